From an optimization exercise on the open Yosys and OpenROAD flow, aimed at small area and a short achievable clock period; shortcuts taken in it are not production practice. Where RTL was checked, it was by simulation tests only, not by an equivalence proof against the original. The runs stand in the order in which they began. Some may have run side by side, so a run need not build on the results above it, and the first need not be the original design. Not every run is shown, and edits may drop behaviour that the tests do not exercise. Only the layout flow was run in runs 2 to 4, 9, 11 and 19; the RTL was not checked for function there. No activity file was given, so power comes from the tool's default toggle rates.

===== design.v =====
`timescale 1ns / 1ps
module computing_core(
    input clk,
    input reset,
    input [31:0] data_kernel,
    input [31:0] data_in_0,
    output [31:0] data_out_0,
    output reg en,
    output reg done
    );
    reg [31:0] mem [7:0];
    reg [2:0] w_pt, r_pt;
    reg [1:0] countr;
    reg [31:0] x;
    wire [2:0] diff = w_pt - r_pt;
    wire wr = ~(w_pt < r_pt) & (diff != 3'd7);
    wire rd = (w_pt != r_pt);
    always @(posedge clk or negedge reset)
        if (!reset) begin
            w_pt <= 0;
            r_pt <= 0;
            countr <= 0;
            en <= 1;
        end else begin
            en <= wr;
            if (wr) w_pt <= w_pt + 1;
            if (countr == 2) begin
                countr <= 0;
                r_pt <= r_pt - 1;
            end else if (rd) begin
                countr <= countr + 1;
                r_pt <= r_pt + 1;
            end
        end
    always @(posedge clk) begin
        if (wr) mem[w_pt] <= data_in_0;
        if (rd) x <= mem[r_pt];
    end
    reg [31:0] kr0, kr1, kr2;
    reg [1:0] kc;
    wire ld = (kc != 2'd3);
    always @(posedge clk or negedge reset)
        if (!reset) kc <= 0;
        else if (ld) kc <= kc + 1;
    always @(posedge clk) begin
        kr0 <= ld ? data_kernel : kr2;
        kr1 <= kr0;
        kr2 <= kr1;
    end
    reg [2:0] c;
    always @(posedge clk or negedge reset)
        if (!reset) begin
            c <= 0;
            done <= 0;
        end else begin
            c <= (c == 3'd7) ? 3'd5 : c + 1;
            done <= (c == 3'd5);
        end
    reg [31:0] p, s;
    always @(posedge clk) begin
        p <= x * kr1;
        s <= p + (done ? 32'd0 : s);
    end
    assign data_out_0 = s;
endmodule

===== run.sh =====
#!/bin/bash
# synth_recipe.tcl (not shown) runs the flow's synth.tcl, then flattens the netlist and writes it again
# the make line also repeats each setting of config.mk as NAME=value (left out here)
make -C /OpenROAD-flow-scripts/flow DESIGN_CONFIG=/design/flow/config.mk WORK_HOME=/design/flow/orfs CLKGATE_MAP_FILE= SYNTH_SCRIPT=/design/flow/synth_recipe.tcl finish

===== config.mk =====
export PLATFORM = sky130hd
export DESIGN_NAME = computing_core
export DESIGN_NICKNAME = computing_core
export VERILOG_FILES = /design/flow/design.v
export SDC_FILE = /design/flow/constraint.sdc
export NUM_CORES = 4
export LEC_CHECK = 0
export CAP_MARGIN = 20
export CORE_MARGIN = 2
export CORE_UTILIZATION = 40
export SLEW_MARGIN = 20

===== constraint.sdc =====
create_clock -name core_clock -period 8.0 [get_ports {clk}]
set_input_delay 1.6000 -clock core_clock [delete_from_list [all_inputs] [get_ports {clk}]]
set_output_delay 1.6000 -clock core_clock [all_outputs]
set_load 0.01 [all_outputs]

==> results of run 1 <==
-- layer usage --
layer / track usage (%) / vias to the layer above / wire, µm
li1: - / 8826 / -
met1: 25.0 / 9914 / 33000
met2: 31.8 / 414 / 36900
met3: 3.24 / 125 / 3690
met4: 4.96 / 4 / 1830
met5: 0 / - / 24
-- synth_stat cells, types with 2 or more instances --
cell type    n  area [µm²]
or2_2        3        18.8
xor2_1      25         219
fa_1       411        8230
mux4_2      64        1440
dfrtp_1     14         350
nand2b_1     8        50.1
o31a_1       2        17.5
nor2_1      35         131
ha_1       161        2010
nor3b_1      5        37.5
dfxtp_1    160        3200
a21o_1      29         218
buf_1       11        41.3
edfxtp_1   288        8650
nand4_1      5        31.3
o21a_1      14         105
xnor2_1     91         797
mux2_2      35         394
nor4_1       2        12.5
and2_1     292        1830
and3_1       4        25.0
o21ai_0     27         135
o21bai_1     7        52.6
a31oi_1      6        37.5
a211o_1      2        17.5
inv_1      412        1550
nand3_1     12        60.1
or3_1        4        25.0
nand2_1    359        1350
a21boi_0     4        30.0
a21oi_1     46         230
clkbuf_1   107         402
nor2b_1     41         257
a211oi_1     5        37.5
nor3_1      15        75.1
-- cells in the final DEF, fill, tap and decap left out, drive strengths merged, types with 14 or more instances in the layout --
master and count:
mux2 35, o21ai 28, nor2b 41, o21a 14, nor3 15, nand2 359
clkdlybuf4s50 99, clkbuf 65, dfrtp 14, a21o 29, a21oi 47, clkinv 16
inv 416, nor2 36, mux4 64, fa 411, xnor2 91, dfxtp 160
edfxtp 288, xor2 25, ha 161, buf 47, and2 292
-- sequential cells by signal (all words and copies together) (netlist names) --
register,count
kr0,32
done,1
mem,256
kc,2
s,32
w_pt,3
p,32
kr2,32
countr,2
kr1,32
en,1
r_pt,3
c,3
x,32
-- logic make-up after synthesis --
family	Yosys count	share of synthesized area [%]
AO/OA/AOI/OAI	157	3.14
XOR/XNOR	116	3.15
adder cells (fa/ha/maj)	572	31.8
buffers and inverters	530	6.17
flip-flops	463	37.9
multiplexers	99	5.69
AND/OR/NAND/NOR	789	12.2
-- final timing paths --
check / endpoint / slack, ns / cells past startpoint
setup / recovery: p[28] / 0.39 / 22
hold / removal: kr1[23] / 0.33 / 0
setup reg to reg: p[28] / 0.39 / 22
hold reg to reg: kr1[23] / 0.33 / 0
max in group asynchronous: r_pt[0] / 6.08 / 1
min in group asynchronous: w_pt[0] / 1.41 / 1
-- final cells by class --
| type | instances | area, µm² |
|---|---|---|
| Fill cell | 7471 | 44000 |
| Tap cell | 1060 | 1330 |
| Timing Repair Buffer | 146 | 1340 |
| Inverter | 412 | 1550 |
| Clock buffer | 65 | 1370 |
| Sequential cell | 463 | 12200 |
| Multi-Input combinational cell | 1733 | 18100 |
| Clock inverter | 25 | 272 |
-- through the flow --
step / hold slack [ns] / setup slack, ns / instance area (µm²) / cells
after global routing: 0.331 / 0.0165 / 36200 / 3904
after CTS: 0.324 / 0.423 / 36200 / 3904
after global placement: 0.310 / 0.608 / 34500 / 3814
after detailed placement: 0.312 / 0.458 / 34500 / 3814
final: 0.326 / 0.389 / 36200 / 3904
after floorplan: 0.310 / 1.09 / 32300 / 2726
-- worst max-delay path, delay by kind of cell, from the launching register on --
family	cells	cell delay, ns
xor gates and xnor gates	1	0.11
and+or+nand+nor	2	0.33
AOI/OAI and AO/OA	7	1.71
adders and majority gates	9	4.19
buffers and inverters	3	0.45
DFF	1	0.72
==> flow_metrics.env, run 1 <==
export IMPL_fin_nets=3444
export IMPL_routedWlPerCell_um=19.3
export IMPL_die_height_um=288
export IMPL_crit_slowest_cell="dfxtp_1"
export IMPL_synth_seq_cells=463
export IMPL_num_vias=19300
export IMPL_num_antenna_cells=0
export IMPL_hold_class="register to register"
export IMPL_clkTransAtPathRegs_ns=0.06
export IMPL_dieArea_um2=82900
export IMPL_ys_flop_type="edfxtp_1"
export IMPL_vias_per_cell=4.94
export IMPL_cts_repair_resized=0
export IMPL_holdBufCountCts=0
export IMPL_dr_pass1_iters=5
export IMPL_drv_slew=0
export IMPL_cp_start_kind="register"
export IMPL_post_route_period_util_pct=95.1
export IMPL_root_buffer="clkbuf_16"
export IMPL_drive_gt1_share_pct=8.51
export IMPL_worstSetupStartpoint="kr1[2]"
export IMPL_syn_nets=3364
export IMPL_core_area_um2=80200
export IMPL_route_antenna_remaining_nets=0
export IMPL_synth_cells=2726
export IMPL_setup_tns_ns=0
export IMPL_grt_pass1_vias=21200
export IMPL_ys_async_sr_fraction_pct=3.24
export IMPL_dieWidth_um=288
export IMPL_synth_distinct_cells=55
export IMPL_drcViolationCount=0
export IMPL_critPathMaxFanout=19
export IMPL_cts_buffers=50
export IMPL_dpl_hpwl_um=56000
export IMPL_synth_edf_count=288
export IMPL_cts_tree="built"
export IMPL_critPathCaptureType="register"
export IMPL_clk_path_buf_depth=3
export IMPL_slowest_delay_ns=0.72
export IMPL_hold_viol_final=0
export IMPL_worst_pin_slew_ns=1.08
export IMPL_grt_overflow=0
export IMPL_grt_max_degree=67
export IMPL_grtUsageTotal_pct=18.8
export IMPL_cts_htree_levels=2
export IMPL_seq_area_frac_synth_pct=37.9
export IMPL_period_minus_slack_ns=7.61
export IMPL_rr_startpoint="kr1[2]"
export IMPL_skew_ns=0.0431
export IMPL_synth_avg_cell_area_um2=11.8
export IMPL_num_rows=104
export IMPL_crit_type="register to register"
export IMPL_syn_area_um2=32300
export IMPL_routed_wl_um=75400
export IMPL_worstHoldStart="kr0[23]"
export IMPL_slew_limit_headroom_pct=28.1
export IMPL_crit_arrival_ns=8.12
export IMPL_cpMostUsedCell="fa_1"
export IMPL_area_growth_synth_to_final_pct=12.1
export IMPL_maxCapViolCount=0
export IMPL_cp_cell_sequence="buf_4 -> and2_1 -> fa_1 -> inv_1 -> fa_1 -> fa_1 -> fa_1 -> inv_1 -> fa_1 -> fa_1 -> fa_1 -> fa_1 -> ha_1 -> a21oi_1 -> a21boi_0 -> a21o_1 -> a21o_1 -> a2111oi_2 -> nor3_1 -> a311o_1 -> a21oi_2 -> xnor2_1"
export IMPL_grt_pass1_wl_um=120000
export IMPL_start_util_pct=40.2
export IMPL_setup_viol=0
export IMPL_worstPathRequired_ns=8.51
export IMPL_antenna_found_initial=3
export IMPL_postCtsSetupBuffers=0
export IMPL_status="finished clean"
export IMPL_insertion_delay_ns=0.62
export IMPL_place_congestion=0.897
export IMPL_ys_warnings_count=1
export IMPL_ioPinCount=100
export IMPL_port_buffers=99
export IMPL_final_core_util_pct=45.1
export IMPL_fmax_ghz=0.131
export IMPL_drt_initial_drc_count=1144
export IMPL_rsz0062_at_grt="false"
export IMPL_clkSinkCount=463
Power of run 1 is not shown: default switching activity piles up to over one toggle a cycle in this logic, so the estimate is an artifact.
==> inputs of run 2 (changes only) <==
==> design.v (replaced) <==
`timescale 1ns / 1ps
module computing_core(
    input clk,
    input reset,
    input [31:0] data_kernel,
    input [31:0] data_in_0,
    output [31:0] data_out_0,
    output reg en,
    output reg done
    );
    reg [5:0] st;
    always @(posedge clk or negedge reset)
        if (!reset) st <= 6'd0;
        else st <= (st == 6'd46) ? 6'd23 : st + 6'd1;
    reg en_n, done_n;
    reg [5:0] wsl;
    reg [6:0] ysl;    
    always @(*) begin
        case (st)
        6'd0: begin en_n = 1'b1; done_n = 1'b0; wsl = 6'b000000; ysl = 7'b1000000; end
        6'd1: begin en_n = 1'b1; done_n = 1'b0; wsl = 6'b000001; ysl = 7'b1000000; end
        6'd2: begin en_n = 1'b1; done_n = 1'b0; wsl = 6'b000010; ysl = 7'b1000000; end
        6'd3: begin en_n = 1'b1; done_n = 1'b0; wsl = 6'b000001; ysl = 7'b0000001; end
        6'd4: begin en_n = 1'b1; done_n = 1'b0; wsl = 6'b000100; ysl = 7'b0000010; end
        6'd5: begin en_n = 1'b1; done_n = 1'b1; wsl = 6'b001000; ysl = 7'b0000001; end
        6'd6: begin en_n = 1'b1; done_n = 1'b0; wsl = 6'b000010; ysl = 7'b0000010; end
        6'd7: begin en_n = 1'b1; done_n = 1'b0; wsl = 6'b010000; ysl = 7'b0000001; end
        6'd8: begin en_n = 1'b0; done_n = 1'b1; wsl = 6'b000000; ysl = 7'b0000100; end
        6'd9: begin en_n = 1'b0; done_n = 1'b0; wsl = 6'b000000; ysl = 7'b0000001; end
        6'd10: begin en_n = 1'b0; done_n = 1'b0; wsl = 6'b000000; ysl = 7'b0000100; end
        6'd11: begin en_n = 1'b0; done_n = 1'b1; wsl = 6'b000000; ysl = 7'b0001000; end
        6'd12: begin en_n = 1'b0; done_n = 1'b0; wsl = 6'b000000; ysl = 7'b0000100; end
        6'd13: begin en_n = 1'b0; done_n = 1'b0; wsl = 6'b000000; ysl = 7'b0001000; end
        6'd14: begin en_n = 1'b0; done_n = 1'b1; wsl = 6'b000000; ysl = 7'b0000010; end
        6'd15: begin en_n = 1'b0; done_n = 1'b0; wsl = 6'b000000; ysl = 7'b0001000; end
        6'd16: begin en_n = 1'b0; done_n = 1'b0; wsl = 6'b000000; ysl = 7'b0000010; end
        6'd17: begin en_n = 1'b0; done_n = 1'b1; wsl = 6'b000000; ysl = 7'b0010000; end
        6'd18: begin en_n = 1'b0; done_n = 1'b0; wsl = 6'b000000; ysl = 7'b0000010; end
        6'd19: begin en_n = 1'b0; done_n = 1'b0; wsl = 6'b000000; ysl = 7'b0010000; end
        6'd20: begin en_n = 1'b0; done_n = 1'b1; wsl = 6'b000000; ysl = 7'b0010000; end
        6'd21: begin en_n = 1'b1; done_n = 1'b0; wsl = 6'b000001; ysl = 7'b0010000; end
        6'd22: begin en_n = 1'b0; done_n = 1'b0; wsl = 6'b000000; ysl = 7'b0000001; end
        6'd23: begin en_n = 1'b1; done_n = 1'b1; wsl = 6'b000010; ysl = 7'b1000000; end
        6'd24: begin en_n = 1'b1; done_n = 1'b0; wsl = 6'b000001; ysl = 7'b0000001; end
        6'd25: begin en_n = 1'b1; done_n = 1'b0; wsl = 6'b000100; ysl = 7'b0000010; end
        6'd26: begin en_n = 1'b1; done_n = 1'b1; wsl = 6'b001000; ysl = 7'b0000001; end
        6'd27: begin en_n = 1'b1; done_n = 1'b0; wsl = 6'b000010; ysl = 7'b0000010; end
        6'd28: begin en_n = 1'b1; done_n = 1'b0; wsl = 6'b010000; ysl = 7'b0000001; end
        6'd29: begin en_n = 1'b1; done_n = 1'b1; wsl = 6'b100000; ysl = 7'b0000100; end
        6'd30: begin en_n = 1'b0; done_n = 1'b0; wsl = 6'b000000; ysl = 7'b0000001; end
        6'd31: begin en_n = 1'b0; done_n = 1'b0; wsl = 6'b000000; ysl = 7'b0000100; end
        6'd32: begin en_n = 1'b0; done_n = 1'b1; wsl = 6'b000000; ysl = 7'b0001000; end
        6'd33: begin en_n = 1'b0; done_n = 1'b0; wsl = 6'b000000; ysl = 7'b0000100; end
        6'd34: begin en_n = 1'b0; done_n = 1'b0; wsl = 6'b000000; ysl = 7'b0001000; end
        6'd35: begin en_n = 1'b0; done_n = 1'b1; wsl = 6'b000000; ysl = 7'b0000010; end
        6'd36: begin en_n = 1'b0; done_n = 1'b0; wsl = 6'b000000; ysl = 7'b0001000; end
        6'd37: begin en_n = 1'b0; done_n = 1'b0; wsl = 6'b000000; ysl = 7'b0000010; end
        6'd38: begin en_n = 1'b0; done_n = 1'b1; wsl = 6'b000000; ysl = 7'b0010000; end
        6'd39: begin en_n = 1'b0; done_n = 1'b0; wsl = 6'b000000; ysl = 7'b0000010; end
        6'd40: begin en_n = 1'b0; done_n = 1'b0; wsl = 6'b000000; ysl = 7'b0010000; end
        6'd41: begin en_n = 1'b0; done_n = 1'b1; wsl = 6'b000000; ysl = 7'b0100000; end
        6'd42: begin en_n = 1'b0; done_n = 1'b0; wsl = 6'b000000; ysl = 7'b0010000; end
        6'd43: begin en_n = 1'b0; done_n = 1'b0; wsl = 6'b000000; ysl = 7'b0100000; end
        6'd44: begin en_n = 1'b0; done_n = 1'b1; wsl = 6'b000000; ysl = 7'b0100000; end
        6'd45: begin en_n = 1'b1; done_n = 1'b0; wsl = 6'b000001; ysl = 7'b0100000; end
        6'd46: begin en_n = 1'b0; done_n = 1'b0; wsl = 6'b000000; ysl = 7'b0000001; end
        default: begin en_n = 1'b0; done_n = 1'b0; wsl = 6'b0; ysl = 7'b0; end
        endcase
    end
    always @(posedge clk or negedge reset)
        if (!reset) begin
            en <= 1'b1;
            done <= 1'b0;
        end else begin
            en <= en_n;
            done <= done_n;
        end
    reg [31:0] q0;
    reg [31:0] q1;
    reg [31:0] q2;
    reg [31:0] q3;
    reg [31:0] q4;
    reg [31:0] q5;
    always @(posedge clk) begin
        if (wsl[0]) q0 <= data_in_0;
        if (wsl[1]) q1 <= data_in_0;
        if (wsl[2]) q2 <= data_in_0;
        if (wsl[3]) q3 <= data_in_0;
        if (wsl[4]) q4 <= data_in_0;
        if (wsl[5]) q5 <= data_in_0;
    end
    wire [31:0] xs = ({32{ysl[0]}} & q0) | ({32{ysl[1]}} & q1) | ({32{ysl[2]}} & q2) | ({32{ysl[3]}} & q3) | ({32{ysl[4]}} & q4) | ({32{ysl[5]}} & q5) | ({32{ysl[6]}} & data_in_0);
    wire [32:0] xe = {xs, 1'b0};
    reg [15:0] b_one, b_two, b_neg;
    integer i;
    always @(posedge clk)
        for (i = 0; i < 16; i = i + 1) begin
            b_neg[i] <= xe[2*i+2];
            b_one[i] <= xe[2*i+1] ^ xe[2*i];
            b_two[i] <= (xe[2*i+2] & ~xe[2*i+1] & ~xe[2*i]) | (~xe[2*i+2] & xe[2*i+1] & xe[2*i]);
        end
    reg [31:0] kr0, kr1, kr2;
    always @(posedge clk) begin
        kr0 <= (st < 6'd3) ? data_kernel : kr2;
        kr1 <= kr0;
        kr2 <= kr1;
    end
    wire pp0_0 = ((b_one[0] & kr0[0]) | (b_two[0] & 1'b0)) ^ b_neg[0];
    wire pp0_1 = ((b_one[0] & kr0[1]) | (b_two[0] & kr0[0])) ^ b_neg[0];
    wire pp0_2 = ((b_one[0] & kr0[2]) | (b_two[0] & kr0[1])) ^ b_neg[0];
    wire pp0_3 = ((b_one[0] & kr0[3]) | (b_two[0] & kr0[2])) ^ b_neg[0];
    wire pp0_4 = ((b_one[0] & kr0[4]) | (b_two[0] & kr0[3])) ^ b_neg[0];
    wire pp0_5 = ((b_one[0] & kr0[5]) | (b_two[0] & kr0[4])) ^ b_neg[0];
    wire pp0_6 = ((b_one[0] & kr0[6]) | (b_two[0] & kr0[5])) ^ b_neg[0];
    wire pp0_7 = ((b_one[0] & kr0[7]) | (b_two[0] & kr0[6])) ^ b_neg[0];
    wire pp0_8 = ((b_one[0] & kr0[8]) | (b_two[0] & kr0[7])) ^ b_neg[0];
    wire pp0_9 = ((b_one[0] & kr0[9]) | (b_two[0] & kr0[8])) ^ b_neg[0];
    wire pp0_10 = ((b_one[0] & kr0[10]) | (b_two[0] & kr0[9])) ^ b_neg[0];
    wire pp0_11 = ((b_one[0] & kr0[11]) | (b_two[0] & kr0[10])) ^ b_neg[0];
    wire pp0_12 = ((b_one[0] & kr0[12]) | (b_two[0] & kr0[11])) ^ b_neg[0];
    wire pp0_13 = ((b_one[0] & kr0[13]) | (b_two[0] & kr0[12])) ^ b_neg[0];
    wire pp0_14 = ((b_one[0] & kr0[14]) | (b_two[0] & kr0[13])) ^ b_neg[0];
    wire pp0_15 = ((b_one[0] & kr0[15]) | (b_two[0] & kr0[14])) ^ b_neg[0];
    wire pp0_16 = ((b_one[0] & kr0[16]) | (b_two[0] & kr0[15])) ^ b_neg[0];
    wire pp0_17 = ((b_one[0] & kr0[17]) | (b_two[0] & kr0[16])) ^ b_neg[0];
    wire pp0_18 = ((b_one[0] & kr0[18]) | (b_two[0] & kr0[17])) ^ b_neg[0];
    wire pp0_19 = ((b_one[0] & kr0[19]) | (b_two[0] & kr0[18])) ^ b_neg[0];
    wire pp0_20 = ((b_one[0] & kr0[20]) | (b_two[0] & kr0[19])) ^ b_neg[0];
    wire pp0_21 = ((b_one[0] & kr0[21]) | (b_two[0] & kr0[20])) ^ b_neg[0];
    wire pp0_22 = ((b_one[0] & kr0[22]) | (b_two[0] & kr0[21])) ^ b_neg[0];
    wire pp0_23 = ((b_one[0] & kr0[23]) | (b_two[0] & kr0[22])) ^ b_neg[0];
    wire pp0_24 = ((b_one[0] & kr0[24]) | (b_two[0] & kr0[23])) ^ b_neg[0];
    wire pp0_25 = ((b_one[0] & kr0[25]) | (b_two[0] & kr0[24])) ^ b_neg[0];
    wire pp0_26 = ((b_one[0] & kr0[26]) | (b_two[0] & kr0[25])) ^ b_neg[0];
    wire pp0_27 = ((b_one[0] & kr0[27]) | (b_two[0] & kr0[26])) ^ b_neg[0];
    wire pp0_28 = ((b_one[0] & kr0[28]) | (b_two[0] & kr0[27])) ^ b_neg[0];
    wire pp0_29 = ((b_one[0] & kr0[29]) | (b_two[0] & kr0[28])) ^ b_neg[0];
    wire pp0_30 = ((b_one[0] & kr0[30]) | (b_two[0] & kr0[29])) ^ b_neg[0];
    wire pp0_31 = ((b_one[0] & kr0[31]) | (b_two[0] & kr0[30])) ^ b_neg[0];
    wire pp1_0 = ((b_one[1] & kr0[0]) | (b_two[1] & 1'b0)) ^ b_neg[1];
    wire pp1_1 = ((b_one[1] & kr0[1]) | (b_two[1] & kr0[0])) ^ b_neg[1];
    wire pp1_2 = ((b_one[1] & kr0[2]) | (b_two[1] & kr0[1])) ^ b_neg[1];
    wire pp1_3 = ((b_one[1] & kr0[3]) | (b_two[1] & kr0[2])) ^ b_neg[1];
    wire pp1_4 = ((b_one[1] & kr0[4]) | (b_two[1] & kr0[3])) ^ b_neg[1];
    wire pp1_5 = ((b_one[1] & kr0[5]) | (b_two[1] & kr0[4])) ^ b_neg[1];
    wire pp1_6 = ((b_one[1] & kr0[6]) | (b_two[1] & kr0[5])) ^ b_neg[1];
    wire pp1_7 = ((b_one[1] & kr0[7]) | (b_two[1] & kr0[6])) ^ b_neg[1];
    wire pp1_8 = ((b_one[1] & kr0[8]) | (b_two[1] & kr0[7])) ^ b_neg[1];
    wire pp1_9 = ((b_one[1] & kr0[9]) | (b_two[1] & kr0[8])) ^ b_neg[1];
    wire pp1_10 = ((b_one[1] & kr0[10]) | (b_two[1] & kr0[9])) ^ b_neg[1];
    wire pp1_11 = ((b_one[1] & kr0[11]) | (b_two[1] & kr0[10])) ^ b_neg[1];
    wire pp1_12 = ((b_one[1] & kr0[12]) | (b_two[1] & kr0[11])) ^ b_neg[1];
    wire pp1_13 = ((b_one[1] & kr0[13]) | (b_two[1] & kr0[12])) ^ b_neg[1];
    wire pp1_14 = ((b_one[1] & kr0[14]) | (b_two[1] & kr0[13])) ^ b_neg[1];
    wire pp1_15 = ((b_one[1] & kr0[15]) | (b_two[1] & kr0[14])) ^ b_neg[1];
    wire pp1_16 = ((b_one[1] & kr0[16]) | (b_two[1] & kr0[15])) ^ b_neg[1];
    wire pp1_17 = ((b_one[1] & kr0[17]) | (b_two[1] & kr0[16])) ^ b_neg[1];
    wire pp1_18 = ((b_one[1] & kr0[18]) | (b_two[1] & kr0[17])) ^ b_neg[1];
    wire pp1_19 = ((b_one[1] & kr0[19]) | (b_two[1] & kr0[18])) ^ b_neg[1];
    wire pp1_20 = ((b_one[1] & kr0[20]) | (b_two[1] & kr0[19])) ^ b_neg[1];
    wire pp1_21 = ((b_one[1] & kr0[21]) | (b_two[1] & kr0[20])) ^ b_neg[1];
    wire pp1_22 = ((b_one[1] & kr0[22]) | (b_two[1] & kr0[21])) ^ b_neg[1];
    wire pp1_23 = ((b_one[1] & kr0[23]) | (b_two[1] & kr0[22])) ^ b_neg[1];
    wire pp1_24 = ((b_one[1] & kr0[24]) | (b_two[1] & kr0[23])) ^ b_neg[1];
    wire pp1_25 = ((b_one[1] & kr0[25]) | (b_two[1] & kr0[24])) ^ b_neg[1];
    wire pp1_26 = ((b_one[1] & kr0[26]) | (b_two[1] & kr0[25])) ^ b_neg[1];
    wire pp1_27 = ((b_one[1] & kr0[27]) | (b_two[1] & kr0[26])) ^ b_neg[1];
    wire pp1_28 = ((b_one[1] & kr0[28]) | (b_two[1] & kr0[27])) ^ b_neg[1];
    wire pp1_29 = ((b_one[1] & kr0[29]) | (b_two[1] & kr0[28])) ^ b_neg[1];
    wire pp2_0 = ((b_one[2] & kr0[0]) | (b_two[2] & 1'b0)) ^ b_neg[2];
    wire pp2_1 = ((b_one[2] & kr0[1]) | (b_two[2] & kr0[0])) ^ b_neg[2];
    wire pp2_2 = ((b_one[2] & kr0[2]) | (b_two[2] & kr0[1])) ^ b_neg[2];
    wire pp2_3 = ((b_one[2] & kr0[3]) | (b_two[2] & kr0[2])) ^ b_neg[2];
    wire pp2_4 = ((b_one[2] & kr0[4]) | (b_two[2] & kr0[3])) ^ b_neg[2];
    wire pp2_5 = ((b_one[2] & kr0[5]) | (b_two[2] & kr0[4])) ^ b_neg[2];
    wire pp2_6 = ((b_one[2] & kr0[6]) | (b_two[2] & kr0[5])) ^ b_neg[2];
    wire pp2_7 = ((b_one[2] & kr0[7]) | (b_two[2] & kr0[6])) ^ b_neg[2];
    wire pp2_8 = ((b_one[2] & kr0[8]) | (b_two[2] & kr0[7])) ^ b_neg[2];
    wire pp2_9 = ((b_one[2] & kr0[9]) | (b_two[2] & kr0[8])) ^ b_neg[2];
    wire pp2_10 = ((b_one[2] & kr0[10]) | (b_two[2] & kr0[9])) ^ b_neg[2];
    wire pp2_11 = ((b_one[2] & kr0[11]) | (b_two[2] & kr0[10])) ^ b_neg[2];
    wire pp2_12 = ((b_one[2] & kr0[12]) | (b_two[2] & kr0[11])) ^ b_neg[2];
    wire pp2_13 = ((b_one[2] & kr0[13]) | (b_two[2] & kr0[12])) ^ b_neg[2];
    wire pp2_14 = ((b_one[2] & kr0[14]) | (b_two[2] & kr0[13])) ^ b_neg[2];
    wire pp2_15 = ((b_one[2] & kr0[15]) | (b_two[2] & kr0[14])) ^ b_neg[2];
    wire pp2_16 = ((b_one[2] & kr0[16]) | (b_two[2] & kr0[15])) ^ b_neg[2];
    wire pp2_17 = ((b_one[2] & kr0[17]) | (b_two[2] & kr0[16])) ^ b_neg[2];
    wire pp2_18 = ((b_one[2] & kr0[18]) | (b_two[2] & kr0[17])) ^ b_neg[2];
    wire pp2_19 = ((b_one[2] & kr0[19]) | (b_two[2] & kr0[18])) ^ b_neg[2];
    wire pp2_20 = ((b_one[2] & kr0[20]) | (b_two[2] & kr0[19])) ^ b_neg[2];
    wire pp2_21 = ((b_one[2] & kr0[21]) | (b_two[2] & kr0[20])) ^ b_neg[2];
    wire pp2_22 = ((b_one[2] & kr0[22]) | (b_two[2] & kr0[21])) ^ b_neg[2];
    wire pp2_23 = ((b_one[2] & kr0[23]) | (b_two[2] & kr0[22])) ^ b_neg[2];
    wire pp2_24 = ((b_one[2] & kr0[24]) | (b_two[2] & kr0[23])) ^ b_neg[2];
    wire pp2_25 = ((b_one[2] & kr0[25]) | (b_two[2] & kr0[24])) ^ b_neg[2];
    wire pp2_26 = ((b_one[2] & kr0[26]) | (b_two[2] & kr0[25])) ^ b_neg[2];
    wire pp2_27 = ((b_one[2] & kr0[27]) | (b_two[2] & kr0[26])) ^ b_neg[2];
    wire pp3_0 = ((b_one[3] & kr0[0]) | (b_two[3] & 1'b0)) ^ b_neg[3];
    wire pp3_1 = ((b_one[3] & kr0[1]) | (b_two[3] & kr0[0])) ^ b_neg[3];
    wire pp3_2 = ((b_one[3] & kr0[2]) | (b_two[3] & kr0[1])) ^ b_neg[3];
    wire pp3_3 = ((b_one[3] & kr0[3]) | (b_two[3] & kr0[2])) ^ b_neg[3];
    wire pp3_4 = ((b_one[3] & kr0[4]) | (b_two[3] & kr0[3])) ^ b_neg[3];
    wire pp3_5 = ((b_one[3] & kr0[5]) | (b_two[3] & kr0[4])) ^ b_neg[3];
    wire pp3_6 = ((b_one[3] & kr0[6]) | (b_two[3] & kr0[5])) ^ b_neg[3];
    wire pp3_7 = ((b_one[3] & kr0[7]) | (b_two[3] & kr0[6])) ^ b_neg[3];
    wire pp3_8 = ((b_one[3] & kr0[8]) | (b_two[3] & kr0[7])) ^ b_neg[3];
    wire pp3_9 = ((b_one[3] & kr0[9]) | (b_two[3] & kr0[8])) ^ b_neg[3];
    wire pp3_10 = ((b_one[3] & kr0[10]) | (b_two[3] & kr0[9])) ^ b_neg[3];
    wire pp3_11 = ((b_one[3] & kr0[11]) | (b_two[3] & kr0[10])) ^ b_neg[3];
    wire pp3_12 = ((b_one[3] & kr0[12]) | (b_two[3] & kr0[11])) ^ b_neg[3];
    wire pp3_13 = ((b_one[3] & kr0[13]) | (b_two[3] & kr0[12])) ^ b_neg[3];
    wire pp3_14 = ((b_one[3] & kr0[14]) | (b_two[3] & kr0[13])) ^ b_neg[3];
    wire pp3_15 = ((b_one[3] & kr0[15]) | (b_two[3] & kr0[14])) ^ b_neg[3];
    wire pp3_16 = ((b_one[3] & kr0[16]) | (b_two[3] & kr0[15])) ^ b_neg[3];
    wire pp3_17 = ((b_one[3] & kr0[17]) | (b_two[3] & kr0[16])) ^ b_neg[3];
    wire pp3_18 = ((b_one[3] & kr0[18]) | (b_two[3] & kr0[17])) ^ b_neg[3];
    wire pp3_19 = ((b_one[3] & kr0[19]) | (b_two[3] & kr0[18])) ^ b_neg[3];
    wire pp3_20 = ((b_one[3] & kr0[20]) | (b_two[3] & kr0[19])) ^ b_neg[3];
    wire pp3_21 = ((b_one[3] & kr0[21]) | (b_two[3] & kr0[20])) ^ b_neg[3];
    wire pp3_22 = ((b_one[3] & kr0[22]) | (b_two[3] & kr0[21])) ^ b_neg[3];
    wire pp3_23 = ((b_one[3] & kr0[23]) | (b_two[3] & kr0[22])) ^ b_neg[3];
    wire pp3_24 = ((b_one[3] & kr0[24]) | (b_two[3] & kr0[23])) ^ b_neg[3];
    wire pp3_25 = ((b_one[3] & kr0[25]) | (b_two[3] & kr0[24])) ^ b_neg[3];
    wire pp4_0 = ((b_one[4] & kr0[0]) | (b_two[4] & 1'b0)) ^ b_neg[4];
    wire pp4_1 = ((b_one[4] & kr0[1]) | (b_two[4] & kr0[0])) ^ b_neg[4];
    wire pp4_2 = ((b_one[4] & kr0[2]) | (b_two[4] & kr0[1])) ^ b_neg[4];
    wire pp4_3 = ((b_one[4] & kr0[3]) | (b_two[4] & kr0[2])) ^ b_neg[4];
    wire pp4_4 = ((b_one[4] & kr0[4]) | (b_two[4] & kr0[3])) ^ b_neg[4];
    wire pp4_5 = ((b_one[4] & kr0[5]) | (b_two[4] & kr0[4])) ^ b_neg[4];
    wire pp4_6 = ((b_one[4] & kr0[6]) | (b_two[4] & kr0[5])) ^ b_neg[4];
    wire pp4_7 = ((b_one[4] & kr0[7]) | (b_two[4] & kr0[6])) ^ b_neg[4];
    wire pp4_8 = ((b_one[4] & kr0[8]) | (b_two[4] & kr0[7])) ^ b_neg[4];
    wire pp4_9 = ((b_one[4] & kr0[9]) | (b_two[4] & kr0[8])) ^ b_neg[4];
    wire pp4_10 = ((b_one[4] & kr0[10]) | (b_two[4] & kr0[9])) ^ b_neg[4];
    wire pp4_11 = ((b_one[4] & kr0[11]) | (b_two[4] & kr0[10])) ^ b_neg[4];
    wire pp4_12 = ((b_one[4] & kr0[12]) | (b_two[4] & kr0[11])) ^ b_neg[4];
    wire pp4_13 = ((b_one[4] & kr0[13]) | (b_two[4] & kr0[12])) ^ b_neg[4];
    wire pp4_14 = ((b_one[4] & kr0[14]) | (b_two[4] & kr0[13])) ^ b_neg[4];
    wire pp4_15 = ((b_one[4] & kr0[15]) | (b_two[4] & kr0[14])) ^ b_neg[4];
    wire pp4_16 = ((b_one[4] & kr0[16]) | (b_two[4] & kr0[15])) ^ b_neg[4];
    wire pp4_17 = ((b_one[4] & kr0[17]) | (b_two[4] & kr0[16])) ^ b_neg[4];
    wire pp4_18 = ((b_one[4] & kr0[18]) | (b_two[4] & kr0[17])) ^ b_neg[4];
    wire pp4_19 = ((b_one[4] & kr0[19]) | (b_two[4] & kr0[18])) ^ b_neg[4];
    wire pp4_20 = ((b_one[4] & kr0[20]) | (b_two[4] & kr0[19])) ^ b_neg[4];
    wire pp4_21 = ((b_one[4] & kr0[21]) | (b_two[4] & kr0[20])) ^ b_neg[4];
    wire pp4_22 = ((b_one[4] & kr0[22]) | (b_two[4] & kr0[21])) ^ b_neg[4];
    wire pp4_23 = ((b_one[4] & kr0[23]) | (b_two[4] & kr0[22])) ^ b_neg[4];
    wire pp5_0 = ((b_one[5] & kr0[0]) | (b_two[5] & 1'b0)) ^ b_neg[5];
    wire pp5_1 = ((b_one[5] & kr0[1]) | (b_two[5] & kr0[0])) ^ b_neg[5];
    wire pp5_2 = ((b_one[5] & kr0[2]) | (b_two[5] & kr0[1])) ^ b_neg[5];
    wire pp5_3 = ((b_one[5] & kr0[3]) | (b_two[5] & kr0[2])) ^ b_neg[5];
    wire pp5_4 = ((b_one[5] & kr0[4]) | (b_two[5] & kr0[3])) ^ b_neg[5];
    wire pp5_5 = ((b_one[5] & kr0[5]) | (b_two[5] & kr0[4])) ^ b_neg[5];
    wire pp5_6 = ((b_one[5] & kr0[6]) | (b_two[5] & kr0[5])) ^ b_neg[5];
    wire pp5_7 = ((b_one[5] & kr0[7]) | (b_two[5] & kr0[6])) ^ b_neg[5];
    wire pp5_8 = ((b_one[5] & kr0[8]) | (b_two[5] & kr0[7])) ^ b_neg[5];
    wire pp5_9 = ((b_one[5] & kr0[9]) | (b_two[5] & kr0[8])) ^ b_neg[5];
    wire pp5_10 = ((b_one[5] & kr0[10]) | (b_two[5] & kr0[9])) ^ b_neg[5];
    wire pp5_11 = ((b_one[5] & kr0[11]) | (b_two[5] & kr0[10])) ^ b_neg[5];
    wire pp5_12 = ((b_one[5] & kr0[12]) | (b_two[5] & kr0[11])) ^ b_neg[5];
    wire pp5_13 = ((b_one[5] & kr0[13]) | (b_two[5] & kr0[12])) ^ b_neg[5];
    wire pp5_14 = ((b_one[5] & kr0[14]) | (b_two[5] & kr0[13])) ^ b_neg[5];
    wire pp5_15 = ((b_one[5] & kr0[15]) | (b_two[5] & kr0[14])) ^ b_neg[5];
    wire pp5_16 = ((b_one[5] & kr0[16]) | (b_two[5] & kr0[15])) ^ b_neg[5];
    wire pp5_17 = ((b_one[5] & kr0[17]) | (b_two[5] & kr0[16])) ^ b_neg[5];
    wire pp5_18 = ((b_one[5] & kr0[18]) | (b_two[5] & kr0[17])) ^ b_neg[5];
    wire pp5_19 = ((b_one[5] & kr0[19]) | (b_two[5] & kr0[18])) ^ b_neg[5];
    wire pp5_20 = ((b_one[5] & kr0[20]) | (b_two[5] & kr0[19])) ^ b_neg[5];
    wire pp5_21 = ((b_one[5] & kr0[21]) | (b_two[5] & kr0[20])) ^ b_neg[5];
    wire pp6_0 = ((b_one[6] & kr0[0]) | (b_two[6] & 1'b0)) ^ b_neg[6];
    wire pp6_1 = ((b_one[6] & kr0[1]) | (b_two[6] & kr0[0])) ^ b_neg[6];
    wire pp6_2 = ((b_one[6] & kr0[2]) | (b_two[6] & kr0[1])) ^ b_neg[6];
    wire pp6_3 = ((b_one[6] & kr0[3]) | (b_two[6] & kr0[2])) ^ b_neg[6];
    wire pp6_4 = ((b_one[6] & kr0[4]) | (b_two[6] & kr0[3])) ^ b_neg[6];
    wire pp6_5 = ((b_one[6] & kr0[5]) | (b_two[6] & kr0[4])) ^ b_neg[6];
    wire pp6_6 = ((b_one[6] & kr0[6]) | (b_two[6] & kr0[5])) ^ b_neg[6];
    wire pp6_7 = ((b_one[6] & kr0[7]) | (b_two[6] & kr0[6])) ^ b_neg[6];
    wire pp6_8 = ((b_one[6] & kr0[8]) | (b_two[6] & kr0[7])) ^ b_neg[6];
    wire pp6_9 = ((b_one[6] & kr0[9]) | (b_two[6] & kr0[8])) ^ b_neg[6];
    wire pp6_10 = ((b_one[6] & kr0[10]) | (b_two[6] & kr0[9])) ^ b_neg[6];
    wire pp6_11 = ((b_one[6] & kr0[11]) | (b_two[6] & kr0[10])) ^ b_neg[6];
    wire pp6_12 = ((b_one[6] & kr0[12]) | (b_two[6] & kr0[11])) ^ b_neg[6];
    wire pp6_13 = ((b_one[6] & kr0[13]) | (b_two[6] & kr0[12])) ^ b_neg[6];
    wire pp6_14 = ((b_one[6] & kr0[14]) | (b_two[6] & kr0[13])) ^ b_neg[6];
    wire pp6_15 = ((b_one[6] & kr0[15]) | (b_two[6] & kr0[14])) ^ b_neg[6];
    wire pp6_16 = ((b_one[6] & kr0[16]) | (b_two[6] & kr0[15])) ^ b_neg[6];
    wire pp6_17 = ((b_one[6] & kr0[17]) | (b_two[6] & kr0[16])) ^ b_neg[6];
    wire pp6_18 = ((b_one[6] & kr0[18]) | (b_two[6] & kr0[17])) ^ b_neg[6];
    wire pp6_19 = ((b_one[6] & kr0[19]) | (b_two[6] & kr0[18])) ^ b_neg[6];
    wire pp7_0 = ((b_one[7] & kr0[0]) | (b_two[7] & 1'b0)) ^ b_neg[7];
    wire pp7_1 = ((b_one[7] & kr0[1]) | (b_two[7] & kr0[0])) ^ b_neg[7];
    wire pp7_2 = ((b_one[7] & kr0[2]) | (b_two[7] & kr0[1])) ^ b_neg[7];
    wire pp7_3 = ((b_one[7] & kr0[3]) | (b_two[7] & kr0[2])) ^ b_neg[7];
    wire pp7_4 = ((b_one[7] & kr0[4]) | (b_two[7] & kr0[3])) ^ b_neg[7];
    wire pp7_5 = ((b_one[7] & kr0[5]) | (b_two[7] & kr0[4])) ^ b_neg[7];
    wire pp7_6 = ((b_one[7] & kr0[6]) | (b_two[7] & kr0[5])) ^ b_neg[7];
    wire pp7_7 = ((b_one[7] & kr0[7]) | (b_two[7] & kr0[6])) ^ b_neg[7];
    wire pp7_8 = ((b_one[7] & kr0[8]) | (b_two[7] & kr0[7])) ^ b_neg[7];
    wire pp7_9 = ((b_one[7] & kr0[9]) | (b_two[7] & kr0[8])) ^ b_neg[7];
    wire pp7_10 = ((b_one[7] & kr0[10]) | (b_two[7] & kr0[9])) ^ b_neg[7];
    wire pp7_11 = ((b_one[7] & kr0[11]) | (b_two[7] & kr0[10])) ^ b_neg[7];
    wire pp7_12 = ((b_one[7] & kr0[12]) | (b_two[7] & kr0[11])) ^ b_neg[7];
    wire pp7_13 = ((b_one[7] & kr0[13]) | (b_two[7] & kr0[12])) ^ b_neg[7];
    wire pp7_14 = ((b_one[7] & kr0[14]) | (b_two[7] & kr0[13])) ^ b_neg[7];
    wire pp7_15 = ((b_one[7] & kr0[15]) | (b_two[7] & kr0[14])) ^ b_neg[7];
    wire pp7_16 = ((b_one[7] & kr0[16]) | (b_two[7] & kr0[15])) ^ b_neg[7];
    wire pp7_17 = ((b_one[7] & kr0[17]) | (b_two[7] & kr0[16])) ^ b_neg[7];
    wire pp8_0 = ((b_one[8] & kr0[0]) | (b_two[8] & 1'b0)) ^ b_neg[8];
    wire pp8_1 = ((b_one[8] & kr0[1]) | (b_two[8] & kr0[0])) ^ b_neg[8];
    wire pp8_2 = ((b_one[8] & kr0[2]) | (b_two[8] & kr0[1])) ^ b_neg[8];
    wire pp8_3 = ((b_one[8] & kr0[3]) | (b_two[8] & kr0[2])) ^ b_neg[8];
    wire pp8_4 = ((b_one[8] & kr0[4]) | (b_two[8] & kr0[3])) ^ b_neg[8];
    wire pp8_5 = ((b_one[8] & kr0[5]) | (b_two[8] & kr0[4])) ^ b_neg[8];
    wire pp8_6 = ((b_one[8] & kr0[6]) | (b_two[8] & kr0[5])) ^ b_neg[8];
    wire pp8_7 = ((b_one[8] & kr0[7]) | (b_two[8] & kr0[6])) ^ b_neg[8];
    wire pp8_8 = ((b_one[8] & kr0[8]) | (b_two[8] & kr0[7])) ^ b_neg[8];
    wire pp8_9 = ((b_one[8] & kr0[9]) | (b_two[8] & kr0[8])) ^ b_neg[8];
    wire pp8_10 = ((b_one[8] & kr0[10]) | (b_two[8] & kr0[9])) ^ b_neg[8];
    wire pp8_11 = ((b_one[8] & kr0[11]) | (b_two[8] & kr0[10])) ^ b_neg[8];
    wire pp8_12 = ((b_one[8] & kr0[12]) | (b_two[8] & kr0[11])) ^ b_neg[8];
    wire pp8_13 = ((b_one[8] & kr0[13]) | (b_two[8] & kr0[12])) ^ b_neg[8];
    wire pp8_14 = ((b_one[8] & kr0[14]) | (b_two[8] & kr0[13])) ^ b_neg[8];
    wire pp8_15 = ((b_one[8] & kr0[15]) | (b_two[8] & kr0[14])) ^ b_neg[8];
    wire pp9_0 = ((b_one[9] & kr0[0]) | (b_two[9] & 1'b0)) ^ b_neg[9];
    wire pp9_1 = ((b_one[9] & kr0[1]) | (b_two[9] & kr0[0])) ^ b_neg[9];
    wire pp9_2 = ((b_one[9] & kr0[2]) | (b_two[9] & kr0[1])) ^ b_neg[9];
    wire pp9_3 = ((b_one[9] & kr0[3]) | (b_two[9] & kr0[2])) ^ b_neg[9];
    wire pp9_4 = ((b_one[9] & kr0[4]) | (b_two[9] & kr0[3])) ^ b_neg[9];
    wire pp9_5 = ((b_one[9] & kr0[5]) | (b_two[9] & kr0[4])) ^ b_neg[9];
    wire pp9_6 = ((b_one[9] & kr0[6]) | (b_two[9] & kr0[5])) ^ b_neg[9];
    wire pp9_7 = ((b_one[9] & kr0[7]) | (b_two[9] & kr0[6])) ^ b_neg[9];
    wire pp9_8 = ((b_one[9] & kr0[8]) | (b_two[9] & kr0[7])) ^ b_neg[9];
    wire pp9_9 = ((b_one[9] & kr0[9]) | (b_two[9] & kr0[8])) ^ b_neg[9];
    wire pp9_10 = ((b_one[9] & kr0[10]) | (b_two[9] & kr0[9])) ^ b_neg[9];
    wire pp9_11 = ((b_one[9] & kr0[11]) | (b_two[9] & kr0[10])) ^ b_neg[9];
    wire pp9_12 = ((b_one[9] & kr0[12]) | (b_two[9] & kr0[11])) ^ b_neg[9];
    wire pp9_13 = ((b_one[9] & kr0[13]) | (b_two[9] & kr0[12])) ^ b_neg[9];
    wire pp10_0 = ((b_one[10] & kr0[0]) | (b_two[10] & 1'b0)) ^ b_neg[10];
    wire pp10_1 = ((b_one[10] & kr0[1]) | (b_two[10] & kr0[0])) ^ b_neg[10];
    wire pp10_2 = ((b_one[10] & kr0[2]) | (b_two[10] & kr0[1])) ^ b_neg[10];
    wire pp10_3 = ((b_one[10] & kr0[3]) | (b_two[10] & kr0[2])) ^ b_neg[10];
    wire pp10_4 = ((b_one[10] & kr0[4]) | (b_two[10] & kr0[3])) ^ b_neg[10];
    wire pp10_5 = ((b_one[10] & kr0[5]) | (b_two[10] & kr0[4])) ^ b_neg[10];
    wire pp10_6 = ((b_one[10] & kr0[6]) | (b_two[10] & kr0[5])) ^ b_neg[10];
    wire pp10_7 = ((b_one[10] & kr0[7]) | (b_two[10] & kr0[6])) ^ b_neg[10];
    wire pp10_8 = ((b_one[10] & kr0[8]) | (b_two[10] & kr0[7])) ^ b_neg[10];
    wire pp10_9 = ((b_one[10] & kr0[9]) | (b_two[10] & kr0[8])) ^ b_neg[10];
    wire pp10_10 = ((b_one[10] & kr0[10]) | (b_two[10] & kr0[9])) ^ b_neg[10];
    wire pp10_11 = ((b_one[10] & kr0[11]) | (b_two[10] & kr0[10])) ^ b_neg[10];
    wire pp11_0 = ((b_one[11] & kr0[0]) | (b_two[11] & 1'b0)) ^ b_neg[11];
    wire pp11_1 = ((b_one[11] & kr0[1]) | (b_two[11] & kr0[0])) ^ b_neg[11];
    wire pp11_2 = ((b_one[11] & kr0[2]) | (b_two[11] & kr0[1])) ^ b_neg[11];
    wire pp11_3 = ((b_one[11] & kr0[3]) | (b_two[11] & kr0[2])) ^ b_neg[11];
    wire pp11_4 = ((b_one[11] & kr0[4]) | (b_two[11] & kr0[3])) ^ b_neg[11];
    wire pp11_5 = ((b_one[11] & kr0[5]) | (b_two[11] & kr0[4])) ^ b_neg[11];
    wire pp11_6 = ((b_one[11] & kr0[6]) | (b_two[11] & kr0[5])) ^ b_neg[11];
    wire pp11_7 = ((b_one[11] & kr0[7]) | (b_two[11] & kr0[6])) ^ b_neg[11];
    wire pp11_8 = ((b_one[11] & kr0[8]) | (b_two[11] & kr0[7])) ^ b_neg[11];
    wire pp11_9 = ((b_one[11] & kr0[9]) | (b_two[11] & kr0[8])) ^ b_neg[11];
    wire pp12_0 = ((b_one[12] & kr0[0]) | (b_two[12] & 1'b0)) ^ b_neg[12];
    wire pp12_1 = ((b_one[12] & kr0[1]) | (b_two[12] & kr0[0])) ^ b_neg[12];
    wire pp12_2 = ((b_one[12] & kr0[2]) | (b_two[12] & kr0[1])) ^ b_neg[12];
    wire pp12_3 = ((b_one[12] & kr0[3]) | (b_two[12] & kr0[2])) ^ b_neg[12];
    wire pp12_4 = ((b_one[12] & kr0[4]) | (b_two[12] & kr0[3])) ^ b_neg[12];
    wire pp12_5 = ((b_one[12] & kr0[5]) | (b_two[12] & kr0[4])) ^ b_neg[12];
    wire pp12_6 = ((b_one[12] & kr0[6]) | (b_two[12] & kr0[5])) ^ b_neg[12];
    wire pp12_7 = ((b_one[12] & kr0[7]) | (b_two[12] & kr0[6])) ^ b_neg[12];
    wire pp13_0 = ((b_one[13] & kr0[0]) | (b_two[13] & 1'b0)) ^ b_neg[13];
    wire pp13_1 = ((b_one[13] & kr0[1]) | (b_two[13] & kr0[0])) ^ b_neg[13];
    wire pp13_2 = ((b_one[13] & kr0[2]) | (b_two[13] & kr0[1])) ^ b_neg[13];
    wire pp13_3 = ((b_one[13] & kr0[3]) | (b_two[13] & kr0[2])) ^ b_neg[13];
    wire pp13_4 = ((b_one[13] & kr0[4]) | (b_two[13] & kr0[3])) ^ b_neg[13];
    wire pp13_5 = ((b_one[13] & kr0[5]) | (b_two[13] & kr0[4])) ^ b_neg[13];
    wire pp14_0 = ((b_one[14] & kr0[0]) | (b_two[14] & 1'b0)) ^ b_neg[14];
    wire pp14_1 = ((b_one[14] & kr0[1]) | (b_two[14] & kr0[0])) ^ b_neg[14];
    wire pp14_2 = ((b_one[14] & kr0[2]) | (b_two[14] & kr0[1])) ^ b_neg[14];
    wire pp14_3 = ((b_one[14] & kr0[3]) | (b_two[14] & kr0[2])) ^ b_neg[14];
    wire pp15_0 = ((b_one[15] & kr0[0]) | (b_two[15] & 1'b0)) ^ b_neg[15];
    wire pp15_1 = ((b_one[15] & kr0[1]) | (b_two[15] & kr0[0])) ^ b_neg[15];
    wire ta_s0 = pp0_24 ^ pp1_22;
    wire ta_c0 = pp0_24 & pp1_22;
    wire ta_s1 = pp0_25 ^ pp1_23;
    wire ta_c1 = pp0_25 & pp1_23;
    wire ta_s2 = pp0_26 ^ pp1_24 ^ pp2_22;
    wire ta_c2 = (pp0_26 & pp1_24) | (pp0_26 & pp2_22) | (pp1_24 & pp2_22);
    wire ta_s3 = pp3_20 ^ pp4_18;
    wire ta_c3 = pp3_20 & pp4_18;
    wire ta_s4 = pp0_27 ^ pp1_25 ^ pp2_23;
    wire ta_c4 = (pp0_27 & pp1_25) | (pp0_27 & pp2_23) | (pp1_25 & pp2_23);
    wire ta_s5 = pp3_21 ^ pp4_19;
    wire ta_c5 = pp3_21 & pp4_19;
    wire ta_s6 = pp0_28 ^ pp1_26 ^ pp2_24;
    wire ta_c6 = (pp0_28 & pp1_26) | (pp0_28 & pp2_24) | (pp1_26 & pp2_24);
    wire ta_s7 = pp3_22 ^ pp4_20 ^ pp5_18;
    wire ta_c7 = (pp3_22 & pp4_20) | (pp3_22 & pp5_18) | (pp4_20 & pp5_18);
    wire ta_s8 = pp6_16 ^ pp7_14;
    wire ta_c8 = pp6_16 & pp7_14;
    wire ta_s9 = pp0_29 ^ pp1_27 ^ pp2_25;
    wire ta_c9 = (pp0_29 & pp1_27) | (pp0_29 & pp2_25) | (pp1_27 & pp2_25);
    wire ta_s10 = pp3_23 ^ pp4_21 ^ pp5_19;
    wire ta_c10 = (pp3_23 & pp4_21) | (pp3_23 & pp5_19) | (pp4_21 & pp5_19);
    wire ta_s11 = pp6_17 ^ pp7_15;
    wire ta_c11 = pp6_17 & pp7_15;
    wire ta_s12 = pp0_30 ^ pp1_28 ^ pp2_26;
    wire ta_c12 = (pp0_30 & pp1_28) | (pp0_30 & pp2_26) | (pp1_28 & pp2_26);
    wire ta_s13 = pp3_24 ^ pp4_22 ^ pp5_20;
    wire ta_c13 = (pp3_24 & pp4_22) | (pp3_24 & pp5_20) | (pp4_22 & pp5_20);
    wire ta_s14 = pp6_18 ^ pp7_16 ^ pp8_14;
    wire ta_c14 = (pp6_18 & pp7_16) | (pp6_18 & pp8_14) | (pp7_16 & pp8_14);
    wire ta_s15 = pp9_12 ^ pp10_10;
    wire ta_c15 = pp9_12 & pp10_10;
    wire ta_s16 = pp0_31 ^ pp1_29 ^ pp2_27;
    wire ta_s17 = pp3_25 ^ pp4_23 ^ pp5_21;
    wire ta_s18 = pp6_19 ^ pp7_17 ^ pp8_15;
    wire ta_s19 = pp9_13 ^ pp10_11;
    wire ta_s20 = pp0_16 ^ pp1_14;
    wire ta_c20 = pp0_16 & pp1_14;
    wire ta_s21 = pp0_17 ^ pp1_15;
    wire ta_c21 = pp0_17 & pp1_15;
    wire ta_s22 = pp0_18 ^ pp1_16 ^ pp2_14;
    wire ta_c22 = (pp0_18 & pp1_16) | (pp0_18 & pp2_14) | (pp1_16 & pp2_14);
    wire ta_s23 = pp3_12 ^ pp4_10;
    wire ta_c23 = pp3_12 & pp4_10;
    wire ta_s24 = pp0_19 ^ pp1_17 ^ pp2_15;
    wire ta_c24 = (pp0_19 & pp1_17) | (pp0_19 & pp2_15) | (pp1_17 & pp2_15);
    wire ta_s25 = pp3_13 ^ pp4_11;
    wire ta_c25 = pp3_13 & pp4_11;
    wire ta_s26 = pp0_20 ^ pp1_18 ^ pp2_16;
    wire ta_c26 = (pp0_20 & pp1_18) | (pp0_20 & pp2_16) | (pp1_18 & pp2_16);
    wire ta_s27 = pp3_14 ^ pp4_12 ^ pp5_10;
    wire ta_c27 = (pp3_14 & pp4_12) | (pp3_14 & pp5_10) | (pp4_12 & pp5_10);
    wire ta_s28 = pp6_8 ^ pp7_6;
    wire ta_c28 = pp6_8 & pp7_6;
    wire ta_s29 = pp0_21 ^ pp1_19 ^ pp2_17;
    wire ta_c29 = (pp0_21 & pp1_19) | (pp0_21 & pp2_17) | (pp1_19 & pp2_17);
    wire ta_s30 = pp3_15 ^ pp4_13 ^ pp5_11;
    wire ta_c30 = (pp3_15 & pp4_13) | (pp3_15 & pp5_11) | (pp4_13 & pp5_11);
    wire ta_s31 = pp6_9 ^ pp7_7;
    wire ta_c31 = pp6_9 & pp7_7;
    wire ta_s32 = pp0_22 ^ pp1_20 ^ pp2_18;
    wire ta_c32 = (pp0_22 & pp1_20) | (pp0_22 & pp2_18) | (pp1_20 & pp2_18);
    wire ta_s33 = pp3_16 ^ pp4_14 ^ pp5_12;
    wire ta_c33 = (pp3_16 & pp4_14) | (pp3_16 & pp5_12) | (pp4_14 & pp5_12);
    wire ta_s34 = pp6_10 ^ pp7_8 ^ pp8_6;
    wire ta_c34 = (pp6_10 & pp7_8) | (pp6_10 & pp8_6) | (pp7_8 & pp8_6);
    wire ta_s35 = pp9_4 ^ pp10_2;
    wire ta_c35 = pp9_4 & pp10_2;
    wire ta_s36 = pp0_23 ^ pp1_21 ^ pp2_19;
    wire ta_c36 = (pp0_23 & pp1_21) | (pp0_23 & pp2_19) | (pp1_21 & pp2_19);
    wire ta_s37 = pp3_17 ^ pp4_15 ^ pp5_13;
    wire ta_c37 = (pp3_17 & pp4_15) | (pp3_17 & pp5_13) | (pp4_15 & pp5_13);
    wire ta_s38 = pp6_11 ^ pp7_9 ^ pp8_7;
    wire ta_c38 = (pp6_11 & pp7_9) | (pp6_11 & pp8_7) | (pp7_9 & pp8_7);
    wire ta_s39 = pp9_5 ^ pp10_3;
    wire ta_c39 = pp9_5 & pp10_3;
    wire ta_s40 = ta_s0 ^ pp2_20 ^ pp3_18;
    wire ta_c40 = (ta_s0 & pp2_20) | (ta_s0 & pp3_18) | (pp2_20 & pp3_18);
    wire ta_s41 = pp4_16 ^ pp5_14 ^ pp6_12;
    wire ta_c41 = (pp4_16 & pp5_14) | (pp4_16 & pp6_12) | (pp5_14 & pp6_12);
    wire ta_s42 = pp7_10 ^ pp8_8 ^ pp9_6;
    wire ta_c42 = (pp7_10 & pp8_8) | (pp7_10 & pp9_6) | (pp8_8 & pp9_6);
    wire ta_s43 = pp10_4 ^ pp11_2 ^ pp12_0;
    wire ta_c43 = (pp10_4 & pp11_2) | (pp10_4 & pp12_0) | (pp11_2 & pp12_0);
    wire ta_s44 = ta_c0 ^ ta_s1 ^ pp2_21;
    wire ta_c44 = (ta_c0 & ta_s1) | (ta_c0 & pp2_21) | (ta_s1 & pp2_21);
    wire ta_s45 = pp3_19 ^ pp4_17 ^ pp5_15;
    wire ta_c45 = (pp3_19 & pp4_17) | (pp3_19 & pp5_15) | (pp4_17 & pp5_15);
    wire ta_s46 = pp6_13 ^ pp7_11 ^ pp8_9;
    wire ta_c46 = (pp6_13 & pp7_11) | (pp6_13 & pp8_9) | (pp7_11 & pp8_9);
    wire ta_s47 = pp9_7 ^ pp10_5 ^ pp11_3;
    wire ta_c47 = (pp9_7 & pp10_5) | (pp9_7 & pp11_3) | (pp10_5 & pp11_3);
    wire ta_s48 = ta_c1 ^ ta_s2 ^ ta_s3;
    wire ta_c48 = (ta_c1 & ta_s2) | (ta_c1 & ta_s3) | (ta_s2 & ta_s3);
    wire ta_s49 = pp5_16 ^ pp6_14 ^ pp7_12;
    wire ta_c49 = (pp5_16 & pp6_14) | (pp5_16 & pp7_12) | (pp6_14 & pp7_12);
    wire ta_s50 = pp8_10 ^ pp9_8 ^ pp10_6;
    wire ta_c50 = (pp8_10 & pp9_8) | (pp8_10 & pp10_6) | (pp9_8 & pp10_6);
    wire ta_s51 = pp11_4 ^ pp12_2 ^ pp13_0;
    wire ta_c51 = (pp11_4 & pp12_2) | (pp11_4 & pp13_0) | (pp12_2 & pp13_0);
    wire ta_s52 = ta_c2 ^ ta_c3 ^ ta_s4;
    wire ta_c52 = (ta_c2 & ta_c3) | (ta_c2 & ta_s4) | (ta_c3 & ta_s4);
    wire ta_s53 = ta_s5 ^ pp5_17 ^ pp6_15;
    wire ta_c53 = (ta_s5 & pp5_17) | (ta_s5 & pp6_15) | (pp5_17 & pp6_15);
    wire ta_s54 = pp7_13 ^ pp8_11 ^ pp9_9;
    wire ta_c54 = (pp7_13 & pp8_11) | (pp7_13 & pp9_9) | (pp8_11 & pp9_9);
    wire ta_s55 = pp10_7 ^ pp11_5 ^ pp12_3;
    wire ta_c55 = (pp10_7 & pp11_5) | (pp10_7 & pp12_3) | (pp11_5 & pp12_3);
    wire ta_s56 = ta_c4 ^ ta_c5 ^ ta_s6;
    wire ta_c56 = (ta_c4 & ta_c5) | (ta_c4 & ta_s6) | (ta_c5 & ta_s6);
    wire ta_s57 = ta_s7 ^ ta_s8 ^ pp8_12;
    wire ta_c57 = (ta_s7 & ta_s8) | (ta_s7 & pp8_12) | (ta_s8 & pp8_12);
    wire ta_s58 = pp9_10 ^ pp10_8 ^ pp11_6;
    wire ta_c58 = (pp9_10 & pp10_8) | (pp9_10 & pp11_6) | (pp10_8 & pp11_6);
    wire ta_s59 = pp12_4 ^ pp13_2 ^ pp14_0;
    wire ta_c59 = (pp12_4 & pp13_2) | (pp12_4 & pp14_0) | (pp13_2 & pp14_0);
    wire ta_s60 = ta_c6 ^ ta_c7 ^ ta_c8;
    wire ta_c60 = (ta_c6 & ta_c7) | (ta_c6 & ta_c8) | (ta_c7 & ta_c8);
    wire ta_s61 = ta_s9 ^ ta_s10 ^ ta_s11;
    wire ta_c61 = (ta_s9 & ta_s10) | (ta_s9 & ta_s11) | (ta_s10 & ta_s11);
    wire ta_s62 = pp8_13 ^ pp9_11 ^ pp10_9;
    wire ta_c62 = (pp8_13 & pp9_11) | (pp8_13 & pp10_9) | (pp9_11 & pp10_9);
    wire ta_s63 = pp11_7 ^ pp12_5 ^ pp13_3;
    wire ta_c63 = (pp11_7 & pp12_5) | (pp11_7 & pp13_3) | (pp12_5 & pp13_3);
    wire ta_s64 = ta_c9 ^ ta_c10 ^ ta_c11;
    wire ta_c64 = (ta_c9 & ta_c10) | (ta_c9 & ta_c11) | (ta_c10 & ta_c11);
    wire ta_s65 = ta_s12 ^ ta_s13 ^ ta_s14;
    wire ta_c65 = (ta_s12 & ta_s13) | (ta_s12 & ta_s14) | (ta_s13 & ta_s14);
    wire ta_s66 = ta_s15 ^ pp11_8 ^ pp12_6;
    wire ta_c66 = (ta_s15 & pp11_8) | (ta_s15 & pp12_6) | (pp11_8 & pp12_6);
    wire ta_s67 = pp13_4 ^ pp14_2 ^ pp15_0;
    wire ta_c67 = (pp13_4 & pp14_2) | (pp13_4 & pp15_0) | (pp14_2 & pp15_0);
    wire ta_s68 = ta_c12 ^ ta_c13 ^ ta_c14;
    wire ta_s69 = ta_c15 ^ ta_s16 ^ ta_s17;
    wire ta_s70 = ta_s18 ^ ta_s19 ^ pp11_9;
    wire ta_s71 = pp12_7 ^ pp13_5 ^ pp14_3;
    wire ta_s72 = pp0_10 ^ pp1_8;
    wire ta_c72 = pp0_10 & pp1_8;
    wire ta_s73 = pp0_11 ^ pp1_9;
    wire ta_c73 = pp0_11 & pp1_9;
    wire ta_s74 = pp0_12 ^ pp1_10 ^ pp2_8;
    wire ta_c74 = (pp0_12 & pp1_10) | (pp0_12 & pp2_8) | (pp1_10 & pp2_8);
    wire ta_s75 = pp3_6 ^ pp4_4;
    wire ta_c75 = pp3_6 & pp4_4;
    wire ta_s76 = pp0_13 ^ pp1_11 ^ pp2_9;
    wire ta_c76 = (pp0_13 & pp1_11) | (pp0_13 & pp2_9) | (pp1_11 & pp2_9);
    wire ta_s77 = pp3_7 ^ pp4_5;
    wire ta_c77 = pp3_7 & pp4_5;
    wire ta_s78 = pp0_14 ^ pp1_12 ^ pp2_10;
    wire ta_c78 = (pp0_14 & pp1_12) | (pp0_14 & pp2_10) | (pp1_12 & pp2_10);
    wire ta_s79 = pp3_8 ^ pp4_6 ^ pp5_4;
    wire ta_c79 = (pp3_8 & pp4_6) | (pp3_8 & pp5_4) | (pp4_6 & pp5_4);
    wire ta_s80 = pp6_2 ^ pp7_0;
    wire ta_c80 = pp6_2 & pp7_0;
    wire ta_s81 = pp0_15 ^ pp1_13 ^ pp2_11;
    wire ta_c81 = (pp0_15 & pp1_13) | (pp0_15 & pp2_11) | (pp1_13 & pp2_11);
    wire ta_s82 = pp3_9 ^ pp4_7 ^ pp5_5;
    wire ta_c82 = (pp3_9 & pp4_7) | (pp3_9 & pp5_5) | (pp4_7 & pp5_5);
    wire ta_s83 = pp6_3 ^ pp7_1;
    wire ta_c83 = pp6_3 & pp7_1;
    wire ta_s84 = ta_s20 ^ pp2_12 ^ pp3_10;
    wire ta_c84 = (ta_s20 & pp2_12) | (ta_s20 & pp3_10) | (pp2_12 & pp3_10);
    wire ta_s85 = pp4_8 ^ pp5_6 ^ pp6_4;
    wire ta_c85 = (pp4_8 & pp5_6) | (pp4_8 & pp6_4) | (pp5_6 & pp6_4);
    wire ta_s86 = pp7_2 ^ pp8_0 ^ b_neg[8];
    wire ta_c86 = (pp7_2 & pp8_0) | (pp7_2 & b_neg[8]) | (pp8_0 & b_neg[8]);
    wire ta_s87 = ta_c20 ^ ta_s21 ^ pp2_13;
    wire ta_c87 = (ta_c20 & ta_s21) | (ta_c20 & pp2_13) | (ta_s21 & pp2_13);
    wire ta_s88 = pp3_11 ^ pp4_9 ^ pp5_7;
    wire ta_c88 = (pp3_11 & pp4_9) | (pp3_11 & pp5_7) | (pp4_9 & pp5_7);
    wire ta_s89 = pp6_5 ^ pp7_3 ^ pp8_1;
    wire ta_c89 = (pp6_5 & pp7_3) | (pp6_5 & pp8_1) | (pp7_3 & pp8_1);
    wire ta_s90 = ta_c21 ^ ta_s22 ^ ta_s23;
    wire ta_c90 = (ta_c21 & ta_s22) | (ta_c21 & ta_s23) | (ta_s22 & ta_s23);
    wire ta_s91 = pp5_8 ^ pp6_6 ^ pp7_4;
    wire ta_c91 = (pp5_8 & pp6_6) | (pp5_8 & pp7_4) | (pp6_6 & pp7_4);
    wire ta_s92 = pp8_2 ^ pp9_0 ^ b_neg[9];
    wire ta_c92 = (pp8_2 & pp9_0) | (pp8_2 & b_neg[9]) | (pp9_0 & b_neg[9]);
    wire ta_s93 = ta_c22 ^ ta_c23 ^ ta_s24;
    wire ta_c93 = (ta_c22 & ta_c23) | (ta_c22 & ta_s24) | (ta_c23 & ta_s24);
    wire ta_s94 = ta_s25 ^ pp5_9 ^ pp6_7;
    wire ta_c94 = (ta_s25 & pp5_9) | (ta_s25 & pp6_7) | (pp5_9 & pp6_7);
    wire ta_s95 = pp7_5 ^ pp8_3 ^ pp9_1;
    wire ta_c95 = (pp7_5 & pp8_3) | (pp7_5 & pp9_1) | (pp8_3 & pp9_1);
    wire ta_s96 = ta_c24 ^ ta_c25 ^ ta_s26;
    wire ta_c96 = (ta_c24 & ta_c25) | (ta_c24 & ta_s26) | (ta_c25 & ta_s26);
    wire ta_s97 = ta_s27 ^ ta_s28 ^ pp8_4;
    wire ta_c97 = (ta_s27 & ta_s28) | (ta_s27 & pp8_4) | (ta_s28 & pp8_4);
    wire ta_s98 = pp9_2 ^ pp10_0 ^ b_neg[10];
    wire ta_c98 = (pp9_2 & pp10_0) | (pp9_2 & b_neg[10]) | (pp10_0 & b_neg[10]);
    wire ta_s99 = ta_c26 ^ ta_c27 ^ ta_c28;
    wire ta_c99 = (ta_c26 & ta_c27) | (ta_c26 & ta_c28) | (ta_c27 & ta_c28);
    wire ta_s100 = ta_s29 ^ ta_s30 ^ ta_s31;
    wire ta_c100 = (ta_s29 & ta_s30) | (ta_s29 & ta_s31) | (ta_s30 & ta_s31);
    wire ta_s101 = pp8_5 ^ pp9_3 ^ pp10_1;
    wire ta_c101 = (pp8_5 & pp9_3) | (pp8_5 & pp10_1) | (pp9_3 & pp10_1);
    wire ta_s102 = ta_c29 ^ ta_c30 ^ ta_c31;
    wire ta_c102 = (ta_c29 & ta_c30) | (ta_c29 & ta_c31) | (ta_c30 & ta_c31);
    wire ta_s103 = ta_s32 ^ ta_s33 ^ ta_s34;
    wire ta_c103 = (ta_s32 & ta_s33) | (ta_s32 & ta_s34) | (ta_s33 & ta_s34);
    wire ta_s104 = ta_s35 ^ pp11_0 ^ b_neg[11];
    wire ta_c104 = (ta_s35 & pp11_0) | (ta_s35 & b_neg[11]) | (pp11_0 & b_neg[11]);
    wire ta_s105 = ta_c32 ^ ta_c33 ^ ta_c34;
    wire ta_c105 = (ta_c32 & ta_c33) | (ta_c32 & ta_c34) | (ta_c33 & ta_c34);
    wire ta_s106 = ta_c35 ^ ta_s36 ^ ta_s37;
    wire ta_c106 = (ta_c35 & ta_s36) | (ta_c35 & ta_s37) | (ta_s36 & ta_s37);
    wire ta_s107 = ta_s38 ^ ta_s39 ^ pp11_1;
    wire ta_c107 = (ta_s38 & ta_s39) | (ta_s38 & pp11_1) | (ta_s39 & pp11_1);
    wire ta_s108 = ta_c36 ^ ta_c37 ^ ta_c38;
    wire ta_c108 = (ta_c36 & ta_c37) | (ta_c36 & ta_c38) | (ta_c37 & ta_c38);
    wire ta_s109 = ta_c39 ^ ta_s40 ^ ta_s41;
    wire ta_c109 = (ta_c39 & ta_s40) | (ta_c39 & ta_s41) | (ta_s40 & ta_s41);
    wire ta_s110 = ta_s42 ^ ta_s43 ^ b_neg[12];
    wire ta_c110 = (ta_s42 & ta_s43) | (ta_s42 & b_neg[12]) | (ta_s43 & b_neg[12]);
    wire ta_s111 = ta_c40 ^ ta_c41 ^ ta_c42;
    wire ta_c111 = (ta_c40 & ta_c41) | (ta_c40 & ta_c42) | (ta_c41 & ta_c42);
    wire ta_s112 = ta_c43 ^ ta_s44 ^ ta_s45;
    wire ta_c112 = (ta_c43 & ta_s44) | (ta_c43 & ta_s45) | (ta_s44 & ta_s45);
    wire ta_s113 = ta_s46 ^ ta_s47 ^ pp12_1;
    wire ta_c113 = (ta_s46 & ta_s47) | (ta_s46 & pp12_1) | (ta_s47 & pp12_1);
    wire ta_s114 = ta_c44 ^ ta_c45 ^ ta_c46;
    wire ta_c114 = (ta_c44 & ta_c45) | (ta_c44 & ta_c46) | (ta_c45 & ta_c46);
    wire ta_s115 = ta_c47 ^ ta_s48 ^ ta_s49;
    wire ta_c115 = (ta_c47 & ta_s48) | (ta_c47 & ta_s49) | (ta_s48 & ta_s49);
    wire ta_s116 = ta_s50 ^ ta_s51 ^ b_neg[13];
    wire ta_c116 = (ta_s50 & ta_s51) | (ta_s50 & b_neg[13]) | (ta_s51 & b_neg[13]);
    wire ta_s117 = ta_c48 ^ ta_c49 ^ ta_c50;
    wire ta_c117 = (ta_c48 & ta_c49) | (ta_c48 & ta_c50) | (ta_c49 & ta_c50);
    wire ta_s118 = ta_c51 ^ ta_s52 ^ ta_s53;
    wire ta_c118 = (ta_c51 & ta_s52) | (ta_c51 & ta_s53) | (ta_s52 & ta_s53);
    wire ta_s119 = ta_s54 ^ ta_s55 ^ pp13_1;
    wire ta_c119 = (ta_s54 & ta_s55) | (ta_s54 & pp13_1) | (ta_s55 & pp13_1);
    wire ta_s120 = ta_c52 ^ ta_c53 ^ ta_c54;
    wire ta_c120 = (ta_c52 & ta_c53) | (ta_c52 & ta_c54) | (ta_c53 & ta_c54);
    wire ta_s121 = ta_c55 ^ ta_s56 ^ ta_s57;
    wire ta_c121 = (ta_c55 & ta_s56) | (ta_c55 & ta_s57) | (ta_s56 & ta_s57);
    wire ta_s122 = ta_s58 ^ ta_s59 ^ b_neg[14];
    wire ta_c122 = (ta_s58 & ta_s59) | (ta_s58 & b_neg[14]) | (ta_s59 & b_neg[14]);
    wire ta_s123 = ta_c56 ^ ta_c57 ^ ta_c58;
    wire ta_c123 = (ta_c56 & ta_c57) | (ta_c56 & ta_c58) | (ta_c57 & ta_c58);
    wire ta_s124 = ta_c59 ^ ta_s60 ^ ta_s61;
    wire ta_c124 = (ta_c59 & ta_s60) | (ta_c59 & ta_s61) | (ta_s60 & ta_s61);
    wire ta_s125 = ta_s62 ^ ta_s63 ^ pp14_1;
    wire ta_c125 = (ta_s62 & ta_s63) | (ta_s62 & pp14_1) | (ta_s63 & pp14_1);
    wire ta_s126 = ta_c60 ^ ta_c61 ^ ta_c62;
    wire ta_c126 = (ta_c60 & ta_c61) | (ta_c60 & ta_c62) | (ta_c61 & ta_c62);
    wire ta_s127 = ta_c63 ^ ta_s64 ^ ta_s65;
    wire ta_c127 = (ta_c63 & ta_s64) | (ta_c63 & ta_s65) | (ta_s64 & ta_s65);
    wire ta_s128 = ta_s66 ^ ta_s67 ^ b_neg[15];
    wire ta_c128 = (ta_s66 & ta_s67) | (ta_s66 & b_neg[15]) | (ta_s67 & b_neg[15]);
    wire ta_s129 = ta_c64 ^ ta_c65 ^ ta_c66;
    wire ta_s130 = ta_c67 ^ ta_s68 ^ ta_s69;
    wire ta_s131 = ta_s70 ^ ta_s71 ^ pp15_1;
    reg [166:0] ca;    
    always @(posedge clk) begin
        ca[0] <= pp0_0;
        ca[1] <= b_neg[0];
        ca[2] <= pp0_1;
        ca[3] <= pp0_2;
        ca[4] <= pp1_0;
        ca[5] <= b_neg[1];
        ca[6] <= pp0_3;
        ca[7] <= pp1_1;
        ca[8] <= pp0_4;
        ca[9] <= pp1_2;
        ca[10] <= pp2_0;
        ca[11] <= b_neg[2];
        ca[12] <= pp0_5;
        ca[13] <= pp1_3;
        ca[14] <= pp2_1;
        ca[15] <= pp0_6;
        ca[16] <= pp1_4;
        ca[17] <= pp2_2;
        ca[18] <= pp3_0;
        ca[19] <= b_neg[3];
        ca[20] <= pp0_7;
        ca[21] <= pp1_5;
        ca[22] <= pp2_3;
        ca[23] <= pp3_1;
        ca[24] <= pp0_8;
        ca[25] <= pp1_6;
        ca[26] <= pp2_4;
        ca[27] <= pp3_2;
        ca[28] <= pp4_0;
        ca[29] <= b_neg[4];
        ca[30] <= pp0_9;
        ca[31] <= pp1_7;
        ca[32] <= pp2_5;
        ca[33] <= pp3_3;
        ca[34] <= pp4_1;
        ca[35] <= ta_s72;
        ca[36] <= pp2_6;
        ca[37] <= pp3_4;
        ca[38] <= pp4_2;
        ca[39] <= pp5_0;
        ca[40] <= b_neg[5];
        ca[41] <= ta_c72;
        ca[42] <= ta_s73;
        ca[43] <= pp2_7;
        ca[44] <= pp3_5;
        ca[45] <= pp4_3;
        ca[46] <= pp5_1;
        ca[47] <= ta_c73;
        ca[48] <= ta_s74;
        ca[49] <= ta_s75;
        ca[50] <= pp5_2;
        ca[51] <= pp6_0;
        ca[52] <= b_neg[6];
        ca[53] <= ta_c74;
        ca[54] <= ta_c75;
        ca[55] <= ta_s76;
        ca[56] <= ta_s77;
        ca[57] <= pp5_3;
        ca[58] <= pp6_1;
        ca[59] <= ta_c76;
        ca[60] <= ta_c77;
        ca[61] <= ta_s78;
        ca[62] <= ta_s79;
        ca[63] <= ta_s80;
        ca[64] <= b_neg[7];
        ca[65] <= ta_c78;
        ca[66] <= ta_c79;
        ca[67] <= ta_c80;
        ca[68] <= ta_s81;
        ca[69] <= ta_s82;
        ca[70] <= ta_s83;
        ca[71] <= ta_c81;
        ca[72] <= ta_c82;
        ca[73] <= ta_c83;
        ca[74] <= ta_s84;
        ca[75] <= ta_s85;
        ca[76] <= ta_s86;
        ca[77] <= ta_c84;
        ca[78] <= ta_c85;
        ca[79] <= ta_c86;
        ca[80] <= ta_s87;
        ca[81] <= ta_s88;
        ca[82] <= ta_s89;
        ca[83] <= ta_c87;
        ca[84] <= ta_c88;
        ca[85] <= ta_c89;
        ca[86] <= ta_s90;
        ca[87] <= ta_s91;
        ca[88] <= ta_s92;
        ca[89] <= ta_c90;
        ca[90] <= ta_c91;
        ca[91] <= ta_c92;
        ca[92] <= ta_s93;
        ca[93] <= ta_s94;
        ca[94] <= ta_s95;
        ca[95] <= ta_c93;
        ca[96] <= ta_c94;
        ca[97] <= ta_c95;
        ca[98] <= ta_s96;
        ca[99] <= ta_s97;
        ca[100] <= ta_s98;
        ca[101] <= ta_c96;
        ca[102] <= ta_c97;
        ca[103] <= ta_c98;
        ca[104] <= ta_s99;
        ca[105] <= ta_s100;
        ca[106] <= ta_s101;
        ca[107] <= ta_c99;
        ca[108] <= ta_c100;
        ca[109] <= ta_c101;
        ca[110] <= ta_s102;
        ca[111] <= ta_s103;
        ca[112] <= ta_s104;
        ca[113] <= ta_c102;
        ca[114] <= ta_c103;
        ca[115] <= ta_c104;
        ca[116] <= ta_s105;
        ca[117] <= ta_s106;
        ca[118] <= ta_s107;
        ca[119] <= ta_c105;
        ca[120] <= ta_c106;
        ca[121] <= ta_c107;
        ca[122] <= ta_s108;
        ca[123] <= ta_s109;
        ca[124] <= ta_s110;
        ca[125] <= ta_c108;
        ca[126] <= ta_c109;
        ca[127] <= ta_c110;
        ca[128] <= ta_s111;
        ca[129] <= ta_s112;
        ca[130] <= ta_s113;
        ca[131] <= ta_c111;
        ca[132] <= ta_c112;
        ca[133] <= ta_c113;
        ca[134] <= ta_s114;
        ca[135] <= ta_s115;
        ca[136] <= ta_s116;
        ca[137] <= ta_c114;
        ca[138] <= ta_c115;
        ca[139] <= ta_c116;
        ca[140] <= ta_s117;
        ca[141] <= ta_s118;
        ca[142] <= ta_s119;
        ca[143] <= ta_c117;
        ca[144] <= ta_c118;
        ca[145] <= ta_c119;
        ca[146] <= ta_s120;
        ca[147] <= ta_s121;
        ca[148] <= ta_s122;
        ca[149] <= ta_c120;
        ca[150] <= ta_c121;
        ca[151] <= ta_c122;
        ca[152] <= ta_s123;
        ca[153] <= ta_s124;
        ca[154] <= ta_s125;
        ca[155] <= ta_c123;
        ca[156] <= ta_c124;
        ca[157] <= ta_c125;
        ca[158] <= ta_s126;
        ca[159] <= ta_s127;
        ca[160] <= ta_s128;
        ca[161] <= ta_c126;
        ca[162] <= ta_c127;
        ca[163] <= ta_c128;
        ca[164] <= ta_s129;
        ca[165] <= ta_s130;
        ca[166] <= ta_s131;
    end
    wire tb_s132 = ca[15] ^ ca[16];
    wire tb_c132 = ca[15] & ca[16];
    wire tb_s133 = ca[20] ^ ca[21];
    wire tb_c133 = ca[20] & ca[21];
    wire tb_s134 = ca[24] ^ ca[25] ^ ca[26];
    wire tb_c134 = (ca[24] & ca[25]) | (ca[24] & ca[26]) | (ca[25] & ca[26]);
    wire tb_s135 = ca[27] ^ ca[28];
    wire tb_c135 = ca[27] & ca[28];
    wire tb_s136 = ca[30] ^ ca[31] ^ ca[32];
    wire tb_c136 = (ca[30] & ca[31]) | (ca[30] & ca[32]) | (ca[31] & ca[32]);
    wire tb_s137 = ca[33] ^ ca[34];
    wire tb_c137 = ca[33] & ca[34];
    wire tb_s138 = ca[35] ^ ca[36] ^ ca[37];
    wire tb_c138 = (ca[35] & ca[36]) | (ca[35] & ca[37]) | (ca[36] & ca[37]);
    wire tb_s139 = ca[38] ^ ca[39] ^ ca[40];
    wire tb_c139 = (ca[38] & ca[39]) | (ca[38] & ca[40]) | (ca[39] & ca[40]);
    wire tb_s140 = ca[41] ^ ca[42] ^ ca[43];
    wire tb_c140 = (ca[41] & ca[42]) | (ca[41] & ca[43]) | (ca[42] & ca[43]);
    wire tb_s141 = ca[44] ^ ca[45] ^ ca[46];
    wire tb_c141 = (ca[44] & ca[45]) | (ca[44] & ca[46]) | (ca[45] & ca[46]);
    wire tb_s142 = ca[47] ^ ca[48] ^ ca[49];
    wire tb_c142 = (ca[47] & ca[48]) | (ca[47] & ca[49]) | (ca[48] & ca[49]);
    wire tb_s143 = ca[50] ^ ca[51] ^ ca[52];
    wire tb_c143 = (ca[50] & ca[51]) | (ca[50] & ca[52]) | (ca[51] & ca[52]);
    wire tb_s144 = ca[53] ^ ca[54] ^ ca[55];
    wire tb_c144 = (ca[53] & ca[54]) | (ca[53] & ca[55]) | (ca[54] & ca[55]);
    wire tb_s145 = ca[56] ^ ca[57] ^ ca[58];
    wire tb_c145 = (ca[56] & ca[57]) | (ca[56] & ca[58]) | (ca[57] & ca[58]);
    wire tb_s146 = ca[59] ^ ca[60] ^ ca[61];
    wire tb_c146 = (ca[59] & ca[60]) | (ca[59] & ca[61]) | (ca[60] & ca[61]);
    wire tb_s147 = ca[62] ^ ca[63] ^ ca[64];
    wire tb_c147 = (ca[62] & ca[63]) | (ca[62] & ca[64]) | (ca[63] & ca[64]);
    wire tb_s148 = ca[65] ^ ca[66] ^ ca[67];
    wire tb_c148 = (ca[65] & ca[66]) | (ca[65] & ca[67]) | (ca[66] & ca[67]);
    wire tb_s149 = ca[68] ^ ca[69] ^ ca[70];
    wire tb_c149 = (ca[68] & ca[69]) | (ca[68] & ca[70]) | (ca[69] & ca[70]);
    wire tb_s150 = ca[71] ^ ca[72] ^ ca[73];
    wire tb_c150 = (ca[71] & ca[72]) | (ca[71] & ca[73]) | (ca[72] & ca[73]);
    wire tb_s151 = ca[74] ^ ca[75] ^ ca[76];
    wire tb_c151 = (ca[74] & ca[75]) | (ca[74] & ca[76]) | (ca[75] & ca[76]);
    wire tb_s152 = ca[77] ^ ca[78] ^ ca[79];
    wire tb_c152 = (ca[77] & ca[78]) | (ca[77] & ca[79]) | (ca[78] & ca[79]);
    wire tb_s153 = ca[80] ^ ca[81] ^ ca[82];
    wire tb_c153 = (ca[80] & ca[81]) | (ca[80] & ca[82]) | (ca[81] & ca[82]);
    wire tb_s154 = ca[83] ^ ca[84] ^ ca[85];
    wire tb_c154 = (ca[83] & ca[84]) | (ca[83] & ca[85]) | (ca[84] & ca[85]);
    wire tb_s155 = ca[86] ^ ca[87] ^ ca[88];
    wire tb_c155 = (ca[86] & ca[87]) | (ca[86] & ca[88]) | (ca[87] & ca[88]);
    wire tb_s156 = ca[89] ^ ca[90] ^ ca[91];
    wire tb_c156 = (ca[89] & ca[90]) | (ca[89] & ca[91]) | (ca[90] & ca[91]);
    wire tb_s157 = ca[92] ^ ca[93] ^ ca[94];
    wire tb_c157 = (ca[92] & ca[93]) | (ca[92] & ca[94]) | (ca[93] & ca[94]);
    wire tb_s158 = ca[95] ^ ca[96] ^ ca[97];
    wire tb_c158 = (ca[95] & ca[96]) | (ca[95] & ca[97]) | (ca[96] & ca[97]);
    wire tb_s159 = ca[98] ^ ca[99] ^ ca[100];
    wire tb_c159 = (ca[98] & ca[99]) | (ca[98] & ca[100]) | (ca[99] & ca[100]);
    wire tb_s160 = ca[101] ^ ca[102] ^ ca[103];
    wire tb_c160 = (ca[101] & ca[102]) | (ca[101] & ca[103]) | (ca[102] & ca[103]);
    wire tb_s161 = ca[104] ^ ca[105] ^ ca[106];
    wire tb_c161 = (ca[104] & ca[105]) | (ca[104] & ca[106]) | (ca[105] & ca[106]);
    wire tb_s162 = ca[107] ^ ca[108] ^ ca[109];
    wire tb_c162 = (ca[107] & ca[108]) | (ca[107] & ca[109]) | (ca[108] & ca[109]);
    wire tb_s163 = ca[110] ^ ca[111] ^ ca[112];
    wire tb_c163 = (ca[110] & ca[111]) | (ca[110] & ca[112]) | (ca[111] & ca[112]);
    wire tb_s164 = ca[113] ^ ca[114] ^ ca[115];
    wire tb_c164 = (ca[113] & ca[114]) | (ca[113] & ca[115]) | (ca[114] & ca[115]);
    wire tb_s165 = ca[116] ^ ca[117] ^ ca[118];
    wire tb_c165 = (ca[116] & ca[117]) | (ca[116] & ca[118]) | (ca[117] & ca[118]);
    wire tb_s166 = ca[119] ^ ca[120] ^ ca[121];
    wire tb_c166 = (ca[119] & ca[120]) | (ca[119] & ca[121]) | (ca[120] & ca[121]);
    wire tb_s167 = ca[122] ^ ca[123] ^ ca[124];
    wire tb_c167 = (ca[122] & ca[123]) | (ca[122] & ca[124]) | (ca[123] & ca[124]);
    wire tb_s168 = ca[125] ^ ca[126] ^ ca[127];
    wire tb_c168 = (ca[125] & ca[126]) | (ca[125] & ca[127]) | (ca[126] & ca[127]);
    wire tb_s169 = ca[128] ^ ca[129] ^ ca[130];
    wire tb_c169 = (ca[128] & ca[129]) | (ca[128] & ca[130]) | (ca[129] & ca[130]);
    wire tb_s170 = ca[131] ^ ca[132] ^ ca[133];
    wire tb_c170 = (ca[131] & ca[132]) | (ca[131] & ca[133]) | (ca[132] & ca[133]);
    wire tb_s171 = ca[134] ^ ca[135] ^ ca[136];
    wire tb_c171 = (ca[134] & ca[135]) | (ca[134] & ca[136]) | (ca[135] & ca[136]);
    wire tb_s172 = ca[137] ^ ca[138] ^ ca[139];
    wire tb_c172 = (ca[137] & ca[138]) | (ca[137] & ca[139]) | (ca[138] & ca[139]);
    wire tb_s173 = ca[140] ^ ca[141] ^ ca[142];
    wire tb_c173 = (ca[140] & ca[141]) | (ca[140] & ca[142]) | (ca[141] & ca[142]);
    wire tb_s174 = ca[143] ^ ca[144] ^ ca[145];
    wire tb_c174 = (ca[143] & ca[144]) | (ca[143] & ca[145]) | (ca[144] & ca[145]);
    wire tb_s175 = ca[146] ^ ca[147] ^ ca[148];
    wire tb_c175 = (ca[146] & ca[147]) | (ca[146] & ca[148]) | (ca[147] & ca[148]);
    wire tb_s176 = ca[149] ^ ca[150] ^ ca[151];
    wire tb_c176 = (ca[149] & ca[150]) | (ca[149] & ca[151]) | (ca[150] & ca[151]);
    wire tb_s177 = ca[152] ^ ca[153] ^ ca[154];
    wire tb_c177 = (ca[152] & ca[153]) | (ca[152] & ca[154]) | (ca[153] & ca[154]);
    wire tb_s178 = ca[155] ^ ca[156] ^ ca[157];
    wire tb_c178 = (ca[155] & ca[156]) | (ca[155] & ca[157]) | (ca[156] & ca[157]);
    wire tb_s179 = ca[158] ^ ca[159] ^ ca[160];
    wire tb_c179 = (ca[158] & ca[159]) | (ca[158] & ca[160]) | (ca[159] & ca[160]);
    wire tb_s180 = ca[161] ^ ca[162] ^ ca[163];
    wire tb_s181 = ca[164] ^ ca[165] ^ ca[166];
    wire tb_s182 = ca[8] ^ ca[9];
    wire tb_c182 = ca[8] & ca[9];
    wire tb_s183 = ca[12] ^ ca[13];
    wire tb_c183 = ca[12] & ca[13];
    wire tb_s184 = tb_s132 ^ ca[17] ^ ca[18];
    wire tb_c184 = (tb_s132 & ca[17]) | (tb_s132 & ca[18]) | (ca[17] & ca[18]);
    wire tb_s185 = tb_c132 ^ tb_s133 ^ ca[22];
    wire tb_c185 = (tb_c132 & tb_s133) | (tb_c132 & ca[22]) | (tb_s133 & ca[22]);
    wire tb_s186 = tb_c133 ^ tb_s134 ^ tb_s135;
    wire tb_c186 = (tb_c133 & tb_s134) | (tb_c133 & tb_s135) | (tb_s134 & tb_s135);
    wire tb_s187 = tb_c134 ^ tb_c135 ^ tb_s136;
    wire tb_c187 = (tb_c134 & tb_c135) | (tb_c134 & tb_s136) | (tb_c135 & tb_s136);
    wire tb_s188 = tb_c136 ^ tb_c137 ^ tb_s138;
    wire tb_c188 = (tb_c136 & tb_c137) | (tb_c136 & tb_s138) | (tb_c137 & tb_s138);
    wire tb_s189 = tb_c138 ^ tb_c139 ^ tb_s140;
    wire tb_c189 = (tb_c138 & tb_c139) | (tb_c138 & tb_s140) | (tb_c139 & tb_s140);
    wire tb_s190 = tb_c140 ^ tb_c141 ^ tb_s142;
    wire tb_c190 = (tb_c140 & tb_c141) | (tb_c140 & tb_s142) | (tb_c141 & tb_s142);
    wire tb_s191 = tb_c142 ^ tb_c143 ^ tb_s144;
    wire tb_c191 = (tb_c142 & tb_c143) | (tb_c142 & tb_s144) | (tb_c143 & tb_s144);
    wire tb_s192 = tb_c144 ^ tb_c145 ^ tb_s146;
    wire tb_c192 = (tb_c144 & tb_c145) | (tb_c144 & tb_s146) | (tb_c145 & tb_s146);
    wire tb_s193 = tb_c146 ^ tb_c147 ^ tb_s148;
    wire tb_c193 = (tb_c146 & tb_c147) | (tb_c146 & tb_s148) | (tb_c147 & tb_s148);
    wire tb_s194 = tb_c148 ^ tb_c149 ^ tb_s150;
    wire tb_c194 = (tb_c148 & tb_c149) | (tb_c148 & tb_s150) | (tb_c149 & tb_s150);
    wire tb_s195 = tb_c150 ^ tb_c151 ^ tb_s152;
    wire tb_c195 = (tb_c150 & tb_c151) | (tb_c150 & tb_s152) | (tb_c151 & tb_s152);
    wire tb_s196 = tb_c152 ^ tb_c153 ^ tb_s154;
    wire tb_c196 = (tb_c152 & tb_c153) | (tb_c152 & tb_s154) | (tb_c153 & tb_s154);
    wire tb_s197 = tb_c154 ^ tb_c155 ^ tb_s156;
    wire tb_c197 = (tb_c154 & tb_c155) | (tb_c154 & tb_s156) | (tb_c155 & tb_s156);
    wire tb_s198 = tb_c156 ^ tb_c157 ^ tb_s158;
    wire tb_c198 = (tb_c156 & tb_c157) | (tb_c156 & tb_s158) | (tb_c157 & tb_s158);
    wire tb_s199 = tb_c158 ^ tb_c159 ^ tb_s160;
    wire tb_c199 = (tb_c158 & tb_c159) | (tb_c158 & tb_s160) | (tb_c159 & tb_s160);
    wire tb_s200 = tb_c160 ^ tb_c161 ^ tb_s162;
    wire tb_c200 = (tb_c160 & tb_c161) | (tb_c160 & tb_s162) | (tb_c161 & tb_s162);
    wire tb_s201 = tb_c162 ^ tb_c163 ^ tb_s164;
    wire tb_c201 = (tb_c162 & tb_c163) | (tb_c162 & tb_s164) | (tb_c163 & tb_s164);
    wire tb_s202 = tb_c164 ^ tb_c165 ^ tb_s166;
    wire tb_c202 = (tb_c164 & tb_c165) | (tb_c164 & tb_s166) | (tb_c165 & tb_s166);
    wire tb_s203 = tb_c166 ^ tb_c167 ^ tb_s168;
    wire tb_c203 = (tb_c166 & tb_c167) | (tb_c166 & tb_s168) | (tb_c167 & tb_s168);
    wire tb_s204 = tb_c168 ^ tb_c169 ^ tb_s170;
    wire tb_c204 = (tb_c168 & tb_c169) | (tb_c168 & tb_s170) | (tb_c169 & tb_s170);
    wire tb_s205 = tb_c170 ^ tb_c171 ^ tb_s172;
    wire tb_c205 = (tb_c170 & tb_c171) | (tb_c170 & tb_s172) | (tb_c171 & tb_s172);
    wire tb_s206 = tb_c172 ^ tb_c173 ^ tb_s174;
    wire tb_c206 = (tb_c172 & tb_c173) | (tb_c172 & tb_s174) | (tb_c173 & tb_s174);
    wire tb_s207 = tb_c174 ^ tb_c175 ^ tb_s176;
    wire tb_c207 = (tb_c174 & tb_c175) | (tb_c174 & tb_s176) | (tb_c175 & tb_s176);
    wire tb_s208 = tb_c176 ^ tb_c177 ^ tb_s178;
    wire tb_c208 = (tb_c176 & tb_c177) | (tb_c176 & tb_s178) | (tb_c177 & tb_s178);
    wire tb_s209 = tb_c178 ^ tb_c179 ^ tb_s180;
    wire tb_s210 = ca[3] ^ ca[4];
    wire tb_c210 = ca[3] & ca[4];
    wire tb_s211 = ca[6] ^ ca[7];
    wire tb_c211 = ca[6] & ca[7];
    wire tb_s212 = tb_s182 ^ ca[10] ^ ca[11];
    wire tb_c212 = (tb_s182 & ca[10]) | (tb_s182 & ca[11]) | (ca[10] & ca[11]);
    wire tb_s213 = tb_c182 ^ tb_s183 ^ ca[14];
    wire tb_c213 = (tb_c182 & tb_s183) | (tb_c182 & ca[14]) | (tb_s183 & ca[14]);
    wire tb_s214 = tb_c183 ^ tb_s184 ^ ca[19];
    wire tb_c214 = (tb_c183 & tb_s184) | (tb_c183 & ca[19]) | (tb_s184 & ca[19]);
    wire tb_s215 = tb_c184 ^ tb_s185 ^ ca[23];
    wire tb_c215 = (tb_c184 & tb_s185) | (tb_c184 & ca[23]) | (tb_s185 & ca[23]);
    wire tb_s216 = tb_c185 ^ tb_s186 ^ ca[29];
    wire tb_c216 = (tb_c185 & tb_s186) | (tb_c185 & ca[29]) | (tb_s186 & ca[29]);
    wire tb_s217 = tb_c186 ^ tb_s187 ^ tb_s137;
    wire tb_c217 = (tb_c186 & tb_s187) | (tb_c186 & tb_s137) | (tb_s187 & tb_s137);
    wire tb_s218 = tb_c187 ^ tb_s188 ^ tb_s139;
    wire tb_c218 = (tb_c187 & tb_s188) | (tb_c187 & tb_s139) | (tb_s188 & tb_s139);
    wire tb_s219 = tb_c188 ^ tb_s189 ^ tb_s141;
    wire tb_c219 = (tb_c188 & tb_s189) | (tb_c188 & tb_s141) | (tb_s189 & tb_s141);
    wire tb_s220 = tb_c189 ^ tb_s190 ^ tb_s143;
    wire tb_c220 = (tb_c189 & tb_s190) | (tb_c189 & tb_s143) | (tb_s190 & tb_s143);
    wire tb_s221 = tb_c190 ^ tb_s191 ^ tb_s145;
    wire tb_c221 = (tb_c190 & tb_s191) | (tb_c190 & tb_s145) | (tb_s191 & tb_s145);
    wire tb_s222 = tb_c191 ^ tb_s192 ^ tb_s147;
    wire tb_c222 = (tb_c191 & tb_s192) | (tb_c191 & tb_s147) | (tb_s192 & tb_s147);
    wire tb_s223 = tb_c192 ^ tb_s193 ^ tb_s149;
    wire tb_c223 = (tb_c192 & tb_s193) | (tb_c192 & tb_s149) | (tb_s193 & tb_s149);
    wire tb_s224 = tb_c193 ^ tb_s194 ^ tb_s151;
    wire tb_c224 = (tb_c193 & tb_s194) | (tb_c193 & tb_s151) | (tb_s194 & tb_s151);
    wire tb_s225 = tb_c194 ^ tb_s195 ^ tb_s153;
    wire tb_c225 = (tb_c194 & tb_s195) | (tb_c194 & tb_s153) | (tb_s195 & tb_s153);
    wire tb_s226 = tb_c195 ^ tb_s196 ^ tb_s155;
    wire tb_c226 = (tb_c195 & tb_s196) | (tb_c195 & tb_s155) | (tb_s196 & tb_s155);
    wire tb_s227 = tb_c196 ^ tb_s197 ^ tb_s157;
    wire tb_c227 = (tb_c196 & tb_s197) | (tb_c196 & tb_s157) | (tb_s197 & tb_s157);
    wire tb_s228 = tb_c197 ^ tb_s198 ^ tb_s159;
    wire tb_c228 = (tb_c197 & tb_s198) | (tb_c197 & tb_s159) | (tb_s198 & tb_s159);
    wire tb_s229 = tb_c198 ^ tb_s199 ^ tb_s161;
    wire tb_c229 = (tb_c198 & tb_s199) | (tb_c198 & tb_s161) | (tb_s199 & tb_s161);
    wire tb_s230 = tb_c199 ^ tb_s200 ^ tb_s163;
    wire tb_c230 = (tb_c199 & tb_s200) | (tb_c199 & tb_s163) | (tb_s200 & tb_s163);
    wire tb_s231 = tb_c200 ^ tb_s201 ^ tb_s165;
    wire tb_c231 = (tb_c200 & tb_s201) | (tb_c200 & tb_s165) | (tb_s201 & tb_s165);
    wire tb_s232 = tb_c201 ^ tb_s202 ^ tb_s167;
    wire tb_c232 = (tb_c201 & tb_s202) | (tb_c201 & tb_s167) | (tb_s202 & tb_s167);
    wire tb_s233 = tb_c202 ^ tb_s203 ^ tb_s169;
    wire tb_c233 = (tb_c202 & tb_s203) | (tb_c202 & tb_s169) | (tb_s203 & tb_s169);
    wire tb_s234 = tb_c203 ^ tb_s204 ^ tb_s171;
    wire tb_c234 = (tb_c203 & tb_s204) | (tb_c203 & tb_s171) | (tb_s204 & tb_s171);
    wire tb_s235 = tb_c204 ^ tb_s205 ^ tb_s173;
    wire tb_c235 = (tb_c204 & tb_s205) | (tb_c204 & tb_s173) | (tb_s205 & tb_s173);
    wire tb_s236 = tb_c205 ^ tb_s206 ^ tb_s175;
    wire tb_c236 = (tb_c205 & tb_s206) | (tb_c205 & tb_s175) | (tb_s206 & tb_s175);
    wire tb_s237 = tb_c206 ^ tb_s207 ^ tb_s177;
    wire tb_c237 = (tb_c206 & tb_s207) | (tb_c206 & tb_s177) | (tb_s207 & tb_s177);
    wire tb_s238 = tb_c207 ^ tb_s208 ^ tb_s179;
    wire tb_c238 = (tb_c207 & tb_s208) | (tb_c207 & tb_s179) | (tb_s208 & tb_s179);
    wire tb_s239 = tb_c208 ^ tb_s209 ^ tb_s181;
    reg [31:0] cb0, cb1;
    always @(posedge clk) begin
        cb0[0] <= ca[0];
        cb1[0] <= ca[1];
        cb0[1] <= ca[2];
        cb1[1] <= 1'b0;
        cb0[2] <= tb_s210;
        cb1[2] <= ca[5];
        cb0[3] <= tb_c210;
        cb1[3] <= tb_s211;
        cb0[4] <= tb_c211;
        cb1[4] <= tb_s212;
        cb0[5] <= tb_c212;
        cb1[5] <= tb_s213;
        cb0[6] <= tb_c213;
        cb1[6] <= tb_s214;
        cb0[7] <= tb_c214;
        cb1[7] <= tb_s215;
        cb0[8] <= tb_c215;
        cb1[8] <= tb_s216;
        cb0[9] <= tb_c216;
        cb1[9] <= tb_s217;
        cb0[10] <= tb_c217;
        cb1[10] <= tb_s218;
        cb0[11] <= tb_c218;
        cb1[11] <= tb_s219;
        cb0[12] <= tb_c219;
        cb1[12] <= tb_s220;
        cb0[13] <= tb_c220;
        cb1[13] <= tb_s221;
        cb0[14] <= tb_c221;
        cb1[14] <= tb_s222;
        cb0[15] <= tb_c222;
        cb1[15] <= tb_s223;
        cb0[16] <= tb_c223;
        cb1[16] <= tb_s224;
        cb0[17] <= tb_c224;
        cb1[17] <= tb_s225;
        cb0[18] <= tb_c225;
        cb1[18] <= tb_s226;
        cb0[19] <= tb_c226;
        cb1[19] <= tb_s227;
        cb0[20] <= tb_c227;
        cb1[20] <= tb_s228;
        cb0[21] <= tb_c228;
        cb1[21] <= tb_s229;
        cb0[22] <= tb_c229;
        cb1[22] <= tb_s230;
        cb0[23] <= tb_c230;
        cb1[23] <= tb_s231;
        cb0[24] <= tb_c231;
        cb1[24] <= tb_s232;
        cb0[25] <= tb_c232;
        cb1[25] <= tb_s233;
        cb0[26] <= tb_c233;
        cb1[26] <= tb_s234;
        cb0[27] <= tb_c234;
        cb1[27] <= tb_s235;
        cb0[28] <= tb_c235;
        cb1[28] <= tb_s236;
        cb0[29] <= tb_c236;
        cb1[29] <= tb_s237;
        cb0[30] <= tb_c237;
        cb1[30] <= tb_s238;
        cb0[31] <= tb_c238;
        cb1[31] <= tb_s239;
    end
    reg [31:0] s;
    wire [31:0] m = done ? 32'd0 : s;
    wire [31:0] cs = cb0 ^ cb1 ^ m;
    wire [31:0] cc = (cb0 & cb1) | (cb0 & m) | (cb1 & m);
    always @(posedge clk)
        s <= cs + {cc[30:0], 1'b0};
    assign data_out_0 = s;
endmodule
==> run 2 against run 1 <==
Net effect: sequential share of layout area up 7.4 points; final area down 5.5%; still clean; area after synthesis down 7.4%; critical endpoint is now s[26]; first-iteration DRC count up 33%; sequential cell count up 143; setup slack better by 3.5 ns; largest cell class is now sequential cells; register-to-register slack better by 3.5 ns.
==> flow_metrics.env, run 2 <==
export IMPL_status="finished clean"
export IMPL_yosysMostFrequentCell="dfxtp_1"
export IMPL_reg2regPathDepth=11
export IMPL_synth_area_leader_cell="dfxtp_1"
export IMPL_instances_no_fill=3562
export IMPL_holdBufCountCts=0
export IMPL_worst_pin_slew_ns=1.08
export IMPL_worstHoldStart="kr1[14]"
export IMPL_synth_seq_cells=606
export IMPL_cts_htree_levels=3
export IMPL_cp_start_kind="register"
export IMPL_start_util_pct=40.3
export IMPL_port_buffers=99
export IMPL_layout_commonest_cell="dfxtp_1"
export IMPL_synth_edf_count=192
export IMPL_p_leak_uw=0.0138
export IMPL_hold_viol_final=0
export IMPL_num_vias=18700
export IMPL_ioPinCount=100
export IMPL_worstPathRequired_ns=8.50
export IMPL_grt_pass1_wl_um=116000
export IMPL_routedWlPerCell_um=20.8
export IMPL_cp_cell_sequence="nand2b_1 -> fa_1 -> inv_1 -> ha_1 -> a21oi_1 -> nor2_1 -> o41ai_1 -> a21oi_1 -> o21ai_0 -> o21ai_0 -> a311oi_1"
export IMPL_post_route_period_util_pct=51.5
export IMPL_fin_nets=2893
export IMPL_critical_path_top_delay_family="compound AO/OA/AOI/OAI gates"
export IMPL_clk_path_buf_depth=3
export IMPL_ys_flop_type="dfxtp_1"
export IMPL_path_buf_inv=1
export IMPL_regMostFlops="ca"
export IMPL_most_common_layout_cells="dfxtp_1, inv_1, a22oi_1, xnor2_1, fa_1"
export IMPL_vias_per_cell=5.26
export IMPL_route_antenna_remaining_nets=0
export IMPL_largest_reg_flops=167
export IMPL_cts_repair_resized=0
export IMPL_fmax_ghz=0.243
export IMPL_placed_cells=3436
export IMPL_seq_area_frac_synth_pct=47.2
export IMPL_grt_pass1_vias=19900
export IMPL_drt_initial_drc_count=1526
export IMPL_dr_pass1_iters=5
export IMPL_totalPowerFinal_uw=13200
export IMPL_maxCapViolCount=0
export IMPL_cts_buffers=67
export IMPL_critPathMaxFanout=33
export IMPL_ir_drop_mv=0.236
export IMPL_area_growth_synth_to_final_pct=14.4
export IMPL_ff2ff_setup_slack_ns=3.88
export IMPL_grt_overflow=0
export IMPL_rr_endpoint="s[26]"
export IMPL_synth_top_area_share_pct=27.2
export IMPL_min_path_cells=0
export IMPL_period_minus_slack_ns=4.12
export IMPL_syn_nets=2860
export IMPL_grt_max_degree=34
export IMPL_skew_ns=0.0170
export IMPL_crit_type="register to register"
export IMPL_ys_warnings_count=1
export IMPL_cts_tree="built"
export IMPL_num_rows=100
export IMPL_crit_arrival_ns=4.62
export IMPL_root_buffer="clkbuf_16"
export IMPL_clkSinkCount=606
export IMPL_syn_area_um2=29900
export IMPL_dpl_hpwl_um=49700
export IMPL_clkTransAtPathRegs_ns=0.06
export IMPL_dieWidth_um=277
export IMPL_postCtsSetupBuffers=0
export IMPL_hold_class="register to register"
export IMPL_antenna_found_initial=3
export IMPL_rsz0062_at_grt="false"
export IMPL_core_area_um2=74200
export IMPL_insertion_delay_ns=0.61
export IMPL_drive_gt1_share_pct=8.56
export IMPL_crit_slowest_cell="dfrtp_1"
export IMPL_drv_slew=0
export IMPL_die_height_um=277
export IMPL_setup_viol=0
export IMPL_synth_cells=2504
export IMPL_slowest_delay_ns=0.90
export IMPL_grtUsageTotal_pct=19.4
export IMPL_dieArea_um2=76900
export IMPL_synth_distinct_cells=72
export IMPL_power_density_nw_per_um2=387
export IMPL_holdPathEnd="kr2[14]"
export IMPL_ys_async_sr_fraction_pct=1.32
export IMPL_synthTopCellsByArea="dfxtp_1, edfxtp_1, fa_1"
export IMPL_synth_avg_cell_area_um2=11.9
export IMPL_place_congestion=0.922
export IMPL_yosys_top_cells_count="dfxtp_1, inv_1, a22oi_1"
export IMPL_critPathCaptureType="register"
export IMPL_drcViolationCount=0
export IMPL_rr_startpoint="done"
export IMPL_slew_limit_headroom_pct=28.1
export IMPL_setup_tns_ns=0
export IMPL_routed_wl_um=74200
==> run 2: cell count changes in the layout (fill, tap and decap cells not counted), moves of 63 or more <==
cell | before | now
fa_1 | 411 | 223
mux4_2 | 64 | 1
xor2_1 | 25 | 91
xnor2_1 | 91 | 259
and2_1 | 292 | 4
inv_1 | 411 | 331
edfxtp_1 | 288 | 192
dfxtp_1 | 160 | 403
nand2_1 | 359 | 45
a22oi_1 | 0 | 290
ha_1 | 160 | 67
==> run 2: final cells by class <==
class	instances	area, µm²
Multi-Input combinational cell	1388	13800
Clock buffer	88	1920
Tap cell	969	1210
Timing Repair Buffer	143	1330
Fill cell	6681	40000
Inverter	331	1240
Antenna cell	1	2.50
Clock inverter	36	542
Sequential cell	606	14100
==> run 2: cell families (layout without fill, tap and decap cells) <==
logic type      after synthesis  after routing  synth area share (%)
simple gates                208            208                  3.65
compound gates              484            484                  12.4
flops                       606            606                  47.2
fa+ha+maj                   290            290                  17.8
other cells                   0              1                     0
buf+inv                     510            598                  6.68
mux                          56             56                  2.09
xor+xnor                    350            350                  10.3
==> run 2: worst max-delay path by stage <==
stage	startpoint	to	slack, ns	cells after the start
after floorplan	done	s[19]	4.62	12
after global placement	done	s[19]	3.93	11
after detailed placement	done	s[19]	3.83	11
after CTS	done	s[19]	3.82	11
after global routing	done	s[26]	3.39	11
final	done	s[26]	3.88	11
==> run 2: stage by stage <==
step | area (µm²) | utilization, % | setup WS, ns | hold slack, ns
after floorplan | 29900 | - | 4.62 | 0.310
after global placement | 31700 | 42.7 | 3.93 | 0.311
after global routing | 34200 | 46.1 | 3.39 | 0.330
final | 34200 | 46.1 | 3.88 | 0.324
after CTS | 34200 | 46.0 | 3.82 | 0.326
after detailed placement | 31700 | 42.7 | 3.83 | 0.312
==> run 2: power by group <==
part | switching (µW) | internal [µW] | leakage [µW]
combinational | 3330 | 2420 | 0.00730
sequential | 254 | 3830 | 0.00529
clock | 1270 | 2100 | 0.00121
==> run 2: worst reg2reg max path: stages, from the launching register on <==
cell and delay (ns):
dfrtp_1 0.90, nand2b_1 0.22, fa_1 0.41, inv_1 0.10
ha_1 0.24, a21oi_1 0.21, nor2_1 0.11, o41ai_1 0.57
a21oi_1 0.19, o21ai_0 0.53, o21ai_0 0.25, a311oi_1 0.31
==> run 2: metal layers <==
metal | global-route usage [%] | wire, µm
met1 | 24.9 | 31400
met2 | 32.8 | 36200
met3 | 3.27 | 4070
met5 | 0 | 0
met4 | 7.50 | 2500
==> inputs of run 3 (changes only) <==
--- a/config.mk
+++ b/config.mk
@@ -7,2 +7,3 @@
 export LEC_CHECK = 0
+export ABC_CLOCK_PERIOD_IN_PS = 2500
 export CAP_MARGIN = 20
@@ -10,2 +11,3 @@
 export CORE_UTILIZATION = 40
+export SETUP_SLACK_MARGIN = 5
 export SLEW_MARGIN = 20
==> run 3 against run 2 <==
Net effect: total power grew 12%; highest routed layer is now met5; clock power shrank 3%; synthesized cell count is the same; critical path depth is the same; hold slack lost 0.0026 ns; setup slack gained 0.62 ns; area after synthesis is the same; combinational power grew 29%; via count grew 1.7%; utilization grew 1.5 points; critical path type unchanged.
==> flow_metrics.env, run 3 <==
export IMPL_period_minus_slack_ns=3.50
export IMPL_maxCapViolCount=0
export IMPL_fmax_ghz=0.285
export IMPL_num_vias=19100
export IMPL_synth_cells=2504
export IMPL_grt_pass1_vias=20000
export IMPL_post_route_period_util_pct=43.8
export IMPL_synthTopCellsByArea="dfxtp_1, edfxtp_1, fa_1"
export IMPL_layout_commonest_cell="dfxtp_1"
export IMPL_power_density_nw_per_um2=420
export IMPL_grt_pass1_wl_um=117000
export IMPL_num_antenna_cells=0
export IMPL_clkSinkCount=606
export IMPL_num_fill_cells=6613
export IMPL_ir_drop_mv=0.285
export IMPL_worst_pin_slew_ns=1.00
export IMPL_worstSetupStartpoint="done"
export IMPL_ys_warnings_count=1
export IMPL_grtUsageTotal_pct=19.7
export IMPL_worstHoldStart="kr1[25]"
export IMPL_ioPinCount=100
export IMPL_syn_nets=2860
export IMPL_yosys_top_cells_count="dfxtp_1, inv_1, a22oi_1"
export IMPL_slew_limit_headroom_pct=33.2
export IMPL_largest_reg_flops=167
export IMPL_placed_cells=3435
export IMPL_synth_distinct_cells=72
export IMPL_drv_slew=0
export IMPL_critPathMaxFanout=7
export IMPL_synth_avg_cell_area_um2=11.9
export IMPL_clkTransAtPathRegs_ns=0.06
export IMPL_worstPathRequired_ns=8.48
export IMPL_dpl_hpwl_um=49300
export IMPL_area_growth_synth_to_final_pct=18.0
export IMPL_regArea_um2=14100
export IMPL_dieWidth_um=277
export IMPL_routed_wl_um=76000
export IMPL_multi_input_area_um2=14600
export IMPL_die_height_um=277
export IMPL_ys_flop_type="dfxtp_1"
export IMPL_synth_seq_cells=606
export IMPL_synth_edf_count=192
export IMPL_root_buffer="clkbuf_16"
export IMPL_critPathCaptureType="register"
export IMPL_crit_type="register to register"
export IMPL_rr_startpoint="done"
export IMPL_status="finished clean"
export IMPL_num_rows=100
export IMPL_regMostFlops="ca"
export IMPL_core_area_um2=74200
export IMPL_slowest_delay_ns=0.57
export IMPL_crit_slowest_cell="or4_4"
export IMPL_setup_viol=0
export IMPL_seq_area_frac_synth_pct=47.2
export IMPL_routedWlPerCell_um=21.1
export IMPL_skew_ns=0.0223
export IMPL_yosysMostFrequentCell="dfxtp_1"
export IMPL_most_common_layout_cells="dfxtp_1, inv_1, a22oi_1, xnor2_1, fa_1"
export IMPL_route_antenna_remaining_nets=0
export IMPL_insertion_delay_ns=0.61
export IMPL_syn_area_um2=29900
export IMPL_synth_area_leader_cell="dfxtp_1"
export IMPL_clk_path_buf_depth=3
export IMPL_cts_htree_levels=3
export IMPL_grt_max_degree=34
export IMPL_vias_per_cell=5.29
export IMPL_hold_class="register to register"
export IMPL_ys_async_sr_fraction_pct=1.32
export IMPL_cp_cell_sequence="buf_12 -> nand2b_4 -> fa_1 -> inv_2 -> ha_4 -> nand4_1 -> or3_4 -> or4_4 -> a221oi_4 -> a221oi_2 -> xnor2_1"
export IMPL_cts_buffers=67
export IMPL_place_congestion=0.869
export IMPL_setup_tns_ns=0
export IMPL_port_buffers=99
export IMPL_final_core_util_pct=47.5
export IMPL_start_util_pct=40.3
export IMPL_synth_top_area_share_pct=27.2
export IMPL_drcViolationCount=0
export IMPL_ff2ff_setup_slack_ns=4.50
export IMPL_crit_arrival_ns=3.99
export IMPL_dr_pass1_iters=7
export IMPL_instances_no_fill=3607
export IMPL_drive_gt1_share_pct=14.6
export IMPL_hold_viol_final=0
export IMPL_antenna_found_initial=3
export IMPL_drt_initial_drc_count=1613
export IMPL_fin_nets=2940
export IMPL_p_leak_uw=0.0141
export IMPL_cts_tree="built"
export IMPL_dieArea_um2=76900
export IMPL_grt_overflow=0
export IMPL_cp_start_kind="register"
export IMPL_rsz0062_at_grt="true"
run 3: final timing paths:
path	end	cells after the start
setup / recovery	s[31]	11
hold / removal	kr2[25]	0
setup reg to reg	s[31]	11
hold reg to reg	kr2[25]	0
max in group asynchronous	done	1
min in group asynchronous	st[4]	1
run 3: cell families (layout without fill, tap and decap cells):
family | after synthesis | after routing | synth area share (%)
flip-flops | 606 | 606 | 47.2
buffers and inverters | 510 | 643 | 6.68
AO/OA/AOI/OAI | 484 | 484 | 12.4
XOR/XNOR | 350 | 350 | 10.3
adder cells (fa/ha/maj) | 290 | 290 | 17.8
AND/OR/NAND/NOR | 208 | 209 | 3.65
multiplexers | 56 | 56 | 2.09
run 3: repair_timing:
| action | in CTS | in global routing |
|---|---|---|
| pin swaps | 29 | 43 |
| endpoints found under the hold margin | 0 | 0 |
| buffers inserted | 25 | 23 |
| endpoints found under the setup margin | 118 | 44 |
| resized for setup | 141 | 61 |
| gates cloned | 1 | 0 |
| hold buffers | 0 | 0 |
run 3: cell type report:
type | instances | area share [%]
tap | 969 | 3.44
timing repair buffer | 189 | 4.80
clock inverter | 29 | 1.19
sequential | 606 | 40.1
clock buffer | 94 | 5.62
inverter | 331 | 3.52
multi-input combinational | 1389 | 41.3
run 3: stage by stage:
step / setup slack (ns) / hold slack [ns] / instance area (µm²) / power, µW
2_1_floorplan: 4.80 / 0.310 / 30000 / 8220
3_3_place_gp: 4.32 / 0.311 / 31800 / 9850
3_5_place_dp: 4.20 / 0.312 / 31800 / 9960
4_1_cts: 4.57 / 0.325 / 34800 / 14100
5_1_grt: 4.38 / 0.329 / 35300 / 15800
6_report: 4.50 / 0.322 / 35300 / 14800
run 3: power breakdown:
group	total, µW	internal, µW	switching, µW
Combinational	7440	3450	3990
Sequential	4090	3830	259
Clock	3290	2030	1250
run 3: routing by layer:
layer / track usage, % / up-vias / part of all wire, %
li1: - / 8609 / -
met1: 25.1 / 9623 / 42
met2: 34.0 / 685 / 50
met3: 2.95 / 149 / 5.7
met4: 6.70 / 2 / 2.8
met5: 0 / - / 0.017
run 3: critical path: cells and delay by family (launching register included):
kind,cells,cell delay (ns)
AO/OA/AOI/OAI,2,0.48
AND/OR/NAND/NOR,4,1.24
flip-flops,1,0.54
adder cells (fa/ha/maj),2,0.78
XOR/XNOR,1,0.14
buffers and inverters,2,0.21
==> run 4: too many edits to list; what changed since run 3 <==
design.v: 1089 -> 980 lines; modules unchanged: 0
  computing_core: edited, 1088 -> 979 lines, shown in part
==> module computing_core, changes in run 4, first 30 of 1985 lines <==
@@ -10,60 +10,112 @@
     reg [5:0] st;
+    wire [5:0] nst = (st == 6'd46) ? 6'd23 : st + 6'd1;
     always @(posedge clk or negedge reset)
         if (!reset) st <= 6'd0;
-        else st <= (st == 6'd46) ? 6'd23 : st + 6'd1;
-    reg en_n, done_n;
-    reg [5:0] wsl;
-    reg [6:0] ysl;    
+        else st <= nst;
+    reg en_n, dn_n;
+    reg [5:0] wsl_n;
+    reg [6:0] ysl_n;    
     always @(*) begin
         case (st)
-        6'd0: begin en_n = 1'b1; done_n = 1'b0; wsl = 6'b000000; ysl = 7'b1000000; end
-        6'd1: begin en_n = 1'b1; done_n = 1'b0; wsl = 6'b000001; ysl = 7'b1000000; end
-        6'd2: begin en_n = 1'b1; done_n = 1'b0; wsl = 6'b000010; ysl = 7'b1000000; end
-        6'd3: begin en_n = 1'b1; done_n = 1'b0; wsl = 6'b000001; ysl = 7'b0000001; end
-        6'd4: begin en_n = 1'b1; done_n = 1'b0; wsl = 6'b000100; ysl = 7'b0000010; end
-        6'd5: begin en_n = 1'b1; done_n = 1'b1; wsl = 6'b001000; ysl = 7'b0000001; end
-        6'd6: begin en_n = 1'b1; done_n = 1'b0; wsl = 6'b000010; ysl = 7'b0000010; end
-        6'd7: begin en_n = 1'b1; done_n = 1'b0; wsl = 6'b010000; ysl = 7'b0000001; end
-        6'd8: begin en_n = 1'b0; done_n = 1'b1; wsl = 6'b000000; ysl = 7'b0000100; end
-        6'd9: begin en_n = 1'b0; done_n = 1'b0; wsl = 6'b000000; ysl = 7'b0000001; end
-        6'd10: begin en_n = 1'b0; done_n = 1'b0; wsl = 6'b000000; ysl = 7'b0000100; end
-        6'd11: begin en_n = 1'b0; done_n = 1'b1; wsl = 6'b000000; ysl = 7'b0001000; end
-        6'd12: begin en_n = 1'b0; done_n = 1'b0; wsl = 6'b000000; ysl = 7'b0000100; end
-        6'd13: begin en_n = 1'b0; done_n = 1'b0; wsl = 6'b000000; ysl = 7'b0001000; end
-        6'd14: begin en_n = 1'b0; done_n = 1'b1; wsl = 6'b000000; ysl = 7'b0000010; end
--- a/config.mk
+++ b/config.mk
@@ -10,3 +10,3 @@
 export CORE_MARGIN = 2
-export CORE_UTILIZATION = 40
+export CORE_UTILIZATION = 50
 export SETUP_SLACK_MARGIN = 5
==> run 4 against run 3 <==
Net effect: combinational power down 47%; area after synthesis rose by 1.6%; setup slack better by 0.54 ns; non-clock buffer count down 34; total power shrank 25%.
==> flow_metrics.env, run 4 <==
export IMPL_grt_pass1_wl_um=125000
export IMPL_post_route_period_util_pct=37.1
export IMPL_die_height_um=250
export IMPL_antenna_found_initial=2
export IMPL_start_util_pct=50.5
export IMPL_rsz0062_at_grt="true"
export IMPL_synth_area_leader_cell="dfxtp_1"
export IMPL_crit_type="register to register"
export IMPL_clkTransAtPathRegs_ns=0.06
export IMPL_most_common_layout_cells="dfxtp_1, inv_1, xnor2_1, edfxtp_1, fa_1"
export IMPL_synth_distinct_cells=83
export IMPL_crit_arrival_ns=3.44
export IMPL_worst_pin_slew_ns=1.16
export IMPL_route_antenna_remaining_nets=0
export IMPL_synthTopCellsByArea="dfxtp_1, edfxtp_1, fa_1"
export IMPL_cpMostUsedCell="fa_1"
export IMPL_grtUsageTotal_pct=25.8
export IMPL_clk_path_buf_depth=3
export IMPL_layout_commonest_cell="dfxtp_1"
export IMPL_largest_reg_flops=113
export IMPL_maxCapViolCount=0
export IMPL_worstSetupStartpoint="b_m4[0]"
export IMPL_setup_viol=0
export IMPL_num_rows=90
export IMPL_core_area_um2=60100
export IMPL_crit_slowest_cell="fa_1"
export IMPL_fmax_ghz=0.337
export IMPL_syn_nets=2952
export IMPL_drive_gt1_share_pct=10.0
export IMPL_ioPinCount=100
export IMPL_area_growth_synth_to_final_pct=13.2
export IMPL_critPathMaxFanout=30
export IMPL_dpl_hpwl_um=52800
export IMPL_synth_top_area_share_pct=26.5
export IMPL_place_congestion=0.904
export IMPL_grt_overflow=0
export IMPL_num_vias=21200
export IMPL_yosysMostFrequentCell="dfxtp_1"
export IMPL_cts_tree="built"
export IMPL_slowest_delay_ns=0.56
export IMPL_hold_class="register to register"
export IMPL_cts_htree_levels=3
export IMPL_seqPwrFrac_pct=37.1
export IMPL_cts_buffers=66
export IMPL_cp_start_kind="register"
export IMPL_syn_area_um2=30300
export IMPL_clockPowerShare_pct=27.6
export IMPL_rr_endpoint="ca[96]"
export IMPL_yosys_top_cells_count="dfxtp_1, inv_1, xnor2_1"
export IMPL_status="finished clean"
export IMPL_synth_cells=2615
export IMPL_dr_pass1_iters=6
export IMPL_power_density_nw_per_um2=322
export IMPL_drv_slew=0
export IMPL_regMostFlops="ca"
export IMPL_critPathCaptureType="register"
export IMPL_reg2regPathDepth=7
export IMPL_clkSinkCount=603
export IMPL_setup_tns_ns=0
export IMPL_drcViolationCount=0
export IMPL_worstPathRequired_ns=8.47
export IMPL_ys_async_sr_fraction_pct=1.49
export IMPL_vias_per_cell=6.09
export IMPL_cp_cell_sequence="buf_4 -> a22o_1 -> a221oi_1 -> xnor2_1 -> fa_1 -> fa_1 -> fa_1"
export IMPL_insertion_delay_ns=0.62
export IMPL_synth_avg_cell_area_um2=11.6
export IMPL_grt_pass1_vias=21200
export IMPL_grt_max_degree=64
export IMPL_skew_ns=0.0304
export IMPL_hold_viol_final=0
export IMPL_holdBufCountCts=0
export IMPL_seq_area_frac_synth_pct=46.3
export IMPL_period_minus_slack_ns=2.97
export IMPL_p_leak_uw=0.0135
export IMPL_rr_startpoint="b_m4[0]"
export IMPL_ys_flop_type="dfxtp_1"
export IMPL_synth_edf_count=192
export IMPL_dieArea_um2=62700
export IMPL_slew_limit_headroom_pct=22.7
export IMPL_dieWidth_um=250
export IMPL_routed_wl_um=80700
export IMPL_routedWlPerCell_um=23.2
export IMPL_p_comb_share_pct=35.3
export IMPL_ir_drop_mv=0.196
export IMPL_synth_seq_cells=603
export IMPL_drt_initial_drc_count=1970
export IMPL_ys_warnings_count=1
export IMPL_fin_nets=2975
export IMPL_switching_power_uw=3700
export IMPL_swShare_pct=33.5
export IMPL_min_path_cells=0
export IMPL_root_buffer="clkbuf_16"
export IMPL_crit_end="ca[96]"
export IMPL_port_buffers=99
export IMPL_p_int_uw=7360
export IMPL_ff2ff_setup_slack_ns=5.03
export IMPL_holdWs_ns=0.324
## run 4: changes by cell type in the layout (fill, tap and decap cells not counted), moves of 51 or more
cell,delta
xnor2_1,-60
ha_1,+58
nor2_1,+55
a221oi_1,+160
a22oi_1,-214
a22o_1,+134
inv_1,-113
fa_1,-51
nor2b_1,+57
## run 4: power groups by stage
stage / registers (µW) / logic, µW / clock network, µW
after global placement: 4150 / 3830 / 0
after detailed placement: 4160 / 3980 / 0
final: 4100 / 3910 / 3060
after CTS: 4100 / 3960 / 3130
after global routing: 4160 / 4630 / 3260
after floorplan: 4060 / 2970 / 0
## run 4: through the flow
step,power (µW),util [%],instance area (µm²),cells,setup slack (ns)
floorplan,7030,-,30300,2615,5.05
global placement,7980,53.0,31900,3338,4.40
detailed placement,8140,53.0,31900,3338,4.38
CTS,11200,56.7,34100,3459,5.00
global route,12000,57.1,34300,3472,4.98
finish,11100,57.1,34300,3472,5.03
## run 4: worst min path at each step
stage               to     from  slack, ns
2_1_floorplan   kr2[0]   kr1[0]       0.31
3_3_place_gp   kr2[25]  kr1[25]       0.31
3_5_place_dp   kr2[22]  kr1[22]       0.31
4_1_cts         kr2[8]   kr1[8]       0.32
5_1_grt        kr2[17]  kr1[17]       0.33
6_report        kr2[7]   kr1[7]       0.32
## run 4: critical path, delay by kind of cell (launching register included)
family | cells | cell delay (ns)
XOR/XNOR | 1 | 0.21
flip-flops | 1 | 0.29
adder cells (fa/ha/maj) | 3 | 1.50
buffers and inverters | 1 | 0.24
AO/OA/AOI/OAI | 2 | 0.55
## run 4: repair_timing
action,CTS,global route
pin swaps,3,10
setup endpoints to repair,40,17
resized for setup,50,32
buffers inserted,3,11
## run 4: kinds of logic after synthesis
| kind of cell | Yosys count | synth area share [%] |
|---|---|---|
| buffers and inverters | 413 | 5.18 |
| muxes | 45 | 1.62 |
| AOI/OAI and AO/OA | 660 | 17.6 |
| DFF | 603 | 46.3 |
| adders and majority gates | 271 | 15.4 |
| xor gates and xnor gates | 272 | 7.85 |
| and+or+nand+nor | 351 | 6.00 |
## run 4: final cells by class
type	instances	area (µm²)
Multi-Input combinational cell	1599	14900
Antenna cell	2	5.00
Tap cell	782	978
Timing Repair Buffer	155	1390
Fill cell	5098	25800
Clock buffer	92	1890
Clock inverter	26	335
Sequential cell	603	14100
Inverter	213	807
## run 4: per-layer routing
layer	vias to the layer above	share of wire [%]	GRT usage, %
li1	9527	-	-
met1	10500	43	35.3
met2	952	45	39.5
met3	218	7.7	5.45
met4	0	4.7	12.0
met5	-	0	0
==> run 5: too many edits to list; what changed since run 4 <==
design.v: 980 -> 1274 lines; modules unchanged: 0
  computing_core: edited, 979 -> 1273 lines, shown in part
==> module computing_core as of run 5, first 66 of 1273 lines <==
module computing_core(
    input clk,
    input reset,
    input [31:0] data_kernel,
    input [31:0] data_in_0,
    output [31:0] data_out_0,
    output reg en,
    output reg done
    );
    reg [5:0] st;
    wire [5:0] nst = (st == 6'd46) ? 6'd23 : st + 6'd1;
    always @(posedge clk or negedge reset)
        if (!reset) st <= 6'd0;
        else st <= nst;
    reg en_n, dn_n;
    reg [5:0] wsl_n;
    reg [6:0] ysl_n;    
    always @(*) begin
        case (st)
        6'd0: en_n = 1'b1;
        6'd1: en_n = 1'b1;
        6'd2: en_n = 1'b1;
        6'd3: en_n = 1'b1;
        6'd4: en_n = 1'b1;
        6'd5: en_n = 1'b1;
        6'd6: en_n = 1'b1;
        6'd7: en_n = 1'b1;
        6'd8: en_n = 1'b0;
        6'd9: en_n = 1'b0;
        6'd10: en_n = 1'b0;
        6'd11: en_n = 1'b0;
        6'd12: en_n = 1'b0;
        6'd13: en_n = 1'b0;
        6'd14: en_n = 1'b0;
        6'd15: en_n = 1'b0;
        6'd16: en_n = 1'b0;
        6'd17: en_n = 1'b0;
        6'd18: en_n = 1'b0;
        6'd19: en_n = 1'b0;
        6'd20: en_n = 1'b0;
        6'd21: en_n = 1'b1;
        6'd22: en_n = 1'b0;
        6'd23: en_n = 1'b1;
        6'd24: en_n = 1'b1;
        6'd25: en_n = 1'b1;
        6'd26: en_n = 1'b1;
        6'd27: en_n = 1'b1;
        6'd28: en_n = 1'b1;
        6'd29: en_n = 1'b1;
        6'd30: en_n = 1'b0;
        6'd31: en_n = 1'b0;
        6'd32: en_n = 1'b0;
        6'd33: en_n = 1'b0;
        6'd34: en_n = 1'b0;
        6'd35: en_n = 1'b0;
        6'd36: en_n = 1'b0;
        6'd37: en_n = 1'b0;
        6'd38: en_n = 1'b0;
        6'd39: en_n = 1'b0;
        6'd40: en_n = 1'b0;
        6'd41: en_n = 1'b0;
        6'd42: en_n = 1'b0;
        6'd43: en_n = 1'b0;
        6'd44: en_n = 1'b0;
        6'd45: en_n = 1'b1;
        6'd46: en_n = 1'b0;
==> run 5 against run 4 <==
Net effect: still clean on timing, DRC and antenna; sequential power rose by 3%; wire length shrank 13%; synthesized cell count fell by 1.5%; via count down 11%; final cell count is 0.81% lower; hold slack hardly changed; final area is 1.0% higher; critical endpoint is now en; largest power group is now combinational logic; highest routed layer unchanged.
==> flow_metrics.env, run 5 <==
export IMPL_dieWidth_um=251
export IMPL_regArea_um2=14400
export IMPL_fmax_ghz=0.348
export IMPL_reg2regPathDepth=8
export IMPL_synthTopCellsByArea="dfxtp_1, edfxtp_1, fa_1"
export IMPL_fin_nets=2993
export IMPL_grt_max_degree=64
export IMPL_num_antenna_cells=0
export IMPL_holdWs_ns=0.325
export IMPL_synth_edf_count=192
export IMPL_vias_per_cell=5.48
export IMPL_worst_pin_slew_ns=1.03
export IMPL_start_util_pct=50.6
export IMPL_maxCapViolCount=0
export IMPL_ys_async_sr_fraction_pct=1.45
export IMPL_port_buffers=99
export IMPL_num_rows=90
export IMPL_gr_usage_met1_pct=30.2
export IMPL_drive_gt1_share_pct=8.41
export IMPL_setup_viol=0
export IMPL_routed_wl_um=70200
export IMPL_setup_tns_ns=0
export IMPL_crit_type="register to output port"
export IMPL_die_height_um=251
export IMPL_worstSetupStartpoint="en"
export IMPL_p_leak_uw=0.0142
export IMPL_cts_buffers=68
export IMPL_post_route_period_util_pct=35.9
export IMPL_cp_cell_sequence="clkbuf_2"
export IMPL_root_buffer="clkbuf_16"
export IMPL_critPathCaptureType="output port"
export IMPL_path_buf_inv=1
export IMPL_synth_distinct_cells=60
export IMPL_ys_flop_type="dfxtp_1"
export IMPL_yosys_top_cells_count="dfxtp_1, inv_1, a22oi_1"
export IMPL_worstHoldStart="kr1[0]"
export IMPL_ys_warnings_count=1
export IMPL_rr_endpoint="ca[165]"
export IMPL_area_growth_synth_to_final_pct=13.4
export IMPL_grtUsageTotal_pct=23.0
export IMPL_ff2ff_setup_slack_ns=5.14
export IMPL_hold_class="register to register"
export IMPL_clkTransAtPathRegs_ns=0.06
export IMPL_yosysMostFrequentCell="dfxtp_1"
export IMPL_dr_pass1_iters=6
export IMPL_regMostFlops="ca"
export IMPL_synth_cells=2576
export IMPL_num_vias=18900
export IMPL_rsz0062_at_grt="true"
export IMPL_synth_top_area_share_pct=27.4
export IMPL_syn_nets=2962
export IMPL_cts_htree_levels=3
export IMPL_cts_tree="built"
export IMPL_critical_path_top_delay_family="flip-flops"
export IMPL_holdPathEnd="kr2[0]"
export IMPL_drv_slew=0
export IMPL_slew_limit_headroom_pct=31.5
export IMPL_insertion_delay_ns=0.63
export IMPL_critPathMaxFanout=1
export IMPL_grt_overflow=0
export IMPL_status="finished clean"
export IMPL_num_fill_cells=4981
export IMPL_syn_area_um2=30600
export IMPL_grt_pass1_wl_um=113000
export IMPL_grtUsageMet2_pct=38.3
export IMPL_synth_area_leader_cell="dfxtp_1"
export IMPL_seq_area_frac_synth_pct=47.0
export IMPL_grt_pass1_vias=20000
export IMPL_hold_viol_final=0
export IMPL_drt_initial_drc_count=1254
export IMPL_route_antenna_remaining_nets=0
export IMPL_dieArea_um2=63200
export IMPL_met3_usage_pct=3.40
export IMPL_slowest_delay_ns=0.51
export IMPL_period_minus_slack_ns=2.87
export IMPL_clkSinkCount=620
export IMPL_place_congestion=0.821
export IMPL_dpl_hpwl_um=47300
export IMPL_antenna_found_initial=0
export IMPL_crit_slowest_cell="dfstp_2"
export IMPL_most_common_layout_cells="dfxtp_1, inv_1, a22oi_1, xnor2_1, fa_1"
export IMPL_synth_seq_cells=620
export IMPL_cp_start_kind="register"
export IMPL_routedWlPerCell_um=20.4
export IMPL_power_density_nw_per_um2=369
export IMPL_layout_commonest_cell="dfxtp_1"
export IMPL_core_area_um2=60500
export IMPL_ir_drop_mv=0.213
export IMPL_skew_ns=0.0257
export IMPL_synth_avg_cell_area_um2=11.9
export IMPL_top_usage_layer="met2"
export IMPL_crit_arrival_ns=1.27
export IMPL_drcViolationCount=0
export IMPL_ioPinCount=100
export IMPL_clk_path_buf_depth=3
export IMPL_worstPathRequired_ns=6.40
export IMPL_largest_reg_flops=167
export IMPL_min_path_cells=0
export IMPL_rr_startpoint="kr0[11]"
export IMPL_multi_input_area_um2=14300
==> run 5: worst reg2reg max path, cell delays in order (launching register included) <==
cell and delay, ns:
dfxtp_1 0.99, a22oi_1 0.20, xnor2_1 0.18, ha_1 0.23
xnor2_1 0.38, xnor2_1 0.21, xnor2_1 0.16, xnor2_1 0.10
xnor2_1 0.30
==> run 5: routing by layer <==
metal / wire (µm) / part of all wire, %
met1: 30100 / 43
met2: 34300 / 49
met3: 3430 / 4.9
met4: 2310 / 3.3
met5: 0 / 0
==> run 5: where the power goes <==
part | total, µW | leakage, µW | switching (µW) | internal (µW)
Clock | 3400 | 0.00122 | 1330 | 2060
Combinational | 5170 | 0.00755 | 2960 | 2210
Sequential | 4230 | 0.00542 | 271 | 3950
Total | 12800 | 0.0142 | 4570 | 8230
==> run 5: worst max path at each step <==
stage,end,cells after the start
2_1_floorplan,ca[153],9
3_3_place_gp,b_two[12],5
3_5_place_dp,b_two[7],5
4_1_cts,en,1
5_1_grt,dpre,10
6_report,en,1
==> run 5: area by class of cell <==
cell class	count	share of cell area [%]
Timing Repair Buffer	136	3.52
Sequential cell	620	41.5
Clock inverter	30	1.48
Tap cell	782	2.82
Clock buffer	95	5.75
Multi-Input combinational cell	1434	41.1
Inverter	347	3.76
==> run 5: cells by family (layout without fill, tap and decap cells) <==
kind of cell / Yosys count / after routing / share of synthesized area [%]
buffers and inverters: 522 / 608 / 6.42
AO/OA/AOI/OAI: 490 / 490 / 11.8
adder cells (fa/ha/maj): 320 / 320 / 19.3
flip-flops: 620 / 620 / 47.0
multiplexers: 36 / 36 / 1.32
AND/OR/NAND/NOR: 237 / 237 / 4.16
XOR/XNOR: 351 / 351 / 10.0
==> run 5: metrics by stage <==
stage | total power [µW] | setup WS, ns | std cells | area, µm² | utilization (%)
CTS | 13000 | 4.96 | 3443 | 34700 | 57.4
floorplan | 8070 | 5.04 | 2576 | 30600 | -
detailed placement | 9640 | 4.82 | 3318 | 32200 | 53.2
global placement | 9410 | 4.86 | 3318 | 32200 | 53.2
finish | 12800 | 5.13 | 3444 | 34700 | 57.4
global route | 14100 | 4.97 | 3444 | 34700 | 57.4
==> run 5: what timing repair did <==
action	4_1_cts	5_1_grt
buffers inserted	0	1
setup endpoints to repair	44	11
resized for setup	43	14
hold endpoints to repair	0	0
pin swaps	0	1
hold buffers	0	0
==> inputs of run 6 (changes only) <==
--- a/config.mk
+++ b/config.mk
@@ -10,3 +10,5 @@
 export CORE_MARGIN = 2
-export CORE_UTILIZATION = 50
+export CORE_UTILIZATION = 65
+export CTS_CLUSTER_DIAMETER = 80
+export CTS_CLUSTER_SIZE = 30
 export SETUP_SLACK_MARGIN = 5
==> run 6 against run 5 <==
Net effect: register-to-register slack worse by 0.04 ns; final cell count is 7.3% lower; largest cell class unchanged; utilization is 13 points higher; combinational power is 2% higher; largest power group unchanged; critical path depth is 5 higher.
==> flow_metrics.env, run 6 <==
export IMPL_hold_viol_final=0
export IMPL_slew_limit_headroom_pct=37.4
export IMPL_synth_avg_cell_area_um2=11.9
export IMPL_insertion_delay_ns=0.63
export IMPL_synthTopCellsByArea="dfxtp_1, edfxtp_1, fa_1"
export IMPL_cts_buffers=30
export IMPL_cts_htree_levels=1
export IMPL_grt_pass1_vias=19800
export IMPL_rsz0062_at_grt="true"
export IMPL_drv_slew=0
export IMPL_num_vias=19000
export IMPL_final_core_util_pct=70.7
export IMPL_holdWs_ns=0.334
export IMPL_holdBufCountCts=0
export IMPL_clkTransAtPathRegs_ns=0.11
export IMPL_ff2ff_setup_slack_ns=5.10
export IMPL_placed_cells=3138
export IMPL_syn_nets=2962
export IMPL_rr_endpoint="ca[153]"
export IMPL_core_area_um2=46600
export IMPL_routedWlPerCell_um=21.5
export IMPL_drt_initial_drc_count=1613
export IMPL_holdPathEnd="kr2[28]"
export IMPL_synth_top_area_share_pct=27.4
export IMPL_instances_no_fill=3194
export IMPL_hold_class="register to register"
export IMPL_die_height_um=221
export IMPL_drcViolationCount=0
export IMPL_dieArea_um2=48800
export IMPL_area_growth_synth_to_final_pct=7.63
export IMPL_post_route_period_util_pct=36.2
export IMPL_skew_ns=0.0222
export IMPL_syn_area_um2=30600
export IMPL_drive_gt1_share_pct=6.07
export IMPL_ys_flop_type="dfxtp_1"
export IMPL_maxCapViolCount=0
export IMPL_worstHoldStart="kr1[28]"
export IMPL_reg2regPathDepth=6
export IMPL_grt_overflow=0
export IMPL_critPathMaxFanout=15
export IMPL_largest_reg_flops=167
export IMPL_start_util_pct=65.7
export IMPL_vias_per_cell=5.93
export IMPL_grt_pass1_wl_um=110000
export IMPL_most_common_layout_cells="dfxtp_1, inv_1, a22oi_1, xnor2_1, fa_1"
export IMPL_crit_arrival_ns=3.40
export IMPL_antenna_found_initial=0
export IMPL_dieWidth_um=221
export IMPL_power_density_nw_per_um2=343
export IMPL_cts_tree="built"
export IMPL_synth_seq_cells=620
export IMPL_cp_start_kind="register"
export IMPL_period_minus_slack_ns=2.90
export IMPL_route_antenna_remaining_nets=0
export IMPL_yosysMostFrequentCell="dfxtp_1"
export IMPL_num_antenna_cells=0
export IMPL_num_rows=79
export IMPL_fmax_ghz=0.345
export IMPL_grt_max_degree=63
export IMPL_dr_pass1_iters=8
export IMPL_synth_area_leader_cell="dfxtp_1"
export IMPL_yosys_top_cells_count="dfxtp_1, inv_1, a22oi_1"
export IMPL_root_buffer="clkbuf_16"
export IMPL_critPathCaptureType="register"
export IMPL_status="finished clean"
export IMPL_clk_path_buf_depth=3
export IMPL_setup_tns_ns=0
export IMPL_totalPowerFinal_uw=11300
export IMPL_worst_pin_slew_ns=0.939
export IMPL_fin_nets=2949
export IMPL_synth_cells=2576
export IMPL_layout_commonest_cell="dfxtp_1"
export IMPL_p_leak_uw=0.0134
export IMPL_synth_edf_count=192
export IMPL_ys_warnings_count=1
export IMPL_routed_wl_um=68800
export IMPL_seq_area_frac_synth_pct=47.0
export IMPL_ir_drop_mv=0.364
export IMPL_rr_startpoint="kr0[18]"
export IMPL_ys_async_sr_fraction_pct=1.45
export IMPL_ioPinCount=100
export IMPL_setup_viol=0
export IMPL_regMostFlops="ca"
export IMPL_dpl_hpwl_um=47200
export IMPL_port_buffers=99
export IMPL_worstPathRequired_ns=8.51
export IMPL_place_congestion=0.854
export IMPL_synth_distinct_cells=60
export IMPL_clkSinkCount=620
export IMPL_crit_type="register to register"
export IMPL_min_path_cells=0
export IMPL_grtUsageTotal_pct=28.4
run 6: cell types whose count changed in the layout (fill, tap and decap cells not counted), moves of 2 or more:
| cell | change |
|---|---|
| buf_4 | -6 |
| clkinv_2 | -5 |
| clkinv_16 | -4 |
| clkbuf_16 | -39 |
| bufinv_16 | -8 |
| dfxtp_1 | -3 |
| clkbuf_8 | -17 |
| dfxtp_2 | +3 |
| clkinvlp_4 | -3 |
| clkinv_8 | +3 |
| inv_6 | +3 |
| clkbuf_1 | -2 |
| clkinv_1 | -2 |
run 6: how the worst max path moves through the flow:
stage / from / end / slack, ns / depth (start not counted)
after floorplan: b_neg[1] / ca[153] / 5.04 / 9
after global placement: data_in_0[27] / b_two[13] / 4.67 / 5
after detailed placement: data_in_0[27] / b_two[13] / 4.67 / 5
after CTS: en / en / 4.96 / 1
after global routing: st[0] / dpre / 4.97 / 10
final: kr0[18] / ca[153] / 5.10 / 6
run 6: worst max-delay path: stages (launching register included):
cell and delay [ns]:
dfxtp_1 0.77, a22oi_1 0.23, xor2_1 0.21, fa_1 0.53
fa_1 0.52, inv_1 0.06, fa_1 0.47
run 6: repair_timing:
item | 4_1_cts | 5_1_grt
buffers inserted | 0 | 0
resized for setup | 44 | 15
setup endpoints to repair | 50 | 11
run 6: per-layer routing:
layer,vias to the layer above,global-route usage [%],wire (µm)
met5,-,0,0
li1,8600,-,-
met4,0,9.29,2310
met1,9554,37.9,28400
met3,147,3.72,4010
met2,651,48.5,34100
run 6: kinds of logic after synthesis:
logic type	count (synthesis)	synth area share [%]
buffers and inverters	522	6.42
muxes	36	1.32
AOI/OAI and AO/OA	490	11.8
adders and majority gates	320	19.3
xor gates and xnor gates	351	10.0
DFF	620	47.0
and+or+nand+nor	237	4.16
run 6: cell type report:
cell class,count,area (µm²)
Clock inverter,19,220
Fill cell,3335,13600
Multi-Input combinational cell,1434,14300
Clock buffer,37,777
Timing Repair Buffer,130,1180
Sequential cell,620,14400
Tap cell,607,759
Inverter,347,1300
run 6: where the power goes:
group	leakage [µW]	internal, µW	switching, µW
clock	0.000491	770	1050
sequential	0.00542	3950	276
combinational	0.00752	2240	3010
run 6: through the flow:
stage                     setup slack (ns)  instance area (µm²)
after detailed placement              4.67                31900
after global routing                  4.97                32900
after global placement                4.67                31900
after CTS                             4.96                32900
final                                 5.10                32900
after floorplan                       5.04                30600
==> inputs of run 7 (changes only) <==
--- a/design.v
+++ b/design.v
@@ -7,3 +7,3 @@
     output [31:0] data_out_0,
-    output reg en,
+    output en,
     output reg done
@@ -120,6 +120,7 @@
     end
-    reg dpre;
+    reg dpre, en_b;
+    assign en = ~en_b;
     always @(posedge clk or negedge reset)
         if (!reset) begin
-            en <= 1'b1;
+            en_b <= 1'b0;
             dpre <= 1'b0;
@@ -127,3 +128,3 @@
         end else begin
-            en <= en_n;
+            en_b <= ~en_n;
             dpre <= dn_n;
@@ -167,277 +168,277 @@
         end
-    wire pp0_0 = ((b_one[0] & kr0[0]) | (b_two[0] & 1'b0)) ^ b_neg[0];
-    wire pp0_1 = ((b_one[0] & kr0[1]) | (b_two[0] & kr0[0])) ^ b_neg[0];
-    wire pp0_2 = ((b_one[0] & kr0[2]) | (b_two[0] & kr0[1])) ^ b_neg[0];
-    wire pp0_3 = ((b_one[0] & kr0[3]) | (b_two[0] & kr0[2])) ^ b_neg[0];
-    wire pp0_4 = ((b_one[0] & kr0[4]) | (b_two[0] & kr0[3])) ^ b_neg[0];
-    wire pp0_5 = ((b_one[0] & kr0[5]) | (b_two[0] & kr0[4])) ^ b_neg[0];
-    wire pp0_6 = ((b_one[0] & kr0[6]) | (b_two[0] & kr0[5])) ^ b_neg[0];
-    wire pp0_7 = ((b_one[0] & kr0[7]) | (b_two[0] & kr0[6])) ^ b_neg[0];
-    wire pp0_8 = ((b_one[0] & kr0[8]) | (b_two[0] & kr0[7])) ^ b_neg[0];
-    wire pp0_9 = ((b_one[0] & kr0[9]) | (b_two[0] & kr0[8])) ^ b_neg[0];
-    wire pp0_10 = ((b_one[0] & kr0[10]) | (b_two[0] & kr0[9])) ^ b_neg[0];
-    wire pp0_11 = ((b_one[0] & kr0[11]) | (b_two[0] & kr0[10])) ^ b_neg[0];
-    wire pp0_12 = ((b_one[0] & kr0[12]) | (b_two[0] & kr0[11])) ^ b_neg[0];
-    wire pp0_13 = ((b_one[0] & kr0[13]) | (b_two[0] & kr0[12])) ^ b_neg[0];
-    wire pp0_14 = ((b_one[0] & kr0[14]) | (b_two[0] & kr0[13])) ^ b_neg[0];
-    wire pp0_15 = ((b_one[0] & kr0[15]) | (b_two[0] & kr0[14])) ^ b_neg[0];
-    wire pp0_16 = ((b_one[0] & kr0[16]) | (b_two[0] & kr0[15])) ^ b_neg[0];
-    wire pp0_17 = ((b_one[0] & kr0[17]) | (b_two[0] & kr0[16])) ^ b_neg[0];
-    wire pp0_18 = ((b_one[0] & kr0[18]) | (b_two[0] & kr0[17])) ^ b_neg[0];
-    wire pp0_19 = ((b_one[0] & kr0[19]) | (b_two[0] & kr0[18])) ^ b_neg[0];
-    wire pp0_20 = ((b_one[0] & kr0[20]) | (b_two[0] & kr0[19])) ^ b_neg[0];
-    wire pp0_21 = ((b_one[0] & kr0[21]) | (b_two[0] & kr0[20])) ^ b_neg[0];
-    wire pp0_22 = ((b_one[0] & kr0[22]) | (b_two[0] & kr0[21])) ^ b_neg[0];
-    wire pp0_23 = ((b_one[0] & kr0[23]) | (b_two[0] & kr0[22])) ^ b_neg[0];
-    wire pp0_24 = ((b_one[0] & kr0[24]) | (b_two[0] & kr0[23])) ^ b_neg[0];
-    wire pp0_25 = ((b_one[0] & kr0[25]) | (b_two[0] & kr0[24])) ^ b_neg[0];
-    wire pp0_26 = ((b_one[0] & kr0[26]) | (b_two[0] & kr0[25])) ^ b_neg[0];
-    wire pp0_27 = ((b_one[0] & kr0[27]) | (b_two[0] & kr0[26])) ^ b_neg[0];
-    wire pp0_28 = ((b_one[0] & kr0[28]) | (b_two[0] & kr0[27])) ^ b_neg[0];
-    wire pp0_29 = ((b_one[0] & kr0[29]) | (b_two[0] & kr0[28])) ^ b_neg[0];
-    wire pp0_30 = ((b_one[0] & kr0[30]) | (b_two[0] & kr0[29])) ^ b_neg[0];
-    wire pp0_31 = ((b_one[0] & kr0[31]) | (b_two[0] & kr0[30])) ^ b_neg[0];
-    wire pp1_0 = ((b_one[1] & kr0[0]) | (b_two[1] & 1'b0)) ^ b_neg[1];
-    wire pp1_1 = ((b_one[1] & kr0[1]) | (b_two[1] & kr0[0])) ^ b_neg[1];
-    wire pp1_2 = ((b_one[1] & kr0[2]) | (b_two[1] & kr0[1])) ^ b_neg[1];
-    wire pp1_3 = ((b_one[1] & kr0[3]) | (b_two[1] & kr0[2])) ^ b_neg[1];
-    wire pp1_4 = ((b_one[1] & kr0[4]) | (b_two[1] & kr0[3])) ^ b_neg[1];
-    wire pp1_5 = ((b_one[1] & kr0[5]) | (b_two[1] & kr0[4])) ^ b_neg[1];
-    wire pp1_6 = ((b_one[1] & kr0[6]) | (b_two[1] & kr0[5])) ^ b_neg[1];
-    wire pp1_7 = ((b_one[1] & kr0[7]) | (b_two[1] & kr0[6])) ^ b_neg[1];
-    wire pp1_8 = ((b_one[1] & kr0[8]) | (b_two[1] & kr0[7])) ^ b_neg[1];
-    wire pp1_9 = ((b_one[1] & kr0[9]) | (b_two[1] & kr0[8])) ^ b_neg[1];
-    wire pp1_10 = ((b_one[1] & kr0[10]) | (b_two[1] & kr0[9])) ^ b_neg[1];
-    wire pp1_11 = ((b_one[1] & kr0[11]) | (b_two[1] & kr0[10])) ^ b_neg[1];
-    wire pp1_12 = ((b_one[1] & kr0[12]) | (b_two[1] & kr0[11])) ^ b_neg[1];
-    wire pp1_13 = ((b_one[1] & kr0[13]) | (b_two[1] & kr0[12])) ^ b_neg[1];
-    wire pp1_14 = ((b_one[1] & kr0[14]) | (b_two[1] & kr0[13])) ^ b_neg[1];
-    wire pp1_15 = ((b_one[1] & kr0[15]) | (b_two[1] & kr0[14])) ^ b_neg[1];
-    wire pp1_16 = ((b_one[1] & kr0[16]) | (b_two[1] & kr0[15])) ^ b_neg[1];
-    wire pp1_17 = ((b_one[1] & kr0[17]) | (b_two[1] & kr0[16])) ^ b_neg[1];
-    wire pp1_18 = ((b_one[1] & kr0[18]) | (b_two[1] & kr0[17])) ^ b_neg[1];
-    wire pp1_19 = ((b_one[1] & kr0[19]) | (b_two[1] & kr0[18])) ^ b_neg[1];
-    wire pp1_20 = ((b_one[1] & kr0[20]) | (b_two[1] & kr0[19])) ^ b_neg[1];
-    wire pp1_21 = ((b_one[1] & kr0[21]) | (b_two[1] & kr0[20])) ^ b_neg[1];
-    wire pp1_22 = ((b_one[1] & kr0[22]) | (b_two[1] & kr0[21])) ^ b_neg[1];
-    wire pp1_23 = ((b_one[1] & kr0[23]) | (b_two[1] & kr0[22])) ^ b_neg[1];
-    wire pp1_24 = ((b_one[1] & kr0[24]) | (b_two[1] & kr0[23])) ^ b_neg[1];
-    wire pp1_25 = ((b_one[1] & kr0[25]) | (b_two[1] & kr0[24])) ^ b_neg[1];
-    wire pp1_26 = ((b_one[1] & kr0[26]) | (b_two[1] & kr0[25])) ^ b_neg[1];
-    wire pp1_27 = ((b_one[1] & kr0[27]) | (b_two[1] & kr0[26])) ^ b_neg[1];
-    wire pp1_28 = ((b_one[1] & kr0[28]) | (b_two[1] & kr0[27])) ^ b_neg[1];
-    wire pp1_29 = ((b_one[1] & kr0[29]) | (b_two[1] & kr0[28])) ^ b_neg[1];
-    wire pp2_0 = ((b_one[2] & kr0[0]) | (b_two[2] & 1'b0)) ^ b_neg[2];
-    wire pp2_1 = ((b_one[2] & kr0[1]) | (b_two[2] & kr0[0])) ^ b_neg[2];
-    wire pp2_2 = ((b_one[2] & kr0[2]) | (b_two[2] & kr0[1])) ^ b_neg[2];
-    wire pp2_3 = ((b_one[2] & kr0[3]) | (b_two[2] & kr0[2])) ^ b_neg[2];
-    wire pp2_4 = ((b_one[2] & kr0[4]) | (b_two[2] & kr0[3])) ^ b_neg[2];
-    wire pp2_5 = ((b_one[2] & kr0[5]) | (b_two[2] & kr0[4])) ^ b_neg[2];
-    wire pp2_6 = ((b_one[2] & kr0[6]) | (b_two[2] & kr0[5])) ^ b_neg[2];
-    wire pp2_7 = ((b_one[2] & kr0[7]) | (b_two[2] & kr0[6])) ^ b_neg[2];
-    wire pp2_8 = ((b_one[2] & kr0[8]) | (b_two[2] & kr0[7])) ^ b_neg[2];
-    wire pp2_9 = ((b_one[2] & kr0[9]) | (b_two[2] & kr0[8])) ^ b_neg[2];
-    wire pp2_10 = ((b_one[2] & kr0[10]) | (b_two[2] & kr0[9])) ^ b_neg[2];
-    wire pp2_11 = ((b_one[2] & kr0[11]) | (b_two[2] & kr0[10])) ^ b_neg[2];
-    wire pp2_12 = ((b_one[2] & kr0[12]) | (b_two[2] & kr0[11])) ^ b_neg[2];
-    wire pp2_13 = ((b_one[2] & kr0[13]) | (b_two[2] & kr0[12])) ^ b_neg[2];
-    wire pp2_14 = ((b_one[2] & kr0[14]) | (b_two[2] & kr0[13])) ^ b_neg[2];
-    wire pp2_15 = ((b_one[2] & kr0[15]) | (b_two[2] & kr0[14])) ^ b_neg[2];
-    wire pp2_16 = ((b_one[2] & kr0[16]) | (b_two[2] & kr0[15])) ^ b_neg[2];
-    wire pp2_17 = ((b_one[2] & kr0[17]) | (b_two[2] & kr0[16])) ^ b_neg[2];
-    wire pp2_18 = ((b_one[2] & kr0[18]) | (b_two[2] & kr0[17])) ^ b_neg[2];
-    wire pp2_19 = ((b_one[2] & kr0[19]) | (b_two[2] & kr0[18])) ^ b_neg[2];
-    wire pp2_20 = ((b_one[2] & kr0[20]) | (b_two[2] & kr0[19])) ^ b_neg[2];
-    wire pp2_21 = ((b_one[2] & kr0[21]) | (b_two[2] & kr0[20])) ^ b_neg[2];
-    wire pp2_22 = ((b_one[2] & kr0[22]) | (b_two[2] & kr0[21])) ^ b_neg[2];
-    wire pp2_23 = ((b_one[2] & kr0[23]) | (b_two[2] & kr0[22])) ^ b_neg[2];
-    wire pp2_24 = ((b_one[2] & kr0[24]) | (b_two[2] & kr0[23])) ^ b_neg[2];
-    wire pp2_25 = ((b_one[2] & kr0[25]) | (b_two[2] & kr0[24])) ^ b_neg[2];
-    wire pp2_26 = ((b_one[2] & kr0[26]) | (b_two[2] & kr0[25])) ^ b_neg[2];
-    wire pp2_27 = ((b_one[2] & kr0[27]) | (b_two[2] & kr0[26])) ^ b_neg[2];
-    wire pp3_0 = ((b_one[3] & kr0[0]) | (b_two[3] & 1'b0)) ^ b_neg[3];
-    wire pp3_1 = ((b_one[3] & kr0[1]) | (b_two[3] & kr0[0])) ^ b_neg[3];
-    wire pp3_2 = ((b_one[3] & kr0[2]) | (b_two[3] & kr0[1])) ^ b_neg[3];
-    wire pp3_3 = ((b_one[3] & kr0[3]) | (b_two[3] & kr0[2])) ^ b_neg[3];
-    wire pp3_4 = ((b_one[3] & kr0[4]) | (b_two[3] & kr0[3])) ^ b_neg[3];
-    wire pp3_5 = ((b_one[3] & kr0[5]) | (b_two[3] & kr0[4])) ^ b_neg[3];
-    wire pp3_6 = ((b_one[3] & kr0[6]) | (b_two[3] & kr0[5])) ^ b_neg[3];
-    wire pp3_7 = ((b_one[3] & kr0[7]) | (b_two[3] & kr0[6])) ^ b_neg[3];
-    wire pp3_8 = ((b_one[3] & kr0[8]) | (b_two[3] & kr0[7])) ^ b_neg[3];
-    wire pp3_9 = ((b_one[3] & kr0[9]) | (b_two[3] & kr0[8])) ^ b_neg[3];
-    wire pp3_10 = ((b_one[3] & kr0[10]) | (b_two[3] & kr0[9])) ^ b_neg[3];
-    wire pp3_11 = ((b_one[3] & kr0[11]) | (b_two[3] & kr0[10])) ^ b_neg[3];
-    wire pp3_12 = ((b_one[3] & kr0[12]) | (b_two[3] & kr0[11])) ^ b_neg[3];
-    wire pp3_13 = ((b_one[3] & kr0[13]) | (b_two[3] & kr0[12])) ^ b_neg[3];
-    wire pp3_14 = ((b_one[3] & kr0[14]) | (b_two[3] & kr0[13])) ^ b_neg[3];
-    wire pp3_15 = ((b_one[3] & kr0[15]) | (b_two[3] & kr0[14])) ^ b_neg[3];
-    wire pp3_16 = ((b_one[3] & kr0[16]) | (b_two[3] & kr0[15])) ^ b_neg[3];
-    wire pp3_17 = ((b_one[3] & kr0[17]) | (b_two[3] & kr0[16])) ^ b_neg[3];
-    wire pp3_18 = ((b_one[3] & kr0[18]) | (b_two[3] & kr0[17])) ^ b_neg[3];
-    wire pp3_19 = ((b_one[3] & kr0[19]) | (b_two[3] & kr0[18])) ^ b_neg[3];
-    wire pp3_20 = ((b_one[3] & kr0[20]) | (b_two[3] & kr0[19])) ^ b_neg[3];
-    wire pp3_21 = ((b_one[3] & kr0[21]) | (b_two[3] & kr0[20])) ^ b_neg[3];
-    wire pp3_22 = ((b_one[3] & kr0[22]) | (b_two[3] & kr0[21])) ^ b_neg[3];
-    wire pp3_23 = ((b_one[3] & kr0[23]) | (b_two[3] & kr0[22])) ^ b_neg[3];
-    wire pp3_24 = ((b_one[3] & kr0[24]) | (b_two[3] & kr0[23])) ^ b_neg[3];
-    wire pp3_25 = ((b_one[3] & kr0[25]) | (b_two[3] & kr0[24])) ^ b_neg[3];
-    wire pp4_0 = ((b_one[4] & kr0[0]) | (b_two[4] & 1'b0)) ^ b_neg[4];
-    wire pp4_1 = ((b_one[4] & kr0[1]) | (b_two[4] & kr0[0])) ^ b_neg[4];
-    wire pp4_2 = ((b_one[4] & kr0[2]) | (b_two[4] & kr0[1])) ^ b_neg[4];
-    wire pp4_3 = ((b_one[4] & kr0[3]) | (b_two[4] & kr0[2])) ^ b_neg[4];
-    wire pp4_4 = ((b_one[4] & kr0[4]) | (b_two[4] & kr0[3])) ^ b_neg[4];
-    wire pp4_5 = ((b_one[4] & kr0[5]) | (b_two[4] & kr0[4])) ^ b_neg[4];
-    wire pp4_6 = ((b_one[4] & kr0[6]) | (b_two[4] & kr0[5])) ^ b_neg[4];
-    wire pp4_7 = ((b_one[4] & kr0[7]) | (b_two[4] & kr0[6])) ^ b_neg[4];
-    wire pp4_8 = ((b_one[4] & kr0[8]) | (b_two[4] & kr0[7])) ^ b_neg[4];
-    wire pp4_9 = ((b_one[4] & kr0[9]) | (b_two[4] & kr0[8])) ^ b_neg[4];
-    wire pp4_10 = ((b_one[4] & kr0[10]) | (b_two[4] & kr0[9])) ^ b_neg[4];
-    wire pp4_11 = ((b_one[4] & kr0[11]) | (b_two[4] & kr0[10])) ^ b_neg[4];
-    wire pp4_12 = ((b_one[4] & kr0[12]) | (b_two[4] & kr0[11])) ^ b_neg[4];
-    wire pp4_13 = ((b_one[4] & kr0[13]) | (b_two[4] & kr0[12])) ^ b_neg[4];
-    wire pp4_14 = ((b_one[4] & kr0[14]) | (b_two[4] & kr0[13])) ^ b_neg[4];
-    wire pp4_15 = ((b_one[4] & kr0[15]) | (b_two[4] & kr0[14])) ^ b_neg[4];
-    wire pp4_16 = ((b_one[4] & kr0[16]) | (b_two[4] & kr0[15])) ^ b_neg[4];
-    wire pp4_17 = ((b_one[4] & kr0[17]) | (b_two[4] & kr0[16])) ^ b_neg[4];
-    wire pp4_18 = ((b_one[4] & kr0[18]) | (b_two[4] & kr0[17])) ^ b_neg[4];
-    wire pp4_19 = ((b_one[4] & kr0[19]) | (b_two[4] & kr0[18])) ^ b_neg[4];
-    wire pp4_20 = ((b_one[4] & kr0[20]) | (b_two[4] & kr0[19])) ^ b_neg[4];
-    wire pp4_21 = ((b_one[4] & kr0[21]) | (b_two[4] & kr0[20])) ^ b_neg[4];
-    wire pp4_22 = ((b_one[4] & kr0[22]) | (b_two[4] & kr0[21])) ^ b_neg[4];
-    wire pp4_23 = ((b_one[4] & kr0[23]) | (b_two[4] & kr0[22])) ^ b_neg[4];
-    wire pp5_0 = ((b_one[5] & kr0[0]) | (b_two[5] & 1'b0)) ^ b_neg[5];
-    wire pp5_1 = ((b_one[5] & kr0[1]) | (b_two[5] & kr0[0])) ^ b_neg[5];
-    wire pp5_2 = ((b_one[5] & kr0[2]) | (b_two[5] & kr0[1])) ^ b_neg[5];
-    wire pp5_3 = ((b_one[5] & kr0[3]) | (b_two[5] & kr0[2])) ^ b_neg[5];
-    wire pp5_4 = ((b_one[5] & kr0[4]) | (b_two[5] & kr0[3])) ^ b_neg[5];
-    wire pp5_5 = ((b_one[5] & kr0[5]) | (b_two[5] & kr0[4])) ^ b_neg[5];
-    wire pp5_6 = ((b_one[5] & kr0[6]) | (b_two[5] & kr0[5])) ^ b_neg[5];
-    wire pp5_7 = ((b_one[5] & kr0[7]) | (b_two[5] & kr0[6])) ^ b_neg[5];
-    wire pp5_8 = ((b_one[5] & kr0[8]) | (b_two[5] & kr0[7])) ^ b_neg[5];
-    wire pp5_9 = ((b_one[5] & kr0[9]) | (b_two[5] & kr0[8])) ^ b_neg[5];
-    wire pp5_10 = ((b_one[5] & kr0[10]) | (b_two[5] & kr0[9])) ^ b_neg[5];
-    wire pp5_11 = ((b_one[5] & kr0[11]) | (b_two[5] & kr0[10])) ^ b_neg[5];
-    wire pp5_12 = ((b_one[5] & kr0[12]) | (b_two[5] & kr0[11])) ^ b_neg[5];
-    wire pp5_13 = ((b_one[5] & kr0[13]) | (b_two[5] & kr0[12])) ^ b_neg[5];
-    wire pp5_14 = ((b_one[5] & kr0[14]) | (b_two[5] & kr0[13])) ^ b_neg[5];
-    wire pp5_15 = ((b_one[5] & kr0[15]) | (b_two[5] & kr0[14])) ^ b_neg[5];
-    wire pp5_16 = ((b_one[5] & kr0[16]) | (b_two[5] & kr0[15])) ^ b_neg[5];
-    wire pp5_17 = ((b_one[5] & kr0[17]) | (b_two[5] & kr0[16])) ^ b_neg[5];
-    wire pp5_18 = ((b_one[5] & kr0[18]) | (b_two[5] & kr0[17])) ^ b_neg[5];
-    wire pp5_19 = ((b_one[5] & kr0[19]) | (b_two[5] & kr0[18])) ^ b_neg[5];
-    wire pp5_20 = ((b_one[5] & kr0[20]) | (b_two[5] & kr0[19])) ^ b_neg[5];
-    wire pp5_21 = ((b_one[5] & kr0[21]) | (b_two[5] & kr0[20])) ^ b_neg[5];
-    wire pp6_0 = ((b_one[6] & kr0[0]) | (b_two[6] & 1'b0)) ^ b_neg[6];
-    wire pp6_1 = ((b_one[6] & kr0[1]) | (b_two[6] & kr0[0])) ^ b_neg[6];
-    wire pp6_2 = ((b_one[6] & kr0[2]) | (b_two[6] & kr0[1])) ^ b_neg[6];
-    wire pp6_3 = ((b_one[6] & kr0[3]) | (b_two[6] & kr0[2])) ^ b_neg[6];
-    wire pp6_4 = ((b_one[6] & kr0[4]) | (b_two[6] & kr0[3])) ^ b_neg[6];
-    wire pp6_5 = ((b_one[6] & kr0[5]) | (b_two[6] & kr0[4])) ^ b_neg[6];
-    wire pp6_6 = ((b_one[6] & kr0[6]) | (b_two[6] & kr0[5])) ^ b_neg[6];
-    wire pp6_7 = ((b_one[6] & kr0[7]) | (b_two[6] & kr0[6])) ^ b_neg[6];
-    wire pp6_8 = ((b_one[6] & kr0[8]) | (b_two[6] & kr0[7])) ^ b_neg[6];
-    wire pp6_9 = ((b_one[6] & kr0[9]) | (b_two[6] & kr0[8])) ^ b_neg[6];
-    wire pp6_10 = ((b_one[6] & kr0[10]) | (b_two[6] & kr0[9])) ^ b_neg[6];
-    wire pp6_11 = ((b_one[6] & kr0[11]) | (b_two[6] & kr0[10])) ^ b_neg[6];
-    wire pp6_12 = ((b_one[6] & kr0[12]) | (b_two[6] & kr0[11])) ^ b_neg[6];
-    wire pp6_13 = ((b_one[6] & kr0[13]) | (b_two[6] & kr0[12])) ^ b_neg[6];
-    wire pp6_14 = ((b_one[6] & kr0[14]) | (b_two[6] & kr0[13])) ^ b_neg[6];
-    wire pp6_15 = ((b_one[6] & kr0[15]) | (b_two[6] & kr0[14])) ^ b_neg[6];
-    wire pp6_16 = ((b_one[6] & kr0[16]) | (b_two[6] & kr0[15])) ^ b_neg[6];
-    wire pp6_17 = ((b_one[6] & kr0[17]) | (b_two[6] & kr0[16])) ^ b_neg[6];
-    wire pp6_18 = ((b_one[6] & kr0[18]) | (b_two[6] & kr0[17])) ^ b_neg[6];
-    wire pp6_19 = ((b_one[6] & kr0[19]) | (b_two[6] & kr0[18])) ^ b_neg[6];
-    wire pp7_0 = ((b_one[7] & kr0[0]) | (b_two[7] & 1'b0)) ^ b_neg[7];
-    wire pp7_1 = ((b_one[7] & kr0[1]) | (b_two[7] & kr0[0])) ^ b_neg[7];
-    wire pp7_2 = ((b_one[7] & kr0[2]) | (b_two[7] & kr0[1])) ^ b_neg[7];
-    wire pp7_3 = ((b_one[7] & kr0[3]) | (b_two[7] & kr0[2])) ^ b_neg[7];
-    wire pp7_4 = ((b_one[7] & kr0[4]) | (b_two[7] & kr0[3])) ^ b_neg[7];
-    wire pp7_5 = ((b_one[7] & kr0[5]) | (b_two[7] & kr0[4])) ^ b_neg[7];
-    wire pp7_6 = ((b_one[7] & kr0[6]) | (b_two[7] & kr0[5])) ^ b_neg[7];
-    wire pp7_7 = ((b_one[7] & kr0[7]) | (b_two[7] & kr0[6])) ^ b_neg[7];
-    wire pp7_8 = ((b_one[7] & kr0[8]) | (b_two[7] & kr0[7])) ^ b_neg[7];
-    wire pp7_9 = ((b_one[7] & kr0[9]) | (b_two[7] & kr0[8])) ^ b_neg[7];
-    wire pp7_10 = ((b_one[7] & kr0[10]) | (b_two[7] & kr0[9])) ^ b_neg[7];
-    wire pp7_11 = ((b_one[7] & kr0[11]) | (b_two[7] & kr0[10])) ^ b_neg[7];
-    wire pp7_12 = ((b_one[7] & kr0[12]) | (b_two[7] & kr0[11])) ^ b_neg[7];
-    wire pp7_13 = ((b_one[7] & kr0[13]) | (b_two[7] & kr0[12])) ^ b_neg[7];
-    wire pp7_14 = ((b_one[7] & kr0[14]) | (b_two[7] & kr0[13])) ^ b_neg[7];
-    wire pp7_15 = ((b_one[7] & kr0[15]) | (b_two[7] & kr0[14])) ^ b_neg[7];
-    wire pp7_16 = ((b_one[7] & kr0[16]) | (b_two[7] & kr0[15])) ^ b_neg[7];
-    wire pp7_17 = ((b_one[7] & kr0[17]) | (b_two[7] & kr0[16])) ^ b_neg[7];
-    wire pp8_0 = ((b_one[8] & kr0[0]) | (b_two[8] & 1'b0)) ^ b_neg[8];
-    wire pp8_1 = ((b_one[8] & kr0[1]) | (b_two[8] & kr0[0])) ^ b_neg[8];
-    wire pp8_2 = ((b_one[8] & kr0[2]) | (b_two[8] & kr0[1])) ^ b_neg[8];
-    wire pp8_3 = ((b_one[8] & kr0[3]) | (b_two[8] & kr0[2])) ^ b_neg[8];
-    wire pp8_4 = ((b_one[8] & kr0[4]) | (b_two[8] & kr0[3])) ^ b_neg[8];
-    wire pp8_5 = ((b_one[8] & kr0[5]) | (b_two[8] & kr0[4])) ^ b_neg[8];
-    wire pp8_6 = ((b_one[8] & kr0[6]) | (b_two[8] & kr0[5])) ^ b_neg[8];
-    wire pp8_7 = ((b_one[8] & kr0[7]) | (b_two[8] & kr0[6])) ^ b_neg[8];
-    wire pp8_8 = ((b_one[8] & kr0[8]) | (b_two[8] & kr0[7])) ^ b_neg[8];
-    wire pp8_9 = ((b_one[8] & kr0[9]) | (b_two[8] & kr0[8])) ^ b_neg[8];
-    wire pp8_10 = ((b_one[8] & kr0[10]) | (b_two[8] & kr0[9])) ^ b_neg[8];
-    wire pp8_11 = ((b_one[8] & kr0[11]) | (b_two[8] & kr0[10])) ^ b_neg[8];
-    wire pp8_12 = ((b_one[8] & kr0[12]) | (b_two[8] & kr0[11])) ^ b_neg[8];
-    wire pp8_13 = ((b_one[8] & kr0[13]) | (b_two[8] & kr0[12])) ^ b_neg[8];
-    wire pp8_14 = ((b_one[8] & kr0[14]) | (b_two[8] & kr0[13])) ^ b_neg[8];
-    wire pp8_15 = ((b_one[8] & kr0[15]) | (b_two[8] & kr0[14])) ^ b_neg[8];
-    wire pp9_0 = ((b_one[9] & kr0[0]) | (b_two[9] & 1'b0)) ^ b_neg[9];
-    wire pp9_1 = ((b_one[9] & kr0[1]) | (b_two[9] & kr0[0])) ^ b_neg[9];
-    wire pp9_2 = ((b_one[9] & kr0[2]) | (b_two[9] & kr0[1])) ^ b_neg[9];
-    wire pp9_3 = ((b_one[9] & kr0[3]) | (b_two[9] & kr0[2])) ^ b_neg[9];
-    wire pp9_4 = ((b_one[9] & kr0[4]) | (b_two[9] & kr0[3])) ^ b_neg[9];
-    wire pp9_5 = ((b_one[9] & kr0[5]) | (b_two[9] & kr0[4])) ^ b_neg[9];
-    wire pp9_6 = ((b_one[9] & kr0[6]) | (b_two[9] & kr0[5])) ^ b_neg[9];
-    wire pp9_7 = ((b_one[9] & kr0[7]) | (b_two[9] & kr0[6])) ^ b_neg[9];
-    wire pp9_8 = ((b_one[9] & kr0[8]) | (b_two[9] & kr0[7])) ^ b_neg[9];
-    wire pp9_9 = ((b_one[9] & kr0[9]) | (b_two[9] & kr0[8])) ^ b_neg[9];
-    wire pp9_10 = ((b_one[9] & kr0[10]) | (b_two[9] & kr0[9])) ^ b_neg[9];
-    wire pp9_11 = ((b_one[9] & kr0[11]) | (b_two[9] & kr0[10])) ^ b_neg[9];
-    wire pp9_12 = ((b_one[9] & kr0[12]) | (b_two[9] & kr0[11])) ^ b_neg[9];
-    wire pp9_13 = ((b_one[9] & kr0[13]) | (b_two[9] & kr0[12])) ^ b_neg[9];
-    wire pp10_0 = ((b_one[10] & kr0[0]) | (b_two[10] & 1'b0)) ^ b_neg[10];
-    wire pp10_1 = ((b_one[10] & kr0[1]) | (b_two[10] & kr0[0])) ^ b_neg[10];
-    wire pp10_2 = ((b_one[10] & kr0[2]) | (b_two[10] & kr0[1])) ^ b_neg[10];
-    wire pp10_3 = ((b_one[10] & kr0[3]) | (b_two[10] & kr0[2])) ^ b_neg[10];
-    wire pp10_4 = ((b_one[10] & kr0[4]) | (b_two[10] & kr0[3])) ^ b_neg[10];
-    wire pp10_5 = ((b_one[10] & kr0[5]) | (b_two[10] & kr0[4])) ^ b_neg[10];
-    wire pp10_6 = ((b_one[10] & kr0[6]) | (b_two[10] & kr0[5])) ^ b_neg[10];
-    wire pp10_7 = ((b_one[10] & kr0[7]) | (b_two[10] & kr0[6])) ^ b_neg[10];
-    wire pp10_8 = ((b_one[10] & kr0[8]) | (b_two[10] & kr0[7])) ^ b_neg[10];
-    wire pp10_9 = ((b_one[10] & kr0[9]) | (b_two[10] & kr0[8])) ^ b_neg[10];
-    wire pp10_10 = ((b_one[10] & kr0[10]) | (b_two[10] & kr0[9])) ^ b_neg[10];
-    wire pp10_11 = ((b_one[10] & kr0[11]) | (b_two[10] & kr0[10])) ^ b_neg[10];
-    wire pp11_0 = ((b_one[11] & kr0[0]) | (b_two[11] & 1'b0)) ^ b_neg[11];
-    wire pp11_1 = ((b_one[11] & kr0[1]) | (b_two[11] & kr0[0])) ^ b_neg[11];
-    wire pp11_2 = ((b_one[11] & kr0[2]) | (b_two[11] & kr0[1])) ^ b_neg[11];
-    wire pp11_3 = ((b_one[11] & kr0[3]) | (b_two[11] & kr0[2])) ^ b_neg[11];
-    wire pp11_4 = ((b_one[11] & kr0[4]) | (b_two[11] & kr0[3])) ^ b_neg[11];
-    wire pp11_5 = ((b_one[11] & kr0[5]) | (b_two[11] & kr0[4])) ^ b_neg[11];
-    wire pp11_6 = ((b_one[11] & kr0[6]) | (b_two[11] & kr0[5])) ^ b_neg[11];
-    wire pp11_7 = ((b_one[11] & kr0[7]) | (b_two[11] & kr0[6])) ^ b_neg[11];
-    wire pp11_8 = ((b_one[11] & kr0[8]) | (b_two[11] & kr0[7])) ^ b_neg[11];
-    wire pp11_9 = ((b_one[11] & kr0[9]) | (b_two[11] & kr0[8])) ^ b_neg[11];
-    wire pp12_0 = ((b_one[12] & kr0[0]) | (b_two[12] & 1'b0)) ^ b_neg[12];
-    wire pp12_1 = ((b_one[12] & kr0[1]) | (b_two[12] & kr0[0])) ^ b_neg[12];
-    wire pp12_2 = ((b_one[12] & kr0[2]) | (b_two[12] & kr0[1])) ^ b_neg[12];
-    wire pp12_3 = ((b_one[12] & kr0[3]) | (b_two[12] & kr0[2])) ^ b_neg[12];
-    wire pp12_4 = ((b_one[12] & kr0[4]) | (b_two[12] & kr0[3])) ^ b_neg[12];
-    wire pp12_5 = ((b_one[12] & kr0[5]) | (b_two[12] & kr0[4])) ^ b_neg[12];
-    wire pp12_6 = ((b_one[12] & kr0[6]) | (b_two[12] & kr0[5])) ^ b_neg[12];
-    wire pp12_7 = ((b_one[12] & kr0[7]) | (b_two[12] & kr0[6])) ^ b_neg[12];
-    wire pp13_0 = ((b_one[13] & kr0[0]) | (b_two[13] & 1'b0)) ^ b_neg[13];
-    wire pp13_1 = ((b_one[13] & kr0[1]) | (b_two[13] & kr0[0])) ^ b_neg[13];
-    wire pp13_2 = ((b_one[13] & kr0[2]) | (b_two[13] & kr0[1])) ^ b_neg[13];
-    wire pp13_3 = ((b_one[13] & kr0[3]) | (b_two[13] & kr0[2])) ^ b_neg[13];
-    wire pp13_4 = ((b_one[13] & kr0[4]) | (b_two[13] & kr0[3])) ^ b_neg[13];
-    wire pp13_5 = ((b_one[13] & kr0[5]) | (b_two[13] & kr0[4])) ^ b_neg[13];
-    wire pp14_0 = ((b_one[14] & kr0[0]) | (b_two[14] & 1'b0)) ^ b_neg[14];
-    wire pp14_1 = ((b_one[14] & kr0[1]) | (b_two[14] & kr0[0])) ^ b_neg[14];
-    wire pp14_2 = ((b_one[14] & kr0[2]) | (b_two[14] & kr0[1])) ^ b_neg[14];
-    wire pp14_3 = ((b_one[14] & kr0[3]) | (b_two[14] & kr0[2])) ^ b_neg[14];
-    wire pp15_0 = ((b_one[15] & kr0[0]) | (b_two[15] & 1'b0)) ^ b_neg[15];
-    wire pp15_1 = ((b_one[15] & kr0[1]) | (b_two[15] & kr0[0])) ^ b_neg[15];
-    wire ta_s0 = pp0_24 ^ pp1_22;
+    wire pp0_0 = (((b_one[0] & kr0[0]) | (b_two[0] & 1'b0)) ^ b_neg[0]);
+    wire pp0_1 = (((b_one[0] & kr0[1]) | (b_two[0] & kr0[0])) ^ b_neg[0]);
+    wire pp0_2 = (((b_one[0] & kr0[2]) | (b_two[0] & kr0[1])) ^ b_neg[0]);
+    wire pp0_3 = (((b_one[0] & kr0[3]) | (b_two[0] & kr0[2])) ^ b_neg[0]);
+    wire pp0_4 = (((b_one[0] & kr0[4]) | (b_two[0] & kr0[3])) ^ b_neg[0]);
+    wire pp0_5 = (((b_one[0] & kr0[5]) | (b_two[0] & kr0[4])) ^ b_neg[0]);
+    wire pp0_6 = (((b_one[0] & kr0[6]) | (b_two[0] & kr0[5])) ^ b_neg[0]);
+    wire pp0_7 = (((b_one[0] & kr0[7]) | (b_two[0] & kr0[6])) ^ b_neg[0]);
+    wire pp0_8 = (((b_one[0] & kr0[8]) | (b_two[0] & kr0[7])) ^ b_neg[0]);
+    wire pp0_9 = (((b_one[0] & kr0[9]) | (b_two[0] & kr0[8])) ^ b_neg[0]);
+    wire pp0_10 = (((b_one[0] & kr0[10]) | (b_two[0] & kr0[9])) ^ b_neg[0]);
+    wire pp0_11 = (((b_one[0] & kr0[11]) | (b_two[0] & kr0[10])) ^ b_neg[0]);
+    wire pp0_12 = (((b_one[0] & kr0[12]) | (b_two[0] & kr0[11])) ^ b_neg[0]);
+    wire pp0_13 = (((b_one[0] & kr0[13]) | (b_two[0] & kr0[12])) ^ b_neg[0]);
+    wire pp0_14 = (((b_one[0] & kr0[14]) | (b_two[0] & kr0[13])) ^ b_neg[0]);
+    wire pp0_15 = (((b_one[0] & kr0[15]) | (b_two[0] & kr0[14])) ^ b_neg[0]);
+    wire pp0_16 = (((b_one[0] & kr0[16]) | (b_two[0] & kr0[15])) ^ b_neg[0]);
+    wire pp0_17 = (((b_one[0] & kr0[17]) | (b_two[0] & kr0[16])) ^ b_neg[0]);
+    wire pp0_18 = (((b_one[0] & kr0[18]) | (b_two[0] & kr0[17])) ^ b_neg[0]);
+    wire pp0_19 = (((b_one[0] & kr0[19]) | (b_two[0] & kr0[18])) ^ b_neg[0]);
+    wire pp0_20 = (((b_one[0] & kr0[20]) | (b_two[0] & kr0[19])) ^ b_neg[0]);
+    wire pp0_21 = (((b_one[0] & kr0[21]) | (b_two[0] & kr0[20])) ^ b_neg[0]);
+    wire pp0_22 = (((b_one[0] & kr0[22]) | (b_two[0] & kr0[21])) ^ b_neg[0]);
+    wire pp0_23 = (((b_one[0] & kr0[23]) | (b_two[0] & kr0[22])) ^ b_neg[0]);
+    wire pp0_24 = (((b_one[0] & kr0[24]) | (b_two[0] & kr0[23])) ^ b_neg[0]);
+    wire pp0_25 = (((b_one[0] & kr0[25]) | (b_two[0] & kr0[24])) ^ b_neg[0]);
+    wire pp0_26 = (((b_one[0] & kr0[26]) | (b_two[0] & kr0[25])) ^ b_neg[0]);
+    wire pp0_27 = (((b_one[0] & kr0[27]) | (b_two[0] & kr0[26])) ^ b_neg[0]);
+    wire pp0_28 = (((b_one[0] & kr0[28]) | (b_two[0] & kr0[27])) ^ b_neg[0]);
+    wire pp0_29 = (((b_one[0] & kr0[29]) | (b_two[0] & kr0[28])) ^ b_neg[0]);
+    wire pp0_30 = (((b_one[0] & kr0[30]) | (b_two[0] & kr0[29])) ^ b_neg[0]);
+    wire pp0_31 = (((b_one[0] & kr0[31]) | (b_two[0] & kr0[30])) ^ b_neg[0]);
+    wire pp1_0 = (((b_one[1] & kr0[0]) | (b_two[1] & 1'b0)) ^ b_neg[1]);
+    wire pp1_1 = (((b_one[1] & kr0[1]) | (b_two[1] & kr0[0])) ^ b_neg[1]);
+    wire pp1_2 = (((b_one[1] & kr0[2]) | (b_two[1] & kr0[1])) ^ b_neg[1]);
+    wire pp1_3 = (((b_one[1] & kr0[3]) | (b_two[1] & kr0[2])) ^ b_neg[1]);
+    wire pp1_4 = (((b_one[1] & kr0[4]) | (b_two[1] & kr0[3])) ^ b_neg[1]);
+    wire pp1_5 = (((b_one[1] & kr0[5]) | (b_two[1] & kr0[4])) ^ b_neg[1]);
+    wire pp1_6 = (((b_one[1] & kr0[6]) | (b_two[1] & kr0[5])) ^ b_neg[1]);
+    wire pp1_7 = (((b_one[1] & kr0[7]) | (b_two[1] & kr0[6])) ^ b_neg[1]);
+    wire pp1_8 = (((b_one[1] & kr0[8]) | (b_two[1] & kr0[7])) ^ b_neg[1]);
+    wire pp1_9 = (((b_one[1] & kr0[9]) | (b_two[1] & kr0[8])) ^ b_neg[1]);
+    wire pp1_10 = (((b_one[1] & kr0[10]) | (b_two[1] & kr0[9])) ^ b_neg[1]);
+    wire pp1_11 = (((b_one[1] & kr0[11]) | (b_two[1] & kr0[10])) ^ b_neg[1]);
+    wire pp1_12 = (((b_one[1] & kr0[12]) | (b_two[1] & kr0[11])) ^ b_neg[1]);
+    wire pp1_13 = (((b_one[1] & kr0[13]) | (b_two[1] & kr0[12])) ^ b_neg[1]);
+    wire pp1_14 = (((b_one[1] & kr0[14]) | (b_two[1] & kr0[13])) ^ b_neg[1]);
+    wire pp1_15 = (((b_one[1] & kr0[15]) | (b_two[1] & kr0[14])) ^ b_neg[1]);
+    wire pp1_16 = (((b_one[1] & kr0[16]) | (b_two[1] & kr0[15])) ^ b_neg[1]);
+    wire pp1_17 = (((b_one[1] & kr0[17]) | (b_two[1] & kr0[16])) ^ b_neg[1]);
+    wire pp1_18 = (((b_one[1] & kr0[18]) | (b_two[1] & kr0[17])) ^ b_neg[1]);
+    wire pp1_19 = (((b_one[1] & kr0[19]) | (b_two[1] & kr0[18])) ^ b_neg[1]);
+    wire pp1_20 = (((b_one[1] & kr0[20]) | (b_two[1] & kr0[19])) ^ b_neg[1]);
+    wire pp1_21 = (((b_one[1] & kr0[21]) | (b_two[1] & kr0[20])) ^ b_neg[1]);
+    wire pp1_22 = (((b_one[1] & kr0[22]) | (b_two[1] & kr0[21])) ^ b_neg[1]);
+    wire pp1_23 = (((b_one[1] & kr0[23]) | (b_two[1] & kr0[22])) ^ b_neg[1]);
+    wire pp1_24 = (((b_one[1] & kr0[24]) | (b_two[1] & kr0[23])) ^ b_neg[1]);
+    wire pp1_25 = (((b_one[1] & kr0[25]) | (b_two[1] & kr0[24])) ^ b_neg[1]);
+    wire pp1_26 = (((b_one[1] & kr0[26]) | (b_two[1] & kr0[25])) ^ b_neg[1]);
+    wire pp1_27 = (((b_one[1] & kr0[27]) | (b_two[1] & kr0[26])) ^ b_neg[1]);
+    wire pp1_28 = (((b_one[1] & kr0[28]) | (b_two[1] & kr0[27])) ^ b_neg[1]);
+    wire pp1_29 = (((b_one[1] & kr0[29]) | (b_two[1] & kr0[28])) ^ b_neg[1]);
+    wire pp2_0 = (((b_one[2] & kr0[0]) | (b_two[2] & 1'b0)) ^ b_neg[2]);
+    wire pp2_1 = (((b_one[2] & kr0[1]) | (b_two[2] & kr0[0])) ^ b_neg[2]);
+    wire pp2_2 = (((b_one[2] & kr0[2]) | (b_two[2] & kr0[1])) ^ b_neg[2]);
+    wire pp2_3 = (((b_one[2] & kr0[3]) | (b_two[2] & kr0[2])) ^ b_neg[2]);
+    wire pp2_4 = (((b_one[2] & kr0[4]) | (b_two[2] & kr0[3])) ^ b_neg[2]);
+    wire pp2_5 = (((b_one[2] & kr0[5]) | (b_two[2] & kr0[4])) ^ b_neg[2]);
+    wire pp2_6 = (((b_one[2] & kr0[6]) | (b_two[2] & kr0[5])) ^ b_neg[2]);
+    wire pp2_7 = (((b_one[2] & kr0[7]) | (b_two[2] & kr0[6])) ^ b_neg[2]);
+    wire pp2_8 = (((b_one[2] & kr0[8]) | (b_two[2] & kr0[7])) ^ b_neg[2]);
+    wire pp2_9 = (((b_one[2] & kr0[9]) | (b_two[2] & kr0[8])) ^ b_neg[2]);
+    wire pp2_10 = (((b_one[2] & kr0[10]) | (b_two[2] & kr0[9])) ^ b_neg[2]);
+    wire pp2_11 = (((b_one[2] & kr0[11]) | (b_two[2] & kr0[10])) ^ b_neg[2]);
+    wire pp2_12 = (((b_one[2] & kr0[12]) | (b_two[2] & kr0[11])) ^ b_neg[2]);
+    wire pp2_13 = (((b_one[2] & kr0[13]) | (b_two[2] & kr0[12])) ^ b_neg[2]);
+    wire pp2_14 = (((b_one[2] & kr0[14]) | (b_two[2] & kr0[13])) ^ b_neg[2]);
+    wire pp2_15 = (((b_one[2] & kr0[15]) | (b_two[2] & kr0[14])) ^ b_neg[2]);
+    wire pp2_16 = (((b_one[2] & kr0[16]) | (b_two[2] & kr0[15])) ^ b_neg[2]);
+    wire pp2_17 = (((b_one[2] & kr0[17]) | (b_two[2] & kr0[16])) ^ b_neg[2]);
+    wire pp2_18 = (((b_one[2] & kr0[18]) | (b_two[2] & kr0[17])) ^ b_neg[2]);
+    wire pp2_19 = (((b_one[2] & kr0[19]) | (b_two[2] & kr0[18])) ^ b_neg[2]);
+    wire pp2_20 = (((b_one[2] & kr0[20]) | (b_two[2] & kr0[19])) ^ b_neg[2]);
+    wire pp2_21 = (((b_one[2] & kr0[21]) | (b_two[2] & kr0[20])) ^ b_neg[2]);
+    wire pp2_22 = (((b_one[2] & kr0[22]) | (b_two[2] & kr0[21])) ^ b_neg[2]);
+    wire pp2_23 = (((b_one[2] & kr0[23]) | (b_two[2] & kr0[22])) ^ b_neg[2]);
+    wire pp2_24 = (((b_one[2] & kr0[24]) | (b_two[2] & kr0[23])) ^ b_neg[2]);
+    wire pp2_25 = (((b_one[2] & kr0[25]) | (b_two[2] & kr0[24])) ^ b_neg[2]);
+    wire pp2_26 = (((b_one[2] & kr0[26]) | (b_two[2] & kr0[25])) ^ b_neg[2]);
+    wire pp2_27 = (((b_one[2] & kr0[27]) | (b_two[2] & kr0[26])) ^ b_neg[2]);
+    wire pp3_0 = (((b_one[3] & kr0[0]) | (b_two[3] & 1'b0)) ^ b_neg[3]);
+    wire pp3_1 = (((b_one[3] & kr0[1]) | (b_two[3] & kr0[0])) ^ b_neg[3]);
+    wire pp3_2 = (((b_one[3] & kr0[2]) | (b_two[3] & kr0[1])) ^ b_neg[3]);
+    wire pp3_3 = (((b_one[3] & kr0[3]) | (b_two[3] & kr0[2])) ^ b_neg[3]);
+    wire pp3_4 = (((b_one[3] & kr0[4]) | (b_two[3] & kr0[3])) ^ b_neg[3]);
+    wire pp3_5 = (((b_one[3] & kr0[5]) | (b_two[3] & kr0[4])) ^ b_neg[3]);
+    wire pp3_6 = (((b_one[3] & kr0[6]) | (b_two[3] & kr0[5])) ^ b_neg[3]);
+    wire pp3_7 = (((b_one[3] & kr0[7]) | (b_two[3] & kr0[6])) ^ b_neg[3]);
+    wire pp3_8 = (((b_one[3] & kr0[8]) | (b_two[3] & kr0[7])) ^ b_neg[3]);
+    wire pp3_9 = (((b_one[3] & kr0[9]) | (b_two[3] & kr0[8])) ^ b_neg[3]);
+    wire pp3_10 = (((b_one[3] & kr0[10]) | (b_two[3] & kr0[9])) ^ b_neg[3]);
+    wire pp3_11 = (((b_one[3] & kr0[11]) | (b_two[3] & kr0[10])) ^ b_neg[3]);
+    wire pp3_12 = (((b_one[3] & kr0[12]) | (b_two[3] & kr0[11])) ^ b_neg[3]);
+    wire pp3_13 = (((b_one[3] & kr0[13]) | (b_two[3] & kr0[12])) ^ b_neg[3]);
+    wire pp3_14 = (((b_one[3] & kr0[14]) | (b_two[3] & kr0[13])) ^ b_neg[3]);
+    wire pp3_15 = (((b_one[3] & kr0[15]) | (b_two[3] & kr0[14])) ^ b_neg[3]);
+    wire pp3_16 = (((b_one[3] & kr0[16]) | (b_two[3] & kr0[15])) ^ b_neg[3]);
+    wire pp3_17 = (((b_one[3] & kr0[17]) | (b_two[3] & kr0[16])) ^ b_neg[3]);
+    wire pp3_18 = (((b_one[3] & kr0[18]) | (b_two[3] & kr0[17])) ^ b_neg[3]);
+    wire pp3_19 = (((b_one[3] & kr0[19]) | (b_two[3] & kr0[18])) ^ b_neg[3]);
+    wire pp3_20 = (((b_one[3] & kr0[20]) | (b_two[3] & kr0[19])) ^ b_neg[3]);
+    wire pp3_21 = (((b_one[3] & kr0[21]) | (b_two[3] & kr0[20])) ^ b_neg[3]);
+    wire pp3_22 = (((b_one[3] & kr0[22]) | (b_two[3] & kr0[21])) ^ b_neg[3]);
+    wire pp3_23 = (((b_one[3] & kr0[23]) | (b_two[3] & kr0[22])) ^ b_neg[3]);
+    wire pp3_24 = (((b_one[3] & kr0[24]) | (b_two[3] & kr0[23])) ^ b_neg[3]);
+    wire pp3_25 = (((b_one[3] & kr0[25]) | (b_two[3] & kr0[24])) ^ b_neg[3]);
+    wire pp4_0 = (((b_one[4] & kr0[0]) | (b_two[4] & 1'b0)) ^ b_neg[4]);
+    wire pp4_1 = (((b_one[4] & kr0[1]) | (b_two[4] & kr0[0])) ^ b_neg[4]);
+    wire pp4_2 = (((b_one[4] & kr0[2]) | (b_two[4] & kr0[1])) ^ b_neg[4]);
+    wire pp4_3 = (((b_one[4] & kr0[3]) | (b_two[4] & kr0[2])) ^ b_neg[4]);
+    wire pp4_4 = (((b_one[4] & kr0[4]) | (b_two[4] & kr0[3])) ^ b_neg[4]);
+    wire pp4_5 = (((b_one[4] & kr0[5]) | (b_two[4] & kr0[4])) ^ b_neg[4]);
+    wire pp4_6 = (((b_one[4] & kr0[6]) | (b_two[4] & kr0[5])) ^ b_neg[4]);
+    wire pp4_7 = (((b_one[4] & kr0[7]) | (b_two[4] & kr0[6])) ^ b_neg[4]);
+    wire pp4_8 = (((b_one[4] & kr0[8]) | (b_two[4] & kr0[7])) ^ b_neg[4]);
+    wire pp4_9 = (((b_one[4] & kr0[9]) | (b_two[4] & kr0[8])) ^ b_neg[4]);
+    wire pp4_10 = (((b_one[4] & kr0[10]) | (b_two[4] & kr0[9])) ^ b_neg[4]);
+    wire pp4_11 = (((b_one[4] & kr0[11]) | (b_two[4] & kr0[10])) ^ b_neg[4]);
+    wire pp4_12 = (((b_one[4] & kr0[12]) | (b_two[4] & kr0[11])) ^ b_neg[4]);
+    wire pp4_13 = (((b_one[4] & kr0[13]) | (b_two[4] & kr0[12])) ^ b_neg[4]);
+    wire pp4_14 = (((b_one[4] & kr0[14]) | (b_two[4] & kr0[13])) ^ b_neg[4]);
+    wire pp4_15 = (((b_one[4] & kr0[15]) | (b_two[4] & kr0[14])) ^ b_neg[4]);
+    wire pp4_16 = (((b_one[4] & kr0[16]) | (b_two[4] & kr0[15])) ^ b_neg[4]);
+    wire pp4_17 = (((b_one[4] & kr0[17]) | (b_two[4] & kr0[16])) ^ b_neg[4]);
+    wire pp4_18 = (((b_one[4] & kr0[18]) | (b_two[4] & kr0[17])) ^ b_neg[4]);
+    wire pp4_19 = (((b_one[4] & kr0[19]) | (b_two[4] & kr0[18])) ^ b_neg[4]);
+    wire pp4_20 = (((b_one[4] & kr0[20]) | (b_two[4] & kr0[19])) ^ b_neg[4]);
+    wire pp4_21 = (((b_one[4] & kr0[21]) | (b_two[4] & kr0[20])) ^ b_neg[4]);
+    wire pp4_22 = (((b_one[4] & kr0[22]) | (b_two[4] & kr0[21])) ^ b_neg[4]);
+    wire pp4_23 = (((b_one[4] & kr0[23]) | (b_two[4] & kr0[22])) ^ b_neg[4]);
+    wire pp5_0 = (((b_one[5] & kr0[0]) | (b_two[5] & 1'b0)) ^ b_neg[5]);
+    wire pp5_1 = (((b_one[5] & kr0[1]) | (b_two[5] & kr0[0])) ^ b_neg[5]);
+    wire pp5_2 = (((b_one[5] & kr0[2]) | (b_two[5] & kr0[1])) ^ b_neg[5]);
+    wire pp5_3 = (((b_one[5] & kr0[3]) | (b_two[5] & kr0[2])) ^ b_neg[5]);
+    wire pp5_4 = (((b_one[5] & kr0[4]) | (b_two[5] & kr0[3])) ^ b_neg[5]);
+    wire pp5_5 = (((b_one[5] & kr0[5]) | (b_two[5] & kr0[4])) ^ b_neg[5]);
+    wire pp5_6 = (((b_one[5] & kr0[6]) | (b_two[5] & kr0[5])) ^ b_neg[5]);
+    wire pp5_7 = (((b_one[5] & kr0[7]) | (b_two[5] & kr0[6])) ^ b_neg[5]);
+    wire pp5_8 = (((b_one[5] & kr0[8]) | (b_two[5] & kr0[7])) ^ b_neg[5]);
+    wire pp5_9 = (((b_one[5] & kr0[9]) | (b_two[5] & kr0[8])) ^ b_neg[5]);
+    wire pp5_10 = (((b_one[5] & kr0[10]) | (b_two[5] & kr0[9])) ^ b_neg[5]);
+    wire pp5_11 = (((b_one[5] & kr0[11]) | (b_two[5] & kr0[10])) ^ b_neg[5]);
+    wire pp5_12 = (((b_one[5] & kr0[12]) | (b_two[5] & kr0[11])) ^ b_neg[5]);
+    wire pp5_13 = (((b_one[5] & kr0[13]) | (b_two[5] & kr0[12])) ^ b_neg[5]);
+    wire pp5_14 = (((b_one[5] & kr0[14]) | (b_two[5] & kr0[13])) ^ b_neg[5]);
+    wire pp5_15 = (((b_one[5] & kr0[15]) | (b_two[5] & kr0[14])) ^ b_neg[5]);
+    wire pp5_16 = (((b_one[5] & kr0[16]) | (b_two[5] & kr0[15])) ^ b_neg[5]);
+    wire pp5_17 = (((b_one[5] & kr0[17]) | (b_two[5] & kr0[16])) ^ b_neg[5]);
+    wire pp5_18 = (((b_one[5] & kr0[18]) | (b_two[5] & kr0[17])) ^ b_neg[5]);
+    wire pp5_19 = (((b_one[5] & kr0[19]) | (b_two[5] & kr0[18])) ^ b_neg[5]);
+    wire pp5_20 = (((b_one[5] & kr0[20]) | (b_two[5] & kr0[19])) ^ b_neg[5]);
+    wire pp5_21 = (((b_one[5] & kr0[21]) | (b_two[5] & kr0[20])) ^ b_neg[5]);
+    wire pp6_0 = (((b_one[6] & kr0[0]) | (b_two[6] & 1'b0)) ^ b_neg[6]);
+    wire pp6_1 = (((b_one[6] & kr0[1]) | (b_two[6] & kr0[0])) ^ b_neg[6]);
+    wire pp6_2 = (((b_one[6] & kr0[2]) | (b_two[6] & kr0[1])) ^ b_neg[6]);
+    wire pp6_3 = (((b_one[6] & kr0[3]) | (b_two[6] & kr0[2])) ^ b_neg[6]);
+    wire pp6_4 = (((b_one[6] & kr0[4]) | (b_two[6] & kr0[3])) ^ b_neg[6]);
+    wire pp6_5 = (((b_one[6] & kr0[5]) | (b_two[6] & kr0[4])) ^ b_neg[6]);
+    wire pp6_6 = (((b_one[6] & kr0[6]) | (b_two[6] & kr0[5])) ^ b_neg[6]);
+    wire pp6_7 = (((b_one[6] & kr0[7]) | (b_two[6] & kr0[6])) ^ b_neg[6]);
+    wire pp6_8 = (((b_one[6] & kr0[8]) | (b_two[6] & kr0[7])) ^ b_neg[6]);
+    wire pp6_9 = (((b_one[6] & kr0[9]) | (b_two[6] & kr0[8])) ^ b_neg[6]);
+    wire pp6_10 = (((b_one[6] & kr0[10]) | (b_two[6] & kr0[9])) ^ b_neg[6]);
+    wire pp6_11 = (((b_one[6] & kr0[11]) | (b_two[6] & kr0[10])) ^ b_neg[6]);
+    wire pp6_12 = (((b_one[6] & kr0[12]) | (b_two[6] & kr0[11])) ^ b_neg[6]);
+    wire pp6_13 = (((b_one[6] & kr0[13]) | (b_two[6] & kr0[12])) ^ b_neg[6]);
+    wire pp6_14 = (((b_one[6] & kr0[14]) | (b_two[6] & kr0[13])) ^ b_neg[6]);
+    wire pp6_15 = (((b_one[6] & kr0[15]) | (b_two[6] & kr0[14])) ^ b_neg[6]);
+    wire pp6_16 = (((b_one[6] & kr0[16]) | (b_two[6] & kr0[15])) ^ b_neg[6]);
+    wire pp6_17 = (((b_one[6] & kr0[17]) | (b_two[6] & kr0[16])) ^ b_neg[6]);
+    wire pp6_18 = (((b_one[6] & kr0[18]) | (b_two[6] & kr0[17])) ^ b_neg[6]);
+    wire pp6_19 = (((b_one[6] & kr0[19]) | (b_two[6] & kr0[18])) ^ b_neg[6]);
+    wire pp7_0 = (((b_one[7] & kr0[0]) | (b_two[7] & 1'b0)) ^ b_neg[7]);
+    wire pp7_1 = (((b_one[7] & kr0[1]) | (b_two[7] & kr0[0])) ^ b_neg[7]);
+    wire pp7_2 = (((b_one[7] & kr0[2]) | (b_two[7] & kr0[1])) ^ b_neg[7]);
+    wire pp7_3 = (((b_one[7] & kr0[3]) | (b_two[7] & kr0[2])) ^ b_neg[7]);
+    wire pp7_4 = (((b_one[7] & kr0[4]) | (b_two[7] & kr0[3])) ^ b_neg[7]);
+    wire pp7_5 = (((b_one[7] & kr0[5]) | (b_two[7] & kr0[4])) ^ b_neg[7]);
+    wire pp7_6 = (((b_one[7] & kr0[6]) | (b_two[7] & kr0[5])) ^ b_neg[7]);
+    wire pp7_7 = (((b_one[7] & kr0[7]) | (b_two[7] & kr0[6])) ^ b_neg[7]);
+    wire pp7_8 = (((b_one[7] & kr0[8]) | (b_two[7] & kr0[7])) ^ b_neg[7]);
+    wire pp7_9 = (((b_one[7] & kr0[9]) | (b_two[7] & kr0[8])) ^ b_neg[7]);
+    wire pp7_10 = (((b_one[7] & kr0[10]) | (b_two[7] & kr0[9])) ^ b_neg[7]);
+    wire pp7_11 = (((b_one[7] & kr0[11]) | (b_two[7] & kr0[10])) ^ b_neg[7]);
+    wire pp7_12 = (((b_one[7] & kr0[12]) | (b_two[7] & kr0[11])) ^ b_neg[7]);
+    wire pp7_13 = (((b_one[7] & kr0[13]) | (b_two[7] & kr0[12])) ^ b_neg[7]);
+    wire pp7_14 = (((b_one[7] & kr0[14]) | (b_two[7] & kr0[13])) ^ b_neg[7]);
+    wire pp7_15 = (((b_one[7] & kr0[15]) | (b_two[7] & kr0[14])) ^ b_neg[7]);
+    wire pp7_16 = (((b_one[7] & kr0[16]) | (b_two[7] & kr0[15])) ^ b_neg[7]);
+    wire pp7_17 = (((b_one[7] & kr0[17]) | (b_two[7] & kr0[16])) ^ b_neg[7]);
+    wire pp8_0 = (((b_one[8] & kr0[0]) | (b_two[8] & 1'b0)) ^ b_neg[8]);
+    wire pp8_1 = (((b_one[8] & kr0[1]) | (b_two[8] & kr0[0])) ^ b_neg[8]);
+    wire pp8_2 = (((b_one[8] & kr0[2]) | (b_two[8] & kr0[1])) ^ b_neg[8]);
+    wire pp8_3 = (((b_one[8] & kr0[3]) | (b_two[8] & kr0[2])) ^ b_neg[8]);
+    wire pp8_4 = (((b_one[8] & kr0[4]) | (b_two[8] & kr0[3])) ^ b_neg[8]);
+    wire pp8_5 = (((b_one[8] & kr0[5]) | (b_two[8] & kr0[4])) ^ b_neg[8]);
+    wire pp8_6 = (((b_one[8] & kr0[6]) | (b_two[8] & kr0[5])) ^ b_neg[8]);
+    wire pp8_7 = (((b_one[8] & kr0[7]) | (b_two[8] & kr0[6])) ^ b_neg[8]);
+    wire pp8_8 = (((b_one[8] & kr0[8]) | (b_two[8] & kr0[7])) ^ b_neg[8]);
+    wire pp8_9 = (((b_one[8] & kr0[9]) | (b_two[8] & kr0[8])) ^ b_neg[8]);
+    wire pp8_10 = (((b_one[8] & kr0[10]) | (b_two[8] & kr0[9])) ^ b_neg[8]);
+    wire pp8_11 = (((b_one[8] & kr0[11]) | (b_two[8] & kr0[10])) ^ b_neg[8]);
+    wire pp8_12 = (((b_one[8] & kr0[12]) | (b_two[8] & kr0[11])) ^ b_neg[8]);
+    wire pp8_13 = (((b_one[8] & kr0[13]) | (b_two[8] & kr0[12])) ^ b_neg[8]);
+    wire pp8_14 = (((b_one[8] & kr0[14]) | (b_two[8] & kr0[13])) ^ b_neg[8]);
+    wire pp8_15 = (((b_one[8] & kr0[15]) | (b_two[8] & kr0[14])) ^ b_neg[8]);
+    wire pp9_0 = (((b_one[9] & kr0[0]) | (b_two[9] & 1'b0)) ^ b_neg[9]);
+    wire pp9_1 = (((b_one[9] & kr0[1]) | (b_two[9] & kr0[0])) ^ b_neg[9]);
+    wire pp9_2 = (((b_one[9] & kr0[2]) | (b_two[9] & kr0[1])) ^ b_neg[9]);
+    wire pp9_3 = (((b_one[9] & kr0[3]) | (b_two[9] & kr0[2])) ^ b_neg[9]);
+    wire pp9_4 = (((b_one[9] & kr0[4]) | (b_two[9] & kr0[3])) ^ b_neg[9]);
+    wire pp9_5 = (((b_one[9] & kr0[5]) | (b_two[9] & kr0[4])) ^ b_neg[9]);
+    wire pp9_6 = (((b_one[9] & kr0[6]) | (b_two[9] & kr0[5])) ^ b_neg[9]);
+    wire pp9_7 = (((b_one[9] & kr0[7]) | (b_two[9] & kr0[6])) ^ b_neg[9]);
+    wire pp9_8 = (((b_one[9] & kr0[8]) | (b_two[9] & kr0[7])) ^ b_neg[9]);
+    wire pp9_9 = (((b_one[9] & kr0[9]) | (b_two[9] & kr0[8])) ^ b_neg[9]);
+    wire pp9_10 = (((b_one[9] & kr0[10]) | (b_two[9] & kr0[9])) ^ b_neg[9]);
+    wire pp9_11 = (((b_one[9] & kr0[11]) | (b_two[9] & kr0[10])) ^ b_neg[9]);
+    wire pp9_12 = (((b_one[9] & kr0[12]) | (b_two[9] & kr0[11])) ^ b_neg[9]);
+    wire pp9_13 = (((b_one[9] & kr0[13]) | (b_two[9] & kr0[12])) ^ b_neg[9]);
+    wire pp10_0 = (((b_one[10] & kr0[0]) | (b_two[10] & 1'b0)) ^ b_neg[10]);
+    wire pp10_1 = (((b_one[10] & kr0[1]) | (b_two[10] & kr0[0])) ^ b_neg[10]);
+    wire pp10_2 = (((b_one[10] & kr0[2]) | (b_two[10] & kr0[1])) ^ b_neg[10]);
+    wire pp10_3 = (((b_one[10] & kr0[3]) | (b_two[10] & kr0[2])) ^ b_neg[10]);
+    wire pp10_4 = (((b_one[10] & kr0[4]) | (b_two[10] & kr0[3])) ^ b_neg[10]);
+    wire pp10_5 = (((b_one[10] & kr0[5]) | (b_two[10] & kr0[4])) ^ b_neg[10]);
+    wire pp10_6 = (((b_one[10] & kr0[6]) | (b_two[10] & kr0[5])) ^ b_neg[10]);
+    wire pp10_7 = (((b_one[10] & kr0[7]) | (b_two[10] & kr0[6])) ^ b_neg[10]);
+    wire pp10_8 = (((b_one[10] & kr0[8]) | (b_two[10] & kr0[7])) ^ b_neg[10]);
+    wire pp10_9 = (((b_one[10] & kr0[9]) | (b_two[10] & kr0[8])) ^ b_neg[10]);
+    wire pp10_10 = (((b_one[10] & kr0[10]) | (b_two[10] & kr0[9])) ^ b_neg[10]);
+    wire pp10_11 = (((b_one[10] & kr0[11]) | (b_two[10] & kr0[10])) ^ b_neg[10]);
+    wire pp11_0 = (((b_one[11] & kr0[0]) | (b_two[11] & 1'b0)) ^ b_neg[11]);
+    wire pp11_1 = (((b_one[11] & kr0[1]) | (b_two[11] & kr0[0])) ^ b_neg[11]);
+    wire pp11_2 = (((b_one[11] & kr0[2]) | (b_two[11] & kr0[1])) ^ b_neg[11]);
+    wire pp11_3 = (((b_one[11] & kr0[3]) | (b_two[11] & kr0[2])) ^ b_neg[11]);
+    wire pp11_4 = (((b_one[11] & kr0[4]) | (b_two[11] & kr0[3])) ^ b_neg[11]);
+    wire pp11_5 = (((b_one[11] & kr0[5]) | (b_two[11] & kr0[4])) ^ b_neg[11]);
+    wire pp11_6 = (((b_one[11] & kr0[6]) | (b_two[11] & kr0[5])) ^ b_neg[11]);
+    wire pp11_7 = (((b_one[11] & kr0[7]) | (b_two[11] & kr0[6])) ^ b_neg[11]);
+    wire pp11_8 = (((b_one[11] & kr0[8]) | (b_two[11] & kr0[7])) ^ b_neg[11]);
+    wire pp11_9 = (((b_one[11] & kr0[9]) | (b_two[11] & kr0[8])) ^ b_neg[11]);
+    wire pp12_0 = (((b_one[12] & kr0[0]) | (b_two[12] & 1'b0)) ^ b_neg[12]);
+    wire pp12_1 = (((b_one[12] & kr0[1]) | (b_two[12] & kr0[0])) ^ b_neg[12]);
+    wire pp12_2 = (((b_one[12] & kr0[2]) | (b_two[12] & kr0[1])) ^ b_neg[12]);
+    wire pp12_3 = (((b_one[12] & kr0[3]) | (b_two[12] & kr0[2])) ^ b_neg[12]);
+    wire pp12_4 = (((b_one[12] & kr0[4]) | (b_two[12] & kr0[3])) ^ b_neg[12]);
+    wire pp12_5 = (((b_one[12] & kr0[5]) | (b_two[12] & kr0[4])) ^ b_neg[12]);
+    wire pp12_6 = (((b_one[12] & kr0[6]) | (b_two[12] & kr0[5])) ^ b_neg[12]);
+    wire pp12_7 = (((b_one[12] & kr0[7]) | (b_two[12] & kr0[6])) ^ b_neg[12]);
+    wire pp13_0 = (((b_one[13] & kr0[0]) | (b_two[13] & 1'b0)) ^ b_neg[13]);
+    wire pp13_1 = (((b_one[13] & kr0[1]) | (b_two[13] & kr0[0])) ^ b_neg[13]);
+    wire pp13_2 = (((b_one[13] & kr0[2]) | (b_two[13] & kr0[1])) ^ b_neg[13]);
+    wire pp13_3 = (((b_one[13] & kr0[3]) | (b_two[13] & kr0[2])) ^ b_neg[13]);
+    wire pp13_4 = (((b_one[13] & kr0[4]) | (b_two[13] & kr0[3])) ^ b_neg[13]);
+    wire pp13_5 = (((b_one[13] & kr0[5]) | (b_two[13] & kr0[4])) ^ b_neg[13]);
+    wire pp14_0 = (((b_one[14] & kr0[0]) | (b_two[14] & 1'b0)) ^ b_neg[14]);
+    wire pp14_1 = (((b_one[14] & kr0[1]) | (b_two[14] & kr0[0])) ^ b_neg[14]);
+    wire pp14_2 = (((b_one[14] & kr0[2]) | (b_two[14] & kr0[1])) ^ b_neg[14]);
+    wire pp14_3 = (((b_one[14] & kr0[3]) | (b_two[14] & kr0[2])) ^ b_neg[14]);
+    wire pp15_0 = (((b_one[15] & kr0[0]) | (b_two[15] & 1'b0)) ^ b_neg[15]);
+    wire pp15_1 = (((b_one[15] & kr0[1]) | (b_two[15] & kr0[0])) ^ b_neg[15]);
+    wire ta_s0 = (pp0_24 ^ pp1_22);
     wire ta_c0 = pp0_24 & pp1_22;
-    wire ta_s1 = pp0_25 ^ pp1_23;
+    wire ta_s1 = (pp0_25 ^ pp1_23);
     wire ta_c1 = pp0_25 & pp1_23;
@@ -445,3 +446,3 @@
     wire ta_c2 = (pp0_26 & pp1_24) | (pp0_26 & pp2_22) | (pp1_24 & pp2_22);
-    wire ta_s3 = pp3_20 ^ pp4_18;
+    wire ta_s3 = (pp3_20 ^ pp4_18);
     wire ta_c3 = pp3_20 & pp4_18;
@@ -449,3 +450,3 @@
     wire ta_c4 = (pp0_27 & pp1_25) | (pp0_27 & pp2_23) | (pp1_25 & pp2_23);
-    wire ta_s5 = pp3_21 ^ pp4_19;
+    wire ta_s5 = (pp3_21 ^ pp4_19);
     wire ta_c5 = pp3_21 & pp4_19;
@@ -455,3 +456,3 @@
     wire ta_c7 = (pp3_22 & pp4_20) | (pp3_22 & pp5_18) | (pp4_20 & pp5_18);
-    wire ta_s8 = pp6_16 ^ pp7_14;
+    wire ta_s8 = (pp6_16 ^ pp7_14);
     wire ta_c8 = pp6_16 & pp7_14;
@@ -461,3 +462,3 @@
     wire ta_c10 = (pp3_23 & pp4_21) | (pp3_23 & pp5_19) | (pp4_21 & pp5_19);
-    wire ta_s11 = pp6_17 ^ pp7_15;
+    wire ta_s11 = (pp6_17 ^ pp7_15);
     wire ta_c11 = pp6_17 & pp7_15;
@@ -469,3 +470,3 @@
     wire ta_c14 = (pp6_18 & pp7_16) | (pp6_18 & pp8_14) | (pp7_16 & pp8_14);
-    wire ta_s15 = pp9_12 ^ pp10_10;
+    wire ta_s15 = (pp9_12 ^ pp10_10);
     wire ta_c15 = pp9_12 & pp10_10;
@@ -474,6 +475,6 @@
     wire ta_s18 = pp6_19 ^ pp7_17 ^ pp8_15;
-    wire ta_s19 = pp9_13 ^ pp10_11;
-    wire ta_s20 = pp0_16 ^ pp1_14;
+    wire ta_s19 = (pp9_13 ^ pp10_11);
+    wire ta_s20 = (pp0_16 ^ pp1_14);
     wire ta_c20 = pp0_16 & pp1_14;
-    wire ta_s21 = pp0_17 ^ pp1_15;
+    wire ta_s21 = (pp0_17 ^ pp1_15);
     wire ta_c21 = pp0_17 & pp1_15;
@@ -481,3 +482,3 @@
     wire ta_c22 = (pp0_18 & pp1_16) | (pp0_18 & pp2_14) | (pp1_16 & pp2_14);
-    wire ta_s23 = pp3_12 ^ pp4_10;
+    wire ta_s23 = (pp3_12 ^ pp4_10);
     wire ta_c23 = pp3_12 & pp4_10;
@@ -485,3 +486,3 @@
     wire ta_c24 = (pp0_19 & pp1_17) | (pp0_19 & pp2_15) | (pp1_17 & pp2_15);
-    wire ta_s25 = pp3_13 ^ pp4_11;
+    wire ta_s25 = (pp3_13 ^ pp4_11);
     wire ta_c25 = pp3_13 & pp4_11;
@@ -491,3 +492,3 @@
     wire ta_c27 = (pp3_14 & pp4_12) | (pp3_14 & pp5_10) | (pp4_12 & pp5_10);
-    wire ta_s28 = pp6_8 ^ pp7_6;
+    wire ta_s28 = (pp6_8 ^ pp7_6);
     wire ta_c28 = pp6_8 & pp7_6;
@@ -497,3 +498,3 @@
     wire ta_c30 = (pp3_15 & pp4_13) | (pp3_15 & pp5_11) | (pp4_13 & pp5_11);
-    wire ta_s31 = pp6_9 ^ pp7_7;
+    wire ta_s31 = (pp6_9 ^ pp7_7);
     wire ta_c31 = pp6_9 & pp7_7;
@@ -505,3 +506,3 @@
     wire ta_c34 = (pp6_10 & pp7_8) | (pp6_10 & pp8_6) | (pp7_8 & pp8_6);
-    wire ta_s35 = pp9_4 ^ pp10_2;
+    wire ta_s35 = (pp9_4 ^ pp10_2);
     wire ta_c35 = pp9_4 & pp10_2;
@@ -513,3 +514,3 @@
     wire ta_c38 = (pp6_11 & pp7_9) | (pp6_11 & pp8_7) | (pp7_9 & pp8_7);
-    wire ta_s39 = pp9_5 ^ pp10_3;
+    wire ta_s39 = (pp9_5 ^ pp10_3);
     wire ta_c39 = pp9_5 & pp10_3;
@@ -575,5 +576,5 @@
     wire ta_s71 = pp12_7 ^ pp13_5 ^ pp14_3;
-    wire ta_s72 = pp0_10 ^ pp1_8;
+    wire ta_s72 = (pp0_10 ^ pp1_8);
     wire ta_c72 = pp0_10 & pp1_8;
-    wire ta_s73 = pp0_11 ^ pp1_9;
+    wire ta_s73 = (pp0_11 ^ pp1_9);
     wire ta_c73 = pp0_11 & pp1_9;
@@ -581,3 +582,3 @@
     wire ta_c74 = (pp0_12 & pp1_10) | (pp0_12 & pp2_8) | (pp1_10 & pp2_8);
-    wire ta_s75 = pp3_6 ^ pp4_4;
+    wire ta_s75 = (pp3_6 ^ pp4_4);
     wire ta_c75 = pp3_6 & pp4_4;
@@ -585,3 +586,3 @@
     wire ta_c76 = (pp0_13 & pp1_11) | (pp0_13 & pp2_9) | (pp1_11 & pp2_9);
-    wire ta_s77 = pp3_7 ^ pp4_5;
+    wire ta_s77 = (pp3_7 ^ pp4_5);
     wire ta_c77 = pp3_7 & pp4_5;
@@ -591,3 +592,3 @@
     wire ta_c79 = (pp3_8 & pp4_6) | (pp3_8 & pp5_4) | (pp4_6 & pp5_4);
-    wire ta_s80 = pp6_2 ^ pp7_0;
+    wire ta_s80 = (pp6_2 ^ pp7_0);
     wire ta_c80 = pp6_2 & pp7_0;
@@ -597,3 +598,3 @@
     wire ta_c82 = (pp3_9 & pp4_7) | (pp3_9 & pp5_5) | (pp4_7 & pp5_5);
-    wire ta_s83 = pp6_3 ^ pp7_1;
+    wire ta_s83 = (pp6_3 ^ pp7_1);
     wire ta_c83 = pp6_3 & pp7_1;
@@ -865,5 +866,5 @@
     wire [31:0] m1 = dpre ? 32'd0 : acc1;
-    wire tb_s132 = ca[15] ^ ca[16];
+    wire tb_s132 = (ca[15] ^ ca[16]);
     wire tb_c132 = ca[15] & ca[16];
-    wire tb_s133 = ca[20] ^ ca[21];
+    wire tb_s133 = (ca[20] ^ ca[21]);
     wire tb_c133 = ca[20] & ca[21];
@@ -871,3 +872,3 @@
     wire tb_c134 = (ca[24] & ca[25]) | (ca[24] & ca[26]) | (ca[25] & ca[26]);
-    wire tb_s135 = ca[27] ^ ca[28];
+    wire tb_s135 = (ca[27] ^ ca[28]);
     wire tb_c135 = ca[27] & ca[28];
@@ -875,3 +876,3 @@
     wire tb_c136 = (ca[30] & ca[31]) | (ca[30] & ca[32]) | (ca[31] & ca[32]);
-    wire tb_s137 = ca[33] ^ ca[34];
+    wire tb_s137 = (ca[33] ^ ca[34]);
     wire tb_c137 = ca[33] & ca[34];
@@ -963,5 +964,5 @@
     wire tb_s181 = ca[164] ^ ca[165] ^ ca[166];
-    wire tb_s182 = ca[3] ^ ca[4];
+    wire tb_s182 = (ca[3] ^ ca[4]);
     wire tb_c182 = ca[3] & ca[4];
-    wire tb_s183 = ca[6] ^ ca[7];
+    wire tb_s183 = (ca[6] ^ ca[7]);
     wire tb_c183 = ca[6] & ca[7];
@@ -969,3 +970,3 @@
     wire tb_c184 = (ca[8] & ca[9]) | (ca[8] & ca[10]) | (ca[9] & ca[10]);
-    wire tb_s185 = ca[11] ^ m0[4];
+    wire tb_s185 = (ca[11] ^ m0[4]);
     wire tb_c185 = ca[11] & m0[4];
@@ -973,3 +974,3 @@
     wire tb_c186 = (ca[12] & ca[13]) | (ca[12] & ca[14]) | (ca[13] & ca[14]);
-    wire tb_s187 = m0[5] ^ m1[5];
+    wire tb_s187 = (m0[5] ^ m1[5]);
     wire tb_c187 = m0[5] & m1[5];
@@ -1077,5 +1078,5 @@
     wire tb_s239 = tb_s181 ^ m0[31] ^ m1[31];
-    wire tb_s240 = ca[0] ^ ca[1];
+    wire tb_s240 = (ca[0] ^ ca[1]);
     wire tb_c240 = ca[0] & ca[1];
-    wire tb_s241 = ca[2] ^ m0[1];
+    wire tb_s241 = (ca[2] ^ m0[1]);
     wire tb_c241 = ca[2] & m0[1];
@@ -1140,3 +1141,3 @@
     wire tb_s271 = tb_c236 ^ tb_c237 ^ tb_s238;
-    wire tb_s272 = tb_s240 ^ m0[0];
+    wire tb_s272 = (tb_s240 ^ m0[0]);
     wire tb_c272 = tb_s240 & m0[0];
==> run 7 against run 6 <==
Net effect: clock-buffer cell count rose by 8; hold slack got worse by 0.0054 ns; combinational power barely moved; area after synthesis rose by 0.63%; utilization rose by 0.64 points; clock power rose by 13%; register-to-register slack got worse by 0.02 ns; final cell count rose by 1.1%; global-route usage rose by 0.47 points; sequential share of layout area fell by 0.48 points; maximum frequency fell by 0.73%; non-clock buffer count fell by 3; critical path type unchanged.
==> flow_metrics.env, run 7 <==
export IMPL_power_density_nw_per_um2=347
export IMPL_fmax_ghz=0.343
export IMPL_regMostFlops="ca"
export IMPL_num_rows=79
export IMPL_antenna_found_initial=0
export IMPL_clkTransAtPathRegs_ns=0.11
export IMPL_grt_max_degree=63
export IMPL_critPathCaptureType="register"
export IMPL_routed_wl_um=69300
export IMPL_area_growth_synth_to_final_pct=8.15
export IMPL_synth_area_leader_cell="dfxtp_1"
export IMPL_p_leak_uw=0.0135
export IMPL_synthAdderAreaFrac_pct=19.1
export IMPL_worst_pin_slew_ns=0.966
export IMPL_drcViolationCount=0
export IMPL_synthSimpleGateAreaFrac_pct=4.64
export IMPL_hold_viol_final=0
export IMPL_synth_xor_area_share_pct=9.95
export IMPL_final_core_util_pct=71.4
export IMPL_slowest_delay_ns=0.79
export IMPL_post_route_period_util_pct=36.5
export IMPL_cpMostUsedCell="fa_1"
export IMPL_yosysMostFrequentCell="dfxtp_1"
export IMPL_drv_slew=0
export IMPL_port_buffers=99
export IMPL_critPathMaxFanout=17
export IMPL_clkSinkCount=620
export IMPL_dieWidth_um=222
export IMPL_holdBufCountCts=0
export IMPL_syn_area_um2=30800
export IMPL_maxCapViolCount=0
export IMPL_setup_tns_ns=0
export IMPL_route_antenna_remaining_nets=0
export IMPL_rsz0062_at_grt="true"
export IMPL_dr_pass1_iters=19
export IMPL_instances_no_fill=3229
export IMPL_cts_htree_levels=2
export IMPL_layout_commonest_cell="dfxtp_1"
export IMPL_synth_edf_count=192
export IMPL_seq_area_frac_synth_pct=46.7
export IMPL_dieArea_um2=49100
export IMPL_ys_warnings_count=1
export IMPL_drt_initial_drc_count=1576
export IMPL_grtUsageTotal_pct=28.9
export IMPL_setup_viol=0
export IMPL_grt_pass1_wl_um=111000
export IMPL_routedWlPerCell_um=21.5
export IMPL_ys_async_sr_fraction_pct=1.45
export IMPL_num_vias=19300
export IMPL_ff2ff_setup_slack_ns=5.08
export IMPL_clk_path_buf_depth=3
export IMPL_die_height_um=222
export IMPL_cts_tree="built"
export IMPL_slew_limit_headroom_pct=35.5
export IMPL_fin_nets=2982
export IMPL_crit_type="register to register"
export IMPL_ioPinCount=100
export IMPL_largest_reg_flops=167
export IMPL_period_minus_slack_ns=2.92
export IMPL_most_common_layout_cells="dfxtp_1, inv_1, a22oi_1, fa_1, xnor2_1"
export IMPL_ys_flop_type="dfxtp_1"
export IMPL_synth_distinct_cells=69
export IMPL_num_fill_cells=3364
export IMPL_grt_pass1_vias=20300
export IMPL_status="finished clean"
export IMPL_worstPathRequired_ns=8.44
export IMPL_crit_slowest_cell="dfxtp_1"
export IMPL_critical_path_top_delay_family="adder cells"
export IMPL_synthMuxAreaShare_pct=1.32
export IMPL_synth_compound_area_share_pct=11.8
export IMPL_num_antenna_cells=0
export IMPL_core_area_um2=46700
export IMPL_cp_start_kind="register"
export IMPL_place_congestion=0.865
export IMPL_synth_top_family_by_area="adder cells"
export IMPL_start_util_pct=66.0
export IMPL_syn_nets=2992
export IMPL_crit_arrival_ns=3.35
export IMPL_ir_drop_mv=0.316
export IMPL_cts_buffers=35
export IMPL_placed_cells=3165
export IMPL_synthTopCellsByArea="dfxtp_1, edfxtp_1, fa_1"
export IMPL_grt_overflow=0
export IMPL_synth_cells=2606
export IMPL_dpl_hpwl_um=47300
export IMPL_path_buf_inv=1
export IMPL_synth_avg_cell_area_um2=11.8
export IMPL_synth_top_area_share_pct=27.2
export IMPL_skew_ns=0.0361
export IMPL_insertion_delay_ns=0.59
export IMPL_root_buffer="clkbuf_16"
export IMPL_drive_gt1_share_pct=6.48
export IMPL_yosys_top_cells_count="dfxtp_1, inv_1, a22oi_1"
export IMPL_vias_per_cell=5.99
export IMPL_hold_class="register to register"
export IMPL_synth_seq_cells=620
export IMPL_cp_cell_sequence="a22oi_1 -> xor2_1 -> fa_1 -> fa_1 -> inv_1 -> fa_1"
[run 7: cell types whose count changed in the layout (fill, tap and decap cells not counted), moves of 4 or more]
cell       change
dfxtp_1        -4
clkbuf_16      +8
xnor2_1        -6
a21oi_1        +7
or3_1          +5
nor3_1         +4
nand3_1        +6
dfxtp_2        +4
nand2_1        +8
and3_1         -5
[run 7: final cells by class]
cell class	count	area [µm²]	area share [%]
Clock buffer	45	987	2.96
Clock inverter	18	224	0.672
Inverter	349	1310	3.94
Multi-Input combinational cell	1463	14400	43.4
Sequential cell	620	14400	43.3
Tap cell	607	759	2.28
Timing Repair Buffer	127	1160	3.48
[run 7: final timing paths]
check	startpoint	endpoint	cells after the start
worst max-delay path	kr0[16]	ca[159]	6
worst min-delay path	kr1[22]	kr2[22]	0
worst max register to register	kr0[16]	ca[159]	6
worst min register to register	kr1[22]	kr2[22]	0
max in group asynchronous	reset	st[1]	1
min in group asynchronous	reset	st[0]	1
[run 7: kinds of logic (layout without fill, tap and decap cells)]
logic type / after synthesis / count (layout)
buffers and inverters: 523 / 539
flip-flops: 620 / 620
AND/OR/NAND/NOR: 263 / 263
multiplexers: 36 / 36
XOR/XNOR: 349 / 349
adder cells (fa/ha/maj): 320 / 320
AO/OA/AOI/OAI: 495 / 495
[run 7: layer usage]
| layer | share of wire, % | global-route usage [%] | vias to the layer above |
|---|---|---|---|
| li1 | - | - | 8714 |
| met1 | 41 | 38.1 | 9721 |
| met2 | 50 | 49.6 | 751 |
| met3 | 6.1 | 3.58 | 145 |
| met4 | 3.0 | 10.2 | 0 |
| met5 | 0 | 0 | - |
[run 7: power breakdown]
group | switching, µW | internal, µW
combinational | 3020 | 2240
clock | 1120 | 937
sequential | 288 | 3950
[run 7: through the flow]
| step | hold WS [ns] | total power, µW | area (µm²) | setup WS (ns) |
|---|---|---|---|---|
| after floorplan | 0.310 | 8140 | 30800 | 5.04 |
| after global placement | 0.310 | 9300 | 32100 | 4.79 |
| after detailed placement | 0.312 | 9690 | 32100 | 4.67 |
| after CTS | 0.325 | 11700 | 33300 | 5.00 |
| after global routing | 0.342 | 12700 | 33300 | 4.98 |
| final | 0.328 | 11500 | 33300 | 5.08 |
[run 7: worst register-to-register path: stages (launching register included)]
cell	delay, ns
dfxtp_1	0.79
a22oi_1	0.17
xor2_1	0.20
fa_1	0.51
fa_1	0.55
inv_1	0.07
fa_1	0.47
[run 7: repair_timing]
item                                    4_1_cts  5_1_grt
pin swaps                                     1        0
buffers inserted                              1        0
resized for setup                            52        9
cloned                                        0        0
endpoints found under the setup margin       71       16
==> inputs of run 8 (changes only) <==
==> flow/run.sh (new file) <==
#!/bin/bash
# Own flow: the standard layout, with two changes to how the layout is made:
# the port buffers are plain buffers (buf_2) instead of the delay cells
# buffer_ports picks by default, and timing repair aims at a tighter setup margin.
# Each step's full output goes to a log file in the work folder.
set -uo pipefail
bash standard.sh synth > synth.log 2>&1 || { tail -n 50 synth.log; exit 1; }
bash standard.sh "BUFFER_PORTS_ARGS=-buffer_cell sky130_fd_sc_hd__buf_2" SETUP_SLACK_MARGIN=5.25 finish > layout.log 2>&1 || { tail -n 50 layout.log; exit 1; }
==> standard.sh (new file) <==
#!/bin/bash
# synth_recipe.tcl (not shown) runs the flow's synth.tcl, then flattens the netlist and writes it again
# the make line also repeats each setting of config.mk as NAME=value (left out here)
make -C /OpenROAD-flow-scripts/flow DESIGN_CONFIG=/design/flow/config.mk WORK_HOME=/design/flow/orfs CLKGATE_MAP_FILE= SYNTH_SCRIPT=/design/flow/synth_recipe.tcl "${@:-finish}"
removed: run.sh
==> run 8 against run 7 <==
Net effect: still clean on timing, DRC and antenna; sequential cell count did not move; final cell count about the same; sequential share of layout area rose by 0.81 points; first-iteration DRC count is 15% higher; hold slack better by 0.0091 ns; area after synthesis did not move; sequential power about the same; via count fell by 1.4%; combinational power up 0.8%; critical endpoint is now en.
==> flow_metrics.env, run 8 <==
export IMPL_synthMuxAreaShare_pct=1.32
export IMPL_routed_wl_um=67600
export IMPL_cts_buffers=30
export IMPL_cp_start_kind="register"
export IMPL_ir_drop_mv=0.300
export IMPL_p_leak_uw=0.0134
export IMPL_drt_initial_drc_count=1817
export IMPL_root_buffer="clkbuf_16"
export IMPL_power_density_nw_per_um2=347
export IMPL_grt_pass1_wl_um=109000
export IMPL_yosysMostFrequentCell="dfxtp_1"
export IMPL_dieArea_um2=49100
export IMPL_most_common_layout_cells="dfxtp_1, inv_1, a22oi_1, fa_1, xnor2_1"
export IMPL_worstHoldStart="kr1[4]"
export IMPL_area_growth_synth_to_final_pct=6.57
export IMPL_num_vias=19100
export IMPL_num_rows=79
export IMPL_hold_class="register to register"
export IMPL_critPathMaxFanout=1
export IMPL_grt_max_degree=64
export IMPL_dpl_hpwl_um=47000
export IMPL_num_fill_cells=3418
export IMPL_fin_area_um2=32800
export IMPL_grt_pass1_vias=19700
export IMPL_setup_tns_ns=0
export IMPL_ys_async_sr_fraction_pct=1.45
export IMPL_ys_warnings_count=1
export IMPL_dr_pass1_iters=17
export IMPL_finalWorstSetupSlack_ns=5.26
export IMPL_critPathCaptureType="output port"
export IMPL_status="finished clean"
export IMPL_maxCapViolCount=0
export IMPL_skew_ns=0.0196
export IMPL_period_minus_slack_ns=2.74
export IMPL_clkSinkCount=620
export IMPL_slew_limit_headroom_pct=41.3
export IMPL_synthSimpleGateAreaFrac_pct=4.64
export IMPL_grtUsageTotal_pct=28.0
export IMPL_min_path_cells=0
export IMPL_clkTransAtPathRegs_ns=0.11
export IMPL_syn_area_um2=30800
export IMPL_synth_area_leader_cell="dfxtp_1"
export IMPL_drv_slew=0
export IMPL_dieWidth_um=222
export IMPL_drive_gt1_share_pct=12.0
export IMPL_vias_per_cell=5.90
export IMPL_core_area_um2=46700
export IMPL_synth_avg_cell_area_um2=11.8
export IMPL_ff2ff_setup_slack_ns=5.31
export IMPL_synth_distinct_cells=69
export IMPL_synth_xor_area_share_pct=9.95
export IMPL_crit_arrival_ns=1.14
export IMPL_fmax_ghz=0.365
export IMPL_port_buffers=99
export IMPL_synth_top_family_by_area="adder cells"
export IMPL_reg2regPathDepth=8
export IMPL_cts_htree_levels=1
export IMPL_routedWlPerCell_um=20.9
export IMPL_holdBufCountCts=0
export IMPL_regMostFlops="ca"
export IMPL_dpl_worst_slack_ns=4.59
export IMPL_instances_no_fill=3230
export IMPL_holdPathEnd="kr2[4]"
export IMPL_crit_type="register to output port"
export IMPL_start_util_pct=66.0
export IMPL_ys_flop_type="dfxtp_1"
export IMPL_rr_startpoint="ca[144]"
export IMPL_cts_tree="built"
export IMPL_setup_viol=0
export IMPL_largest_reg_flops=167
export IMPL_synthTopCellsByArea="dfxtp_1, edfxtp_1, fa_1"
export IMPL_rsz0062_at_grt="true"
export IMPL_drcViolationCount=0
export IMPL_ioPinCount=100
export IMPL_syn_nets=2992
export IMPL_worst_pin_slew_ns=0.881
export IMPL_hold_viol_final=0
export IMPL_fin_nets=2981
export IMPL_post_route_period_util_pct=34.3
export IMPL_place_congestion=0.846
export IMPL_synth_compound_area_share_pct=11.8
export IMPL_synth_top_area_share_pct=27.2
export IMPL_die_height_um=222
export IMPL_rr_endpoint="acc1[28]"
export IMPL_clk_path_buf_depth=3
export IMPL_synth_cells=2606
export IMPL_layout_commonest_cell="dfxtp_1"
export IMPL_route_antenna_remaining_nets=0
export IMPL_synth_edf_count=192
export IMPL_placed_area_um2=31600
export IMPL_insertion_delay_ns=0.61
export IMPL_synthAdderAreaFrac_pct=19.1
export IMPL_synth_seq_cells=620
export IMPL_yosys_top_cells_count="dfxtp_1, inv_1, a22oi_1"
export IMPL_placed_cells=3166
export IMPL_seq_area_frac_synth_pct=46.7
export IMPL_worstPathRequired_ns=6.40
export IMPL_antenna_found_initial=12
export IMPL_grt_overflow=0
[run 8: cell counts after synthesis]
Identical to the previous run, type by type.
[run 8: power breakdown]
part           total, µW  leakage, µW  switching (µW)  internal [µW]
Combinational       5300      0.00751            3050           2240
Sequential          4240      0.00543             292           3950
Clock               1830     0.000496            1020            811
Total              11400       0.0134            4370           7000
[run 8: worst max path at each step]
stage	from	end	slack (ns)	cells past startpoint
final	en_b	en	5.26	2
after detailed placement	st[0]	dpre	4.59	10
after global placement	st[0]	dpre	4.77	9
after CTS	kr0[21]	ca[135]	5.17	6
after floorplan	b_neg[1]	ca[153]	5.26	9
after global routing	en_b	en	5.20	2
[run 8: timing repair]
action	4_1_cts	5_1_grt
buffers inserted	1	3
pin swaps	4	31
setup endpoints to repair	60	60
gates resized for setup	40	53
[run 8: through the flow]
step	util [%]	power, µW	hold WS [ns]
6_report	70.3	11400	0.337
5_1_grt	70.3	12600	0.345
4_1_cts	70.1	11500	0.338
3_5_place_dp	67.7	9610	0.312
3_3_place_gp	67.7	9220	0.312
2_1_floorplan	-	8140	0.310
[run 8: metal layers]
layer	global-route usage (%)	routed length (µm)	up-vias
met1	37.4	27500	9494
met2	47.6	33500	696
met5	0	68	-
li1	-	-	8726
met4	10.0	2360	10
met3	3.31	4180	125
[run 8: logic make-up after synthesis]
family	after synthesis
flops	620
buf+inv	523
compound gates	495
xor+xnor	349
fa+ha+maj	320
simple gates	263
mux	36
[run 8: area by class of cell]
class / instances / area, µm² / area share, %
Timing Repair Buffer: 131 / 748 / 2.28
Clock buffer: 41 / 845 / 2.57
Tap cell: 607 / 759 / 2.31
Sequential cell: 620 / 14500 / 44.1
Inverter: 349 / 1320 / 4.02
Clock inverter: 14 / 171 / 0.522
Multi-Input combinational cell: 1463 / 14500 / 44.1
Antenna cell: 5 / 12.5 / 0.0381
[run 8: critical path: stages, from the launching register on]
cell and delay, ns:
dfrtp_1 0.37, inv_1 0.04, buf_2 0.12
## Run 9: large edit since run 8, in outline
design.v: 1275 -> 981 lines; modules unchanged: 0
  computing_core: edited, 1274 -> 980 lines, shown in part
==> module computing_core, changes in run 9, first 33 of 1912 lines <==
@@ -158,537 +158,401 @@
     wire [31:0] xs = ({32{ysl[0]}} & q0) | ({32{ysl[1]}} & q1) | ({32{ysl[2]}} & q2) | ({32{ysl[3]}} & q3) | ({32{ysl[4]}} & q4) | ({32{ysl[5]}} & q5) | ({32{ysl[6]}} & data_in_0);
-    wire [32:0] xe = {xs, 1'b0};
-    reg [15:0] b_one, b_two, b_neg;
-    integer i;
-    always @(posedge clk)
-        for (i = 0; i < 16; i = i + 1) begin
-            b_neg[i] <= xe[2*i+2];
-            b_one[i] <= xe[2*i+1] ^ xe[2*i];
-            b_two[i] <= (xe[2*i+2] & ~xe[2*i+1] & ~xe[2*i]) | (~xe[2*i+2] & xe[2*i+1] & xe[2*i]);
+    wire [33:0] xe = {1'b0, xs, 1'b0};
+    wire [10:0] c2, c1, c0;
+    reg [10:0] b_m1, b_m2, b_m3, b_m4, b_neg;
+    genvar g;
+    generate for (g = 0; g < 11; g = g + 1) begin : enc
+        assign c2[g] = xe[3*g+2] ^ xe[3*g+3];
+        assign c1[g] = xe[3*g+1] ^ xe[3*g+3];
+        assign c0[g] = xe[3*g] ^ xe[3*g+3];
+        always @(posedge clk) begin
+            b_neg[g] <= xe[3*g+3];
+            b_m1[g] <= ~c2[g] & (c1[g] ^ c0[g]);
+            b_m2[g] <= (c2[g] & ~c1[g] & ~c0[g]) | (~c2[g] & c1[g] & c0[g]);
+            b_m3[g] <= c2[g] & (c1[g] ^ c0[g]);
+            b_m4[g] <= c2[g] & c1[g] & c0[g];
         end
-    wire pp0_0 = (((b_one[0] & kr0[0]) | (b_two[0] & 1'b0)) ^ b_neg[0]);
-    wire pp0_1 = (((b_one[0] & kr0[1]) | (b_two[0] & kr0[0])) ^ b_neg[0]);
-    wire pp0_2 = (((b_one[0] & kr0[2]) | (b_two[0] & kr0[1])) ^ b_neg[0]);
-    wire pp0_3 = (((b_one[0] & kr0[3]) | (b_two[0] & kr0[2])) ^ b_neg[0]);
-    wire pp0_4 = (((b_one[0] & kr0[4]) | (b_two[0] & kr0[3])) ^ b_neg[0]);
-    wire pp0_5 = (((b_one[0] & kr0[5]) | (b_two[0] & kr0[4])) ^ b_neg[0]);
-    wire pp0_6 = (((b_one[0] & kr0[6]) | (b_two[0] & kr0[5])) ^ b_neg[0]);
-    wire pp0_7 = (((b_one[0] & kr0[7]) | (b_two[0] & kr0[6])) ^ b_neg[0]);
==> run 9 against run 8 <==
Net effect: final area increased by 1.1%; combinational power is 25% lower; first-iteration DRC count increased by 29%; critical endpoint is now ca[108]; total power fell by 12%; sequential share of layout area fell by 1.6 points; hold slack worse by 0.0061 ns; still clean on timing, DRC and antenna; via count up 11%; register-to-register slack worse by 0.11 ns; sequential power down 3%; non-clock buffer count is 37 higher; clock-buffer cell count down 3; critical path type is now register to register.
==> flow_metrics.env, run 9 <==
export IMPL_synth_seq_cells=603
export IMPL_dpl_worst_slack_ns=4.82
export IMPL_root_buffer="clkbuf_16"
export IMPL_clkSinkCount=603
export IMPL_grtUsageTotal_pct=31.4
export IMPL_num_antenna_cells=0
export IMPL_dieArea_um2=48500
export IMPL_grt_max_degree=63
export IMPL_layout_commonest_cell="dfxtp_1"
export IMPL_num_vias=21200
export IMPL_power_density_nw_per_um2=302
export IMPL_setup_tns_ns=0
export IMPL_cts_htree_levels=1
export IMPL_rsz0062_at_grt="true"
export IMPL_cp_start_kind="register"
export IMPL_multi_input_area_um2=15100
export IMPL_synthTopCellsByArea="dfxtp_1, edfxtp_1, fa_1"
export IMPL_synth_area_leader_cell="dfxtp_1"
export IMPL_finalWorstSetupSlack_ns=5.20
export IMPL_ys_warnings_count=1
export IMPL_syn_area_um2=30400
export IMPL_drive_gt1_share_pct=13.3
export IMPL_dr_pass1_iters=8
export IMPL_drv_slew=0
export IMPL_insertion_delay_ns=0.63
export IMPL_slew_limit_headroom_pct=35.0
export IMPL_period_minus_slack_ns=2.80
export IMPL_antenna_found_initial=2
export IMPL_critPathCaptureType="register"
export IMPL_synth_cells=2645
export IMPL_die_height_um=220
export IMPL_cts_buffers=30
export IMPL_clk_path_buf_depth=3
export IMPL_most_common_layout_cells="dfxtp_1, inv_1, xnor2_1, edfxtp_1, fa_1"
export IMPL_vias_per_cell=6.47
export IMPL_synth_avg_cell_area_um2=11.5
export IMPL_drt_initial_drc_count=2350
export IMPL_ioPinCount=100
export IMPL_yosys_top_cells_count="dfxtp_1, inv_1, xnor2_1"
export IMPL_num_rows=79
export IMPL_fin_area_um2=33200
export IMPL_synth_top_area_share_pct=26.5
export IMPL_yosysMostFrequentCell="dfxtp_1"
export IMPL_ys_async_sr_fraction_pct=1.49
export IMPL_area_growth_synth_to_final_pct=9.08
export IMPL_cts_tree="built"
export IMPL_post_route_period_util_pct=35.0
export IMPL_critPathMaxFanout=9
export IMPL_dpl_hpwl_um=51800
export IMPL_syn_nets=2982
export IMPL_ir_drop_mv=0.375
export IMPL_fmax_ghz=0.357
export IMPL_start_util_pct=65.6
export IMPL_grt_pass1_vias=20300
export IMPL_ys_flop_type="dfxtp_1"
export IMPL_p_leak_uw=0.0132
export IMPL_worst_pin_slew_ns=0.976
export IMPL_regMostFlops="ca"
export IMPL_port_buffers=99
export IMPL_hold_class="register to register"
export IMPL_hold_viol_final=0
export IMPL_regArea_um2=14100
export IMPL_skew_ns=0.0386
export IMPL_placed_area_um2=31300
export IMPL_synth_edf_count=192
export IMPL_totalPowerFinal_uw=10000
export IMPL_place_congestion=0.992
export IMPL_worstPathRequired_ns=8.50
export IMPL_routed_wl_um=76700
export IMPL_setup_viol=0
export IMPL_seq_area_frac_synth_pct=46.2
export IMPL_dieWidth_um=220
export IMPL_fin_nets=2985
export IMPL_core_area_um2=46400
export IMPL_grt_pass1_wl_um=117000
export IMPL_num_fill_cells=3245
export IMPL_final_core_util_pct=71.5
export IMPL_crit_arrival_ns=3.30
export IMPL_synth_distinct_cells=65
export IMPL_largest_reg_flops=113
export IMPL_maxCapViolCount=0
export IMPL_grt_overflow=0
export IMPL_route_antenna_remaining_nets=0
export IMPL_status="finished clean"
export IMPL_drcViolationCount=0
export IMPL_routedWlPerCell_um=23.4
export IMPL_clkTransAtPathRegs_ns=0.11
export IMPL_crit_type="register to register"
export IMPL_holdBufCountCts=0
==> run 9: timing repair <==
| item | CTS | global route |
|---|---|---|
| buffers inserted | 12 | 6 |
| gates resized for setup | 64 | 57 |
| endpoints found under the setup margin | 39 | 52 |
| pin swaps | 11 | 20 |
| gates cloned | 4 | 2 |
==> run 9: worst paths after layout <==
| check | from | end | slack, ns | depth (start not counted) |
|---|---|---|---|---|
| max reg2reg | b_m4[0] | ca[108] | 5.20 | 8 |
| max | b_m4[0] | ca[108] | 5.20 | 8 |
| min in group asynchronous | reset | en_b | 0.83 | 1 |
| min | kr1[2] | kr2[2] | 0.33 | 0 |
| max in group asynchronous | reset | st[0] | 6.97 | 1 |
| min reg2reg | kr1[2] | kr2[2] | 0.33 | 0 |
==> run 9: per-layer routing <==
metal / track usage (%) / wire length, µm / up-vias
met1: 45.8 / 33400 / 10400
met3: 5.13 / 6530 / 198
li1: - / - / 9540
met5: 0 / 0 / -
met2: 47.1 / 33100 / 1069
met4: 12.8 / 3650 / 0
==> run 9: logic make-up after synthesis <==
kind of cell | after synthesis | share of synthesized area (%)
compound gates | 669 | 17.6
xor+xnor | 296 | 8.53
fa+ha+maj | 271 | 15.4
buf+inv | 411 | 5.10
flops | 603 | 46.2
mux | 34 | 1.26
simple gates | 361 | 5.97
==> run 9: report_power, final <==
group | switching [µW] | internal [µW]
sequential | 315 | 3790
combinational | 2230 | 1740
clock | 1070 | 859
total | 3620 | 6390
==> run 9: layout make-up <==
type,count,share of cell area [%]
multi-input combinational,1631,45.6
sequential,603,42.5
timing repair buffer,168,3.81
clock buffer,38,2.48
inverter,214,2.43
tap,607,2.29
clock inverter,18,0.883
==> run 9: worst max-delay path, stage by stage (launching register included) <==
cell	delay, ns
dfxtp_4	0.37
buf_12	0.14
a22o_1	0.21
a221oi_2	0.19
xor2_1	0.27
fa_1	0.48
fa_1	0.53
inv_1	0.06
fa_1	0.42
==> run 9: metrics by stage <==
step           instances  hold WS [ns]
2_1_floorplan       2645         0.310
3_3_place_gp        3199         0.310
3_5_place_dp        3199         0.312
4_1_cts             3271         0.333
5_1_grt             3279         0.336
6_report            3279         0.331
==> inputs of run 10 (changes only) <==
==> design.v: back to that of run 7 <==
--- a/config.mk
+++ b/config.mk
@@ -10,3 +10,3 @@
 export CORE_MARGIN = 2
-export CORE_UTILIZATION = 65
+export CORE_UTILIZATION = 75
 export CTS_CLUSTER_DIAMETER = 80
==> run 10 against run 9 <==
Net effect: total power grew 15%; global-route usage grew 1.2 points; final area shrank 1.4%; largest power group is now combinational logic; via count shrank 8.5%; sequential share of layout area grew 1.8 points; critical path type is now register to output port; sequential cell count grew 17; clock skew shrank 0.012 ns; clock-buffer cell count shrank 1; maximum frequency grew 1.7%; clock power shrank 9%.
==> flow_metrics.env, run 10 <==
export IMPL_area_growth_synth_to_final_pct=6.22
export IMPL_drive_gt1_share_pct=12.6
export IMPL_slew_limit_headroom_pct=43.3
export IMPL_holdBufCountCts=0
export IMPL_cp_cell_sequence="inv_1 -> buf_2"
export IMPL_ys_flop_type="dfxtp_1"
export IMPL_crit_arrival_ns=1.16
export IMPL_hold_class="register to register"
export IMPL_clkTransAtPathRegs_ns=0.11
export IMPL_grt_pass1_vias=19700
export IMPL_seqPwrFrac_pct=36.9
export IMPL_dr_pass1_iters=9
export IMPL_p_leak_uw=0.0134
export IMPL_yosys_top_cells_count="dfxtp_1, inv_1, a22oi_1"
export IMPL_die_height_um=207
export IMPL_port_buffers=99
export IMPL_route_antenna_remaining_nets=0
export IMPL_critPathMaxFanout=1
export IMPL_clk_path_buf_depth=3
export IMPL_most_common_layout_cells="dfxtp_1, inv_1, a22oi_1, fa_1, xnor2_1"
export IMPL_p_int_uw=7040
export IMPL_crit_type="register to output port"
export IMPL_slowest_delay_ns=0.38
export IMPL_layout_commonest_cell="dfxtp_1"
export IMPL_ir_drop_mv=0.303
export IMPL_fin_nets=2981
export IMPL_crit_slowest_cell="dfrtp_1"
export IMPL_synth_seq_cells=620
export IMPL_largest_reg_flops=167
export IMPL_dpl_hpwl_um=47600
export IMPL_synth_distinct_cells=69
export IMPL_num_vias=19400
export IMPL_period_minus_slack_ns=2.76
export IMPL_ff2ff_setup_slack_ns=5.29
export IMPL_regMostFlops="ca"
export IMPL_syn_nets=2992
export IMPL_swShare_pct=38.9
export IMPL_worstPathRequired_ns=6.40
export IMPL_ys_warnings_count=1
export IMPL_seq_area_frac_synth_pct=46.7
export IMPL_p_comb_share_pct=47.7
export IMPL_hold_viol_final=0
export IMPL_switching_power_uw=4470
export IMPL_path_buf_inv=2
export IMPL_synth_cells=2606
export IMPL_maxCapViolCount=0
export IMPL_drt_initial_drc_count=1981
export IMPL_setup_tns_ns=0
export IMPL_clockPowerShare_pct=15.3
export IMPL_setup_viol=0
export IMPL_ioPinCount=100
export IMPL_critical_path_top_delay_family="flip-flops"
export IMPL_vias_per_cell=6.16
export IMPL_synth_area_leader_cell="dfxtp_1"
export IMPL_synthTopCellsByArea="dfxtp_1, edfxtp_1, fa_1"
export IMPL_critPathCaptureType="output port"
export IMPL_holdWs_ns=0.336
export IMPL_worst_pin_slew_ns=0.850
export IMPL_num_fill_cells=2423
export IMPL_grt_max_degree=64
export IMPL_cts_buffers=27
export IMPL_root_buffer="clkbuf_16"
export IMPL_syn_area_um2=30800
export IMPL_ys_async_sr_fraction_pct=1.45
export IMPL_synth_top_area_share_pct=27.2
export IMPL_routedWlPerCell_um=21.6
export IMPL_routed_wl_um=67900
export IMPL_dieWidth_um=207
export IMPL_fmax_ghz=0.363
export IMPL_power_density_nw_per_um2=352
export IMPL_skew_ns=0.0271
export IMPL_drv_slew=0
export IMPL_cp_start_kind="register"
export IMPL_cts_htree_levels=1
export IMPL_grt_pass1_wl_um=107000
export IMPL_insertion_delay_ns=0.62
export IMPL_clkSinkCount=620
export IMPL_core_area_um2=40600
export IMPL_rsz0062_at_grt="true"
export IMPL_yosysMostFrequentCell="dfxtp_1"
export IMPL_grt_overflow=0
export IMPL_grtUsageTotal_pct=32.6
export IMPL_status="finished clean"
export IMPL_start_util_pct=75.8
export IMPL_cts_tree="built"
export IMPL_antenna_found_initial=4
export IMPL_synth_avg_cell_area_um2=11.8
export IMPL_dieArea_um2=42700
export IMPL_place_congestion=0.881
export IMPL_num_rows=74
export IMPL_drcViolationCount=0
export IMPL_synth_edf_count=192
export IMPL_post_route_period_util_pct=34.5
run 10: kinds of logic (layout without fill, tap and decap cells):
| family | count (synthesis) | in the layout | share of synthesized area, % |
|---|---|---|---|
| adders and majority gates | 320 | 320 | 19.1 |
| AOI/OAI and AO/OA | 495 | 495 | 11.8 |
| other | 0 | 2 | 0 |
| DFF | 620 | 620 | 46.7 |
| and+or+nand+nor | 263 | 263 | 4.64 |
| buffers and inverters | 523 | 531 | 6.49 |
| xor gates and xnor gates | 349 | 349 | 9.95 |
| muxes | 36 | 36 | 1.32 |
run 10: layer usage:
metal | share of wire, % | vias to the layer above | global-route usage (%) | wire (µm)
met3 | 7.1 | 184 | 3.92 | 4810
met4 | 4.8 | 4 | 14.1 | 3240
met1 | 38 | 9592 | 43.1 | 26100
li1 | - | 8696 | - | -
met2 | 50 | 916 | 54.9 | 33800
met5 | 0.032 | - | 0.461 | 22
run 10: path summary, 6_finish.rpt:
path / depth (start not counted) / end / startpoint
min reg2reg: 0 / kr2[8] / kr1[8]
min: 0 / kr2[8] / kr1[8]
max in group asynchronous: 1 / st[0] / reset
max: 2 / en / en_b
max reg2reg: 8 / acc1[28] / ca[143]
min in group asynchronous: 1 / st[2] / reset
run 10: per-stage QoR:
| stage | cells | power, µW | setup slack (ns) | cell area (µm²) | util (%) |
|---|---|---|---|---|---|
| global route | 3147 | 12600 | 5.18 | 32700 | 80.5 |
| CTS | 3143 | 11500 | 5.21 | 32500 | 80.0 |
| finish | 3148 | 11500 | 5.24 | 32700 | 80.5 |
| detailed placement | 3092 | 9670 | 4.70 | 31500 | 77.5 |
| floorplan | 2606 | 8140 | 5.26 | 30800 | - |
| global placement | 3092 | 9150 | 4.88 | 31500 | 77.5 |
run 10: power groups by stage:
stage          Clock [µW]  Combinational [µW]  Sequential [µW]
4_1_cts              1790                5440             4250
2_1_floorplan           0                3900             4240
5_1_grt              1880                6440             4310
6_report             1760                5490             4250
3_5_place_dp            0                5350             4320
3_3_place_gp            0                4850             4300
run 10: timing repair:
| item | CTS | global route |
|---|---|---|
| buffers inserted | 3 | 3 |
| pin swaps | 3 | 44 |
| endpoints found under the setup margin | 53 | 68 |
| resized for setup | 43 | 81 |
run 10: area by class of cell:
type / count / area (µm²) / area share, %
Multi-Input combinational cell: 1463 / 14500 / 44.4
Sequential cell: 620 / 14500 / 44.3
Antenna cell: 2 / 5.00 / 0.0153
Clock buffer: 37 / 723 / 2.21
Tap cell: 532 / 666 / 2.04
Inverter: 349 / 1310 / 4.01
Clock inverter: 11 / 204 / 0.624
Timing Repair Buffer: 134 / 777 / 2.38
run 10: worst reg2reg max path: cells and delay by family, from the launching register on:
family / cells / cell delay (ns)
adders and majority gates: 4 / 2.06
DFF: 1 / 0.35
buffers and inverters: 4 / 0.18
--- run 11: outline of the changes from run 10 ---
design.v: 1275 -> 1291 lines; modules unchanged: 0
  computing_core: edited, 1274 -> 1290 lines, shown in part
==> module computing_core, changes in run 11, first 35 of 1126 lines <==
@@ -443,33 +443,36 @@
     wire ta_c1 = pp0_25 & pp1_23;
-    wire ta_s2 = pp0_26 ^ pp1_24 ^ pp2_22;
-    wire ta_c2 = (pp0_26 & pp1_24) | (pp0_26 & pp2_22) | (pp1_24 & pp2_22);
+    wire ta_s2, ta_c2;
+    assign {ta_c2, ta_s2} = {1'b0,pp0_26} + {1'b0,pp1_24} + {1'b0,pp2_22};
     wire ta_s3 = (pp3_20 ^ pp4_18);
     wire ta_c3 = pp3_20 & pp4_18;
-    wire ta_s4 = pp0_27 ^ pp1_25 ^ pp2_23;
-    wire ta_c4 = (pp0_27 & pp1_25) | (pp0_27 & pp2_23) | (pp1_25 & pp2_23);
+    wire ta_s4, ta_c4;
+    assign {ta_c4, ta_s4} = {1'b0,pp0_27} + {1'b0,pp1_25} + {1'b0,pp2_23};
     wire ta_s5 = (pp3_21 ^ pp4_19);
     wire ta_c5 = pp3_21 & pp4_19;
-    wire ta_s6 = pp0_28 ^ pp1_26 ^ pp2_24;
-    wire ta_c6 = (pp0_28 & pp1_26) | (pp0_28 & pp2_24) | (pp1_26 & pp2_24);
-    wire ta_s7 = pp3_22 ^ pp4_20 ^ pp5_18;
-    wire ta_c7 = (pp3_22 & pp4_20) | (pp3_22 & pp5_18) | (pp4_20 & pp5_18);
+    wire ta_s6, ta_c6;
+    assign {ta_c6, ta_s6} = {1'b0,pp0_28} + {1'b0,pp1_26} + {1'b0,pp2_24};
+    wire ta_s7, ta_c7;
+    assign {ta_c7, ta_s7} = {1'b0,pp3_22} + {1'b0,pp4_20} + {1'b0,pp5_18};
     wire ta_s8 = (pp6_16 ^ pp7_14);
     wire ta_c8 = pp6_16 & pp7_14;
-    wire ta_s9 = pp0_29 ^ pp1_27 ^ pp2_25;
-    wire ta_c9 = (pp0_29 & pp1_27) | (pp0_29 & pp2_25) | (pp1_27 & pp2_25);
-    wire ta_s10 = pp3_23 ^ pp4_21 ^ pp5_19;
-    wire ta_c10 = (pp3_23 & pp4_21) | (pp3_23 & pp5_19) | (pp4_21 & pp5_19);
+    wire ta_s9, ta_c9;
+    assign {ta_c9, ta_s9} = {1'b0,pp0_29} + {1'b0,pp1_27} + {1'b0,pp2_25};
+    wire ta_s10, ta_c10;
+    assign {ta_c10, ta_s10} = {1'b0,pp3_23} + {1'b0,pp4_21} + {1'b0,pp5_19};
     wire ta_s11 = (pp6_17 ^ pp7_15);
     wire ta_c11 = pp6_17 & pp7_15;
-    wire ta_s12 = pp0_30 ^ pp1_28 ^ pp2_26;
--- a/config.mk
+++ b/config.mk
@@ -10,3 +10,3 @@
 export CORE_MARGIN = 2
-export CORE_UTILIZATION = 75
+export CORE_UTILIZATION = 65
 export CTS_CLUSTER_DIAMETER = 80
==> run 11 against run 10 <==
Net effect: utilization shrank 9.8 points; total power grew 1.8%; sequential cell count is the same; register-to-register slack gained 0.05 ns; via count shrank 2.5%; maximum frequency grew 0.56%; final area grew 0.58%; clock power grew about 10%; sequential power grew 0.9%; area after synthesis shrank 0.34%; wire length grew 0.34%; final cell count grew 1.4%; critical endpoint unchanged.
==> flow_metrics.env, run 11 <==
export IMPL_status="finished clean"
export IMPL_power_density_nw_per_um2=356
export IMPL_seq_area_frac_synth_pct=46.9
export IMPL_p_leak_uw=0.0133
export IMPL_hold_class="register to register"
export IMPL_crit_arrival_ns=1.14
export IMPL_dpl_hpwl_um=46900
export IMPL_root_buffer="clkbuf_16"
export IMPL_slowest_delay_ns=0.37
export IMPL_period_minus_slack_ns=2.74
export IMPL_yosysMostFrequentCell="dfxtp_1"
export IMPL_fin_area_um2=32900
export IMPL_ys_flop_type="dfxtp_1"
export IMPL_post_route_period_util_pct=34.3
export IMPL_setup_tns_ns=0
export IMPL_synth_edf_count=192
export IMPL_drt_initial_drc_count=1760
export IMPL_cts_buffers=31
export IMPL_grt_overflow=0
export IMPL_routedWlPerCell_um=21.4
export IMPL_cp_start_kind="register"
export IMPL_slew_limit_headroom_pct=39.9
export IMPL_rsz0062_at_grt="true"
export IMPL_cts_tree="built"
export IMPL_most_common_layout_cells="dfxtp_1, a22oi_1, inv_1, fa_1, edfxtp_1"
export IMPL_setup_viol=0
export IMPL_swShare_pct=37.6
export IMPL_dpl_worst_slack_ns=4.81
export IMPL_seqPwrFrac_pct=36.6
export IMPL_route_antenna_remaining_nets=0
export IMPL_ff2ff_setup_slack_ns=5.34
export IMPL_num_vias=18900
export IMPL_syn_nets=2945
export IMPL_port_buffers=99
export IMPL_routed_wl_um=68200
export IMPL_switching_power_uw=4410
export IMPL_dieWidth_um=221
export IMPL_finalWorstSetupSlack_ns=5.26
export IMPL_yosys_top_cells_count="dfxtp_1, a22oi_1, inv_1"
export IMPL_dr_pass1_iters=6
export IMPL_fin_nets=2946
export IMPL_start_util_pct=65.9
export IMPL_die_height_um=221
export IMPL_p_int_uw=7310
export IMPL_dieArea_um2=49000
export IMPL_place_congestion=0.883
export IMPL_synth_cells=2559
export IMPL_grt_max_degree=65
export IMPL_skew_ns=0.0431
export IMPL_vias_per_cell=5.92
export IMPL_grt_pass1_vias=19700
export IMPL_synth_top_area_share_pct=27.3
export IMPL_clk_path_buf_depth=3
export IMPL_synthTopCellsByArea="dfxtp_1, edfxtp_1, fa_1"
export IMPL_rr_startpoint="acc0[1]"
export IMPL_synth_area_leader_cell="dfxtp_1"
export IMPL_drcViolationCount=0
export IMPL_num_rows=79
export IMPL_synth_distinct_cells=78
export IMPL_ir_drop_mv=0.453
export IMPL_reg2regPathDepth=11
export IMPL_crit_slowest_cell="dfrtp_1"
export IMPL_hold_viol_final=0
export IMPL_ys_async_sr_fraction_pct=1.45
export IMPL_clkSinkCount=620
export IMPL_crit_end="en"
export IMPL_drive_gt1_share_pct=11.4
export IMPL_layout_commonest_cell="dfxtp_1"
export IMPL_worstPathRequired_ns=6.40
export IMPL_rr_endpoint="s[27]"
export IMPL_worst_pin_slew_ns=0.901
export IMPL_fmax_ghz=0.365
export IMPL_critPathMaxFanout=1
export IMPL_p_comb_share_pct=46.8
export IMPL_clkTransAtPathRegs_ns=0.10
export IMPL_maxCapViolCount=0
export IMPL_ys_warnings_count=1
export IMPL_largest_reg_flops=167
export IMPL_synth_seq_cells=620
export IMPL_regMostFlops="ca"
export IMPL_ioPinCount=100
export IMPL_cts_htree_levels=1
export IMPL_placed_area_um2=31500
export IMPL_insertion_delay_ns=0.63
export IMPL_crit_type="register to output port"
export IMPL_clockPowerShare_pct=16.6
export IMPL_area_growth_synth_to_final_pct=7.20
export IMPL_worstSetupStartpoint="en_b"
export IMPL_critPathCaptureType="output port"
export IMPL_antenna_found_initial=3
export IMPL_core_area_um2=46600
export IMPL_synth_avg_cell_area_um2=12.0
export IMPL_grtUsageTotal_pct=28.3
export IMPL_syn_area_um2=30700
export IMPL_cp_cell_sequence="inv_1 -> buf_2"
export IMPL_drv_slew=0
export IMPL_grt_pass1_wl_um=109000
[run 11: changes by cell type after synthesis, moves of 5 or more]
cell	before	now
a21o_1	11	6
a21oi_1	47	30
inv_1	347	303
nand2_1	55	46
nor2_1	23	34
xnor2_1	250	186
xor2_1	98	164
[run 11: worst min-delay path by stage]
stage               cells past startpoint  endpoint     from  slack, ns
floorplan                               0    kr2[0]   kr1[0]       0.31
global placement                        0    kr2[1]   kr1[1]       0.31
detailed placement                      0   kr2[23]  kr1[23]       0.31
CTS                                     0   kr2[24]  kr1[24]       0.34
global route                            0   kr2[11]  kr1[11]       0.34
finish                                  0    kr2[9]   kr1[9]       0.34
[run 11: power groups by stage]
stage / Sequential, µW / Clock, µW / Combinational (µW)
after detailed placement: 4360 / 0 / 5490
after global placement: 4350 / 0 / 5200
after global routing: 4340 / 2090 / 6460
after CTS: 4290 / 1980 / 5550
final: 4290 / 1940 / 5490
after floorplan: 4280 / 0 / 4210
[run 11: critical path, delay by kind of cell (launching register included)]
kind	cells	cell delay [ns]
flops	1	0.37
buf+inv	2	0.15
[run 11: metrics by stage]
stage / std cells / utilization, % / power, µW / hold WS (ns)
3_5_place_dp: 3123 / 67.7 / 9850 / 0.312
6_report: 3192 / 70.7 / 11700 / 0.338
2_1_floorplan: 2559 / - / 8490 / 0.310
4_1_cts: 3180 / 70.2 / 11800 / 0.336
5_1_grt: 3191 / 70.7 / 12900 / 0.344
3_3_place_gp: 3123 / 67.7 / 9550 / 0.311
[run 11: repair_timing]
item	in CTS	in global routing
hold buffers	0	0
gates cloned	0	1
buffers inserted	0	10
setup endpoints to repair	41	66
pin swaps	0	13
resized for setup	24	35
[run 11: cells by family (layout without fill, tap and decap cells)]
logic type / count (synthesis) / count (layout) / synth area share (%)
AOI/OAI and AO/OA: 481 / 481 / 11.7
xor gates and xnor gates: 352 / 352 / 10.1
adders and majority gates: 320 / 320 / 19.2
buffers and inverters: 479 / 503 / 5.95
DFF: 620 / 620 / 46.9
muxes: 40 / 40 / 1.49
other: 0 / 1 / 0
and+or+nand+nor: 267 / 268 / 4.71
[run 11: layout make-up]
| class | count | area (µm²) |
|---|---|---|
| multi-input cells | 1461 | 14600 |
| flip-flops and latches | 620 | 14400 |
| fillers | 3350 | 13700 |
| inverters | 304 | 1140 |
| repair buffers | 142 | 862 |
| clock buffers | 40 | 831 |
| well taps | 607 | 759 |
| clock inverters | 17 | 294 |
| diodes | 1 | 2.50 |
[run 11: metal layers]
metal / track usage [%] / vias up / wire length, µm
met5: 0 / - / 27
met1: 36.9 / 9471 / 27400
met4: 11.3 / 4 / 3000
li1: - / 8630 / -
met3: 3.57 / 151 / 3850
met2: 48.3 / 653 / 33900
## Run 12: large edit since run 11, in outline
design.v: 1291 -> 1209 lines; modules unchanged: 0
  computing_core: edited, 1290 -> 1208 lines, shown in part
==> module computing_core as of run 12, first 66 of 1208 lines <==
module computing_core(
    input clk,
    input reset,
    input [31:0] data_kernel,
    input [31:0] data_in_0,
    output [31:0] data_out_0,
    output en,
    output reg done
    );
    reg [5:0] st;
    wire [5:0] nst = (st == 6'd46) ? 6'd23 : st + 6'd1;
    always @(posedge clk or negedge reset)
        if (!reset) st <= 6'd0;
        else st <= nst;
    reg en_n, dn_n;
    reg [5:0] wsl_n;
    reg [6:0] ysl_n;    
    always @(*) begin
        case (st)
        6'd0: en_n = 1'b1;
        6'd1: en_n = 1'b1;
        6'd2: en_n = 1'b1;
        6'd3: en_n = 1'b1;
        6'd4: en_n = 1'b1;
        6'd5: en_n = 1'b1;
        6'd6: en_n = 1'b1;
        6'd7: en_n = 1'b1;
        6'd8: en_n = 1'b0;
        6'd9: en_n = 1'b0;
        6'd10: en_n = 1'b0;
        6'd11: en_n = 1'b0;
        6'd12: en_n = 1'b0;
        6'd13: en_n = 1'b0;
        6'd14: en_n = 1'b0;
        6'd15: en_n = 1'b0;
        6'd16: en_n = 1'b0;
        6'd17: en_n = 1'b0;
        6'd18: en_n = 1'b0;
        6'd19: en_n = 1'b0;
        6'd20: en_n = 1'b0;
        6'd21: en_n = 1'b1;
        6'd22: en_n = 1'b0;
        6'd23: en_n = 1'b1;
        6'd24: en_n = 1'b1;
        6'd25: en_n = 1'b1;
        6'd26: en_n = 1'b1;
        6'd27: en_n = 1'b1;
        6'd28: en_n = 1'b1;
        6'd29: en_n = 1'b1;
        6'd30: en_n = 1'b0;
        6'd31: en_n = 1'b0;
        6'd32: en_n = 1'b0;
        6'd33: en_n = 1'b0;
        6'd34: en_n = 1'b0;
        6'd35: en_n = 1'b0;
        6'd36: en_n = 1'b0;
        6'd37: en_n = 1'b0;
        6'd38: en_n = 1'b0;
        6'd39: en_n = 1'b0;
        6'd40: en_n = 1'b0;
        6'd41: en_n = 1'b0;
        6'd42: en_n = 1'b0;
        6'd43: en_n = 1'b0;
        6'd44: en_n = 1'b0;
        6'd45: en_n = 1'b1;
        6'd46: en_n = 1'b0;
==> run 12 against run 11 <==
Net effect: still clean on timing, DRC and antenna; maximum frequency shrank 0.55%; via count fell by 0.77%; sequential cell count is 66 lower; largest cell class unchanged.
==> flow_metrics.env, run 12 <==
export IMPL_wl_met3_um=5540
export IMPL_setup_tns_ns=0
export IMPL_syn_area_um2=29200
export IMPL_clkSinkCount=554
export IMPL_maxCapViolCount=0
export IMPL_critPathCaptureType="output port"
export IMPL_ioPinCount=100
export IMPL_skew_ns=0.0547
export IMPL_fmax_ghz=0.363
export IMPL_critPathMaxFanout=1
export IMPL_cts_htree_levels=1
export IMPL_dpl_hpwl_um=45300
export IMPL_num_rows=77
export IMPL_largest_reg_flops=101
export IMPL_worstPathRequired_ns=6.40
export IMPL_grt_pass1_vias=19300
export IMPL_slew_limit_headroom_pct=41.5
export IMPL_worst_pin_slew_ns=0.877
export IMPL_ys_flop_type="dfxtp_1"
export IMPL_crit_arrival_ns=1.16
export IMPL_rsz0062_at_grt="true"
export IMPL_insertion_delay_ns=0.64
export IMPL_drv_slew=0
export IMPL_p_leak_uw=0.0128
export IMPL_synth_top_area_share_pct=24.2
export IMPL_top_layer="met5"
export IMPL_cp_start_kind="register"
export IMPL_dr_pass1_iters=7
export IMPL_clkTransAtPathRegs_ns=0.10
export IMPL_hold_class="register to register"
export IMPL_drcViolationCount=0
export IMPL_setup_viol=0
export IMPL_ys_warnings_count=1
export IMPL_cts_tree="built"
export IMPL_drt_initial_drc_count=1868
export IMPL_grtUsageTotal_pct=29.4
export IMPL_hold_viol_final=0
export IMPL_yosysMostFrequentCell="dfxtp_1"
export IMPL_grt_pass1_wl_um=107000
export IMPL_most_common_layout_cells="a22oi_1, dfxtp_1, fa_1, inv_1, xnor2_1"
export IMPL_routedWlPerCell_um=22.6
export IMPL_seq_area_frac_synth_pct=44.7
export IMPL_wl_met2_um=34200
export IMPL_route_antenna_remaining_nets=0
export IMPL_holdBufCountCts=0
export IMPL_layout_commonest_cell="a22oi_1"
export IMPL_ir_drop_mv=0.294
export IMPL_clk_path_buf_depth=3
export IMPL_dieArea_um2=46700
export IMPL_crit_type="register to output port"
export IMPL_dieWidth_um=216
export IMPL_synthTopCellsByArea="dfxtp_1, edfxtp_1, fa_1"
export IMPL_routed_wl_um=70100
export IMPL_vias_per_cell=6.05
export IMPL_post_route_period_util_pct=34.5
export IMPL_grt_overflow=0
export IMPL_num_antenna_cells=0
export IMPL_place_congestion=0.913
export IMPL_synth_distinct_cells=74
export IMPL_cp_cell_sequence="inv_1 -> buf_2"
export IMPL_power_density_nw_per_um2=306
export IMPL_regMostFlops="ca"
export IMPL_slowest_delay_ns=0.37
export IMPL_cts_buffers=28
export IMPL_period_minus_slack_ns=2.76
export IMPL_regArea_um2=13200
export IMPL_die_height_um=216
export IMPL_final_core_util_pct=72.1
export IMPL_port_buffers=99
export IMPL_crit_slowest_cell="dfrtp_1"
export IMPL_area_growth_synth_to_final_pct=9.31
export IMPL_core_area_um2=44300
export IMPL_yosys_top_cells_count="dfxtp_1, a22oi_1, fa_1"
export IMPL_root_buffer="clkbuf_16"
export IMPL_grt_max_degree=64
export IMPL_synth_area_leader_cell="dfxtp_1"
export IMPL_ys_async_sr_fraction_pct=1.62
export IMPL_antenna_found_initial=1
export IMPL_fin_nets=2871
export IMPL_wl_met1_um=27000
export IMPL_num_fill_cells=3110
export IMPL_num_vias=18800
export IMPL_synth_cells=2469
export IMPL_status="finished clean"
export IMPL_synth_avg_cell_area_um2=11.8
export IMPL_drive_gt1_share_pct=13.9
export IMPL_multi_input_area_um2=14600
export IMPL_synth_edf_count=192
export IMPL_start_util_pct=65.9
export IMPL_syn_nets=2851
export IMPL_synth_seq_cells=554
## run 12: changes by cell type after synthesis, sizes merged, moves of 9 or more
cell    delta
nand2b    -33
nor2      +11
a21oi     +13
dfxtp     -66
o21ai      +9
xnor2     +43
nor2b     +18
nand2     +27
inv       -51
xor2      -41
## run 12: cell families (layout without fill, tap and decap cells)
group	after synthesis	count (layout)	share of synthesized area, %
adder cells (fa/ha/maj)	316	316	19.9
AND/OR/NAND/NOR	277	277	4.83
AO/OA/AOI/OAI	499	499	12.8
XOR/XNOR	354	354	10.7
buffers and inverters	430	471	5.62
flip-flops	554	554	44.7
multiplexers	39	39	1.49
## run 12: cell type report
class	instances	area share, %
repair buffers	166	4.13
clock buffers	37	2.46
inverters	254	3.01
clock inverters	14	0.862
multi-input cells	1485	45.8
well taps	592	2.32
flip-flops and latches	554	41.4
## run 12: worst paths after layout
kind / startpoint / endpoint / slack (ns) / cells past startpoint
worst max-delay path: en_b / en / 5.24 / 2
worst min-delay path: kr1[0] / kr2[0] / 0.33 / 0
worst max register to register: kr0[2] / ca[18] / 5.26 / 9
worst min register to register: kr1[0] / kr2[0] / 0.33 / 0
max in group asynchronous: reset / st[0] / 7.02 / 1
min in group asynchronous: reset / st[1] / 0.79 / 1
## run 12: timing repair
action	CTS	global route
gates resized for setup	77	75
cloned	0	4
endpoints found under the setup margin	88	61
setup buffers	4	32
pin swaps	1	5
## run 12: worst max-delay path, delay by kind of cell, from the launching register on
kind     cells  cell delay [ns]
flops        1             0.37
buf+inv      2             0.15
## run 12: through the flow
step | setup slack (ns) | area [µm²] | total power, µW | std cells | hold WS, ns
2_1_floorplan | 5.21 | 29300 | 6970 | 2469 | 0.310
3_3_place_gp | 4.71 | 30000 | 7820 | 3011 | 0.310
3_5_place_dp | 4.67 | 30000 | 8040 | 3011 | 0.312
4_1_cts | 5.19 | 31200 | 9850 | 3066 | 0.337
5_1_grt | 5.18 | 31900 | 10700 | 3102 | 0.341
6_report | 5.24 | 31900 | 9770 | 3102 | 0.331
## run 12: routing by layer
metal | up-vias | track usage [%]
li1 | 8449 | -
met1 | 9224 | 37.4
met2 | 874 | 51.4
met3 | 215 | 4.19
met4 | 2 | 11.0
met5 | - | 0
## run 12: report_power, final
part / internal [µW] / switching, µW / leakage, µW
registers: 3520 / 235 / 0.00488
logic: 1810 / 2420 / 0.00739
clock network: 793 / 1000 / 0.000503
==> inputs of run 13 (changes only) <==
--- a/config.mk
+++ b/config.mk
@@ -10,3 +10,3 @@
 export CORE_MARGIN = 2
-export CORE_UTILIZATION = 65
+export CORE_UTILIZATION = 55
 export CTS_CLUSTER_DIAMETER = 80
==> run 13 against run 12 <==
Net effect: still clean; first-iteration DRC count rose by 1.3%; register-to-register slack got worse by 0.03 ns; sequential power barely moved; maximum frequency fell by 0.52%; global-route usage fell by 2.6 points; final area rose by 1.8%; combinational power rose by 1%; critical path depth rose by 5; die area rose by 18%; wire length rose by 6.9%; largest power group unchanged.
==> flow_metrics.env, run 13 <==
export IMPL_cts_buffers=34
export IMPL_dieArea_um2=55000
export IMPL_critPathMaxFanout=9
export IMPL_cp_start_kind="register"
export IMPL_drt_initial_drc_count=1893
export IMPL_cts_htree_levels=2
export IMPL_placed_cells=3110
export IMPL_synthTopCellsByArea="dfxtp_1, edfxtp_1, fa_1"
export IMPL_routed_wl_um=74900
export IMPL_finalWorstSetupSlack_ns=5.23
export IMPL_drcViolationCount=0
export IMPL_clkTransAtPathRegs_ns=0.11
export IMPL_dieWidth_um=235
export IMPL_ys_flop_type="dfxtp_1"
export IMPL_slew_limit_headroom_pct=40.0
export IMPL_rsz0062_at_grt="true"
export IMPL_synth_distinct_cells=74
export IMPL_insertion_delay_ns=0.60
export IMPL_worstPathRequired_ns=8.47
export IMPL_port_buffers=99
export IMPL_ff2ff_setup_slack_ns=5.23
export IMPL_cpMostUsedCell="fa_1"
export IMPL_hold_class="register to register"
export IMPL_dpl_worst_slack_ns=4.63
export IMPL_status="finished clean"
export IMPL_rr_endpoint="ca[94]"
export IMPL_period_minus_slack_ns=2.77
export IMPL_dpl_hpwl_um=47800
export IMPL_grt_pass1_vias=19300
export IMPL_critPathCaptureType="register"
export IMPL_maxCapViolCount=0
export IMPL_synth_cells=2469
export IMPL_synth_area_leader_cell="dfxtp_1"
export IMPL_route_antenna_remaining_nets=0
export IMPL_yosysMostFrequentCell="dfxtp_1"
export IMPL_fin_area_um2=32500
export IMPL_root_buffer="clkbuf_16"
export IMPL_drive_gt1_share_pct=15.4
export IMPL_clk_path_buf_depth=3
export IMPL_largest_reg_flops=101
export IMPL_die_height_um=235
export IMPL_num_fill_cells=4251
export IMPL_min_path_cells=0
export IMPL_setup_tns_ns=0
export IMPL_start_util_pct=55.6
export IMPL_place_congestion=0.851
export IMPL_reg2regPathDepth=7
export IMPL_crit_arrival_ns=3.24
export IMPL_crit_type="register to register"
export IMPL_ioPinCount=100
export IMPL_placed_area_um2=30100
export IMPL_crit_slowest_cell="fa_1"
export IMPL_rr_startpoint="b_two[1]"
export IMPL_hold_viol_final=0
export IMPL_antenna_found_initial=3
export IMPL_clkSinkCount=554
export IMPL_layout_commonest_cell="a22oi_1"
export IMPL_skew_ns=0.0378
export IMPL_ys_warnings_count=1
export IMPL_cts_tree="built"
export IMPL_setup_viol=0
export IMPL_grt_overflow=0
export IMPL_num_vias=18900
export IMPL_post_route_period_util_pct=34.7
export IMPL_regMostFlops="ca"
export IMPL_vias_per_cell=5.87
export IMPL_syn_area_um2=29200
export IMPL_fin_nets=2884
export IMPL_multi_input_area_um2=14700
export IMPL_synth_edf_count=192
export IMPL_fmax_ghz=0.361
export IMPL_seq_area_frac_synth_pct=44.7
export IMPL_synth_avg_cell_area_um2=11.8
export IMPL_syn_nets=2851
export IMPL_p_leak_uw=0.0130
export IMPL_grt_pass1_wl_um=112000
export IMPL_ys_async_sr_fraction_pct=1.62
export IMPL_slowest_delay_ns=0.55
export IMPL_num_rows=84
export IMPL_synth_seq_cells=554
export IMPL_power_density_nw_per_um2=310
export IMPL_ir_drop_mv=0.171
export IMPL_worst_pin_slew_ns=0.899
export IMPL_grt_max_degree=39
export IMPL_instances_no_fill=3217
export IMPL_most_common_layout_cells="a22oi_1, dfxtp_1, fa_1, inv_1, xnor2_1"
export IMPL_area_growth_synth_to_final_pct=11.3
export IMPL_regArea_um2=13200
export IMPL_drv_slew=0
export IMPL_dr_pass1_iters=6
export IMPL_grtUsageTotal_pct=26.8
export IMPL_synth_top_area_share_pct=24.2
export IMPL_yosys_top_cells_count="dfxtp_1, a22oi_1, fa_1"
export IMPL_cp_cell_sequence="buf_4 -> a22oi_1 -> xor2_1 -> fa_1 -> fa_1 -> inv_1 -> fa_1"
export IMPL_routedWlPerCell_um=23.3
export IMPL_holdPathEnd="kr2[3]"
export IMPL_worstHoldStart="kr1[3]"
export IMPL_core_area_um2=52600
## run 13: cell counts after synthesis
No cell type changed its count.
## run 13: worst max-delay path by stage
stage               cells after the start  startpoint  slack [ns]  endpoint
floorplan                              10    b_neg[5]        5.21    ca[18]
global placement                        7    b_two[0]        4.69    ca[66]
detailed placement                      7    b_two[1]        4.63    ca[66]
CTS                                     9    b_neg[2]        5.15    ca[18]
global route                            8    b_two[1]        5.18    ca[66]
finish                                  7    b_two[1]        5.23    ca[94]
## run 13: logic make-up (layout without fill, tap and decap cells)
family	after synthesis	in the layout	share of synthesized area (%)
and+or+nand+nor	277	277	4.83
DFF	554	554	44.7
muxes	39	39	1.49
AOI/OAI and AO/OA	499	499	12.8
xor gates and xnor gates	354	354	10.7
adders and majority gates	316	316	19.9
other	0	2	0
buffers and inverters	430	488	5.62
## run 13: final cells by class
class                      instances  share of cell area (%)
antenna                            2                  0.0154
clock buffer                      43                    3.04
clock inverter                    18                   0.819
inverter                         254                    2.98
multi-input combinational       1485                    45.2
sequential                       554                    40.7
tap                              688                    2.65
timing repair buffer             173                    4.64
## run 13: metrics by stage
stage	power, µW	utilization [%]	hold WS, ns
CTS	10200	60.2	0.332
global placement	7900	57.3	0.310
detailed placement	8090	57.3	0.312
global route	11000	61.9	0.335
floorplan	6970	-	0.310
finish	10100	61.9	0.327
## run 13: worst max-delay path, delay by kind of cell (launching register included)
kind                       cells  cell delay (ns)
buffers and inverters          2             0.24
adders and majority gates      3             1.52
AOI/OAI and AO/OA              1             0.23
xor gates and xnor gates       1             0.24
DFF                            1             0.41
## run 13: metal layers
metal,share of wire (%),track usage [%],vias up,wire length [µm]
met3,6.1,3.50,182,4580
met1,41,34.3,9474,30400
met5,0.028,0,-,21
met4,3.8,9.39,4,2850
li1,-,-,8506,-
met2,50,47.0,702,37100
## run 13: where the power goes
| part | total [µW] | switching [µW] | leakage [µW] | internal, µW |
|---|---|---|---|---|
| sequential | 3760 | 242 | 0.00488 | 3520 |
| clock | 2030 | 1050 | 0.000613 | 987 |
| combinational | 4280 | 2450 | 0.00747 | 1830 |
| total | 10100 | 3740 | 0.0130 | 6340 |
## run 13: timing repair
action / CTS / global route
resized for setup: 88 / 101
buffers inserted: 1 / 35
pin swaps: 2 / 13
setup endpoints to repair: 89 / 62
hold buffers: 0 / 0
cloned: 1 / 7
==> inputs of run 14 (changes only) <==
==> flow/run.sh (replaced) <==
#!/bin/bash
# Own flow: the standard layout with these changes to how the layout is made:
#  - after the standard synthesis, flow/faopt.py re-chooses the polarity of the
#    full-adder cells (a full adder is self-dual) to drop most of the inverters
#    Yosys's extract_fa leaves between them; registers and other cells are kept;
#  - the port buffers are plain buffers (buf_2) instead of the delay cells
#    buffer_ports picks by default;
#  - timing repair aims at a tighter setup margin.
# Each step's full output goes to a log file in the work folder.
set -uo pipefail
R=orfs/results/sky130hd/computing_core/base
bash standard.sh synth > synth.log 2>&1 || { tail -n 50 synth.log; exit 1; }
cp $R/1_2_yosys.v $R/1_2_yosys_standard.v
python3 flow/faopt.py $R/1_2_yosys_standard.v $R/1_2_yosys.v > faopt.log 2>&1 || { tail -n 20 faopt.log; exit 1; }
rm -f $R/1_synth.odb $R/1_synth.sdc
bash standard.sh "BUFFER_PORTS_ARGS=-buffer_cell sky130_fd_sc_hd__buf_2" SETUP_SLACK_MARGIN=5.25 finish > layout.log 2>&1 || { tail -n 50 layout.log; exit 1; }
==> flow/faopt.py (new file) <==
#!/usr/bin/env python3
"""Full-adder polarity clean-up of a synthesized sky130 netlist.

Yosys's extract_fa leaves inverters on many full-adder pins. A full adder is
self-dual: fa(~a, ~b, ~c) = (~sum, ~cout). This script chooses, for each
sky130_fd_sc_hd__fa_* cell, whether it works on complemented signals, so that
as few inverters as possible are needed, and rewrites the netlist. Registers
and all other cells are kept; only inverters are removed or added and
full-adder pins reconnected.
usage: faopt.py IN.v OUT.v"""
import re, sys, random

src = open(sys.argv[1]).read()
m = re.search(r'^module\s+(\w+)\s*\((.*?)\);', src, re.S | re.M)
body_start = m.end()
endm = src.rindex('endmodule')
body = src[body_start:endm]
inst_re = re.compile(r'^\s*(sky130_fd_sc_hd__\w+)\s+(\S+)\s*\((.*?)\);\s*$', re.S | re.M)
pin_re = re.compile(r'\.(\w+)\((.*?)\)\s*(?:,|$)', re.S)
insts = []
first = None
for mm in inst_re.finditer(body):
    if first is None: first = mm.start()
    pins = [(p, n.strip()) for p, n in pin_re.findall(mm.group(3))]
    insts.append([mm.group(1), mm.group(2), pins])
decls = body[:first]
rest = body[first:]
# everything in the body after the declarations must be instances
leftover = inst_re.sub('', rest).strip()
if leftover:
    sys.exit("unexpected netlist content: " + leftover[:200])

OUTS = {'X', 'Y', 'Q', 'Q_N', 'SUM', 'COUT', 'HI', 'LO'}
ports = set()
for d in re.findall(r'^\s*(input|output|inout)\s+(\[[^\]]*\]\s*)?(.*?);', decls, re.M):
    for nm in d[2].split(','):
        nm = nm.strip()
        if d[1]:
            hi, lo = [int(x) for x in d[1].strip()[1:-1].split(':')]
            for i in range(min(hi, lo), max(hi, lo) + 1): ports.add('%s[%d]' % (nm, i))
        ports.add(nm)

driver = {}
loads = {}
for k, (t, nm, pins) in enumerate(insts):
    for p, n in pins:
        if p in OUTS: driver[n] = (k, p)
        else: loads.setdefault(n, []).append((k, p))
isinv = lambda k: re.match(r'sky130_fd_sc_hd__inv_\d+$', insts[k][0]) is not None
isfa = lambda k: re.match(r'sky130_fd_sc_hd__fa_\d+$', insts[k][0]) is not None

def pin(k, p):
    for q, n in insts[k][2]:
        if q == p: return n
    return None

# resolve each net to (base net, relative polarity) through chains of inverters
base = {}
def resolve(n):
    if n in base: return base[n]
    seen = []
    r = 0
    cur = n
    while cur in driver and isinv(driver[cur][0]):
        seen.append(cur)
        cur = pin(driver[cur][0], 'A')
        r ^= 1
        if len(seen) > 50: sys.exit("inverter loop")
    base[n] = (cur, r)
    return base[n]

nets = set(driver) | set(loads)
classes = {}
for n in nets:
    b, r = resolve(n)
    classes.setdefault(b, set()).add(n)
frozen = set()
for b, members in classes.items():
    if members & ports or b not in driver:
        frozen.add(b)
fa_ids = [k for k in range(len(insts)) if isfa(k)]
flippable = set()
for k in fa_ids:
    ok = True
    for p, n in insts[k][2]:
        if resolve(n)[0] in frozen: ok = False
    if ok: flippable.add(k)

# loads of each class: (inst, pin, rel) for non-inverter loads
cl_loads = {}
for b, members in classes.items():
    L = []
    for n in members:
        r = resolve(n)[1]
        for k, p in loads.get(n, []):
            if isinv(k): continue
            L.append((k, p, r))
    cl_loads[b] = L
flip = {k: 0 for k in fa_ids}
def dp(b):
    k, p = driver[b]
    return flip.get(k, 0) if isfa(k) else 0
def need_flags(b):
    d = dp(b)
    pos = neg = False
    for k, p, r in cl_loads[b]:
        w = r ^ (flip.get(k, 0) if isfa(k) else 0)
        if w == d: pos = True
        else: neg = True
    return pos, neg
def cost(b):
    if b in frozen: return 0
    return 1 if need_flags(b)[1] else 0
fa_classes = {}
for k in fa_ids:
    s = set(resolve(n)[0] for p, n in insts[k][2])
    fa_classes[k] = [b for b in s if b not in frozen]
def total():
    return sum(cost(b) for b in classes if b not in frozen)
start = total()
import math
random.seed(1)
order = sorted(flippable)
cur = start
best = cur
best_flip = dict(flip)
T = 2.0
steps = 200000
for it in range(steps):
    k = order[random.randrange(len(order))]
    cs = fa_classes[k]
    before = sum(cost(b) for b in cs)
    flip[k] ^= 1
    delta = sum(cost(b) for b in cs) - before
    if delta <= 0 or random.random() < math.exp(-delta / T):
        cur += delta
        if cur < best:
            best = cur
            best_flip = dict(flip)
    else:
        flip[k] ^= 1
    T = max(0.02, 2.0 * (1 - it / steps))
flip = best_flip
end = total()

# rewrite
remove = set()
newwires = []
newinsts = []
conn = {}   # (inst, pin) -> net
cnt = 0
for b, members in classes.items():
    if b in frozen: continue
    pos, neg = need_flags(b)
    for n in members:
        if n in driver and isinv(driver[n][0]): remove.add(driver[n][0])
    if neg:
        cnt += 1
        cn = "_faopt_n%d_" % cnt
        newwires.append(cn)
        newinsts.append(("sky130_fd_sc_hd__inv_1", "_faopt_i%d_" % cnt, [("A", b), ("Y", cn)]))
    d = dp(b)
    for k, p, r in cl_loads[b]:
        w = r ^ (flip.get(k, 0) if isfa(k) else 0)
        conn[(k, p)] = b if w == d else cn
out = []
for k, (t, nm, pins) in enumerate(insts):
    if k in remove: continue
    ps = [(p, conn.get((k, p), n)) for p, n in pins]
    out.append((t, nm, ps))
out += newinsts
def esc(n):
    return n + " " if n.startswith("\\") else n
def fmt(t, nm, ps):
    return "  %s %s (\n%s\n  );\n" % (t, esc(nm), ",\n".join("    .%s(%s)" % (p, esc(n)) for p, n in ps))
text = src[:body_start] + decls + "".join("  wire %s;\n" % w for w in newwires) + "".join(fmt(*x) for x in out) + "endmodule\n"
open(sys.argv[2], 'w').write(text)
ninv0 = sum(1 for k in range(len(insts)) if isinv(k))
ninv1 = sum(1 for t, nm, ps in out if re.match(r'sky130_fd_sc_hd__inv_\d+$', t))
print("faopt: %d full adders (%d may flip, %d flipped); inverters %d -> %d" % (
    len(fa_ids), len(flippable), sum(flip.values()), ninv0, ninv1))
--- a/config.mk
+++ b/config.mk
@@ -10,3 +10,3 @@
 export CORE_MARGIN = 2
-export CORE_UTILIZATION = 55
+export CORE_UTILIZATION = 65
 export CTS_CLUSTER_DIAMETER = 80
==> run 14 against run 13 <==
Net effect: sequential cell count unchanged; still clean; first-iteration DRC count increased by 12%; sequential power about the same; hold slack improved by 0.00068 ns; critical path depth unchanged; largest power group unchanged; final area decreased by 3.7%; critical path type unchanged; utilization increased by 9.4 points; clock skew decreased by 0.0027 ns.
==> flow_metrics.env, run 14 <==
export IMPL_routedWlPerCell_um=24.3
export IMPL_critPathCaptureType="register"
export IMPL_hold_class="register to register"
export IMPL_num_rows=77
export IMPL_maxCapViolCount=0
export IMPL_dieWidth_um=214
export IMPL_clkTransAtPathRegs_ns=0.11
export IMPL_insertion_delay_ns=0.61
export IMPL_hold_viol_final=0
export IMPL_fin_nets=2727
export IMPL_crit_type="register to register"
export IMPL_route_antenna_remaining_nets=0
export IMPL_worst_pin_slew_ns=0.868
export IMPL_area_growth_synth_to_final_pct=9.08
export IMPL_setup_tns_ns=0
export IMPL_skew_ns=0.0351
export IMPL_regMostFlops="ca"
export IMPL_cts_htree_levels=1
export IMPL_totalPowerFinal_uw=9790
export IMPL_period_minus_slack_ns=2.80
export IMPL_cts_buffers=29
export IMPL_dieArea_um2=45900
export IMPL_layout_commonest_cell="a22oi_1"
export IMPL_place_congestion=0.943
export IMPL_critPathMaxFanout=26
export IMPL_antenna_found_initial=4
export IMPL_p_leak_uw=0.0120
export IMPL_drcViolationCount=0
export IMPL_cp_cell_sequence="buf_4 -> a22oi_1 -> xor2_1 -> fa_1 -> fa_1 -> fa_1 -> inv_1"
export IMPL_regArea_um2=13200
export IMPL_grt_max_degree=64
export IMPL_die_height_um=214
export IMPL_worstPathRequired_ns=8.49
export IMPL_synth_avg_cell_area_um2=12.3
export IMPL_grt_pass1_vias=19600
export IMPL_drt_initial_drc_count=2114
export IMPL_routed_wl_um=71900
export IMPL_setup_viol=0
export IMPL_most_common_layout_cells="a22oi_1, dfxtp_1, fa_1, xnor2_1, edfxtp_1"
export IMPL_syn_area_um2=28700
export IMPL_num_fill_cells=3098
export IMPL_syn_nets=2715
export IMPL_slew_limit_headroom_pct=42.2
export IMPL_grt_overflow=0
export IMPL_vias_per_cell=6.30
export IMPL_num_vias=18700
export IMPL_rsz0062_at_grt="true"
export IMPL_slowest_delay_ns=0.55
export IMPL_clk_path_buf_depth=3
export IMPL_power_density_nw_per_um2=313
export IMPL_post_route_period_util_pct=35.0
export IMPL_clkSinkCount=554
export IMPL_grtUsageTotal_pct=31.5
export IMPL_cpMostUsedCell="fa_1"
export IMPL_drv_slew=0
export IMPL_root_buffer="clkbuf_16"
export IMPL_multi_input_area_um2=14600
export IMPL_core_area_um2=43900
export IMPL_status="finished clean"
export IMPL_start_util_pct=65.4
export IMPL_port_buffers=99
export IMPL_grt_pass1_wl_um=113000
export IMPL_crit_arrival_ns=3.29
export IMPL_ir_drop_mv=0.321
export IMPL_ys_warnings_count=1
export IMPL_dpl_hpwl_um=46100
export IMPL_ioPinCount=100
export IMPL_cp_start_kind="register"
export IMPL_largest_reg_flops=101
export IMPL_drive_gt1_share_pct=13.5
export IMPL_synth_cells=2333
export IMPL_crit_slowest_cell="fa_1"
export IMPL_dr_pass1_iters=8
export IMPL_fmax_ghz=0.357
export IMPL_cts_tree="built"
[run 14: power breakdown]
part	internal [µW]	switching [µW]	leakage, µW
logic	1930	2290	0.00667
clock network	773	1010	0.000496
registers	3520	266	0.00487
[run 14: worst max-delay path, delay by kind of cell (launching register included)]
family | cells | cell delay [ns]
xor+xnor | 1 | 0.31
fa+ha+maj | 3 | 1.53
flops | 1 | 0.32
compound gates | 1 | 0.15
buf+inv | 2 | 0.38
[run 14: through the flow]
step	cells	area [µm²]	hold slack (ns)	utilization (%)	setup slack (ns)
floorplan	2333	28800	0.310	-	5.23
global placement	2880	29500	0.311	67.2	4.58
detailed placement	2880	29500	0.312	67.2	4.63
CTS	2942	30900	0.334	70.2	5.20
global route	2959	31300	0.338	71.3	5.15
finish	2960	31300	0.328	71.3	5.20
[run 14: cell type report]
cell class                 instances  area share [%]
inverter                         118            1.47
antenna                            2          0.0160
clock inverter                    15           0.947
timing repair buffer             157            4.00
multi-input combinational       1485            46.7
tap                              592            2.37
clock buffer                      37            2.41
sequential                       554            42.1
[run 14: worst paths after layout]
path                           from       to  depth (start not counted)  slack (ns)
max                        b_one[3]   ca[94]                          7        5.20
min                         kr1[24]  kr2[24]                          0        0.33
max reg2reg                b_one[3]   ca[94]                          7        5.20
min reg2reg                 kr1[24]  kr2[24]                          0        0.33
max in group asynchronous     reset     dpre                          1        6.97
min in group asynchronous     reset    st[5]                          1        0.83
[run 14: metal layers]
metal	wire (µm)	GRT usage, %
met4	3440	14.5
met1	27900	40.7
met2	34600	52.8
met5	21	0
met3	5970	5.08
[run 14: what timing repair did]
| item | CTS | global route |
|---|---|---|
| pin swaps | 0 | 9 |
| cloned | 1 | 1 |
| endpoints found under the setup margin | 89 | 59 |
| hold buffers | 0 | 0 |
| gates resized for setup | 65 | 77 |
| buffers inserted | 9 | 15 |
==> inputs of run 15 (changes only) <==
--- a/flow/run.sh
+++ b/flow/run.sh
@@ -15,2 +15,2 @@
 rm -f $R/1_synth.odb $R/1_synth.sdc
-bash standard.sh "BUFFER_PORTS_ARGS=-buffer_cell sky130_fd_sc_hd__buf_2" SETUP_SLACK_MARGIN=5.25 finish > layout.log 2>&1 || { tail -n 50 layout.log; exit 1; }
+bash standard.sh "BUFFER_PORTS_ARGS=-buffer_cell sky130_fd_sc_hd__buf_2" SETUP_SLACK_MARGIN=5.35 finish > layout.log 2>&1 || { tail -n 50 layout.log; exit 1; }
==> run 15 against run 14 <==
Net effect: synthesized cell count is the same; sequential cell count stayed put; sequential share of layout area is 1.8 points lower; largest power group unchanged; sequential power is essentially flat.
==> flow_metrics.env, run 15 <==
export IMPL_ff2ff_setup_slack_ns=5.24
export IMPL_ioPinCount=100
export IMPL_critPathMaxFanout=1
export IMPL_finalWorstSetupSlack_ns=5.23
export IMPL_core_area_um2=43900
export IMPL_largest_reg_flops=101
export IMPL_grtUsageTotal_pct=30.9
export IMPL_dpl_hpwl_um=45800
export IMPL_critical_path_top_delay_family="flip-flops"
export IMPL_placed_area_um2=29500
export IMPL_cts_tree="built"
export IMPL_worst_pin_slew_ns=0.896
export IMPL_route_antenna_remaining_nets=0
export IMPL_drcViolationCount=0
export IMPL_crit_arrival_ns=1.17
export IMPL_critPathCaptureType="output port"
export IMPL_placed_cells=2875
export IMPL_synth_avg_cell_area_um2=12.3
export IMPL_clkTransAtPathRegs_ns=0.11
export IMPL_holdWs_ns=0.336
export IMPL_clkSinkCount=554
export IMPL_status="finished clean"
export IMPL_cp_depth=2
export IMPL_min_path_cells=0
export IMPL_grt_max_degree=63
export IMPL_cts_htree_levels=1
export IMPL_crit_slowest_cell="dfrtp_1"
export IMPL_routed_wl_um=80100
export IMPL_clk_path_buf_depth=3
export IMPL_syn_area_um2=28700
export IMPL_num_antenna_cells=0
export IMPL_grt_pass1_wl_um=110000
export IMPL_path_buf_inv=2
export IMPL_maxCapViolCount=0
export IMPL_setup_tns_ns=0
export IMPL_dr_pass1_iters=7
export IMPL_drt_initial_drc_count=2333
export IMPL_worstPathRequired_ns=6.40
export IMPL_p_leak_uw=0.0127
export IMPL_area_growth_synth_to_final_pct=14.6
export IMPL_start_util_pct=65.4
export IMPL_num_rows=77
export IMPL_cts_buffers=29
export IMPL_rsz0062_at_grt="true"
export IMPL_instances_no_fill=3037
export IMPL_syn_nets=2715
export IMPL_fin_nets=2804
export IMPL_port_buffers=99
export IMPL_slew_limit_headroom_pct=40.3
export IMPL_reg2regPathDepth=6
export IMPL_dpl_worst_slack_ns=4.70
export IMPL_antenna_found_initial=2
export IMPL_holdBufCountCts=0
export IMPL_fmax_ghz=0.361
export IMPL_regMostFlops="ca"
export IMPL_dieWidth_um=214
export IMPL_ys_warnings_count=1
export IMPL_vias_per_cell=6.46
export IMPL_routedWlPerCell_um=26.4
export IMPL_hold_viol_final=0
export IMPL_grt_overflow=0
export IMPL_drv_slew=0
export IMPL_most_common_layout_cells="dfxtp_1, a22oi_1, fa_1, xnor2_1, edfxtp_1"
export IMPL_crit_type="register to output port"
export IMPL_ir_drop_mv=0.256
export IMPL_synth_cells=2333
export IMPL_period_minus_slack_ns=2.77
export IMPL_fin_area_um2=32900
export IMPL_cp_cell_sequence="inv_1 -> buf_2"
export IMPL_layout_commonest_cell="dfxtp_1"
export IMPL_hold_class="register to register"
export IMPL_drive_gt1_share_pct=20.6
export IMPL_insertion_delay_ns=0.65
export IMPL_setup_viol=0
export IMPL_skew_ns=0.0321
export IMPL_power_density_nw_per_um2=302
export IMPL_place_congestion=0.901
export IMPL_num_vias=19600
export IMPL_root_buffer="clkbuf_16"
export IMPL_post_route_period_util_pct=34.6
export IMPL_die_height_um=214
export IMPL_grt_pass1_vias=19500
export IMPL_cp_start_kind="register"
export IMPL_dieArea_um2=45900
export IMPL_slowest_delay_ns=0.37
==> run 15: path summary, 6_finish.rpt <==
path                       startpoint     end
hold reg to reg                kr1[1]  kr2[1]
setup reg to reg             b_two[1]  ca[28]
hold / removal                 kr1[1]  kr2[1]
setup / recovery                 en_b      en
max in group asynchronous       reset   st[0]
min in group asynchronous       reset    done
==> run 15: layer usage <==
layer | GRT usage [%] | vias up | part of all wire (%)
met5 | 0 | - | 0.034
met4 | 13.6 | 4 | 7.0
met3 | 4.89 | 414 | 11
met2 | 52.1 | 1231 | 46
met1 | 39.7 | 9662 | 36
li1 | - | 8318 | -
==> run 15: final cells by class <==
| type | count | area [µm²] |
|---|---|---|
| Timing Repair Buffer | 234 | 2350 |
| Clock buffer | 36 | 752 |
| Clock inverter | 18 | 310 |
| Sequential cell | 554 | 13300 |
| Multi-Input combinational cell | 1485 | 15000 |
| Inverter | 118 | 464 |
| Fill cell | 2854 | 11000 |
| Tap cell | 592 | 741 |
==> run 15: through the flow <==
stage / util [%] / total power, µW
global route: 74.9 / 10800
CTS: 70.8 / 9900
floorplan: - / 6890
detailed placement: 67.2 / 8050
global placement: 67.1 / 7760
finish: 74.9 / 9930
==> run 15: where the power goes <==
part | leakage (µW) | internal [µW] | switching (µW)
Sequential | 0.00488 | 3520 | 263
Clock | 0.000502 | 776 | 1040
Combinational | 0.00732 | 1990 | 2340
Total | 0.0127 | 6280 | 3640
==> run 15: what timing repair did <==
action                     CTS  global route
buffers inserted            17            78
setup endpoints to repair  137           106
resized for setup          117           156
gates cloned                 1            12
pin swaps                    1            55
hold endpoints to repair     0             0
==> inputs of run 16 (changes only) <==
==> flow/run.sh (replaced) <==
#!/bin/bash
# Own flow: the standard layout, with two changes to how the layout is made:
# the port buffers are plain buffers (buf_2) instead of the delay cells
# buffer_ports picks by default, and timing repair aims at a tighter setup margin.
# Each step's full output goes to a log file in the work folder.
set -uo pipefail
bash standard.sh synth > synth.log 2>&1 || { tail -n 50 synth.log; exit 1; }
bash standard.sh "BUFFER_PORTS_ARGS=-buffer_cell sky130_fd_sc_hd__buf_2" SETUP_SLACK_MARGIN=5.2 finish > layout.log 2>&1 || { tail -n 50 layout.log; exit 1; }
removed: flow/faopt.py
==> run 16 against run 15 <==
Net effect: still clean on timing, DRC and antenna; synthesized cell count grew 5.8%; final cell count grew 1.3%; clock-buffer cell count shrank 2.
==> flow_metrics.env, run 16 <==
export IMPL_fmax_ghz=0.362
export IMPL_num_rows=77
export IMPL_synth_top_area_share_pct=24.2
export IMPL_crit_arrival_ns=1.16
export IMPL_rsz0062_at_grt="true"
export IMPL_routedWlPerCell_um=22.6
export IMPL_ys_async_sr_fraction_pct=1.62
export IMPL_maxCapViolCount=0
export IMPL_regMostFlops="ca"
export IMPL_met3_usage_pct=4.16
export IMPL_worst_pin_slew_ns=0.904
export IMPL_synth_avg_cell_area_um2=11.8
export IMPL_worstSetupStartpoint="en_b"
export IMPL_top_usage_layer="met2"
export IMPL_drive_gt1_share_pct=12.3
export IMPL_layout_commonest_cell="a22oi_1"
export IMPL_synth_seq_cells=554
export IMPL_synth_cells=2469
export IMPL_route_antenna_remaining_nets=0
export IMPL_crit_end="en"
export IMPL_ys_flop_type="dfxtp_1"
export IMPL_skew_ns=0.0304
export IMPL_port_buffers=99
export IMPL_syn_nets=2851
export IMPL_ys_warnings_count=1
export IMPL_crit_type="register to output port"
export IMPL_syn_area_um2=29200
export IMPL_root_buffer="clkbuf_16"
export IMPL_hold_viol_final=0
export IMPL_grt_overflow=0
export IMPL_drt_initial_drc_count=1973
export IMPL_largest_reg_flops=101
export IMPL_dieArea_um2=46700
export IMPL_yosysMostFrequentCell="dfxtp_1"
export IMPL_period_minus_slack_ns=2.76
export IMPL_synth_edf_count=192
export IMPL_grtUsageTotal_pct=30.2
export IMPL_routed_wl_um=69600
export IMPL_critPathCaptureType="output port"
export IMPL_drcViolationCount=0
export IMPL_setup_tns_ns=0
export IMPL_worstHoldStart="kr1[5]"
export IMPL_grt_pass1_wl_um=110000
export IMPL_seq_area_frac_synth_pct=44.7
export IMPL_reg2regPathDepth=9
export IMPL_setup_viol=0
export IMPL_synth_distinct_cells=74
export IMPL_finalWorstSetupSlack_ns=5.24
export IMPL_dr_pass1_iters=7
export IMPL_dieWidth_um=216
export IMPL_rr_endpoint="ca[18]"
export IMPL_final_core_util_pct=70.9
export IMPL_grt_max_degree=64
export IMPL_status="finished clean"
export IMPL_clk_path_buf_depth=3
export IMPL_drv_slew=0
export IMPL_place_congestion=0.907
export IMPL_post_route_period_util_pct=34.5
export IMPL_holdBufCountCts=0
export IMPL_grtUsageMet2_pct=52.4
export IMPL_clkTransAtPathRegs_ns=0.10
export IMPL_synthTopCellsByArea="dfxtp_1, edfxtp_1, fa_1"
export IMPL_worstPathRequired_ns=6.40
export IMPL_core_area_um2=44300
export IMPL_start_util_pct=65.9
export IMPL_ff2ff_setup_slack_ns=5.24
export IMPL_num_fill_cells=3182
export IMPL_die_height_um=216
export IMPL_most_common_layout_cells="a22oi_1, dfxtp_1, inv_1, fa_1, xnor2_1"
export IMPL_dpl_hpwl_um=46100
export IMPL_insertion_delay_ns=0.62
export IMPL_clkSinkCount=554
export IMPL_fin_nets=2846
export IMPL_power_density_nw_per_um2=308
export IMPL_num_vias=18700
export IMPL_ioPinCount=100
export IMPL_cts_buffers=27
export IMPL_slew_limit_headroom_pct=39.7
export IMPL_ir_drop_mv=0.270
export IMPL_cp_start_kind="register"
export IMPL_p_leak_uw=0.0125
export IMPL_gr_usage_met1_pct=39.0
export IMPL_rr_startpoint="b_neg[2]"
export IMPL_critPathMaxFanout=1
export IMPL_cts_tree="built"
export IMPL_dpl_worst_slack_ns=4.69
export IMPL_yosys_top_cells_count="dfxtp_1, a22oi_1, fa_1"
export IMPL_grt_pass1_vias=19600
export IMPL_area_growth_synth_to_final_pct=7.57
export IMPL_antenna_found_initial=2
export IMPL_hold_class="register to register"
export IMPL_synth_area_leader_cell="dfxtp_1"
export IMPL_cts_htree_levels=1
export IMPL_vias_per_cell=6.09
[run 16: report_power, final]
group,leakage (µW),switching (µW),total (µW),internal (µW)
Combinational,0.00720,2430,4250,1820
Clock,0.000452,975,1670,693
Sequential,0.00487,239,3760,3520
Total,0.0125,3650,9680,6040
[run 16: cells by family (layout without fill, tap and decap cells)]
group	Yosys count	in the layout	synth area share [%]
fa+ha+maj	316	316	19.9
other cells	0	2	0
flops	554	554	44.7
compound gates	499	499	12.8
buf+inv	430	444	5.62
xor+xnor	354	354	10.7
simple gates	277	277	4.83
mux	39	39	1.49
[run 16: cell type report]
| class | count | area, µm² | area share [%] |
|---|---|---|---|
| timing repair buffer | 142 | 1010 | 3.20 |
| sequential | 554 | 13200 | 42.0 |
| multi-input combinational | 1485 | 14600 | 46.4 |
| clock inverter | 14 | 224 | 0.713 |
| tap | 592 | 741 | 2.36 |
| clock buffer | 34 | 712 | 2.26 |
| antenna | 2 | 5.00 | 0.0159 |
| inverter | 254 | 967 | 3.08 |
[run 16: routing by layer]
layer / vias to the layer above / part of all wire [%] / wire [µm]
met4: 0 / 3.7 / 2590
li1: 8404 / - / -
met2: 835 / 50 / 35000
met3: 162 / 6.8 / 4730
met5: - / 0 / 0
met1: 9330 / 39 / 27300
[run 16: through the flow]
step,total power [µW],cell area [µm²],instances,hold slack (ns)
2_1_floorplan,6970,29300,2469,0.310
3_3_place_gp,7830,30000,3012,0.310
3_5_place_dp,8080,30000,3012,0.312
4_1_cts,9740,31000,3060,0.334
5_1_grt,10600,31400,3076,0.343
6_report,9680,31400,3077,0.335
[run 16: worst min-delay path by stage]
stage	endpoint	slack, ns	cells past startpoint
finish	kr2[5]	0.33	0
global route	kr2[5]	0.34	0
CTS	kr2[5]	0.33	0
detailed placement	kr2[7]	0.31	0
global placement	kr2[2]	0.31	0
floorplan	kr2[0]	0.31	0
[run 16: worst max-delay path, cell delays in order, from the launching register on]
cell	delay (ns)
dfrtp_1	0.37
inv_1	0.05
buf_2	0.12
[run 16: timing repair]
item / CTS / global route
setup buffers: 0 / 13
endpoints found under the hold margin: 0 / 0
setup endpoints to repair: 82 / 50
pin swaps: 0 / 3
gates resized for setup: 59 / 61
cloned: 0 / 2
==> inputs of run 17 (changes only) <==
==> flow/run.sh (replaced) <==
#!/bin/bash
# Own flow: the standard layout with these changes to how the layout is made:
#  - after the standard synthesis, flow/faopt.py re-chooses the polarity of the
#    full-adder cells (a full adder is self-dual) to drop most of the inverters
#    Yosys's extract_fa leaves between them; registers and other cells are kept;
#  - the port buffers are plain buffers (buf_2) instead of the delay cells
#    buffer_ports picks by default;
#  - timing repair aims at a tighter setup margin.
# Each step's full output goes to a log file in the work folder.
set -uo pipefail
R=orfs/results/sky130hd/computing_core/base
bash standard.sh synth > synth.log 2>&1 || { tail -n 50 synth.log; exit 1; }
cp $R/1_2_yosys.v $R/1_2_yosys_standard.v
python3 flow/faopt.py $R/1_2_yosys_standard.v $R/1_2_yosys.v > faopt.log 2>&1 || { tail -n 20 faopt.log; exit 1; }
rm -f $R/1_synth.odb $R/1_synth.sdc
bash standard.sh "BUFFER_PORTS_ARGS=-buffer_cell sky130_fd_sc_hd__buf_2" SETUP_SLACK_MARGIN=5.2 finish > layout.log 2>&1 || { tail -n 50 layout.log; exit 1; }
==> flow/faopt.py: back to that of run 14 <==
==> run 17 against run 16 <==
Net effect: non-clock buffer count is 4 higher; sequential power hardly changed; clock power hardly changed; final cell count is 4.3% lower; setup slack worse by 0.0041 ns; still clean; hold slack better by 0.0015 ns; highest routed layer is now met5; wire length is 0.39% higher; sequential cell count stayed put; global-route usage is 0.54 points higher; utilization is 0.45 points lower; critical path depth is 5 higher.
==> flow_metrics.env, run 17 <==
export IMPL_drcViolationCount=0
export IMPL_clkTransAtPathRegs_ns=0.11
export IMPL_cts_htree_levels=1
export IMPL_power_density_nw_per_um2=310
export IMPL_cpMostUsedCell="fa_1"
export IMPL_period_minus_slack_ns=2.76
export IMPL_placed_area_um2=29500
export IMPL_min_path_cells=0
export IMPL_core_area_um2=43900
export IMPL_num_rows=77
export IMPL_grt_pass1_wl_um=110000
export IMPL_crit_slowest_cell="fa_1"
export IMPL_setup_viol=0
export IMPL_synth_avg_cell_area_um2=12.3
export IMPL_slew_limit_headroom_pct=41.9
export IMPL_port_buffers=99
export IMPL_clkSinkCount=554
export IMPL_drt_initial_drc_count=2003
export IMPL_dr_pass1_iters=6
export IMPL_holdWs_ns=0.336
export IMPL_crit_end="ca[48]"
export IMPL_cts_buffers=27
export IMPL_start_util_pct=65.4
export IMPL_regMostFlops="ca"
export IMPL_regArea_um2=13200
export IMPL_crit_arrival_ns=3.25
export IMPL_grt_overflow=0
export IMPL_placed_cells=2877
export IMPL_critPathCaptureType="register"
export IMPL_syn_area_um2=28700
export IMPL_drive_gt1_share_pct=13.1
export IMPL_hold_class="register to register"
export IMPL_ys_warnings_count=1
export IMPL_fin_area_um2=31000
export IMPL_critPathMaxFanout=14
export IMPL_ioPinCount=100
export IMPL_place_congestion=0.878
export IMPL_dpl_hpwl_um=45400
export IMPL_clk_path_buf_depth=3
export IMPL_largest_reg_flops=101
export IMPL_cp_start_kind="register"
export IMPL_worstPathRequired_ns=8.48
export IMPL_reg2regPathDepth=7
export IMPL_ff2ff_setup_slack_ns=5.24
export IMPL_holdBufCountCts=0
export IMPL_maxCapViolCount=0
export IMPL_die_height_um=214
export IMPL_route_antenna_remaining_nets=0
export IMPL_num_fill_cells=3146
export IMPL_rr_startpoint="kr0[8]"
export IMPL_crit_type="register to register"
export IMPL_setup_tns_ns=0
export IMPL_synth_cells=2333
export IMPL_status="finished clean"
export IMPL_layout_commonest_cell="a22oi_1"
export IMPL_final_core_util_pct=70.5
export IMPL_worst_pin_slew_ns=0.872
export IMPL_hold_viol_final=0
export IMPL_p_leak_uw=0.0119
export IMPL_skew_ns=0.0416
export IMPL_multi_input_area_um2=14600
export IMPL_insertion_delay_ns=0.60
export IMPL_most_common_layout_cells="a22oi_1, dfxtp_1, fa_1, xnor2_1, edfxtp_1"
export IMPL_instances_no_fill=2945
export IMPL_worstSetupStartpoint="kr0[8]"
export IMPL_routed_wl_um=69900
export IMPL_antenna_found_initial=2
export IMPL_fin_nets=2714
export IMPL_post_route_period_util_pct=34.5
export IMPL_dieArea_um2=45900
export IMPL_fmax_ghz=0.362
export IMPL_grt_max_degree=64
export IMPL_cp_cell_sequence="buf_8 -> a22oi_1 -> xnor2_1 -> fa_1 -> fa_1 -> fa_1 -> inv_1"
export IMPL_rr_endpoint="ca[48]"
export IMPL_grtUsageTotal_pct=30.7
export IMPL_area_growth_synth_to_final_pct=7.84
export IMPL_syn_nets=2715
export IMPL_grt_pass1_vias=19400
export IMPL_dieWidth_um=214
export IMPL_rsz0062_at_grt="true"
export IMPL_drv_slew=0
export IMPL_routedWlPerCell_um=23.7
export IMPL_cts_tree="built"
export IMPL_vias_per_cell=6.27
export IMPL_root_buffer="clkbuf_16"
export IMPL_slowest_delay_ns=0.57
export IMPL_num_vias=18500
export IMPL_ir_drop_mv=0.286
## run 17: per-layer routing
metal	part of all wire, %	global-route usage, %	vias up
li1	-	-	8130
met4	3.9	11.7	2
met2	49	51.9	901
met3	7.8	4.74	197
met1	39	40.3	9246
met5	0.019	0	-
## run 17: worst min path at each step
| stage | startpoint | end | slack (ns) |
|---|---|---|---|
| after floorplan | kr1[0] | kr2[0] | 0.31 |
| after CTS | kr1[7] | kr2[7] | 0.34 |
| after global placement | kr1[3] | kr2[3] | 0.31 |
| after detailed placement | kr1[13] | kr2[13] | 0.31 |
| final | kr1[11] | kr2[11] | 0.34 |
| after global routing | kr1[26] | kr2[26] | 0.34 |
## run 17: cell type report
class,instances,share of cell area [%]
sequential,554,42.6
clock buffer,37,2.34
clock inverter,12,0.752
timing repair buffer,146,3.19
antenna,1,0.00808
inverter,118,1.50
multi-input combinational,1485,47.3
tap,592,2.39
## run 17: per-stage QoR
step | setup WS, ns | power (µW)
2_1_floorplan | 5.20 | 6890
3_3_place_gp | 4.57 | 7750
3_5_place_dp | 4.57 | 7980
4_1_cts | 5.21 | 9660
5_1_grt | 5.18 | 10500
6_report | 5.24 | 9600
## run 17: report_power, final
part	switching (µW)	total (µW)	internal [µW]
Sequential	268	3790	3520
Clock	951	1680	724
Combinational	2250	4130	1880
Total	3470	9600	6130
## run 17: worst max-delay path, delay by kind of cell (launching register included)
family / cells / cell delay (ns)
xor gates and xnor gates: 1 / 0.17
DFF: 1 / 0.54
buffers and inverters: 2 / 0.28
adders and majority gates: 3 / 1.55
AOI/OAI and AO/OA: 1 / 0.10
## run 17: repair_timing
item / 4_1_cts / 5_1_grt
gates cloned: 0 / 1
gates resized for setup: 49 / 60
pin swaps: 0 / 1
endpoints found under the hold margin: 0 / 0
setup buffers: 9 / 8
setup endpoints to repair: 84 / 59
==> inputs of run 18 (changes only) <==
==> flow/run.sh (replaced) <==
#!/bin/bash
# Own flow: the standard layout, with two changes to how the layout is made:
# the port buffers are plain buffers (buf_2) instead of the delay cells
# buffer_ports picks by default, and timing repair aims at a tighter setup margin.
# Each step's full output goes to a log file in the work folder.
set -uo pipefail
bash standard.sh synth > synth.log 2>&1 || { tail -n 50 synth.log; exit 1; }
bash standard.sh "BUFFER_PORTS_ARGS=-buffer_cell sky130_fd_sc_hd__buf_2" SETUP_SLACK_MARGIN=5.2 finish > layout.log 2>&1 || { tail -n 50 layout.log; exit 1; }
--- a/config.mk
+++ b/config.mk
@@ -8,3 +8,3 @@
 export ABC_CLOCK_PERIOD_IN_PS = 2500
-export CAP_MARGIN = 20
+export CAP_MARGIN = 5
 export CORE_MARGIN = 2
@@ -14,2 +14,2 @@
 export SETUP_SLACK_MARGIN = 5
-export SLEW_MARGIN = 20
+export SLEW_MARGIN = 5
removed: flow/faopt.py
==> run 18 against run 17 <==
Net effect: setup slack better by 0.0041 ns; area after synthesis is 1.8% higher; final area is 1.5% higher; synthesized cell count is 5.8% higher; sequential power hardly changed; sequential share of layout area is 0.61 points lower; first-iteration DRC count is 1.5% lower; register-to-register slack hardly changed; via count is 1.4% higher; critical endpoint is now en; largest cell class unchanged; largest power group unchanged.
==> flow_metrics.env, run 18 <==
export IMPL_hold_class="register to register"
export IMPL_setup_tns_ns=0
export IMPL_routedWlPerCell_um=22.6
export IMPL_critPathMaxFanout=1
export IMPL_instances_no_fill=3077
export IMPL_regMostFlops="ca"
export IMPL_worstPathRequired_ns=6.40
export IMPL_period_minus_slack_ns=2.76
export IMPL_insertion_delay_ns=0.62
export IMPL_clk_path_buf_depth=3
export IMPL_antenna_found_initial=2
export IMPL_synth_edf_count=192
export IMPL_drv_slew=0
export IMPL_grt_overflow=0
export IMPL_dpl_hpwl_um=46100
export IMPL_route_antenna_remaining_nets=0
export IMPL_slew_limit_headroom_pct=39.7
export IMPL_setup_viol=0
export IMPL_fin_nets=2846
export IMPL_hold_viol_final=0
export IMPL_clockPowerShare_pct=17.2
export IMPL_cp_start_kind="register"
export IMPL_layout_commonest_cell="a22oi_1"
export IMPL_start_util_pct=65.9
export IMPL_critPathCaptureType="output port"
export IMPL_ir_drop_mv=0.270
export IMPL_routed_wl_um=69600
export IMPL_cts_buffers=27
export IMPL_syn_nets=2851
export IMPL_seqPwrFrac_pct=38.9
export IMPL_area_growth_synth_to_final_pct=7.57
export IMPL_drcViolationCount=0
export IMPL_synth_cells=2469
export IMPL_die_height_um=216
export IMPL_status="finished clean"
export IMPL_synth_distinct_cells=74
export IMPL_p_comb_share_pct=43.9
export IMPL_fmax_ghz=0.362
export IMPL_port_buffers=99
export IMPL_skew_ns=0.0304
export IMPL_yosysMostFrequentCell="dfxtp_1"
export IMPL_syn_area_um2=29200
export IMPL_p_int_uw=6040
export IMPL_seq_area_frac_synth_pct=44.7
export IMPL_p_leak_uw=0.0125
export IMPL_grt_pass1_vias=19600
export IMPL_rsz0062_at_grt="true"
export IMPL_cts_htree_levels=1
export IMPL_dr_pass1_iters=7
export IMPL_ys_async_sr_fraction_pct=1.62
export IMPL_drt_initial_drc_count=1973
export IMPL_crit_type="register to output port"
export IMPL_min_path_cells=0
export IMPL_num_fill_cells=3182
export IMPL_largest_reg_flops=101
export IMPL_dieArea_um2=46700
export IMPL_crit_arrival_ns=1.16
export IMPL_ys_warnings_count=1
export IMPL_placed_cells=3012
export IMPL_swShare_pct=37.7
export IMPL_num_vias=18700
export IMPL_place_congestion=0.907
export IMPL_grt_max_degree=64
export IMPL_clkSinkCount=554
export IMPL_grtUsageTotal_pct=30.2
export IMPL_power_density_nw_per_um2=308
export IMPL_cts_tree="built"
export IMPL_post_route_period_util_pct=34.5
export IMPL_reg2regPathDepth=9
export IMPL_grt_pass1_wl_um=110000
export IMPL_most_common_layout_cells="a22oi_1, dfxtp_1, inv_1, fa_1, xnor2_1"
export IMPL_yosys_top_cells_count="dfxtp_1, a22oi_1, fa_1"
export IMPL_synth_seq_cells=554
export IMPL_root_buffer="clkbuf_16"
export IMPL_ioPinCount=100
export IMPL_worst_pin_slew_ns=0.904
export IMPL_dieWidth_um=216
export IMPL_placed_area_um2=30000
export IMPL_synth_top_area_share_pct=24.2
export IMPL_vias_per_cell=6.09
export IMPL_num_rows=77
export IMPL_fin_area_um2=31400
export IMPL_synthTopCellsByArea="dfxtp_1, edfxtp_1, fa_1"
export IMPL_ys_flop_type="dfxtp_1"
export IMPL_switching_power_uw=3650
export IMPL_drive_gt1_share_pct=12.3
export IMPL_synth_avg_cell_area_um2=11.8
export IMPL_synth_area_leader_cell="dfxtp_1"
export IMPL_maxCapViolCount=0
export IMPL_clkTransAtPathRegs_ns=0.10
export IMPL_core_area_um2=44300
run 18: layout make-up:
class | instances | area [µm²] | share of cell area, %
diodes | 2 | 5.00 | 0.0159
flip-flops and latches | 554 | 13200 | 42.0
inverters | 254 | 967 | 3.08
clock buffers | 34 | 712 | 2.26
multi-input cells | 1485 | 14600 | 46.4
well taps | 592 | 741 | 2.36
repair buffers | 142 | 1010 | 3.20
clock inverters | 14 | 224 | 0.713
run 18: final timing paths:
check,slack [ns],start,endpoint
max in group asynchronous,6.99,reset,st[0]
worst min register to register,0.33,kr1[5],kr2[5]
worst min-delay path,0.33,kr1[5],kr2[5]
min in group asynchronous,0.81,reset,st[1]
worst max register to register,5.24,b_neg[2],ca[18]
worst max-delay path,5.24,en_b,en
run 18: routing by layer:
layer  global-route usage, %  part of all wire (%)  vias to the layer above  wire [µm]
li1                        -                     -                     8404          -
met1                    39.0                    39                     9330      27300
met2                    52.4                    50                      835      35000
met3                    4.16                   6.8                      162       4730
met4                    10.5                   3.7                        0       2590
met5                       0                     0                        -          0
run 18: kinds of logic after synthesis:
| logic type | synth area share [%] |
|---|---|
| AOI/OAI and AO/OA | 12.8 |
| adders and majority gates | 19.9 |
| DFF | 44.7 |
| muxes | 1.49 |
| buffers and inverters | 5.62 |
| xor gates and xnor gates | 10.7 |
| and+or+nand+nor | 4.83 |
run 18: per-stage QoR:
stage	hold WS, ns	utilization, %	total power [µW]	worst slack (ns)
after floorplan	0.310	-	6970	5.21
after global placement	0.310	67.7	7830	4.71
after detailed placement	0.312	67.7	8080	4.69
after CTS	0.334	70.1	9740	5.12
after global routing	0.343	70.9	10600	5.15
final	0.335	70.9	9680	5.24
run 18: timing repair:
action                     in CTS  in global routing
pin swaps                       0                  3
buffers inserted                0                 13
hold buffers                    0                  0
setup endpoints to repair      82                 50
resized for setup              59                 61
gates cloned                    0                  2
run 18: power by group through the flow:
stage               Combinational [µW]  Clock, µW  Sequential (µW)
floorplan                         3190          0             3780
CTS                               4270       1700             3770
detailed placement                4250          0             3830
finish                            4250       1670             3760
global placement                  4010          0             3820
global route                      5030       1790             3810
run 18: worst max-delay path, stage by stage, from the launching register on:
cell     delay [ns]
dfrtp_1        0.37
inv_1          0.05
buf_2          0.12
==> inputs of run 19 (changes only) <==
--- a/design.v
+++ b/design.v
@@ -161,2 +161,3 @@
     reg [15:0] b_one, b_two, b_neg;
+    reg [3:0] b_onen, b_twon, b_negn;
     integer i;
@@ -168,2 +169,8 @@
         end
+    always @(posedge clk)
+        for (i = 0; i < 4; i = i + 1) begin
+            b_negn[i] <= ~xe[2*i+2];
+            b_onen[i] <= ~(xe[2*i+1] ^ xe[2*i]);
+            b_twon[i] <= ~((xe[2*i+2] & ~xe[2*i+1] & ~xe[2*i]) | (~xe[2*i+2] & xe[2*i+1] & xe[2*i]));
+        end
     wire pp0_0 = (((b_one[0] & kr0[0]) | (b_two[0] & 1'b0)) ^ b_neg[0]);
@@ -184,18 +191,18 @@
     wire pp0_15 = (((b_one[0] & kr0[15]) | (b_two[0] & kr0[14])) ^ b_neg[0]);
-    wire pp0_16 = (((b_one[0] & kr0[16]) | (b_two[0] & kr0[15])) ^ b_neg[0]);
-    wire pp0_17 = (((b_one[0] & kr0[17]) | (b_two[0] & kr0[16])) ^ b_neg[0]);
-    wire pp0_18 = (((b_one[0] & kr0[18]) | (b_two[0] & kr0[17])) ^ b_neg[0]);
-    wire pp0_19 = (((b_one[0] & kr0[19]) | (b_two[0] & kr0[18])) ^ b_neg[0]);
-    wire pp0_20 = (((b_one[0] & kr0[20]) | (b_two[0] & kr0[19])) ^ b_neg[0]);
-    wire pp0_21 = (((b_one[0] & kr0[21]) | (b_two[0] & kr0[20])) ^ b_neg[0]);
-    wire pp0_22 = (((b_one[0] & kr0[22]) | (b_two[0] & kr0[21])) ^ b_neg[0]);
-    wire pp0_23 = (((b_one[0] & kr0[23]) | (b_two[0] & kr0[22])) ^ b_neg[0]);
-    wire pp0_24 = (((b_one[0] & kr0[24]) | (b_two[0] & kr0[23])) ^ b_neg[0]);
-    wire pp0_25 = (((b_one[0] & kr0[25]) | (b_two[0] & kr0[24])) ^ b_neg[0]);
-    wire pp0_26 = (((b_one[0] & kr0[26]) | (b_two[0] & kr0[25])) ^ b_neg[0]);
-    wire pp0_27 = (((b_one[0] & kr0[27]) | (b_two[0] & kr0[26])) ^ b_neg[0]);
-    wire pp0_28 = (((b_one[0] & kr0[28]) | (b_two[0] & kr0[27])) ^ b_neg[0]);
-    wire pp0_29 = (((b_one[0] & kr0[29]) | (b_two[0] & kr0[28])) ^ b_neg[0]);
-    wire pp0_30 = (((b_one[0] & kr0[30]) | (b_two[0] & kr0[29])) ^ b_neg[0]);
-    wire pp0_31 = (((b_one[0] & kr0[31]) | (b_two[0] & kr0[30])) ^ b_neg[0]);
+    wire pp0_16 = (((~b_onen[0] & kr0[16]) | (~b_twon[0] & kr0[15])) ^ ~b_negn[0]);
+    wire pp0_17 = (((~b_onen[0] & kr0[17]) | (~b_twon[0] & kr0[16])) ^ ~b_negn[0]);
+    wire pp0_18 = (((~b_onen[0] & kr0[18]) | (~b_twon[0] & kr0[17])) ^ ~b_negn[0]);
+    wire pp0_19 = (((~b_onen[0] & kr0[19]) | (~b_twon[0] & kr0[18])) ^ ~b_negn[0]);
+    wire pp0_20 = (((~b_onen[0] & kr0[20]) | (~b_twon[0] & kr0[19])) ^ ~b_negn[0]);
+    wire pp0_21 = (((~b_onen[0] & kr0[21]) | (~b_twon[0] & kr0[20])) ^ ~b_negn[0]);
+    wire pp0_22 = (((~b_onen[0] & kr0[22]) | (~b_twon[0] & kr0[21])) ^ ~b_negn[0]);
+    wire pp0_23 = (((~b_onen[0] & kr0[23]) | (~b_twon[0] & kr0[22])) ^ ~b_negn[0]);
+    wire pp0_24 = (((~b_onen[0] & kr0[24]) | (~b_twon[0] & kr0[23])) ^ ~b_negn[0]);
+    wire pp0_25 = (((~b_onen[0] & kr0[25]) | (~b_twon[0] & kr0[24])) ^ ~b_negn[0]);
+    wire pp0_26 = (((~b_onen[0] & kr0[26]) | (~b_twon[0] & kr0[25])) ^ ~b_negn[0]);
+    wire pp0_27 = (((~b_onen[0] & kr0[27]) | (~b_twon[0] & kr0[26])) ^ ~b_negn[0]);
+    wire pp0_28 = (((~b_onen[0] & kr0[28]) | (~b_twon[0] & kr0[27])) ^ ~b_negn[0]);
+    wire pp0_29 = (((~b_onen[0] & kr0[29]) | (~b_twon[0] & kr0[28])) ^ ~b_negn[0]);
+    wire pp0_30 = (((~b_onen[0] & kr0[30]) | (~b_twon[0] & kr0[29])) ^ ~b_negn[0]);
+    wire pp0_31 = (((~b_onen[0] & kr0[31]) | (~b_twon[0] & kr0[30])) ^ ~b_negn[0]);
     wire pp1_0 = (((b_one[1] & kr0[0]) | (b_two[1] & 1'b0)) ^ b_neg[1]);
@@ -215,17 +222,17 @@
     wire pp1_14 = (((b_one[1] & kr0[14]) | (b_two[1] & kr0[13])) ^ b_neg[1]);
-    wire pp1_15 = (((b_one[1] & kr0[15]) | (b_two[1] & kr0[14])) ^ b_neg[1]);
-    wire pp1_16 = (((b_one[1] & kr0[16]) | (b_two[1] & kr0[15])) ^ b_neg[1]);
-    wire pp1_17 = (((b_one[1] & kr0[17]) | (b_two[1] & kr0[16])) ^ b_neg[1]);
-    wire pp1_18 = (((b_one[1] & kr0[18]) | (b_two[1] & kr0[17])) ^ b_neg[1]);
-    wire pp1_19 = (((b_one[1] & kr0[19]) | (b_two[1] & kr0[18])) ^ b_neg[1]);
-    wire pp1_20 = (((b_one[1] & kr0[20]) | (b_two[1] & kr0[19])) ^ b_neg[1]);
-    wire pp1_21 = (((b_one[1] & kr0[21]) | (b_two[1] & kr0[20])) ^ b_neg[1]);
-    wire pp1_22 = (((b_one[1] & kr0[22]) | (b_two[1] & kr0[21])) ^ b_neg[1]);
-    wire pp1_23 = (((b_one[1] & kr0[23]) | (b_two[1] & kr0[22])) ^ b_neg[1]);
-    wire pp1_24 = (((b_one[1] & kr0[24]) | (b_two[1] & kr0[23])) ^ b_neg[1]);
-    wire pp1_25 = (((b_one[1] & kr0[25]) | (b_two[1] & kr0[24])) ^ b_neg[1]);
-    wire pp1_26 = (((b_one[1] & kr0[26]) | (b_two[1] & kr0[25])) ^ b_neg[1]);
-    wire pp1_27 = (((b_one[1] & kr0[27]) | (b_two[1] & kr0[26])) ^ b_neg[1]);
-    wire pp1_28 = (((b_one[1] & kr0[28]) | (b_two[1] & kr0[27])) ^ b_neg[1]);
-    wire pp1_29 = (((b_one[1] & kr0[29]) | (b_two[1] & kr0[28])) ^ b_neg[1]);
+    wire pp1_15 = (((~b_onen[1] & kr0[15]) | (~b_twon[1] & kr0[14])) ^ ~b_negn[1]);
+    wire pp1_16 = (((~b_onen[1] & kr0[16]) | (~b_twon[1] & kr0[15])) ^ ~b_negn[1]);
+    wire pp1_17 = (((~b_onen[1] & kr0[17]) | (~b_twon[1] & kr0[16])) ^ ~b_negn[1]);
+    wire pp1_18 = (((~b_onen[1] & kr0[18]) | (~b_twon[1] & kr0[17])) ^ ~b_negn[1]);
+    wire pp1_19 = (((~b_onen[1] & kr0[19]) | (~b_twon[1] & kr0[18])) ^ ~b_negn[1]);
+    wire pp1_20 = (((~b_onen[1] & kr0[20]) | (~b_twon[1] & kr0[19])) ^ ~b_negn[1]);
+    wire pp1_21 = (((~b_onen[1] & kr0[21]) | (~b_twon[1] & kr0[20])) ^ ~b_negn[1]);
+    wire pp1_22 = (((~b_onen[1] & kr0[22]) | (~b_twon[1] & kr0[21])) ^ ~b_negn[1]);
+    wire pp1_23 = (((~b_onen[1] & kr0[23]) | (~b_twon[1] & kr0[22])) ^ ~b_negn[1]);
+    wire pp1_24 = (((~b_onen[1] & kr0[24]) | (~b_twon[1] & kr0[23])) ^ ~b_negn[1]);
+    wire pp1_25 = (((~b_onen[1] & kr0[25]) | (~b_twon[1] & kr0[24])) ^ ~b_negn[1]);
+    wire pp1_26 = (((~b_onen[1] & kr0[26]) | (~b_twon[1] & kr0[25])) ^ ~b_negn[1]);
+    wire pp1_27 = (((~b_onen[1] & kr0[27]) | (~b_twon[1] & kr0[26])) ^ ~b_negn[1]);
+    wire pp1_28 = (((~b_onen[1] & kr0[28]) | (~b_twon[1] & kr0[27])) ^ ~b_negn[1]);
+    wire pp1_29 = (((~b_onen[1] & kr0[29]) | (~b_twon[1] & kr0[28])) ^ ~b_negn[1]);
     wire pp2_0 = (((b_one[2] & kr0[0]) | (b_two[2] & 1'b0)) ^ b_neg[2]);
@@ -244,16 +251,16 @@
     wire pp2_13 = (((b_one[2] & kr0[13]) | (b_two[2] & kr0[12])) ^ b_neg[2]);
-    wire pp2_14 = (((b_one[2] & kr0[14]) | (b_two[2] & kr0[13])) ^ b_neg[2]);
-    wire pp2_15 = (((b_one[2] & kr0[15]) | (b_two[2] & kr0[14])) ^ b_neg[2]);
-    wire pp2_16 = (((b_one[2] & kr0[16]) | (b_two[2] & kr0[15])) ^ b_neg[2]);
-    wire pp2_17 = (((b_one[2] & kr0[17]) | (b_two[2] & kr0[16])) ^ b_neg[2]);
-    wire pp2_18 = (((b_one[2] & kr0[18]) | (b_two[2] & kr0[17])) ^ b_neg[2]);
-    wire pp2_19 = (((b_one[2] & kr0[19]) | (b_two[2] & kr0[18])) ^ b_neg[2]);
-    wire pp2_20 = (((b_one[2] & kr0[20]) | (b_two[2] & kr0[19])) ^ b_neg[2]);
-    wire pp2_21 = (((b_one[2] & kr0[21]) | (b_two[2] & kr0[20])) ^ b_neg[2]);
-    wire pp2_22 = (((b_one[2] & kr0[22]) | (b_two[2] & kr0[21])) ^ b_neg[2]);
-    wire pp2_23 = (((b_one[2] & kr0[23]) | (b_two[2] & kr0[22])) ^ b_neg[2]);
-    wire pp2_24 = (((b_one[2] & kr0[24]) | (b_two[2] & kr0[23])) ^ b_neg[2]);
-    wire pp2_25 = (((b_one[2] & kr0[25]) | (b_two[2] & kr0[24])) ^ b_neg[2]);
-    wire pp2_26 = (((b_one[2] & kr0[26]) | (b_two[2] & kr0[25])) ^ b_neg[2]);
-    wire pp2_27 = (((b_one[2] & kr0[27]) | (b_two[2] & kr0[26])) ^ b_neg[2]);
+    wire pp2_14 = (((~b_onen[2] & kr0[14]) | (~b_twon[2] & kr0[13])) ^ ~b_negn[2]);
+    wire pp2_15 = (((~b_onen[2] & kr0[15]) | (~b_twon[2] & kr0[14])) ^ ~b_negn[2]);
+    wire pp2_16 = (((~b_onen[2] & kr0[16]) | (~b_twon[2] & kr0[15])) ^ ~b_negn[2]);
+    wire pp2_17 = (((~b_onen[2] & kr0[17]) | (~b_twon[2] & kr0[16])) ^ ~b_negn[2]);
+    wire pp2_18 = (((~b_onen[2] & kr0[18]) | (~b_twon[2] & kr0[17])) ^ ~b_negn[2]);
+    wire pp2_19 = (((~b_onen[2] & kr0[19]) | (~b_twon[2] & kr0[18])) ^ ~b_negn[2]);
+    wire pp2_20 = (((~b_onen[2] & kr0[20]) | (~b_twon[2] & kr0[19])) ^ ~b_negn[2]);
+    wire pp2_21 = (((~b_onen[2] & kr0[21]) | (~b_twon[2] & kr0[20])) ^ ~b_negn[2]);
+    wire pp2_22 = (((~b_onen[2] & kr0[22]) | (~b_twon[2] & kr0[21])) ^ ~b_negn[2]);
+    wire pp2_23 = (((~b_onen[2] & kr0[23]) | (~b_twon[2] & kr0[22])) ^ ~b_negn[2]);
+    wire pp2_24 = (((~b_onen[2] & kr0[24]) | (~b_twon[2] & kr0[23])) ^ ~b_negn[2]);
+    wire pp2_25 = (((~b_onen[2] & kr0[25]) | (~b_twon[2] & kr0[24])) ^ ~b_negn[2]);
+    wire pp2_26 = (((~b_onen[2] & kr0[26]) | (~b_twon[2] & kr0[25])) ^ ~b_negn[2]);
+    wire pp2_27 = (((~b_onen[2] & kr0[27]) | (~b_twon[2] & kr0[26])) ^ ~b_negn[2]);
     wire pp3_0 = (((b_one[3] & kr0[0]) | (b_two[3] & 1'b0)) ^ b_neg[3]);
@@ -271,15 +278,15 @@
     wire pp3_12 = (((b_one[3] & kr0[12]) | (b_two[3] & kr0[11])) ^ b_neg[3]);
-    wire pp3_13 = (((b_one[3] & kr0[13]) | (b_two[3] & kr0[12])) ^ b_neg[3]);
-    wire pp3_14 = (((b_one[3] & kr0[14]) | (b_two[3] & kr0[13])) ^ b_neg[3]);
-    wire pp3_15 = (((b_one[3] & kr0[15]) | (b_two[3] & kr0[14])) ^ b_neg[3]);
-    wire pp3_16 = (((b_one[3] & kr0[16]) | (b_two[3] & kr0[15])) ^ b_neg[3]);
-    wire pp3_17 = (((b_one[3] & kr0[17]) | (b_two[3] & kr0[16])) ^ b_neg[3]);
-    wire pp3_18 = (((b_one[3] & kr0[18]) | (b_two[3] & kr0[17])) ^ b_neg[3]);
-    wire pp3_19 = (((b_one[3] & kr0[19]) | (b_two[3] & kr0[18])) ^ b_neg[3]);
-    wire pp3_20 = (((b_one[3] & kr0[20]) | (b_two[3] & kr0[19])) ^ b_neg[3]);
-    wire pp3_21 = (((b_one[3] & kr0[21]) | (b_two[3] & kr0[20])) ^ b_neg[3]);
-    wire pp3_22 = (((b_one[3] & kr0[22]) | (b_two[3] & kr0[21])) ^ b_neg[3]);
-    wire pp3_23 = (((b_one[3] & kr0[23]) | (b_two[3] & kr0[22])) ^ b_neg[3]);
-    wire pp3_24 = (((b_one[3] & kr0[24]) | (b_two[3] & kr0[23])) ^ b_neg[3]);
-    wire pp3_25 = (((b_one[3] & kr0[25]) | (b_two[3] & kr0[24])) ^ b_neg[3]);
+    wire pp3_13 = (((~b_onen[3] & kr0[13]) | (~b_twon[3] & kr0[12])) ^ ~b_negn[3]);
+    wire pp3_14 = (((~b_onen[3] & kr0[14]) | (~b_twon[3] & kr0[13])) ^ ~b_negn[3]);
+    wire pp3_15 = (((~b_onen[3] & kr0[15]) | (~b_twon[3] & kr0[14])) ^ ~b_negn[3]);
+    wire pp3_16 = (((~b_onen[3] & kr0[16]) | (~b_twon[3] & kr0[15])) ^ ~b_negn[3]);
+    wire pp3_17 = (((~b_onen[3] & kr0[17]) | (~b_twon[3] & kr0[16])) ^ ~b_negn[3]);
+    wire pp3_18 = (((~b_onen[3] & kr0[18]) | (~b_twon[3] & kr0[17])) ^ ~b_negn[3]);
+    wire pp3_19 = (((~b_onen[3] & kr0[19]) | (~b_twon[3] & kr0[18])) ^ ~b_negn[3]);
+    wire pp3_20 = (((~b_onen[3] & kr0[20]) | (~b_twon[3] & kr0[19])) ^ ~b_negn[3]);
+    wire pp3_21 = (((~b_onen[3] & kr0[21]) | (~b_twon[3] & kr0[20])) ^ ~b_negn[3]);
+    wire pp3_22 = (((~b_onen[3] & kr0[22]) | (~b_twon[3] & kr0[21])) ^ ~b_negn[3]);
+    wire pp3_23 = (((~b_onen[3] & kr0[23]) | (~b_twon[3] & kr0[22])) ^ ~b_negn[3]);
+    wire pp3_24 = (((~b_onen[3] & kr0[24]) | (~b_twon[3] & kr0[23])) ^ ~b_negn[3]);
+    wire pp3_25 = (((~b_onen[3] & kr0[25]) | (~b_twon[3] & kr0[24])) ^ ~b_negn[3]);
     wire pp4_0 = (((b_one[4] & kr0[0]) | (b_two[4] & 1'b0)) ^ b_neg[4]);
==> flow/run.sh (replaced) <==
#!/bin/bash
# Own flow: the standard layout with these changes to how the layout is made:
#  - after the standard synthesis, flow/faopt.py re-chooses the polarity of the
#    full-adder cells (a full adder is self-dual) to drop most of the inverters
#    Yosys's extract_fa leaves between them; registers and other cells are kept;
#  - the port buffers are plain buffers (buf_2) instead of the delay cells
#    buffer_ports picks by default;
#  - timing repair aims at a tighter setup margin.
# Each step's full output goes to a log file in the work folder.
set -uo pipefail
R=orfs/results/sky130hd/computing_core/base
bash standard.sh synth > synth.log 2>&1 || { tail -n 50 synth.log; exit 1; }
cp $R/1_2_yosys.v $R/1_2_yosys_standard.v
python3 flow/faopt.py $R/1_2_yosys_standard.v $R/1_2_yosys.v > faopt.log 2>&1 || { tail -n 20 faopt.log; exit 1; }
rm -f $R/1_synth.odb $R/1_synth.sdc
bash standard.sh "BUFFER_PORTS_ARGS=-buffer_cell sky130_fd_sc_hd__buf_2" SETUP_SLACK_MARGIN=5.2 finish > layout.log 2>&1 || { tail -n 50 layout.log; exit 1; }
==> flow/faopt.py: back to that of run 14 <==
--- a/config.mk
+++ b/config.mk
@@ -8,3 +8,3 @@
 export ABC_CLOCK_PERIOD_IN_PS = 2500
-export CAP_MARGIN = 5
+export CAP_MARGIN = 20
 export CORE_MARGIN = 2
@@ -14,2 +14,2 @@
 export SETUP_SLACK_MARGIN = 5
-export SLEW_MARGIN = 5
+export SLEW_MARGIN = 20
==> run 19 against run 18 <==
Net effect: combinational power is 3% lower; final cell count is 3.5% lower; first-iteration DRC count is 4.0% higher.
==> flow_metrics.env, run 19 <==
export IMPL_die_height_um=215
export IMPL_maxCapViolCount=0
export IMPL_fmax_ghz=0.361
export IMPL_hold_class="register to register"
export IMPL_cts_tree="built"
export IMPL_fin_area_um2=31000
export IMPL_place_congestion=0.929
export IMPL_dieWidth_um=215
export IMPL_hold_viol_final=0
export IMPL_setup_tns_ns=0
export IMPL_most_common_layout_cells="dfxtp_1, a22oi_1, fa_1, xnor2_1, edfxtp_1"
export IMPL_crit_type="register to register"
export IMPL_instances_no_fill=2968
export IMPL_worstPathRequired_ns=8.53
export IMPL_holdBufCountCts=0
export IMPL_critPathMaxFanout=9
export IMPL_num_rows=77
export IMPL_rsz0062_at_grt="true"
export IMPL_placed_cells=2903
export IMPL_worst_pin_slew_ns=0.888
export IMPL_root_buffer="clkbuf_16"
export IMPL_drt_initial_drc_count=2052
export IMPL_largest_reg_flops=101
export IMPL_dpl_hpwl_um=46800
export IMPL_antenna_found_initial=3
export IMPL_ir_drop_mv=0.266
export IMPL_clk_path_buf_depth=3
export IMPL_syn_nets=2736
export IMPL_syn_area_um2=28800
export IMPL_ys_warnings_count=1
export IMPL_period_minus_slack_ns=2.77
export IMPL_cts_buffers=29
export IMPL_vias_per_cell=6.19
export IMPL_layout_commonest_cell="dfxtp_1"
export IMPL_clkTransAtPathRegs_ns=0.11
export IMPL_routed_wl_um=69300
export IMPL_status="finished clean"
export IMPL_grt_max_degree=64
export IMPL_slew_limit_headroom_pct=40.8
export IMPL_p_leak_uw=0.0120
export IMPL_drcViolationCount=0
export IMPL_critPathCaptureType="register"
export IMPL_route_antenna_remaining_nets=0
export IMPL_skew_ns=0.0343
export IMPL_start_util_pct=65.5
export IMPL_setup_viol=0
export IMPL_cts_htree_levels=1
export IMPL_synth_avg_cell_area_um2=12.3
export IMPL_drive_gt1_share_pct=12.8
export IMPL_fin_nets=2735
export IMPL_ff2ff_setup_slack_ns=5.23
export IMPL_grtUsageTotal_pct=30.5
export IMPL_core_area_um2=44000
export IMPL_holdWs_ns=0.336
export IMPL_grt_pass1_vias=19200
export IMPL_port_buffers=99
export IMPL_synth_cells=2354
export IMPL_clkSinkCount=566
export IMPL_regMostFlops="ca"
export IMPL_power_density_nw_per_um2=314
export IMPL_drv_slew=0
export IMPL_dr_pass1_iters=6
export IMPL_num_antenna_cells=0
export IMPL_routedWlPerCell_um=23.4
export IMPL_num_vias=18400
export IMPL_grt_pass1_wl_um=109000
export IMPL_area_growth_synth_to_final_pct=7.50
export IMPL_dieArea_um2=46100
export IMPL_post_route_period_util_pct=34.7
export IMPL_grt_overflow=0
export IMPL_crit_arrival_ns=3.30
export IMPL_insertion_delay_ns=0.63
export IMPL_cp_start_kind="register"
export IMPL_placed_area_um2=29600
export IMPL_ioPinCount=100
==> run 19: through the flow <==
stage,total power (µW),worst slack (ns),util [%]
after global routing,10600,5.10,70.4
after global placement,7770,4.70,67.3
after CTS,9840,5.17,70.0
after floorplan,6940,5.20,-
final,9730,5.23,70.4
after detailed placement,8060,4.62,67.3
==> run 19: final cells by class <==
type / count / area [µm²]
Multi-Input combinational cell: 1476 / 14400
Sequential cell: 566 / 13400
Fill cell: 3198 / 13000
Timing Repair Buffer: 133 / 826
Clock buffer: 37 / 756
Tap cell: 592 / 741
Inverter: 147 / 582
Clock inverter: 17 / 292
==> run 19: report_power, final <==
group / internal (µW) / switching, µW
sequential: 3580 / 241
clock: 772 / 1020
combinational: 1890 / 2220
==> run 19: repair_timing <==
action | CTS | global route
setup buffers | 5 | 6
resized for setup | 51 | 55
pin swaps | 0 | 1
setup endpoints to repair | 71 | 61
endpoints found under the hold margin | 0 | 0
==> run 19: per-layer routing <==
| layer | global-route usage, % | up-vias | wire length [µm] |
|---|---|---|---|
| met5 | 0 | - | 26 |
| met1 | 40.9 | 9143 | 28400 |
| met4 | 10.3 | 4 | 1940 |
| met3 | 4.85 | 165 | 5480 |
| met2 | 51.0 | 854 | 33400 |
| li1 | - | 8205 | - |
==> run 19: worst max-delay path, cell delays in order, from the launching register on <==
cell	delay, ns
dfxtp_1	0.64
a22oi_1	0.16
xor2_1	0.20
fa_1	0.54
fa_1	0.52
fa_1	0.57
inv_1	0.04
==> run 19: path summary, 6_finish.rpt <==
path,from,to,depth (start not counted)
setup / recovery,b_two[11],ca[94],6
hold reg to reg,kr1[7],kr2[7],0
max in group asynchronous,reset,st[0],1
min in group asynchronous,reset,en_b,1
setup reg to reg,b_two[11],ca[94],6
hold / removal,kr1[7],kr2[7],0
==> inputs of run 20 (changes only) <==
==> design.v: back to that of run 12 <==
--- a/config.mk
+++ b/config.mk
@@ -13,2 +13,3 @@
 export CTS_CLUSTER_SIZE = 30
+export PLACE_DENSITY = 0.75
 export SETUP_SLACK_MARGIN = 5
==> run 20 against run 19 <==
Net effect: first-iteration DRC count is 5.4% higher; largest cell class unchanged; sequential cell count is 12 lower; sequential power shrank 1%; setup slack worse by 0.047 ns; synthesized cell count is 0.89% lower; via count up 1.4%; global-route usage is essentially flat; utilization grew 0.10 points; maximum frequency is 1.7% lower; clock-buffer cell count increased by 1; final cell count fell by 0.40%.
==> flow_metrics.env, run 20 <==
export IMPL_die_height_um=214
export IMPL_critPathCaptureType="register"
export IMPL_skew_ns=0.0382
export IMPL_most_common_layout_cells="a22oi_1, dfxtp_1, fa_1, xnor2_1, edfxtp_1"
export IMPL_ys_warnings_count=1
export IMPL_clk_path_buf_depth=3
export IMPL_power_density_nw_per_um2=310
export IMPL_syn_nets=2715
export IMPL_route_antenna_remaining_nets=0
export IMPL_fin_nets=2724
export IMPL_clkTransAtPathRegs_ns=0.11
export IMPL_grt_max_degree=64
export IMPL_cts_tree="built"
export IMPL_clkSinkCount=554
export IMPL_synth_avg_cell_area_um2=12.3
export IMPL_synth_cells=2333
export IMPL_antenna_found_initial=1
export IMPL_p_leak_uw=0.0119
export IMPL_drv_slew=0
export IMPL_regMostFlops="ca"
export IMPL_crit_arrival_ns=3.31
export IMPL_grt_pass1_wl_um=109000
export IMPL_dieWidth_um=214
export IMPL_critPathMaxFanout=14
export IMPL_ir_drop_mv=0.284
export IMPL_dpl_hpwl_um=45300
export IMPL_period_minus_slack_ns=2.82
export IMPL_routedWlPerCell_um=23.5
export IMPL_top_layer="met4"
export IMPL_worst_pin_slew_ns=0.849
export IMPL_grt_pass1_vias=19600
export IMPL_fmax_ghz=0.354
export IMPL_num_vias=18600
export IMPL_maxCapViolCount=0
export IMPL_finalWorstSetupSlack_ns=5.18
export IMPL_crit_type="register to register"
export IMPL_num_fill_cells=3120
export IMPL_cts_buffers=28
export IMPL_wl_met3_um=5630
export IMPL_rsz0062_at_grt="true"
export IMPL_grtUsageTotal_pct=30.4
export IMPL_worstPathRequired_ns=8.49
export IMPL_wl_met1_um=27500
export IMPL_cts_htree_levels=1
export IMPL_port_buffers=99
export IMPL_setup_viol=0
export IMPL_setup_tns_ns=0
export IMPL_layout_commonest_cell="a22oi_1"
export IMPL_wl_met2_um=33000
export IMPL_grt_overflow=0
export IMPL_drive_gt1_share_pct=13.3
export IMPL_area_growth_synth_to_final_pct=7.91
export IMPL_insertion_delay_ns=0.61
export IMPL_largest_reg_flops=101
export IMPL_core_area_um2=43900
export IMPL_drcViolationCount=0
export IMPL_hold_viol_final=0
export IMPL_vias_per_cell=6.30
export IMPL_hold_class="register to register"
export IMPL_root_buffer="clkbuf_16"
export IMPL_dr_pass1_iters=6
export IMPL_place_congestion=0.879
export IMPL_dpl_worst_slack_ns=4.60
export IMPL_drt_initial_drc_count=2163
export IMPL_routed_wl_um=69600
export IMPL_syn_area_um2=28700
export IMPL_cp_start_kind="register"
export IMPL_ioPinCount=100
export IMPL_start_util_pct=65.4
export IMPL_slew_limit_headroom_pct=43.4
export IMPL_dieArea_um2=45900
export IMPL_num_rows=77
export IMPL_post_route_period_util_pct=35.3
export IMPL_status="finished clean"
export IMPL_holdBufCountCts=0
run 20: cell type report:
cell class                      count  area [µm²]  area share (%)
Antenna cell                        1        2.50         0.00808
Clock buffer                       38         758            2.45
Clock inverter                     13         210           0.678
Tap cell                          592         741            2.39
Inverter                          118         459            1.48
Sequential cell                   554       13200            42.5
Multi-Input combinational cell   1485       14600            47.1
Timing Repair Buffer              155        1050            3.40
run 20: path summary, 6_finish.rpt:
check                      startpoint      end  slack (ns)  cells past startpoint
max in group asynchronous       reset     dpre        6.99                      1
max reg2reg                   kr0[19]   ca[94]        5.18                      6
min in group asynchronous       reset    st[3]        0.81                      1
min reg2reg                   kr1[21]  kr2[21]        0.33                      0
max                           kr0[19]   ca[94]        5.18                      6
min                           kr1[21]  kr2[21]        0.33                      0
run 20: power breakdown:
group          switching (µW)  internal (µW)
registers                 266           3530
clock network             939            740
logic                    2240           1890
total                    3450           6150
run 20: repair_timing:
item                       in CTS  in global routing
gates cloned                    0                  1
buffers inserted               14                 11
pin swaps                       0                  1
setup endpoints to repair      75                 56
resized for setup              50                 55
run 20: stage by stage:
step / hold slack [ns] / area (µm²) / util, % / power, µW / cells
finish: 0.335 / 31000 / 70.5 / 9600 / 2956
global route: 0.342 / 31000 / 70.5 / 10400 / 2955
CTS: 0.337 / 30700 / 69.9 / 9690 / 2943
detailed placement: 0.312 / 29500 / 67.2 / 8030 / 2878
global placement: 0.310 / 29500 / 67.2 / 7720 / 2878
floorplan: 0.310 / 28700 / - / 6890 / 2333
run 20: layer usage:
metal / track usage (%) / vias to the layer above
li1: - / 8167
met1: 39.9 / 9193
met2: 51.0 / 1008
met3: 4.51 / 264
met4: 13.0 / 0
met5: 0 / -
run 20: critical path, cell delays in order (launching register included):
cell	delay (ns)
dfxtp_2	0.63
a22oi_1	0.19
xnor2_1	0.31
fa_1	0.46
fa_1	0.49
fa_1	0.56
inv_1	0.04
==> inputs of run 21 (changes only) <==
--- a/flow/run.sh
+++ b/flow/run.sh
@@ -15,2 +15,2 @@
 rm -f $R/1_synth.odb $R/1_synth.sdc
-bash standard.sh "BUFFER_PORTS_ARGS=-buffer_cell sky130_fd_sc_hd__buf_2" SETUP_SLACK_MARGIN=5.2 finish > layout.log 2>&1 || { tail -n 50 layout.log; exit 1; }
+bash standard.sh "BUFFER_PORTS_ARGS=-buffer_cell sky130_fd_sc_hd__buf_2" SETUP_SLACK_MARGIN=5.2 "CTS_ARGS=-sink_clustering_enable -repair_clock_nets -sink_clustering_size 30 -sink_clustering_max_diameter 80 -dont_use_dummy_load" finish > layout.log 2>&1 || { tail -n 50 layout.log; exit 1; }
--- a/config.mk
+++ b/config.mk
@@ -13,3 +13,2 @@
 export CTS_CLUSTER_SIZE = 30
-export PLACE_DENSITY = 0.75
 export SETUP_SLACK_MARGIN = 5
==> run 21 against run 20 <==
Net effect: still clean on timing, DRC and antenna; non-clock buffer count is 12 higher; setup slack better by 0.066 ns; combinational power hardly changed; clock power is 14% lower; final cell count is 0.27% lower; maximum frequency is 2.4% higher; global-route usage is 0.81 points higher; sequential power hardly changed; wire length is 4.1% higher; critical path type is now register to output port; largest power group unchanged.
==> flow_metrics.env, run 21 <==
export IMPL_status="finished clean"
export IMPL_switching_power_uw=3330
export IMPL_dpl_worst_slack_ns=4.55
export IMPL_cts_buffers=28
export IMPL_crit_slowest_cell="dfrtp_1"
export IMPL_slew_limit_headroom_pct=43.2
export IMPL_routed_wl_um=72400
export IMPL_clockPowerShare_pct=15.5
export IMPL_swShare_pct=35.6
export IMPL_post_route_period_util_pct=34.4
export IMPL_regArea_um2=13200
export IMPL_p_leak_uw=0.0119
export IMPL_insertion_delay_ns=0.63
export IMPL_place_congestion=0.921
export IMPL_grt_pass1_vias=19600
export IMPL_clk_path_buf_depth=3
export IMPL_fmax_ghz=0.363
export IMPL_dieWidth_um=214
export IMPL_core_area_um2=43900
export IMPL_p_int_uw=6030
export IMPL_num_vias=18700
export IMPL_synth_avg_cell_area_um2=12.3
export IMPL_cts_tree="built"
export IMPL_fin_nets=2737
export IMPL_cts_htree_levels=1
export IMPL_drcViolationCount=0
export IMPL_reg2regPathDepth=6
export IMPL_clkSinkCount=554
export IMPL_grt_max_degree=64
export IMPL_crit_end="en"
export IMPL_worst_pin_slew_ns=0.852
export IMPL_syn_area_um2=28700
export IMPL_cp_cell_sequence="inv_1 -> buf_2"
export IMPL_skew_ns=0.0986
export IMPL_grtUsageTotal_pct=31.2
export IMPL_dieArea_um2=45900
export IMPL_drv_slew=0
export IMPL_path_buf_inv=2
export IMPL_grt_pass1_wl_um=112000
export IMPL_layout_commonest_cell="a22oi_1"
export IMPL_num_fill_cells=3125
export IMPL_multi_input_area_um2=14600
export IMPL_worstHoldStart="kr1[24]"
export IMPL_vias_per_cell=6.35
export IMPL_ff2ff_setup_slack_ns=5.24
export IMPL_clkTransAtPathRegs_ns=0.11
export IMPL_ir_drop_mv=0.244
export IMPL_drive_gt1_share_pct=13.9
export IMPL_largest_reg_flops=101
export IMPL_critPathMaxFanout=1
export IMPL_dpl_hpwl_um=45600
export IMPL_setup_tns_ns=0
export IMPL_rsz0062_at_grt="true"
export IMPL_wl_met1_um=28000
export IMPL_power_density_nw_per_um2=301
export IMPL_synth_cells=2333
export IMPL_finalWorstSetupSlack_ns=5.24
export IMPL_regMostFlops="ca"
export IMPL_hold_viol_final=0
export IMPL_fin_area_um2=31100
export IMPL_num_rows=77
export IMPL_final_core_util_pct=70.7
export IMPL_min_path_cells=0
export IMPL_ys_warnings_count=1
export IMPL_maxCapViolCount=0
export IMPL_slowest_delay_ns=0.37
export IMPL_setup_viol=0
export IMPL_top_layer="met5"
export IMPL_crit_arrival_ns=1.16
export IMPL_die_height_um=214
export IMPL_cp_depth=2
export IMPL_most_common_layout_cells="a22oi_1, dfxtp_1, fa_1, xnor2_1, edfxtp_1"
export IMPL_syn_nets=2715
export IMPL_route_antenna_remaining_nets=0
export IMPL_cp_start_kind="register"
export IMPL_rr_startpoint="kr0[9]"
export IMPL_rr_endpoint="ca[48]"
export IMPL_area_growth_synth_to_final_pct=8.23
export IMPL_critical_path_top_delay_family="flip-flops"
export IMPL_dr_pass1_iters=6
export IMPL_seqPwrFrac_pct=40.5
export IMPL_wl_met2_um=34900
export IMPL_drt_initial_drc_count=2135
export IMPL_port_buffers=99
export IMPL_placed_area_um2=29500
export IMPL_ioPinCount=100
export IMPL_crit_type="register to output port"
export IMPL_start_util_pct=65.4
export IMPL_grt_overflow=0
export IMPL_routedWlPerCell_um=24.6
export IMPL_wl_met3_um=6290
export IMPL_totalPowerFinal_uw=9360
export IMPL_critPathCaptureType="output port"
export IMPL_hold_class="register to register"
export IMPL_worstSetupStartpoint="en_b"
export IMPL_period_minus_slack_ns=2.76
export IMPL_antenna_found_initial=3
export IMPL_root_buffer="clkbuf_16"
export IMPL_worstPathRequired_ns=6.40
export IMPL_p_comb_share_pct=44.1
[run 21: layout make-up]
type / count / area share (%)
multi-input combinational: 1485 / 47.1
sequential: 554 / 42.5
timing repair buffer: 167 / 4.23
tap: 592 / 2.38
clock buffer: 28 / 2.25
inverter: 118 / 1.50
antenna: 3 / 0.0242
timing repair inverter: 1 / 0.0161
[run 21: worst min-delay path by stage]
stage and to:
2_1_floorplan kr2[0], 3_3_place_gp kr2[0], 3_5_place_dp kr2[16], 4_1_cts kr2[26], 5_1_grt kr2[24], 6_report kr2[24]
[run 21: metrics by stage]
| step | cells | hold WS [ns] |
|---|---|---|
| 5_1_grt | 2947 | 0.335 |
| 3_3_place_gp | 2877 | 0.311 |
| 2_1_floorplan | 2333 | 0.310 |
| 6_report | 2948 | 0.334 |
| 4_1_cts | 2916 | 0.336 |
| 3_5_place_dp | 2877 | 0.312 |
[run 21: worst register-to-register path, stage by stage (launching register included)]
cell	delay, ns
dfxtp_4	0.61
a22oi_1	0.20
xnor2_1	0.19
fa_1	0.47
fa_1	0.50
fa_1	0.55
inv_1	0.04
[run 21: power by group through the flow]
stage	logic, µW	registers [µW]	clock network (µW)
6_report	4130	3790	1450
5_1_grt	4820	3840	1570
4_1_cts	4160	3790	1480
3_5_place_dp	4140	3850	0
3_3_place_gp	3910	3850	0
2_1_floorplan	3080	3800	0
[run 21: routing by layer]
layer | GRT usage (%) | up-vias
li1 | - | 8168
met1 | 40.2 | 9319
met2 | 52.6 | 1016
met3 | 6.06 | 225
met4 | 12.3 | 2
met5 | 0 | -
[run 21: repair_timing]
item | in CTS | in global routing
setup endpoints to repair | 84 | 74
pin swaps | 0 | 9
setup buffers | 10 | 26
resized for setup | 70 | 71
hold buffers | 0 | 0
gates cloned | 1 | 3

## static timing again, ports no longer ideal
No port has a modelled driver above. Below, the same layouts with a new extraction and two added sets of constraints.
Step 1 sets driving cells, clkbuf_16 on the clock port and buf_2 on the other inputs (assumed; they add their load-dependent delay and slew).
Step 2 moves the port delays by t, midway between the first and last clock arrival at a register: inputs arrive t later, outputs are due t later. That takes back most of the time a late clock gives input paths.
Three values: ideal ports, drivers, drivers and shift; two values: the first two.
run	t (ns)	setup WS [ns]	worst setup path at the end	slew at the worst register clock pin (ns)	worst slew at a driven data input, ns
run 1	0.662	0.389 / 0.389 / 0.389	register to register	0.06 / 0.06	0.07
run 2	0.664	3.880 / 3.880 / 3.880	register to register	0.06 / 0.06	0.09
run 3	0.665	4.497 / 4.497 / 4.497	register to register	0.06 / 0.06	0.11
run 4	0.664	5.032 / 5.004 / 4.485	input to register	0.07 / 0.07	0.08
run 5	0.680	5.129 / 5.068 / 4.785	input to register	0.06 / 0.06	0.09
run 6	0.675	5.104 / 5.069 / 4.665	input to register	0.11 / 0.11	0.10
run 7	0.628	5.083 / 5.083 / 4.749	input to register	0.11 / 0.11	0.07
run 8	0.662	5.259 / 5.200 / 5.176	input to register	0.11 / 0.11	0.08
run 9	0.674	5.196 / 5.193 / 4.828	input to register	0.11 / 0.11	0.07
run 10	0.665	5.242 / 5.184 / 5.171	input to register	0.11 / 0.11	0.08
run 11	0.666	5.257 / 5.198 / 5.195	input to register	0.11 / 0.11	0.08
run 12	0.673	5.242 / 5.182 / 5.124	input to register	0.11 / 0.11	0.07
run 13	0.637	5.228 / 5.228 / 5.154	input to register	0.11 / 0.11	0.07
run 14	0.649	5.200 / 5.200 / 4.908	input to register	0.11 / 0.11	0.08
run 15	0.689	5.231 / 5.174 / 5.057	input to register	0.11 / 0.11	0.06
run 16	0.667	5.240 / 5.178 / 5.148	input to register	0.11 / 0.11	0.08
run 17	0.643	5.236 / 5.215 / 5.149	input to register	0.11 / 0.11	0.06
run 18	0.667	5.240 / 5.178 / 5.148	input to register	0.11 / 0.11	0.08
run 19	0.671	5.226 / 5.180 / 4.931	input to register	0.11 / 0.11	0.08
run 20	0.653	5.179 / 5.179 / 5.095	input to register	0.11 / 0.11	0.06
run 21	0.632	5.245 / 5.190 / 5.155	input to register	0.11 / 0.11	0.09
After both steps every run listed still meets setup and hold. For run 4, which loses most, drivers alone change the setup slack by -0.028 ns; drivers and shift together by -0.547 ns.
